Background: an optimization exercise with open tools, aiming at small area and a short achievable clock period. Do not read the settings as production practice.
At most, simulation tests tie the RTL to the original design; equivalence was not proved.
Runs are listed by start time; runs that overlapped did not see each other's results, and the first one shown may already differ from the original design.
The series may have gaps, and a smaller design here may also do less where the tests do not look.
Only the layout flow was run in runs 5, 6, 8, 15 and 19; the RTL was not checked for function there.

--- flow/config.mk ---
export PLATFORM = sky130hd
export DESIGN_NAME = processor
export DESIGN_NICKNAME = processor
export VERILOG_FILES = /design/flow/design.v
export SDC_FILE = /design/flow/constraint.sdc
export NUM_CORES = 4
export LEC_CHECK = 0
export CAP_MARGIN = 20
export CORE_MARGIN = 2
export CORE_UTILIZATION = 40
export PLACE_DENSITY = 0.6
export SLEW_MARGIN = 20
--- flow/constraint.sdc ---
create_clock -name core_clock -period 12.5 [get_ports {clk}]
set_input_delay 2.5000 -clock core_clock [delete_from_list [all_inputs] [get_ports {clk}]]
set_output_delay 2.5000 -clock core_clock [all_outputs]
set_load 0.01 [all_outputs]
--- flow/design.v ---
module mem_registradores(
  input         clk,
  input         w,
  input  [4:0]  dst1,
  input  [4:0]  src1,
  input  [4:0]  src2,
  output [31:0] v1,
  output [31:0] v2,
  input  [31:0] t1);
reg [31:0] memory [31:0];
assign v1 = memory[src1];
assign v2 = memory[src2];
always @(posedge clk) begin
  if (w) begin
    memory[dst1] <= t1;
  end
end
endmodule
module alu(
  input [31:0] v1,
  input [31:0] v2,
  input [4:0]  op,
  output [31:0] alu_out);
reg [31:0] alu_out_reg;
assign alu_out = alu_out_reg;
always @(v1, v2, op) begin
  case(op)
    0: alu_out_reg = v1 + v2;
    1: alu_out_reg = v1 - v2;
    2: alu_out_reg = v1 * v2;
    3: alu_out_reg = v1 << v2;
    4: alu_out_reg = v1 & v2;
    5: alu_out_reg = v1 | v2;
    default: alu_out_reg = 32'd0;
  endcase
end
endmodule
module inst_decoder(
  input [31:0] instruction,
  output b,  
  output w,  
  output [4:0] op,  
  output i,  
  output [4:0] imm,  
  output [4:0] dst1,  
  output [4:0] src1,  
  output [4:0] src2);  
  assign op   = instruction[31:27];
  assign b    = instruction[26];
  assign w    = instruction[25];
  assign i    = instruction[24];
  assign dst1 = instruction[23:19];
  assign src1 = instruction[18:14];
  assign src2 = instruction[13:9];
  assign imm  = instruction[8:4];
endmodule
module processor(
  input clk,
  input rst,
  input [31:0] instruction,
  output [31:0] instruction_addr);
  wire b, w, i;
  wire [4:0] op;
  wire [4:0] imm;
  wire [4:0] dst1;
  wire [4:0] src1;
  wire [4:0] src2;
  wire [31:0] alu_out;
  wire [31:0] t1;
  wire [31:0] v1;
  wire [31:0] v2;
  assign t1 = i ? alu_out : imm;
  reg [31:0] pc;
  assign instruction_addr = pc;
  always @(posedge clk) begin
    if (rst)
      pc <= 0;
    else if (b)
      pc <= pc + t1;
    else
      pc <= pc + 1;
  end
  mem_registradores R(
    clk,
    w,
    dst1,
    src1,
    src2,
    v1,
    v2,
    t1);
  alu A(
    v1,
    v2,
    op,
    alu_out);
  inst_decoder D(
    instruction, 
    b, 
    w, 
    op, 
    i, 
    imm, 
    dst1, 
    src1, 
    src2);
  endmodule
--- flow/run.sh ---
#!/bin/bash
# synth_recipe.tcl (not shown) runs the flow's synth.tcl, then flattens the netlist and writes it again
# the make line also repeats each setting of config.mk as NAME=value (left out here)
make -C /OpenROAD-flow-scripts/flow DESIGN_CONFIG=/design/flow/config.mk WORK_HOME=/design/flow/orfs CLKGATE_MAP_FILE= SYNTH_SCRIPT=/design/flow/synth_recipe.tcl finish
==> summary.md, run 1 <==
| Metric | Value |
|---|---|
| R2R setup slack | 2.00 ns |
| Synth Register Bits | 1056 |
| Asr flop ratio synth | 0% |
| Final setup viols | 0 |
| H-tree levels | 3 |
| I/O Pins | 66 |
| Clk_skew | 0.0410 ns |
| Most used cell, CP | fa_1 |
| Reg2reg end | pc[28] |
| Cell Rows | 153 |
| Post-DP HPWL | 179 mm |
| Worst path depth | 40 |
| Worst-Skew Late Latency | 0.73 ns |
| Layout cells sized above 1 | 27.1% |
| First-pass DRT Iterations | 6 |
| GPL Wtd Cong | 1.01 |
| Status | no timing/DRC/antenna violations |
| Worst slew pin tran | 1.13 ns |
| CP required | 13.12 ns |
| Final wirelength | 255 mm |
| Sink Count | 1056 |
| Min-Delay Endpoint | pc[0] |
| Antenna Nets Post-Route | 0 |
| CP Max Fanout | 8 |
| Synth area leaders | edfxtp_1 44%, mux4_2 15%, fa_1 12%, mux2i_1 4.0%, ha_1 3.3% |
| Worst-path clk slew | 0.06 ns |
| WP buf/inv | 9 |
| Commonest non-fill, non-tap cells in the layout | 1024 x edfxtp_1, 689 x buf_4, 523 x inv_1 |
| CP Class | in -> reg |
| Global-route wire length before repair | 364 mm |
| Max Cap Violations | 0 |
| Worst R2R Start | R.memory[15][2] |
| TritonCTS buffer count | 102 |
| Hold Vio Cnt, Final | 0 |
| Sequential fraction of the synthesis area | 44.7% |
| PortBufs | 61 |
| WL per Instance | 30.9 µm |
| Die area | 0.179 mm² |
| Top cell family by delay on the critical path | adder cells |
| Synth top area share | 43.7% |
| Root Driver | clkbuf_16 |
| Worst R2R Path Depth | 39 |
| Initial antenna violation count | 4 |
| Synth Net Count | 5855 |
| Initial Util | 40.4% |
| Via density | 5.96 |
| Main synth FF type | edfxtp_1 |
| Hold Crit Depth | 2 |
| Gr ovfl total | 0 |
| Core area | 0.174 mm² |
| Largest net degree at the start of global routing | 53 |
| Min-delay src | pc[0] |
| Setup TNS | 0 ns |
| Nets@finish | 6483 |
| Critical path's slowest cell | mux4_2 |
| Final Cycle Share | 96.7% |
| Arrival @ worst endpoint | 12.70 ns |
| Dominant cell type by area after synthesis | edfxtp_1 |
| Ys Warns | 3 |
| CP Launch Type | input pin |
| Setup crit end kind | register |
| Post-Synthesis Cells | 5223 |
| Vias | 49200 |
| TritonCTS clock tree | built |
| Die Span X | 423 µm |
| EDFF count, synth | 1024 |
| Netlist cell types | 80 |
| Bufs on Longest Clock Path | 3 |
| FMAX | 82.7 MHz |
| Initial DRC count | 6070 |
| Slew HR | 24.4% |
| Die height | 423 µm |
| # DRC | 0 |
| Max Slew Vio Count | 0 |
| Min Tclk post-route | 12.09 ns |
| Peak per-stage delay on the critical path | 0.54 ns |
| Commonest non-fill, non-tap cell in the layout | edfxtp_1 |
| Worst Hold Class | reg -> reg |
| Layout area overhead | 18.6% |
| Vias in the first global route | 50500 |
| GRT Total Usage | 28.4% |
| Syn Area/Cell | 13.5 µm² |
| Mapped Area | 0.0703 mm² |
-- flip-flops by register name, summed over array words and instances, names as in the netlist --
register / cells
pc: 32
R.memory: 1024
-- area by class of cell --
cell class	count	area (µm²)
repair buffers	836	7530
clock inverters	66	682
clock buffers	116	2610
well taps	2325	2910
multi-input cells	3319	36200
fillers	15200	90900
diodes	4	10.0
flip-flops and latches	1056	31400
inverters	536	2010
-- metal layers --
metal  wire length (µm)  track usage, %
met3              24300            5.05
met4              14600            14.2
met2             119000            45.4
met5                 23               0
met1              97100            37.4
-- per-stage QoR --
stage	instance area, µm²	std cells	hold WS (ns)	util [%]	setup WS, ns
2_1_floorplan	70800	5223	0.629	-	-0.216
4_1_cts	83200	8246	0.681	47.7	0.151
5_1_grt	83300	8254	0.712	47.8	-0.00315
3_3_place_gp	79900	8064	0.633	45.8	-0.828
3_5_place_dp	79900	8064	0.643	45.8	-0.882
6_report	83300	8258	0.677	47.8	0.411
-- synthesized netlist by cell type (all sizes together), types with 15 or more instances --
library cell  instances
edfxtp             1024
inv                 529
mux4                478
nand2               424
fa                  410
nor2                349
mux2i               283
ha                  188
clkbuf              168
buf                 144
a21oi               135
xnor2               107
a22oi               103
and2                 95
o21ai                86
nand3                76
nor2b                62
nand2b               53
mux2                 47
a21o                 44
xor2                 40
nor3                 35
dfxtp                32
nand4                26
a31oi                20
and3                 20
maj3                 17
o21bai               16
a221oi               15
-- cell families after synthesis --
family          share of synthesized area, %
mux                                     20.1
xor+xnor                                1.99
fa+ha+maj                               15.3
compound gates                          5.29
buf+inv                                 4.94
flops                                   44.7
simple gates                            7.76
-- how the worst max path moves through the flow --
stage | endpoint | start
after floorplan | pc[31] | instruction[14]
after global placement | pc[28] | instruction[14]
after detailed placement | pc[28] | instruction[14]
after CTS | pc[28] | instruction[14]
after global routing | pc[31] | instruction[14]
final | pc[28] | instruction[10]
-- what timing repair did --
item                       4_1_cts  5_1_grt
buffers inserted                 0        7
hold buffers                     0        0
setup endpoints to repair        3        7
gates resized for setup          1       16
cloned                           0        1
pin swaps                        0        2
-- worst reg2reg max path, delay by kind of cell, from the launching register on --
kind,cells,cell delay (ns)
AO/OA/AOI/OAI,13,3.09
XOR/XNOR,1,0.25
adder cells (fa/ha/maj),10,3.92
buffers and inverters,8,0.91
flip-flops,1,0.39
multiplexers,3,1.24
AND/OR/NAND/NOR,4,0.57
Power of run 1 is not shown: the default activity estimate is doubtful for this run.
==> run 2: changes to the inputs <==
==> flow/design.v (replaced) <==
module processor(
  input clk,
  input rst,
  input [31:0] instruction,
  output [31:0] instruction_addr);
  wire [4:0] op   = instruction[31:27];
  wire       br   = instruction[26];
  wire       w    = instruction[25];
  wire       i    = instruction[24];
  wire [4:0] dst  = instruction[23:19];
  wire [4:0] src1 = instruction[18:14];
  wire [4:0] src2 = instruction[13:9];
  wire [4:0] imm  = instruction[8:4];
  reg [31:0] pc;
  assign instruction_addr = pc;
  wire [31:0] t;
  wire [31:0] sel1 = 32'd1 << src1;
  wire [31:0] sel2 = 32'd1 << src2;
  wire [31:0] wen  = (32'd1 << dst) & {32{w}};
  wire [31:0] rd1 [0:31];
  wire [31:0] rd2 [0:31];
  genvar g;
  generate
    for (g = 0; g < 32; g = g + 1) begin : R
      reg [31:0] r;
      always @(posedge clk)
        if (wen[g]) r <= t;
      assign rd1[g] = r & {32{sel1[g]}};
      assign rd2[g] = r & {32{sel2[g]}};
    end
  endgenerate
  reg [31:0] a, b;
  integer k;
  always @* begin
    a = 32'd0;
    b = 32'd0;
    for (k = 0; k < 32; k = k + 1) begin
      a = a | rd1[k];
      b = b | rd2[k];
    end
  end
  wire [32:0] bx = {b, 1'b0};
  wire [15:0] bone, btwo, bneg;
  generate
    for (g = 0; g < 16; g = g + 1) begin : BE
      assign bone[g] = bx[2*g+1] ^ bx[2*g];
      assign btwo[g] = (bx[2*g+2] & ~bx[2*g+1] & ~bx[2*g]) | (~bx[2*g+2] & bx[2*g+1] & bx[2*g]);
      assign bneg[g] = bx[2*g+2];
    end
  endgenerate
  wire pp0_0 = ((bone[0] & a[0]) | (btwo[0] & 1'b0)) ^ bneg[0];
  wire pp0_1 = ((bone[0] & a[1]) | (btwo[0] & a[0])) ^ bneg[0];
  wire pp0_2 = ((bone[0] & a[2]) | (btwo[0] & a[1])) ^ bneg[0];
  wire pp0_3 = ((bone[0] & a[3]) | (btwo[0] & a[2])) ^ bneg[0];
  wire pp0_4 = ((bone[0] & a[4]) | (btwo[0] & a[3])) ^ bneg[0];
  wire pp0_5 = ((bone[0] & a[5]) | (btwo[0] & a[4])) ^ bneg[0];
  wire pp0_6 = ((bone[0] & a[6]) | (btwo[0] & a[5])) ^ bneg[0];
  wire pp0_7 = ((bone[0] & a[7]) | (btwo[0] & a[6])) ^ bneg[0];
  wire pp0_8 = ((bone[0] & a[8]) | (btwo[0] & a[7])) ^ bneg[0];
  wire pp0_9 = ((bone[0] & a[9]) | (btwo[0] & a[8])) ^ bneg[0];
  wire pp0_10 = ((bone[0] & a[10]) | (btwo[0] & a[9])) ^ bneg[0];
  wire pp0_11 = ((bone[0] & a[11]) | (btwo[0] & a[10])) ^ bneg[0];
  wire pp0_12 = ((bone[0] & a[12]) | (btwo[0] & a[11])) ^ bneg[0];
  wire pp0_13 = ((bone[0] & a[13]) | (btwo[0] & a[12])) ^ bneg[0];
  wire pp0_14 = ((bone[0] & a[14]) | (btwo[0] & a[13])) ^ bneg[0];
  wire pp0_15 = ((bone[0] & a[15]) | (btwo[0] & a[14])) ^ bneg[0];
  wire pp0_16 = ((bone[0] & a[16]) | (btwo[0] & a[15])) ^ bneg[0];
  wire pp0_17 = ((bone[0] & a[17]) | (btwo[0] & a[16])) ^ bneg[0];
  wire pp0_18 = ((bone[0] & a[18]) | (btwo[0] & a[17])) ^ bneg[0];
  wire pp0_19 = ((bone[0] & a[19]) | (btwo[0] & a[18])) ^ bneg[0];
  wire pp0_20 = ((bone[0] & a[20]) | (btwo[0] & a[19])) ^ bneg[0];
  wire pp0_21 = ((bone[0] & a[21]) | (btwo[0] & a[20])) ^ bneg[0];
  wire pp0_22 = ((bone[0] & a[22]) | (btwo[0] & a[21])) ^ bneg[0];
  wire pp0_23 = ((bone[0] & a[23]) | (btwo[0] & a[22])) ^ bneg[0];
  wire pp0_24 = ((bone[0] & a[24]) | (btwo[0] & a[23])) ^ bneg[0];
  wire pp0_25 = ((bone[0] & a[25]) | (btwo[0] & a[24])) ^ bneg[0];
  wire pp0_26 = ((bone[0] & a[26]) | (btwo[0] & a[25])) ^ bneg[0];
  wire pp0_27 = ((bone[0] & a[27]) | (btwo[0] & a[26])) ^ bneg[0];
  wire pp0_28 = ((bone[0] & a[28]) | (btwo[0] & a[27])) ^ bneg[0];
  wire pp0_29 = ((bone[0] & a[29]) | (btwo[0] & a[28])) ^ bneg[0];
  wire pp0_30 = ((bone[0] & a[30]) | (btwo[0] & a[29])) ^ bneg[0];
  wire pp0_31 = ((bone[0] & a[31]) | (btwo[0] & a[30])) ^ bneg[0];
  wire pp1_0 = ((bone[1] & a[0]) | (btwo[1] & 1'b0)) ^ bneg[1];
  wire pp1_1 = ((bone[1] & a[1]) | (btwo[1] & a[0])) ^ bneg[1];
  wire pp1_2 = ((bone[1] & a[2]) | (btwo[1] & a[1])) ^ bneg[1];
  wire pp1_3 = ((bone[1] & a[3]) | (btwo[1] & a[2])) ^ bneg[1];
  wire pp1_4 = ((bone[1] & a[4]) | (btwo[1] & a[3])) ^ bneg[1];
  wire pp1_5 = ((bone[1] & a[5]) | (btwo[1] & a[4])) ^ bneg[1];
  wire pp1_6 = ((bone[1] & a[6]) | (btwo[1] & a[5])) ^ bneg[1];
  wire pp1_7 = ((bone[1] & a[7]) | (btwo[1] & a[6])) ^ bneg[1];
  wire pp1_8 = ((bone[1] & a[8]) | (btwo[1] & a[7])) ^ bneg[1];
  wire pp1_9 = ((bone[1] & a[9]) | (btwo[1] & a[8])) ^ bneg[1];
  wire pp1_10 = ((bone[1] & a[10]) | (btwo[1] & a[9])) ^ bneg[1];
  wire pp1_11 = ((bone[1] & a[11]) | (btwo[1] & a[10])) ^ bneg[1];
  wire pp1_12 = ((bone[1] & a[12]) | (btwo[1] & a[11])) ^ bneg[1];
  wire pp1_13 = ((bone[1] & a[13]) | (btwo[1] & a[12])) ^ bneg[1];
  wire pp1_14 = ((bone[1] & a[14]) | (btwo[1] & a[13])) ^ bneg[1];
  wire pp1_15 = ((bone[1] & a[15]) | (btwo[1] & a[14])) ^ bneg[1];
  wire pp1_16 = ((bone[1] & a[16]) | (btwo[1] & a[15])) ^ bneg[1];
  wire pp1_17 = ((bone[1] & a[17]) | (btwo[1] & a[16])) ^ bneg[1];
  wire pp1_18 = ((bone[1] & a[18]) | (btwo[1] & a[17])) ^ bneg[1];
  wire pp1_19 = ((bone[1] & a[19]) | (btwo[1] & a[18])) ^ bneg[1];
  wire pp1_20 = ((bone[1] & a[20]) | (btwo[1] & a[19])) ^ bneg[1];
  wire pp1_21 = ((bone[1] & a[21]) | (btwo[1] & a[20])) ^ bneg[1];
  wire pp1_22 = ((bone[1] & a[22]) | (btwo[1] & a[21])) ^ bneg[1];
  wire pp1_23 = ((bone[1] & a[23]) | (btwo[1] & a[22])) ^ bneg[1];
  wire pp1_24 = ((bone[1] & a[24]) | (btwo[1] & a[23])) ^ bneg[1];
  wire pp1_25 = ((bone[1] & a[25]) | (btwo[1] & a[24])) ^ bneg[1];
  wire pp1_26 = ((bone[1] & a[26]) | (btwo[1] & a[25])) ^ bneg[1];
  wire pp1_27 = ((bone[1] & a[27]) | (btwo[1] & a[26])) ^ bneg[1];
  wire pp1_28 = ((bone[1] & a[28]) | (btwo[1] & a[27])) ^ bneg[1];
  wire pp1_29 = ((bone[1] & a[29]) | (btwo[1] & a[28])) ^ bneg[1];
  wire pp2_0 = ((bone[2] & a[0]) | (btwo[2] & 1'b0)) ^ bneg[2];
  wire pp2_1 = ((bone[2] & a[1]) | (btwo[2] & a[0])) ^ bneg[2];
  wire pp2_2 = ((bone[2] & a[2]) | (btwo[2] & a[1])) ^ bneg[2];
  wire pp2_3 = ((bone[2] & a[3]) | (btwo[2] & a[2])) ^ bneg[2];
  wire pp2_4 = ((bone[2] & a[4]) | (btwo[2] & a[3])) ^ bneg[2];
  wire pp2_5 = ((bone[2] & a[5]) | (btwo[2] & a[4])) ^ bneg[2];
  wire pp2_6 = ((bone[2] & a[6]) | (btwo[2] & a[5])) ^ bneg[2];
  wire pp2_7 = ((bone[2] & a[7]) | (btwo[2] & a[6])) ^ bneg[2];
  wire pp2_8 = ((bone[2] & a[8]) | (btwo[2] & a[7])) ^ bneg[2];
  wire pp2_9 = ((bone[2] & a[9]) | (btwo[2] & a[8])) ^ bneg[2];
  wire pp2_10 = ((bone[2] & a[10]) | (btwo[2] & a[9])) ^ bneg[2];
  wire pp2_11 = ((bone[2] & a[11]) | (btwo[2] & a[10])) ^ bneg[2];
  wire pp2_12 = ((bone[2] & a[12]) | (btwo[2] & a[11])) ^ bneg[2];
  wire pp2_13 = ((bone[2] & a[13]) | (btwo[2] & a[12])) ^ bneg[2];
  wire pp2_14 = ((bone[2] & a[14]) | (btwo[2] & a[13])) ^ bneg[2];
  wire pp2_15 = ((bone[2] & a[15]) | (btwo[2] & a[14])) ^ bneg[2];
  wire pp2_16 = ((bone[2] & a[16]) | (btwo[2] & a[15])) ^ bneg[2];
  wire pp2_17 = ((bone[2] & a[17]) | (btwo[2] & a[16])) ^ bneg[2];
  wire pp2_18 = ((bone[2] & a[18]) | (btwo[2] & a[17])) ^ bneg[2];
  wire pp2_19 = ((bone[2] & a[19]) | (btwo[2] & a[18])) ^ bneg[2];
  wire pp2_20 = ((bone[2] & a[20]) | (btwo[2] & a[19])) ^ bneg[2];
  wire pp2_21 = ((bone[2] & a[21]) | (btwo[2] & a[20])) ^ bneg[2];
  wire pp2_22 = ((bone[2] & a[22]) | (btwo[2] & a[21])) ^ bneg[2];
  wire pp2_23 = ((bone[2] & a[23]) | (btwo[2] & a[22])) ^ bneg[2];
  wire pp2_24 = ((bone[2] & a[24]) | (btwo[2] & a[23])) ^ bneg[2];
  wire pp2_25 = ((bone[2] & a[25]) | (btwo[2] & a[24])) ^ bneg[2];
  wire pp2_26 = ((bone[2] & a[26]) | (btwo[2] & a[25])) ^ bneg[2];
  wire pp2_27 = ((bone[2] & a[27]) | (btwo[2] & a[26])) ^ bneg[2];
  wire pp3_0 = ((bone[3] & a[0]) | (btwo[3] & 1'b0)) ^ bneg[3];
  wire pp3_1 = ((bone[3] & a[1]) | (btwo[3] & a[0])) ^ bneg[3];
  wire pp3_2 = ((bone[3] & a[2]) | (btwo[3] & a[1])) ^ bneg[3];
  wire pp3_3 = ((bone[3] & a[3]) | (btwo[3] & a[2])) ^ bneg[3];
  wire pp3_4 = ((bone[3] & a[4]) | (btwo[3] & a[3])) ^ bneg[3];
  wire pp3_5 = ((bone[3] & a[5]) | (btwo[3] & a[4])) ^ bneg[3];
  wire pp3_6 = ((bone[3] & a[6]) | (btwo[3] & a[5])) ^ bneg[3];
  wire pp3_7 = ((bone[3] & a[7]) | (btwo[3] & a[6])) ^ bneg[3];
  wire pp3_8 = ((bone[3] & a[8]) | (btwo[3] & a[7])) ^ bneg[3];
  wire pp3_9 = ((bone[3] & a[9]) | (btwo[3] & a[8])) ^ bneg[3];
  wire pp3_10 = ((bone[3] & a[10]) | (btwo[3] & a[9])) ^ bneg[3];
  wire pp3_11 = ((bone[3] & a[11]) | (btwo[3] & a[10])) ^ bneg[3];
  wire pp3_12 = ((bone[3] & a[12]) | (btwo[3] & a[11])) ^ bneg[3];
  wire pp3_13 = ((bone[3] & a[13]) | (btwo[3] & a[12])) ^ bneg[3];
  wire pp3_14 = ((bone[3] & a[14]) | (btwo[3] & a[13])) ^ bneg[3];
  wire pp3_15 = ((bone[3] & a[15]) | (btwo[3] & a[14])) ^ bneg[3];
  wire pp3_16 = ((bone[3] & a[16]) | (btwo[3] & a[15])) ^ bneg[3];
  wire pp3_17 = ((bone[3] & a[17]) | (btwo[3] & a[16])) ^ bneg[3];
  wire pp3_18 = ((bone[3] & a[18]) | (btwo[3] & a[17])) ^ bneg[3];
  wire pp3_19 = ((bone[3] & a[19]) | (btwo[3] & a[18])) ^ bneg[3];
  wire pp3_20 = ((bone[3] & a[20]) | (btwo[3] & a[19])) ^ bneg[3];
  wire pp3_21 = ((bone[3] & a[21]) | (btwo[3] & a[20])) ^ bneg[3];
  wire pp3_22 = ((bone[3] & a[22]) | (btwo[3] & a[21])) ^ bneg[3];
  wire pp3_23 = ((bone[3] & a[23]) | (btwo[3] & a[22])) ^ bneg[3];
  wire pp3_24 = ((bone[3] & a[24]) | (btwo[3] & a[23])) ^ bneg[3];
  wire pp3_25 = ((bone[3] & a[25]) | (btwo[3] & a[24])) ^ bneg[3];
  wire pp4_0 = ((bone[4] & a[0]) | (btwo[4] & 1'b0)) ^ bneg[4];
  wire pp4_1 = ((bone[4] & a[1]) | (btwo[4] & a[0])) ^ bneg[4];
  wire pp4_2 = ((bone[4] & a[2]) | (btwo[4] & a[1])) ^ bneg[4];
  wire pp4_3 = ((bone[4] & a[3]) | (btwo[4] & a[2])) ^ bneg[4];
  wire pp4_4 = ((bone[4] & a[4]) | (btwo[4] & a[3])) ^ bneg[4];
  wire pp4_5 = ((bone[4] & a[5]) | (btwo[4] & a[4])) ^ bneg[4];
  wire pp4_6 = ((bone[4] & a[6]) | (btwo[4] & a[5])) ^ bneg[4];
  wire pp4_7 = ((bone[4] & a[7]) | (btwo[4] & a[6])) ^ bneg[4];
  wire pp4_8 = ((bone[4] & a[8]) | (btwo[4] & a[7])) ^ bneg[4];
  wire pp4_9 = ((bone[4] & a[9]) | (btwo[4] & a[8])) ^ bneg[4];
  wire pp4_10 = ((bone[4] & a[10]) | (btwo[4] & a[9])) ^ bneg[4];
  wire pp4_11 = ((bone[4] & a[11]) | (btwo[4] & a[10])) ^ bneg[4];
  wire pp4_12 = ((bone[4] & a[12]) | (btwo[4] & a[11])) ^ bneg[4];
  wire pp4_13 = ((bone[4] & a[13]) | (btwo[4] & a[12])) ^ bneg[4];
  wire pp4_14 = ((bone[4] & a[14]) | (btwo[4] & a[13])) ^ bneg[4];
  wire pp4_15 = ((bone[4] & a[15]) | (btwo[4] & a[14])) ^ bneg[4];
  wire pp4_16 = ((bone[4] & a[16]) | (btwo[4] & a[15])) ^ bneg[4];
  wire pp4_17 = ((bone[4] & a[17]) | (btwo[4] & a[16])) ^ bneg[4];
  wire pp4_18 = ((bone[4] & a[18]) | (btwo[4] & a[17])) ^ bneg[4];
  wire pp4_19 = ((bone[4] & a[19]) | (btwo[4] & a[18])) ^ bneg[4];
  wire pp4_20 = ((bone[4] & a[20]) | (btwo[4] & a[19])) ^ bneg[4];
  wire pp4_21 = ((bone[4] & a[21]) | (btwo[4] & a[20])) ^ bneg[4];
  wire pp4_22 = ((bone[4] & a[22]) | (btwo[4] & a[21])) ^ bneg[4];
  wire pp4_23 = ((bone[4] & a[23]) | (btwo[4] & a[22])) ^ bneg[4];
  wire pp5_0 = ((bone[5] & a[0]) | (btwo[5] & 1'b0)) ^ bneg[5];
  wire pp5_1 = ((bone[5] & a[1]) | (btwo[5] & a[0])) ^ bneg[5];
  wire pp5_2 = ((bone[5] & a[2]) | (btwo[5] & a[1])) ^ bneg[5];
  wire pp5_3 = ((bone[5] & a[3]) | (btwo[5] & a[2])) ^ bneg[5];
  wire pp5_4 = ((bone[5] & a[4]) | (btwo[5] & a[3])) ^ bneg[5];
  wire pp5_5 = ((bone[5] & a[5]) | (btwo[5] & a[4])) ^ bneg[5];
  wire pp5_6 = ((bone[5] & a[6]) | (btwo[5] & a[5])) ^ bneg[5];
  wire pp5_7 = ((bone[5] & a[7]) | (btwo[5] & a[6])) ^ bneg[5];
  wire pp5_8 = ((bone[5] & a[8]) | (btwo[5] & a[7])) ^ bneg[5];
  wire pp5_9 = ((bone[5] & a[9]) | (btwo[5] & a[8])) ^ bneg[5];
  wire pp5_10 = ((bone[5] & a[10]) | (btwo[5] & a[9])) ^ bneg[5];
  wire pp5_11 = ((bone[5] & a[11]) | (btwo[5] & a[10])) ^ bneg[5];
  wire pp5_12 = ((bone[5] & a[12]) | (btwo[5] & a[11])) ^ bneg[5];
  wire pp5_13 = ((bone[5] & a[13]) | (btwo[5] & a[12])) ^ bneg[5];
  wire pp5_14 = ((bone[5] & a[14]) | (btwo[5] & a[13])) ^ bneg[5];
  wire pp5_15 = ((bone[5] & a[15]) | (btwo[5] & a[14])) ^ bneg[5];
  wire pp5_16 = ((bone[5] & a[16]) | (btwo[5] & a[15])) ^ bneg[5];
  wire pp5_17 = ((bone[5] & a[17]) | (btwo[5] & a[16])) ^ bneg[5];
  wire pp5_18 = ((bone[5] & a[18]) | (btwo[5] & a[17])) ^ bneg[5];
  wire pp5_19 = ((bone[5] & a[19]) | (btwo[5] & a[18])) ^ bneg[5];
  wire pp5_20 = ((bone[5] & a[20]) | (btwo[5] & a[19])) ^ bneg[5];
  wire pp5_21 = ((bone[5] & a[21]) | (btwo[5] & a[20])) ^ bneg[5];
  wire pp6_0 = ((bone[6] & a[0]) | (btwo[6] & 1'b0)) ^ bneg[6];
  wire pp6_1 = ((bone[6] & a[1]) | (btwo[6] & a[0])) ^ bneg[6];
  wire pp6_2 = ((bone[6] & a[2]) | (btwo[6] & a[1])) ^ bneg[6];
  wire pp6_3 = ((bone[6] & a[3]) | (btwo[6] & a[2])) ^ bneg[6];
  wire pp6_4 = ((bone[6] & a[4]) | (btwo[6] & a[3])) ^ bneg[6];
  wire pp6_5 = ((bone[6] & a[5]) | (btwo[6] & a[4])) ^ bneg[6];
  wire pp6_6 = ((bone[6] & a[6]) | (btwo[6] & a[5])) ^ bneg[6];
  wire pp6_7 = ((bone[6] & a[7]) | (btwo[6] & a[6])) ^ bneg[6];
  wire pp6_8 = ((bone[6] & a[8]) | (btwo[6] & a[7])) ^ bneg[6];
  wire pp6_9 = ((bone[6] & a[9]) | (btwo[6] & a[8])) ^ bneg[6];
  wire pp6_10 = ((bone[6] & a[10]) | (btwo[6] & a[9])) ^ bneg[6];
  wire pp6_11 = ((bone[6] & a[11]) | (btwo[6] & a[10])) ^ bneg[6];
  wire pp6_12 = ((bone[6] & a[12]) | (btwo[6] & a[11])) ^ bneg[6];
  wire pp6_13 = ((bone[6] & a[13]) | (btwo[6] & a[12])) ^ bneg[6];
  wire pp6_14 = ((bone[6] & a[14]) | (btwo[6] & a[13])) ^ bneg[6];
  wire pp6_15 = ((bone[6] & a[15]) | (btwo[6] & a[14])) ^ bneg[6];
  wire pp6_16 = ((bone[6] & a[16]) | (btwo[6] & a[15])) ^ bneg[6];
  wire pp6_17 = ((bone[6] & a[17]) | (btwo[6] & a[16])) ^ bneg[6];
  wire pp6_18 = ((bone[6] & a[18]) | (btwo[6] & a[17])) ^ bneg[6];
  wire pp6_19 = ((bone[6] & a[19]) | (btwo[6] & a[18])) ^ bneg[6];
  wire pp7_0 = ((bone[7] & a[0]) | (btwo[7] & 1'b0)) ^ bneg[7];
  wire pp7_1 = ((bone[7] & a[1]) | (btwo[7] & a[0])) ^ bneg[7];
  wire pp7_2 = ((bone[7] & a[2]) | (btwo[7] & a[1])) ^ bneg[7];
  wire pp7_3 = ((bone[7] & a[3]) | (btwo[7] & a[2])) ^ bneg[7];
  wire pp7_4 = ((bone[7] & a[4]) | (btwo[7] & a[3])) ^ bneg[7];
  wire pp7_5 = ((bone[7] & a[5]) | (btwo[7] & a[4])) ^ bneg[7];
  wire pp7_6 = ((bone[7] & a[6]) | (btwo[7] & a[5])) ^ bneg[7];
  wire pp7_7 = ((bone[7] & a[7]) | (btwo[7] & a[6])) ^ bneg[7];
  wire pp7_8 = ((bone[7] & a[8]) | (btwo[7] & a[7])) ^ bneg[7];
  wire pp7_9 = ((bone[7] & a[9]) | (btwo[7] & a[8])) ^ bneg[7];
  wire pp7_10 = ((bone[7] & a[10]) | (btwo[7] & a[9])) ^ bneg[7];
  wire pp7_11 = ((bone[7] & a[11]) | (btwo[7] & a[10])) ^ bneg[7];
  wire pp7_12 = ((bone[7] & a[12]) | (btwo[7] & a[11])) ^ bneg[7];
  wire pp7_13 = ((bone[7] & a[13]) | (btwo[7] & a[12])) ^ bneg[7];
  wire pp7_14 = ((bone[7] & a[14]) | (btwo[7] & a[13])) ^ bneg[7];
  wire pp7_15 = ((bone[7] & a[15]) | (btwo[7] & a[14])) ^ bneg[7];
  wire pp7_16 = ((bone[7] & a[16]) | (btwo[7] & a[15])) ^ bneg[7];
  wire pp7_17 = ((bone[7] & a[17]) | (btwo[7] & a[16])) ^ bneg[7];
  wire pp8_0 = ((bone[8] & a[0]) | (btwo[8] & 1'b0)) ^ bneg[8];
  wire pp8_1 = ((bone[8] & a[1]) | (btwo[8] & a[0])) ^ bneg[8];
  wire pp8_2 = ((bone[8] & a[2]) | (btwo[8] & a[1])) ^ bneg[8];
  wire pp8_3 = ((bone[8] & a[3]) | (btwo[8] & a[2])) ^ bneg[8];
  wire pp8_4 = ((bone[8] & a[4]) | (btwo[8] & a[3])) ^ bneg[8];
  wire pp8_5 = ((bone[8] & a[5]) | (btwo[8] & a[4])) ^ bneg[8];
  wire pp8_6 = ((bone[8] & a[6]) | (btwo[8] & a[5])) ^ bneg[8];
  wire pp8_7 = ((bone[8] & a[7]) | (btwo[8] & a[6])) ^ bneg[8];
  wire pp8_8 = ((bone[8] & a[8]) | (btwo[8] & a[7])) ^ bneg[8];
  wire pp8_9 = ((bone[8] & a[9]) | (btwo[8] & a[8])) ^ bneg[8];
  wire pp8_10 = ((bone[8] & a[10]) | (btwo[8] & a[9])) ^ bneg[8];
  wire pp8_11 = ((bone[8] & a[11]) | (btwo[8] & a[10])) ^ bneg[8];
  wire pp8_12 = ((bone[8] & a[12]) | (btwo[8] & a[11])) ^ bneg[8];
  wire pp8_13 = ((bone[8] & a[13]) | (btwo[8] & a[12])) ^ bneg[8];
  wire pp8_14 = ((bone[8] & a[14]) | (btwo[8] & a[13])) ^ bneg[8];
  wire pp8_15 = ((bone[8] & a[15]) | (btwo[8] & a[14])) ^ bneg[8];
  wire pp9_0 = ((bone[9] & a[0]) | (btwo[9] & 1'b0)) ^ bneg[9];
  wire pp9_1 = ((bone[9] & a[1]) | (btwo[9] & a[0])) ^ bneg[9];
  wire pp9_2 = ((bone[9] & a[2]) | (btwo[9] & a[1])) ^ bneg[9];
  wire pp9_3 = ((bone[9] & a[3]) | (btwo[9] & a[2])) ^ bneg[9];
  wire pp9_4 = ((bone[9] & a[4]) | (btwo[9] & a[3])) ^ bneg[9];
  wire pp9_5 = ((bone[9] & a[5]) | (btwo[9] & a[4])) ^ bneg[9];
  wire pp9_6 = ((bone[9] & a[6]) | (btwo[9] & a[5])) ^ bneg[9];
  wire pp9_7 = ((bone[9] & a[7]) | (btwo[9] & a[6])) ^ bneg[9];
  wire pp9_8 = ((bone[9] & a[8]) | (btwo[9] & a[7])) ^ bneg[9];
  wire pp9_9 = ((bone[9] & a[9]) | (btwo[9] & a[8])) ^ bneg[9];
  wire pp9_10 = ((bone[9] & a[10]) | (btwo[9] & a[9])) ^ bneg[9];
  wire pp9_11 = ((bone[9] & a[11]) | (btwo[9] & a[10])) ^ bneg[9];
  wire pp9_12 = ((bone[9] & a[12]) | (btwo[9] & a[11])) ^ bneg[9];
  wire pp9_13 = ((bone[9] & a[13]) | (btwo[9] & a[12])) ^ bneg[9];
  wire pp10_0 = ((bone[10] & a[0]) | (btwo[10] & 1'b0)) ^ bneg[10];
  wire pp10_1 = ((bone[10] & a[1]) | (btwo[10] & a[0])) ^ bneg[10];
  wire pp10_2 = ((bone[10] & a[2]) | (btwo[10] & a[1])) ^ bneg[10];
  wire pp10_3 = ((bone[10] & a[3]) | (btwo[10] & a[2])) ^ bneg[10];
  wire pp10_4 = ((bone[10] & a[4]) | (btwo[10] & a[3])) ^ bneg[10];
  wire pp10_5 = ((bone[10] & a[5]) | (btwo[10] & a[4])) ^ bneg[10];
  wire pp10_6 = ((bone[10] & a[6]) | (btwo[10] & a[5])) ^ bneg[10];
  wire pp10_7 = ((bone[10] & a[7]) | (btwo[10] & a[6])) ^ bneg[10];
  wire pp10_8 = ((bone[10] & a[8]) | (btwo[10] & a[7])) ^ bneg[10];
  wire pp10_9 = ((bone[10] & a[9]) | (btwo[10] & a[8])) ^ bneg[10];
  wire pp10_10 = ((bone[10] & a[10]) | (btwo[10] & a[9])) ^ bneg[10];
  wire pp10_11 = ((bone[10] & a[11]) | (btwo[10] & a[10])) ^ bneg[10];
  wire pp11_0 = ((bone[11] & a[0]) | (btwo[11] & 1'b0)) ^ bneg[11];
  wire pp11_1 = ((bone[11] & a[1]) | (btwo[11] & a[0])) ^ bneg[11];
  wire pp11_2 = ((bone[11] & a[2]) | (btwo[11] & a[1])) ^ bneg[11];
  wire pp11_3 = ((bone[11] & a[3]) | (btwo[11] & a[2])) ^ bneg[11];
  wire pp11_4 = ((bone[11] & a[4]) | (btwo[11] & a[3])) ^ bneg[11];
  wire pp11_5 = ((bone[11] & a[5]) | (btwo[11] & a[4])) ^ bneg[11];
  wire pp11_6 = ((bone[11] & a[6]) | (btwo[11] & a[5])) ^ bneg[11];
  wire pp11_7 = ((bone[11] & a[7]) | (btwo[11] & a[6])) ^ bneg[11];
  wire pp11_8 = ((bone[11] & a[8]) | (btwo[11] & a[7])) ^ bneg[11];
  wire pp11_9 = ((bone[11] & a[9]) | (btwo[11] & a[8])) ^ bneg[11];
  wire pp12_0 = ((bone[12] & a[0]) | (btwo[12] & 1'b0)) ^ bneg[12];
  wire pp12_1 = ((bone[12] & a[1]) | (btwo[12] & a[0])) ^ bneg[12];
  wire pp12_2 = ((bone[12] & a[2]) | (btwo[12] & a[1])) ^ bneg[12];
  wire pp12_3 = ((bone[12] & a[3]) | (btwo[12] & a[2])) ^ bneg[12];
  wire pp12_4 = ((bone[12] & a[4]) | (btwo[12] & a[3])) ^ bneg[12];
  wire pp12_5 = ((bone[12] & a[5]) | (btwo[12] & a[4])) ^ bneg[12];
  wire pp12_6 = ((bone[12] & a[6]) | (btwo[12] & a[5])) ^ bneg[12];
  wire pp12_7 = ((bone[12] & a[7]) | (btwo[12] & a[6])) ^ bneg[12];
  wire pp13_0 = ((bone[13] & a[0]) | (btwo[13] & 1'b0)) ^ bneg[13];
  wire pp13_1 = ((bone[13] & a[1]) | (btwo[13] & a[0])) ^ bneg[13];
  wire pp13_2 = ((bone[13] & a[2]) | (btwo[13] & a[1])) ^ bneg[13];
  wire pp13_3 = ((bone[13] & a[3]) | (btwo[13] & a[2])) ^ bneg[13];
  wire pp13_4 = ((bone[13] & a[4]) | (btwo[13] & a[3])) ^ bneg[13];
  wire pp13_5 = ((bone[13] & a[5]) | (btwo[13] & a[4])) ^ bneg[13];
  wire pp14_0 = ((bone[14] & a[0]) | (btwo[14] & 1'b0)) ^ bneg[14];
  wire pp14_1 = ((bone[14] & a[1]) | (btwo[14] & a[0])) ^ bneg[14];
  wire pp14_2 = ((bone[14] & a[2]) | (btwo[14] & a[1])) ^ bneg[14];
  wire pp14_3 = ((bone[14] & a[3]) | (btwo[14] & a[2])) ^ bneg[14];
  wire pp15_0 = ((bone[15] & a[0]) | (btwo[15] & 1'b0)) ^ bneg[15];
  wire pp15_1 = ((bone[15] & a[1]) | (btwo[15] & a[0])) ^ bneg[15];
  wire hs1 = pp0_24 ^ pp1_22;
  wire hc1 = pp0_24 & pp1_22;
  wire hs2 = pp0_25 ^ pp1_23;
  wire hc2 = pp0_25 & pp1_23;
  wire fs3 = pp0_26 ^ pp1_24 ^ pp2_22;
  wire fc3 = (pp0_26 & pp1_24) | (pp2_22 & (pp0_26 ^ pp1_24));
  wire hs4 = pp3_20 ^ pp4_18;
  wire hc4 = pp3_20 & pp4_18;
  wire fs5 = pp0_27 ^ pp1_25 ^ pp2_23;
  wire fc5 = (pp0_27 & pp1_25) | (pp2_23 & (pp0_27 ^ pp1_25));
  wire hs6 = pp3_21 ^ pp4_19;
  wire hc6 = pp3_21 & pp4_19;
  wire fs7 = pp0_28 ^ pp1_26 ^ pp2_24;
  wire fc7 = (pp0_28 & pp1_26) | (pp2_24 & (pp0_28 ^ pp1_26));
  wire fs8 = pp3_22 ^ pp4_20 ^ pp5_18;
  wire fc8 = (pp3_22 & pp4_20) | (pp5_18 & (pp3_22 ^ pp4_20));
  wire hs9 = pp6_16 ^ pp7_14;
  wire hc9 = pp6_16 & pp7_14;
  wire fs10 = pp0_29 ^ pp1_27 ^ pp2_25;
  wire fc10 = (pp0_29 & pp1_27) | (pp2_25 & (pp0_29 ^ pp1_27));
  wire fs11 = pp3_23 ^ pp4_21 ^ pp5_19;
  wire fc11 = (pp3_23 & pp4_21) | (pp5_19 & (pp3_23 ^ pp4_21));
  wire hs12 = pp6_17 ^ pp7_15;
  wire hc12 = pp6_17 & pp7_15;
  wire fs13 = pp0_30 ^ pp1_28 ^ pp2_26;
  wire fc13 = (pp0_30 & pp1_28) | (pp2_26 & (pp0_30 ^ pp1_28));
  wire fs14 = pp3_24 ^ pp4_22 ^ pp5_20;
  wire fc14 = (pp3_24 & pp4_22) | (pp5_20 & (pp3_24 ^ pp4_22));
  wire fs15 = pp6_18 ^ pp7_16 ^ pp8_14;
  wire fc15 = (pp6_18 & pp7_16) | (pp8_14 & (pp6_18 ^ pp7_16));
  wire hs16 = pp9_12 ^ pp10_10;
  wire hc16 = pp9_12 & pp10_10;
  wire fs17 = pp0_31 ^ pp1_29 ^ pp2_27;
  wire fc17 = (pp0_31 & pp1_29) | (pp2_27 & (pp0_31 ^ pp1_29));
  wire fs18 = pp3_25 ^ pp4_23 ^ pp5_21;
  wire fc18 = (pp3_25 & pp4_23) | (pp5_21 & (pp3_25 ^ pp4_23));
  wire fs19 = pp6_19 ^ pp7_17 ^ pp8_15;
  wire fc19 = (pp6_19 & pp7_17) | (pp8_15 & (pp6_19 ^ pp7_17));
  wire hs20 = pp9_13 ^ pp10_11;
  wire hc20 = pp9_13 & pp10_11;
  wire hs21 = pp0_16 ^ pp1_14;
  wire hc21 = pp0_16 & pp1_14;
  wire hs22 = pp0_17 ^ pp1_15;
  wire hc22 = pp0_17 & pp1_15;
  wire fs23 = pp0_18 ^ pp1_16 ^ pp2_14;
  wire fc23 = (pp0_18 & pp1_16) | (pp2_14 & (pp0_18 ^ pp1_16));
  wire hs24 = pp3_12 ^ pp4_10;
  wire hc24 = pp3_12 & pp4_10;
  wire fs25 = pp0_19 ^ pp1_17 ^ pp2_15;
  wire fc25 = (pp0_19 & pp1_17) | (pp2_15 & (pp0_19 ^ pp1_17));
  wire hs26 = pp3_13 ^ pp4_11;
  wire hc26 = pp3_13 & pp4_11;
  wire fs27 = pp0_20 ^ pp1_18 ^ pp2_16;
  wire fc27 = (pp0_20 & pp1_18) | (pp2_16 & (pp0_20 ^ pp1_18));
  wire fs28 = pp3_14 ^ pp4_12 ^ pp5_10;
  wire fc28 = (pp3_14 & pp4_12) | (pp5_10 & (pp3_14 ^ pp4_12));
  wire hs29 = pp6_8 ^ pp7_6;
  wire hc29 = pp6_8 & pp7_6;
  wire fs30 = pp0_21 ^ pp1_19 ^ pp2_17;
  wire fc30 = (pp0_21 & pp1_19) | (pp2_17 & (pp0_21 ^ pp1_19));
  wire fs31 = pp3_15 ^ pp4_13 ^ pp5_11;
  wire fc31 = (pp3_15 & pp4_13) | (pp5_11 & (pp3_15 ^ pp4_13));
  wire hs32 = pp6_9 ^ pp7_7;
  wire hc32 = pp6_9 & pp7_7;
  wire fs33 = pp0_22 ^ pp1_20 ^ pp2_18;
  wire fc33 = (pp0_22 & pp1_20) | (pp2_18 & (pp0_22 ^ pp1_20));
  wire fs34 = pp3_16 ^ pp4_14 ^ pp5_12;
  wire fc34 = (pp3_16 & pp4_14) | (pp5_12 & (pp3_16 ^ pp4_14));
  wire fs35 = pp6_10 ^ pp7_8 ^ pp8_6;
  wire fc35 = (pp6_10 & pp7_8) | (pp8_6 & (pp6_10 ^ pp7_8));
  wire hs36 = pp9_4 ^ pp10_2;
  wire hc36 = pp9_4 & pp10_2;
  wire fs37 = pp0_23 ^ pp1_21 ^ pp2_19;
  wire fc37 = (pp0_23 & pp1_21) | (pp2_19 & (pp0_23 ^ pp1_21));
  wire fs38 = pp3_17 ^ pp4_15 ^ pp5_13;
  wire fc38 = (pp3_17 & pp4_15) | (pp5_13 & (pp3_17 ^ pp4_15));
  wire fs39 = pp6_11 ^ pp7_9 ^ pp8_7;
  wire fc39 = (pp6_11 & pp7_9) | (pp8_7 & (pp6_11 ^ pp7_9));
  wire hs40 = pp9_5 ^ pp10_3;
  wire hc40 = pp9_5 & pp10_3;
  wire fs41 = pp2_20 ^ pp3_18 ^ pp4_16;
  wire fc41 = (pp2_20 & pp3_18) | (pp4_16 & (pp2_20 ^ pp3_18));
  wire fs42 = pp5_14 ^ pp6_12 ^ pp7_10;
  wire fc42 = (pp5_14 & pp6_12) | (pp7_10 & (pp5_14 ^ pp6_12));
  wire fs43 = pp8_8 ^ pp9_6 ^ pp10_4;
  wire fc43 = (pp8_8 & pp9_6) | (pp10_4 & (pp8_8 ^ pp9_6));
  wire fs44 = pp11_2 ^ pp12_0 ^ bneg[12];
  wire fc44 = (pp11_2 & pp12_0) | (bneg[12] & (pp11_2 ^ pp12_0));
  wire fs45 = pp2_21 ^ pp3_19 ^ pp4_17;
  wire fc45 = (pp2_21 & pp3_19) | (pp4_17 & (pp2_21 ^ pp3_19));
  wire fs46 = pp5_15 ^ pp6_13 ^ pp7_11;
  wire fc46 = (pp5_15 & pp6_13) | (pp7_11 & (pp5_15 ^ pp6_13));
  wire fs47 = pp8_9 ^ pp9_7 ^ pp10_5;
  wire fc47 = (pp8_9 & pp9_7) | (pp10_5 & (pp8_9 ^ pp9_7));
  wire fs48 = pp11_3 ^ pp12_1 ^ hc1;
  wire fc48 = (pp11_3 & pp12_1) | (hc1 & (pp11_3 ^ pp12_1));
  wire fs49 = pp5_16 ^ pp6_14 ^ pp7_12;
  wire fc49 = (pp5_16 & pp6_14) | (pp7_12 & (pp5_16 ^ pp6_14));
  wire fs50 = pp8_10 ^ pp9_8 ^ pp10_6;
  wire fc50 = (pp8_10 & pp9_8) | (pp10_6 & (pp8_10 ^ pp9_8));
  wire fs51 = pp11_4 ^ pp12_2 ^ pp13_0;
  wire fc51 = (pp11_4 & pp12_2) | (pp13_0 & (pp11_4 ^ pp12_2));
  wire fs52 = bneg[13] ^ hc2 ^ fs3;
  wire fc52 = (bneg[13] & hc2) | (fs3 & (bneg[13] ^ hc2));
  wire fs53 = pp5_17 ^ pp6_15 ^ pp7_13;
  wire fc53 = (pp5_17 & pp6_15) | (pp7_13 & (pp5_17 ^ pp6_15));
  wire fs54 = pp8_11 ^ pp9_9 ^ pp10_7;
  wire fc54 = (pp8_11 & pp9_9) | (pp10_7 & (pp8_11 ^ pp9_9));
  wire fs55 = pp11_5 ^ pp12_3 ^ pp13_1;
  wire fc55 = (pp11_5 & pp12_3) | (pp13_1 & (pp11_5 ^ pp12_3));
  wire fs56 = fc3 ^ hc4 ^ fs5;
  wire fc56 = (fc3 & hc4) | (fs5 & (fc3 ^ hc4));
  wire fs57 = pp8_12 ^ pp9_10 ^ pp10_8;
  wire fc57 = (pp8_12 & pp9_10) | (pp10_8 & (pp8_12 ^ pp9_10));
  wire fs58 = pp11_6 ^ pp12_4 ^ pp13_2;
  wire fc58 = (pp11_6 & pp12_4) | (pp13_2 & (pp11_6 ^ pp12_4));
  wire fs59 = pp14_0 ^ bneg[14] ^ fc5;
  wire fc59 = (pp14_0 & bneg[14]) | (fc5 & (pp14_0 ^ bneg[14]));
  wire fs60 = hc6 ^ fs7 ^ fs8;
  wire fc60 = (hc6 & fs7) | (fs8 & (hc6 ^ fs7));
  wire fs61 = pp8_13 ^ pp9_11 ^ pp10_9;
  wire fc61 = (pp8_13 & pp9_11) | (pp10_9 & (pp8_13 ^ pp9_11));
  wire fs62 = pp11_7 ^ pp12_5 ^ pp13_3;
  wire fc62 = (pp11_7 & pp12_5) | (pp13_3 & (pp11_7 ^ pp12_5));
  wire fs63 = pp14_1 ^ fc7 ^ fc8;
  wire fc63 = (pp14_1 & fc7) | (fc8 & (pp14_1 ^ fc7));
  wire fs64 = hc9 ^ fs10 ^ fs11;
  wire fc64 = (hc9 & fs10) | (fs11 & (hc9 ^ fs10));
  wire fs65 = pp11_8 ^ pp12_6 ^ pp13_4;
  wire fc65 = (pp11_8 & pp12_6) | (pp13_4 & (pp11_8 ^ pp12_6));
  wire fs66 = pp14_2 ^ pp15_0 ^ bneg[15];
  wire fc66 = (pp14_2 & pp15_0) | (bneg[15] & (pp14_2 ^ pp15_0));
  wire fs67 = fc10 ^ fc11 ^ hc12;
  wire fc67 = (fc10 & fc11) | (hc12 & (fc10 ^ fc11));
  wire fs68 = fs13 ^ fs14 ^ fs15;
  wire fc68 = (fs13 & fs14) | (fs15 & (fs13 ^ fs14));
  wire fs69 = pp11_9 ^ pp12_7 ^ pp13_5;
  wire fc69 = (pp11_9 & pp12_7) | (pp13_5 & (pp11_9 ^ pp12_7));
  wire fs70 = pp14_3 ^ pp15_1 ^ fc13;
  wire fc70 = (pp14_3 & pp15_1) | (fc13 & (pp14_3 ^ pp15_1));
  wire fs71 = fc14 ^ fc15 ^ hc16;
  wire fc71 = (fc14 & fc15) | (hc16 & (fc14 ^ fc15));
  wire fs72 = fs17 ^ fs18 ^ fs19;
  wire fc72 = (fs17 & fs18) | (fs19 & (fs17 ^ fs18));
  wire hs73 = pp0_10 ^ pp1_8;
  wire hc73 = pp0_10 & pp1_8;
  wire hs74 = pp0_11 ^ pp1_9;
  wire hc74 = pp0_11 & pp1_9;
  wire fs75 = pp0_12 ^ pp1_10 ^ pp2_8;
  wire fc75 = (pp0_12 & pp1_10) | (pp2_8 & (pp0_12 ^ pp1_10));
  wire hs76 = pp3_6 ^ pp4_4;
  wire hc76 = pp3_6 & pp4_4;
  wire fs77 = pp0_13 ^ pp1_11 ^ pp2_9;
  wire fc77 = (pp0_13 & pp1_11) | (pp2_9 & (pp0_13 ^ pp1_11));
  wire hs78 = pp3_7 ^ pp4_5;
  wire hc78 = pp3_7 & pp4_5;
  wire fs79 = pp0_14 ^ pp1_12 ^ pp2_10;
  wire fc79 = (pp0_14 & pp1_12) | (pp2_10 & (pp0_14 ^ pp1_12));
  wire fs80 = pp3_8 ^ pp4_6 ^ pp5_4;
  wire fc80 = (pp3_8 & pp4_6) | (pp5_4 & (pp3_8 ^ pp4_6));
  wire hs81 = pp6_2 ^ pp7_0;
  wire hc81 = pp6_2 & pp7_0;
  wire fs82 = pp0_15 ^ pp1_13 ^ pp2_11;
  wire fc82 = (pp0_15 & pp1_13) | (pp2_11 & (pp0_15 ^ pp1_13));
  wire fs83 = pp3_9 ^ pp4_7 ^ pp5_5;
  wire fc83 = (pp3_9 & pp4_7) | (pp5_5 & (pp3_9 ^ pp4_7));
  wire hs84 = pp6_3 ^ pp7_1;
  wire hc84 = pp6_3 & pp7_1;
  wire fs85 = pp2_12 ^ pp3_10 ^ pp4_8;
  wire fc85 = (pp2_12 & pp3_10) | (pp4_8 & (pp2_12 ^ pp3_10));
  wire fs86 = pp5_6 ^ pp6_4 ^ pp7_2;
  wire fc86 = (pp5_6 & pp6_4) | (pp7_2 & (pp5_6 ^ pp6_4));
  wire fs87 = pp8_0 ^ bneg[8] ^ hs21;
  wire fc87 = (pp8_0 & bneg[8]) | (hs21 & (pp8_0 ^ bneg[8]));
  wire fs88 = pp2_13 ^ pp3_11 ^ pp4_9;
  wire fc88 = (pp2_13 & pp3_11) | (pp4_9 & (pp2_13 ^ pp3_11));
  wire fs89 = pp5_7 ^ pp6_5 ^ pp7_3;
  wire fc89 = (pp5_7 & pp6_5) | (pp7_3 & (pp5_7 ^ pp6_5));
  wire fs90 = pp8_1 ^ hc21 ^ hs22;
  wire fc90 = (pp8_1 & hc21) | (hs22 & (pp8_1 ^ hc21));
  wire fs91 = pp5_8 ^ pp6_6 ^ pp7_4;
  wire fc91 = (pp5_8 & pp6_6) | (pp7_4 & (pp5_8 ^ pp6_6));
  wire fs92 = pp8_2 ^ pp9_0 ^ bneg[9];
  wire fc92 = (pp8_2 & pp9_0) | (bneg[9] & (pp8_2 ^ pp9_0));
  wire fs93 = hc22 ^ fs23 ^ hs24;
  wire fc93 = (hc22 & fs23) | (hs24 & (hc22 ^ fs23));
  wire fs94 = pp5_9 ^ pp6_7 ^ pp7_5;
  wire fc94 = (pp5_9 & pp6_7) | (pp7_5 & (pp5_9 ^ pp6_7));
  wire fs95 = pp8_3 ^ pp9_1 ^ fc23;
  wire fc95 = (pp8_3 & pp9_1) | (fc23 & (pp8_3 ^ pp9_1));
  wire fs96 = hc24 ^ fs25 ^ hs26;
  wire fc96 = (hc24 & fs25) | (hs26 & (hc24 ^ fs25));
  wire fs97 = pp8_4 ^ pp9_2 ^ pp10_0;
  wire fc97 = (pp8_4 & pp9_2) | (pp10_0 & (pp8_4 ^ pp9_2));
  wire fs98 = bneg[10] ^ fc25 ^ hc26;
  wire fc98 = (bneg[10] & fc25) | (hc26 & (bneg[10] ^ fc25));
  wire fs99 = fs27 ^ fs28 ^ hs29;
  wire fc99 = (fs27 & fs28) | (hs29 & (fs27 ^ fs28));
  wire fs100 = pp8_5 ^ pp9_3 ^ pp10_1;
  wire fc100 = (pp8_5 & pp9_3) | (pp10_1 & (pp8_5 ^ pp9_3));
  wire fs101 = fc27 ^ fc28 ^ hc29;
  wire fc101 = (fc27 & fc28) | (hc29 & (fc27 ^ fc28));
  wire fs102 = fs30 ^ fs31 ^ hs32;
  wire fc102 = (fs30 & fs31) | (hs32 & (fs30 ^ fs31));
  wire fs103 = pp11_0 ^ bneg[11] ^ fc30;
  wire fc103 = (pp11_0 & bneg[11]) | (fc30 & (pp11_0 ^ bneg[11]));
  wire fs104 = fc31 ^ hc32 ^ fs33;
  wire fc104 = (fc31 & hc32) | (fs33 & (fc31 ^ hc32));
  wire fs105 = fs34 ^ fs35 ^ hs36;
  wire fc105 = (fs34 & fs35) | (hs36 & (fs34 ^ fs35));
  wire fs106 = pp11_1 ^ fc33 ^ fc34;
  wire fc106 = (pp11_1 & fc33) | (fc34 & (pp11_1 ^ fc33));
  wire fs107 = fc35 ^ hc36 ^ fs37;
  wire fc107 = (fc35 & hc36) | (fs37 & (fc35 ^ hc36));
  wire fs108 = fs38 ^ fs39 ^ hs40;
  wire fc108 = (fs38 & fs39) | (hs40 & (fs38 ^ fs39));
  wire fs109 = hs1 ^ fc37 ^ fc38;
  wire fc109 = (hs1 & fc37) | (fc38 & (hs1 ^ fc37));
  wire fs110 = fc39 ^ hc40 ^ fs41;
  wire fc110 = (fc39 & hc40) | (fs41 & (fc39 ^ hc40));
  wire fs111 = fs42 ^ fs43 ^ fs44;
  wire fc111 = (fs42 & fs43) | (fs44 & (fs42 ^ fs43));
  wire fs112 = hs2 ^ fc41 ^ fc42;
  wire fc112 = (hs2 & fc41) | (fc42 & (hs2 ^ fc41));
  wire fs113 = fc43 ^ fc44 ^ fs45;
  wire fc113 = (fc43 & fc44) | (fs45 & (fc43 ^ fc44));
  wire fs114 = fs46 ^ fs47 ^ fs48;
  wire fc114 = (fs46 & fs47) | (fs48 & (fs46 ^ fs47));
  wire fs115 = hs4 ^ fc45 ^ fc46;
  wire fc115 = (hs4 & fc45) | (fc46 & (hs4 ^ fc45));
  wire fs116 = fc47 ^ fc48 ^ fs49;
  wire fc116 = (fc47 & fc48) | (fs49 & (fc47 ^ fc48));
  wire fs117 = fs50 ^ fs51 ^ fs52;
  wire fc117 = (fs50 & fs51) | (fs52 & (fs50 ^ fs51));
  wire fs118 = hs6 ^ fc49 ^ fc50;
  wire fc118 = (hs6 & fc49) | (fc50 & (hs6 ^ fc49));
  wire fs119 = fc51 ^ fc52 ^ fs53;
  wire fc119 = (fc51 & fc52) | (fs53 & (fc51 ^ fc52));
  wire fs120 = fs54 ^ fs55 ^ fs56;
  wire fc120 = (fs54 & fs55) | (fs56 & (fs54 ^ fs55));
  wire fs121 = hs9 ^ fc53 ^ fc54;
  wire fc121 = (hs9 & fc53) | (fc54 & (hs9 ^ fc53));
  wire fs122 = fc55 ^ fc56 ^ fs57;
  wire fc122 = (fc55 & fc56) | (fs57 & (fc55 ^ fc56));
  wire fs123 = fs58 ^ fs59 ^ fs60;
  wire fc123 = (fs58 & fs59) | (fs60 & (fs58 ^ fs59));
  wire fs124 = hs12 ^ fc57 ^ fc58;
  wire fc124 = (hs12 & fc57) | (fc58 & (hs12 ^ fc57));
  wire fs125 = fc59 ^ fc60 ^ fs61;
  wire fc125 = (fc59 & fc60) | (fs61 & (fc59 ^ fc60));
  wire fs126 = fs62 ^ fs63 ^ fs64;
  wire fc126 = (fs62 & fs63) | (fs64 & (fs62 ^ fs63));
  wire fs127 = hs16 ^ fc61 ^ fc62;
  wire fc127 = (hs16 & fc61) | (fc62 & (hs16 ^ fc61));
  wire fs128 = fc63 ^ fc64 ^ fs65;
  wire fc128 = (fc63 & fc64) | (fs65 & (fc63 ^ fc64));
  wire fs129 = fs66 ^ fs67 ^ fs68;
  wire fc129 = (fs66 & fs67) | (fs68 & (fs66 ^ fs67));
  wire fs130 = hs20 ^ fc65 ^ fc66;
  wire fc130 = (hs20 & fc65) | (fc66 & (hs20 ^ fc65));
  wire fs131 = fc67 ^ fc68 ^ fs69;
  wire fc131 = (fc67 & fc68) | (fs69 & (fc67 ^ fc68));
  wire fs132 = fs70 ^ fs71 ^ fs72;
  wire fc132 = (fs70 & fs71) | (fs72 & (fs70 ^ fs71));
  wire hs133 = pp0_6 ^ pp1_4;
  wire hc133 = pp0_6 & pp1_4;
  wire hs134 = pp0_7 ^ pp1_5;
  wire hc134 = pp0_7 & pp1_5;
  wire fs135 = pp0_8 ^ pp1_6 ^ pp2_4;
  wire fc135 = (pp0_8 & pp1_6) | (pp2_4 & (pp0_8 ^ pp1_6));
  wire hs136 = pp3_2 ^ pp4_0;
  wire hc136 = pp3_2 & pp4_0;
  wire fs137 = pp0_9 ^ pp1_7 ^ pp2_5;
  wire fc137 = (pp0_9 & pp1_7) | (pp2_5 & (pp0_9 ^ pp1_7));
  wire hs138 = pp3_3 ^ pp4_1;
  wire hc138 = pp3_3 & pp4_1;
  wire fs139 = pp2_6 ^ pp3_4 ^ pp4_2;
  wire fc139 = (pp2_6 & pp3_4) | (pp4_2 & (pp2_6 ^ pp3_4));
  wire fs140 = pp5_0 ^ bneg[5] ^ hs73;
  wire fc140 = (pp5_0 & bneg[5]) | (hs73 & (pp5_0 ^ bneg[5]));
  wire fs141 = pp2_7 ^ pp3_5 ^ pp4_3;
  wire fc141 = (pp2_7 & pp3_5) | (pp4_3 & (pp2_7 ^ pp3_5));
  wire fs142 = pp5_1 ^ hc73 ^ hs74;
  wire fc142 = (pp5_1 & hc73) | (hs74 & (pp5_1 ^ hc73));
  wire fs143 = pp5_2 ^ pp6_0 ^ bneg[6];
  wire fc143 = (pp5_2 & pp6_0) | (bneg[6] & (pp5_2 ^ pp6_0));
  wire fs144 = hc74 ^ fs75 ^ hs76;
  wire fc144 = (hc74 & fs75) | (hs76 & (hc74 ^ fs75));
  wire fs145 = pp5_3 ^ pp6_1 ^ fc75;
  wire fc145 = (pp5_3 & pp6_1) | (fc75 & (pp5_3 ^ pp6_1));
  wire fs146 = hc76 ^ fs77 ^ hs78;
  wire fc146 = (hc76 & fs77) | (hs78 & (hc76 ^ fs77));
  wire fs147 = bneg[7] ^ fc77 ^ hc78;
  wire fc147 = (bneg[7] & fc77) | (hc78 & (bneg[7] ^ fc77));
  wire fs148 = fs79 ^ fs80 ^ hs81;
  wire fc148 = (fs79 & fs80) | (hs81 & (fs79 ^ fs80));
  wire fs149 = fc79 ^ fc80 ^ hc81;
  wire fc149 = (fc79 & fc80) | (hc81 & (fc79 ^ fc80));
  wire fs150 = fs82 ^ fs83 ^ hs84;
  wire fc150 = (fs82 & fs83) | (hs84 & (fs82 ^ fs83));
  wire fs151 = fc82 ^ fc83 ^ hc84;
  wire fc151 = (fc82 & fc83) | (hc84 & (fc82 ^ fc83));
  wire fs152 = fs85 ^ fs86 ^ fs87;
  wire fc152 = (fs85 & fs86) | (fs87 & (fs85 ^ fs86));
  wire fs153 = fc85 ^ fc86 ^ fc87;
  wire fc153 = (fc85 & fc86) | (fc87 & (fc85 ^ fc86));
  wire fs154 = fs88 ^ fs89 ^ fs90;
  wire fc154 = (fs88 & fs89) | (fs90 & (fs88 ^ fs89));
  wire fs155 = fc88 ^ fc89 ^ fc90;
  wire fc155 = (fc88 & fc89) | (fc90 & (fc88 ^ fc89));
  wire fs156 = fs91 ^ fs92 ^ fs93;
  wire fc156 = (fs91 & fs92) | (fs93 & (fs91 ^ fs92));
  wire fs157 = fc91 ^ fc92 ^ fc93;
  wire fc157 = (fc91 & fc92) | (fc93 & (fc91 ^ fc92));
  wire fs158 = fs94 ^ fs95 ^ fs96;
  wire fc158 = (fs94 & fs95) | (fs96 & (fs94 ^ fs95));
  wire fs159 = fc94 ^ fc95 ^ fc96;
  wire fc159 = (fc94 & fc95) | (fc96 & (fc94 ^ fc95));
  wire fs160 = fs97 ^ fs98 ^ fs99;
  wire fc160 = (fs97 & fs98) | (fs99 & (fs97 ^ fs98));
  wire fs161 = fc97 ^ fc98 ^ fc99;
  wire fc161 = (fc97 & fc98) | (fc99 & (fc97 ^ fc98));
  wire fs162 = fs100 ^ fs101 ^ fs102;
  wire fc162 = (fs100 & fs101) | (fs102 & (fs100 ^ fs101));
  wire fs163 = fc100 ^ fc101 ^ fc102;
  wire fc163 = (fc100 & fc101) | (fc102 & (fc100 ^ fc101));
  wire fs164 = fs103 ^ fs104 ^ fs105;
  wire fc164 = (fs103 & fs104) | (fs105 & (fs103 ^ fs104));
  wire fs165 = fc103 ^ fc104 ^ fc105;
  wire fc165 = (fc103 & fc104) | (fc105 & (fc103 ^ fc104));
  wire fs166 = fs106 ^ fs107 ^ fs108;
  wire fc166 = (fs106 & fs107) | (fs108 & (fs106 ^ fs107));
  wire fs167 = fc106 ^ fc107 ^ fc108;
  wire fc167 = (fc106 & fc107) | (fc108 & (fc106 ^ fc107));
  wire fs168 = fs109 ^ fs110 ^ fs111;
  wire fc168 = (fs109 & fs110) | (fs111 & (fs109 ^ fs110));
  wire fs169 = fc109 ^ fc110 ^ fc111;
  wire fc169 = (fc109 & fc110) | (fc111 & (fc109 ^ fc110));
  wire fs170 = fs112 ^ fs113 ^ fs114;
  wire fc170 = (fs112 & fs113) | (fs114 & (fs112 ^ fs113));
  wire fs171 = fc112 ^ fc113 ^ fc114;
  wire fc171 = (fc112 & fc113) | (fc114 & (fc112 ^ fc113));
  wire fs172 = fs115 ^ fs116 ^ fs117;
  wire fc172 = (fs115 & fs116) | (fs117 & (fs115 ^ fs116));
  wire fs173 = fc115 ^ fc116 ^ fc117;
  wire fc173 = (fc115 & fc116) | (fc117 & (fc115 ^ fc116));
  wire fs174 = fs118 ^ fs119 ^ fs120;
  wire fc174 = (fs118 & fs119) | (fs120 & (fs118 ^ fs119));
  wire fs175 = fc118 ^ fc119 ^ fc120;
  wire fc175 = (fc118 & fc119) | (fc120 & (fc118 ^ fc119));
  wire fs176 = fs121 ^ fs122 ^ fs123;
  wire fc176 = (fs121 & fs122) | (fs123 & (fs121 ^ fs122));
  wire fs177 = fc121 ^ fc122 ^ fc123;
  wire fc177 = (fc121 & fc122) | (fc123 & (fc121 ^ fc122));
  wire fs178 = fs124 ^ fs125 ^ fs126;
  wire fc178 = (fs124 & fs125) | (fs126 & (fs124 ^ fs125));
  wire fs179 = fc124 ^ fc125 ^ fc126;
  wire fc179 = (fc124 & fc125) | (fc126 & (fc124 ^ fc125));
  wire fs180 = fs127 ^ fs128 ^ fs129;
  wire fc180 = (fs127 & fs128) | (fs129 & (fs127 ^ fs128));
  wire fs181 = fc127 ^ fc128 ^ fc129;
  wire fc181 = (fc127 & fc128) | (fc129 & (fc127 ^ fc128));
  wire fs182 = fs130 ^ fs131 ^ fs132;
  wire fc182 = (fs130 & fs131) | (fs132 & (fs130 ^ fs131));
  wire hs183 = pp0_4 ^ pp1_2;
  wire hc183 = pp0_4 & pp1_2;
  wire hs184 = pp0_5 ^ pp1_3;
  wire hc184 = pp0_5 & pp1_3;
  wire fs185 = pp2_2 ^ pp3_0 ^ bneg[3];
  wire fc185 = (pp2_2 & pp3_0) | (bneg[3] & (pp2_2 ^ pp3_0));
  wire fs186 = pp2_3 ^ pp3_1 ^ hc133;
  wire fc186 = (pp2_3 & pp3_1) | (hc133 & (pp2_3 ^ pp3_1));
  wire fs187 = bneg[4] ^ hc134 ^ fs135;
  wire fc187 = (bneg[4] & hc134) | (fs135 & (bneg[4] ^ hc134));
  wire fs188 = fc135 ^ hc136 ^ fs137;
  wire fc188 = (fc135 & hc136) | (fs137 & (fc135 ^ hc136));
  wire fs189 = fc137 ^ hc138 ^ fs139;
  wire fc189 = (fc137 & hc138) | (fs139 & (fc137 ^ hc138));
  wire fs190 = fc139 ^ fc140 ^ fs141;
  wire fc190 = (fc139 & fc140) | (fs141 & (fc139 ^ fc140));
  wire fs191 = fc141 ^ fc142 ^ fs143;
  wire fc191 = (fc141 & fc142) | (fs143 & (fc141 ^ fc142));
  wire fs192 = fc143 ^ fc144 ^ fs145;
  wire fc192 = (fc143 & fc144) | (fs145 & (fc143 ^ fc144));
  wire fs193 = fc145 ^ fc146 ^ fs147;
  wire fc193 = (fc145 & fc146) | (fs147 & (fc145 ^ fc146));
  wire fs194 = fc147 ^ fc148 ^ fs149;
  wire fc194 = (fc147 & fc148) | (fs149 & (fc147 ^ fc148));
  wire fs195 = fc149 ^ fc150 ^ fs151;
  wire fc195 = (fc149 & fc150) | (fs151 & (fc149 ^ fc150));
  wire fs196 = fc151 ^ fc152 ^ fs153;
  wire fc196 = (fc151 & fc152) | (fs153 & (fc151 ^ fc152));
  wire fs197 = fc153 ^ fc154 ^ fs155;
  wire fc197 = (fc153 & fc154) | (fs155 & (fc153 ^ fc154));
  wire fs198 = fc155 ^ fc156 ^ fs157;
  wire fc198 = (fc155 & fc156) | (fs157 & (fc155 ^ fc156));
  wire fs199 = fc157 ^ fc158 ^ fs159;
  wire fc199 = (fc157 & fc158) | (fs159 & (fc157 ^ fc158));
  wire fs200 = fc159 ^ fc160 ^ fs161;
  wire fc200 = (fc159 & fc160) | (fs161 & (fc159 ^ fc160));
  wire fs201 = fc161 ^ fc162 ^ fs163;
  wire fc201 = (fc161 & fc162) | (fs163 & (fc161 ^ fc162));
  wire fs202 = fc163 ^ fc164 ^ fs165;
  wire fc202 = (fc163 & fc164) | (fs165 & (fc163 ^ fc164));
  wire fs203 = fc165 ^ fc166 ^ fs167;
  wire fc203 = (fc165 & fc166) | (fs167 & (fc165 ^ fc166));
  wire fs204 = fc167 ^ fc168 ^ fs169;
  wire fc204 = (fc167 & fc168) | (fs169 & (fc167 ^ fc168));
  wire fs205 = fc169 ^ fc170 ^ fs171;
  wire fc205 = (fc169 & fc170) | (fs171 & (fc169 ^ fc170));
  wire fs206 = fc171 ^ fc172 ^ fs173;
  wire fc206 = (fc171 & fc172) | (fs173 & (fc171 ^ fc172));
  wire fs207 = fc173 ^ fc174 ^ fs175;
  wire fc207 = (fc173 & fc174) | (fs175 & (fc173 ^ fc174));
  wire fs208 = fc175 ^ fc176 ^ fs177;
  wire fc208 = (fc175 & fc176) | (fs177 & (fc175 ^ fc176));
  wire fs209 = fc177 ^ fc178 ^ fs179;
  wire fc209 = (fc177 & fc178) | (fs179 & (fc177 ^ fc178));
  wire fs210 = fc179 ^ fc180 ^ fs181;
  wire fc210 = (fc179 & fc180) | (fs181 & (fc179 ^ fc180));
  wire hs211 = pp0_2 ^ pp1_0;
  wire hc211 = pp0_2 & pp1_0;
  wire hs212 = pp0_3 ^ pp1_1;
  wire hc212 = pp0_3 & pp1_1;
  wire fs213 = pp2_0 ^ bneg[2] ^ hs183;
  wire fc213 = (pp2_0 & bneg[2]) | (hs183 & (pp2_0 ^ bneg[2]));
  wire fs214 = pp2_1 ^ hc183 ^ hs184;
  wire fc214 = (pp2_1 & hc183) | (hs184 & (pp2_1 ^ hc183));
  wire fs215 = hs133 ^ hc184 ^ fs185;
  wire fc215 = (hs133 & hc184) | (fs185 & (hs133 ^ hc184));
  wire fs216 = hs134 ^ fc185 ^ fs186;
  wire fc216 = (hs134 & fc185) | (fs186 & (hs134 ^ fc185));
  wire fs217 = hs136 ^ fc186 ^ fs187;
  wire fc217 = (hs136 & fc186) | (fs187 & (hs136 ^ fc186));
  wire fs218 = hs138 ^ fc187 ^ fs188;
  wire fc218 = (hs138 & fc187) | (fs188 & (hs138 ^ fc187));
  wire fs219 = fs140 ^ fc188 ^ fs189;
  wire fc219 = (fs140 & fc188) | (fs189 & (fs140 ^ fc188));
  wire fs220 = fs142 ^ fc189 ^ fs190;
  wire fc220 = (fs142 & fc189) | (fs190 & (fs142 ^ fc189));
  wire fs221 = fs144 ^ fc190 ^ fs191;
  wire fc221 = (fs144 & fc190) | (fs191 & (fs144 ^ fc190));
  wire fs222 = fs146 ^ fc191 ^ fs192;
  wire fc222 = (fs146 & fc191) | (fs192 & (fs146 ^ fc191));
  wire fs223 = fs148 ^ fc192 ^ fs193;
  wire fc223 = (fs148 & fc192) | (fs193 & (fs148 ^ fc192));
  wire fs224 = fs150 ^ fc193 ^ fs194;
  wire fc224 = (fs150 & fc193) | (fs194 & (fs150 ^ fc193));
  wire fs225 = fs152 ^ fc194 ^ fs195;
  wire fc225 = (fs152 & fc194) | (fs195 & (fs152 ^ fc194));
  wire fs226 = fs154 ^ fc195 ^ fs196;
  wire fc226 = (fs154 & fc195) | (fs196 & (fs154 ^ fc195));
  wire fs227 = fs156 ^ fc196 ^ fs197;
  wire fc227 = (fs156 & fc196) | (fs197 & (fs156 ^ fc196));
  wire fs228 = fs158 ^ fc197 ^ fs198;
  wire fc228 = (fs158 & fc197) | (fs198 & (fs158 ^ fc197));
  wire fs229 = fs160 ^ fc198 ^ fs199;
  wire fc229 = (fs160 & fc198) | (fs199 & (fs160 ^ fc198));
  wire fs230 = fs162 ^ fc199 ^ fs200;
  wire fc230 = (fs162 & fc199) | (fs200 & (fs162 ^ fc199));
  wire fs231 = fs164 ^ fc200 ^ fs201;
  wire fc231 = (fs164 & fc200) | (fs201 & (fs164 ^ fc200));
  wire fs232 = fs166 ^ fc201 ^ fs202;
  wire fc232 = (fs166 & fc201) | (fs202 & (fs166 ^ fc201));
  wire fs233 = fs168 ^ fc202 ^ fs203;
  wire fc233 = (fs168 & fc202) | (fs203 & (fs168 ^ fc202));
  wire fs234 = fs170 ^ fc203 ^ fs204;
  wire fc234 = (fs170 & fc203) | (fs204 & (fs170 ^ fc203));
  wire fs235 = fs172 ^ fc204 ^ fs205;
  wire fc235 = (fs172 & fc204) | (fs205 & (fs172 ^ fc204));
  wire fs236 = fs174 ^ fc205 ^ fs206;
  wire fc236 = (fs174 & fc205) | (fs206 & (fs174 ^ fc205));
  wire fs237 = fs176 ^ fc206 ^ fs207;
  wire fc237 = (fs176 & fc206) | (fs207 & (fs176 ^ fc206));
  wire fs238 = fs178 ^ fc207 ^ fs208;
  wire fc238 = (fs178 & fc207) | (fs208 & (fs178 ^ fc207));
  wire fs239 = fs180 ^ fc208 ^ fs209;
  wire fc239 = (fs180 & fc208) | (fs209 & (fs180 ^ fc208));
  wire fs240 = fs182 ^ fc209 ^ fs210;
  wire fc240 = (fs182 & fc209) | (fs210 & (fs182 ^ fc209));
  wire [31:0] ms = {fc239, fc238, fc237, fc236, fc235, fc234, fc233, fc232, fc231, fc230, fc229, fc228, fc227, fc226, fc225, fc224, fc223, fc222, fc221, fc220, fc219, fc218, fc217, fc216, fc215, fc214, fc213, hc212, hc211, bneg[1], pp0_1, pp0_0};
  wire [31:0] mc = {fs240, fs239, fs238, fs237, fs236, fs235, fs234, fs233, fs232, fs231, fs230, fs229, fs228, fs227, fs226, fs225, fs224, fs223, fs222, fs221, fs220, fs219, fs218, fs217, fs216, fs215, fs214, fs213, hs212, hs211, 1'b0, bneg[0]};
  wire op_add = (op == 5'd0);
  wire op_sub = (op == 5'd1);
  wire op_mul = (op == 5'd2);
  wire op_shl = (op == 5'd3);
  wire op_and = (op == 5'd4);
  wire op_or  = (op == 5'd5);
  wire [31:0] shl = (|b[31:5]) ? 32'd0 : (a << b[4:0]);
  wire [31:0] lv = (shl & {32{op_shl}}) | (a & b & {32{op_and}}) | ((a | b) & {32{op_or}});
  wire s_mul = i & op_mul;
  wire s_as  = i & (op_add | op_sub);
  wire s_add = i & op_add;
  wire s_sub = i & op_sub;
  wire s_lv  = i & ~(op_add | op_sub | op_mul);
  wire s_imm = ~i;
  wire [31:0] P = (ms & {32{s_mul}}) | (a & {32{s_as}}) | (lv & {32{s_lv}}) | ({27'd0, imm} & {32{s_imm}});
  wire [31:0] Q = (mc & {32{s_mul}}) | (b & {32{s_add}}) | (~b & {32{s_sub}});
  wire [32:0] tsum = {P, 1'b1} + {Q, s_sub};
  assign t = tsum[32:1];
  wire [31:0] Pp = (ms & {32{s_mul & br}}) | (a & {32{s_as & br}}) | (lv & {32{s_lv & br}}) | ({27'd0, imm} & {32{s_imm & br}});
  wire [31:0] Qp = (mc & {32{s_mul & br}}) | (b & {32{s_add & br}}) | (~b & {32{s_sub & br}});
  wire cinp = br ? s_sub : 1'b1;
  wire [31:0] x3 = pc ^ Pp ^ Qp;
  wire [31:0] y3 = (pc & Pp) | (Qp & (pc ^ Pp));
  wire [31:0] pcn = x3 + {y3[30:0], cinp};
  always @(posedge clk) begin
    if (rst)
      pc <= 32'd0;
    else
      pc <= pcn;
  end
endmodule
==> summary.md, run 2 <==
| Metric | Value |
|---|---|
| EDFF count, synth | 1024 |
| Status | no timing/DRC/antenna violations |
| WL per Instance | 43.3 µm |
| Synth Net Count | 6878 |
| Vias in the first global route | 64600 |
| Hold Crit Depth | 4 |
| Gr ovfl total | 0 |
| Die area | 0.171 mm² |
| Hold Vio Cnt, Final | 0 |
| Core area | 0.167 mm² |
| Synth Register Bits | 1056 |
| Most flops, register | R.r |
| Peak per-stage delay on the critical path | 0.84 ns |
| Worst R2R Path Depth | 31 |
| CTS resizes | 0 |
| Most frequent cells after synthesis | 1024 x edfxtp_1, 649 x a22oi_1, 490 x nand3_1 |
| TritonCTS buffer count | 114 |
| Filler cells | 15100 |
| H-tree levels | 3 |
| Via density | 7.17 |
| I/O Pins | 66 |
| Initial Util | 40.2% |
| Setup bufs post-CTS | 0 |
| Most used cell, CP | fa_1 |
| Mapped Area | 0.0672 mm² |
| GRT Total Usage | 47.9% |
| Bufs on Longest Clock Path | 3 |
| Post-Synthesis Cells | 6526 |
| Min Tclk post-route | 12.17 ns |
| WHS | 0.897 ns |
| Largest registers | R.r x1024, pc x32 |
| Syn Area/Cell | 10.3 µm² |
| Final wirelength | 418 mm |
| Arrival @ worst endpoint | 12.83 ns |
| Setup crit end kind | register |
| FMAX | 82.2 MHz |
| CP Class | in -> reg |
| Unrepaired setup endpoints after global routing | false |
| Clk_skew | 0.0585 ns |
| Max Cap Violations | 0 |
| Initial antenna violation count | 27 |
| First-pass DRT Iterations | 10 |
| Hold Buf Count CTS | 0 |
| Netlist cell types | 97 |
| Max reg flops | 1024 |
| TritonCTS clock tree | built |
| CP Launch Type | input pin |
| Asr flop ratio synth | 0% |
| Worst-path clk slew | 0.07 ns |
| R2R setup slack | 2.86 ns |
| GPL Wtd Cong | 1.07 |
| Final Cycle Share | 97.3% |
| Commonest non-fill, non-tap cell in the layout | buf_4 |
| PortBufs | 61 |
| Commonest non-fill, non-tap cells in the layout | 1034 x buf_4, 1024 x edfxtp_1, 649 x a22oi_1 |
| CP required | 13.16 ns |
| Slew HR | 9.45% |
| Min-delay src | pc[0] |
| Nets@finish | 7651 |
| CP Max Fanout | 20 |
| Synth area leaders | edfxtp_1 46%, a22oi_1 7.3%, fa_1 6.5%, nand3_1 3.7%, clkbuf_1 2.4% |
| Global-route wire length before repair | 556 mm |
| Main synth FF type | edfxtp_1 |
| # DRC | 0 |
| Worst Hold Class | reg -> reg |
| Synth top area share | 45.8% |
| Ys Warns | 1 |
| Reg2reg end | pc[31] |
| Max Slew Vio Count | 0 |
| Layout area overhead | 25.3% |
| Layout cells sized above 1 | 22.1% |
| Worst-Skew Late Latency | 0.82 ns |
| Min-Delay Endpoint | pc[1] |
| Sink Count | 1056 |
| Die Span X | 414 µm |
| Worst R2R Start | R[30].r[11] |
| Post-DP HPWL | 294 mm |
| Dominant cell type by area after synthesis | edfxtp_1 |
| Worst slew pin tran | 1.36 ns |
| Largest net degree at the start of global routing | 66 |
| Die height | 414 µm |
| Initial DRC count | 12400 |
| Most frequent cell after synthesis | edfxtp_1 |
| Antenna Nets Post-Route | 0 |
| Sequential fraction of the synthesis area | 46.7% |
| Final setup viols | 0 |
| Critical path's slowest cell | nor4_4 |
| Vias | 69100 |
| Root Driver | clkbuf_16 |
| Cell Rows | 150 |
## run 2: per-layer routing
layer,track usage (%),vias up,part of all wire (%)
li1,-,26600,-
met1,57.3,33600,34
met2,69.0,6726,41
met3,17.0,2139,14
met4,39.5,40,11
met5,0.848,-,0.12
## run 2: logic make-up after synthesis
kind of cell / synth area share, %
multiplexers: 1.53
AO/OA/AOI/OAI: 19.2
AND/OR/NAND/NOR: 14.9
flip-flops: 46.7
XOR/XNOR: 3.04
buffers and inverters: 5.60
adder cells (fa/ha/maj): 8.98
## run 2: how the worst max path moves through the flow
stage / from / to / slack (ns) / cells past startpoint
2_1_floorplan: instruction[10] / R[0].r[30] / 0.54 / 38
3_3_place_gp: instruction[18] / pc[30] / -0.34 / 34
3_5_place_dp: instruction[13] / pc[31] / -0.08 / 36
4_1_cts: instruction[13] / pc[30] / 0.70 / 37
5_1_grt: instruction[13] / pc[30] / 0.02 / 43
6_report: instruction[13] / pc[31] / 0.33 / 34
## run 2: cell type report
cell class	count	area (µm²)	area share, %
tap	2204	2760	3.27
inverter	346	1300	1.54
clock buffer	127	2920	3.47
sequential	1056	31400	37.3
timing repair buffer	1254	11600	13.7
clock inverter	90	1170	1.39
antenna	40	100	0.119
multi-input combinational	4527	33000	39.2
## run 2: through the flow
step | instance area (µm²) | std cells | TNS (ns) | utilization, % | setup slack, ns
3_3_place_gp | 79900 | 9382 | -3.12 | 47.8 | -0.336
5_1_grt | 84100 | 9610 | 0 | 50.4 | 0.0189
4_1_cts | 84100 | 9604 | 0 | 50.3 | 0.701
2_1_floorplan | 67200 | 6526 | 0 | - | 0.543
6_report | 84200 | 9644 | 0 | 50.4 | 0.333
3_5_place_dp | 80000 | 9387 | -0.156 | 47.9 | -0.0843
## run 2: worst max-delay path, delay by kind of cell
kind,cells,cell delay [ns]
buffers and inverters,10,1.78
adders and majority gates,8,4.38
AOI/OAI and AO/OA,5,1.54
xor gates and xnor gates,1,0.12
and+or+nand+nor,9,2.26
muxes,1,0.21
Power of run 2 is not shown: the default activity estimate is doubtful for this run.
==> run 3: changes to the inputs <==
--- a/flow/config.mk
+++ b/flow/config.mk
@@ -9,4 +9,5 @@
 export CORE_MARGIN = 2
 export CORE_UTILIZATION = 40
 export PLACE_DENSITY = 0.6
+export SETUP_SLACK_MARGIN = 5
 export SLEW_MARGIN = 20
==> summary.md, run 3 <==
| Metric | Value |
|---|---|
| Met3 WL | 71.3 mm |
| Initial Util | 40.2% |
| Largest net degree at the start of global routing | 66 |
| PortBufs | 61 |
| Bufs on Longest Clock Path | 3 |
| Min-delay src | pc[31] |
| CP Max Fanout | 14 |
| Synth Register Bits | 1056 |
| Reg2reg end | pc[31] |
| TritonCTS clock tree | built |
| Synth top area share | 45.8% |
| Sink Count | 1056 |
| Max reg flops | 1024 |
| Post-Synthesis Cells | 6526 |
| Most frequent cells after synthesis | 1024 x edfxtp_1, 649 x a22oi_1, 490 x nand3_1 |
| TritonCTS buffer count | 109 |
| FMAX | 96.7 MHz |
| Unrepaired setup endpoints after global routing | true |
| Syn Area/Cell | 10.3 µm² |
| Worst-path clk slew | 0.06 ns |
| Main synth FF type | edfxtp_1 |
| First-pass DRT Iterations | 7 |
| Asr flop ratio synth | 0% |
| Max Slew Vio Count | 0 |
| Sequential fraction of the synthesis area | 46.7% |
| Most frequent cell after synthesis | edfxtp_1 |
| Antenna Nets Post-Route | 0 |
| Most used cell, CP | buf_4 |
| Arrival @ worst endpoint | 10.86 ns |
| GRT Total Usage | 50.3% |
| Hold Vio Cnt, Final | 0 |
| GPL Wtd Cong | 1.03 |
| Setup crit end kind | register |
| CP Class | in -> reg |
| Worst slew pin tran | 1.32 ns |
| Multi-input gate area | 0.0376 mm² |
| Clk_skew | 0.0756 ns |
| I/O Pins | 66 |
| Worst R2R Path Depth | 36 |
| H-tree levels | 3 |
| Dominant cell type by area after synthesis | edfxtp_1 |
| Synth Net Count | 6878 |
| CP required | 13.01 ns |
| Worst-Skew Late Latency | 0.83 ns |
| Ys Warns | 1 |
| WL per Instance | 44.8 µm |
| Filler cells | 14200 |
| Initial DRC count | 13200 |
| Core area | 0.167 mm² |
| Gr ovfl total | 0 |
| Register area | 0.0314 mm² |
| R2R setup slack | 4.10 ns |
| EDFF count, synth | 1024 |
| Status | no timing/DRC/antenna violations |
| Cell Rows | 150 |
| Root Driver | clkbuf_16 |
| Setup TNS | 0 ns |
| Netlist cell types | 97 |
| Final wirelength | 446 mm |
| Die area | 0.171 mm² |
| CP Launch Type | input pin |
| Worst Hold Class | reg -> reg |
| Min-Delay Endpoint | pc[31] |
| Vias in the first global route | 67700 |
| Mapped Area | 0.0672 mm² |
| Critical path's slowest cell | nor3b_2 |
| DR WL met2 | 178 mm |
| Max Cap Violations | 0 |
| # DRC | 0 |
| Hold Crit Depth | 4 |
| Initial antenna violation count | 26 |
| Vias | 72800 |
| Commonest non-fill, non-tap cell in the layout | edfxtp_1 |
| Via density | 7.32 |
| Hold Buf Count CTS | 0 |
| Synth area leaders | edfxtp_1 46%, a22oi_1 7.3%, fa_1 6.5%, nand3_1 3.7%, clkbuf_1 2.4% |
| Final setup viols | 0 |
| Layout area overhead | 40.2% |
| Nets@finish | 7986 |
| Final Cycle Share | 82.7% |
| Commonest non-fill, non-tap cells in the layout | 1024 x edfxtp_1, 973 x buf_4, 606 x a22oi_1 |
| Die Span X | 414 µm |
| M1 WL | 143 mm |
| Global-route wire length before repair | 583 mm |
| Post-DP HPWL | 282 mm |
| Largest registers | R.r x1024, pc x32 |
| Peak per-stage delay on the critical path | 0.72 ns |
| Layout cells sized above 1 | 33.3% |
| Die height | 414 µm |
| Worst R2R Start | R[24].r[5] |
| Slew HR | 11.9% |
| Min Tclk post-route | 10.34 ns |
| Max layer used | met5 |
| Most flops, register | R.r |
[run 3: worst max path at each step]
stage / depth (start not counted) / from / to
6_report: 39 / instruction[16] / R[29].r[29]
5_1_grt: 39 / instruction[10] / R[17].r[29]
4_1_cts: 35 / instruction[10] / R[8].r[31]
3_5_place_dp: 35 / instruction[10] / R[6].r[31]
3_3_place_gp: 37 / instruction[16] / R[5].r[31]
2_1_floorplan: 36 / instruction[10] / R[0].r[28]
[run 3: worst max-delay path, delay by kind of cell]
kind | cells | cell delay, ns
xor gates and xnor gates | 2 | 0.39
and+or+nand+nor | 5 | 1.09
adders and majority gates | 5 | 1.97
buffers and inverters | 14 | 2.18
AOI/OAI and AO/OA | 13 | 2.68
[run 3: per-stage QoR]
stage / utilization [%] / setup WS (ns) / instance area (µm²) / hold slack (ns) / std cells
floorplan: - / 2.33 / 68900 / 0.838 / 6526
global placement: 47.1 / 0.0859 / 78700 / 0.875 / 9143
detailed placement: 47.1 / 0.0525 / 78700 / 0.905 / 9145
CTS: 54.6 / 2.42 / 91200 / 0.939 / 9804
global route: 56.4 / 2.01 / 94200 / 0.994 / 9934
finish: 56.4 / 2.16 / 94200 / 0.900 / 9951
[run 3: cell type report]
class	instances	share of cell area [%]
inverter	346	1.43
clock buffer	128	2.97
clock inverter	74	0.919
antenna	22	0.0584
sequential	1056	33.3
timing repair inverter	1	0.00797
tap	2204	2.93
multi-input combinational	4539	40.0
timing repair buffer	1581	18.4
[run 3: logic make-up after synthesis]
group                    share of synthesized area (%)
adder cells (fa/ha/maj)                           8.98
flip-flops                                        46.7
XOR/XNOR                                          3.04
AO/OA/AOI/OAI                                     19.2
AND/OR/NAND/NOR                                   14.9
multiplexers                                      1.53
buffers and inverters                             5.60
[run 3: timing repair]
item,4_1_cts,5_1_grt
cloned,49,22
pin swaps,270,207
endpoints found under the setup margin,1056,1023
setup buffers,408,102
gates resized for setup,935,348
[run 3: per-layer routing]
metal	vias to the layer above	global-route usage, %
met4	26	44.0
met1	35500	57.5
met2	7461	70.5
met5	-	1.44
li1	27300	-
met3	2565	22.8
Power of run 3 is not shown: the default activity estimate is doubtful for this run.
==> run 4: too many edits to list; what changed since run 3 <==
flow/design.v: 835 -> 944 lines; modules unchanged: 0
  processor: edited, 835 -> 944 lines, shown in part
==> module processor, changes in run 4, first 58 of 1193 lines <==
@@ -14,38 +14,37 @@
   reg [31:0] pc;
   assign instruction_addr = pc;
   wire [31:0] t;
-  wire [31:0] sel1 = 32'd1 << src1;
-  wire [31:0] sel2 = 32'd1 << src2;
-  wire [31:0] wen  = (32'd1 << dst) & {32{w}};
-  wire [31:0] rd1 [0:31];
-  wire [31:0] rd2 [0:31];
-  genvar g;
-  generate
-    for (g = 0; g < 32; g = g + 1) begin : R
-      reg [31:0] r;
-      always @(posedge clk)
-        if (wen[g]) r <= t;
-      assign rd1[g] = r & {32{sel1[g]}};
-      assign rd2[g] = r & {32{sel2[g]}};
-    end
-  endgenerate
-  reg [31:0] a, b;
-  integer k;
-  always @* begin
-    a = 32'd0;
-    b = 32'd0;
-    for (k = 0; k < 32; k = k + 1) begin
-      a = a | rd1[k];
-      b = b | rd2[k];
-    end
-  end
+  reg [31:0] rf [0:31];
+  always @(posedge clk)
+    if (w) rf[dst] <= t;
+  wire [31:0] a = rf[src1];
+  wire [31:0] b = rf[src2];
+  wire op_add = (op == 5'd0);
+  wire op_sub = (op == 5'd1);
+  wire op_mul = (op == 5'd2);
+  wire op_shl = (op == 5'd3);
+  wire op_and = (op == 5'd4);
+  wire op_or  = (op == 5'd5);
+  wire s_mul = i & op_mul;
+  wire s_as  = i & (op_add | op_sub);
+  wire s_add = i & op_add;
+  wire s_sub = i & op_sub;
+  wire s_shl = i & op_shl;
+  wire s_and = i & op_and;
+  wire s_or  = i & op_or;
+  wire s_imm = ~i;
+  wire [31:0] shl = (|b[31:5]) ? 32'd0 : (a << b[4:0]);
+  wire [31:0] X = (a & {32{s_as}}) | (shl & {32{s_shl}}) | (a & b & {32{s_and}}) |
+                  ((a | b) & {32{s_or}}) | ({27'd0, imm} & {32{s_imm}});
+  wire [31:0] Y = (b & {32{s_add}}) | (~b & {32{s_sub}});
   wire [32:0] bx = {b, 1'b0};
   wire [15:0] bone, btwo, bneg;
+  genvar g;
   generate
     for (g = 0; g < 16; g = g + 1) begin : BE
-      assign bone[g] = bx[2*g+1] ^ bx[2*g];
--- a/flow/config.mk
+++ b/flow/config.mk
@@ -7,7 +7,7 @@
 export LEC_CHECK = 0
 export CAP_MARGIN = 20
 export CORE_MARGIN = 2
-export CORE_UTILIZATION = 40
-export PLACE_DENSITY = 0.6
-export SETUP_SLACK_MARGIN = 5
+export CORE_UTILIZATION = 60
+export PLACE_DENSITY = 0.72
+export SETUP_SLACK_MARGIN = 2.5
 export SLEW_MARGIN = 20
==> summary.md, run 4 <==
| Metric | Value |
|---|---|
| Status | no timing/DRC/antenna violations |
| Worst-Skew Late Latency | 0.72 ns |
| Dominant cell type by area after synthesis | edfxtp_1 |
| Unrepaired setup endpoints after global routing | true |
| CP Class | in -> reg |
| Worst-path clk slew | 0.06 ns |
| Max reg flops | 1024 |
| WL per Instance | 36.7 µm |
| Multi-input gate area | 0.0360 mm² |
| Vias in the first global route | 49600 |
| Setup TNS | 0 ns |
| Nets@finish | 5700 |
| Root Driver | clkbuf_16 |
| Hold Buf Count CTS | 0 |
| Arrival @ worst endpoint | 10.75 ns |
| Register area | 0.0314 mm² |
| Global-route wire length before repair | 351 mm |
| Die Span X | 340 µm |
| FMAX | 98.3 MHz |
| Min Tclk post-route | 10.17 ns |
| Initial DRC count | 8429 |
| H-tree levels | 3 |
| Synth Register Bits | 1056 |
| Mapped Area | 0.0678 mm² |
| TritonCTS buffer count | 105 |
| Bufs on Longest Clock Path | 3 |
| Slew HR | 22.3% |
| Final wirelength | 252 mm |
| GPL Wtd Cong | 1.03 |
| Die height | 340 µm |
| Syn Area/Cell | 13.8 µm² |
| GRT Total Usage | 42.9% |
| Synth top area share | 45.4% |
| Most frequent cells after synthesis | 1024 x edfxtp_1, 438 x mux4_2, 343 x a22oi_1 |
| Vias | 50400 |
| Most flops, register | rf |
| Worst Hold Class | reg -> reg |
| CP Max Fanout | 30 |
| Layout area overhead | 18.8% |
| Post-DP HPWL | 154 mm |
| Filler cells | 7209 |
| Main synth FF type | edfxtp_1 |
| Initial antenna violation count | 7 |
| Largest registers | rf x1024, pc x32 |
| Max Slew Vio Count | 0 |
| Setup crit end kind | register |
| Synth Net Count | 5346 |
| Gr ovfl total | 0 |
| Largest net degree at the start of global routing | 68 |
| Commonest non-fill, non-tap cells in the layout | 1024 x edfxtp_1, 438 x mux4_2, 407 x buf_4 |
| Die area | 0.116 mm² |
| PortBufs | 61 |
| Clk_skew | 0.0420 ns |
| Asr flop ratio synth | 0% |
| Ys Warns | 1 |
| Peak per-stage delay on the critical path | 0.57 ns |
| Via density | 7.35 |
| Final Cycle Share | 81.4% |
| Initial Util | 60.4% |
| Final setup viols | 0 |
| Netlist cell types | 98 |
| Sink Count | 1056 |
| Cell Rows | 123 |
| Max Cap Violations | 0 |
| Synth area leaders | edfxtp_1 45%, mux4_2 15%, fa_1 8.5%, a22oi_1 3.8%, mux2i_1 3.4% |
| Util after Layout | 71.8% |
| Post-Synthesis Cells | 4918 |
| Critical path's slowest cell | fa_2 |
| First-pass DRT Iterations | 8 |
| Worst slew pin tran | 1.16 ns |
| Core area | 0.112 mm² |
| Antenna Nets Post-Route | 0 |
| CP Launch Type | input pin |
| # DRC | 0 |
| TritonCTS clock tree | built |
| Layout cells sized above 1 | 30.9% |
| CP required | 13.07 ns |
| I/O Pins | 66 |
| WHS | 0.720 ns |
| Commonest non-fill, non-tap cell in the layout | edfxtp_1 |
| EDFF count, synth | 1024 |
| Hold Vio Cnt, Final | 0 |
| Most frequent cell after synthesis | edfxtp_1 |
| Sequential fraction of the synthesis area | 46.3% |
## run 4: cell count changes in the layout (fill, tap and decap cells not counted), moves of 79 or more
cell and delta:
o21ai_0 -108, a21oi_1 -123, buf_4 -566, a22oi_1 -298, nand4_1 -156, nand2_1 -198
xnor2_1 +105, mux2i_1 +148, nand3_1 -448, fa_1 +79, buf_6 -181, buf_12 -177
and3_1 -164, mux4_2 +437
## run 4: area by class of cell
class                           count  area share (%)
Multi-Input combinational cell   3178            44.7
Sequential cell                  1056            39.0
Timing Repair Buffer              615            8.29
Clock buffer                      134            3.42
Tap cell                         1500            2.33
Inverter                          316            1.49
Clock inverter                     56           0.740
Antenna cell                        2         0.00622
## run 4: kinds of logic (layout without fill, tap and decap cells)
kind of cell,count (synthesis),in the layout,synth area share (%)
compound gates,943,944,9.51
xor+xnor,357,361,4.71
fa+ha+maj,394,394,10.5
buf+inv,690,1121,4.69
flops,1056,1056,46.3
mux,707,708,18.7
other cells,0,2,0
simple gates,771,771,5.58
## run 4: worst max-delay path, delay by kind of cell
kind                     cells  cell delay (ns)
AND/OR/NAND/NOR              5             0.82
XOR/XNOR                     1             0.20
adder cells (fa/ha/maj)      7             3.05
multiplexers                 1             0.28
AO/OA/AOI/OAI               13             2.50
buffers and inverters        9             1.34
## run 4: path summary, 6_finish.rpt
kind / cells after the start / to / slack, ns / start
max: 36 / pc[31] / 2.33 / instruction[13]
min: 3 / pc[1] / 0.72 / pc[0]
max reg2reg: 30 / pc[31] / 4.06 / rf[22][1]
min reg2reg: 3 / pc[1] / 0.72 / pc[0]
## run 4: routing by layer
| metal | vias to the layer above | track usage, % | wire length, µm |
|---|---|---|---|
| li1 | 19600 | - | - |
| met1 | 24900 | 52.7 | 79300 |
| met2 | 4615 | 64.4 | 111000 |
| met3 | 1288 | 14.5 | 38200 |
| met4 | 10 | 29.8 | 23100 |
| met5 | - | 0 | 78 |
## run 4: timing repair
item / CTS / global route
resized for setup: 244 / 231
cloned: 29 / 6
setup endpoints to repair: 655 / 425
setup buffers: 127 / 75
pin swaps: 72 / 151
## run 4: through the flow
step	cell area, µm²	std cells	worst slack [ns]
6_report	80500	6857	2.33
5_1_grt	80500	6855	2.22
4_1_cts	78800	6773	2.47
3_5_place_dp	72300	6427	0.470
3_3_place_gp	72300	6427	0.559
2_1_floorplan	68900	4918	2.04
Power of run 4 is not shown: the default activity estimate is doubtful for this run.
==> run 5: changes to the inputs <==
--- a/flow/design.v
+++ b/flow/design.v
@@ -1,52 +1,29 @@
-module processor(
-  input clk,
-  input rst,
-  input [31:0] instruction,
-  output [31:0] instruction_addr);
-  wire [4:0] op   = instruction[31:27];
-  wire       br   = instruction[26];
-  wire       w    = instruction[25];
-  wire       i    = instruction[24];
-  wire [4:0] dst  = instruction[23:19];
-  wire [4:0] src1 = instruction[18:14];
-  wire [4:0] src2 = instruction[13:9];
-  wire [4:0] imm  = instruction[8:4];
-  reg [31:0] pc;
-  assign instruction_addr = pc;
-  wire [31:0] t;
-  reg [31:0] rf [0:31];
-  always @(posedge clk)
-    if (w) rf[dst] <= t;
-  wire [31:0] a = rf[src1];
-  wire [31:0] b = rf[src2];
-  wire op_add = (op == 5'd0);
-  wire op_sub = (op == 5'd1);
-  wire op_mul = (op == 5'd2);
-  wire op_shl = (op == 5'd3);
-  wire op_and = (op == 5'd4);
-  wire op_or  = (op == 5'd5);
-  wire s_mul = i & op_mul;
-  wire s_as  = i & (op_add | op_sub);
-  wire s_add = i & op_add;
-  wire s_sub = i & op_sub;
-  wire s_shl = i & op_shl;
-  wire s_and = i & op_and;
-  wire s_or  = i & op_or;
-  wire s_imm = ~i;
-  wire [31:0] shl = (|b[31:5]) ? 32'd0 : (a << b[4:0]);
-  wire [31:0] X = (a & {32{s_as}}) | (shl & {32{s_shl}}) | (a & b & {32{s_and}}) |
-                  ((a | b) & {32{s_or}}) | ({27'd0, imm} & {32{s_imm}});
-  wire [31:0] Y = (b & {32{s_add}}) | (~b & {32{s_sub}});
+module booth_enc(
+  input  [31:0] b,
+  input         en,
+  output [15:0] bone,
+  output [15:0] btwo,
+  output [15:0] bneg);
   wire [32:0] bx = {b, 1'b0};
-  wire [15:0] bone, btwo, bneg;
   genvar g;
   generate
     for (g = 0; g < 16; g = g + 1) begin : BE
-      assign bone[g] = s_mul & (bx[2*g+1] ^ bx[2*g]);
-      assign btwo[g] = s_mul & ((bx[2*g+2] & ~bx[2*g+1] & ~bx[2*g]) | (~bx[2*g+2] & bx[2*g+1] & bx[2*g]));
-      assign bneg[g] = s_mul & bx[2*g+2];
+      assign bone[g] = en & (bx[2*g+1] ^ bx[2*g]);
+      assign btwo[g] = en & ((bx[2*g+2] & ~bx[2*g+1] & ~bx[2*g]) | (~bx[2*g+2] & bx[2*g+1] & bx[2*g]));
+      assign bneg[g] = en & bx[2*g+2];
     end
   endgenerate
+endmodule
+module csa_tree(
+  input  [31:0] a,
+  input  [15:0] bone,
+  input  [15:0] btwo,
+  input  [15:0] bneg,
+  input  [31:0] X,
+  input  [31:0] Y,
+  input         s_sub,
+  output [31:0] ms,
+  output [31:0] mc);
   wire pp0_0 = ((bone[0] & a[0]) | (btwo[0] & 1'b0)) ^ bneg[0];
   wire pp0_1 = ((bone[0] & a[1]) | (btwo[0] & a[0])) ^ bneg[0];
   wire pp0_2 = ((bone[0] & a[2]) | (btwo[0] & a[1])) ^ bneg[0];
@@ -927,14 +904,86 @@
   wire fc303 = (fs301 & fc285) | (fs302 & (fs301 ^ fc285));
   wire hs304 = fc286 ^ fs303;
   wire hc304 = fc286 & fs303;
-  wire [31:0] ms = {hc287, hc270, hc254, hc238, hc223, hc208, hc194, hc180, fs179, hc154, hc142, hc130, hc119, hc108, hc98, hc88, hc79, fs78, hc62, hc54, hc47, hc40, hc34, fs33, hc23, fs22, fs17, hs14, fs9, hs7, fs3, hs2};
-  wire [31:0] mc = {hs304, hs287, hs270, hs254, hs238, hs223, hs208, hs194, hs180, hs167, hs154, hs142, hs130, hs119, hs108, hs98, hs88, hs79, hs70, hs62, hs54, hs47, hs40, hs34, hs28, hs23, hs18, fs13, hs10, fs6, hs4, X[0]};
-  assign t = ms + mc;
+  assign ms = {hc287, hc270, hc254, hc238, hc223, hc208, hc194, hc180, fs179, hc154, hc142, hc130, hc119, hc108, hc98, hc88, hc79, fs78, hc62, hc54, hc47, hc40, hc34, fs33, hc23, fs22, fs17, hs14, fs9, hs7, fs3, hs2};
+  assign mc = {hs304, hs287, hs270, hs254, hs238, hs223, hs208, hs194, hs180, hs167, hs154, hs142, hs130, hs119, hs108, hs98, hs88, hs79, hs70, hs62, hs54, hs47, hs40, hs34, hs28, hs23, hs18, fs13, hs10, fs6, hs4, X[0]};
+endmodule
+module add32(
+  input  [31:0] x,
+  input  [31:0] y,
+  input         cin,
+  output [31:0] s);
+  assign s = x + y + cin;
+endmodule
+module next_pc(
+  input  [31:0] pc,
+  input  [31:0] ms,
+  input  [31:0] mc,
+  input         br,
+  output [31:0] pcn);
   wire [31:0] Pp = ms & {32{br}};
   wire [31:0] Qp = mc & {32{br}};
   wire [31:0] x3 = pc ^ Pp ^ Qp;
   wire [31:0] y3 = (pc & Pp) | (Qp & (pc ^ Pp));
-  wire [31:0] pcn = x3 + {y3[30:0], ~br};
+  assign pcn = x3 + {y3[30:0], ~br};
+endmodule
+module xrow(
+  input  [31:0] a,
+  input  [31:0] b,
+  input  [4:0]  imm,
+  input         s_as,
+  input         s_shl,
+  input         s_and,
+  input         s_or,
+  input         s_imm,
+  output [31:0] X);
+  wire [31:0] shl = (|b[31:5]) ? 32'd0 : (a << b[4:0]);
+  assign X = (a & {32{s_as}}) | (shl & {32{s_shl}}) | (a & b & {32{s_and}}) |
+             ((a | b) & {32{s_or}}) | ({27'd0, imm} & {32{s_imm}});
+endmodule
+module processor(
+  input clk,
+  input rst,
+  input [31:0] instruction,
+  output [31:0] instruction_addr);
+  wire [4:0] op   = instruction[31:27];
+  wire       br   = instruction[26];
+  wire       w    = instruction[25];
+  wire       i    = instruction[24];
+  wire [4:0] dst  = instruction[23:19];
+  wire [4:0] src1 = instruction[18:14];
+  wire [4:0] src2 = instruction[13:9];
+  wire [4:0] imm  = instruction[8:4];
+  reg [31:0] pc;
+  assign instruction_addr = pc;
+  wire [31:0] t;
+  reg [31:0] rf [0:31];
+  always @(posedge clk)
+    if (w) rf[dst] <= t;
+  wire [31:0] a = rf[src1];
+  wire [31:0] b = rf[src2];
+  genvar g;
+  wire op_add = (op == 5'd0);
+  wire op_sub = (op == 5'd1);
+  wire op_mul = (op == 5'd2);
+  wire op_shl = (op == 5'd3);
+  wire op_and = (op == 5'd4);
+  wire op_or  = (op == 5'd5);
+  wire s_mul = i & op_mul;
+  wire s_as  = i & (op_add | op_sub);
+  wire s_add = i & op_add;
+  wire s_sub = i & op_sub;
+  wire [31:0] X;
+  xrow XR(.a(a), .b(b), .imm(imm), .s_as(s_as), .s_shl(i & op_shl),
+          .s_and(i & op_and), .s_or(i & op_or), .s_imm(~i), .X(X));
+  wire [31:0] Y = (b & {32{s_add}}) | (~b & {32{s_sub}});
+  wire [15:0] bone, btwo, bneg;
+  booth_enc BE(.b(b), .en(s_mul), .bone(bone), .btwo(btwo), .bneg(bneg));
+  wire [31:0] ms, mc;
+  csa_tree T(.a(a), .bone(bone), .btwo(btwo), .bneg(bneg), .X(X), .Y(Y),
+             .s_sub(s_sub), .ms(ms), .mc(mc));
+  add32 AT(.x(ms), .y(mc), .cin(1'b0), .s(t));
+  wire [31:0] pcn;
+  next_pc NP(.pc(pc), .ms(ms), .mc(mc), .br(br), .pcn(pcn));
   always @(posedge clk) begin
     if (rst)
       pc <= 32'd0;
--- a/flow/config.mk
+++ b/flow/config.mk
@@ -11,3 +11,5 @@
 export PLACE_DENSITY = 0.72
 export SETUP_SLACK_MARGIN = 2.5
 export SLEW_MARGIN = 20
+export SYNTH_HIERARCHICAL = 1
+export SYNTH_MINIMUM_KEEP_SIZE = 0
==> summary.md, run 5 <==
| Metric | Value |
|---|---|
| Status | no timing/DRC/antenna violations |
| Max Cap Violations | 0 |
| Layout cells sized above 1 | 27.6% |
| Bufs on Longest Clock Path | 3 |
| Worst-Skew Late Latency | 0.72 ns |
| GRT Total Usage | 40.8% |
| Initial Util | 60.2% |
| Final Cycle Share | 82.1% |
| Post-DP HPWL | 139 mm |
| Netlist cell types | 100 |
| Most flops, register | rf |
| Most frequent cells after synthesis | 1024 x edfxtp_1, 545 x mux2i_1, 542 x a22oi_1 |
| Die Span X | 342 µm |
| Slew HR | 22.2% |
| CP startpoint | instruction[14] |
| Most frequent cell after synthesis | edfxtp_1 |
| Commonest non-fill, non-tap cells in the layout | 1024 x edfxtp_1, 540 x mux2i_1, 526 x a22oi_1 |
| FMAX | 97.5 MHz |
| Clk_skew | 0.0561 ns |
| First-pass DRT Iterations | 6 |
| Filler cells | 7392 |
| Gr ovfl total | 0 |
| Via density | 7.38 |
| Largest net degree at the start of global routing | 67 |
| Critical Path Sink | rf[25][31] |
| # DRC | 0 |
| Commonest non-fill, non-tap cell in the layout | edfxtp_1 |
| TritonCTS buffer count | 105 |
| I/O Pins | 66 |
| Setup TNS | 0 ns |
| Unrepaired setup endpoints after global routing | true |
| Post-Synthesis Cells | 4893 |
| Layout area overhead | 17.6% |
| Synth area leaders | edfxtp_1 45%, mux4_2 12%, fa_1 8.5%, mux2i_1 8.0%, a22oi_1 5.9% |
| Sequential fraction of the synthesis area | 45.8% |
| EDFF count, synth | 1024 |
| Reg2reg end | rf[25][31] |
| Min Tclk post-route | 10.26 ns |
| Syn Area/Cell | 14.0 µm² |
| Nets@finish | 5513 |
| Worst R2R Path Depth | 23 |
| Final wirelength | 242 mm |
| CP Launch Type | input pin |
| Root Driver | clkbuf_16 |
| Synth Register Bits | 1056 |
| Largest registers | rf x1024, pc x32 |
| Global-route wire length before repair | 340 mm |
| Initial antenna violation count | 17 |
| Cell Rows | 124 |
| Worst R2R Start | rf[24][5] |
| CP Max Fanout | 11 |
| CP Class | in -> reg |
| WL per Instance | 36.1 µm |
| Worst-path clk slew | 0.07 ns |
| Main synth FF type | edfxtp_1 |
| PortBufs | 61 |
| Ys Warns | 7 |
| TritonCTS clock tree | built |
| Vias in the first global route | 49100 |
| Max reg flops | 1024 |
| GPL Wtd Cong | 0.984 |
| CP required | 13.02 ns |
| Setup crit end kind | register |
| Max Slew Vio Count | 0 |
| Hold Vio Cnt, Final | 0 |
| Worst slew pin tran | 1.17 ns |
| Vias | 49500 |
| Core area | 0.114 mm² |
| Arrival @ worst endpoint | 10.78 ns |
| Asr flop ratio synth | 0% |
| Worst Hold Class | reg -> reg |
| WHS | 0.858 ns |
| Antenna Nets Post-Route | 0 |
| Die area | 0.117 mm² |
| Synth top area share | 44.9% |
| Synth Net Count | 5308 |
| Initial DRC count | 7516 |
| Sink Count | 1056 |
| Hold Crit Depth | 4 |
| Die height | 342 µm |
| Dominant cell type by area after synthesis | edfxtp_1 |
| H-tree levels | 3 |
| Final setup viols | 0 |
| Mapped Area | 0.0685 mm² |
| R2R setup slack | 4.18 ns |
[run 5: cell count changes after synthesis, moves of 32 or more]
cell,delta
buf_4,+65
a22oi_1,+199
o22ai_1,-32
inv_1,-110
mux2i_1,+312
nor2_1,-177
nand2_1,-89
clkbuf_1,+37
nor3_1,-32
o21ai_0,-117
mux4_2,-87
[run 5: layout make-up]
type	instances	area (µm²)	share of cell area, %
Inverter	208	790	0.979
Clock buffer	125	2700	3.35
Multi-Input combinational cell	3188	36800	45.7
Tap cell	1512	1890	2.35
Timing Repair Buffer	539	6340	7.86
Sequential cell	1056	31400	38.9
Clock inverter	68	681	0.844
Antenna cell	10	25.0	0.0310
[run 5: per-stage QoR]
| stage | worst slack (ns) | instance area [µm²] | util (%) | instances |
|---|---|---|---|---|
| floorplan | 2.25 | 69800 | - | 4893 |
| global placement | 0.567 | 72300 | 63.5 | 6267 |
| detailed placement | 0.425 | 72300 | 63.5 | 6267 |
| CTS | 2.39 | 79300 | 69.6 | 6648 |
| global route | 2.13 | 80600 | 70.8 | 6696 |
| finish | 2.24 | 80600 | 70.8 | 6706 |
[run 5: logic make-up after synthesis]
family	synth area share, %
AO/OA/AOI/OAI	9.91
XOR/XNOR	4.97
adder cells (fa/ha/maj)	10.1
buffers and inverters	4.48
flip-flops	45.8
multiplexers	20.4
other	0.00547
AND/OR/NAND/NOR	4.26
[run 5: worst min path at each step]
| stage | from | end | slack, ns |
|---|---|---|---|
| finish | pc[0] | pc[0] | 0.86 |
| global route | pc[0] | pc[0] | 0.93 |
| CTS | pc[0] | pc[0] | 0.87 |
| detailed placement | pc[0] | pc[3] | 0.85 |
| global placement | pc[0] | pc[3] | 0.85 |
| floorplan | pc[0] | pc[3] | 0.76 |
[run 5: critical path: stages]
cell and delay (ns):
buf_16 0.14, buf_12 0.14, buf_4 0.14, buf_16 0.16, mux4_2 0.52, mux4_2 0.52
mux2_8 0.38, mux4_2 0.53, mux2_2 0.31, a222oi_1 0.32, buf_4 0.18, o22ai_1 0.08
inv_1 0.15, fa_1 0.47, fa_2 0.41, fa_2 0.40, fa_1 0.49, fa_2 0.39
xnor2_2 0.16, xnor2_2 0.17, xnor3_1 0.34, xnor3_1 0.23, xnor3_2 0.41, xnor2_4 0.35
o21ai_4 0.13, nor2_4 0.37, a211o_4 0.34
[run 5: metal layers]
metal  up-vias  part of all wire [%]  GRT usage, %
met3      1037                    15          12.7
met2      4182                    45          62.7
met4        10                   7.5          25.0
li1      19500                     -             -
met1     24800                    33          50.8
met5         -                 0.026             0
[run 5: repair_timing]
| action | CTS | global route |
|---|---|---|
| setup buffers | 143 | 37 |
| gates cloned | 45 | 11 |
| gates resized for setup | 249 | 156 |
| setup endpoints to repair | 692 | 498 |
| pin swaps | 59 | 35 |
| hold buffers | 0 | 0 |
[run 5: Yosys stat by module, one instance, submodules excluded]
module     area, µm²  copies in the design  cells  flip-flops and latches
csa_tree       11900                     1   1230                       0
next_pc         2860                     1    346                       0
booth_enc        739                     1     99                       0
processor      48700                     1   2688                    1056
add32           1820                     1    258                       0
xrow            2530                     1    272                       0
Power of run 5 is not shown: the default activity estimate is doubtful for this run.
==> run 6: too many edits to list; what changed since run 5 <==
flow/design.v: 993 -> 929 lines; modules unchanged: 1
  booth_enc: edited, 16 -> 19 lines
  csa_tree: edited, 893 -> 828 lines, shown in part
  next_pc: edited, 12 -> 9 lines
  xrow: edited, 14 -> 13 lines
  processor: edited, 51 -> 53 lines
==> module booth_enc as of run 6 <==
module booth_enc(
  input  [31:0] b,
  input         s_mul,
  input         s_shl,
  input         s_as,
  output [15:0] bone,
  output [15:0] btwo,
  output [15:0] bneg);
  wire [32:0] bx = {b, 1'b0};
  wire [31:0] dec = (32'd1 << b[4:0]) & {32{s_shl & ~(|b[31:5])}};
  genvar g;
  generate
    for (g = 0; g < 16; g = g + 1) begin : BE
      assign bone[g] = (s_mul & (bx[2*g+1] ^ bx[2*g])) | dec[2*g] | ((g == 0) & s_as);
      assign btwo[g] = (s_mul & ((bx[2*g+2] & ~bx[2*g+1] & ~bx[2*g]) | (~bx[2*g+2] & bx[2*g+1] & bx[2*g]))) | dec[2*g+1];
      assign bneg[g] = s_mul & bx[2*g+2];
    end
  endgenerate
endmodule
==> module csa_tree as of run 6, first 33 of 828 lines <==
module csa_tree(
  input  [31:0] a,
  input  [15:0] bone,
  input  [15:0] btwo,
  input  [15:0] bneg,
  input  [31:0] X,
  input         s_sub,
  output [31:0] ms,
  output [31:0] mc);
  wire pp0_0 = ((bone[0] & a[0]) | (btwo[0] & 1'b0)) ^ bneg[0];
  wire pp0_1 = ((bone[0] & a[1]) | (btwo[0] & a[0])) ^ bneg[0];
  wire pp0_2 = ((bone[0] & a[2]) | (btwo[0] & a[1])) ^ bneg[0];
  wire pp0_3 = ((bone[0] & a[3]) | (btwo[0] & a[2])) ^ bneg[0];
  wire pp0_4 = ((bone[0] & a[4]) | (btwo[0] & a[3])) ^ bneg[0];
  wire pp0_5 = ((bone[0] & a[5]) | (btwo[0] & a[4])) ^ bneg[0];
  wire pp0_6 = ((bone[0] & a[6]) | (btwo[0] & a[5])) ^ bneg[0];
  wire pp0_7 = ((bone[0] & a[7]) | (btwo[0] & a[6])) ^ bneg[0];
  wire pp0_8 = ((bone[0] & a[8]) | (btwo[0] & a[7])) ^ bneg[0];
  wire pp0_9 = ((bone[0] & a[9]) | (btwo[0] & a[8])) ^ bneg[0];
  wire pp0_10 = ((bone[0] & a[10]) | (btwo[0] & a[9])) ^ bneg[0];
  wire pp0_11 = ((bone[0] & a[11]) | (btwo[0] & a[10])) ^ bneg[0];
  wire pp0_12 = ((bone[0] & a[12]) | (btwo[0] & a[11])) ^ bneg[0];
  wire pp0_13 = ((bone[0] & a[13]) | (btwo[0] & a[12])) ^ bneg[0];
  wire pp0_14 = ((bone[0] & a[14]) | (btwo[0] & a[13])) ^ bneg[0];
  wire pp0_15 = ((bone[0] & a[15]) | (btwo[0] & a[14])) ^ bneg[0];
  wire pp0_16 = ((bone[0] & a[16]) | (btwo[0] & a[15])) ^ bneg[0];
  wire pp0_17 = ((bone[0] & a[17]) | (btwo[0] & a[16])) ^ bneg[0];
  wire pp0_18 = ((bone[0] & a[18]) | (btwo[0] & a[17])) ^ bneg[0];
  wire pp0_19 = ((bone[0] & a[19]) | (btwo[0] & a[18])) ^ bneg[0];
  wire pp0_20 = ((bone[0] & a[20]) | (btwo[0] & a[19])) ^ bneg[0];
  wire pp0_21 = ((bone[0] & a[21]) | (btwo[0] & a[20])) ^ bneg[0];
  wire pp0_22 = ((bone[0] & a[22]) | (btwo[0] & a[21])) ^ bneg[0];
  wire pp0_23 = ((bone[0] & a[23]) | (btwo[0] & a[22])) ^ bneg[0];
==> module next_pc as of run 6 <==
module next_pc(
  input  [31:0] pc,
  input  [31:0] ms,
  input  [31:0] mc,
  output [31:0] pcn);
  wire [31:0] x3 = pc ^ ms ^ mc;
  wire [31:0] y3 = (pc & ms) | (mc & (pc ^ ms));
  assign pcn = x3 + {y3[30:0], 1'b0};
endmodule
==> module xrow as of run 6 <==
module xrow(
  input  [31:0] a,
  input  [31:0] b,
  input  [4:0]  imm,
  input         s_add,
  input         s_sub,
  input         s_and,
  input         s_or,
  input         s_imm,
  output [31:0] X);
  assign X = (b & {32{s_add}}) | (~b & {32{s_sub}}) | (a & b & {32{s_and}}) |
             ((a | b) & {32{s_or}}) | ({27'd0, imm} & {32{s_imm}});
endmodule
==> module processor as of run 6 <==
module processor(
  input clk,
  input rst,
  input [31:0] instruction,
  output [31:0] instruction_addr);
  wire [4:0] op   = instruction[31:27];
  wire       br   = instruction[26];
  wire       w    = instruction[25];
  wire       i    = instruction[24];
  wire [4:0] dst  = instruction[23:19];
  wire [4:0] src1 = instruction[18:14];
  wire [4:0] src2 = instruction[13:9];
  wire [4:0] imm  = instruction[8:4];
  reg [31:0] pc;
  assign instruction_addr = pc;
  wire [31:0] t;
  reg [31:0] rf [0:31];
  always @(posedge clk)
    if (w) rf[dst] <= t;
  wire [31:0] a = rf[src1];
  wire [31:0] b = rf[src2];
  genvar g;
  wire op_add = (op == 5'd0);
  wire op_sub = (op == 5'd1);
  wire op_mul = (op == 5'd2);
  wire op_shl = (op == 5'd3);
  wire op_and = (op == 5'd4);
  wire op_or  = (op == 5'd5);
  wire s_mul = i & op_mul;
  wire s_as  = i & (op_add | op_sub);
  wire s_add = i & op_add;
  wire s_sub = i & op_sub;
  wire [31:0] X;
  xrow XR(.a(a), .b(b), .imm(imm), .s_add(s_add), .s_sub(s_sub),
          .s_and(i & op_and), .s_or(i & op_or), .s_imm(~i), .X(X));
  wire [15:0] bone, btwo, bneg;
  booth_enc BE(.b(b), .s_mul(s_mul), .s_shl(i & op_shl), .s_as(s_as), .bone(bone), .btwo(btwo), .bneg(bneg));
  wire [31:0] ms, mc;
  csa_tree T(.a(a), .bone(bone), .btwo(btwo), .bneg(bneg), .X(X),
             .s_sub(s_sub), .ms(ms), .mc(mc));
  add32 AT(.x(ms), .y(mc), .cin(1'b0), .s(t));
  wire [31:0] pct;
  next_pc NP(.pc(pc), .ms(ms), .mc(mc), .pcn(pct));
  wire [31:0] pc1 = pc + 32'd1;
  always @(posedge clk) begin
    if (rst)
      pc <= 32'd0;
    else if (br)
      pc <= pct;
    else
      pc <= pc1;
  end
endmodule
==> summary.md, run 6 <==
| Metric | Value |
|---|---|
| Status | no timing/DRC/antenna violations |
| Initial Util | 60.3% |
| CP Max Fanout | 16 |
| Most flops, register | rf |
| Syn Area/Cell | 15.1 µm² |
| Main synth FF type | edfxtp_1 |
| FMAX | 94.1 MHz |
| WP buf/inv | 10 |
| Synth top area share | 47.8% |
| WL per Instance | 37.4 µm |
| Netlist cell types | 94 |
| GPL Wtd Cong | 0.932 |
| Worst-path clk slew | 0.06 ns |
| Synth Net Count | 4669 |
| Most frequent cells after synthesis | 1024 x edfxtp_1, 512 x mux4_2, 317 x xnor2_1 |
| Final Cycle Share | 85.0% |
| Synth Register Bits | 1056 |
| Filler cells | 6328 |
| Top cell family by delay on the critical path | adder cells |
| GRT Total Usage | 39.6% |
| Post-Synthesis Cells | 4271 |
| I/O Pins | 66 |
| Via density | 7.63 |
| Initial DRC count | 7331 |
| Arrival @ worst endpoint | 11.26 ns |
| CP Launch Type | input pin |
| Worst slew pin tran | 1.11 ns |
| Peak per-stage delay on the critical path | 0.64 ns |
| Die height | 331 µm |
| Max Cap Violations | 0 |
| H-tree levels | 3 |
| Layout cells sized above 1 | 37.6% |
| Critical path's slowest cell | fa_2 |
| Synth area leaders | edfxtp_1 48%, mux4_2 18%, fa_1 8.1%, xnor2_1 4.3%, a22oi_1 2.9% |
| Dominant cell type by area after synthesis | edfxtp_1 |
| Asr flop ratio synth | 0% |
| Multi-input gate area | 0.0342 mm² |
| PortBufs | 61 |
| Hold Buf Count CTS | 0 |
| Largest registers | rf x1024, pc x32 |
| Die area | 0.110 mm² |
| Mapped Area | 0.0643 mm² |
| Cell Rows | 120 |
| Largest net degree at the start of global routing | 87 |
| Nets@finish | 4959 |
| Max Slew Vio Count | 0 |
| Worst-Skew Late Latency | 0.73 ns |
| Layout area overhead | 21.1% |
| Root Driver | clkbuf_16 |
| Sequential fraction of the synthesis area | 48.8% |
| Clk_skew | 0.0393 ns |
| TritonCTS clock tree | built |
| Most frequent cell after synthesis | edfxtp_1 |
| First-pass DRT Iterations | 6 |
| Vias | 46100 |
| Gr ovfl total | 0 |
| CP Class | in -> reg |
| Sink Count | 1056 |
| Post-DP HPWL | 129 mm |
| Core area | 0.107 mm² |
| Final setup viols | 0 |
| Commonest non-fill, non-tap cell in the layout | edfxtp_1 |
| Max reg flops | 1024 |
| Global-route wire length before repair | 312 mm |
| Bufs on Longest Clock Path | 3 |
| Register area | 0.0314 mm² |
| # DRC | 0 |
| Die Span X | 331 µm |
| Unrepaired setup endpoints after global routing | true |
| Initial antenna violation count | 6 |
| Ys Warns | 7 |
| EDFF count, synth | 1024 |
| TritonCTS buffer count | 105 |
| Antenna Nets Post-Route | 0 |
| Slew HR | 25.9% |
| Setup crit end kind | register |
| Worst Hold Class | reg -> reg |
| CP required | 13.14 ns |
| Commonest non-fill, non-tap cells in the layout | 1024 x edfxtp_1, 512 x mux4_2, 351 x buf_4 |
| Min Tclk post-route | 10.63 ns |
| Vias in the first global route | 45700 |
| Hold Vio Cnt, Final | 0 |
| Most used cell, CP | fa_1 |
| Setup TNS | 0 ns |
| Final wirelength | 226 mm |
[run 6: cell types whose count changed in the layout (fill, tap and decap cells not counted), sizes merged, moves of 57 or more]
cell / change
a21oi: -129
mux4: +156
o22ai: +263
mux2i: -543
a22oi: -285
and2: -78
mux2: -57
[run 6: Yosys stat by module (local to each module, per instance)]
module | copies in the design | cells | cell area, µm² | flops+latches
add32 | 1 | 258 | 1820 | 0
booth_enc | 1 | 168 | 1190 | 0
csa_tree | 1 | 1142 | 11100 | 0
next_pc | 1 | 259 | 2260 | 0
processor | 1 | 2320 | 47200 | 1056
xrow | 1 | 124 | 807 | 0
[run 6: final cells by class]
type,count,share of cell area [%]
Clock inverter,65,0.779
Tap cell,1403,2.25
Sequential cell,1056,40.3
Multi-Input combinational cell,2631,43.9
Inverter,189,0.929
Antenna cell,3,0.00963
Clock buffer,126,3.55
Timing Repair Buffer,578,8.27
[run 6: tightest hold or removal path, stage by stage, from the launching register on]
cell	delay, ns
dfxtp_1	0.38
o31ai_1	0.10
a31oi_1	0.08
[run 6: logic make-up (layout without fill, tap and decap cells)]
logic type	after synthesis	count (layout)	share of synthesized area, %
DFF	1056	1056	48.8
AOI/OAI and AO/OA	878	881	9.64
buffers and inverters	593	958	4.17
muxes	514	514	18.0
and+or+nand+nor	492	492	4.21
xor gates and xnor gates	373	379	5.11
adders and majority gates	364	364	10.1
other	1	4	0.00583
[run 6: metal layers]
layer	wire length [µm]	up-vias	share of wire [%]	GRT usage, %
met3	30500	1001	13	11.9
met1	72600	23300	32	49.1
met5	152	-	0.067	0
li1	-	17700	-	-
met4	17100	12	7.6	23.1
met2	106000	4109	47	62.1
[run 6: final timing paths]
path / startpoint / endpoint / slack, ns / cells after the start
worst max-delay path: instruction[9] / pc[31] / 1.87 / 35
worst min-delay path: pc[21] / pc[21] / 0.60 / 2
worst max register to register: rf[6][6] / pc[31] / 3.66 / 33
worst min register to register: pc[21] / pc[21] / 0.60 / 2
[run 6: what timing repair did]
item,in CTS,in global routing
pin swaps,81,110
gates resized for setup,296,203
setup buffers,89,81
cloned,28,14
setup endpoints to repair,660,595
[run 6: per-stage QoR]
step	setup slack [ns]	hold slack [ns]	utilization, %	instances	cell area [µm²]
final	1.87	0.599	73.0	6051	77900
after global routing	1.68	0.633	73.0	6048	77900
after CTS	2.06	0.594	71.1	5953	75900
after detailed placement	0.247	0.584	64.9	5645	69300
after global placement	0.340	0.591	64.9	5645	69300
after floorplan	1.76	0.561	-	4271	65900
Power of run 6 is not shown: the default activity estimate is doubtful for this run.
==> run 7: changes to the inputs <==
--- a/flow/design.v
+++ b/flow/design.v
@@ -1,4 +1,6 @@
 module booth_enc(
+  input  [31:0] a,
+  output [31:0] am,
   input  [31:0] b,
   input         s_mul,
   input         s_shl,
@@ -7,7 +9,8 @@
   output [15:0] btwo,
   output [15:0] bneg);
   wire [32:0] bx = {b, 1'b0};
-  wire [31:0] dec = (32'd1 << b[4:0]) & {32{s_shl & ~(|b[31:5])}};
+  wire [31:0] dec = (32'd1 << b[4:0]) & {32{s_shl}};
+  assign am = a & {32{~(s_shl & (|b[31:5]))}};
   genvar g;
   generate
     for (g = 0; g < 16; g = g + 1) begin : BE
@@ -910,9 +913,10 @@
   xrow XR(.a(a), .b(b), .imm(imm), .s_add(s_add), .s_sub(s_sub),
           .s_and(i & op_and), .s_or(i & op_or), .s_imm(~i), .X(X));
   wire [15:0] bone, btwo, bneg;
-  booth_enc BE(.b(b), .s_mul(s_mul), .s_shl(i & op_shl), .s_as(s_as), .bone(bone), .btwo(btwo), .bneg(bneg));
+  wire [31:0] am;
+  booth_enc BE(.a(a), .am(am), .b(b), .s_mul(s_mul), .s_shl(i & op_shl), .s_as(s_as), .bone(bone), .btwo(btwo), .bneg(bneg));
   wire [31:0] ms, mc;
-  csa_tree T(.a(a), .bone(bone), .btwo(btwo), .bneg(bneg), .X(X),
+  csa_tree T(.a(am), .bone(bone), .btwo(btwo), .bneg(bneg), .X(X),
              .s_sub(s_sub), .ms(ms), .mc(mc));
   add32 AT(.x(ms), .y(mc), .cin(1'b0), .s(t));
   wire [31:0] pct;
==> summary.md, run 7 <==
| Metric | Value |
|---|---|
| Status | no timing/DRC/antenna violations |
| # diodes | 0 |
| Arrival @ worst endpoint | 10.75 ns |
| Filler cells | 6192 |
| Die Span X | 332 µm |
| Via density | 7.70 |
| Met3 WL | 37.0 mm |
| Initial Util | 60.4% |
| Unrepaired setup endpoints after global routing | true |
| Max layer used | met5 |
| Syn Area/Cell | 14.9 µm² |
| Peak per-stage delay on the critical path | 0.66 ns |
| Main synth FF type | edfxtp_1 |
| Most frequent cell after synthesis | edfxtp_1 |
| Layout area overhead | 22.0% |
| Slew HR | 22.5% |
| Synth area leaders | edfxtp_1 48%, mux4_2 18%, fa_1 8.1%, xnor2_1 4.3%, a22oi_1 2.9% |
| Initial DRC count | 8472 |
| Synth top area share | 47.7% |
| Min Tclk post-route | 10.32 ns |
| H-tree levels | 3 |
| Bufs on Longest Clock Path | 3 |
| Largest registers | rf x1024, pc x32 |
| Largest net degree at the start of global routing | 79 |
| First-pass DRT Iterations | 8 |
| Core area | 0.107 mm² |
| Worst-Skew Late Latency | 0.73 ns |
| Final setup viols | 0 |
| DR WL met2 | 106 mm |
| CP Class | in -> reg |
| M1 WL | 73.1 mm |
| Critical path's slowest cell | fa_2 |
| Setup TNS | 0 ns |
| Vias in the first global route | 46800 |
| Vias | 47400 |
| Final wirelength | 240 mm |
| Final Cycle Share | 82.5% |
| Global-route wire length before repair | 331 mm |
| Gr ovfl total | 0 |
| Most frequent cells after synthesis | 1024 x edfxtp_1, 512 x mux4_2, 320 x xnor2_1 |
| Cell Rows | 120 |
| Commonest non-fill, non-tap cells in the layout | 1024 x edfxtp_1, 512 x mux4_2, 394 x buf_4 |
| Most flops, register | rf |
| Worst slew pin tran | 1.16 ns |
| FMAX | 96.9 MHz |
| Hold Vio Cnt, Final | 0 |
| Hold Buf Count CTS | 0 |
| Post-Synthesis Cells | 4325 |
| I/O Pins | 66 |
| CP Max Fanout | 46 |
| Sequential fraction of the synthesis area | 48.7% |
| Max Cap Violations | 0 |
| Ys Warns | 7 |
| PortBufs | 61 |
| Antenna Nets Post-Route | 0 |
| CP required | 12.94 ns |
| Asr flop ratio synth | 0% |
| Die area | 0.110 mm² |
| WL per Instance | 39.0 µm |
| Worst-path clk slew | 0.06 ns |
| Mapped Area | 0.0645 mm² |
| Initial antenna violation count | 8 |
| # DRC | 0 |
| Synth Register Bits | 1056 |
| GRT Total Usage | 42.6% |
| Commonest non-fill, non-tap cell in the layout | edfxtp_1 |
| EDFF count, synth | 1024 |
| Max Slew Vio Count | 0 |
| CP Launch Type | input pin |
| Netlist cell types | 82 |
| GPL Wtd Cong | 0.993 |
| Die height | 332 µm |
| TritonCTS buffer count | 105 |
| Dominant cell type by area after synthesis | edfxtp_1 |
| Sink Count | 1056 |
| Worst Hold Class | reg -> reg |
| Clk_skew | 0.0361 ns |
| Synth Net Count | 4723 |
| Post-DP HPWL | 136 mm |
| Nets@finish | 5068 |
| Max reg flops | 1024 |
| Layout cells sized above 1 | 38.0% |
| Setup crit end kind | register |
| TritonCTS clock tree | built |
| Root Driver | clkbuf_16 |
-- run 7: changes by cell type in the layout (fill, tap and decap cells not counted), sizes merged, moves of 6 or more --
cell	previous run	this run
bufbuf	2	9
nand2b	16	22
buf	512	570
a22o	15	0
xor2	58	52
and2	24	54
or4	16	9
o21ai	46	61
inv	191	199
clkinv	47	53
nand2	113	129
xnor2	321	328
-- run 7: Yosys stat by module (local to each module, per instance) --
module     flip-flops and latches  copies in the design
add32                           0                     1
processor                    1056                     1
booth_enc                       0                     1
csa_tree                        0                     1
next_pc                         0                     1
xrow                            0                     1
-- run 7: kinds of logic (layout without fill, tap and decap cells) --
kind of cell               after synthesis  after routing  share of synthesized area, %
adders and majority gates              364            364                          10.1
AOI/OAI and AO/OA                      884            889                          9.57
muxes                                  514            514                          17.9
xor gates and xnor gates               372            380                          5.09
and+or+nand+nor                        525            527                          4.34
other                                    1              1                       0.00582
buffers and inverters                  609           1023                          4.27
DFF                                   1056           1056                          48.7
-- run 7: critical path: cells and delay by family --
family,cells,cell delay (ns)
buf+inv,12,1.81
mux,1,0.40
simple gates,3,0.44
xor+xnor,1,0.18
compound gates,8,1.83
fa+ha+maj,9,3.51
-- run 7: path summary, 6_finish.rpt --
check             slack, ns       startpoint  cells past startpoint    endpoint
setup / recovery       2.18  instruction[11]                     34  rf[30][31]
hold / removal         0.59            pc[0]                      3       pc[0]
setup reg to reg       3.92        rf[1][21]                     32  rf[30][31]
hold reg to reg        0.59            pc[0]                      3       pc[0]
-- run 7: repair_timing --
action                                 CTS  global route
setup endpoints to repair              690           466
setup buffers                          116            89
pin swaps                               62           113
cloned                                  41             7
gates resized for setup                318           199
endpoints found under the hold margin    0             0
-- run 7: layer usage --
layer | GRT usage, % | up-vias
met5 | 0 | -
met1 | 50.4 | 23500
met2 | 63.9 | 4622
met4 | 32.4 | 12
li1 | - | 18000
met3 | 15.5 | 1295
-- run 7: metrics by stage --
step	cell area, µm²	utilization (%)	hold WS [ns]	setup slack (ns)	cells
finish	78600	73.6	0.589	2.18	6157
global route	78600	73.6	0.635	2.02	6157
detailed placement	69400	65.0	0.583	0.295	5713
global placement	69300	65.0	0.577	0.363	5713
floorplan	66200	-	0.561	2.18	4325
CTS	76500	71.6	0.598	2.34	6061
-- run 7: area by class of cell --
cell class / count / area (µm²) / share of cell area, %
multi-input cells: 2675 / 34100 / 43.4
flip-flops and latches: 1056 / 31400 / 39.9
repair buffers: 636 / 7300 / 9.29
clock buffers: 127 / 2750 / 3.50
well taps: 1403 / 1760 / 2.23
inverters: 196 / 736 / 0.936
clock inverters: 64 / 541 / 0.688
Power of run 7 is not shown: the default activity estimate is doubtful for this run.
==> run 8: changes to the inputs <==
--- a/flow/design.v
+++ b/flow/design.v
@@ -1,7 +1,6 @@
 module booth_enc(
-  input  [31:0] a,
-  output [31:0] am,
   input  [31:0] b,
+  input         big,
   input         s_mul,
   input         s_shl,
   input         s_as,
@@ -9,8 +8,7 @@
   output [15:0] btwo,
   output [15:0] bneg);
   wire [32:0] bx = {b, 1'b0};
-  wire [31:0] dec = (32'd1 << b[4:0]) & {32{s_shl}};
-  assign am = a & {32{~(s_shl & (|b[31:5]))}};
+  wire [31:0] dec = (32'd1 << b[4:0]) & {32{s_shl & ~big}};
   genvar g;
   generate
     for (g = 0; g < 16; g = g + 1) begin : BE
@@ -898,7 +896,14 @@
     if (w) rf[dst] <= t;
   wire [31:0] a = rf[src1];
   wire [31:0] b = rf[src2];
+  wire [31:0] bigv;
   genvar g;
+  generate
+    for (g = 0; g < 32; g = g + 1) begin : BG
+      assign bigv[g] = |rf[g][31:5];
+    end
+  endgenerate
+  wire big = bigv[src2];
   wire op_add = (op == 5'd0);
   wire op_sub = (op == 5'd1);
   wire op_mul = (op == 5'd2);
@@ -913,10 +918,9 @@
   xrow XR(.a(a), .b(b), .imm(imm), .s_add(s_add), .s_sub(s_sub),
           .s_and(i & op_and), .s_or(i & op_or), .s_imm(~i), .X(X));
   wire [15:0] bone, btwo, bneg;
-  wire [31:0] am;
-  booth_enc BE(.a(a), .am(am), .b(b), .s_mul(s_mul), .s_shl(i & op_shl), .s_as(s_as), .bone(bone), .btwo(btwo), .bneg(bneg));
+  booth_enc BE(.b(b), .big(big), .s_mul(s_mul), .s_shl(i & op_shl), .s_as(s_as), .bone(bone), .btwo(btwo), .bneg(bneg));
   wire [31:0] ms, mc;
-  csa_tree T(.a(am), .bone(bone), .btwo(btwo), .bneg(bneg), .X(X),
+  csa_tree T(.a(a), .bone(bone), .btwo(btwo), .bneg(bneg), .X(X),
              .s_sub(s_sub), .ms(ms), .mc(mc));
   add32 AT(.x(ms), .y(mc), .cin(1'b0), .s(t));
   wire [31:0] pct;
--- a/flow/config.mk
+++ b/flow/config.mk
@@ -13,3 +13,4 @@
 export SLEW_MARGIN = 20
 export SYNTH_HIERARCHICAL = 1
 export SYNTH_MINIMUM_KEEP_SIZE = 0
+export TNS_END_PERCENT = 5
==> summary.md, run 8 <==
| Metric | Value |
|---|---|
| Status | no timing/DRC/antenna violations |
| Layout area overhead | 12.9% |
| Initial antenna violation count | 5 |
| Most frequent cell after synthesis | edfxtp_1 |
| Die Span X | 340 µm |
| Multi-input gate area | 0.0353 mm² |
| Sink Count | 1056 |
| Vias | 46600 |
| Initial Util | 60.4% |
| Netlist cell types | 101 |
| Vias in the first global route | 45800 |
| Peak per-stage delay on the critical path | 0.51 ns |
| CP Launch Type | input pin |
| Asr flop ratio synth | 0% |
| TritonCTS buffer count | 106 |
| Synth Register Bits | 1056 |
| Arrival @ worst endpoint | 10.87 ns |
| Layout cells sized above 1 | 32.2% |
| Reg2reg end | pc[31] |
| Nets@finish | 4877 |
| Via density | 7.66 |
| Final Cycle Share | 82.3% |
| Commonest non-fill, non-tap cells in the layout | 1024 x edfxtp_1, 640 x mux4_2, 300 x xnor2_1 |
| Register area | 0.0314 mm² |
| Final setup viols | 0 |
| Most flops, register | rf |
| Synth top area share | 45.4% |
| CP Max Fanout | 19 |
| Pre-CTS setup slack | 0.398 ns |
| Commonest non-fill, non-tap cell in the layout | edfxtp_1 |
| Post-Synthesis Cells | 4422 |
| Hold Crit Depth | 3 |
| Hold Vio Cnt, Final | 0 |
| Final wirelength | 227 mm |
| Setup TNS | 0 ns |
| Largest registers | rf x1024, pc x32 |
| Main synth FF type | edfxtp_1 |
| Critical path's slowest cell | fa_1 |
| Max Cap Violations | 0 |
| WHS | 0.667 ns |
| FMAX | 97.2 MHz |
| Most used cell, CP | fa_1 |
| Max reg flops | 1024 |
| Min Tclk post-route | 10.28 ns |
| Design area | 0.0765 mm² |
| Global-route wire length before repair | 324 mm |
| H-tree levels | 3 |
| Placed Area | 0.0707 mm² |
| First-pass DRT Iterations | 7 |
| TritonCTS clock tree | built |
| Syn Area/Cell | 15.3 µm² |
| Worst-Skew Late Latency | 0.73 ns |
| I/O Pins | 66 |
| Bufs on Longest Clock Path | 3 |
| GRT Total Usage | 39.2% |
| Worst R2R Start | rf[22][28] |
| Setup WS post-layout | 2.22 ns |
| Die area | 0.116 mm² |
| # DRC | 0 |
| Worst slew pin tran | 1.18 ns |
| Setup crit end kind | register |
| Min-Delay Endpoint | pc[0] |
| Root Driver | clkbuf_16 |
| Slew HR | 21.3% |
| Mapped Area | 0.0677 mm² |
| Synth Net Count | 4807 |
| Sequential fraction of the synthesis area | 46.3% |
| Antenna Nets Post-Route | 0 |
| Max Slew Vio Count | 0 |
| R2R setup slack | 3.18 ns |
| Worst Hold Class | reg -> reg |
| Filler cells | 7442 |
| Gr ovfl total | 0 |
| Post-DP HPWL | 152 mm |
| Initial DRC count | 7578 |
| Ys Warns | 7 |
| Most frequent cells after synthesis | 1024 x edfxtp_1, 640 x mux4_2, 326 x xnor2_1 |
| Die height | 340 µm |
| Clk_skew | 0.0649 ns |
| Hold Buf Count CTS | 0 |
| CP required | 13.09 ns |
| EDFF count, synth | 1024 |
| Min-delay src | pc[0] |
| Unrepaired setup endpoints after global routing | true |
| Core area | 0.112 mm² |
| WL per Instance | 37.3 µm |
| Worst R2R Path Depth | 32 |
| Synth area leaders | edfxtp_1 45%, mux4_2 21%, fa_1 7.7%, xnor2_1 4.2%, a22oi_1 2.8% |
| Worst-path clk slew | 0.08 ns |
| Largest net degree at the start of global routing | 78 |
| Dominant cell type by area after synthesis | edfxtp_1 |
| GPL Wtd Cong | 1.00 |
| CP Class | in -> reg |
| PortBufs | 61 |
| Cell Rows | 123 |
-- run 8: cell types whose count changed in the layout (fill, tap and decap cells not counted), moves of 38 or more --
| cell | change |
|---|---|
| buf_12 | -49 |
| buf_4 | -182 |
| fa_1 | +38 |
| fa_2 | -38 |
| mux2_2 | +57 |
| mux4_2 | +128 |
| nand4_1 | +38 |
| nor4_1 | +168 |
| o22ai_1 | -172 |
| o22ai_2 | -67 |
-- run 8: metrics by stage --
stage,std cells,utilization [%]
after floorplan,4422,-
after global placement,5796,63.0
after detailed placement,5796,63.0
after CTS,6045,67.4
after global routing,6080,68.2
final,6082,68.2
-- run 8: routing by layer --
metal,track usage [%],vias to the layer above,share of wire [%]
met3,9.11,834,13
met2,60.4,4229,46
met5,0,-,0.023
met1,51.6,23500,33
met4,23.2,8,7.7
li1,-,18000,-
-- run 8: timing repair --
action / in CTS / in global routing
endpoints found under the setup margin: 644 / 559
gates resized for setup: 147 / 116
cloned: 11 / 5
endpoints found under the hold margin: 0 / 0
pin swaps: 66 / 63
setup buffers: 42 / 30
-- run 8: worst max path at each step --
stage / from / to / slack (ns) / depth (start not counted)
2_1_floorplan: instruction[9] / pc[29] / 2.09 / 34
3_3_place_gp: instruction[9] / rf[10][27] / 0.49 / 28
3_5_place_dp: instruction[9] / rf[0][27] / 0.40 / 25
4_1_cts: instruction[9] / pc[31] / 2.28 / 32
5_1_grt: instruction[9] / pc[26] / 1.99 / 34
6_report: instruction[9] / pc[31] / 2.22 / 32
-- run 8: cell families (layout without fill, tap and decap cells) --
kind of cell	Yosys count	in the layout	share of synthesized area, %
compound gates	623	623	6.65
xor+xnor	403	404	5.23
fa+ha+maj	351	351	9.36
buf+inv	559	716	4.03
flops	1056	1056	46.3
mux	715	715	22.5
other cells	1	3	0.00554
simple gates	714	714	5.87
-- run 8: cell type report --
type / count / share of cell area [%]
antenna: 2 / 0.00654
clock buffer: 125 / 3.62
clock inverter: 71 / 0.834
sequential: 1056 / 41.0
tap: 1500 / 2.45
timing repair buffer: 362 / 5.07
multi-input combinational: 2808 / 46.2
inverter: 158 / 0.785
-- run 8: Yosys stat by module (local to each module, per instance) --
module	area, µm²	times used	flip-flops and latches	cells
next_pc	2280	1	0	265
csa_tree	11100	1	0	1142
xrow	807	1	0	124
processor	50600	1	1056	2486
add32	1820	1	0	258
booth_enc	1060	1	0	147
-- run 8: worst max-delay path, delay by kind of cell --
family / cells / cell delay (ns)
and+or+nand+nor: 5 / 0.62
xor gates and xnor gates: 2 / 0.37
buffers and inverters: 8 / 1.25
muxes: 4 / 1.49
adders and majority gates: 9 / 3.74
AOI/OAI and AO/OA: 4 / 0.84
Power of run 8 is not shown: the default activity estimate is doubtful for this run.
==> run 9: changes to the inputs <==
--- a/flow/design.v
+++ b/flow/design.v
@@ -1,6 +1,7 @@
 module booth_enc(
+  input  [31:0] a,
+  output [31:0] am,
   input  [31:0] b,
-  input         big,
   input         s_mul,
   input         s_shl,
   input         s_as,
@@ -8,7 +9,8 @@
   output [15:0] btwo,
   output [15:0] bneg);
   wire [32:0] bx = {b, 1'b0};
-  wire [31:0] dec = (32'd1 << b[4:0]) & {32{s_shl & ~big}};
+  wire [31:0] dec = (32'd1 << b[4:0]) & {32{s_shl}};
+  assign am = a & {32{~(s_shl & (|b[31:5]))}};
   genvar g;
   generate
     for (g = 0; g < 16; g = g + 1) begin : BE
@@ -896,14 +898,7 @@
     if (w) rf[dst] <= t;
   wire [31:0] a = rf[src1];
   wire [31:0] b = rf[src2];
-  wire [31:0] bigv;
   genvar g;
-  generate
-    for (g = 0; g < 32; g = g + 1) begin : BG
-      assign bigv[g] = |rf[g][31:5];
-    end
-  endgenerate
-  wire big = bigv[src2];
   wire op_add = (op == 5'd0);
   wire op_sub = (op == 5'd1);
   wire op_mul = (op == 5'd2);
@@ -918,9 +913,10 @@
   xrow XR(.a(a), .b(b), .imm(imm), .s_add(s_add), .s_sub(s_sub),
           .s_and(i & op_and), .s_or(i & op_or), .s_imm(~i), .X(X));
   wire [15:0] bone, btwo, bneg;
-  booth_enc BE(.b(b), .big(big), .s_mul(s_mul), .s_shl(i & op_shl), .s_as(s_as), .bone(bone), .btwo(btwo), .bneg(bneg));
+  wire [31:0] am;
+  booth_enc BE(.a(a), .am(am), .b(b), .s_mul(s_mul), .s_shl(i & op_shl), .s_as(s_as), .bone(bone), .btwo(btwo), .bneg(bneg));
   wire [31:0] ms, mc;
-  csa_tree T(.a(a), .bone(bone), .btwo(btwo), .bneg(bneg), .X(X),
+  csa_tree T(.a(am), .bone(bone), .btwo(btwo), .bneg(bneg), .X(X),
              .s_sub(s_sub), .ms(ms), .mc(mc));
   add32 AT(.x(ms), .y(mc), .cin(1'b0), .s(t));
   wire [31:0] pct;
--- a/flow/config.mk
+++ b/flow/config.mk
@@ -9,7 +9,7 @@
 export CORE_MARGIN = 2
 export CORE_UTILIZATION = 60
 export PLACE_DENSITY = 0.72
-export SETUP_SLACK_MARGIN = 2.5
+export SETUP_SLACK_MARGIN = 4
 export SLEW_MARGIN = 20
 export SYNTH_HIERARCHICAL = 1
 export SYNTH_MINIMUM_KEEP_SIZE = 0
==> summary.md, run 9 <==
| Metric | Value |
|---|---|
| H-tree levels | 3 |
| Via density | 7.51 |
| Unrepaired setup endpoints after global routing | true |
| Gr ovfl total | 0 |
| Util after Layout | 70.8% |
| TritonCTS buffer count | 105 |
| Commonest non-fill, non-tap cells in the layout | 1024 x edfxtp_1, 512 x mux4_2, 366 x buf_4 |
| WL per Instance | 36.6 µm |
| Clk_skew | 0.0578 ns |
| Max reg flops | 1024 |
| Main synth FF type | edfxtp_1 |
| Status | no timing/DRC/antenna violations |
| Initial DRC count | 7022 |
| Most flops, register | rf |
| Worst R2R Start | rf[28][14] |
| Hold Vio Cnt, Final | 0 |
| Placed Area | 0.0696 mm² |
| CP Max Fanout | 25 |
| # DRC | 0 |
| GRT Total Usage | 40.1% |
| Nets@finish | 4954 |
| Commonest non-fill, non-tap cell in the layout | edfxtp_1 |
| Dominant cell type by area after synthesis | edfxtp_1 |
| Min Tclk post-route | 10.45 ns |
| Core area | 0.107 mm² |
| Netlist cell types | 82 |
| Max Slew Vio Count | 0 |
| I/O Pins | 66 |
| CP startpoint | instruction[13] |
| Final Cycle Share | 83.6% |
| Cell Rows | 120 |
| Critical Path Sink | pc[31] |
| Die Span X | 332 µm |
| FMAX | 95.7 MHz |
| Mapped Area | 0.0645 mm² |
| Syn Area/Cell | 14.9 µm² |
| Vias | 45400 |
| Layout area overhead | 17.2% |
| R2R setup slack | 3.84 ns |
| CP required | 13.14 ns |
| CP Class | in -> reg |
| Antenna Nets Post-Route | 0 |
| Setup crit end kind | register |
| Reg2reg end | pc[31] |
| Final wirelength | 222 mm |
| Global-route wire length before repair | 316 mm |
| Worst-path clk slew | 0.06 ns |
| TritonCTS clock tree | built |
| Max Cap Violations | 0 |
| Slew HR | 29.8% |
| Worst-Skew Late Latency | 0.72 ns |
| EDFF count, synth | 1024 |
| Ys Warns | 7 |
| Arrival @ worst endpoint | 11.09 ns |
| Synth Register Bits | 1056 |
| PortBufs | 61 |
| GPL Wtd Cong | 0.948 |
| Largest registers | rf x1024, pc x32 |
| Largest net degree at the start of global routing | 73 |
| Worst R2R Path Depth | 35 |
| Design area | 0.0755 mm² |
| Worst Hold Class | reg -> reg |
| Die height | 332 µm |
| Synth area leaders | edfxtp_1 48%, mux4_2 18%, fa_1 8.1%, xnor2_1 4.3%, a22oi_1 2.9% |
| Synth top area share | 47.7% |
| Synth Net Count | 4723 |
| Peak per-stage delay on the critical path | 0.59 ns |
| Worst slew pin tran | 1.05 ns |
| Sequential fraction of the synthesis area | 48.7% |
| Die area | 0.110 mm² |
| Layout cells sized above 1 | 33.2% |
| Most frequent cell after synthesis | edfxtp_1 |
| Post-DP HPWL | 130 mm |
| Bufs on Longest Clock Path | 3 |
| Initial Util | 60.4% |
| Vias in the first global route | 46000 |
| Initial antenna violation count | 7 |
| Sink Count | 1056 |
| Root Driver | clkbuf_16 |
| First-pass DRT Iterations | 9 |
| Most used cell, CP | fa_1 |
| Post-Synthesis Cells | 4325 |
| Most frequent cells after synthesis | 1024 x edfxtp_1, 512 x mux4_2, 320 x xnor2_1 |
| Setup TNS | 0 ns |
| Final setup viols | 0 |
| Critical path's slowest cell | fa_1 |
| CP Launch Type | input pin |
| Asr flop ratio synth | 0% |
## run 9: changes by cell type after synthesis, moves of 32 or more
cell and change:
mux2_2 -64, mux4_2 -128, and2_1 +32, buf_4 -33, clkbuf_1 +56, nand4_1 -38, inv_1 +39, o22ai_1 +260
nor4_1 -133
## run 9: what timing repair did
item,in CTS,in global routing
gates cloned,22,2
resized for setup,192,67
pin swaps,32,23
buffers inserted,60,6
setup endpoints to repair,957,890
hold buffers,0,0
## run 9: how the worst min path moves through the flow
stage                      start     end  depth (start not counted)
final                     pc[21]  pc[21]                          2
after global routing      pc[21]  pc[21]                          2
after floorplan           pc[21]  pc[21]                          2
after global placement    pc[21]  pc[21]                          2
after CTS                 pc[21]  pc[21]                          2
after detailed placement  pc[21]  pc[21]                          2
## run 9: layer usage
metal  track usage, %  up-vias  share of wire (%)
li1                 -    17700                  -
met1             49.5    22700                 32
met2             62.0     4028                 46
met3             12.2      963                 14
met4             26.3        2                7.8
met5                0        -             0.0050
## run 9: cell families after synthesis
family,count (synthesis),synth area share (%)
compound gates,884,9.57
xor+xnor,372,5.09
fa+ha+maj,364,10.1
buf+inv,609,4.27
flops,1056,48.7
mux,514,17.9
other cells,1,0.00582
simple gates,525,4.34
## run 9: layout make-up
| class | instances | area, µm² |
|---|---|---|
| diodes | 7 | 17.5 |
| clock buffers | 121 | 2690 |
| clock inverters | 69 | 737 |
| fillers | 6684 | 31200 |
| inverters | 196 | 736 |
| multi-input cells | 2667 | 32700 |
| flip-flops and latches | 1056 | 31400 |
| well taps | 1403 | 1760 |
| repair buffers | 530 | 5530 |
## run 9: per-module statistics from Yosys, one instance, submodules excluded
module     cells  area [µm²]
processor   2320       47200
add32        258        1820
booth_enc    211        1310
next_pc      270        2260
xrow         124         807
csa_tree    1142       11100
## run 9: stage by stage
step	worst slack, ns	instances	hold slack [ns]
5_1_grt	1.85	6044	0.637
2_1_floorplan	2.18	4325	0.561
3_5_place_dp	0.135	5762	0.585
3_3_place_gp	0.212	5762	0.580
6_report	2.05	6049	0.596
4_1_cts	2.21	6034	0.596
## run 9: critical path: cells and delay by family
kind,cells,cell delay (ns)
AOI/OAI and AO/OA,8,1.27
xor gates and xnor gates,2,0.51
buffers and inverters,11,1.79
and+or+nand+nor,5,0.97
adders and majority gates,10,4.02
Power of run 9 is not shown: the default activity estimate is doubtful for this run.
==> run 10: changes to the inputs <==
--- a/flow/config.mk
+++ b/flow/config.mk
@@ -9,7 +9,7 @@
 export CORE_MARGIN = 2
 export CORE_UTILIZATION = 60
 export PLACE_DENSITY = 0.72
-export SETUP_SLACK_MARGIN = 4
+export SETUP_SLACK_MARGIN = 2.5
 export SLEW_MARGIN = 20
 export SYNTH_HIERARCHICAL = 1
 export SYNTH_MINIMUM_KEEP_SIZE = 0
==> summary.md, run 10 <==
| Metric | Value |
|---|---|
| Arrival @ worst endpoint | 11.04 ns |
| Dominant cell type by area after synthesis | edfxtp_1 |
| Via density | 7.54 |
| Commonest non-fill, non-tap cells in the layout | 1024 x edfxtp_1, 512 x mux4_2, 394 x buf_4 |
| Synth Register Bits | 1056 |
| Main synth FF type | edfxtp_1 |
| First-pass DRT Iterations | 6 |
| Commonest non-fill, non-tap cell in the layout | edfxtp_1 |
| Slew HR | 34.8% |
| Final wirelength | 225 mm |
| PortBufs | 61 |
| Gr ovfl total | 0 |
| Pre-CTS setup slack | 0.314 ns |
| CP Max Fanout | 21 |
| Synth Net Count | 4723 |
| CP Launch Type | input pin |
| Post-DP HPWL | 130 mm |
| Worst Hold Class | reg -> reg |
| Peak per-stage delay on the critical path | 0.68 ns |
| Initial antenna violation count | 6 |
| Most flops, register | rf |
| Global-route wire length before repair | 313 mm |
| Max Cap Violations | 0 |
| Die Span X | 332 µm |
| TritonCTS buffer count | 102 |
| FMAX | 96.1 MHz |
| Most frequent cells after synthesis | 1024 x edfxtp_1, 512 x mux4_2, 320 x xnor2_1 |
| Util after Layout | 72.1% |
| WL per Instance | 36.8 µm |
| Post-Synthesis Cells | 4325 |
| GRT Total Usage | 39.6% |
| Final Cycle Share | 83.3% |
| # DRC | 0 |
| Most frequent cell after synthesis | edfxtp_1 |
| Antenna Nets Post-Route | 0 |
| H-tree levels | 3 |
| Hold Vio Cnt, Final | 0 |
| # diodes | 0 |
| Layout area overhead | 19.5% |
| Final setup viols | 0 |
| Nets@finish | 5031 |
| Cell Rows | 120 |
| Core area | 0.107 mm² |
| Asr flop ratio synth | 0% |
| Critical path's slowest cell | clkdlybuf4s50_1 |
| Setup WS post-layout | 2.09 ns |
| Hold Buf Count CTS | 0 |
| Initial Util | 60.4% |
| Min Tclk post-route | 10.41 ns |
| Setup TNS | 0 ns |
| Vias in the first global route | 45500 |
| Synth top area share | 47.7% |
| Worst slew pin tran | 0.978 ns |
| Worst-path clk slew | 0.06 ns |
| Die area | 0.110 mm² |
| Layout cells sized above 1 | 35.8% |
| Bufs on Longest Clock Path | 3 |
| Die height | 332 µm |
| WHS | 0.603 ns |
| I/O Pins | 66 |
| Synth area leaders | edfxtp_1 48%, mux4_2 18%, fa_1 8.1%, xnor2_1 4.3%, a22oi_1 2.9% |
| Sequential fraction of the synthesis area | 48.7% |
| Netlist cell types | 82 |
| Initial DRC count | 6740 |
| Root Driver | clkbuf_16 |
| Status | no timing/DRC/antenna violations |
| Vias | 46100 |
| Ys Warns | 7 |
| Worst-Skew Late Latency | 0.72 ns |
| GPL Wtd Cong | 0.988 |
| Mapped Area | 0.0645 mm² |
| Clk_skew | 0.0440 ns |
| Max Slew Vio Count | 0 |
| Unrepaired setup endpoints after global routing | true |
| Setup crit end kind | register |
| CP Class | in -> reg |
| Syn Area/Cell | 14.9 µm² |
| Largest registers | rf x1024, pc x32 |
| CP required | 13.14 ns |
| Sink Count | 1056 |
| Largest net degree at the start of global routing | 83 |
| EDFF count, synth | 1024 |
| Max reg flops | 1024 |
| TritonCTS clock tree | built |
run 10: cell counts after synthesis:
No cell type changed its count.
run 10: timing repair:
item	CTS	global route
gates cloned	24	13
endpoints found under the setup margin	662	593
pin swaps	85	79
buffers inserted	90	40
resized for setup	237	154
run 10: per-stage QoR:
step / area [µm²] / std cells
finish: 77000 / 6118
global route: 77000 / 6118
detailed placement: 69700 / 5765
CTS: 75600 / 6065
floorplan: 66000 / 4325
global placement: 69700 / 5765
run 10: kinds of logic (layout without fill, tap and decap cells):
group	Yosys count	after routing	share of synthesized area, %
XOR/XNOR	372	375	5.09
other	1	1	0.00582
buffers and inverters	609	994	4.27
multiplexers	514	514	17.9
flip-flops	1056	1056	48.7
adder cells (fa/ha/maj)	364	364	10.1
AO/OA/AOI/OAI	884	884	9.57
AND/OR/NAND/NOR	525	527	4.34
run 10: cell type report:
| type | count | area, µm² |
|---|---|---|
| clock buffer | 125 | 2660 |
| clock inverter | 61 | 495 |
| fill | 6507 | 29700 |
| inverter | 196 | 738 |
| multi-input combinational | 2665 | 33300 |
| sequential | 1056 | 31400 |
| tap | 1403 | 1760 |
| timing repair buffer | 612 | 6700 |
run 10: worst max-delay path, delay by kind of cell:
kind	cells	cell delay, ns
and+or+nand+nor	5	1.44
buffers and inverters	7	1.79
adders and majority gates	8	3.67
xor gates and xnor gates	2	0.34
AOI/OAI and AO/OA	8	1.29
run 10: per-layer routing:
metal | wire length, µm | GRT usage, % | vias up
li1 | - | - | 17800
met1 | 69400 | 47.5 | 23000
met2 | 104000 | 62.9 | 4082
met3 | 30900 | 10.6 | 1198
met4 | 21000 | 27.8 | 6
met5 | 52 | 0 | -
run 10: path summary, 6_finish.rpt:
check | from | to | slack, ns | cells past startpoint
worst max-delay path | instruction[18] | pc[31] | 2.09 | 30
worst min-delay path | pc[0] | pc[0] | 0.60 | 3
worst max register to register | rf[30][29] | pc[31] | 3.87 | 34
worst min register to register | pc[0] | pc[0] | 0.60 | 3
run 10: per-module statistics from Yosys, one instance, submodules excluded:
module | area (µm²) | times used | flip-flops and latches
xrow | 807 | 1 | 0
add32 | 1820 | 1 | 0
booth_enc | 1310 | 1 | 0
processor | 47200 | 1 | 1056
csa_tree | 11100 | 1 | 0
next_pc | 2260 | 1 | 0
Power of run 10 is not shown: the default activity estimate is doubtful for this run.
==> run 11: changes to the inputs <==
--- a/flow/config.mk
+++ b/flow/config.mk
@@ -9,7 +9,7 @@
 export CORE_MARGIN = 2
 export CORE_UTILIZATION = 60
 export PLACE_DENSITY = 0.72
-export SETUP_SLACK_MARGIN = 2.5
+export SETUP_SLACK_MARGIN = 1.5
 export SLEW_MARGIN = 20
 export SYNTH_HIERARCHICAL = 1
 export SYNTH_MINIMUM_KEEP_SIZE = 0
==> summary.md, run 11 <==
| Metric | Value |
|---|---|
| Status | no timing/DRC/antenna violations |
| Top cell family by delay on the critical path | adder cells |
| Main synth FF type | edfxtp_1 |
| Sink Count | 1056 |
| Max reg flops | 1024 |
| GPL Wtd Cong | 0.945 |
| Cell Rows | 120 |
| Via density | 7.43 |
| Critical path's slowest cell | or3b_2 |
| Min Tclk post-route | 10.87 ns |
| CP required | 13.02 ns |
| Reg2reg end | rf[8][28] |
| Largest registers | rf x1024, pc x32 |
| Nets@finish | 4880 |
| Post-Synthesis Cells | 4325 |
| Layout area overhead | 13.7% |
| Global-route wire length before repair | 297 mm |
| Die Span X | 332 µm |
| Clk_skew | 0.0587 ns |
| Synth Register Bits | 1056 |
| TritonCTS clock tree | built |
| H-tree levels | 3 |
| Die height | 332 µm |
| Initial DRC count | 6343 |
| Initial Util | 60.4% |
| CP Launch Type | input pin |
| R2R setup slack | 3.68 ns |
| Post-DP HPWL | 131 mm |
| Final wirelength | 209 mm |
| Core area | 0.107 mm² |
| GRT Total Usage | 37.4% |
| Hold Buf Count CTS | 0 |
| Sequential fraction of the synthesis area | 48.7% |
| Worst R2R Start | rf[16][16] |
| Antenna Nets Post-Route | 0 |
| EDFF count, synth | 1024 |
| # DRC | 0 |
| Unrepaired setup endpoints after global routing | true |
| Commonest non-fill, non-tap cell in the layout | edfxtp_1 |
| Vias in the first global route | 44100 |
| Arrival @ worst endpoint | 11.39 ns |
| Vias | 44400 |
| Hold Crit Depth | 3 |
| Initial antenna violation count | 4 |
| Max Slew Vio Count | 0 |
| WL per Instance | 35.0 µm |
| Layout cells sized above 1 | 27.8% |
| Synth area leaders | edfxtp_1 48%, mux4_2 18%, fa_1 8.1%, xnor2_1 4.3%, a22oi_1 2.9% |
| Most frequent cells after synthesis | 1024 x edfxtp_1, 512 x mux4_2, 320 x xnor2_1 |
| Setup TNS | 0 ns |
| First-pass DRT Iterations | 6 |
| Worst Hold Class | reg -> reg |
| TritonCTS buffer count | 103 |
| Bufs on Longest Clock Path | 3 |
| I/O Pins | 66 |
| Netlist cell types | 82 |
| Worst R2R Path Depth | 30 |
| Gr ovfl total | 0 |
| Dominant cell type by area after synthesis | edfxtp_1 |
| WP buf/inv | 10 |
| Final Cycle Share | 87.0% |
| Hold Vio Cnt, Final | 0 |
| FMAX | 92.0 MHz |
| Max Cap Violations | 0 |
| Min-Delay Endpoint | pc[0] |
| Most flops, register | rf |
| Worst-Skew Late Latency | 0.71 ns |
| Mapped Area | 0.0645 mm² |
| Largest net degree at the start of global routing | 69 |
| Commonest non-fill, non-tap cells in the layout | 1024 x edfxtp_1, 512 x mux4_2, 322 x buf_4 |
| Ys Warns | 7 |
| Syn Area/Cell | 14.9 µm² |
| Die area | 0.110 mm² |
| CP Max Fanout | 41 |
| Setup crit end kind | register |
| Slew HR | 25.7% |
| Peak per-stage delay on the critical path | 0.65 ns |
| Worst slew pin tran | 1.11 ns |
| Most frequent cell after synthesis | edfxtp_1 |
| Asr flop ratio synth | 0% |
| Final setup viols | 0 |
| Synth top area share | 47.7% |
| Root Driver | clkbuf_16 |
| Min-delay src | pc[0] |
| CP Class | in -> reg |
| WHS | 0.584 ns |
| PortBufs | 61 |
| Synth Net Count | 4723 |
| Worst-path clk slew | 0.06 ns |
-- run 11: per-module statistics from Yosys (local to each module, per instance) --
module     times used  cells
add32               1    258
booth_enc           1    211
csa_tree            1   1142
next_pc             1    270
processor           1   2320
xrow                1    124
-- run 11: layout make-up --
cell class	instances	area [µm²]
fill	6984	33500
clock buffer	128	2760
inverter	196	736
antenna	4	10.0
clock inverter	60	602
multi-input combinational	2661	31300
sequential	1056	31400
timing repair buffer	464	4670
tap	1403	1760
-- run 11: repair_timing --
| item | CTS | global route |
|---|---|---|
| endpoints found under the setup margin | 394 | 436 |
| gates cloned | 1 | 5 |
| resized for setup | 31 | 47 |
| setup buffers | 4 | 2 |
| pin swaps | 4 | 3 |
-- run 11: kinds of logic (layout without fill, tap and decap cells) --
family                     Yosys count  count (layout)  synth area share (%)
DFF                               1056            1056                  48.7
AOI/OAI and AO/OA                  884             884                  9.57
buffers and inverters              609             848                  4.27
and+or+nand+nor                    525             525                  4.34
muxes                              514             514                  17.9
xor gates and xnor gates           372             373                  5.09
adders and majority gates          364             364                  10.1
other                                1               5               0.00582
-- run 11: how the worst max path moves through the flow --
| stage | end | from | depth (start not counted) |
|---|---|---|---|
| finish | rf[8][28] | instruction[11] | 30 |
| detailed placement | pc[30] | instruction[13] | 33 |
| global placement | pc[30] | instruction[12] | 33 |
| global route | pc[30] | instruction[13] | 35 |
| floorplan | rf[0][28] | instruction[10] | 32 |
| CTS | pc[30] | instruction[11] | 29 |
-- run 11: metal layers --
metal / vias up / part of all wire (%) / GRT usage, %
met4: 4 / 7.8 / 23.1
met5: - / 0.028 / 0.304
met2: 3545 / 47 / 60.4
met3: 875 / 12 / 8.96
li1: 17500 / - / -
met1: 22400 / 33 / 45.8
-- run 11: through the flow --
| stage | worst slack, ns | area [µm²] | utilization [%] | instances |
|---|---|---|---|---|
| 2_1_floorplan | 1.26 | 64500 | - | 4325 |
| 3_3_place_gp | 0.211 | 69300 | 64.9 | 5768 |
| 3_5_place_dp | 0.215 | 69300 | 64.9 | 5768 |
| 4_1_cts | 1.55 | 72900 | 68.3 | 5961 |
| 5_1_grt | 1.41 | 73200 | 68.6 | 5968 |
| 6_report | 1.63 | 73300 | 68.6 | 5972 |
-- run 11: tightest hold or removal path: cells and delay by family (launching register included) --
| kind | cells | cell delay, ns |
|---|---|---|
| flip-flops | 1 | 0.34 |
| AO/OA/AOI/OAI | 1 | 0.04 |
| AND/OR/NAND/NOR | 2 | 0.16 |
Power of run 11 is not shown: the default activity estimate is doubtful for this run.
==> run 12: changes to the inputs <==
--- a/flow/design.v
+++ b/flow/design.v
@@ -1,16 +1,15 @@
 module booth_enc(
-  input  [31:0] a,
-  output [31:0] am,
   input  [31:0] b,
   input         s_mul,
   input         s_shl,
   input         s_as,
   output [15:0] bone,
   output [15:0] btwo,
-  output [15:0] bneg);
+  output [15:0] bneg,
+  output        kill);
   wire [32:0] bx = {b, 1'b0};
+  assign kill = s_shl & (|b[31:5]);
   wire [31:0] dec = (32'd1 << b[4:0]) & {32{s_shl}};
-  assign am = a & {32{~(s_shl & (|b[31:5]))}};
   genvar g;
   generate
     for (g = 0; g < 16; g = g + 1) begin : BE
@@ -851,9 +850,9 @@
 module add32(
   input  [31:0] x,
   input  [31:0] y,
-  input         cin,
+  input         kill,
   output [31:0] s);
-  assign s = x + y + cin;
+  assign s = (x + y) & {32{~kill}};
 endmodule
 module next_pc(
   input  [31:0] pc,
@@ -913,12 +912,12 @@
   xrow XR(.a(a), .b(b), .imm(imm), .s_add(s_add), .s_sub(s_sub),
           .s_and(i & op_and), .s_or(i & op_or), .s_imm(~i), .X(X));
   wire [15:0] bone, btwo, bneg;
-  wire [31:0] am;
-  booth_enc BE(.a(a), .am(am), .b(b), .s_mul(s_mul), .s_shl(i & op_shl), .s_as(s_as), .bone(bone), .btwo(btwo), .bneg(bneg));
+  wire kill;
+  booth_enc BE(.b(b), .s_mul(s_mul), .s_shl(i & op_shl), .s_as(s_as), .bone(bone), .btwo(btwo), .bneg(bneg), .kill(kill));
   wire [31:0] ms, mc;
-  csa_tree T(.a(am), .bone(bone), .btwo(btwo), .bneg(bneg), .X(X),
+  csa_tree T(.a(a), .bone(bone), .btwo(btwo), .bneg(bneg), .X(X),
              .s_sub(s_sub), .ms(ms), .mc(mc));
-  add32 AT(.x(ms), .y(mc), .cin(1'b0), .s(t));
+    add32 AT(.x(ms), .y(mc), .kill(kill), .s(t));
   wire [31:0] pct;
   next_pc NP(.pc(pc), .ms(ms), .mc(mc), .pcn(pct));
   wire [31:0] pc1 = pc + 32'd1;
@@ -926,7 +925,7 @@
     if (rst)
       pc <= 32'd0;
     else if (br)
-      pc <= pct;
+      pc <= kill ? pc : pct;
     else
       pc <= pc1;
   end
--- a/flow/config.mk
+++ b/flow/config.mk
@@ -9,7 +9,7 @@
 export CORE_MARGIN = 2
 export CORE_UTILIZATION = 60
 export PLACE_DENSITY = 0.72
-export SETUP_SLACK_MARGIN = 1.5
+export SETUP_SLACK_MARGIN = 2.5
 export SLEW_MARGIN = 20
 export SYNTH_HIERARCHICAL = 1
 export SYNTH_MINIMUM_KEEP_SIZE = 0
==> summary.md, run 12 <==
| Metric | Value |
|---|---|
| # DRC | 0 |
| Hold Buf Count CTS | 0 |
| Synth top area share | 47.7% |
| Worst R2R Start | rf[14][0] |
| Worst Hold Class | reg -> reg |
| Core area | 0.107 mm² |
| Worst-path clk slew | 0.07 ns |
| Status | no timing/DRC/antenna violations |
| H-tree levels | 3 |
| Cell Rows | 120 |
| Gr ovfl total | 0 |
| Worst slew pin tran | 1.32 ns |
| Arrival @ worst endpoint | 10.61 ns |
| Vias | 44900 |
| Synth area leaders | edfxtp_1 48%, mux4_2 18%, fa_1 8.0%, xnor2_1 4.1%, a22oi_1 2.9% |
| Global-route wire length before repair | 307 mm |
| Asr flop ratio synth | 0% |
| Commonest non-fill, non-tap cells in the layout | 1024 x edfxtp_1, 512 x mux4_2, 298 x xnor2_1 |
| Nets@finish | 4886 |
| Critical Path Sink | pc[31] |
| Final wirelength | 216 mm |
| Main synth FF type | edfxtp_1 |
| Critical path's slowest cell | fa_2 |
| Final Cycle Share | 79.8% |
| Vias in the first global route | 44900 |
| CP required | 13.13 ns |
| CP Launch Type | input pin |
| Netlist cell types | 95 |
| FMAX | 100 MHz |
| Largest net degree at the start of global routing | 73 |
| First-pass DRT Iterations | 8 |
| Initial DRC count | 6800 |
| Hold Vio Cnt, Final | 0 |
| Setup crit end kind | register |
| Root Driver | clkbuf_16 |
| Largest registers | rf x1024, pc x32 |
| Setup TNS | 0 ns |
| Synth Net Count | 4748 |
| Worst R2R Path Depth | 30 |
| Die height | 332 µm |
| Dominant cell type by area after synthesis | edfxtp_1 |
| R2R setup slack | 4.30 ns |
| Bufs on Longest Clock Path | 3 |
| Mapped Area | 0.0645 mm² |
| Max Cap Violations | 0 |
| Die Span X | 332 µm |
| Peak per-stage delay on the critical path | 0.63 ns |
| Max Slew Vio Count | 0 |
| EDFF count, synth | 1024 |
| Post-Synthesis Cells | 4350 |
| Most frequent cell after synthesis | edfxtp_1 |
| Post-DP HPWL | 132 mm |
| Die area | 0.110 mm² |
| CP Max Fanout | 9 |
| Most frequent cells after synthesis | 1024 x edfxtp_1, 512 x mux4_2, 304 x xnor2_1 |
| Via density | 7.50 |
| Min Tclk post-route | 9.98 ns |
| Ys Warns | 7 |
| CP startpoint | instruction[9] |
| TritonCTS buffer count | 105 |
| Unrepaired setup endpoints after global routing | true |
| PortBufs | 61 |
| Layout cells sized above 1 | 30.9% |
| Antenna Nets Post-Route | 0 |
| TritonCTS clock tree | built |
| WL per Instance | 36.2 µm |
| Initial antenna violation count | 5 |
| Sink Count | 1056 |
| Initial Util | 60.4% |
| Sequential fraction of the synthesis area | 48.6% |
| Synth Register Bits | 1056 |
| GRT Total Usage | 38.9% |
| GPL Wtd Cong | 0.946 |
| Worst-Skew Late Latency | 0.72 ns |
| Slew HR | 11.7% |
| Layout area overhead | 14.8% |
| Filler cells | 6981 |
| Syn Area/Cell | 14.8 µm² |
| Final setup viols | 0 |
| CP Class | in -> reg |
| Reg2reg end | pc[31] |
| Clk_skew | 0.0695 ns |
| Most flops, register | rf |
| Max reg flops | 1024 |
| Util after Layout | 69.3% |
| I/O Pins | 66 |
| Commonest non-fill, non-tap cell in the layout | edfxtp_1 |
run 12: per-layer routing:
layer,routed length (µm),vias to the layer above,global-route usage (%),part of all wire (%)
met5,50,-,0,0.023
li1,-,17600,-,-
met3,27600,871,9.55,13
met1,70200,22700,48.2,32
met4,16200,8,25.1,7.5
met2,102000,3655,61.8,47
run 12: cell families after synthesis:
kind of cell / Yosys count / share of synthesized area [%]
AOI/OAI and AO/OA: 894 / 9.62
DFF: 1056 / 48.6
buffers and inverters: 586 / 4.11
xor gates and xnor gates: 359 / 4.92
adders and majority gates: 364 / 10.1
and+or+nand+nor: 568 / 4.59
muxes: 523 / 18.1
run 12: worst min path at each step:
stage / start / to / slack (ns) / cells past startpoint
floorplan: pc[8] / pc[8] / 0.57 / 2
detailed placement: pc[8] / pc[8] / 0.60 / 2
global route: pc[3] / pc[3] / 0.64 / 2
finish: pc[10] / pc[10] / 0.61 / 2
CTS: pc[8] / pc[8] / 0.62 / 2
global placement: pc[8] / pc[8] / 0.60 / 2
run 12: Yosys stat by module (local to each module, per instance):
module	flip-flops and latches	area [µm²]	times used
next_pc	0	2260	1
csa_tree	0	11100	1
add32	0	1980	1
booth_enc	0	1100	1
xrow	0	807	1
processor	1056	47300	1
run 12: final cells by class:
| cell class | count | area, µm² | area share (%) |
|---|---|---|---|
| multi-input cells | 2710 | 32300 | 43.6 |
| flip-flops and latches | 1056 | 31400 | 42.4 |
| repair buffers | 436 | 4620 | 6.23 |
| clock buffers | 126 | 2750 | 3.71 |
| well taps | 1403 | 1760 | 2.37 |
| inverters | 179 | 681 | 0.918 |
| clock inverters | 66 | 569 | 0.768 |
| diodes | 4 | 10.0 | 0.0135 |
run 12: metrics by stage:
stage	cell area, µm²	instances	hold slack [ns]	worst slack [ns]
6_report	74100	5980	0.615	2.52
3_5_place_dp	68300	5681	0.603	0.500
5_1_grt	74100	5976	0.644	2.37
2_1_floorplan	65000	4350	0.565	2.08
4_1_cts	73200	5936	0.616	2.51
3_3_place_gp	68300	5681	0.596	0.571
run 12: worst max-delay path: cells and delay by family:
family                     cells  cell delay (ns)
AOI/OAI and AO/OA              8             1.44
xor gates and xnor gates       2             0.43
adders and majority gates      9             3.71
buffers and inverters          9             1.30
muxes                          1             0.11
and+or+nand+nor                4             1.09
run 12: what timing repair did:
item | in CTS | in global routing
cloned | 10 | 5
setup buffers | 53 | 34
resized for setup | 155 | 128
endpoints found under the setup margin | 626 | 362
pin swaps | 57 | 83
Power of run 12 is not shown: the default activity estimate is doubtful for this run.
==> run 13: changes to the inputs <==
--- a/flow/config.mk
+++ b/flow/config.mk
@@ -9,7 +9,7 @@
 export CORE_MARGIN = 2
 export CORE_UTILIZATION = 60
 export PLACE_DENSITY = 0.72
-export SETUP_SLACK_MARGIN = 2.5
+export SETUP_SLACK_MARGIN = 1.5
 export SLEW_MARGIN = 20
 export SYNTH_HIERARCHICAL = 1
 export SYNTH_MINIMUM_KEEP_SIZE = 0
==> summary.md, run 13 <==
| Metric | Value |
|---|---|
| Setup TNS | 0 ns |
| CP Launch Type | input pin |
| TritonCTS buffer count | 105 |
| Vias | 43900 |
| GRT Total Usage | 37.0% |
| Initial antenna violation count | 2 |
| WP buf/inv | 3 |
| Commonest non-fill, non-tap cells in the layout | 1024 x edfxtp_1, 512 x mux4_2, 304 x xnor2_1 |
| Clk_skew | 0.0438 ns |
| CP Max Fanout | 14 |
| Min Tclk post-route | 10.61 ns |
| Netlist cell types | 95 |
| Via density | 7.40 |
| Top cell family by delay on the critical path | adder cells |
| Most frequent cell after synthesis | edfxtp_1 |
| Max Cap Violations | 0 |
| Syn Area/Cell | 14.8 µm² |
| GPL Wtd Cong | 0.943 |
| M1 WL | 69.1 mm |
| Unrepaired setup endpoints after global routing | false |
| Adder-cell share of the synthesized area | 10.1% |
| First-pass DRT Iterations | 6 |
| DR WL met2 | 97.0 mm |
| TritonCTS clock tree | built |
| Critical path's slowest cell | nor4_2 |
| # DRC | 0 |
| Vias in the first global route | 43800 |
| Layout area overhead | 12.0% |
| Antenna Nets Post-Route | 0 |
| Slew HR | 30.0% |
| WL per Instance | 34.6 µm |
| Compound-gate portion of the synthesized area | 9.62% |
| Worst slew pin tran | 1.04 ns |
| Status | no timing/DRC/antenna violations |
| FMAX | 94.2 MHz |
| Ys Warns | 7 |
| Commonest non-fill, non-tap cell in the layout | edfxtp_1 |
| Gr ovfl total | 0 |
| CP Class | in -> reg |
| Die area | 0.110 mm² |
| Post-Synthesis Cells | 4350 |
| Max Slew Vio Count | 0 |
| Sink Count | 1056 |
| H-tree levels | 3 |
| Nets@finish | 4837 |
| EDFF count, synth | 1024 |
| Global-route wire length before repair | 295 mm |
| Worst-Skew Late Latency | 0.72 ns |
| Initial DRC count | 6433 |
| Sequential fraction of the synthesis area | 48.6% |
| XOR/XNOR Fraction of Synth Area | 4.92% |
| PortBufs | 61 |
| Simple-gate area share of the yosys netlist | 4.59% |
| Post-DP HPWL | 130 mm |
| Largest net degree at the start of global routing | 78 |
| Main synth FF type | edfxtp_1 |
| Root Driver | clkbuf_16 |
| Worst Hold Class | reg -> reg |
| Die height | 332 µm |
| Mux cell area share after synthesis | 18.1% |
| Final Cycle Share | 84.9% |
| Die Span X | 332 µm |
| Most used cell, CP | fa_1 |
| Cell Rows | 120 |
| Worst-path clk slew | 0.07 ns |
| Final setup viols | 0 |
| Max layer used | met4 |
| Util after Layout | 67.6% |
| CP required | 13.14 ns |
| Arrival @ worst endpoint | 11.25 ns |
| Most frequent cells after synthesis | 1024 x edfxtp_1, 512 x mux4_2, 304 x xnor2_1 |
| Mapped Area | 0.0645 mm² |
| Synth Register Bits | 1056 |
| Hold Vio Cnt, Final | 0 |
| Synth Net Count | 4748 |
| Dominant cell type by area after synthesis | edfxtp_1 |
| Core area | 0.107 mm² |
| Final wirelength | 205 mm |
| Asr flop ratio synth | 0% |
| Layout cells sized above 1 | 26.7% |
| Synth area leaders | edfxtp_1 48%, mux4_2 18%, fa_1 8.0%, xnor2_1 4.1%, a22oi_1 2.9% |
| Setup crit end kind | register |
| Peak per-stage delay on the critical path | 0.86 ns |
| Max reg flops | 1024 |
| Hold Buf Count CTS | 0 |
| Bufs on Longest Clock Path | 3 |
| I/O Pins | 66 |
| Met3 WL | 25.6 mm |
| Largest registers | rf x1024, pc x32 |
| Synth top area share | 47.7% |
| Largest family of logic cells by synthesized area | multiplexers |
| Most flops, register | rf |
| Initial Util | 60.4% |
## run 13: cell types whose count changed in the layout (fill, tap and decap cells not counted), moves of 17 or more
cell	before	now
buf_6	30	9
o22ai_2	18	1
o22ai_1	248	270
ha_1	78	105
buf_12	51	34
ha_4	22	0
fa_2	53	0
fa_1	206	259
## run 13: worst paths after layout
check / start / to / slack, ns / depth (start not counted)
worst max-delay path: instruction[14] / pc[31] / 1.89 / 27
worst min-delay path: pc[8] / pc[8] / 0.61 / 2
worst max register to register: rf[28][0] / rf[0][31] / 3.78 / 28
worst min register to register: pc[8] / pc[8] / 0.61 / 2
## run 13: modules after synthesis, one instance, submodules excluded
| module | flops+latches | copies in the design | area, µm² |
|---|---|---|---|
| add32 | 0 | 1 | 1980 |
| booth_enc | 0 | 1 | 1100 |
| csa_tree | 0 | 1 | 11100 |
| next_pc | 0 | 1 | 2260 |
| processor | 1056 | 1 | 47300 |
| xrow | 0 | 1 | 807 |
## run 13: timing repair
action | CTS | global route
endpoints found under the hold margin | 0 | 0
setup buffers | 1 | 2
endpoints found under the setup margin | 34 | 216
gates cloned | 0 | 2
gates resized for setup | 1 | 28
## run 13: metrics by stage
step	hold WS, ns	setup slack, ns	std cells	instance area [µm²]
floorplan	0.565	1.38	4350	64500
global placement	0.601	0.760	5729	68500
detailed placement	0.606	0.757	5729	68500
CTS	0.615	1.51	5923	72000
global route	0.652	1.57	5928	72200
finish	0.607	1.89	5929	72200
## run 13: cells by family (layout without fill, tap and decap cells)
| kind of cell | count (synthesis) | count (layout) |
|---|---|---|
| mux | 523 | 523 |
| buf+inv | 586 | 761 |
| fa+ha+maj | 364 | 364 |
| other cells | 0 | 1 |
| flops | 1056 | 1056 |
| xor+xnor | 359 | 359 |
| compound gates | 894 | 894 |
| simple gates | 568 | 568 |
## run 13: area by class of cell
cell class	count	area [µm²]
fillers	7150	34700
flip-flops and latches	1056	31400
multi-input cells	2708	31200
repair buffers	389	3650
clock buffers	124	2720
well taps	1403	1760
clock inverters	69	813
inverters	179	672
diodes	1	2.50
## run 13: worst min-delay path, cell delays in order, from the launching register on
cell and delay (ns):
dfxtp_1 0.40, nand3_1 0.10, a21oi_1 0.06
## run 13: layer usage
metal  global-route usage, %  vias up
met1                    48.0    22100
met2                    58.8     3488
met4                    19.9        0
met5                       0        -
met3                    8.41      752
li1                        -    17500
Power of run 13 is not shown: the default activity estimate is doubtful for this run.
==> run 14: changes to the inputs <==
--- a/flow/config.mk
+++ b/flow/config.mk
@@ -9,7 +9,7 @@
 export CORE_MARGIN = 2
 export CORE_UTILIZATION = 60
 export PLACE_DENSITY = 0.72
-export SETUP_SLACK_MARGIN = 1.5
+export SETUP_SLACK_MARGIN = 4
 export SLEW_MARGIN = 20
 export SYNTH_HIERARCHICAL = 1
 export SYNTH_MINIMUM_KEEP_SIZE = 0
==> summary.md, run 14 <==
| Metric | Value |
|---|---|
| Status | no timing/DRC/antenna violations |
| Final wirelength | 223 mm |
| # DRC | 0 |
| Sink Count | 1056 |
| Mapped Area | 0.0645 mm² |
| WL per Instance | 36.7 µm |
| Critical path's slowest cell | fa_2 |
| Initial antenna violation count | 7 |
| Gr ovfl total | 0 |
| Bufs on Longest Clock Path | 3 |
| H-tree levels | 3 |
| GPL Wtd Cong | 0.964 |
| Post-Synthesis Cells | 4350 |
| Clk_skew | 0.0522 ns |
| Via density | 7.59 |
| I/O Pins | 66 |
| Global-route wire length before repair | 315 mm |
| Final Cycle Share | 77.9% |
| Asr flop ratio synth | 0% |
| Final setup viols | 0 |
| Worst Hold Class | reg -> reg |
| Die area | 0.110 mm² |
| Worst-path clk slew | 0.06 ns |
| Root Driver | clkbuf_16 |
| Main synth FF type | edfxtp_1 |
| Sequential fraction of the synthesis area | 48.6% |
| Initial Util | 60.4% |
| Commonest non-fill, non-tap cell in the layout | edfxtp_1 |
| Commonest non-fill, non-tap cells in the layout | 1024 x edfxtp_1, 512 x mux4_2, 306 x buf_4 |
| Dominant cell type by area after synthesis | edfxtp_1 |
| Post-DP HPWL | 130 mm |
| Max reg flops | 1024 |
| CP Class | in -> reg |
| Largest registers | rf x1024, pc x32 |
| EDFF count, synth | 1024 |
| Syn Area/Cell | 14.8 µm² |
| FMAX | 103 MHz |
| Die height | 332 µm |
| First-pass DRT Iterations | 8 |
| Most flops, register | rf |
| Hold Vio Cnt, Final | 0 |
| Vias in the first global route | 45900 |
| Design area | 0.0763 mm² |
| Peak per-stage delay on the critical path | 0.62 ns |
| Hold Buf Count CTS | 0 |
| TritonCTS buffer count | 105 |
| Most frequent cell after synthesis | edfxtp_1 |
| Most frequent cells after synthesis | 1024 x edfxtp_1, 512 x mux4_2, 304 x xnor2_1 |
| Largest net degree at the start of global routing | 69 |
| Cell Rows | 120 |
| Core area | 0.107 mm² |
| Setup TNS | 0 ns |
| Layout cells sized above 1 | 34.4% |
| Placed Area | 0.0684 mm² |
| Ys Warns | 7 |
| Arrival @ worst endpoint | 10.36 ns |
| Synth Register Bits | 1056 |
| Synth Net Count | 4748 |
| Filler cells | 6650 |
| Worst-Skew Late Latency | 0.73 ns |
| CP Max Fanout | 8 |
| Unrepaired setup endpoints after global routing | true |
| Most used cell, CP | fa_1 |
| Multi-input gate area | 0.0332 mm² |
| PortBufs | 61 |
| Max Slew Vio Count | 0 |
| Max Cap Violations | 0 |
| GRT Total Usage | 39.9% |
| Vias | 46100 |
| Register area | 0.0314 mm² |
| CP required | 13.12 ns |
| Min Tclk post-route | 9.74 ns |
| Synth area leaders | edfxtp_1 48%, mux4_2 18%, fa_1 8.0%, xnor2_1 4.1%, a22oi_1 2.9% |
| TritonCTS clock tree | built |
| Initial DRC count | 7164 |
| Netlist cell types | 95 |
| Nets@finish | 4982 |
| Antenna Nets Post-Route | 0 |
| Die Span X | 332 µm |
| Slew HR | 28.9% |
| CP Launch Type | input pin |
| Worst slew pin tran | 1.06 ns |
| Synth top area share | 47.7% |
| Setup crit end kind | register |
| Layout area overhead | 18.2% |
-- run 14: critical path, delay by kind of cell --
kind	cells	cell delay [ns]
adders and majority gates	9	3.90
AOI/OAI and AO/OA	6	1.13
and+or+nand+nor	5	1.35
xor gates and xnor gates	2	0.42
buffers and inverters	7	1.04
-- run 14: routing by layer --
layer	routed length (µm)	vias up	global-route usage, %
met3	30000	1019	11.4
li1	-	17800	-
met2	103000	4070	62.7
met5	75	-	0
met4	18200	10	26.1
met1	71500	23200	48.8
-- run 14: path summary, 6_finish.rpt --
kind | startpoint | endpoint | slack (ns) | cells after the start
max | instruction[13] | pc[30] | 2.76 | 29
min | pc[10] | pc[10] | 0.61 | 2
max reg2reg | rf[14][1] | pc[29] | 4.39 | 31
min reg2reg | pc[10] | pc[10] | 0.61 | 2
-- run 14: metrics by stage --
stage                     setup slack [ns]  std cells  hold slack (ns)  utilization (%)
after global routing                  2.60       6074            0.636             71.3
after detailed placement             0.367       5665            0.605             64.0
final                                 2.76       6075            0.613             71.3
after floorplan                       2.30       4350            0.565                -
after CTS                             2.86       6019            0.613             70.4
after global placement               0.413       5665            0.593             64.0
-- run 14: timing repair --
| item | in CTS | in global routing |
|---|---|---|
| pin swaps | 146 | 95 |
| endpoints found under the setup margin | 922 | 791 |
| setup buffers | 137 | 47 |
| gates cloned | 23 | 8 |
| resized for setup | 331 | 111 |
-- run 14: final cells by class --
cell class | count | share of cell area (%)
clock buffers | 128 | 3.59
flip-flops and latches | 1056 | 41.2
well taps | 1403 | 2.30
repair buffers | 530 | 7.78
multi-input cells | 2712 | 43.5
inverters | 179 | 0.896
clock inverters | 66 | 0.814
diodes | 1 | 0.00328
-- run 14: kinds of logic (layout without fill, tap and decap cells) --
group,after synthesis,in the layout,synth area share [%]
buf+inv,586,903,4.11
simple gates,568,569,4.59
xor+xnor,359,359,4.92
other cells,0,1,0
fa+ha+maj,364,364,10.1
flops,1056,1056,48.6
mux,523,526,18.1
compound gates,894,894,9.62
-- run 14: modules after synthesis, one instance, submodules excluded --
module	cells	cell area, µm²
next_pc	259	2260
xrow	124	807
add32	302	1980
csa_tree	1142	11100
processor	2347	47300
booth_enc	176	1100
Power of run 14 is not shown: the default activity estimate is doubtful for this run.
==> run 15: changes to the inputs <==
--- a/flow/design.v
+++ b/flow/design.v
@@ -921,12 +921,8 @@
   wire [31:0] pct;
   next_pc NP(.pc(pc), .ms(ms), .mc(mc), .pcn(pct));
   wire [31:0] pc1 = pc + 32'd1;
-  always @(posedge clk) begin
-    if (rst)
-      pc <= 32'd0;
-    else if (br)
-      pc <= kill ? pc : pct;
-    else
-      pc <= pc1;
-  end
+  wire sel_t = ~rst & br & ~kill;
+  wire [31:0] other = rst ? 32'd0 : (br ? pc : pc1);
+  always @(posedge clk)
+    pc <= (pct & {32{sel_t}}) | (other & {32{~sel_t}});
 endmodule
--- a/flow/config.mk
+++ b/flow/config.mk
@@ -9,7 +9,7 @@
 export CORE_MARGIN = 2
 export CORE_UTILIZATION = 60
 export PLACE_DENSITY = 0.72
-export SETUP_SLACK_MARGIN = 4
+export SETUP_SLACK_MARGIN = 2.5
 export SLEW_MARGIN = 20
 export SYNTH_HIERARCHICAL = 1
 export SYNTH_MINIMUM_KEEP_SIZE = 0
==> summary.md, run 15 <==
| Metric | Value |
|---|---|
| Slew HR | 28.7% |
| Final wirelength | 213 mm |
| Unrepaired setup endpoints after global routing | true |
| CP Class | in -> reg |
| Max reg flops | 1024 |
| Min Tclk post-route | 10.01 ns |
| Final setup viols | 0 |
| Layout area overhead | 14.9% |
| Most frequent cell after synthesis | edfxtp_1 |
| Final Cycle Share | 80.1% |
| Largest registers | rf x1024, pc x32 |
| Grt met2 use | 59.1% |
| Bufs on Longest Clock Path | 3 |
| CP Launch Type | input pin |
| WL per Instance | 35.6 µm |
| GRT Total Usage | 38.1% |
| CP required | 13.09 ns |
| Synth Register Bits | 1056 |
| Vias | 44800 |
| Mapped Area | 0.0646 mm² |
| Initial DRC count | 7547 |
| Ys Warns | 7 |
| Max Cap Violations | 0 |
| PortBufs | 61 |
| Setup TNS | 0 ns |
| FMAX | 99.9 MHz |
| Worst R2R Path Depth | 29 |
| Hold Crit Depth | 3 |
| Root Driver | clkbuf_16 |
| Sink Count | 1056 |
| Worst-path clk slew | 0.06 ns |
| Arrival @ worst endpoint | 10.60 ns |
| Clk_skew | 0.0378 ns |
| Global routing's busiest layer | met2 |
| Filler cells | 6885 |
| Synth Net Count | 4705 |
| Hold Buf Count CTS | 0 |
| Worst slew pin tran | 1.07 ns |
| Met3 usage | 10.7% |
| First-pass DRT Iterations | 6 |
| Main synth FF type | edfxtp_1 |
| Post-route insts no fill | 5980 |
| Nets@finish | 4891 |
| Vias in the first global route | 44000 |
| EDFF count, synth | 1024 |
| Synth area leaders | edfxtp_1 48%, mux4_2 18%, fa_1 8.0%, xnor2_1 4.1%, a22oi_1 2.9% |
| Syn Area/Cell | 15.0 µm² |
| Post-DP HPWL | 129 mm |
| # DRC | 0 |
| Post-Synthesis Cells | 4307 |
| Hold Vio Cnt, Final | 0 |
| Global-route wire length before repair | 303 mm |
| Core area | 0.107 mm² |
| Cell Rows | 120 |
| Die Span X | 332 µm |
| Asr flop ratio synth | 0% |
| Most flops, register | rf |
| Die area | 0.110 mm² |
| Placed Cells | 5677 |
| Dominant cell type by area after synthesis | edfxtp_1 |
| Gr ovfl total | 0 |
| Register area | 0.0314 mm² |
| Layout cells sized above 1 | 31.6% |
| Max Slew Vio Count | 0 |
| Largest net degree at the start of global routing | 77 |
| H-tree levels | 3 |
| Worst Hold Class | reg -> reg |
| Critical path's slowest cell | fa_2 |
| Antenna Nets Post-Route | 0 |
| Commonest non-fill, non-tap cells in the layout | 1024 x edfxtp_1, 512 x mux4_2, 312 x buf_4 |
| CP Max Fanout | 23 |
| Most used cell, CP | fa_1 |
| I/O Pins | 66 |
| Via density | 7.50 |
| Sequential fraction of the synthesis area | 48.6% |
| TritonCTS buffer count | 105 |
| TritonCTS clock tree | built |
| Met1 Use GR | 49.6% |
| Initial Util | 60.5% |
| Status | no timing/DRC/antenna violations |
| Synth top area share | 47.6% |
| Setup crit end kind | register |
| Util after Layout | 69.5% |
| Peak per-stage delay on the critical path | 0.52 ns |
| Commonest non-fill, non-tap cell in the layout | edfxtp_1 |
| Initial antenna violation count | 2 |
| Multi-input gate area | 0.0322 mm² |
| Most frequent cells after synthesis | 1024 x edfxtp_1, 512 x mux4_2, 305 x xnor2_1 |
| GPL Wtd Cong | 0.969 |
| Worst-Skew Late Latency | 0.72 ns |
| Netlist cell types | 91 |
| # diodes | 0 |
| Die height | 332 µm |
run 15: stage by stage:
step,hold WS (ns),setup slack (ns),area (µm²)
finish,0.648,2.49,74300
global placement,0.615,0.451,68200
detailed placement,0.631,0.377,68200
floorplan,0.608,1.93,64900
global route,0.697,2.37,74300
CTS,0.651,2.50,73200
run 15: layout make-up:
type	instances	share of cell area [%]
clock buffers	135	3.76
inverters	178	0.908
clock inverters	56	0.603
well taps	1403	2.36
repair buffers	481	6.73
multi-input cells	2671	43.4
flip-flops and latches	1056	42.3
run 15: timing repair:
| item | 4_1_cts | 5_1_grt |
|---|---|---|
| gates resized for setup | 170 | 141 |
| endpoints found under the setup margin | 658 | 279 |
| buffers inserted | 58 | 37 |
| endpoints found under the hold margin | 0 | 0 |
| pin swaps | 31 | 84 |
| cloned | 15 | 2 |
run 15: path summary, 6_finish.rpt:
check	slack, ns	start	endpoint
max	2.49	instruction[11]	pc[31]
min	0.65	pc[0]	pc[0]
max reg2reg	4.18	rf[2][0]	pc[31]
min reg2reg	0.65	pc[0]	pc[0]
run 15: cell families after synthesis:
family,after synthesis,synth area share (%)
flops,1056,48.6
compound gates,853,9.11
buf+inv,580,4.59
simple gates,550,4.48
mux,520,18.0
xor+xnor,384,5.24
fa+ha+maj,364,10.1
run 15: routing by layer:
metal / wire, µm / part of all wire [%] / vias up
li1: - / - / 17400
met1: 70800 / 33 / 22600
met2: 99000 / 47 / 4020
met3: 30500 / 14 / 737
met4: 12500 / 5.9 / 4
met5: 25 / 0.012 / -
run 15: worst max-delay path: cells and delay by family:
family                     cells  cell delay [ns]
AOI/OAI and AO/OA              7             1.45
xor gates and xnor gates       2             0.38
adders and majority gates      9             3.71
buffers and inverters          7             1.09
muxes                          1             0.38
and+or+nand+nor                4             1.00
run 15: modules after synthesis, one instance, submodules excluded:
module	times used	cell area, µm²	flops+latches
add32	1	1980	0
booth_enc	1	1100	0
csa_tree	1	11100	0
next_pc	1	2260	0
processor	1	47400	1056
xrow	1	807	0
Power of run 15 is not shown: the default activity estimate is doubtful for this run.
==> run 16: changes to the inputs <==
==> flow/design.v (replaced) <==
module booth_enc(
  input  [31:0] b,
  input         s_mul,
  input         s_shl,
  input         s_as,
  output [15:0] bone,
  output [15:0] btwo,
  output [15:0] bneg,
  output        kill);
  wire [32:0] bx = {b, 1'b0};
  assign kill = s_shl & (|b[31:5]);
  wire [31:0] dec = (32'd1 << b[4:0]) & {32{s_shl}};
  genvar g;
  generate
    for (g = 0; g < 16; g = g + 1) begin : BE
      assign bone[g] = (s_mul & (bx[2*g+1] ^ bx[2*g])) | dec[2*g] | ((g == 0) & s_as);
      assign btwo[g] = (s_mul & ((bx[2*g+2] & ~bx[2*g+1] & ~bx[2*g]) | (~bx[2*g+2] & bx[2*g+1] & bx[2*g]))) | dec[2*g+1];
      assign bneg[g] = s_mul & bx[2*g+2];
    end
  endgenerate
endmodule
module csa_tree(
  input  [31:0] a,
  input  [15:0] bone,
  input  [15:0] btwo,
  input  [15:0] bneg,
  input  [31:0] X,
  input         s_sub,
  output [31:0] ms,
  output [31:0] mc);
  wire pp0_0 = ((bone[0] & a[0]) | (btwo[0] & 1'b0)) ^ bneg[0];
  wire pp0_1 = ((bone[0] & a[1]) | (btwo[0] & a[0])) ^ bneg[0];
  wire pp0_2 = ((bone[0] & a[2]) | (btwo[0] & a[1])) ^ bneg[0];
  wire pp0_3 = ((bone[0] & a[3]) | (btwo[0] & a[2])) ^ bneg[0];
  wire pp0_4 = ((bone[0] & a[4]) | (btwo[0] & a[3])) ^ bneg[0];
  wire pp0_5 = ((bone[0] & a[5]) | (btwo[0] & a[4])) ^ bneg[0];
  wire pp0_6 = ((bone[0] & a[6]) | (btwo[0] & a[5])) ^ bneg[0];
  wire pp0_7 = ((bone[0] & a[7]) | (btwo[0] & a[6])) ^ bneg[0];
  wire pp0_8 = ((bone[0] & a[8]) | (btwo[0] & a[7])) ^ bneg[0];
  wire pp0_9 = ((bone[0] & a[9]) | (btwo[0] & a[8])) ^ bneg[0];
  wire pp0_10 = ((bone[0] & a[10]) | (btwo[0] & a[9])) ^ bneg[0];
  wire pp0_11 = ((bone[0] & a[11]) | (btwo[0] & a[10])) ^ bneg[0];
  wire pp0_12 = ((bone[0] & a[12]) | (btwo[0] & a[11])) ^ bneg[0];
  wire pp0_13 = ((bone[0] & a[13]) | (btwo[0] & a[12])) ^ bneg[0];
  wire pp0_14 = ((bone[0] & a[14]) | (btwo[0] & a[13])) ^ bneg[0];
  wire pp0_15 = ((bone[0] & a[15]) | (btwo[0] & a[14])) ^ bneg[0];
  wire pp0_16 = ((bone[0] & a[16]) | (btwo[0] & a[15])) ^ bneg[0];
  wire pp0_17 = ((bone[0] & a[17]) | (btwo[0] & a[16])) ^ bneg[0];
  wire pp0_18 = ((bone[0] & a[18]) | (btwo[0] & a[17])) ^ bneg[0];
  wire pp0_19 = ((bone[0] & a[19]) | (btwo[0] & a[18])) ^ bneg[0];
  wire pp0_20 = ((bone[0] & a[20]) | (btwo[0] & a[19])) ^ bneg[0];
  wire pp0_21 = ((bone[0] & a[21]) | (btwo[0] & a[20])) ^ bneg[0];
  wire pp0_22 = ((bone[0] & a[22]) | (btwo[0] & a[21])) ^ bneg[0];
  wire pp0_23 = ((bone[0] & a[23]) | (btwo[0] & a[22])) ^ bneg[0];
  wire pp0_24 = ((bone[0] & a[24]) | (btwo[0] & a[23])) ^ bneg[0];
  wire pp0_25 = ((bone[0] & a[25]) | (btwo[0] & a[24])) ^ bneg[0];
  wire pp0_26 = ((bone[0] & a[26]) | (btwo[0] & a[25])) ^ bneg[0];
  wire pp0_27 = ((bone[0] & a[27]) | (btwo[0] & a[26])) ^ bneg[0];
  wire pp0_28 = ((bone[0] & a[28]) | (btwo[0] & a[27])) ^ bneg[0];
  wire pp0_29 = ((bone[0] & a[29]) | (btwo[0] & a[28])) ^ bneg[0];
  wire pp0_30 = ((bone[0] & a[30]) | (btwo[0] & a[29])) ^ bneg[0];
  wire pp0_31 = ((bone[0] & a[31]) | (btwo[0] & a[30])) ^ bneg[0];
  wire pp1_0 = (((bone[1] & a[0]) | (btwo[1] & 1'b0)) ^ bneg[1]) | X[2];
  wire pp1_1 = (((bone[1] & a[1]) | (btwo[1] & a[0])) ^ bneg[1]) | X[3];
  wire pp1_2 = (((bone[1] & a[2]) | (btwo[1] & a[1])) ^ bneg[1]) | X[4];
  wire pp1_3 = (((bone[1] & a[3]) | (btwo[1] & a[2])) ^ bneg[1]) | X[5];
  wire pp1_4 = (((bone[1] & a[4]) | (btwo[1] & a[3])) ^ bneg[1]) | X[6];
  wire pp1_5 = (((bone[1] & a[5]) | (btwo[1] & a[4])) ^ bneg[1]) | X[7];
  wire pp1_6 = (((bone[1] & a[6]) | (btwo[1] & a[5])) ^ bneg[1]) | X[8];
  wire pp1_7 = (((bone[1] & a[7]) | (btwo[1] & a[6])) ^ bneg[1]) | X[9];
  wire pp1_8 = (((bone[1] & a[8]) | (btwo[1] & a[7])) ^ bneg[1]) | X[10];
  wire pp1_9 = (((bone[1] & a[9]) | (btwo[1] & a[8])) ^ bneg[1]) | X[11];
  wire pp1_10 = (((bone[1] & a[10]) | (btwo[1] & a[9])) ^ bneg[1]) | X[12];
  wire pp1_11 = (((bone[1] & a[11]) | (btwo[1] & a[10])) ^ bneg[1]) | X[13];
  wire pp1_12 = (((bone[1] & a[12]) | (btwo[1] & a[11])) ^ bneg[1]) | X[14];
  wire pp1_13 = (((bone[1] & a[13]) | (btwo[1] & a[12])) ^ bneg[1]) | X[15];
  wire pp1_14 = (((bone[1] & a[14]) | (btwo[1] & a[13])) ^ bneg[1]) | X[16];
  wire pp1_15 = (((bone[1] & a[15]) | (btwo[1] & a[14])) ^ bneg[1]) | X[17];
  wire pp1_16 = (((bone[1] & a[16]) | (btwo[1] & a[15])) ^ bneg[1]) | X[18];
  wire pp1_17 = (((bone[1] & a[17]) | (btwo[1] & a[16])) ^ bneg[1]) | X[19];
  wire pp1_18 = (((bone[1] & a[18]) | (btwo[1] & a[17])) ^ bneg[1]) | X[20];
  wire pp1_19 = (((bone[1] & a[19]) | (btwo[1] & a[18])) ^ bneg[1]) | X[21];
  wire pp1_20 = (((bone[1] & a[20]) | (btwo[1] & a[19])) ^ bneg[1]) | X[22];
  wire pp1_21 = (((bone[1] & a[21]) | (btwo[1] & a[20])) ^ bneg[1]) | X[23];
  wire pp1_22 = (((bone[1] & a[22]) | (btwo[1] & a[21])) ^ bneg[1]) | X[24];
  wire pp1_23 = (((bone[1] & a[23]) | (btwo[1] & a[22])) ^ bneg[1]) | X[25];
  wire pp1_24 = (((bone[1] & a[24]) | (btwo[1] & a[23])) ^ bneg[1]) | X[26];
  wire pp1_25 = (((bone[1] & a[25]) | (btwo[1] & a[24])) ^ bneg[1]) | X[27];
  wire pp1_26 = (((bone[1] & a[26]) | (btwo[1] & a[25])) ^ bneg[1]) | X[28];
  wire pp1_27 = (((bone[1] & a[27]) | (btwo[1] & a[26])) ^ bneg[1]) | X[29];
  wire pp1_28 = (((bone[1] & a[28]) | (btwo[1] & a[27])) ^ bneg[1]) | X[30];
  wire pp1_29 = (((bone[1] & a[29]) | (btwo[1] & a[28])) ^ bneg[1]) | X[31];
  wire pp2_0 = ((bone[2] & a[0]) | (btwo[2] & 1'b0)) ^ bneg[2];
  wire pp2_1 = ((bone[2] & a[1]) | (btwo[2] & a[0])) ^ bneg[2];
  wire pp2_2 = ((bone[2] & a[2]) | (btwo[2] & a[1])) ^ bneg[2];
  wire pp2_3 = ((bone[2] & a[3]) | (btwo[2] & a[2])) ^ bneg[2];
  wire pp2_4 = ((bone[2] & a[4]) | (btwo[2] & a[3])) ^ bneg[2];
  wire pp2_5 = ((bone[2] & a[5]) | (btwo[2] & a[4])) ^ bneg[2];
  wire pp2_6 = ((bone[2] & a[6]) | (btwo[2] & a[5])) ^ bneg[2];
  wire pp2_7 = ((bone[2] & a[7]) | (btwo[2] & a[6])) ^ bneg[2];
  wire pp2_8 = ((bone[2] & a[8]) | (btwo[2] & a[7])) ^ bneg[2];
  wire pp2_9 = ((bone[2] & a[9]) | (btwo[2] & a[8])) ^ bneg[2];
  wire pp2_10 = ((bone[2] & a[10]) | (btwo[2] & a[9])) ^ bneg[2];
  wire pp2_11 = ((bone[2] & a[11]) | (btwo[2] & a[10])) ^ bneg[2];
  wire pp2_12 = ((bone[2] & a[12]) | (btwo[2] & a[11])) ^ bneg[2];
  wire pp2_13 = ((bone[2] & a[13]) | (btwo[2] & a[12])) ^ bneg[2];
  wire pp2_14 = ((bone[2] & a[14]) | (btwo[2] & a[13])) ^ bneg[2];
  wire pp2_15 = ((bone[2] & a[15]) | (btwo[2] & a[14])) ^ bneg[2];
  wire pp2_16 = ((bone[2] & a[16]) | (btwo[2] & a[15])) ^ bneg[2];
  wire pp2_17 = ((bone[2] & a[17]) | (btwo[2] & a[16])) ^ bneg[2];
  wire pp2_18 = ((bone[2] & a[18]) | (btwo[2] & a[17])) ^ bneg[2];
  wire pp2_19 = ((bone[2] & a[19]) | (btwo[2] & a[18])) ^ bneg[2];
  wire pp2_20 = ((bone[2] & a[20]) | (btwo[2] & a[19])) ^ bneg[2];
  wire pp2_21 = ((bone[2] & a[21]) | (btwo[2] & a[20])) ^ bneg[2];
  wire pp2_22 = ((bone[2] & a[22]) | (btwo[2] & a[21])) ^ bneg[2];
  wire pp2_23 = ((bone[2] & a[23]) | (btwo[2] & a[22])) ^ bneg[2];
  wire pp2_24 = ((bone[2] & a[24]) | (btwo[2] & a[23])) ^ bneg[2];
  wire pp2_25 = ((bone[2] & a[25]) | (btwo[2] & a[24])) ^ bneg[2];
  wire pp2_26 = ((bone[2] & a[26]) | (btwo[2] & a[25])) ^ bneg[2];
  wire pp2_27 = ((bone[2] & a[27]) | (btwo[2] & a[26])) ^ bneg[2];
  wire pp3_0 = ((bone[3] & a[0]) | (btwo[3] & 1'b0)) ^ bneg[3];
  wire pp3_1 = ((bone[3] & a[1]) | (btwo[3] & a[0])) ^ bneg[3];
  wire pp3_2 = ((bone[3] & a[2]) | (btwo[3] & a[1])) ^ bneg[3];
  wire pp3_3 = ((bone[3] & a[3]) | (btwo[3] & a[2])) ^ bneg[3];
  wire pp3_4 = ((bone[3] & a[4]) | (btwo[3] & a[3])) ^ bneg[3];
  wire pp3_5 = ((bone[3] & a[5]) | (btwo[3] & a[4])) ^ bneg[3];
  wire pp3_6 = ((bone[3] & a[6]) | (btwo[3] & a[5])) ^ bneg[3];
  wire pp3_7 = ((bone[3] & a[7]) | (btwo[3] & a[6])) ^ bneg[3];
  wire pp3_8 = ((bone[3] & a[8]) | (btwo[3] & a[7])) ^ bneg[3];
  wire pp3_9 = ((bone[3] & a[9]) | (btwo[3] & a[8])) ^ bneg[3];
  wire pp3_10 = ((bone[3] & a[10]) | (btwo[3] & a[9])) ^ bneg[3];
  wire pp3_11 = ((bone[3] & a[11]) | (btwo[3] & a[10])) ^ bneg[3];
  wire pp3_12 = ((bone[3] & a[12]) | (btwo[3] & a[11])) ^ bneg[3];
  wire pp3_13 = ((bone[3] & a[13]) | (btwo[3] & a[12])) ^ bneg[3];
  wire pp3_14 = ((bone[3] & a[14]) | (btwo[3] & a[13])) ^ bneg[3];
  wire pp3_15 = ((bone[3] & a[15]) | (btwo[3] & a[14])) ^ bneg[3];
  wire pp3_16 = ((bone[3] & a[16]) | (btwo[3] & a[15])) ^ bneg[3];
  wire pp3_17 = ((bone[3] & a[17]) | (btwo[3] & a[16])) ^ bneg[3];
  wire pp3_18 = ((bone[3] & a[18]) | (btwo[3] & a[17])) ^ bneg[3];
  wire pp3_19 = ((bone[3] & a[19]) | (btwo[3] & a[18])) ^ bneg[3];
  wire pp3_20 = ((bone[3] & a[20]) | (btwo[3] & a[19])) ^ bneg[3];
  wire pp3_21 = ((bone[3] & a[21]) | (btwo[3] & a[20])) ^ bneg[3];
  wire pp3_22 = ((bone[3] & a[22]) | (btwo[3] & a[21])) ^ bneg[3];
  wire pp3_23 = ((bone[3] & a[23]) | (btwo[3] & a[22])) ^ bneg[3];
  wire pp3_24 = ((bone[3] & a[24]) | (btwo[3] & a[23])) ^ bneg[3];
  wire pp3_25 = ((bone[3] & a[25]) | (btwo[3] & a[24])) ^ bneg[3];
  wire pp4_0 = ((bone[4] & a[0]) | (btwo[4] & 1'b0)) ^ bneg[4];
  wire pp4_1 = ((bone[4] & a[1]) | (btwo[4] & a[0])) ^ bneg[4];
  wire pp4_2 = ((bone[4] & a[2]) | (btwo[4] & a[1])) ^ bneg[4];
  wire pp4_3 = ((bone[4] & a[3]) | (btwo[4] & a[2])) ^ bneg[4];
  wire pp4_4 = ((bone[4] & a[4]) | (btwo[4] & a[3])) ^ bneg[4];
  wire pp4_5 = ((bone[4] & a[5]) | (btwo[4] & a[4])) ^ bneg[4];
  wire pp4_6 = ((bone[4] & a[6]) | (btwo[4] & a[5])) ^ bneg[4];
  wire pp4_7 = ((bone[4] & a[7]) | (btwo[4] & a[6])) ^ bneg[4];
  wire pp4_8 = ((bone[4] & a[8]) | (btwo[4] & a[7])) ^ bneg[4];
  wire pp4_9 = ((bone[4] & a[9]) | (btwo[4] & a[8])) ^ bneg[4];
  wire pp4_10 = ((bone[4] & a[10]) | (btwo[4] & a[9])) ^ bneg[4];
  wire pp4_11 = ((bone[4] & a[11]) | (btwo[4] & a[10])) ^ bneg[4];
  wire pp4_12 = ((bone[4] & a[12]) | (btwo[4] & a[11])) ^ bneg[4];
  wire pp4_13 = ((bone[4] & a[13]) | (btwo[4] & a[12])) ^ bneg[4];
  wire pp4_14 = ((bone[4] & a[14]) | (btwo[4] & a[13])) ^ bneg[4];
  wire pp4_15 = ((bone[4] & a[15]) | (btwo[4] & a[14])) ^ bneg[4];
  wire pp4_16 = ((bone[4] & a[16]) | (btwo[4] & a[15])) ^ bneg[4];
  wire pp4_17 = ((bone[4] & a[17]) | (btwo[4] & a[16])) ^ bneg[4];
  wire pp4_18 = ((bone[4] & a[18]) | (btwo[4] & a[17])) ^ bneg[4];
  wire pp4_19 = ((bone[4] & a[19]) | (btwo[4] & a[18])) ^ bneg[4];
  wire pp4_20 = ((bone[4] & a[20]) | (btwo[4] & a[19])) ^ bneg[4];
  wire pp4_21 = ((bone[4] & a[21]) | (btwo[4] & a[20])) ^ bneg[4];
  wire pp4_22 = ((bone[4] & a[22]) | (btwo[4] & a[21])) ^ bneg[4];
  wire pp4_23 = ((bone[4] & a[23]) | (btwo[4] & a[22])) ^ bneg[4];
  wire pp5_0 = ((bone[5] & a[0]) | (btwo[5] & 1'b0)) ^ bneg[5];
  wire pp5_1 = ((bone[5] & a[1]) | (btwo[5] & a[0])) ^ bneg[5];
  wire pp5_2 = ((bone[5] & a[2]) | (btwo[5] & a[1])) ^ bneg[5];
  wire pp5_3 = ((bone[5] & a[3]) | (btwo[5] & a[2])) ^ bneg[5];
  wire pp5_4 = ((bone[5] & a[4]) | (btwo[5] & a[3])) ^ bneg[5];
  wire pp5_5 = ((bone[5] & a[5]) | (btwo[5] & a[4])) ^ bneg[5];
  wire pp5_6 = ((bone[5] & a[6]) | (btwo[5] & a[5])) ^ bneg[5];
  wire pp5_7 = ((bone[5] & a[7]) | (btwo[5] & a[6])) ^ bneg[5];
  wire pp5_8 = ((bone[5] & a[8]) | (btwo[5] & a[7])) ^ bneg[5];
  wire pp5_9 = ((bone[5] & a[9]) | (btwo[5] & a[8])) ^ bneg[5];
  wire pp5_10 = ((bone[5] & a[10]) | (btwo[5] & a[9])) ^ bneg[5];
  wire pp5_11 = ((bone[5] & a[11]) | (btwo[5] & a[10])) ^ bneg[5];
  wire pp5_12 = ((bone[5] & a[12]) | (btwo[5] & a[11])) ^ bneg[5];
  wire pp5_13 = ((bone[5] & a[13]) | (btwo[5] & a[12])) ^ bneg[5];
  wire pp5_14 = ((bone[5] & a[14]) | (btwo[5] & a[13])) ^ bneg[5];
  wire pp5_15 = ((bone[5] & a[15]) | (btwo[5] & a[14])) ^ bneg[5];
  wire pp5_16 = ((bone[5] & a[16]) | (btwo[5] & a[15])) ^ bneg[5];
  wire pp5_17 = ((bone[5] & a[17]) | (btwo[5] & a[16])) ^ bneg[5];
  wire pp5_18 = ((bone[5] & a[18]) | (btwo[5] & a[17])) ^ bneg[5];
  wire pp5_19 = ((bone[5] & a[19]) | (btwo[5] & a[18])) ^ bneg[5];
  wire pp5_20 = ((bone[5] & a[20]) | (btwo[5] & a[19])) ^ bneg[5];
  wire pp5_21 = ((bone[5] & a[21]) | (btwo[5] & a[20])) ^ bneg[5];
  wire pp6_0 = ((bone[6] & a[0]) | (btwo[6] & 1'b0)) ^ bneg[6];
  wire pp6_1 = ((bone[6] & a[1]) | (btwo[6] & a[0])) ^ bneg[6];
  wire pp6_2 = ((bone[6] & a[2]) | (btwo[6] & a[1])) ^ bneg[6];
  wire pp6_3 = ((bone[6] & a[3]) | (btwo[6] & a[2])) ^ bneg[6];
  wire pp6_4 = ((bone[6] & a[4]) | (btwo[6] & a[3])) ^ bneg[6];
  wire pp6_5 = ((bone[6] & a[5]) | (btwo[6] & a[4])) ^ bneg[6];
  wire pp6_6 = ((bone[6] & a[6]) | (btwo[6] & a[5])) ^ bneg[6];
  wire pp6_7 = ((bone[6] & a[7]) | (btwo[6] & a[6])) ^ bneg[6];
  wire pp6_8 = ((bone[6] & a[8]) | (btwo[6] & a[7])) ^ bneg[6];
  wire pp6_9 = ((bone[6] & a[9]) | (btwo[6] & a[8])) ^ bneg[6];
  wire pp6_10 = ((bone[6] & a[10]) | (btwo[6] & a[9])) ^ bneg[6];
  wire pp6_11 = ((bone[6] & a[11]) | (btwo[6] & a[10])) ^ bneg[6];
  wire pp6_12 = ((bone[6] & a[12]) | (btwo[6] & a[11])) ^ bneg[6];
  wire pp6_13 = ((bone[6] & a[13]) | (btwo[6] & a[12])) ^ bneg[6];
  wire pp6_14 = ((bone[6] & a[14]) | (btwo[6] & a[13])) ^ bneg[6];
  wire pp6_15 = ((bone[6] & a[15]) | (btwo[6] & a[14])) ^ bneg[6];
  wire pp6_16 = ((bone[6] & a[16]) | (btwo[6] & a[15])) ^ bneg[6];
  wire pp6_17 = ((bone[6] & a[17]) | (btwo[6] & a[16])) ^ bneg[6];
  wire pp6_18 = ((bone[6] & a[18]) | (btwo[6] & a[17])) ^ bneg[6];
  wire pp6_19 = ((bone[6] & a[19]) | (btwo[6] & a[18])) ^ bneg[6];
  wire pp7_0 = ((bone[7] & a[0]) | (btwo[7] & 1'b0)) ^ bneg[7];
  wire pp7_1 = ((bone[7] & a[1]) | (btwo[7] & a[0])) ^ bneg[7];
  wire pp7_2 = ((bone[7] & a[2]) | (btwo[7] & a[1])) ^ bneg[7];
  wire pp7_3 = ((bone[7] & a[3]) | (btwo[7] & a[2])) ^ bneg[7];
  wire pp7_4 = ((bone[7] & a[4]) | (btwo[7] & a[3])) ^ bneg[7];
  wire pp7_5 = ((bone[7] & a[5]) | (btwo[7] & a[4])) ^ bneg[7];
  wire pp7_6 = ((bone[7] & a[6]) | (btwo[7] & a[5])) ^ bneg[7];
  wire pp7_7 = ((bone[7] & a[7]) | (btwo[7] & a[6])) ^ bneg[7];
  wire pp7_8 = ((bone[7] & a[8]) | (btwo[7] & a[7])) ^ bneg[7];
  wire pp7_9 = ((bone[7] & a[9]) | (btwo[7] & a[8])) ^ bneg[7];
  wire pp7_10 = ((bone[7] & a[10]) | (btwo[7] & a[9])) ^ bneg[7];
  wire pp7_11 = ((bone[7] & a[11]) | (btwo[7] & a[10])) ^ bneg[7];
  wire pp7_12 = ((bone[7] & a[12]) | (btwo[7] & a[11])) ^ bneg[7];
  wire pp7_13 = ((bone[7] & a[13]) | (btwo[7] & a[12])) ^ bneg[7];
  wire pp7_14 = ((bone[7] & a[14]) | (btwo[7] & a[13])) ^ bneg[7];
  wire pp7_15 = ((bone[7] & a[15]) | (btwo[7] & a[14])) ^ bneg[7];
  wire pp7_16 = ((bone[7] & a[16]) | (btwo[7] & a[15])) ^ bneg[7];
  wire pp7_17 = ((bone[7] & a[17]) | (btwo[7] & a[16])) ^ bneg[7];
  wire pp8_0 = ((bone[8] & a[0]) | (btwo[8] & 1'b0)) ^ bneg[8];
  wire pp8_1 = ((bone[8] & a[1]) | (btwo[8] & a[0])) ^ bneg[8];
  wire pp8_2 = ((bone[8] & a[2]) | (btwo[8] & a[1])) ^ bneg[8];
  wire pp8_3 = ((bone[8] & a[3]) | (btwo[8] & a[2])) ^ bneg[8];
  wire pp8_4 = ((bone[8] & a[4]) | (btwo[8] & a[3])) ^ bneg[8];
  wire pp8_5 = ((bone[8] & a[5]) | (btwo[8] & a[4])) ^ bneg[8];
  wire pp8_6 = ((bone[8] & a[6]) | (btwo[8] & a[5])) ^ bneg[8];
  wire pp8_7 = ((bone[8] & a[7]) | (btwo[8] & a[6])) ^ bneg[8];
  wire pp8_8 = ((bone[8] & a[8]) | (btwo[8] & a[7])) ^ bneg[8];
  wire pp8_9 = ((bone[8] & a[9]) | (btwo[8] & a[8])) ^ bneg[8];
  wire pp8_10 = ((bone[8] & a[10]) | (btwo[8] & a[9])) ^ bneg[8];
  wire pp8_11 = ((bone[8] & a[11]) | (btwo[8] & a[10])) ^ bneg[8];
  wire pp8_12 = ((bone[8] & a[12]) | (btwo[8] & a[11])) ^ bneg[8];
  wire pp8_13 = ((bone[8] & a[13]) | (btwo[8] & a[12])) ^ bneg[8];
  wire pp8_14 = ((bone[8] & a[14]) | (btwo[8] & a[13])) ^ bneg[8];
  wire pp8_15 = ((bone[8] & a[15]) | (btwo[8] & a[14])) ^ bneg[8];
  wire pp9_0 = ((bone[9] & a[0]) | (btwo[9] & 1'b0)) ^ bneg[9];
  wire pp9_1 = ((bone[9] & a[1]) | (btwo[9] & a[0])) ^ bneg[9];
  wire pp9_2 = ((bone[9] & a[2]) | (btwo[9] & a[1])) ^ bneg[9];
  wire pp9_3 = ((bone[9] & a[3]) | (btwo[9] & a[2])) ^ bneg[9];
  wire pp9_4 = ((bone[9] & a[4]) | (btwo[9] & a[3])) ^ bneg[9];
  wire pp9_5 = ((bone[9] & a[5]) | (btwo[9] & a[4])) ^ bneg[9];
  wire pp9_6 = ((bone[9] & a[6]) | (btwo[9] & a[5])) ^ bneg[9];
  wire pp9_7 = ((bone[9] & a[7]) | (btwo[9] & a[6])) ^ bneg[9];
  wire pp9_8 = ((bone[9] & a[8]) | (btwo[9] & a[7])) ^ bneg[9];
  wire pp9_9 = ((bone[9] & a[9]) | (btwo[9] & a[8])) ^ bneg[9];
  wire pp9_10 = ((bone[9] & a[10]) | (btwo[9] & a[9])) ^ bneg[9];
  wire pp9_11 = ((bone[9] & a[11]) | (btwo[9] & a[10])) ^ bneg[9];
  wire pp9_12 = ((bone[9] & a[12]) | (btwo[9] & a[11])) ^ bneg[9];
  wire pp9_13 = ((bone[9] & a[13]) | (btwo[9] & a[12])) ^ bneg[9];
  wire pp10_0 = ((bone[10] & a[0]) | (btwo[10] & 1'b0)) ^ bneg[10];
  wire pp10_1 = ((bone[10] & a[1]) | (btwo[10] & a[0])) ^ bneg[10];
  wire pp10_2 = ((bone[10] & a[2]) | (btwo[10] & a[1])) ^ bneg[10];
  wire pp10_3 = ((bone[10] & a[3]) | (btwo[10] & a[2])) ^ bneg[10];
  wire pp10_4 = ((bone[10] & a[4]) | (btwo[10] & a[3])) ^ bneg[10];
  wire pp10_5 = ((bone[10] & a[5]) | (btwo[10] & a[4])) ^ bneg[10];
  wire pp10_6 = ((bone[10] & a[6]) | (btwo[10] & a[5])) ^ bneg[10];
  wire pp10_7 = ((bone[10] & a[7]) | (btwo[10] & a[6])) ^ bneg[10];
  wire pp10_8 = ((bone[10] & a[8]) | (btwo[10] & a[7])) ^ bneg[10];
  wire pp10_9 = ((bone[10] & a[9]) | (btwo[10] & a[8])) ^ bneg[10];
  wire pp10_10 = ((bone[10] & a[10]) | (btwo[10] & a[9])) ^ bneg[10];
  wire pp10_11 = ((bone[10] & a[11]) | (btwo[10] & a[10])) ^ bneg[10];
  wire pp11_0 = ((bone[11] & a[0]) | (btwo[11] & 1'b0)) ^ bneg[11];
  wire pp11_1 = ((bone[11] & a[1]) | (btwo[11] & a[0])) ^ bneg[11];
  wire pp11_2 = ((bone[11] & a[2]) | (btwo[11] & a[1])) ^ bneg[11];
  wire pp11_3 = ((bone[11] & a[3]) | (btwo[11] & a[2])) ^ bneg[11];
  wire pp11_4 = ((bone[11] & a[4]) | (btwo[11] & a[3])) ^ bneg[11];
  wire pp11_5 = ((bone[11] & a[5]) | (btwo[11] & a[4])) ^ bneg[11];
  wire pp11_6 = ((bone[11] & a[6]) | (btwo[11] & a[5])) ^ bneg[11];
  wire pp11_7 = ((bone[11] & a[7]) | (btwo[11] & a[6])) ^ bneg[11];
  wire pp11_8 = ((bone[11] & a[8]) | (btwo[11] & a[7])) ^ bneg[11];
  wire pp11_9 = ((bone[11] & a[9]) | (btwo[11] & a[8])) ^ bneg[11];
  wire pp12_0 = ((bone[12] & a[0]) | (btwo[12] & 1'b0)) ^ bneg[12];
  wire pp12_1 = ((bone[12] & a[1]) | (btwo[12] & a[0])) ^ bneg[12];
  wire pp12_2 = ((bone[12] & a[2]) | (btwo[12] & a[1])) ^ bneg[12];
  wire pp12_3 = ((bone[12] & a[3]) | (btwo[12] & a[2])) ^ bneg[12];
  wire pp12_4 = ((bone[12] & a[4]) | (btwo[12] & a[3])) ^ bneg[12];
  wire pp12_5 = ((bone[12] & a[5]) | (btwo[12] & a[4])) ^ bneg[12];
  wire pp12_6 = ((bone[12] & a[6]) | (btwo[12] & a[5])) ^ bneg[12];
  wire pp12_7 = ((bone[12] & a[7]) | (btwo[12] & a[6])) ^ bneg[12];
  wire pp13_0 = ((bone[13] & a[0]) | (btwo[13] & 1'b0)) ^ bneg[13];
  wire pp13_1 = ((bone[13] & a[1]) | (btwo[13] & a[0])) ^ bneg[13];
  wire pp13_2 = ((bone[13] & a[2]) | (btwo[13] & a[1])) ^ bneg[13];
  wire pp13_3 = ((bone[13] & a[3]) | (btwo[13] & a[2])) ^ bneg[13];
  wire pp13_4 = ((bone[13] & a[4]) | (btwo[13] & a[3])) ^ bneg[13];
  wire pp13_5 = ((bone[13] & a[5]) | (btwo[13] & a[4])) ^ bneg[13];
  wire pp14_0 = ((bone[14] & a[0]) | (btwo[14] & 1'b0)) ^ bneg[14];
  wire pp14_1 = ((bone[14] & a[1]) | (btwo[14] & a[0])) ^ bneg[14];
  wire pp14_2 = ((bone[14] & a[2]) | (btwo[14] & a[1])) ^ bneg[14];
  wire pp14_3 = ((bone[14] & a[3]) | (btwo[14] & a[2])) ^ bneg[14];
  wire pp15_0 = ((bone[15] & a[0]) | (btwo[15] & 1'b0)) ^ bneg[15];
  wire pp15_1 = ((bone[15] & a[1]) | (btwo[15] & a[0])) ^ bneg[15];
  wire fs1 = s_sub ^ X[0] ^ bneg[0];
  wire fc1 = (s_sub & X[0]) | (bneg[0] & (s_sub ^ X[0]));
  wire hs2 = X[1] ^ fc1;
  wire hc2 = X[1] & fc1;
  wire fs3 = bneg[1] ^ pp0_2 ^ pp1_0;
  wire fc3 = (bneg[1] & pp0_2) | (pp1_0 & (bneg[1] ^ pp0_2));
  wire hs4 = pp0_3 ^ pp1_1;
  wire hc4 = pp0_3 & pp1_1;
  wire fs5 = bneg[2] ^ pp0_4 ^ pp1_2;
  wire fc5 = (bneg[2] & pp0_4) | (pp1_2 & (bneg[2] ^ pp0_4));
  wire hs6 = pp2_0 ^ hc4;
  wire hc6 = pp2_0 & hc4;
  wire fs7 = pp0_5 ^ pp1_3 ^ pp2_1;
  wire fc7 = (pp0_5 & pp1_3) | (pp2_1 & (pp0_5 ^ pp1_3));
  wire hs8 = fc5 ^ hc6;
  wire hc8 = fc5 & hc6;
  wire fs9 = bneg[3] ^ pp0_6 ^ pp1_4;
  wire fc9 = (bneg[3] & pp0_6) | (pp1_4 & (bneg[3] ^ pp0_6));
  wire fs10 = pp2_2 ^ pp3_0 ^ fc7;
  wire fc10 = (pp2_2 & pp3_0) | (fc7 & (pp2_2 ^ pp3_0));
  wire hs11 = fs9 ^ hc8;
  wire hc11 = fs9 & hc8;
  wire fs12 = pp0_7 ^ pp1_5 ^ pp2_3;
  wire fc12 = (pp0_7 & pp1_5) | (pp2_3 & (pp0_7 ^ pp1_5));
  wire fs13 = pp3_1 ^ fc9 ^ fs12;
  wire fc13 = (pp3_1 & fc9) | (fs12 & (pp3_1 ^ fc9));
  wire hs14 = fc10 ^ hc11;
  wire hc14 = fc10 & hc11;
  wire fs15 = bneg[4] ^ pp0_8 ^ pp1_6;
  wire fc15 = (bneg[4] & pp0_8) | (pp1_6 & (bneg[4] ^ pp0_8));
  wire fs16 = pp2_4 ^ pp3_2 ^ pp4_0;
  wire fc16 = (pp2_4 & pp3_2) | (pp4_0 & (pp2_4 ^ pp3_2));
  wire fs17 = fc12 ^ fs15 ^ fs16;
  wire fc17 = (fc12 & fs15) | (fs16 & (fc12 ^ fs15));
  wire hs18 = fc13 ^ fs17;
  wire hc18 = fc13 & fs17;
  wire fs19 = pp0_9 ^ pp1_7 ^ pp2_5;
  wire fc19 = (pp0_9 & pp1_7) | (pp2_5 & (pp0_9 ^ pp1_7));
  wire fs20 = pp3_3 ^ pp4_1 ^ fc15;
  wire fc20 = (pp3_3 & pp4_1) | (fc15 & (pp3_3 ^ pp4_1));
  wire fs21 = fc16 ^ fs19 ^ fc17;
  wire fc21 = (fc16 & fs19) | (fc17 & (fc16 ^ fs19));
  wire hs22 = fs20 ^ hc18;
  wire hc22 = fs20 & hc18;
  wire fs23 = bneg[5] ^ pp0_10 ^ pp1_8;
  wire fc23 = (bneg[5] & pp0_10) | (pp1_8 & (bneg[5] ^ pp0_10));
  wire fs24 = pp2_6 ^ pp3_4 ^ pp4_2;
  wire fc24 = (pp2_6 & pp3_4) | (pp4_2 & (pp2_6 ^ pp3_4));
  wire fs25 = pp5_0 ^ fc19 ^ fs23;
  wire fc25 = (pp5_0 & fc19) | (fs23 & (pp5_0 ^ fc19));
  wire fs26 = fs24 ^ fc20 ^ fs25;
  wire fc26 = (fs24 & fc20) | (fs25 & (fs24 ^ fc20));
  wire hs27 = fc21 ^ hc22;
  wire hc27 = fc21 & hc22;
  wire fs28 = pp0_11 ^ pp1_9 ^ pp2_7;
  wire fc28 = (pp0_11 & pp1_9) | (pp2_7 & (pp0_11 ^ pp1_9));
  wire fs29 = pp3_5 ^ pp4_3 ^ pp5_1;
  wire fc29 = (pp3_5 & pp4_3) | (pp5_1 & (pp3_5 ^ pp4_3));
  wire fs30 = fc23 ^ fc24 ^ fs28;
  wire fc30 = (fc23 & fc24) | (fs28 & (fc23 ^ fc24));
  wire fs31 = fs29 ^ fc25 ^ fs30;
  wire fc31 = (fs29 & fc25) | (fs30 & (fs29 ^ fc25));
  wire hs32 = fc26 ^ fs31;
  wire hc32 = fc26 & fs31;
  wire fs33 = bneg[6] ^ pp0_12 ^ pp1_10;
  wire fc33 = (bneg[6] & pp0_12) | (pp1_10 & (bneg[6] ^ pp0_12));
  wire fs34 = pp2_8 ^ pp3_6 ^ pp4_4;
  wire fc34 = (pp2_8 & pp3_6) | (pp4_4 & (pp2_8 ^ pp3_6));
  wire fs35 = pp5_2 ^ pp6_0 ^ fc28;
  wire fc35 = (pp5_2 & pp6_0) | (fc28 & (pp5_2 ^ pp6_0));
  wire fs36 = fc29 ^ fs33 ^ fs34;
  wire fc36 = (fc29 & fs33) | (fs34 & (fc29 ^ fs33));
  wire fs37 = fc30 ^ fs35 ^ fs36;
  wire fc37 = (fc30 & fs35) | (fs36 & (fc30 ^ fs35));
  wire hs38 = fc31 ^ fs37;
  wire hc38 = fc31 & fs37;
  wire fs39 = pp0_13 ^ pp1_11 ^ pp2_9;
  wire fc39 = (pp0_13 & pp1_11) | (pp2_9 & (pp0_13 ^ pp1_11));
  wire fs40 = pp3_7 ^ pp4_5 ^ pp5_3;
  wire fc40 = (pp3_7 & pp4_5) | (pp5_3 & (pp3_7 ^ pp4_5));
  wire fs41 = pp6_1 ^ fc33 ^ fc34;
  wire fc41 = (pp6_1 & fc33) | (fc34 & (pp6_1 ^ fc33));
  wire fs42 = fs39 ^ fs40 ^ fc35;
  wire fc42 = (fs39 & fs40) | (fc35 & (fs39 ^ fs40));
  wire fs43 = fc36 ^ fs41 ^ fs42;
  wire fc43 = (fc36 & fs41) | (fs42 & (fc36 ^ fs41));
  wire hs44 = fc37 ^ hc38;
  wire hc44 = fc37 & hc38;
  wire fs45 = bneg[7] ^ pp0_14 ^ pp1_12;
  wire fc45 = (bneg[7] & pp0_14) | (pp1_12 & (bneg[7] ^ pp0_14));
  wire fs46 = pp2_10 ^ pp3_8 ^ pp4_6;
  wire fc46 = (pp2_10 & pp3_8) | (pp4_6 & (pp2_10 ^ pp3_8));
  wire fs47 = pp5_4 ^ pp6_2 ^ pp7_0;
  wire fc47 = (pp5_4 & pp6_2) | (pp7_0 & (pp5_4 ^ pp6_2));
  wire fs48 = fc39 ^ fc40 ^ fs45;
  wire fc48 = (fc39 & fc40) | (fs45 & (fc39 ^ fc40));
  wire fs49 = fs46 ^ fs47 ^ fc41;
  wire fc49 = (fs46 & fs47) | (fc41 & (fs46 ^ fs47));
  wire fs50 = fs48 ^ fc42 ^ fs49;
  wire fc50 = (fs48 & fc42) | (fs49 & (fs48 ^ fc42));
  wire hs51 = fc43 ^ fs50;
  wire hc51 = fc43 & fs50;
  wire fs52 = pp0_15 ^ pp1_13 ^ pp2_11;
  wire fc52 = (pp0_15 & pp1_13) | (pp2_11 & (pp0_15 ^ pp1_13));
  wire fs53 = pp3_9 ^ pp4_7 ^ pp5_5;
  wire fc53 = (pp3_9 & pp4_7) | (pp5_5 & (pp3_9 ^ pp4_7));
  wire fs54 = pp6_3 ^ pp7_1 ^ fc45;
  wire fc54 = (pp6_3 & pp7_1) | (fc45 & (pp6_3 ^ pp7_1));
  wire fs55 = fc46 ^ fc47 ^ fs52;
  wire fc55 = (fc46 & fc47) | (fs52 & (fc46 ^ fc47));
  wire fs56 = fs53 ^ fc48 ^ fs54;
  wire fc56 = (fs53 & fc48) | (fs54 & (fs53 ^ fc48));
  wire fs57 = fs55 ^ fc49 ^ fs56;
  wire fc57 = (fs55 & fc49) | (fs56 & (fs55 ^ fc49));
  wire hs58 = fc50 ^ fs57;
  wire hc58 = fc50 & fs57;
  wire fs59 = bneg[8] ^ pp0_16 ^ pp1_14;
  wire fc59 = (bneg[8] & pp0_16) | (pp1_14 & (bneg[8] ^ pp0_16));
  wire fs60 = pp2_12 ^ pp3_10 ^ pp4_8;
  wire fc60 = (pp2_12 & pp3_10) | (pp4_8 & (pp2_12 ^ pp3_10));
  wire fs61 = pp5_6 ^ pp6_4 ^ pp7_2;
  wire fc61 = (pp5_6 & pp6_4) | (pp7_2 & (pp5_6 ^ pp6_4));
  wire fs62 = pp8_0 ^ fc52 ^ fc53;
  wire fc62 = (pp8_0 & fc52) | (fc53 & (pp8_0 ^ fc52));
  wire fs63 = fs59 ^ fs60 ^ fs61;
  wire fc63 = (fs59 & fs60) | (fs61 & (fs59 ^ fs60));
  wire fs64 = fc54 ^ fc55 ^ fs62;
  wire fc64 = (fc54 & fc55) | (fs62 & (fc54 ^ fc55));
  wire fs65 = fs63 ^ fc56 ^ fs64;
  wire fc65 = (fs63 & fc56) | (fs64 & (fs63 ^ fc56));
  wire hs66 = fc57 ^ fs65;
  wire hc66 = fc57 & fs65;
  wire fs67 = pp0_17 ^ pp1_15 ^ pp2_13;
  wire fc67 = (pp0_17 & pp1_15) | (pp2_13 & (pp0_17 ^ pp1_15));
  wire fs68 = pp3_11 ^ pp4_9 ^ pp5_7;
  wire fc68 = (pp3_11 & pp4_9) | (pp5_7 & (pp3_11 ^ pp4_9));
  wire fs69 = pp6_5 ^ pp7_3 ^ pp8_1;
  wire fc69 = (pp6_5 & pp7_3) | (pp8_1 & (pp6_5 ^ pp7_3));
  wire fs70 = fc59 ^ fc60 ^ fc61;
  wire fc70 = (fc59 & fc60) | (fc61 & (fc59 ^ fc60));
  wire fs71 = fs67 ^ fs68 ^ fs69;
  wire fc71 = (fs67 & fs68) | (fs69 & (fs67 ^ fs68));
  wire fs72 = fc62 ^ fc63 ^ fs70;
  wire fc72 = (fc62 & fc63) | (fs70 & (fc62 ^ fc63));
  wire fs73 = fs71 ^ fc64 ^ fs72;
  wire fc73 = (fs71 & fc64) | (fs72 & (fs71 ^ fc64));
  wire hs74 = fc65 ^ fs73;
  wire hc74 = fc65 & fs73;
  wire fs75 = bneg[9] ^ pp0_18 ^ pp1_16;
  wire fc75 = (bneg[9] & pp0_18) | (pp1_16 & (bneg[9] ^ pp0_18));
  wire fs76 = pp2_14 ^ pp3_12 ^ pp4_10;
  wire fc76 = (pp2_14 & pp3_12) | (pp4_10 & (pp2_14 ^ pp3_12));
  wire fs77 = pp5_8 ^ pp6_6 ^ pp7_4;
  wire fc77 = (pp5_8 & pp6_6) | (pp7_4 & (pp5_8 ^ pp6_6));
  wire fs78 = pp8_2 ^ pp9_0 ^ fc67;
  wire fc78 = (pp8_2 & pp9_0) | (fc67 & (pp8_2 ^ pp9_0));
  wire fs79 = fc68 ^ fc69 ^ fs75;
  wire fc79 = (fc68 & fc69) | (fs75 & (fc68 ^ fc69));
  wire fs80 = fs76 ^ fs77 ^ fc70;
  wire fc80 = (fs76 & fs77) | (fc70 & (fs76 ^ fs77));
  wire fs81 = fc71 ^ fs78 ^ fs79;
  wire fc81 = (fc71 & fs78) | (fs79 & (fc71 ^ fs78));
  wire fs82 = fc72 ^ fs80 ^ fs81;
  wire fc82 = (fc72 & fs80) | (fs81 & (fc72 ^ fs80));
  wire hs83 = fc73 ^ fs82;
  wire hc83 = fc73 & fs82;
  wire fs84 = pp0_19 ^ pp1_17 ^ pp2_15;
  wire fc84 = (pp0_19 & pp1_17) | (pp2_15 & (pp0_19 ^ pp1_17));
  wire fs85 = pp3_13 ^ pp4_11 ^ pp5_9;
  wire fc85 = (pp3_13 & pp4_11) | (pp5_9 & (pp3_13 ^ pp4_11));
  wire fs86 = pp6_7 ^ pp7_5 ^ pp8_3;
  wire fc86 = (pp6_7 & pp7_5) | (pp8_3 & (pp6_7 ^ pp7_5));
  wire fs87 = pp9_1 ^ fc75 ^ fc76;
  wire fc87 = (pp9_1 & fc75) | (fc76 & (pp9_1 ^ fc75));
  wire fs88 = fc77 ^ fs84 ^ fs85;
  wire fc88 = (fc77 & fs84) | (fs85 & (fc77 ^ fs84));
  wire fs89 = fs86 ^ fc78 ^ fc79;
  wire fc89 = (fs86 & fc78) | (fc79 & (fs86 ^ fc78));
  wire fs90 = fs87 ^ fs88 ^ fc80;
  wire fc90 = (fs87 & fs88) | (fc80 & (fs87 ^ fs88));
  wire fs91 = fs89 ^ fc81 ^ fs90;
  wire fc91 = (fs89 & fc81) | (fs90 & (fs89 ^ fc81));
  wire hs92 = fc82 ^ fs91;
  wire hc92 = fc82 & fs91;
  wire fs93 = bneg[10] ^ pp0_20 ^ pp10_0;
  wire fc93 = (bneg[10] & pp0_20) | (pp10_0 & (bneg[10] ^ pp0_20));
  wire fs94 = pp1_18 ^ pp2_16 ^ pp3_14;
  wire fc94 = (pp1_18 & pp2_16) | (pp3_14 & (pp1_18 ^ pp2_16));
  wire fs95 = pp4_12 ^ pp5_10 ^ pp6_8;
  wire fc95 = (pp4_12 & pp5_10) | (pp6_8 & (pp4_12 ^ pp5_10));
  wire fs96 = pp7_6 ^ pp8_4 ^ pp9_2;
  wire fc96 = (pp7_6 & pp8_4) | (pp9_2 & (pp7_6 ^ pp8_4));
  wire fs97 = fc84 ^ fc85 ^ fc86;
  wire fc97 = (fc84 & fc85) | (fc86 & (fc84 ^ fc85));
  wire fs98 = fs93 ^ fs94 ^ fs95;
  wire fc98 = (fs93 & fs94) | (fs95 & (fs93 ^ fs94));
  wire fs99 = fs96 ^ fc87 ^ fc88;
  wire fc99 = (fs96 & fc87) | (fc88 & (fs96 ^ fc87));
  wire fs100 = fs97 ^ fs98 ^ fc89;
  wire fc100 = (fs97 & fs98) | (fc89 & (fs97 ^ fs98));
  wire fs101 = fs99 ^ fc90 ^ fs100;
  wire fc101 = (fs99 & fc90) | (fs100 & (fs99 ^ fc90));
  wire hs102 = fc91 ^ fs101;
  wire hc102 = fc91 & fs101;
  wire fs103 = pp0_21 ^ pp10_1 ^ pp1_19;
  wire fc103 = (pp0_21 & pp10_1) | (pp1_19 & (pp0_21 ^ pp10_1));
  wire fs104 = pp2_17 ^ pp3_15 ^ pp4_13;
  wire fc104 = (pp2_17 & pp3_15) | (pp4_13 & (pp2_17 ^ pp3_15));
  wire fs105 = pp5_11 ^ pp6_9 ^ pp7_7;
  wire fc105 = (pp5_11 & pp6_9) | (pp7_7 & (pp5_11 ^ pp6_9));
  wire fs106 = pp8_5 ^ pp9_3 ^ fc93;
  wire fc106 = (pp8_5 & pp9_3) | (fc93 & (pp8_5 ^ pp9_3));
  wire fs107 = fc94 ^ fc95 ^ fc96;
  wire fc107 = (fc94 & fc95) | (fc96 & (fc94 ^ fc95));
  wire fs108 = fs103 ^ fs104 ^ fs105;
  wire fc108 = (fs103 & fs104) | (fs105 & (fs103 ^ fs104));
  wire fs109 = fc97 ^ fc98 ^ fs106;
  wire fc109 = (fc97 & fc98) | (fs106 & (fc97 ^ fc98));
  wire fs110 = fs107 ^ fs108 ^ fc99;
  wire fc110 = (fs107 & fs108) | (fc99 & (fs107 ^ fs108));
  wire fs111 = fs109 ^ fc100 ^ fs110;
  wire fc111 = (fs109 & fc100) | (fs110 & (fs109 ^ fc100));
  wire hs112 = fc101 ^ fs111;
  wire hc112 = fc101 & fs111;
  wire fs113 = bneg[11] ^ pp0_22 ^ pp10_2;
  wire fc113 = (bneg[11] & pp0_22) | (pp10_2 & (bneg[11] ^ pp0_22));
  wire fs114 = pp11_0 ^ pp1_20 ^ pp2_18;
  wire fc114 = (pp11_0 & pp1_20) | (pp2_18 & (pp11_0 ^ pp1_20));
  wire fs115 = pp3_16 ^ pp4_14 ^ pp5_12;
  wire fc115 = (pp3_16 & pp4_14) | (pp5_12 & (pp3_16 ^ pp4_14));
  wire fs116 = pp6_10 ^ pp7_8 ^ pp8_6;
  wire fc116 = (pp6_10 & pp7_8) | (pp8_6 & (pp6_10 ^ pp7_8));
  wire fs117 = pp9_4 ^ fc103 ^ fc104;
  wire fc117 = (pp9_4 & fc103) | (fc104 & (pp9_4 ^ fc103));
  wire fs118 = fc105 ^ fs113 ^ fs114;
  wire fc118 = (fc105 & fs113) | (fs114 & (fc105 ^ fs113));
  wire fs119 = fs115 ^ fs116 ^ fc106;
  wire fc119 = (fs115 & fs116) | (fc106 & (fs115 ^ fs116));
  wire fs120 = fc107 ^ fc108 ^ fs117;
  wire fc120 = (fc107 & fc108) | (fs117 & (fc107 ^ fc108));
  wire fs121 = fs118 ^ fc109 ^ fs119;
  wire fc121 = (fs118 & fc109) | (fs119 & (fs118 ^ fc109));
  wire fs122 = fs120 ^ fc110 ^ fs121;
  wire fc122 = (fs120 & fc110) | (fs121 & (fs120 ^ fc110));
  wire hs123 = fc111 ^ fs122;
  wire hc123 = fc111 & fs122;
  wire fs124 = pp0_23 ^ pp10_3 ^ pp11_1;
  wire fc124 = (pp0_23 & pp10_3) | (pp11_1 & (pp0_23 ^ pp10_3));
  wire fs125 = pp1_21 ^ pp2_19 ^ pp3_17;
  wire fc125 = (pp1_21 & pp2_19) | (pp3_17 & (pp1_21 ^ pp2_19));
  wire fs126 = pp4_15 ^ pp5_13 ^ pp6_11;
  wire fc126 = (pp4_15 & pp5_13) | (pp6_11 & (pp4_15 ^ pp5_13));
  wire fs127 = pp7_9 ^ pp8_7 ^ pp9_5;
  wire fc127 = (pp7_9 & pp8_7) | (pp9_5 & (pp7_9 ^ pp8_7));
  wire fs128 = fc113 ^ fc114 ^ fc115;
  wire fc128 = (fc113 & fc114) | (fc115 & (fc113 ^ fc114));
  wire fs129 = fc116 ^ fs124 ^ fs125;
  wire fc129 = (fc116 & fs124) | (fs125 & (fc116 ^ fs124));
  wire fs130 = fs126 ^ fs127 ^ fc117;
  wire fc130 = (fs126 & fs127) | (fc117 & (fs126 ^ fs127));
  wire fs131 = fc118 ^ fs128 ^ fs129;
  wire fc131 = (fc118 & fs128) | (fs129 & (fc118 ^ fs128));
  wire fs132 = fc119 ^ fc120 ^ fs130;
  wire fc132 = (fc119 & fc120) | (fs130 & (fc119 ^ fc120));
  wire fs133 = fs131 ^ fc121 ^ fs132;
  wire fc133 = (fs131 & fc121) | (fs132 & (fs131 ^ fc121));
  wire hs134 = fc122 ^ fs133;
  wire hc134 = fc122 & fs133;
  wire fs135 = bneg[12] ^ pp0_24 ^ pp10_4;
  wire fc135 = (bneg[12] & pp0_24) | (pp10_4 & (bneg[12] ^ pp0_24));
  wire fs136 = pp11_2 ^ pp12_0 ^ pp1_22;
  wire fc136 = (pp11_2 & pp12_0) | (pp1_22 & (pp11_2 ^ pp12_0));
  wire fs137 = pp2_20 ^ pp3_18 ^ pp4_16;
  wire fc137 = (pp2_20 & pp3_18) | (pp4_16 & (pp2_20 ^ pp3_18));
  wire fs138 = pp5_14 ^ pp6_12 ^ pp7_10;
  wire fc138 = (pp5_14 & pp6_12) | (pp7_10 & (pp5_14 ^ pp6_12));
  wire fs139 = pp8_8 ^ pp9_6 ^ fc124;
  wire fc139 = (pp8_8 & pp9_6) | (fc124 & (pp8_8 ^ pp9_6));
  wire fs140 = fc125 ^ fc126 ^ fc127;
  wire fc140 = (fc125 & fc126) | (fc127 & (fc125 ^ fc126));
  wire fs141 = fs135 ^ fs136 ^ fs137;
  wire fc141 = (fs135 & fs136) | (fs137 & (fs135 ^ fs136));
  wire fs142 = fs138 ^ fc128 ^ fc129;
  wire fc142 = (fs138 & fc128) | (fc129 & (fs138 ^ fc128));
  wire fs143 = fs139 ^ fs140 ^ fs141;
  wire fc143 = (fs139 & fs140) | (fs141 & (fs139 ^ fs140));
  wire fs144 = fc130 ^ fs142 ^ fc131;
  wire fc144 = (fc130 & fs142) | (fc131 & (fc130 ^ fs142));
  wire fs145 = fs143 ^ fc132 ^ fs144;
  wire fc145 = (fs143 & fc132) | (fs144 & (fs143 ^ fc132));
  wire hs146 = fc133 ^ fs145;
  wire hc146 = fc133 & fs145;
  wire fs147 = pp0_25 ^ pp10_5 ^ pp11_3;
  wire fc147 = (pp0_25 & pp10_5) | (pp11_3 & (pp0_25 ^ pp10_5));
  wire fs148 = pp12_1 ^ pp1_23 ^ pp2_21;
  wire fc148 = (pp12_1 & pp1_23) | (pp2_21 & (pp12_1 ^ pp1_23));
  wire fs149 = pp3_19 ^ pp4_17 ^ pp5_15;
  wire fc149 = (pp3_19 & pp4_17) | (pp5_15 & (pp3_19 ^ pp4_17));
  wire fs150 = pp6_13 ^ pp7_11 ^ pp8_9;
  wire fc150 = (pp6_13 & pp7_11) | (pp8_9 & (pp6_13 ^ pp7_11));
  wire fs151 = pp9_7 ^ fc135 ^ fc136;
  wire fc151 = (pp9_7 & fc135) | (fc136 & (pp9_7 ^ fc135));
  wire fs152 = fc137 ^ fc138 ^ fs147;
  wire fc152 = (fc137 & fc138) | (fs147 & (fc137 ^ fc138));
  wire fs153 = fs148 ^ fs149 ^ fs150;
  wire fc153 = (fs148 & fs149) | (fs150 & (fs148 ^ fs149));
  wire fs154 = fc139 ^ fc140 ^ fc141;
  wire fc154 = (fc139 & fc140) | (fc141 & (fc139 ^ fc140));
  wire fs155 = fs151 ^ fs152 ^ fs153;
  wire fc155 = (fs151 & fs152) | (fs153 & (fs151 ^ fs152));
  wire fs156 = fc142 ^ fs154 ^ fc143;
  wire fc156 = (fc142 & fs154) | (fc143 & (fc142 ^ fs154));
  wire fs157 = fs155 ^ fc144 ^ fs156;
  wire fc157 = (fs155 & fc144) | (fs156 & (fs155 ^ fc144));
  wire hs158 = fc145 ^ fs157;
  wire hc158 = fc145 & fs157;
  wire fs159 = bneg[13] ^ pp0_26 ^ pp10_6;
  wire fc159 = (bneg[13] & pp0_26) | (pp10_6 & (bneg[13] ^ pp0_26));
  wire fs160 = pp11_4 ^ pp12_2 ^ pp13_0;
  wire fc160 = (pp11_4 & pp12_2) | (pp13_0 & (pp11_4 ^ pp12_2));
  wire fs161 = pp1_24 ^ pp2_22 ^ pp3_20;
  wire fc161 = (pp1_24 & pp2_22) | (pp3_20 & (pp1_24 ^ pp2_22));
  wire fs162 = pp4_18 ^ pp5_16 ^ pp6_14;
  wire fc162 = (pp4_18 & pp5_16) | (pp6_14 & (pp4_18 ^ pp5_16));
  wire fs163 = pp7_12 ^ pp8_10 ^ pp9_8;
  wire fc163 = (pp7_12 & pp8_10) | (pp9_8 & (pp7_12 ^ pp8_10));
  wire fs164 = fc147 ^ fc148 ^ fc149;
  wire fc164 = (fc147 & fc148) | (fc149 & (fc147 ^ fc148));
  wire fs165 = fc150 ^ fs159 ^ fs160;
  wire fc165 = (fc150 & fs159) | (fs160 & (fc150 ^ fs159));
  wire fs166 = fs161 ^ fs162 ^ fs163;
  wire fc166 = (fs161 & fs162) | (fs163 & (fs161 ^ fs162));
  wire fs167 = fc151 ^ fc152 ^ fc153;
  wire fc167 = (fc151 & fc152) | (fc153 & (fc151 ^ fc152));
  wire fs168 = fs164 ^ fs165 ^ fs166;
  wire fc168 = (fs164 & fs165) | (fs166 & (fs164 ^ fs165));
  wire fs169 = fc154 ^ fs167 ^ fc155;
  wire fc169 = (fc154 & fs167) | (fc155 & (fc154 ^ fs167));
  wire fs170 = fs168 ^ fc156 ^ fs169;
  wire fc170 = (fs168 & fc156) | (fs169 & (fs168 ^ fc156));
  wire hs171 = fc157 ^ fs170;
  wire hc171 = fc157 & fs170;
  wire fs172 = pp0_27 ^ pp10_7 ^ pp11_5;
  wire fc172 = (pp0_27 & pp10_7) | (pp11_5 & (pp0_27 ^ pp10_7));
  wire fs173 = pp12_3 ^ pp13_1 ^ pp1_25;
  wire fc173 = (pp12_3 & pp13_1) | (pp1_25 & (pp12_3 ^ pp13_1));
  wire fs174 = pp2_23 ^ pp3_21 ^ pp4_19;
  wire fc174 = (pp2_23 & pp3_21) | (pp4_19 & (pp2_23 ^ pp3_21));
  wire fs175 = pp5_17 ^ pp6_15 ^ pp7_13;
  wire fc175 = (pp5_17 & pp6_15) | (pp7_13 & (pp5_17 ^ pp6_15));
  wire fs176 = pp8_11 ^ pp9_9 ^ fc159;
  wire fc176 = (pp8_11 & pp9_9) | (fc159 & (pp8_11 ^ pp9_9));
  wire fs177 = fc160 ^ fc161 ^ fc162;
  wire fc177 = (fc160 & fc161) | (fc162 & (fc160 ^ fc161));
  wire fs178 = fc163 ^ fs172 ^ fs173;
  wire fc178 = (fc163 & fs172) | (fs173 & (fc163 ^ fs172));
  wire fs179 = fs174 ^ fs175 ^ fc164;
  wire fc179 = (fs174 & fs175) | (fc164 & (fs174 ^ fs175));
  wire fs180 = fc165 ^ fc166 ^ fs176;
  wire fc180 = (fc165 & fc166) | (fs176 & (fc165 ^ fc166));
  wire fs181 = fs177 ^ fs178 ^ fc167;
  wire fc181 = (fs177 & fs178) | (fc167 & (fs177 ^ fs178));
  wire fs182 = fs179 ^ fs180 ^ fc168;
  wire fc182 = (fs179 & fs180) | (fc168 & (fs179 ^ fs180));
  wire fs183 = fs181 ^ fc169 ^ fs182;
  wire fc183 = (fs181 & fc169) | (fs182 & (fs181 ^ fc169));
  wire hs184 = fc170 ^ fs183;
  wire hc184 = fc170 & fs183;
  wire fs185 = bneg[14] ^ pp0_28 ^ pp10_8;
  wire fc185 = (bneg[14] & pp0_28) | (pp10_8 & (bneg[14] ^ pp0_28));
  wire fs186 = pp11_6 ^ pp12_4 ^ pp13_2;
  wire fc186 = (pp11_6 & pp12_4) | (pp13_2 & (pp11_6 ^ pp12_4));
  wire fs187 = pp14_0 ^ pp1_26 ^ pp2_24;
  wire fc187 = (pp14_0 & pp1_26) | (pp2_24 & (pp14_0 ^ pp1_26));
  wire fs188 = pp3_22 ^ pp4_20 ^ pp5_18;
  wire fc188 = (pp3_22 & pp4_20) | (pp5_18 & (pp3_22 ^ pp4_20));
  wire fs189 = pp6_16 ^ pp7_14 ^ pp8_12;
  wire fc189 = (pp6_16 & pp7_14) | (pp8_12 & (pp6_16 ^ pp7_14));
  wire fs190 = pp9_10 ^ fc172 ^ fc173;
  wire fc190 = (pp9_10 & fc172) | (fc173 & (pp9_10 ^ fc172));
  wire fs191 = fc174 ^ fc175 ^ fs185;
  wire fc191 = (fc174 & fc175) | (fs185 & (fc174 ^ fc175));
  wire fs192 = fs186 ^ fs187 ^ fs188;
  wire fc192 = (fs186 & fs187) | (fs188 & (fs186 ^ fs187));
  wire fs193 = fs189 ^ fc176 ^ fc177;
  wire fc193 = (fs189 & fc176) | (fc177 & (fs189 ^ fc176));
  wire fs194 = fc178 ^ fs190 ^ fs191;
  wire fc194 = (fc178 & fs190) | (fs191 & (fc178 ^ fs190));
  wire fs195 = fs192 ^ fc179 ^ fc180;
  wire fc195 = (fs192 & fc179) | (fc180 & (fs192 ^ fc179));
  wire fs196 = fs193 ^ fs194 ^ fc181;
  wire fc196 = (fs193 & fs194) | (fc181 & (fs193 ^ fs194));
  wire fs197 = fs195 ^ fc182 ^ fs196;
  wire fc197 = (fs195 & fc182) | (fs196 & (fs195 ^ fc182));
  wire hs198 = fc183 ^ hc184;
  wire hc198 = fc183 & hc184;
  wire fs199 = pp0_29 ^ pp10_9 ^ pp11_7;
  wire fc199 = (pp0_29 & pp10_9) | (pp11_7 & (pp0_29 ^ pp10_9));
  wire fs200 = pp12_5 ^ pp13_3 ^ pp14_1;
  wire fc200 = (pp12_5 & pp13_3) | (pp14_1 & (pp12_5 ^ pp13_3));
  wire fs201 = pp1_27 ^ pp2_25 ^ pp3_23;
  wire fc201 = (pp1_27 & pp2_25) | (pp3_23 & (pp1_27 ^ pp2_25));
  wire fs202 = pp4_21 ^ pp5_19 ^ pp6_17;
  wire fc202 = (pp4_21 & pp5_19) | (pp6_17 & (pp4_21 ^ pp5_19));
  wire fs203 = pp7_15 ^ pp8_13 ^ pp9_11;
  wire fc203 = (pp7_15 & pp8_13) | (pp9_11 & (pp7_15 ^ pp8_13));
  wire fs204 = fc185 ^ fc186 ^ fc187;
  wire fc204 = (fc185 & fc186) | (fc187 & (fc185 ^ fc186));
  wire fs205 = fc188 ^ fc189 ^ fs199;
  wire fc205 = (fc188 & fc189) | (fs199 & (fc188 ^ fc189));
  wire fs206 = fs200 ^ fs201 ^ fs202;
  wire fc206 = (fs200 & fs201) | (fs202 & (fs200 ^ fs201));
  wire fs207 = fs203 ^ fc190 ^ fc191;
  wire fc207 = (fs203 & fc190) | (fc191 & (fs203 ^ fc190));
  wire fs208 = fc192 ^ fs204 ^ fs205;
  wire fc208 = (fc192 & fs204) | (fs205 & (fc192 ^ fs204));
  wire fs209 = fs206 ^ fc193 ^ fs207;
  wire fc209 = (fs206 & fc193) | (fs207 & (fs206 ^ fc193));
  wire fs210 = fc194 ^ fs208 ^ fc195;
  wire fc210 = (fc194 & fs208) | (fc195 & (fc194 ^ fs208));
  wire fs211 = fs209 ^ fc196 ^ fs210;
  wire fc211 = (fs209 & fc196) | (fs210 & (fs209 ^ fc196));
  wire hs212 = fc197 ^ fs211;
  wire hc212 = fc197 & fs211;
  wire fs213 = bneg[15] ^ pp0_30 ^ pp10_10;
  wire fc213 = (bneg[15] & pp0_30) | (pp10_10 & (bneg[15] ^ pp0_30));
  wire fs214 = pp11_8 ^ pp12_6 ^ pp13_4;
  wire fc214 = (pp11_8 & pp12_6) | (pp13_4 & (pp11_8 ^ pp12_6));
  wire fs215 = pp14_2 ^ pp15_0 ^ pp1_28;
  wire fc215 = (pp14_2 & pp15_0) | (pp1_28 & (pp14_2 ^ pp15_0));
  wire fs216 = pp2_26 ^ pp3_24 ^ pp4_22;
  wire fc216 = (pp2_26 & pp3_24) | (pp4_22 & (pp2_26 ^ pp3_24));
  wire fs217 = pp5_20 ^ pp6_18 ^ pp7_16;
  wire fc217 = (pp5_20 & pp6_18) | (pp7_16 & (pp5_20 ^ pp6_18));
  wire fs218 = pp8_14 ^ pp9_12 ^ fc199;
  wire fc218 = (pp8_14 & pp9_12) | (fc199 & (pp8_14 ^ pp9_12));
  wire fs219 = fc200 ^ fc201 ^ fc202;
  wire fc219 = (fc200 & fc201) | (fc202 & (fc200 ^ fc201));
  wire fs220 = fc203 ^ fs213 ^ fs214;
  wire fc220 = (fc203 & fs213) | (fs214 & (fc203 ^ fs213));
  wire fs221 = fs215 ^ fs216 ^ fs217;
  wire fc221 = (fs215 & fs216) | (fs217 & (fs215 ^ fs216));
  wire fs222 = fc204 ^ fc205 ^ fc206;
  wire fc222 = (fc204 & fc205) | (fc206 & (fc204 ^ fc205));
  wire fs223 = fs218 ^ fs219 ^ fs220;
  wire fc223 = (fs218 & fs219) | (fs220 & (fs218 ^ fs219));
  wire fs224 = fs221 ^ fc207 ^ fs222;
  wire fc224 = (fs221 & fc207) | (fs222 & (fs221 ^ fc207));
  wire fs225 = fc208 ^ fs223 ^ fc209;
  wire fc225 = (fc208 & fs223) | (fc209 & (fc208 ^ fs223));
  wire fs226 = fs224 ^ fc210 ^ fs225;
  wire fc226 = (fs224 & fc210) | (fs225 & (fs224 ^ fc210));
  wire hs227 = fc211 ^ fs226;
  wire hc227 = fc211 & fs226;
  wire fs228 = pp0_31 ^ pp10_11 ^ pp11_9;
  wire fc228 = (pp0_31 & pp10_11) | (pp11_9 & (pp0_31 ^ pp10_11));
  wire fs229 = pp12_7 ^ pp13_5 ^ pp14_3;
  wire fc229 = (pp12_7 & pp13_5) | (pp14_3 & (pp12_7 ^ pp13_5));
  wire fs230 = pp15_1 ^ pp1_29 ^ pp2_27;
  wire fc230 = (pp15_1 & pp1_29) | (pp2_27 & (pp15_1 ^ pp1_29));
  wire fs231 = pp3_25 ^ pp4_23 ^ pp5_21;
  wire fc231 = (pp3_25 & pp4_23) | (pp5_21 & (pp3_25 ^ pp4_23));
  wire fs232 = pp6_19 ^ pp7_17 ^ pp8_15;
  wire fc232 = (pp6_19 & pp7_17) | (pp8_15 & (pp6_19 ^ pp7_17));
  wire fs233 = pp9_13 ^ fc213 ^ fc214;
  wire fc233 = (pp9_13 & fc213) | (fc214 & (pp9_13 ^ fc213));
  wire fs234 = fc215 ^ fc216 ^ fc217;
  wire fc234 = (fc215 & fc216) | (fc217 & (fc215 ^ fc216));
  wire fs235 = fs228 ^ fs229 ^ fs230;
  wire fc235 = (fs228 & fs229) | (fs230 & (fs228 ^ fs229));
  wire fs236 = fs231 ^ fs232 ^ fc218;
  wire fc236 = (fs231 & fs232) | (fc218 & (fs231 ^ fs232));
  wire fs237 = fc219 ^ fc220 ^ fc221;
  wire fc237 = (fc219 & fc220) | (fc221 & (fc219 ^ fc220));
  wire fs238 = fs233 ^ fs234 ^ fs235;
  wire fc238 = (fs233 & fs234) | (fs235 & (fs233 ^ fs234));
  wire fs239 = fc222 ^ fs236 ^ fs237;
  wire fc239 = (fc222 & fs236) | (fs237 & (fc222 ^ fs236));
  wire fs240 = fc223 ^ fs238 ^ fc224;
  wire fc240 = (fc223 & fs238) | (fc224 & (fc223 ^ fs238));
  wire fs241 = fs239 ^ fc225 ^ fs240;
  wire fc241 = (fs239 & fc225) | (fs240 & (fs239 ^ fc225));
  wire hs242 = fc226 ^ fs241;
  wire hc242 = fc226 & fs241;
  assign ms = {hc227, hc212, hc198, fs197, hc171, hc158, hc146, hc134, hc123, hc112, hc102, hc92, hc83, hc74, hc66, hc58, hc51, hc44, fs43, hc32, hc27, fs26, fs21, hc14, fs13, fs10, fs7, fs5, hs4, hc2, pp0_1, pp0_0};
  assign mc = {hs242, hs227, hs212, hs198, hs184, hs171, hs158, hs146, hs134, hs123, hs112, hs102, hs92, hs83, hs74, hs66, hs58, hs51, hs44, hs38, hs32, hs27, hs22, hs18, hs14, hs11, hs8, hs6, fc3, fs3, hs2, fs1};
endmodule
module add32(
  input  [31:0] x,
  input  [31:0] y,
  input         kill,
  output [31:0] s);
  assign s = (x + y) & {32{~kill}};
endmodule
module next_pc(
  input  [31:0] pc,
  input  [31:0] ms,
  input  [31:0] mc,
  output [31:0] pcn);
  wire [31:0] x3 = pc ^ ms ^ mc;
  wire [31:0] y3 = (pc & ms) | (mc & (pc ^ ms));
  assign pcn = x3 + {y3[30:0], 1'b0};
endmodule
module xrow(
  input  [31:0] a,
  input  [31:0] b,
  input  [4:0]  imm,
  input         s_add,
  input         s_sub,
  input         s_and,
  input         s_or,
  input         s_imm,
  output [31:0] X);
  assign X = (b & {32{s_add}}) | (~b & {32{s_sub}}) | (a & b & {32{s_and}}) |
             ((a | b) & {32{s_or}}) | ({27'd0, imm} & {32{s_imm}});
endmodule
module processor(
  input clk,
  input rst,
  input [31:0] instruction,
  output [31:0] instruction_addr);
  wire [4:0] op   = instruction[31:27];
  wire       br   = instruction[26];
  wire       w    = instruction[25];
  wire       i    = instruction[24];
  wire [4:0] dst  = instruction[23:19];
  wire [4:0] src1 = instruction[18:14];
  wire [4:0] src2 = instruction[13:9];
  wire [4:0] imm  = instruction[8:4];
  reg [31:0] pc;
  assign instruction_addr = pc;
  wire [31:0] t;
  reg [31:0] rf [0:31];
  always @(posedge clk)
    if (w) rf[dst] <= t;
  wire [31:0] a = rf[src1];
  wire [31:0] b = rf[src2];
  genvar g;
  wire op_add = (op == 5'd0);
  wire op_sub = (op == 5'd1);
  wire op_mul = (op == 5'd2);
  wire op_shl = (op == 5'd3);
  wire op_and = (op == 5'd4);
  wire op_or  = (op == 5'd5);
  wire s_mul = i & op_mul;
  wire s_as  = i & (op_add | op_sub);
  wire s_add = i & op_add;
  wire s_sub = i & op_sub;
  wire [31:0] X;
  xrow XR(.a(a), .b(b), .imm(imm), .s_add(s_add), .s_sub(s_sub),
          .s_and(i & op_and), .s_or(i & op_or), .s_imm(~i), .X(X));
  wire [15:0] bone, btwo, bneg;
  wire kill;
  booth_enc BE(.b(b), .s_mul(s_mul), .s_shl(i & op_shl), .s_as(s_as), .bone(bone), .btwo(btwo), .bneg(bneg), .kill(kill));
  wire [31:0] ms, mc;
  csa_tree T(.a(a), .bone(bone), .btwo(btwo), .bneg(bneg), .X(X),
             .s_sub(s_sub), .ms(ms), .mc(mc));
    add32 AT(.x(ms), .y(mc), .kill(kill), .s(t));
  wire [31:0] pct;
  next_pc NP(.pc(pc), .ms(ms), .mc(mc), .pcn(pct));
  wire [31:0] pc1 = pc + 32'd1;
  always @(posedge clk) begin
    if (rst)
      pc <= 32'd0;
    else if (br)
      pc <= kill ? pc : pct;
    else
      pc <= pc1;
  end
endmodule
==> summary.md, run 16 <==
| Metric | Value |
|---|---|
| Die height | 330 µm |
| CP Launch Type | input pin |
| Top cell family by delay on the critical path | adder cells |
| # DRC | 0 |
| Worst-path clk slew | 0.06 ns |
| Slew HR | 24.6% |
| Max Slew Vio Count | 0 |
| Layout area overhead | 14.6% |
| First-pass DRT Iterations | 19 |
| Final Cycle Share | 79.6% |
| Most used cell, CP | buf_4 |
| Multi-input gate area | 0.0317 mm² |
| Largest net degree at the start of global routing | 83 |
| Largest registers | rf x1024, pc x32 |
| Register area | 0.0314 mm² |
| WL per Instance | 35.9 µm |
| Final wirelength | 212 mm |
| Peak per-stage delay on the critical path | 0.61 ns |
| Global-route wire length before repair | 304 mm |
| Synth area leaders | edfxtp_1 48%, mux4_2 18%, fa_1 7.2%, a22oi_1 3.1%, xor2_1 2.7% |
| Most frequent cells after synthesis | 1024 x edfxtp_1, 512 x mux4_2, 271 x o22ai_1 |
| I/O Pins | 66 |
| Worst-Skew Late Latency | 0.74 ns |
| Max Cap Violations | 0 |
| Filler cells | 6808 |
| Initial DRC count | 6890 |
| Arrival @ worst endpoint | 10.55 ns |
| Max reg flops | 1024 |
| H-tree levels | 3 |
| TritonCTS buffer count | 105 |
| Netlist cell types | 90 |
| Antenna Nets Post-Route | 0 |
| Bufs on Longest Clock Path | 3 |
| GPL Wtd Cong | 0.942 |
| Min-delay src | pc[8] |
| Die area | 0.109 mm² |
| FMAX | 101 MHz |
| Root Driver | clkbuf_16 |
| Worst R2R Start | rf[31][3] |
| WP buf/inv | 6 |
| Layout cells sized above 1 | 29.7% |
| Post-Synthesis Cells | 4324 |
| Ys Warns | 7 |
| Post-DP HPWL | 128 mm |
| Dominant cell type by area after synthesis | edfxtp_1 |
| Worst Hold Class | reg -> reg |
| GRT Total Usage | 39.0% |
| Most flops, register | rf |
| Hold Vio Cnt, Final | 0 |
| Nets@finish | 4803 |
| Die Span X | 330 µm |
| Worst slew pin tran | 1.12 ns |
| Mapped Area | 0.0639 mm² |
| TritonCTS clock tree | built |
| Gr ovfl total | 0 |
| Clk_skew | 0.102 ns |
| Critical path's slowest cell | fa_2 |
| CP Max Fanout | 8 |
| Synth Net Count | 4692 |
| Asr flop ratio synth | 0% |
| Commonest non-fill, non-tap cells in the layout | 1024 x edfxtp_1, 512 x mux4_2, 273 x buf_4 |
| Final setup viols | 0 |
| Initial antenna violation count | 4 |
| Sequential fraction of the synthesis area | 49.1% |
| Cell Rows | 119 |
| Core area | 0.105 mm² |
| Synth Register Bits | 1056 |
| Syn Area/Cell | 14.8 µm² |
| Most frequent cell after synthesis | edfxtp_1 |
| Setup TNS | 0 ns |
| CP required | 13.11 ns |
| Commonest non-fill, non-tap cell in the layout | edfxtp_1 |
| Main synth FF type | edfxtp_1 |
| Status | no timing/DRC/antenna violations |
| Initial Util | 60.6% |
| EDFF count, synth | 1024 |
| Sink Count | 1056 |
| Vias | 44600 |
| CP Class | in -> reg |
| CP startpoint | instruction[12] |
| Hold Buf Count CTS | 0 |
| Min Tclk post-route | 9.94 ns |
| Vias in the first global route | 44800 |
| Unrepaired setup endpoints after global routing | true |
| Via density | 7.55 |
| Setup crit end kind | register |
| Synth top area share | 48.1% |
| PortBufs | 61 |
-- run 16: changes by cell type after synthesis, moves of 10 or more --
| cell | change |
|---|---|
| fa_1 | -29 |
| a22oi_1 | +13 |
| xnor2_1 | -154 |
| inv_1 | -23 |
| xor2_1 | +124 |
| a21oi_1 | +21 |
| clkbuf_1 | +66 |
| nor2_1 | +27 |
| nand2_1 | -10 |
| buf_6 | -35 |
| buf_4 | -23 |
| buf_1 | +15 |
-- run 16: final cells by class --
| class | instances | area share, % |
|---|---|---|
| antenna | 1 | 0.00342 |
| timing repair buffer | 419 | 5.88 |
| tap | 1391 | 2.38 |
| inverter | 145 | 0.743 |
| sequential | 1056 | 42.9 |
| clock buffer | 119 | 3.69 |
| multi-input combinational | 2708 | 43.3 |
| clock inverter | 73 | 1.10 |
-- run 16: tightest hold or removal path, cell delays in order (launching register included) --
cell,delay [ns]
dfxtp_1,0.39
nand3_1,0.10
a21oi_1,0.06
-- run 16: timing repair --
item | CTS | global route
gates resized for setup | 142 | 106
cloned | 13 | 4
setup buffers | 75 | 26
pin swaps | 40 | 41
endpoints found under the setup margin | 627 | 362
-- run 16: worst paths after layout --
path,cells past startpoint,slack [ns],to
hold / removal,2,0.60,pc[8]
setup / recovery,30,2.56,pc[29]
setup reg to reg,29,4.19,pc[29]
hold reg to reg,2,0.60,pc[8]
-- run 16: kinds of logic (layout without fill, tap and decap cells) --
group                      after synthesis  count (layout)  share of synthesized area, %
AOI/OAI and AO/OA                      895             895                          9.63
xor gates and xnor gates               355             355                          4.92
adders and majority gates              334             334                          9.24
buffers and inverters                  562             756                          3.97
DFF                                   1056            1056                          49.1
muxes                                  528             528                          18.3
other                                    0               1                             0
and+or+nand+nor                        594             596                          4.77
-- run 16: per-module statistics from Yosys (local to each module, per instance) --
module,cells,flip-flops and latches,area (µm²)
booth_enc,176,0,1100
processor,2349,1056,47300
next_pc,259,0,2260
xrow,124,0,807
csa_tree,1114,0,10500
add32,302,0,1980
-- run 16: routing by layer --
layer	global-route usage [%]	vias up	wire length [µm]
met5	0	-	46
met4	23.9	6	15900
met3	10.7	875	27200
met2	62.1	3780	100000
met1	47.9	22500	68900
li1	-	17500	-
-- run 16: metrics by stage --
step | util [%] | std cells | setup WS [ns] | hold WS, ns | instance area [µm²]
after floorplan | - | 4324 | 2.17 | 0.561 | 64500
after global placement | 63.7 | 5599 | 0.578 | 0.591 | 67100
after detailed placement | 63.7 | 5599 | 0.501 | 0.585 | 67100
after CTS | 68.7 | 5879 | 2.35 | 0.596 | 72400
after global routing | 69.4 | 5911 | 2.34 | 0.629 | 73200
final | 69.4 | 5912 | 2.56 | 0.601 | 73200
Power of run 16 is not shown: the default activity estimate is doubtful for this run.
==> run 17: changes to the inputs <==
--- a/flow/config.mk
+++ b/flow/config.mk
@@ -9,7 +9,7 @@
 export CORE_MARGIN = 2
 export CORE_UTILIZATION = 60
 export PLACE_DENSITY = 0.72
-export SETUP_SLACK_MARGIN = 2.5
+export SETUP_SLACK_MARGIN = 3.5
 export SLEW_MARGIN = 20
 export SYNTH_HIERARCHICAL = 1
 export SYNTH_MINIMUM_KEEP_SIZE = 0
==> summary.md, run 17 <==
| Metric | Value |
|---|---|
| Critical path's slowest cell | fa_2 |
| Final setup viols | 0 |
| I/O Pins | 66 |
| Die Span X | 330 µm |
| Layout cells sized above 1 | 35.1% |
| GRT Total Usage | 39.9% |
| Commonest non-fill, non-tap cell in the layout | edfxtp_1 |
| Status | no timing/DRC/antenna violations |
| Antenna Nets Post-Route | 0 |
| CP Class | in -> reg |
| Setup TNS | 0 ns |
| Asr flop ratio synth | 0% |
| Synth Net Count | 4692 |
| # DRC | 0 |
| Worst-path clk slew | 0.06 ns |
| EDFF count, synth | 1024 |
| Setup crit end kind | register |
| Initial DRC count | 8023 |
| Most used cell, CP | fa_1 |
| Cell Rows | 119 |
| Via density | 7.62 |
| Ys Warns | 7 |
| Largest registers | rf x1024, pc x32 |
| Final wirelength | 221 mm |
| H-tree levels | 3 |
| Sink Count | 1056 |
| Main synth FF type | edfxtp_1 |
| Mapped Area | 0.0639 mm² |
| Bufs on Longest Clock Path | 3 |
| Post-Synthesis Cells | 4324 |
| Hold Buf Count CTS | 0 |
| Final Cycle Share | 78.9% |
| Max Slew Vio Count | 0 |
| Largest net degree at the start of global routing | 75 |
| Sequential fraction of the synthesis area | 49.1% |
| Gr ovfl total | 0 |
| CP Launch Type | input pin |
| GPL Wtd Cong | 0.954 |
| Grt met2 use | 62.9% |
| Most flops, register | rf |
| Commonest non-fill, non-tap cells in the layout | 1024 x edfxtp_1, 512 x mux4_2, 335 x buf_4 |
| Unrepaired setup endpoints after global routing | true |
| Max reg flops | 1024 |
| Die area | 0.109 mm² |
| Min Tclk post-route | 9.86 ns |
| Synth top area share | 48.1% |
| Global routing's busiest layer | met2 |
| Root Driver | clkbuf_16 |
| Die height | 330 µm |
| Layout area overhead | 18.7% |
| First-pass DRT Iterations | 19 |
| Peak per-stage delay on the critical path | 0.64 ns |
| Post-DP HPWL | 128 mm |
| Met1 Use GR | 50.2% |
| Most frequent cells after synthesis | 1024 x edfxtp_1, 512 x mux4_2, 271 x o22ai_1 |
| Worst-Skew Late Latency | 0.73 ns |
| Nets@finish | 4937 |
| PortBufs | 61 |
| WL per Instance | 36.5 µm |
| Met3 usage | 9.59% |
| Core area | 0.105 mm² |
| Initial Util | 60.6% |
| TritonCTS buffer count | 106 |
| Worst Hold Class | reg -> reg |
| Syn Area/Cell | 14.8 µm² |
| Hold Vio Cnt, Final | 0 |
| Vias | 46000 |
| Initial antenna violation count | 4 |
| Netlist cell types | 90 |
| FMAX | 101 MHz |
| Max Cap Violations | 0 |
| Synth Register Bits | 1056 |
| Vias in the first global route | 45600 |
| CP Max Fanout | 8 |
| Arrival @ worst endpoint | 10.29 ns |
| Most frequent cell after synthesis | edfxtp_1 |
| Dominant cell type by area after synthesis | edfxtp_1 |
| CP required | 12.93 ns |
| Clk_skew | 0.0485 ns |
| Global-route wire length before repair | 309 mm |
| Synth area leaders | edfxtp_1 48%, mux4_2 18%, fa_1 7.2%, a22oi_1 3.1%, xor2_1 2.7% |
| TritonCTS clock tree | built |
| Slew HR | 30.7% |
| Worst slew pin tran | 1.04 ns |
## run 17: cell count changes in the layout (fill, tap and decap cells not counted), moves of 12 or more
cell	before	now
o22ai_4	5	17
a21oi_1	78	64
ha_1	83	54
xnor2_1	148	135
fa_2	17	68
buf_6	24	61
ha_4	17	44
buf_4	273	335
xnor2_2	5	17
o22ai_1	241	226
fa_1	213	162
buf_12	34	61
## run 17: layer usage
metal  vias up  part of all wire (%)
met5         -                 0.021
met4         6                   7.7
met1     23000                    32
li1      17800                     -
met3      1036                    14
met2      4198                    47
## run 17: critical path: cells and delay by family
family | cells | cell delay (ns)
buf+inv | 10 | 1.43
simple gates | 6 | 1.09
xor+xnor | 1 | 0.21
fa+ha+maj | 7 | 3.15
compound gates | 5 | 1.32
mux | 1 | 0.56
## run 17: path summary, 6_finish.rpt
kind              startpoint          to  slack, ns  depth (start not counted)
max          instruction[10]  rf[21][31]       2.64                         30
min                    pc[8]       pc[8]       0.60                          2
max reg2reg        rf[14][2]  rf[21][31]       4.41                         28
min reg2reg            pc[8]       pc[8]       0.60                          2
## run 17: cell type report
class / count / area, µm²
multi-input cells: 2710 / 32900
clock inverters: 63 / 498
clock buffers: 129 / 2740
diodes: 2 / 5.00
inverters: 145 / 547
flip-flops and latches: 1056 / 31400
fillers: 6430 / 29600
well taps: 1391 / 1740
repair buffers: 550 / 5970
## run 17: per-module statistics from Yosys (local to each module, per instance)
module	flip-flops and latches	times used	cells inside
add32	0	1	302
booth_enc	0	1	176
csa_tree	0	1	1114
next_pc	0	1	259
processor	1056	1	2349
xrow	0	1	124
## run 17: metrics by stage
stage                     instance area (µm²)  worst slack [ns]  utilization, %  hold WS, ns  cells
final                                   75800              2.64            71.9        0.604   6046
after detailed placement                67700             0.373            64.2        0.600   5627
after global placement                  67700             0.405            64.2        0.589   5626
after global routing                    75800              2.53            71.9        0.617   6044
after CTS                               74500              2.83            70.6        0.607   5997
after floorplan                         65000              2.29               -        0.561   4324
## run 17: what timing repair did
action / CTS / global route
endpoints found under the setup margin: 857 / 692
pin swaps: 140 / 93
gates resized for setup: 330 / 159
setup buffers: 160 / 39
gates cloned: 18 / 7
## run 17: logic make-up (layout without fill, tap and decap cells)
family | Yosys count | after routing | share of synthesized area [%]
AND/OR/NAND/NOR | 594 | 598 | 4.77
buffers and inverters | 562 | 887 | 3.97
flip-flops | 1056 | 1056 | 49.1
adder cells (fa/ha/maj) | 334 | 334 | 9.24
AO/OA/AOI/OAI | 895 | 895 | 9.63
multiplexers | 528 | 528 | 18.3
XOR/XNOR | 355 | 355 | 4.92
other | 0 | 2 | 0
Power of run 17 is not shown: the default activity estimate is doubtful for this run.
==> run 18: changes to the inputs <==
--- a/flow/config.mk
+++ b/flow/config.mk
@@ -7,9 +7,9 @@
 export LEC_CHECK = 0
 export CAP_MARGIN = 20
 export CORE_MARGIN = 2
-export CORE_UTILIZATION = 60
-export PLACE_DENSITY = 0.72
-export SETUP_SLACK_MARGIN = 3.5
+export CORE_UTILIZATION = 55
+export PLACE_DENSITY = 0.68
+export SETUP_SLACK_MARGIN = 2.5
 export SLEW_MARGIN = 20
 export SYNTH_HIERARCHICAL = 1
 export SYNTH_MINIMUM_KEEP_SIZE = 0
==> summary.md, run 18 <==
| Metric | Value |
|---|---|
| Commonest non-fill, non-tap cells in the layout | 1024 x edfxtp_1, 512 x mux4_2, 281 x buf_4 |
| Commonest non-fill, non-tap cell in the layout | edfxtp_1 |
| GPL Wtd Cong | 0.955 |
| Synth Register Bits | 1056 |
| Placed Area | 0.0676 mm² |
| Slew HR | 21.5% |
| Asr flop ratio synth | 0% |
| PortBufs | 61 |
| Most flops, register | rf |
| Worst-path clk slew | 0.06 ns |
| Util after Layout | 63.5% |
| Post-DP HPWL | 129 mm |
| Final setup viols | 0 |
| Gr ovfl total | 0 |
| Min Tclk post-route | 10.03 ns |
| TritonCTS buffer count | 107 |
| WL per Instance | 34.6 µm |
| Die Span X | 345 µm |
| Netlist cell types | 90 |
| Worst R2R Path Depth | 32 |
| Final Cycle Share | 80.2% |
| Most used cell, CP | fa_1 |
| Critical path's slowest cell | mux4_2 |
| WHS | 0.608 ns |
| Max reg flops | 1024 |
| Nets@finish | 4824 |
| Post-Synthesis Cells | 4324 |
| Hold Vio Cnt, Final | 0 |
| Most frequent cell after synthesis | edfxtp_1 |
| Filler cells | 8305 |
| Layout area overhead | 15.1% |
| FMAX | 99.7 MHz |
| Cell Rows | 125 |
| Synth Net Count | 4692 |
| First-pass DRT Iterations | 7 |
| Initial DRC count | 6666 |
| Global-route wire length before repair | 299 mm |
| Main synth FF type | edfxtp_1 |
| # DRC | 0 |
| Most frequent cells after synthesis | 1024 x edfxtp_1, 512 x mux4_2, 271 x o22ai_1 |
| Peak per-stage delay on the critical path | 0.53 ns |
| Synth top area share | 48.1% |
| Root Driver | clkbuf_16 |
| Status | no timing/DRC/antenna violations |
| Worst slew pin tran | 1.17 ns |
| Setup TNS | 0 ns |
| Syn Area/Cell | 14.8 µm² |
| Die area | 0.119 mm² |
| I/O Pins | 66 |
| Via density | 7.26 |
| GRT Total Usage | 35.3% |
| TritonCTS clock tree | built |
| Max Slew Vio Count | 0 |
| Synth area leaders | edfxtp_1 48%, mux4_2 18%, fa_1 7.2%, a22oi_1 3.1%, xor2_1 2.7% |
| # diodes | 0 |
| Arrival @ worst endpoint | 10.63 ns |
| Clk_skew | 0.0745 ns |
| CP Launch Type | input pin |
| CP Class | in -> reg |
| Layout cells sized above 1 | 30.0% |
| CP Max Fanout | 8 |
| Mapped Area | 0.0639 mm² |
| Largest net degree at the start of global routing | 82 |
| Initial Util | 55.2% |
| Largest registers | rf x1024, pc x32 |
| Die height | 345 µm |
| Antenna Nets Post-Route | 0 |
| Core area | 0.116 mm² |
| Max Cap Violations | 0 |
| Dominant cell type by area after synthesis | edfxtp_1 |
| CP required | 13.11 ns |
| Bufs on Longest Clock Path | 3 |
| EDFF count, synth | 1024 |
| Unrepaired setup endpoints after global routing | true |
| Design area | 0.0735 mm² |
| Ys Warns | 7 |
| Sink Count | 1056 |
| H-tree levels | 3 |
| Initial antenna violation count | 5 |
| Sequential fraction of the synthesis area | 49.1% |
| Vias | 44100 |
| Worst-Skew Late Latency | 0.72 ns |
| Hold Crit Depth | 2 |
| Vias in the first global route | 43600 |
| Worst Hold Class | reg -> reg |
| Setup crit end kind | register |
| Final wirelength | 210 mm |
-- run 18: cell counts after synthesis --
No cell type changed its count.
-- run 18: final timing paths --
path / startpoint / to / slack [ns]
setup / recovery: instruction[10] / pc[30] / 2.47
hold / removal: pc[8] / pc[8] / 0.61
setup reg to reg: rf[22][1] / pc[30] / 4.21
hold reg to reg: pc[8] / pc[8] / 0.61
-- run 18: metrics by stage --
stage | worst slack, ns | cells
after floorplan | 2.17 | 4324
after global placement | 0.465 | 5755
after detailed placement | 0.344 | 5756
after CTS | 2.50 | 6048
after global routing | 2.28 | 6071
final | 2.47 | 6071
-- run 18: worst max-delay path: cells and delay by family --
family | cells | cell delay (ns)
fa+ha+maj | 8 | 3.41
compound gates | 11 | 1.90
buf+inv | 8 | 1.13
simple gates | 4 | 0.74
mux | 1 | 0.53
xor+xnor | 2 | 0.39
-- run 18: final cells by class --
class	count	area [µm²]	share of cell area, %
clock inverter	74	614	0.836
timing repair buffer	438	4580	6.23
tap	1524	1910	2.59
clock buffer	126	2770	3.77
sequential	1056	31400	42.7
inverter	145	544	0.740
multi-input combinational	2708	31700	43.1
-- run 18: cells by family (layout without fill, tap and decap cells) --
family	count (synthesis)	count (layout)	share of synthesized area, %
simple gates	594	596	4.77
mux	528	528	18.3
buf+inv	562	783	3.97
fa+ha+maj	334	334	9.24
xor+xnor	355	355	4.92
flops	1056	1056	49.1
compound gates	895	895	9.63
-- run 18: modules after synthesis, one instance, submodules excluded --
module,cells,area [µm²],copies in the design
xrow,124,807,1
add32,302,1980,1
processor,2349,47300,1
booth_enc,176,1100,1
csa_tree,1114,10500,1
next_pc,259,2260,1
-- run 18: repair_timing --
item,4_1_cts,5_1_grt
resized for setup,167,88
endpoints found under the hold margin,0,0
pin swaps,35,35
endpoints found under the setup margin,659,266
cloned,14,6
buffers inserted,78,17
hold buffers,0,0
-- run 18: per-layer routing --
layer	GRT usage [%]	up-vias	part of all wire [%]
met5	0	-	0.014
met4	16.8	4	5.8
met3	7.98	720	12
met2	57.6	3287	48
met1	45.2	22600	34
li1	-	17500	-
Power of run 18 is not shown: the default activity estimate is doubtful for this run.
==> run 19: changes to the inputs <==
==> flow/design.v (replaced) <==
module booth_enc(
  input  [31:0] b,
  input         s_mul,
  input         s_shl,
  input         s_as,
  output [15:0] bone,
  output [15:0] btwo,
  output [15:0] bneg,
  output        kill);
  wire [32:0] bx = {b, 1'b0};
  assign kill = s_shl & (|b[31:5]);
  wire [31:0] dec = (32'd1 << b[4:0]) & {32{s_shl}};
  genvar g;
  generate
    for (g = 0; g < 16; g = g + 1) begin : BE
      assign bone[g] = (s_mul & (bx[2*g+1] ^ bx[2*g])) | dec[2*g] | ((g == 0) & s_as);
      assign btwo[g] = (s_mul & ((bx[2*g+2] & ~bx[2*g+1] & ~bx[2*g]) | (~bx[2*g+2] & bx[2*g+1] & bx[2*g]))) | dec[2*g+1];
      assign bneg[g] = s_mul & bx[2*g+2];
    end
  endgenerate
endmodule
module csa_tree(
  input  [31:0] a,
  input  [15:0] bonel,
  input  [15:0] btwol,
  input  [15:0] bnegl,
  input  [15:0] boneh,
  input  [15:0] btwoh,
  input  [15:0] bnegh,
  input  [31:0] X,
  input         s_sub,
  output [31:0] ms,
  output [31:0] mc);
  wire pp0_0 = ((bonel[0] & a[0]) | (btwol[0] & 1'b0)) ^ bnegl[0];
  wire pp0_1 = ((bonel[0] & a[1]) | (btwol[0] & a[0])) ^ bnegl[0];
  wire pp0_2 = ((bonel[0] & a[2]) | (btwol[0] & a[1])) ^ bnegl[0];
  wire pp0_3 = ((bonel[0] & a[3]) | (btwol[0] & a[2])) ^ bnegl[0];
  wire pp0_4 = ((bonel[0] & a[4]) | (btwol[0] & a[3])) ^ bnegl[0];
  wire pp0_5 = ((bonel[0] & a[5]) | (btwol[0] & a[4])) ^ bnegl[0];
  wire pp0_6 = ((bonel[0] & a[6]) | (btwol[0] & a[5])) ^ bnegl[0];
  wire pp0_7 = ((bonel[0] & a[7]) | (btwol[0] & a[6])) ^ bnegl[0];
  wire pp0_8 = ((bonel[0] & a[8]) | (btwol[0] & a[7])) ^ bnegl[0];
  wire pp0_9 = ((bonel[0] & a[9]) | (btwol[0] & a[8])) ^ bnegl[0];
  wire pp0_10 = ((bonel[0] & a[10]) | (btwol[0] & a[9])) ^ bnegl[0];
  wire pp0_11 = ((bonel[0] & a[11]) | (btwol[0] & a[10])) ^ bnegl[0];
  wire pp0_12 = ((bonel[0] & a[12]) | (btwol[0] & a[11])) ^ bnegl[0];
  wire pp0_13 = ((bonel[0] & a[13]) | (btwol[0] & a[12])) ^ bnegl[0];
  wire pp0_14 = ((bonel[0] & a[14]) | (btwol[0] & a[13])) ^ bnegl[0];
  wire pp0_15 = ((bonel[0] & a[15]) | (btwol[0] & a[14])) ^ bnegl[0];
  wire pp0_16 = ((boneh[0] & a[16]) | (btwoh[0] & a[15])) ^ bnegh[0];
  wire pp0_17 = ((boneh[0] & a[17]) | (btwoh[0] & a[16])) ^ bnegh[0];
  wire pp0_18 = ((boneh[0] & a[18]) | (btwoh[0] & a[17])) ^ bnegh[0];
  wire pp0_19 = ((boneh[0] & a[19]) | (btwoh[0] & a[18])) ^ bnegh[0];
  wire pp0_20 = ((boneh[0] & a[20]) | (btwoh[0] & a[19])) ^ bnegh[0];
  wire pp0_21 = ((boneh[0] & a[21]) | (btwoh[0] & a[20])) ^ bnegh[0];
  wire pp0_22 = ((boneh[0] & a[22]) | (btwoh[0] & a[21])) ^ bnegh[0];
  wire pp0_23 = ((boneh[0] & a[23]) | (btwoh[0] & a[22])) ^ bnegh[0];
  wire pp0_24 = ((boneh[0] & a[24]) | (btwoh[0] & a[23])) ^ bnegh[0];
  wire pp0_25 = ((boneh[0] & a[25]) | (btwoh[0] & a[24])) ^ bnegh[0];
  wire pp0_26 = ((boneh[0] & a[26]) | (btwoh[0] & a[25])) ^ bnegh[0];
  wire pp0_27 = ((boneh[0] & a[27]) | (btwoh[0] & a[26])) ^ bnegh[0];
  wire pp0_28 = ((boneh[0] & a[28]) | (btwoh[0] & a[27])) ^ bnegh[0];
  wire pp0_29 = ((boneh[0] & a[29]) | (btwoh[0] & a[28])) ^ bnegh[0];
  wire pp0_30 = ((boneh[0] & a[30]) | (btwoh[0] & a[29])) ^ bnegh[0];
  wire pp0_31 = ((boneh[0] & a[31]) | (btwoh[0] & a[30])) ^ bnegh[0];
  wire pp1_0 = (((bonel[1] & a[0]) | (btwol[1] & 1'b0)) ^ bnegl[1]) | X[2];
  wire pp1_1 = (((bonel[1] & a[1]) | (btwol[1] & a[0])) ^ bnegl[1]) | X[3];
  wire pp1_2 = (((bonel[1] & a[2]) | (btwol[1] & a[1])) ^ bnegl[1]) | X[4];
  wire pp1_3 = (((bonel[1] & a[3]) | (btwol[1] & a[2])) ^ bnegl[1]) | X[5];
  wire pp1_4 = (((bonel[1] & a[4]) | (btwol[1] & a[3])) ^ bnegl[1]) | X[6];
  wire pp1_5 = (((bonel[1] & a[5]) | (btwol[1] & a[4])) ^ bnegl[1]) | X[7];
  wire pp1_6 = (((bonel[1] & a[6]) | (btwol[1] & a[5])) ^ bnegl[1]) | X[8];
  wire pp1_7 = (((bonel[1] & a[7]) | (btwol[1] & a[6])) ^ bnegl[1]) | X[9];
  wire pp1_8 = (((bonel[1] & a[8]) | (btwol[1] & a[7])) ^ bnegl[1]) | X[10];
  wire pp1_9 = (((bonel[1] & a[9]) | (btwol[1] & a[8])) ^ bnegl[1]) | X[11];
  wire pp1_10 = (((bonel[1] & a[10]) | (btwol[1] & a[9])) ^ bnegl[1]) | X[12];
  wire pp1_11 = (((bonel[1] & a[11]) | (btwol[1] & a[10])) ^ bnegl[1]) | X[13];
  wire pp1_12 = (((bonel[1] & a[12]) | (btwol[1] & a[11])) ^ bnegl[1]) | X[14];
  wire pp1_13 = (((bonel[1] & a[13]) | (btwol[1] & a[12])) ^ bnegl[1]) | X[15];
  wire pp1_14 = (((boneh[1] & a[14]) | (btwoh[1] & a[13])) ^ bnegh[1]) | X[16];
  wire pp1_15 = (((boneh[1] & a[15]) | (btwoh[1] & a[14])) ^ bnegh[1]) | X[17];
  wire pp1_16 = (((boneh[1] & a[16]) | (btwoh[1] & a[15])) ^ bnegh[1]) | X[18];
  wire pp1_17 = (((boneh[1] & a[17]) | (btwoh[1] & a[16])) ^ bnegh[1]) | X[19];
  wire pp1_18 = (((boneh[1] & a[18]) | (btwoh[1] & a[17])) ^ bnegh[1]) | X[20];
  wire pp1_19 = (((boneh[1] & a[19]) | (btwoh[1] & a[18])) ^ bnegh[1]) | X[21];
  wire pp1_20 = (((boneh[1] & a[20]) | (btwoh[1] & a[19])) ^ bnegh[1]) | X[22];
  wire pp1_21 = (((boneh[1] & a[21]) | (btwoh[1] & a[20])) ^ bnegh[1]) | X[23];
  wire pp1_22 = (((boneh[1] & a[22]) | (btwoh[1] & a[21])) ^ bnegh[1]) | X[24];
  wire pp1_23 = (((boneh[1] & a[23]) | (btwoh[1] & a[22])) ^ bnegh[1]) | X[25];
  wire pp1_24 = (((boneh[1] & a[24]) | (btwoh[1] & a[23])) ^ bnegh[1]) | X[26];
  wire pp1_25 = (((boneh[1] & a[25]) | (btwoh[1] & a[24])) ^ bnegh[1]) | X[27];
  wire pp1_26 = (((boneh[1] & a[26]) | (btwoh[1] & a[25])) ^ bnegh[1]) | X[28];
  wire pp1_27 = (((boneh[1] & a[27]) | (btwoh[1] & a[26])) ^ bnegh[1]) | X[29];
  wire pp1_28 = (((boneh[1] & a[28]) | (btwoh[1] & a[27])) ^ bnegh[1]) | X[30];
  wire pp1_29 = (((boneh[1] & a[29]) | (btwoh[1] & a[28])) ^ bnegh[1]) | X[31];
  wire pp2_0 = ((bonel[2] & a[0]) | (btwol[2] & 1'b0)) ^ bnegl[2];
  wire pp2_1 = ((bonel[2] & a[1]) | (btwol[2] & a[0])) ^ bnegl[2];
  wire pp2_2 = ((bonel[2] & a[2]) | (btwol[2] & a[1])) ^ bnegl[2];
  wire pp2_3 = ((bonel[2] & a[3]) | (btwol[2] & a[2])) ^ bnegl[2];
  wire pp2_4 = ((bonel[2] & a[4]) | (btwol[2] & a[3])) ^ bnegl[2];
  wire pp2_5 = ((bonel[2] & a[5]) | (btwol[2] & a[4])) ^ bnegl[2];
  wire pp2_6 = ((bonel[2] & a[6]) | (btwol[2] & a[5])) ^ bnegl[2];
  wire pp2_7 = ((bonel[2] & a[7]) | (btwol[2] & a[6])) ^ bnegl[2];
  wire pp2_8 = ((bonel[2] & a[8]) | (btwol[2] & a[7])) ^ bnegl[2];
  wire pp2_9 = ((bonel[2] & a[9]) | (btwol[2] & a[8])) ^ bnegl[2];
  wire pp2_10 = ((bonel[2] & a[10]) | (btwol[2] & a[9])) ^ bnegl[2];
  wire pp2_11 = ((bonel[2] & a[11]) | (btwol[2] & a[10])) ^ bnegl[2];
  wire pp2_12 = ((boneh[2] & a[12]) | (btwoh[2] & a[11])) ^ bnegh[2];
  wire pp2_13 = ((boneh[2] & a[13]) | (btwoh[2] & a[12])) ^ bnegh[2];
  wire pp2_14 = ((boneh[2] & a[14]) | (btwoh[2] & a[13])) ^ bnegh[2];
  wire pp2_15 = ((boneh[2] & a[15]) | (btwoh[2] & a[14])) ^ bnegh[2];
  wire pp2_16 = ((boneh[2] & a[16]) | (btwoh[2] & a[15])) ^ bnegh[2];
  wire pp2_17 = ((boneh[2] & a[17]) | (btwoh[2] & a[16])) ^ bnegh[2];
  wire pp2_18 = ((boneh[2] & a[18]) | (btwoh[2] & a[17])) ^ bnegh[2];
  wire pp2_19 = ((boneh[2] & a[19]) | (btwoh[2] & a[18])) ^ bnegh[2];
  wire pp2_20 = ((boneh[2] & a[20]) | (btwoh[2] & a[19])) ^ bnegh[2];
  wire pp2_21 = ((boneh[2] & a[21]) | (btwoh[2] & a[20])) ^ bnegh[2];
  wire pp2_22 = ((boneh[2] & a[22]) | (btwoh[2] & a[21])) ^ bnegh[2];
  wire pp2_23 = ((boneh[2] & a[23]) | (btwoh[2] & a[22])) ^ bnegh[2];
  wire pp2_24 = ((boneh[2] & a[24]) | (btwoh[2] & a[23])) ^ bnegh[2];
  wire pp2_25 = ((boneh[2] & a[25]) | (btwoh[2] & a[24])) ^ bnegh[2];
  wire pp2_26 = ((boneh[2] & a[26]) | (btwoh[2] & a[25])) ^ bnegh[2];
  wire pp2_27 = ((boneh[2] & a[27]) | (btwoh[2] & a[26])) ^ bnegh[2];
  wire pp3_0 = ((bonel[3] & a[0]) | (btwol[3] & 1'b0)) ^ bnegl[3];
  wire pp3_1 = ((bonel[3] & a[1]) | (btwol[3] & a[0])) ^ bnegl[3];
  wire pp3_2 = ((bonel[3] & a[2]) | (btwol[3] & a[1])) ^ bnegl[3];
  wire pp3_3 = ((bonel[3] & a[3]) | (btwol[3] & a[2])) ^ bnegl[3];
  wire pp3_4 = ((bonel[3] & a[4]) | (btwol[3] & a[3])) ^ bnegl[3];
  wire pp3_5 = ((bonel[3] & a[5]) | (btwol[3] & a[4])) ^ bnegl[3];
  wire pp3_6 = ((bonel[3] & a[6]) | (btwol[3] & a[5])) ^ bnegl[3];
  wire pp3_7 = ((bonel[3] & a[7]) | (btwol[3] & a[6])) ^ bnegl[3];
  wire pp3_8 = ((bonel[3] & a[8]) | (btwol[3] & a[7])) ^ bnegl[3];
  wire pp3_9 = ((bonel[3] & a[9]) | (btwol[3] & a[8])) ^ bnegl[3];
  wire pp3_10 = ((boneh[3] & a[10]) | (btwoh[3] & a[9])) ^ bnegh[3];
  wire pp3_11 = ((boneh[3] & a[11]) | (btwoh[3] & a[10])) ^ bnegh[3];
  wire pp3_12 = ((boneh[3] & a[12]) | (btwoh[3] & a[11])) ^ bnegh[3];
  wire pp3_13 = ((boneh[3] & a[13]) | (btwoh[3] & a[12])) ^ bnegh[3];
  wire pp3_14 = ((boneh[3] & a[14]) | (btwoh[3] & a[13])) ^ bnegh[3];
  wire pp3_15 = ((boneh[3] & a[15]) | (btwoh[3] & a[14])) ^ bnegh[3];
  wire pp3_16 = ((boneh[3] & a[16]) | (btwoh[3] & a[15])) ^ bnegh[3];
  wire pp3_17 = ((boneh[3] & a[17]) | (btwoh[3] & a[16])) ^ bnegh[3];
  wire pp3_18 = ((boneh[3] & a[18]) | (btwoh[3] & a[17])) ^ bnegh[3];
  wire pp3_19 = ((boneh[3] & a[19]) | (btwoh[3] & a[18])) ^ bnegh[3];
  wire pp3_20 = ((boneh[3] & a[20]) | (btwoh[3] & a[19])) ^ bnegh[3];
  wire pp3_21 = ((boneh[3] & a[21]) | (btwoh[3] & a[20])) ^ bnegh[3];
  wire pp3_22 = ((boneh[3] & a[22]) | (btwoh[3] & a[21])) ^ bnegh[3];
  wire pp3_23 = ((boneh[3] & a[23]) | (btwoh[3] & a[22])) ^ bnegh[3];
  wire pp3_24 = ((boneh[3] & a[24]) | (btwoh[3] & a[23])) ^ bnegh[3];
  wire pp3_25 = ((boneh[3] & a[25]) | (btwoh[3] & a[24])) ^ bnegh[3];
  wire pp4_0 = ((bonel[4] & a[0]) | (btwol[4] & 1'b0)) ^ bnegl[4];
  wire pp4_1 = ((bonel[4] & a[1]) | (btwol[4] & a[0])) ^ bnegl[4];
  wire pp4_2 = ((bonel[4] & a[2]) | (btwol[4] & a[1])) ^ bnegl[4];
  wire pp4_3 = ((bonel[4] & a[3]) | (btwol[4] & a[2])) ^ bnegl[4];
  wire pp4_4 = ((bonel[4] & a[4]) | (btwol[4] & a[3])) ^ bnegl[4];
  wire pp4_5 = ((bonel[4] & a[5]) | (btwol[4] & a[4])) ^ bnegl[4];
  wire pp4_6 = ((bonel[4] & a[6]) | (btwol[4] & a[5])) ^ bnegl[4];
  wire pp4_7 = ((bonel[4] & a[7]) | (btwol[4] & a[6])) ^ bnegl[4];
  wire pp4_8 = ((boneh[4] & a[8]) | (btwoh[4] & a[7])) ^ bnegh[4];
  wire pp4_9 = ((boneh[4] & a[9]) | (btwoh[4] & a[8])) ^ bnegh[4];
  wire pp4_10 = ((boneh[4] & a[10]) | (btwoh[4] & a[9])) ^ bnegh[4];
  wire pp4_11 = ((boneh[4] & a[11]) | (btwoh[4] & a[10])) ^ bnegh[4];
  wire pp4_12 = ((boneh[4] & a[12]) | (btwoh[4] & a[11])) ^ bnegh[4];
  wire pp4_13 = ((boneh[4] & a[13]) | (btwoh[4] & a[12])) ^ bnegh[4];
  wire pp4_14 = ((boneh[4] & a[14]) | (btwoh[4] & a[13])) ^ bnegh[4];
  wire pp4_15 = ((boneh[4] & a[15]) | (btwoh[4] & a[14])) ^ bnegh[4];
  wire pp4_16 = ((boneh[4] & a[16]) | (btwoh[4] & a[15])) ^ bnegh[4];
  wire pp4_17 = ((boneh[4] & a[17]) | (btwoh[4] & a[16])) ^ bnegh[4];
  wire pp4_18 = ((boneh[4] & a[18]) | (btwoh[4] & a[17])) ^ bnegh[4];
  wire pp4_19 = ((boneh[4] & a[19]) | (btwoh[4] & a[18])) ^ bnegh[4];
  wire pp4_20 = ((boneh[4] & a[20]) | (btwoh[4] & a[19])) ^ bnegh[4];
  wire pp4_21 = ((boneh[4] & a[21]) | (btwoh[4] & a[20])) ^ bnegh[4];
  wire pp4_22 = ((boneh[4] & a[22]) | (btwoh[4] & a[21])) ^ bnegh[4];
  wire pp4_23 = ((boneh[4] & a[23]) | (btwoh[4] & a[22])) ^ bnegh[4];
  wire pp5_0 = ((bonel[5] & a[0]) | (btwol[5] & 1'b0)) ^ bnegl[5];
  wire pp5_1 = ((bonel[5] & a[1]) | (btwol[5] & a[0])) ^ bnegl[5];
  wire pp5_2 = ((bonel[5] & a[2]) | (btwol[5] & a[1])) ^ bnegl[5];
  wire pp5_3 = ((bonel[5] & a[3]) | (btwol[5] & a[2])) ^ bnegl[5];
  wire pp5_4 = ((bonel[5] & a[4]) | (btwol[5] & a[3])) ^ bnegl[5];
  wire pp5_5 = ((bonel[5] & a[5]) | (btwol[5] & a[4])) ^ bnegl[5];
  wire pp5_6 = ((boneh[5] & a[6]) | (btwoh[5] & a[5])) ^ bnegh[5];
  wire pp5_7 = ((boneh[5] & a[7]) | (btwoh[5] & a[6])) ^ bnegh[5];
  wire pp5_8 = ((boneh[5] & a[8]) | (btwoh[5] & a[7])) ^ bnegh[5];
  wire pp5_9 = ((boneh[5] & a[9]) | (btwoh[5] & a[8])) ^ bnegh[5];
  wire pp5_10 = ((boneh[5] & a[10]) | (btwoh[5] & a[9])) ^ bnegh[5];
  wire pp5_11 = ((boneh[5] & a[11]) | (btwoh[5] & a[10])) ^ bnegh[5];
  wire pp5_12 = ((boneh[5] & a[12]) | (btwoh[5] & a[11])) ^ bnegh[5];
  wire pp5_13 = ((boneh[5] & a[13]) | (btwoh[5] & a[12])) ^ bnegh[5];
  wire pp5_14 = ((boneh[5] & a[14]) | (btwoh[5] & a[13])) ^ bnegh[5];
  wire pp5_15 = ((boneh[5] & a[15]) | (btwoh[5] & a[14])) ^ bnegh[5];
  wire pp5_16 = ((boneh[5] & a[16]) | (btwoh[5] & a[15])) ^ bnegh[5];
  wire pp5_17 = ((boneh[5] & a[17]) | (btwoh[5] & a[16])) ^ bnegh[5];
  wire pp5_18 = ((boneh[5] & a[18]) | (btwoh[5] & a[17])) ^ bnegh[5];
  wire pp5_19 = ((boneh[5] & a[19]) | (btwoh[5] & a[18])) ^ bnegh[5];
  wire pp5_20 = ((boneh[5] & a[20]) | (btwoh[5] & a[19])) ^ bnegh[5];
  wire pp5_21 = ((boneh[5] & a[21]) | (btwoh[5] & a[20])) ^ bnegh[5];
  wire pp6_0 = ((bonel[6] & a[0]) | (btwol[6] & 1'b0)) ^ bnegl[6];
  wire pp6_1 = ((bonel[6] & a[1]) | (btwol[6] & a[0])) ^ bnegl[6];
  wire pp6_2 = ((bonel[6] & a[2]) | (btwol[6] & a[1])) ^ bnegl[6];
  wire pp6_3 = ((bonel[6] & a[3]) | (btwol[6] & a[2])) ^ bnegl[6];
  wire pp6_4 = ((boneh[6] & a[4]) | (btwoh[6] & a[3])) ^ bnegh[6];
  wire pp6_5 = ((boneh[6] & a[5]) | (btwoh[6] & a[4])) ^ bnegh[6];
  wire pp6_6 = ((boneh[6] & a[6]) | (btwoh[6] & a[5])) ^ bnegh[6];
  wire pp6_7 = ((boneh[6] & a[7]) | (btwoh[6] & a[6])) ^ bnegh[6];
  wire pp6_8 = ((boneh[6] & a[8]) | (btwoh[6] & a[7])) ^ bnegh[6];
  wire pp6_9 = ((boneh[6] & a[9]) | (btwoh[6] & a[8])) ^ bnegh[6];
  wire pp6_10 = ((boneh[6] & a[10]) | (btwoh[6] & a[9])) ^ bnegh[6];
  wire pp6_11 = ((boneh[6] & a[11]) | (btwoh[6] & a[10])) ^ bnegh[6];
  wire pp6_12 = ((boneh[6] & a[12]) | (btwoh[6] & a[11])) ^ bnegh[6];
  wire pp6_13 = ((boneh[6] & a[13]) | (btwoh[6] & a[12])) ^ bnegh[6];
  wire pp6_14 = ((boneh[6] & a[14]) | (btwoh[6] & a[13])) ^ bnegh[6];
  wire pp6_15 = ((boneh[6] & a[15]) | (btwoh[6] & a[14])) ^ bnegh[6];
  wire pp6_16 = ((boneh[6] & a[16]) | (btwoh[6] & a[15])) ^ bnegh[6];
  wire pp6_17 = ((boneh[6] & a[17]) | (btwoh[6] & a[16])) ^ bnegh[6];
  wire pp6_18 = ((boneh[6] & a[18]) | (btwoh[6] & a[17])) ^ bnegh[6];
  wire pp6_19 = ((boneh[6] & a[19]) | (btwoh[6] & a[18])) ^ bnegh[6];
  wire pp7_0 = ((bonel[7] & a[0]) | (btwol[7] & 1'b0)) ^ bnegl[7];
  wire pp7_1 = ((bonel[7] & a[1]) | (btwol[7] & a[0])) ^ bnegl[7];
  wire pp7_2 = ((boneh[7] & a[2]) | (btwoh[7] & a[1])) ^ bnegh[7];
  wire pp7_3 = ((boneh[7] & a[3]) | (btwoh[7] & a[2])) ^ bnegh[7];
  wire pp7_4 = ((boneh[7] & a[4]) | (btwoh[7] & a[3])) ^ bnegh[7];
  wire pp7_5 = ((boneh[7] & a[5]) | (btwoh[7] & a[4])) ^ bnegh[7];
  wire pp7_6 = ((boneh[7] & a[6]) | (btwoh[7] & a[5])) ^ bnegh[7];
  wire pp7_7 = ((boneh[7] & a[7]) | (btwoh[7] & a[6])) ^ bnegh[7];
  wire pp7_8 = ((boneh[7] & a[8]) | (btwoh[7] & a[7])) ^ bnegh[7];
  wire pp7_9 = ((boneh[7] & a[9]) | (btwoh[7] & a[8])) ^ bnegh[7];
  wire pp7_10 = ((boneh[7] & a[10]) | (btwoh[7] & a[9])) ^ bnegh[7];
  wire pp7_11 = ((boneh[7] & a[11]) | (btwoh[7] & a[10])) ^ bnegh[7];
  wire pp7_12 = ((boneh[7] & a[12]) | (btwoh[7] & a[11])) ^ bnegh[7];
  wire pp7_13 = ((boneh[7] & a[13]) | (btwoh[7] & a[12])) ^ bnegh[7];
  wire pp7_14 = ((boneh[7] & a[14]) | (btwoh[7] & a[13])) ^ bnegh[7];
  wire pp7_15 = ((boneh[7] & a[15]) | (btwoh[7] & a[14])) ^ bnegh[7];
  wire pp7_16 = ((boneh[7] & a[16]) | (btwoh[7] & a[15])) ^ bnegh[7];
  wire pp7_17 = ((boneh[7] & a[17]) | (btwoh[7] & a[16])) ^ bnegh[7];
  wire pp8_0 = ((boneh[8] & a[0]) | (btwoh[8] & 1'b0)) ^ bnegh[8];
  wire pp8_1 = ((boneh[8] & a[1]) | (btwoh[8] & a[0])) ^ bnegh[8];
  wire pp8_2 = ((boneh[8] & a[2]) | (btwoh[8] & a[1])) ^ bnegh[8];
  wire pp8_3 = ((boneh[8] & a[3]) | (btwoh[8] & a[2])) ^ bnegh[8];
  wire pp8_4 = ((boneh[8] & a[4]) | (btwoh[8] & a[3])) ^ bnegh[8];
  wire pp8_5 = ((boneh[8] & a[5]) | (btwoh[8] & a[4])) ^ bnegh[8];
  wire pp8_6 = ((boneh[8] & a[6]) | (btwoh[8] & a[5])) ^ bnegh[8];
  wire pp8_7 = ((boneh[8] & a[7]) | (btwoh[8] & a[6])) ^ bnegh[8];
  wire pp8_8 = ((boneh[8] & a[8]) | (btwoh[8] & a[7])) ^ bnegh[8];
  wire pp8_9 = ((boneh[8] & a[9]) | (btwoh[8] & a[8])) ^ bnegh[8];
  wire pp8_10 = ((boneh[8] & a[10]) | (btwoh[8] & a[9])) ^ bnegh[8];
  wire pp8_11 = ((boneh[8] & a[11]) | (btwoh[8] & a[10])) ^ bnegh[8];
  wire pp8_12 = ((boneh[8] & a[12]) | (btwoh[8] & a[11])) ^ bnegh[8];
  wire pp8_13 = ((boneh[8] & a[13]) | (btwoh[8] & a[12])) ^ bnegh[8];
  wire pp8_14 = ((boneh[8] & a[14]) | (btwoh[8] & a[13])) ^ bnegh[8];
  wire pp8_15 = ((boneh[8] & a[15]) | (btwoh[8] & a[14])) ^ bnegh[8];
  wire pp9_0 = ((boneh[9] & a[0]) | (btwoh[9] & 1'b0)) ^ bnegh[9];
  wire pp9_1 = ((boneh[9] & a[1]) | (btwoh[9] & a[0])) ^ bnegh[9];
  wire pp9_2 = ((boneh[9] & a[2]) | (btwoh[9] & a[1])) ^ bnegh[9];
  wire pp9_3 = ((boneh[9] & a[3]) | (btwoh[9] & a[2])) ^ bnegh[9];
  wire pp9_4 = ((boneh[9] & a[4]) | (btwoh[9] & a[3])) ^ bnegh[9];
  wire pp9_5 = ((boneh[9] & a[5]) | (btwoh[9] & a[4])) ^ bnegh[9];
  wire pp9_6 = ((boneh[9] & a[6]) | (btwoh[9] & a[5])) ^ bnegh[9];
  wire pp9_7 = ((boneh[9] & a[7]) | (btwoh[9] & a[6])) ^ bnegh[9];
  wire pp9_8 = ((boneh[9] & a[8]) | (btwoh[9] & a[7])) ^ bnegh[9];
  wire pp9_9 = ((boneh[9] & a[9]) | (btwoh[9] & a[8])) ^ bnegh[9];
  wire pp9_10 = ((boneh[9] & a[10]) | (btwoh[9] & a[9])) ^ bnegh[9];
  wire pp9_11 = ((boneh[9] & a[11]) | (btwoh[9] & a[10])) ^ bnegh[9];
  wire pp9_12 = ((boneh[9] & a[12]) | (btwoh[9] & a[11])) ^ bnegh[9];
  wire pp9_13 = ((boneh[9] & a[13]) | (btwoh[9] & a[12])) ^ bnegh[9];
  wire pp10_0 = ((boneh[10] & a[0]) | (btwoh[10] & 1'b0)) ^ bnegh[10];
  wire pp10_1 = ((boneh[10] & a[1]) | (btwoh[10] & a[0])) ^ bnegh[10];
  wire pp10_2 = ((boneh[10] & a[2]) | (btwoh[10] & a[1])) ^ bnegh[10];
  wire pp10_3 = ((boneh[10] & a[3]) | (btwoh[10] & a[2])) ^ bnegh[10];
  wire pp10_4 = ((boneh[10] & a[4]) | (btwoh[10] & a[3])) ^ bnegh[10];
  wire pp10_5 = ((boneh[10] & a[5]) | (btwoh[10] & a[4])) ^ bnegh[10];
  wire pp10_6 = ((boneh[10] & a[6]) | (btwoh[10] & a[5])) ^ bnegh[10];
  wire pp10_7 = ((boneh[10] & a[7]) | (btwoh[10] & a[6])) ^ bnegh[10];
  wire pp10_8 = ((boneh[10] & a[8]) | (btwoh[10] & a[7])) ^ bnegh[10];
  wire pp10_9 = ((boneh[10] & a[9]) | (btwoh[10] & a[8])) ^ bnegh[10];
  wire pp10_10 = ((boneh[10] & a[10]) | (btwoh[10] & a[9])) ^ bnegh[10];
  wire pp10_11 = ((boneh[10] & a[11]) | (btwoh[10] & a[10])) ^ bnegh[10];
  wire pp11_0 = ((boneh[11] & a[0]) | (btwoh[11] & 1'b0)) ^ bnegh[11];
  wire pp11_1 = ((boneh[11] & a[1]) | (btwoh[11] & a[0])) ^ bnegh[11];
  wire pp11_2 = ((boneh[11] & a[2]) | (btwoh[11] & a[1])) ^ bnegh[11];
  wire pp11_3 = ((boneh[11] & a[3]) | (btwoh[11] & a[2])) ^ bnegh[11];
  wire pp11_4 = ((boneh[11] & a[4]) | (btwoh[11] & a[3])) ^ bnegh[11];
  wire pp11_5 = ((boneh[11] & a[5]) | (btwoh[11] & a[4])) ^ bnegh[11];
  wire pp11_6 = ((boneh[11] & a[6]) | (btwoh[11] & a[5])) ^ bnegh[11];
  wire pp11_7 = ((boneh[11] & a[7]) | (btwoh[11] & a[6])) ^ bnegh[11];
  wire pp11_8 = ((boneh[11] & a[8]) | (btwoh[11] & a[7])) ^ bnegh[11];
  wire pp11_9 = ((boneh[11] & a[9]) | (btwoh[11] & a[8])) ^ bnegh[11];
  wire pp12_0 = ((boneh[12] & a[0]) | (btwoh[12] & 1'b0)) ^ bnegh[12];
  wire pp12_1 = ((boneh[12] & a[1]) | (btwoh[12] & a[0])) ^ bnegh[12];
  wire pp12_2 = ((boneh[12] & a[2]) | (btwoh[12] & a[1])) ^ bnegh[12];
  wire pp12_3 = ((boneh[12] & a[3]) | (btwoh[12] & a[2])) ^ bnegh[12];
  wire pp12_4 = ((boneh[12] & a[4]) | (btwoh[12] & a[3])) ^ bnegh[12];
  wire pp12_5 = ((boneh[12] & a[5]) | (btwoh[12] & a[4])) ^ bnegh[12];
  wire pp12_6 = ((boneh[12] & a[6]) | (btwoh[12] & a[5])) ^ bnegh[12];
  wire pp12_7 = ((boneh[12] & a[7]) | (btwoh[12] & a[6])) ^ bnegh[12];
  wire pp13_0 = ((boneh[13] & a[0]) | (btwoh[13] & 1'b0)) ^ bnegh[13];
  wire pp13_1 = ((boneh[13] & a[1]) | (btwoh[13] & a[0])) ^ bnegh[13];
  wire pp13_2 = ((boneh[13] & a[2]) | (btwoh[13] & a[1])) ^ bnegh[13];
  wire pp13_3 = ((boneh[13] & a[3]) | (btwoh[13] & a[2])) ^ bnegh[13];
  wire pp13_4 = ((boneh[13] & a[4]) | (btwoh[13] & a[3])) ^ bnegh[13];
  wire pp13_5 = ((boneh[13] & a[5]) | (btwoh[13] & a[4])) ^ bnegh[13];
  wire pp14_0 = ((boneh[14] & a[0]) | (btwoh[14] & 1'b0)) ^ bnegh[14];
  wire pp14_1 = ((boneh[14] & a[1]) | (btwoh[14] & a[0])) ^ bnegh[14];
  wire pp14_2 = ((boneh[14] & a[2]) | (btwoh[14] & a[1])) ^ bnegh[14];
  wire pp14_3 = ((boneh[14] & a[3]) | (btwoh[14] & a[2])) ^ bnegh[14];
  wire pp15_0 = ((boneh[15] & a[0]) | (btwoh[15] & 1'b0)) ^ bnegh[15];
  wire pp15_1 = ((boneh[15] & a[1]) | (btwoh[15] & a[0])) ^ bnegh[15];
  wire fs1 = s_sub ^ X[0] ^ bnegl[0];
  wire fc1 = (s_sub & X[0]) | (bnegl[0] & (s_sub ^ X[0]));
  wire hs2 = X[1] ^ fc1;
  wire hc2 = X[1] & fc1;
  wire fs3 = bnegl[1] ^ pp0_2 ^ pp1_0;
  wire fc3 = (bnegl[1] & pp0_2) | (pp1_0 & (bnegl[1] ^ pp0_2));
  wire hs4 = pp0_3 ^ pp1_1;
  wire hc4 = pp0_3 & pp1_1;
  wire fs5 = bnegl[2] ^ pp0_4 ^ pp1_2;
  wire fc5 = (bnegl[2] & pp0_4) | (pp1_2 & (bnegl[2] ^ pp0_4));
  wire hs6 = pp2_0 ^ hc4;
  wire hc6 = pp2_0 & hc4;
  wire fs7 = pp0_5 ^ pp1_3 ^ pp2_1;
  wire fc7 = (pp0_5 & pp1_3) | (pp2_1 & (pp0_5 ^ pp1_3));
  wire hs8 = fc5 ^ hc6;
  wire hc8 = fc5 & hc6;
  wire fs9 = bnegl[3] ^ pp0_6 ^ pp1_4;
  wire fc9 = (bnegl[3] & pp0_6) | (pp1_4 & (bnegl[3] ^ pp0_6));
  wire fs10 = pp2_2 ^ pp3_0 ^ fc7;
  wire fc10 = (pp2_2 & pp3_0) | (fc7 & (pp2_2 ^ pp3_0));
  wire hs11 = fs9 ^ hc8;
  wire hc11 = fs9 & hc8;
  wire fs12 = pp0_7 ^ pp1_5 ^ pp2_3;
  wire fc12 = (pp0_7 & pp1_5) | (pp2_3 & (pp0_7 ^ pp1_5));
  wire fs13 = pp3_1 ^ fc9 ^ fs12;
  wire fc13 = (pp3_1 & fc9) | (fs12 & (pp3_1 ^ fc9));
  wire hs14 = fc10 ^ hc11;
  wire hc14 = fc10 & hc11;
  wire fs15 = bnegl[4] ^ pp0_8 ^ pp1_6;
  wire fc15 = (bnegl[4] & pp0_8) | (pp1_6 & (bnegl[4] ^ pp0_8));
  wire fs16 = pp2_4 ^ pp3_2 ^ pp4_0;
  wire fc16 = (pp2_4 & pp3_2) | (pp4_0 & (pp2_4 ^ pp3_2));
  wire fs17 = fc12 ^ fs15 ^ fs16;
  wire fc17 = (fc12 & fs15) | (fs16 & (fc12 ^ fs15));
  wire hs18 = fc13 ^ fs17;
  wire hc18 = fc13 & fs17;
  wire fs19 = pp0_9 ^ pp1_7 ^ pp2_5;
  wire fc19 = (pp0_9 & pp1_7) | (pp2_5 & (pp0_9 ^ pp1_7));
  wire fs20 = pp3_3 ^ pp4_1 ^ fc15;
  wire fc20 = (pp3_3 & pp4_1) | (fc15 & (pp3_3 ^ pp4_1));
  wire fs21 = fc16 ^ fs19 ^ fc17;
  wire fc21 = (fc16 & fs19) | (fc17 & (fc16 ^ fs19));
  wire hs22 = fs20 ^ hc18;
  wire hc22 = fs20 & hc18;
  wire fs23 = bnegl[5] ^ pp0_10 ^ pp1_8;
  wire fc23 = (bnegl[5] & pp0_10) | (pp1_8 & (bnegl[5] ^ pp0_10));
  wire fs24 = pp2_6 ^ pp3_4 ^ pp4_2;
  wire fc24 = (pp2_6 & pp3_4) | (pp4_2 & (pp2_6 ^ pp3_4));
  wire fs25 = pp5_0 ^ fc19 ^ fs23;
  wire fc25 = (pp5_0 & fc19) | (fs23 & (pp5_0 ^ fc19));
  wire fs26 = fs24 ^ fc20 ^ fs25;
  wire fc26 = (fs24 & fc20) | (fs25 & (fs24 ^ fc20));
  wire hs27 = fc21 ^ hc22;
  wire hc27 = fc21 & hc22;
  wire fs28 = pp0_11 ^ pp1_9 ^ pp2_7;
  wire fc28 = (pp0_11 & pp1_9) | (pp2_7 & (pp0_11 ^ pp1_9));
  wire fs29 = pp3_5 ^ pp4_3 ^ pp5_1;
  wire fc29 = (pp3_5 & pp4_3) | (pp5_1 & (pp3_5 ^ pp4_3));
  wire fs30 = fc23 ^ fc24 ^ fs28;
  wire fc30 = (fc23 & fc24) | (fs28 & (fc23 ^ fc24));
  wire fs31 = fs29 ^ fc25 ^ fs30;
  wire fc31 = (fs29 & fc25) | (fs30 & (fs29 ^ fc25));
  wire hs32 = fc26 ^ fs31;
  wire hc32 = fc26 & fs31;
  wire fs33 = bnegl[6] ^ pp0_12 ^ pp1_10;
  wire fc33 = (bnegl[6] & pp0_12) | (pp1_10 & (bnegl[6] ^ pp0_12));
  wire fs34 = pp2_8 ^ pp3_6 ^ pp4_4;
  wire fc34 = (pp2_8 & pp3_6) | (pp4_4 & (pp2_8 ^ pp3_6));
  wire fs35 = pp5_2 ^ pp6_0 ^ fc28;
  wire fc35 = (pp5_2 & pp6_0) | (fc28 & (pp5_2 ^ pp6_0));
  wire fs36 = fc29 ^ fs33 ^ fs34;
  wire fc36 = (fc29 & fs33) | (fs34 & (fc29 ^ fs33));
  wire fs37 = fc30 ^ fs35 ^ fs36;
  wire fc37 = (fc30 & fs35) | (fs36 & (fc30 ^ fs35));
  wire hs38 = fc31 ^ fs37;
  wire hc38 = fc31 & fs37;
  wire fs39 = pp0_13 ^ pp1_11 ^ pp2_9;
  wire fc39 = (pp0_13 & pp1_11) | (pp2_9 & (pp0_13 ^ pp1_11));
  wire fs40 = pp3_7 ^ pp4_5 ^ pp5_3;
  wire fc40 = (pp3_7 & pp4_5) | (pp5_3 & (pp3_7 ^ pp4_5));
  wire fs41 = pp6_1 ^ fc33 ^ fc34;
  wire fc41 = (pp6_1 & fc33) | (fc34 & (pp6_1 ^ fc33));
  wire fs42 = fs39 ^ fs40 ^ fc35;
  wire fc42 = (fs39 & fs40) | (fc35 & (fs39 ^ fs40));
  wire fs43 = fc36 ^ fs41 ^ fs42;
  wire fc43 = (fc36 & fs41) | (fs42 & (fc36 ^ fs41));
  wire hs44 = fc37 ^ hc38;
  wire hc44 = fc37 & hc38;
  wire fs45 = bnegl[7] ^ pp0_14 ^ pp1_12;
  wire fc45 = (bnegl[7] & pp0_14) | (pp1_12 & (bnegl[7] ^ pp0_14));
  wire fs46 = pp2_10 ^ pp3_8 ^ pp4_6;
  wire fc46 = (pp2_10 & pp3_8) | (pp4_6 & (pp2_10 ^ pp3_8));
  wire fs47 = pp5_4 ^ pp6_2 ^ pp7_0;
  wire fc47 = (pp5_4 & pp6_2) | (pp7_0 & (pp5_4 ^ pp6_2));
  wire fs48 = fc39 ^ fc40 ^ fs45;
  wire fc48 = (fc39 & fc40) | (fs45 & (fc39 ^ fc40));
  wire fs49 = fs46 ^ fs47 ^ fc41;
  wire fc49 = (fs46 & fs47) | (fc41 & (fs46 ^ fs47));
  wire fs50 = fs48 ^ fc42 ^ fs49;
  wire fc50 = (fs48 & fc42) | (fs49 & (fs48 ^ fc42));
  wire hs51 = fc43 ^ fs50;
  wire hc51 = fc43 & fs50;
  wire fs52 = pp0_15 ^ pp1_13 ^ pp2_11;
  wire fc52 = (pp0_15 & pp1_13) | (pp2_11 & (pp0_15 ^ pp1_13));
  wire fs53 = pp3_9 ^ pp4_7 ^ pp5_5;
  wire fc53 = (pp3_9 & pp4_7) | (pp5_5 & (pp3_9 ^ pp4_7));
  wire fs54 = pp6_3 ^ pp7_1 ^ fc45;
  wire fc54 = (pp6_3 & pp7_1) | (fc45 & (pp6_3 ^ pp7_1));
  wire fs55 = fc46 ^ fc47 ^ fs52;
  wire fc55 = (fc46 & fc47) | (fs52 & (fc46 ^ fc47));
  wire fs56 = fs53 ^ fc48 ^ fs54;
  wire fc56 = (fs53 & fc48) | (fs54 & (fs53 ^ fc48));
  wire fs57 = fs55 ^ fc49 ^ fs56;
  wire fc57 = (fs55 & fc49) | (fs56 & (fs55 ^ fc49));
  wire hs58 = fc50 ^ fs57;
  wire hc58 = fc50 & fs57;
  wire fs59 = bnegh[8] ^ pp0_16 ^ pp1_14;
  wire fc59 = (bnegh[8] & pp0_16) | (pp1_14 & (bnegh[8] ^ pp0_16));
  wire fs60 = pp2_12 ^ pp3_10 ^ pp4_8;
  wire fc60 = (pp2_12 & pp3_10) | (pp4_8 & (pp2_12 ^ pp3_10));
  wire fs61 = pp5_6 ^ pp6_4 ^ pp7_2;
  wire fc61 = (pp5_6 & pp6_4) | (pp7_2 & (pp5_6 ^ pp6_4));
  wire fs62 = pp8_0 ^ fc52 ^ fc53;
  wire fc62 = (pp8_0 & fc52) | (fc53 & (pp8_0 ^ fc52));
  wire fs63 = fs59 ^ fs60 ^ fs61;
  wire fc63 = (fs59 & fs60) | (fs61 & (fs59 ^ fs60));
  wire fs64 = fc54 ^ fc55 ^ fs62;
  wire fc64 = (fc54 & fc55) | (fs62 & (fc54 ^ fc55));
  wire fs65 = fs63 ^ fc56 ^ fs64;
  wire fc65 = (fs63 & fc56) | (fs64 & (fs63 ^ fc56));
  wire hs66 = fc57 ^ fs65;
  wire hc66 = fc57 & fs65;
  wire fs67 = pp0_17 ^ pp1_15 ^ pp2_13;
  wire fc67 = (pp0_17 & pp1_15) | (pp2_13 & (pp0_17 ^ pp1_15));
  wire fs68 = pp3_11 ^ pp4_9 ^ pp5_7;
  wire fc68 = (pp3_11 & pp4_9) | (pp5_7 & (pp3_11 ^ pp4_9));
  wire fs69 = pp6_5 ^ pp7_3 ^ pp8_1;
  wire fc69 = (pp6_5 & pp7_3) | (pp8_1 & (pp6_5 ^ pp7_3));
  wire fs70 = fc59 ^ fc60 ^ fc61;
  wire fc70 = (fc59 & fc60) | (fc61 & (fc59 ^ fc60));
  wire fs71 = fs67 ^ fs68 ^ fs69;
  wire fc71 = (fs67 & fs68) | (fs69 & (fs67 ^ fs68));
  wire fs72 = fc62 ^ fc63 ^ fs70;
  wire fc72 = (fc62 & fc63) | (fs70 & (fc62 ^ fc63));
  wire fs73 = fs71 ^ fc64 ^ fs72;
  wire fc73 = (fs71 & fc64) | (fs72 & (fs71 ^ fc64));
  wire hs74 = fc65 ^ fs73;
  wire hc74 = fc65 & fs73;
  wire fs75 = bnegh[9] ^ pp0_18 ^ pp1_16;
  wire fc75 = (bnegh[9] & pp0_18) | (pp1_16 & (bnegh[9] ^ pp0_18));
  wire fs76 = pp2_14 ^ pp3_12 ^ pp4_10;
  wire fc76 = (pp2_14 & pp3_12) | (pp4_10 & (pp2_14 ^ pp3_12));
  wire fs77 = pp5_8 ^ pp6_6 ^ pp7_4;
  wire fc77 = (pp5_8 & pp6_6) | (pp7_4 & (pp5_8 ^ pp6_6));
  wire fs78 = pp8_2 ^ pp9_0 ^ fc67;
  wire fc78 = (pp8_2 & pp9_0) | (fc67 & (pp8_2 ^ pp9_0));
  wire fs79 = fc68 ^ fc69 ^ fs75;
  wire fc79 = (fc68 & fc69) | (fs75 & (fc68 ^ fc69));
  wire fs80 = fs76 ^ fs77 ^ fc70;
  wire fc80 = (fs76 & fs77) | (fc70 & (fs76 ^ fs77));
  wire fs81 = fc71 ^ fs78 ^ fs79;
  wire fc81 = (fc71 & fs78) | (fs79 & (fc71 ^ fs78));
  wire fs82 = fc72 ^ fs80 ^ fs81;
  wire fc82 = (fc72 & fs80) | (fs81 & (fc72 ^ fs80));
  wire hs83 = fc73 ^ fs82;
  wire hc83 = fc73 & fs82;
  wire fs84 = pp0_19 ^ pp1_17 ^ pp2_15;
  wire fc84 = (pp0_19 & pp1_17) | (pp2_15 & (pp0_19 ^ pp1_17));
  wire fs85 = pp3_13 ^ pp4_11 ^ pp5_9;
  wire fc85 = (pp3_13 & pp4_11) | (pp5_9 & (pp3_13 ^ pp4_11));
  wire fs86 = pp6_7 ^ pp7_5 ^ pp8_3;
  wire fc86 = (pp6_7 & pp7_5) | (pp8_3 & (pp6_7 ^ pp7_5));
  wire fs87 = pp9_1 ^ fc75 ^ fc76;
  wire fc87 = (pp9_1 & fc75) | (fc76 & (pp9_1 ^ fc75));
  wire fs88 = fc77 ^ fs84 ^ fs85;
  wire fc88 = (fc77 & fs84) | (fs85 & (fc77 ^ fs84));
  wire fs89 = fs86 ^ fc78 ^ fc79;
  wire fc89 = (fs86 & fc78) | (fc79 & (fs86 ^ fc78));
  wire fs90 = fs87 ^ fs88 ^ fc80;
  wire fc90 = (fs87 & fs88) | (fc80 & (fs87 ^ fs88));
  wire fs91 = fs89 ^ fc81 ^ fs90;
  wire fc91 = (fs89 & fc81) | (fs90 & (fs89 ^ fc81));
  wire hs92 = fc82 ^ fs91;
  wire hc92 = fc82 & fs91;
  wire fs93 = bnegh[10] ^ pp0_20 ^ pp10_0;
  wire fc93 = (bnegh[10] & pp0_20) | (pp10_0 & (bnegh[10] ^ pp0_20));
  wire fs94 = pp1_18 ^ pp2_16 ^ pp3_14;
  wire fc94 = (pp1_18 & pp2_16) | (pp3_14 & (pp1_18 ^ pp2_16));
  wire fs95 = pp4_12 ^ pp5_10 ^ pp6_8;
  wire fc95 = (pp4_12 & pp5_10) | (pp6_8 & (pp4_12 ^ pp5_10));
  wire fs96 = pp7_6 ^ pp8_4 ^ pp9_2;
  wire fc96 = (pp7_6 & pp8_4) | (pp9_2 & (pp7_6 ^ pp8_4));
  wire fs97 = fc84 ^ fc85 ^ fc86;
  wire fc97 = (fc84 & fc85) | (fc86 & (fc84 ^ fc85));
  wire fs98 = fs93 ^ fs94 ^ fs95;
  wire fc98 = (fs93 & fs94) | (fs95 & (fs93 ^ fs94));
  wire fs99 = fs96 ^ fc87 ^ fc88;
  wire fc99 = (fs96 & fc87) | (fc88 & (fs96 ^ fc87));
  wire fs100 = fs97 ^ fs98 ^ fc89;
  wire fc100 = (fs97 & fs98) | (fc89 & (fs97 ^ fs98));
  wire fs101 = fs99 ^ fc90 ^ fs100;
  wire fc101 = (fs99 & fc90) | (fs100 & (fs99 ^ fc90));
  wire hs102 = fc91 ^ fs101;
  wire hc102 = fc91 & fs101;
  wire fs103 = pp0_21 ^ pp10_1 ^ pp1_19;
  wire fc103 = (pp0_21 & pp10_1) | (pp1_19 & (pp0_21 ^ pp10_1));
  wire fs104 = pp2_17 ^ pp3_15 ^ pp4_13;
  wire fc104 = (pp2_17 & pp3_15) | (pp4_13 & (pp2_17 ^ pp3_15));
  wire fs105 = pp5_11 ^ pp6_9 ^ pp7_7;
  wire fc105 = (pp5_11 & pp6_9) | (pp7_7 & (pp5_11 ^ pp6_9));
  wire fs106 = pp8_5 ^ pp9_3 ^ fc93;
  wire fc106 = (pp8_5 & pp9_3) | (fc93 & (pp8_5 ^ pp9_3));
  wire fs107 = fc94 ^ fc95 ^ fc96;
  wire fc107 = (fc94 & fc95) | (fc96 & (fc94 ^ fc95));
  wire fs108 = fs103 ^ fs104 ^ fs105;
  wire fc108 = (fs103 & fs104) | (fs105 & (fs103 ^ fs104));
  wire fs109 = fc97 ^ fc98 ^ fs106;
  wire fc109 = (fc97 & fc98) | (fs106 & (fc97 ^ fc98));
  wire fs110 = fs107 ^ fs108 ^ fc99;
  wire fc110 = (fs107 & fs108) | (fc99 & (fs107 ^ fs108));
  wire fs111 = fs109 ^ fc100 ^ fs110;
  wire fc111 = (fs109 & fc100) | (fs110 & (fs109 ^ fc100));
  wire hs112 = fc101 ^ fs111;
  wire hc112 = fc101 & fs111;
  wire fs113 = bnegh[11] ^ pp0_22 ^ pp10_2;
  wire fc113 = (bnegh[11] & pp0_22) | (pp10_2 & (bnegh[11] ^ pp0_22));
  wire fs114 = pp11_0 ^ pp1_20 ^ pp2_18;
  wire fc114 = (pp11_0 & pp1_20) | (pp2_18 & (pp11_0 ^ pp1_20));
  wire fs115 = pp3_16 ^ pp4_14 ^ pp5_12;
  wire fc115 = (pp3_16 & pp4_14) | (pp5_12 & (pp3_16 ^ pp4_14));
  wire fs116 = pp6_10 ^ pp7_8 ^ pp8_6;
  wire fc116 = (pp6_10 & pp7_8) | (pp8_6 & (pp6_10 ^ pp7_8));
  wire fs117 = pp9_4 ^ fc103 ^ fc104;
  wire fc117 = (pp9_4 & fc103) | (fc104 & (pp9_4 ^ fc103));
  wire fs118 = fc105 ^ fs113 ^ fs114;
  wire fc118 = (fc105 & fs113) | (fs114 & (fc105 ^ fs113));
  wire fs119 = fs115 ^ fs116 ^ fc106;
  wire fc119 = (fs115 & fs116) | (fc106 & (fs115 ^ fs116));
  wire fs120 = fc107 ^ fc108 ^ fs117;
  wire fc120 = (fc107 & fc108) | (fs117 & (fc107 ^ fc108));
  wire fs121 = fs118 ^ fc109 ^ fs119;
  wire fc121 = (fs118 & fc109) | (fs119 & (fs118 ^ fc109));
  wire fs122 = fs120 ^ fc110 ^ fs121;
  wire fc122 = (fs120 & fc110) | (fs121 & (fs120 ^ fc110));
  wire hs123 = fc111 ^ fs122;
  wire hc123 = fc111 & fs122;
  wire fs124 = pp0_23 ^ pp10_3 ^ pp11_1;
  wire fc124 = (pp0_23 & pp10_3) | (pp11_1 & (pp0_23 ^ pp10_3));
  wire fs125 = pp1_21 ^ pp2_19 ^ pp3_17;
  wire fc125 = (pp1_21 & pp2_19) | (pp3_17 & (pp1_21 ^ pp2_19));
  wire fs126 = pp4_15 ^ pp5_13 ^ pp6_11;
  wire fc126 = (pp4_15 & pp5_13) | (pp6_11 & (pp4_15 ^ pp5_13));
  wire fs127 = pp7_9 ^ pp8_7 ^ pp9_5;
  wire fc127 = (pp7_9 & pp8_7) | (pp9_5 & (pp7_9 ^ pp8_7));
  wire fs128 = fc113 ^ fc114 ^ fc115;
  wire fc128 = (fc113 & fc114) | (fc115 & (fc113 ^ fc114));
  wire fs129 = fc116 ^ fs124 ^ fs125;
  wire fc129 = (fc116 & fs124) | (fs125 & (fc116 ^ fs124));
  wire fs130 = fs126 ^ fs127 ^ fc117;
  wire fc130 = (fs126 & fs127) | (fc117 & (fs126 ^ fs127));
  wire fs131 = fc118 ^ fs128 ^ fs129;
  wire fc131 = (fc118 & fs128) | (fs129 & (fc118 ^ fs128));
  wire fs132 = fc119 ^ fc120 ^ fs130;
  wire fc132 = (fc119 & fc120) | (fs130 & (fc119 ^ fc120));
  wire fs133 = fs131 ^ fc121 ^ fs132;
  wire fc133 = (fs131 & fc121) | (fs132 & (fs131 ^ fc121));
  wire hs134 = fc122 ^ fs133;
  wire hc134 = fc122 & fs133;
  wire fs135 = bnegh[12] ^ pp0_24 ^ pp10_4;
  wire fc135 = (bnegh[12] & pp0_24) | (pp10_4 & (bnegh[12] ^ pp0_24));
  wire fs136 = pp11_2 ^ pp12_0 ^ pp1_22;
  wire fc136 = (pp11_2 & pp12_0) | (pp1_22 & (pp11_2 ^ pp12_0));
  wire fs137 = pp2_20 ^ pp3_18 ^ pp4_16;
  wire fc137 = (pp2_20 & pp3_18) | (pp4_16 & (pp2_20 ^ pp3_18));
  wire fs138 = pp5_14 ^ pp6_12 ^ pp7_10;
  wire fc138 = (pp5_14 & pp6_12) | (pp7_10 & (pp5_14 ^ pp6_12));
  wire fs139 = pp8_8 ^ pp9_6 ^ fc124;
  wire fc139 = (pp8_8 & pp9_6) | (fc124 & (pp8_8 ^ pp9_6));
  wire fs140 = fc125 ^ fc126 ^ fc127;
  wire fc140 = (fc125 & fc126) | (fc127 & (fc125 ^ fc126));
  wire fs141 = fs135 ^ fs136 ^ fs137;
  wire fc141 = (fs135 & fs136) | (fs137 & (fs135 ^ fs136));
  wire fs142 = fs138 ^ fc128 ^ fc129;
  wire fc142 = (fs138 & fc128) | (fc129 & (fs138 ^ fc128));
  wire fs143 = fs139 ^ fs140 ^ fs141;
  wire fc143 = (fs139 & fs140) | (fs141 & (fs139 ^ fs140));
  wire fs144 = fc130 ^ fs142 ^ fc131;
  wire fc144 = (fc130 & fs142) | (fc131 & (fc130 ^ fs142));
  wire fs145 = fs143 ^ fc132 ^ fs144;
  wire fc145 = (fs143 & fc132) | (fs144 & (fs143 ^ fc132));
  wire hs146 = fc133 ^ fs145;
  wire hc146 = fc133 & fs145;
  wire fs147 = pp0_25 ^ pp10_5 ^ pp11_3;
  wire fc147 = (pp0_25 & pp10_5) | (pp11_3 & (pp0_25 ^ pp10_5));
  wire fs148 = pp12_1 ^ pp1_23 ^ pp2_21;
  wire fc148 = (pp12_1 & pp1_23) | (pp2_21 & (pp12_1 ^ pp1_23));
  wire fs149 = pp3_19 ^ pp4_17 ^ pp5_15;
  wire fc149 = (pp3_19 & pp4_17) | (pp5_15 & (pp3_19 ^ pp4_17));
  wire fs150 = pp6_13 ^ pp7_11 ^ pp8_9;
  wire fc150 = (pp6_13 & pp7_11) | (pp8_9 & (pp6_13 ^ pp7_11));
  wire fs151 = pp9_7 ^ fc135 ^ fc136;
  wire fc151 = (pp9_7 & fc135) | (fc136 & (pp9_7 ^ fc135));
  wire fs152 = fc137 ^ fc138 ^ fs147;
  wire fc152 = (fc137 & fc138) | (fs147 & (fc137 ^ fc138));
  wire fs153 = fs148 ^ fs149 ^ fs150;
  wire fc153 = (fs148 & fs149) | (fs150 & (fs148 ^ fs149));
  wire fs154 = fc139 ^ fc140 ^ fc141;
  wire fc154 = (fc139 & fc140) | (fc141 & (fc139 ^ fc140));
  wire fs155 = fs151 ^ fs152 ^ fs153;
  wire fc155 = (fs151 & fs152) | (fs153 & (fs151 ^ fs152));
  wire fs156 = fc142 ^ fs154 ^ fc143;
  wire fc156 = (fc142 & fs154) | (fc143 & (fc142 ^ fs154));
  wire fs157 = fs155 ^ fc144 ^ fs156;
  wire fc157 = (fs155 & fc144) | (fs156 & (fs155 ^ fc144));
  wire hs158 = fc145 ^ fs157;
  wire hc158 = fc145 & fs157;
  wire fs159 = bnegh[13] ^ pp0_26 ^ pp10_6;
  wire fc159 = (bnegh[13] & pp0_26) | (pp10_6 & (bnegh[13] ^ pp0_26));
  wire fs160 = pp11_4 ^ pp12_2 ^ pp13_0;
  wire fc160 = (pp11_4 & pp12_2) | (pp13_0 & (pp11_4 ^ pp12_2));
  wire fs161 = pp1_24 ^ pp2_22 ^ pp3_20;
  wire fc161 = (pp1_24 & pp2_22) | (pp3_20 & (pp1_24 ^ pp2_22));
  wire fs162 = pp4_18 ^ pp5_16 ^ pp6_14;
  wire fc162 = (pp4_18 & pp5_16) | (pp6_14 & (pp4_18 ^ pp5_16));
  wire fs163 = pp7_12 ^ pp8_10 ^ pp9_8;
  wire fc163 = (pp7_12 & pp8_10) | (pp9_8 & (pp7_12 ^ pp8_10));
  wire fs164 = fc147 ^ fc148 ^ fc149;
  wire fc164 = (fc147 & fc148) | (fc149 & (fc147 ^ fc148));
  wire fs165 = fc150 ^ fs159 ^ fs160;
  wire fc165 = (fc150 & fs159) | (fs160 & (fc150 ^ fs159));
  wire fs166 = fs161 ^ fs162 ^ fs163;
  wire fc166 = (fs161 & fs162) | (fs163 & (fs161 ^ fs162));
  wire fs167 = fc151 ^ fc152 ^ fc153;
  wire fc167 = (fc151 & fc152) | (fc153 & (fc151 ^ fc152));
  wire fs168 = fs164 ^ fs165 ^ fs166;
  wire fc168 = (fs164 & fs165) | (fs166 & (fs164 ^ fs165));
  wire fs169 = fc154 ^ fs167 ^ fc155;
  wire fc169 = (fc154 & fs167) | (fc155 & (fc154 ^ fs167));
  wire fs170 = fs168 ^ fc156 ^ fs169;
  wire fc170 = (fs168 & fc156) | (fs169 & (fs168 ^ fc156));
  wire hs171 = fc157 ^ fs170;
  wire hc171 = fc157 & fs170;
  wire fs172 = pp0_27 ^ pp10_7 ^ pp11_5;
  wire fc172 = (pp0_27 & pp10_7) | (pp11_5 & (pp0_27 ^ pp10_7));
  wire fs173 = pp12_3 ^ pp13_1 ^ pp1_25;
  wire fc173 = (pp12_3 & pp13_1) | (pp1_25 & (pp12_3 ^ pp13_1));
  wire fs174 = pp2_23 ^ pp3_21 ^ pp4_19;
  wire fc174 = (pp2_23 & pp3_21) | (pp4_19 & (pp2_23 ^ pp3_21));
  wire fs175 = pp5_17 ^ pp6_15 ^ pp7_13;
  wire fc175 = (pp5_17 & pp6_15) | (pp7_13 & (pp5_17 ^ pp6_15));
  wire fs176 = pp8_11 ^ pp9_9 ^ fc159;
  wire fc176 = (pp8_11 & pp9_9) | (fc159 & (pp8_11 ^ pp9_9));
  wire fs177 = fc160 ^ fc161 ^ fc162;
  wire fc177 = (fc160 & fc161) | (fc162 & (fc160 ^ fc161));
  wire fs178 = fc163 ^ fs172 ^ fs173;
  wire fc178 = (fc163 & fs172) | (fs173 & (fc163 ^ fs172));
  wire fs179 = fs174 ^ fs175 ^ fc164;
  wire fc179 = (fs174 & fs175) | (fc164 & (fs174 ^ fs175));
  wire fs180 = fc165 ^ fc166 ^ fs176;
  wire fc180 = (fc165 & fc166) | (fs176 & (fc165 ^ fc166));
  wire fs181 = fs177 ^ fs178 ^ fc167;
  wire fc181 = (fs177 & fs178) | (fc167 & (fs177 ^ fs178));
  wire fs182 = fs179 ^ fs180 ^ fc168;
  wire fc182 = (fs179 & fs180) | (fc168 & (fs179 ^ fs180));
  wire fs183 = fs181 ^ fc169 ^ fs182;
  wire fc183 = (fs181 & fc169) | (fs182 & (fs181 ^ fc169));
  wire hs184 = fc170 ^ fs183;
  wire hc184 = fc170 & fs183;
  wire fs185 = bnegh[14] ^ pp0_28 ^ pp10_8;
  wire fc185 = (bnegh[14] & pp0_28) | (pp10_8 & (bnegh[14] ^ pp0_28));
  wire fs186 = pp11_6 ^ pp12_4 ^ pp13_2;
  wire fc186 = (pp11_6 & pp12_4) | (pp13_2 & (pp11_6 ^ pp12_4));
  wire fs187 = pp14_0 ^ pp1_26 ^ pp2_24;
  wire fc187 = (pp14_0 & pp1_26) | (pp2_24 & (pp14_0 ^ pp1_26));
  wire fs188 = pp3_22 ^ pp4_20 ^ pp5_18;
  wire fc188 = (pp3_22 & pp4_20) | (pp5_18 & (pp3_22 ^ pp4_20));
  wire fs189 = pp6_16 ^ pp7_14 ^ pp8_12;
  wire fc189 = (pp6_16 & pp7_14) | (pp8_12 & (pp6_16 ^ pp7_14));
  wire fs190 = pp9_10 ^ fc172 ^ fc173;
  wire fc190 = (pp9_10 & fc172) | (fc173 & (pp9_10 ^ fc172));
  wire fs191 = fc174 ^ fc175 ^ fs185;
  wire fc191 = (fc174 & fc175) | (fs185 & (fc174 ^ fc175));
  wire fs192 = fs186 ^ fs187 ^ fs188;
  wire fc192 = (fs186 & fs187) | (fs188 & (fs186 ^ fs187));
  wire fs193 = fs189 ^ fc176 ^ fc177;
  wire fc193 = (fs189 & fc176) | (fc177 & (fs189 ^ fc176));
  wire fs194 = fc178 ^ fs190 ^ fs191;
  wire fc194 = (fc178 & fs190) | (fs191 & (fc178 ^ fs190));
  wire fs195 = fs192 ^ fc179 ^ fc180;
  wire fc195 = (fs192 & fc179) | (fc180 & (fs192 ^ fc179));
  wire fs196 = fs193 ^ fs194 ^ fc181;
  wire fc196 = (fs193 & fs194) | (fc181 & (fs193 ^ fs194));
  wire fs197 = fs195 ^ fc182 ^ fs196;
  wire fc197 = (fs195 & fc182) | (fs196 & (fs195 ^ fc182));
  wire hs198 = fc183 ^ hc184;
  wire hc198 = fc183 & hc184;
  wire fs199 = pp0_29 ^ pp10_9 ^ pp11_7;
  wire fc199 = (pp0_29 & pp10_9) | (pp11_7 & (pp0_29 ^ pp10_9));
  wire fs200 = pp12_5 ^ pp13_3 ^ pp14_1;
  wire fc200 = (pp12_5 & pp13_3) | (pp14_1 & (pp12_5 ^ pp13_3));
  wire fs201 = pp1_27 ^ pp2_25 ^ pp3_23;
  wire fc201 = (pp1_27 & pp2_25) | (pp3_23 & (pp1_27 ^ pp2_25));
  wire fs202 = pp4_21 ^ pp5_19 ^ pp6_17;
  wire fc202 = (pp4_21 & pp5_19) | (pp6_17 & (pp4_21 ^ pp5_19));
  wire fs203 = pp7_15 ^ pp8_13 ^ pp9_11;
  wire fc203 = (pp7_15 & pp8_13) | (pp9_11 & (pp7_15 ^ pp8_13));
  wire fs204 = fc185 ^ fc186 ^ fc187;
  wire fc204 = (fc185 & fc186) | (fc187 & (fc185 ^ fc186));
  wire fs205 = fc188 ^ fc189 ^ fs199;
  wire fc205 = (fc188 & fc189) | (fs199 & (fc188 ^ fc189));
  wire fs206 = fs200 ^ fs201 ^ fs202;
  wire fc206 = (fs200 & fs201) | (fs202 & (fs200 ^ fs201));
  wire fs207 = fs203 ^ fc190 ^ fc191;
  wire fc207 = (fs203 & fc190) | (fc191 & (fs203 ^ fc190));
  wire fs208 = fc192 ^ fs204 ^ fs205;
  wire fc208 = (fc192 & fs204) | (fs205 & (fc192 ^ fs204));
  wire fs209 = fs206 ^ fc193 ^ fs207;
  wire fc209 = (fs206 & fc193) | (fs207 & (fs206 ^ fc193));
  wire fs210 = fc194 ^ fs208 ^ fc195;
  wire fc210 = (fc194 & fs208) | (fc195 & (fc194 ^ fs208));
  wire fs211 = fs209 ^ fc196 ^ fs210;
  wire fc211 = (fs209 & fc196) | (fs210 & (fs209 ^ fc196));
  wire hs212 = fc197 ^ fs211;
  wire hc212 = fc197 & fs211;
  wire fs213 = bnegh[15] ^ pp0_30 ^ pp10_10;
  wire fc213 = (bnegh[15] & pp0_30) | (pp10_10 & (bnegh[15] ^ pp0_30));
  wire fs214 = pp11_8 ^ pp12_6 ^ pp13_4;
  wire fc214 = (pp11_8 & pp12_6) | (pp13_4 & (pp11_8 ^ pp12_6));
  wire fs215 = pp14_2 ^ pp15_0 ^ pp1_28;
  wire fc215 = (pp14_2 & pp15_0) | (pp1_28 & (pp14_2 ^ pp15_0));
  wire fs216 = pp2_26 ^ pp3_24 ^ pp4_22;
  wire fc216 = (pp2_26 & pp3_24) | (pp4_22 & (pp2_26 ^ pp3_24));
  wire fs217 = pp5_20 ^ pp6_18 ^ pp7_16;
  wire fc217 = (pp5_20 & pp6_18) | (pp7_16 & (pp5_20 ^ pp6_18));
  wire fs218 = pp8_14 ^ pp9_12 ^ fc199;
  wire fc218 = (pp8_14 & pp9_12) | (fc199 & (pp8_14 ^ pp9_12));
  wire fs219 = fc200 ^ fc201 ^ fc202;
  wire fc219 = (fc200 & fc201) | (fc202 & (fc200 ^ fc201));
  wire fs220 = fc203 ^ fs213 ^ fs214;
  wire fc220 = (fc203 & fs213) | (fs214 & (fc203 ^ fs213));
  wire fs221 = fs215 ^ fs216 ^ fs217;
  wire fc221 = (fs215 & fs216) | (fs217 & (fs215 ^ fs216));
  wire fs222 = fc204 ^ fc205 ^ fc206;
  wire fc222 = (fc204 & fc205) | (fc206 & (fc204 ^ fc205));
  wire fs223 = fs218 ^ fs219 ^ fs220;
  wire fc223 = (fs218 & fs219) | (fs220 & (fs218 ^ fs219));
  wire fs224 = fs221 ^ fc207 ^ fs222;
  wire fc224 = (fs221 & fc207) | (fs222 & (fs221 ^ fc207));
  wire fs225 = fc208 ^ fs223 ^ fc209;
  wire fc225 = (fc208 & fs223) | (fc209 & (fc208 ^ fs223));
  wire fs226 = fs224 ^ fc210 ^ fs225;
  wire fc226 = (fs224 & fc210) | (fs225 & (fs224 ^ fc210));
  wire hs227 = fc211 ^ fs226;
  wire hc227 = fc211 & fs226;
  wire fs228 = pp0_31 ^ pp10_11 ^ pp11_9;
  wire fc228 = (pp0_31 & pp10_11) | (pp11_9 & (pp0_31 ^ pp10_11));
  wire fs229 = pp12_7 ^ pp13_5 ^ pp14_3;
  wire fc229 = (pp12_7 & pp13_5) | (pp14_3 & (pp12_7 ^ pp13_5));
  wire fs230 = pp15_1 ^ pp1_29 ^ pp2_27;
  wire fc230 = (pp15_1 & pp1_29) | (pp2_27 & (pp15_1 ^ pp1_29));
  wire fs231 = pp3_25 ^ pp4_23 ^ pp5_21;
  wire fc231 = (pp3_25 & pp4_23) | (pp5_21 & (pp3_25 ^ pp4_23));
  wire fs232 = pp6_19 ^ pp7_17 ^ pp8_15;
  wire fc232 = (pp6_19 & pp7_17) | (pp8_15 & (pp6_19 ^ pp7_17));
  wire fs233 = pp9_13 ^ fc213 ^ fc214;
  wire fc233 = (pp9_13 & fc213) | (fc214 & (pp9_13 ^ fc213));
  wire fs234 = fc215 ^ fc216 ^ fc217;
  wire fc234 = (fc215 & fc216) | (fc217 & (fc215 ^ fc216));
  wire fs235 = fs228 ^ fs229 ^ fs230;
  wire fc235 = (fs228 & fs229) | (fs230 & (fs228 ^ fs229));
  wire fs236 = fs231 ^ fs232 ^ fc218;
  wire fc236 = (fs231 & fs232) | (fc218 & (fs231 ^ fs232));
  wire fs237 = fc219 ^ fc220 ^ fc221;
  wire fc237 = (fc219 & fc220) | (fc221 & (fc219 ^ fc220));
  wire fs238 = fs233 ^ fs234 ^ fs235;
  wire fc238 = (fs233 & fs234) | (fs235 & (fs233 ^ fs234));
  wire fs239 = fc222 ^ fs236 ^ fs237;
  wire fc239 = (fc222 & fs236) | (fs237 & (fc222 ^ fs236));
  wire fs240 = fc223 ^ fs238 ^ fc224;
  wire fc240 = (fc223 & fs238) | (fc224 & (fc223 ^ fs238));
  wire fs241 = fs239 ^ fc225 ^ fs240;
  wire fc241 = (fs239 & fc225) | (fs240 & (fs239 ^ fc225));
  wire hs242 = fc226 ^ fs241;
  wire hc242 = fc226 & fs241;
  assign ms = {hc227, hc212, hc198, fs197, hc171, hc158, hc146, hc134, hc123, hc112, hc102, hc92, hc83, hc74, hc66, hc58, hc51, hc44, fs43, hc32, hc27, fs26, fs21, hc14, fs13, fs10, fs7, fs5, hs4, hc2, pp0_1, pp0_0};
  assign mc = {hs242, hs227, hs212, hs198, hs184, hs171, hs158, hs146, hs134, hs123, hs112, hs102, hs92, hs83, hs74, hs66, hs58, hs51, hs44, hs38, hs32, hs27, hs22, hs18, hs14, hs11, hs8, hs6, fc3, fs3, hs2, fs1};
endmodule
module add32(
  input  [31:0] x,
  input  [31:0] y,
  input         kill,
  output [31:0] s);
  assign s = (x + y) & {32{~kill}};
endmodule
module next_pc(
  input  [31:0] pc,
  input  [31:0] ms,
  input  [31:0] mc,
  output [31:0] pcn);
  wire [31:0] x3 = pc ^ ms ^ mc;
  wire [31:0] y3 = (pc & ms) | (mc & (pc ^ ms));
  assign pcn = x3 + {y3[30:0], 1'b0};
endmodule
module xrow(
  input  [31:0] a,
  input  [31:0] b,
  input  [4:0]  imm,
  input         s_add,
  input         s_sub,
  input         s_and,
  input         s_or,
  input         s_imm,
  output [31:0] X);
  assign X = (b & {32{s_add}}) | (~b & {32{s_sub}}) | (a & b & {32{s_and}}) |
             ((a | b) & {32{s_or}}) | ({27'd0, imm} & {32{s_imm}});
endmodule
module processor(
  input clk,
  input rst,
  input [31:0] instruction,
  output [31:0] instruction_addr);
  wire [4:0] op   = instruction[31:27];
  wire       br   = instruction[26];
  wire       w    = instruction[25];
  wire       i    = instruction[24];
  wire [4:0] dst  = instruction[23:19];
  wire [4:0] src1 = instruction[18:14];
  wire [4:0] src2 = instruction[13:9];
  wire [4:0] imm  = instruction[8:4];
  reg [31:0] pc;
  assign instruction_addr = pc;
  wire [31:0] t;
  reg [31:0] rf [0:31];
  always @(posedge clk)
    if (w) rf[dst] <= t;
  wire [31:0] a = rf[src1];
  wire [31:0] b = rf[src2];
  genvar g;
  wire op_add = (op == 5'd0);
  wire op_sub = (op == 5'd1);
  wire op_mul = (op == 5'd2);
  wire op_shl = (op == 5'd3);
  wire op_and = (op == 5'd4);
  wire op_or  = (op == 5'd5);
  wire s_mul = i & op_mul;
  wire s_as  = i & (op_add | op_sub);
  wire s_add = i & op_add;
  wire s_sub = i & op_sub;
  wire [31:0] X;
  xrow XR(.a(a), .b(b), .imm(imm), .s_add(s_add), .s_sub(s_sub),
          .s_and(i & op_and), .s_or(i & op_or), .s_imm(~i), .X(X));
  wire [15:0] bonel, btwol, bnegl, boneh, btwoh, bnegh;
  wire kill, killh;
  booth_enc BE(.b(b), .s_mul(s_mul), .s_shl(i & op_shl), .s_as(s_as), .bone(bonel), .btwo(btwol), .bneg(bnegl), .kill(kill));
  booth_enc BH(.b(b), .s_mul(s_mul), .s_shl(i & op_shl), .s_as(s_as), .bone(boneh), .btwo(btwoh), .bneg(bnegh), .kill(killh));
  wire [31:0] ms, mc;
  csa_tree T(.a(a), .bonel(bonel), .btwol(btwol), .bnegl(bnegl), .boneh(boneh), .btwoh(btwoh), .bnegh(bnegh), .X(X),
             .s_sub(s_sub), .ms(ms), .mc(mc));
    add32 AT(.x(ms), .y(mc), .kill(kill), .s(t));
  wire [31:0] pct;
  next_pc NP(.pc(pc), .ms(ms), .mc(mc), .pcn(pct));
  wire [31:0] pc1 = pc + 32'd1;
  always @(posedge clk) begin
    if (rst)
      pc <= 32'd0;
    else if (br)
      pc <= kill ? pc : pct;
    else
      pc <= pc1;
  end
endmodule
--- a/flow/config.mk
+++ b/flow/config.mk
@@ -7,8 +7,8 @@
 export LEC_CHECK = 0
 export CAP_MARGIN = 20
 export CORE_MARGIN = 2
-export CORE_UTILIZATION = 55
-export PLACE_DENSITY = 0.68
+export CORE_UTILIZATION = 60
+export PLACE_DENSITY = 0.72
 export SETUP_SLACK_MARGIN = 2.5
 export SLEW_MARGIN = 20
 export SYNTH_HIERARCHICAL = 1
==> summary.md, run 19 <==
| Metric | Value |
|---|---|
| Status | no timing/DRC/antenna violations |
| Final setup viols | 0 |
| Worst-Skew Late Latency | 0.74 ns |
| Layout area overhead | 13.3% |
| Bufs on Longest Clock Path | 3 |
| First-pass DRT Iterations | 8 |
| Setup WS post-layout | 2.42 ns |
| Critical path's slowest cell | clkdlybuf4s50_1 |
| CP Launch Type | input pin |
| Initial DRC count | 6650 |
| FMAX | 99.2 MHz |
| Worst R2R Start | rf[23][1] |
| Ys Warns | 7 |
| Setup crit end kind | register |
| Worst Hold Class | reg -> reg |
| Mapped Area | 0.0646 mm² |
| Root Driver | clkbuf_16 |
| CP required | 13.14 ns |
| Initial antenna violation count | 7 |
| Reg2reg end | pc[29] |
| PortBufs | 61 |
| I/O Pins | 66 |
| Antenna Nets Post-Route | 0 |
| Min-delay src | pc[30] |
| Largest net degree at the start of global routing | 76 |
| CP Max Fanout | 16 |
| CP startpoint | instruction[14] |
| Unrepaired setup endpoints after global routing | true |
| WP buf/inv | 5 |
| Vias | 44700 |
| Hold Vio Cnt, Final | 0 |
| Largest registers | rf x1024, pc x32 |
| Sink Count | 1056 |
| Max Cap Violations | 0 |
| Hold Crit Depth | 2 |
| Most used cell, CP | fa_1 |
| Global-route wire length before repair | 301 mm |
| TritonCTS clock tree | built |
| Worst slew pin tran | 1.07 ns |
| Syn Area/Cell | 14.6 µm² |
| Cell Rows | 120 |
| # DRC | 0 |
| Worst-path clk slew | 0.06 ns |
| WHS | 0.601 ns |
| Final wirelength | 209 mm |
| Via density | 7.45 |
| Multi-input gate area | 0.0322 mm² |
| Die area | 0.110 mm² |
| H-tree levels | 3 |
| Core area | 0.107 mm² |
| Clk_skew | 0.0827 ns |
| Most flops, register | rf |
| WL per Instance | 34.8 µm |
| Setup TNS | 0 ns |
| Gr ovfl total | 0 |
| GPL Wtd Cong | 0.942 |
| Filler cells | 7053 |
| Die Span X | 332 µm |
| Worst R2R Path Depth | 28 |
| CP Class | in -> reg |
| Min Tclk post-route | 10.08 ns |
| Layout cells sized above 1 | 28.3% |
| Synth Net Count | 4820 |
| Peak per-stage delay on the critical path | 0.71 ns |
| R2R setup slack | 4.18 ns |
| Slew HR | 28.4% |
| TritonCTS buffer count | 105 |
| Min-Delay Endpoint | pc[30] |
| Initial Util | 60.5% |
| Pre-CTS setup slack | 0.295 ns |
| Post-Synthesis Cells | 4439 |
| Commonest non-fill, non-tap cells in the layout | 1024 x edfxtp_1, 512 x mux4_2, 261 x a22oi_1 |
| Die height | 332 µm |
| Final Cycle Share | 80.6% |
| Arrival @ worst endpoint | 10.72 ns |
| Commonest non-fill, non-tap cell in the layout | edfxtp_1 |
| Util after Layout | 68.5% |
| Post-DP HPWL | 125 mm |
| Max reg flops | 1024 |
| Nets@finish | 4879 |
| GRT Total Usage | 37.7% |
| Top cell family by delay on the critical path | adder cells |
| Max Slew Vio Count | 0 |
| Vias in the first global route | 44500 |
| Register area | 0.0314 mm² |
[run 19: tightest hold or removal path: stages, from the launching register on]
cell,delay [ns]
dfxtp_1,0.36
a21oi_1,0.13
a211oi_1,0.06
[run 19: per-stage QoR]
step / instance area, µm² / std cells
2_1_floorplan: 65300 / 4439
6_report: 73200 / 5991
3_5_place_dp: 67900 / 5715
3_3_place_gp: 67900 / 5715
5_1_grt: 73200 / 5988
4_1_cts: 72700 / 5970
[run 19: worst max path at each step]
stage	cells past startpoint	slack (ns)	endpoint
6_report	27	2.42	pc[29]
5_1_grt	32	2.30	pc[31]
4_1_cts	31	2.49	pc[31]
3_5_place_dp	29	0.29	pc[31]
3_3_place_gp	28	0.30	pc[31]
2_1_floorplan	30	2.15	rf[0][26]
[run 19: final cells by class]
cell class / instances / area share, %
well taps: 1403 / 2.40
diodes: 3 / 0.0103
multi-input cells: 2783 / 44.0
clock buffers: 127 / 3.76
flip-flops and latches: 1056 / 42.9
repair buffers: 380 / 5.30
clock inverters: 67 / 0.767
inverters: 172 / 0.887
[run 19: what timing repair did]
item                                    4_1_cts  5_1_grt
buffers inserted                             50       17
hold endpoints to repair                      0        0
gates cloned                                 11        1
resized for setup                           165       61
hold buffers                                  0        0
pin swaps                                    40       27
endpoints found under the setup margin      659      270
[run 19: metal layers]
metal,global-route usage (%),wire length (µm)
met5,0,27
met2,60.1,99000
met3,8.71,26300
met1,48.3,69900
met4,20.7,13300
Power of run 19 is not shown: the default activity estimate is doubtful for this run.

[separate check: timing with driven ports]
No port has a modelled driver above. Below, the same layouts with a new extraction and two added sets of constraints. Step 1 (the two cells are an assumption about what drives the block):
set clk [get_ports {clk}]
set_driving_cell -lib_cell sky130_fd_sc_hd__clkbuf_16 $clk
set_driving_cell -lib_cell sky130_fd_sc_hd__buf_2 [delete_from_list [all_inputs] $clk]
Step 2 times the ports against the registers' clock, not the clock port: input delays grow and output delays shrink by t, the midpoint of the rising clock arrivals with the driver on. Three values: ideal ports, drivers, drivers and shift; two values: the first two.
run | t, ns | setup WS [ns] | worst hold slack (ns) | worst setup path after step 2 | cell pins on the clock port's net
run 1 | 0.790 | 0.411 / 0.371 / -0.418 | 0.677 / 0.677 / 0.677 | input to register | 1
run 2 | 0.881 | 0.333 / 0.389 / -0.492 | 0.897 / 0.897 / 0.897 | input to register | 1
run 3 | 0.878 | 2.156 / 2.046 / 1.168 | 0.900 / 0.900 / 0.900 | input to register | 1
run 4 | 0.775 | 2.327 / 2.118 / 1.343 | 0.720 / 0.720 / 0.720 | input to register | 1
run 5 | 0.772 | 2.243 / 2.028 / 1.256 | 0.858 / 0.858 / 0.858 | input to register | 1
run 6 | 0.776 | 1.875 / 1.693 / 0.917 | 0.599 / 0.599 / 0.599 | input to register | 1
run 7 | 0.781 | 2.184 / 1.846 / 1.065 | 0.589 / 0.589 / 0.589 | input to register | 1
run 8 | 0.783 | 2.216 / 2.061 / 1.277 | 0.667 / 0.667 / 0.667 | input to register | 1
run 9 | 0.767 | 2.050 / 1.918 / 1.151 | 0.596 / 0.596 / 0.596 | input to register | 1
run 10 | 0.777 | 2.093 / 1.889 / 1.112 | 0.603 / 0.603 / 0.603 | input to register | 1
run 11 | 0.756 | 1.627 / 1.622 / 0.867 | 0.584 / 0.584 / 0.584 | input to register | 1
run 12 | 0.756 | 2.523 / 2.258 / 1.502 | 0.615 / 0.615 / 0.615 | input to register | 1
run 13 | 0.779 | 1.887 / 1.933 / 1.154 | 0.607 / 0.607 / 0.607 | input to register | 1
run 14 | 0.778 | 2.757 / 2.306 / 1.528 | 0.613 / 0.613 / 0.613 | input to register | 1
run 15 | 0.770 | 2.490 / 2.186 / 1.416 | 0.648 / 0.648 / 0.648 | input to register | 1
run 16 | 0.757 | 2.556 / 2.278 / 1.521 | 0.601 / 0.601 / 0.601 | input to register | 1
run 17 | 0.784 | 2.639 / 2.344 / 1.559 | 0.604 / 0.604 / 0.604 | input to register | 1
run 18 | 0.764 | 2.475 / 2.350 / 1.587 | 0.608 / 0.608 / 0.608 | input to register | 1
run 19 | 0.778 | 2.420 / 2.342 / 1.564 | 0.601 / 0.601 / 0.601 | input to register | 1
Met with ideal ports but missed after step 2: setup timing in run 1 and run 2. The setup slack of run 14, which loses most, moves by -0.451 ns with the drivers and by -1.229 ns with both steps.
